This is an optimization exercise on Yosys and OpenROAD, whose aim is small area and a short achievable clock period, not a production implementation.
At most, simulation tests tie the RTL to the original design; equivalence was not proved.
The runs stand in the order in which they began. Some may have run side by side, so a run need not build on the results above it, and the first need not be the original design.
Not every run is shown, and edits may drop behaviour that the tests do not exercise.
No functional check of the RTL was part of runs 9, 14 to 16, 20, 21 and 36.
Power figures rest on the tool's default switching activity, not on a simulated workload.

### design/flow/config.mk
export PLATFORM = sky130hd
export DESIGN_NAME = FIR
export DESIGN_NICKNAME = FIR
export VERILOG_FILES = /design/flow/design.v
export SDC_FILE = /design/flow/constraint.sdc
export NUM_CORES = 8
export LEC_CHECK = 0
export CAP_MARGIN = 20
export CORE_MARGIN = 2
export CORE_UTILIZATION = 40
export SLEW_MARGIN = 20
### design/flow/constraint.sdc
create_clock -name core_clock -period 24.0 [get_ports {CLK}]
set_input_delay 4.8000 -clock core_clock [delete_from_list [all_inputs] [get_ports {CLK}]]
set_output_delay 4.8000 -clock core_clock [all_outputs]
set_load 0.01 [all_outputs]
### design/flow/design.v
module signed_mul #(
	parameter IN_WIDTH  = 16,
	parameter OUT_WIDTH = 2 * IN_WIDTH
)
(
	input  wire [IN_WIDTH-1:0]  in0,
	input  wire [IN_WIDTH-1:0]  in1,
	output wire [OUT_WIDTH-1:0] out
);
wire [IN_WIDTH-1:0]  passed_in0;
wire [IN_WIDTH-1:0]  passed_in1;
wire [OUT_WIDTH-1:0] passed_out;
assign passed_in0 = (in0[IN_WIDTH-1])? (~in0 + 1): in0;
assign passed_in1 = (in1[IN_WIDTH-1])? (~in1 + 1): in1;
assign passed_out = passed_in0 * passed_in1;
assign out = (in0[IN_WIDTH-1] ^ in1[IN_WIDTH-1])? (~passed_out + 1) : passed_out;
endmodule
module FIR #(
	parameter SAMPLE_IN_WIDTH  = 16,
	parameter SAMPLE_OUT_WIDTH = SAMPLE_IN_WIDTH*2,
	parameter TAPS	 		   = 67
)
(
	input  wire 	   				    rst_n,
	input  wire 	   				    CLK,
	input  wire  [SAMPLE_IN_WIDTH-1:0]  sample_in,
	input  wire        				    En_FIR,
	output wire  [SAMPLE_OUT_WIDTH-1:0] sample_out 
);
integer i;
wire [SAMPLE_IN_WIDTH-1:0]  FIR_Coef   [TAPS-1:0];
wire [SAMPLE_OUT_WIDTH-1:0] mul_res    [TAPS-1:0];
reg  [SAMPLE_OUT_WIDTH-1:0] add_res    [TAPS-2:0];
reg  [SAMPLE_IN_WIDTH-1:0]  delay_regs [TAPS-1:0];
genvar x;
generate
for (x = 0; x < TAPS; x = x + 1) begin
	signed_mul mul_insts (
		.in0(FIR_Coef[x]),
		.in1(delay_regs[x]),
		.out(mul_res[x])
	);
end
endgenerate
assign FIR_Coef[0]  = 16'hFFF8; 
assign FIR_Coef[1]  = 16'hFFE7; 
assign FIR_Coef[2]  = 16'hFFE8; 
assign FIR_Coef[3]  = 16'h0000; 
assign FIR_Coef[4]  = 16'h0021; 
assign FIR_Coef[5]  = 16'h002F; 
assign FIR_Coef[6]  = 16'h0012; 
assign FIR_Coef[7]  = 16'hFFD6; 
assign FIR_Coef[8]  = 16'hFFA9; 
assign FIR_Coef[9]  = 16'hFFC3; 
assign FIR_Coef[10] = 16'h0026; 
assign FIR_Coef[11] = 16'h008C; 
assign FIR_Coef[12] = 16'h008C; 
assign FIR_Coef[13] = 16'h0000; 
assign FIR_Coef[14] = 16'hFF40; 
assign FIR_Coef[15] = 16'hFEFA; 
assign FIR_Coef[16] = 16'hFF9E; 
assign FIR_Coef[17] = 16'h00D8; 
assign FIR_Coef[18] = 16'h01A6; 
assign FIR_Coef[19] = 16'h011C; 
assign FIR_Coef[20] = 16'hFF55; 
assign FIR_Coef[21] = 16'hFDA3; 
assign FIR_Coef[22] = 16'hFDB0; 
assign FIR_Coef[23] = 16'h0000; 
assign FIR_Coef[24] = 16'h0316; 
assign FIR_Coef[25] = 16'h043C; 
assign FIR_Coef[26] = 16'h01A0; 
assign FIR_Coef[27] = 16'hFC4B; 
assign FIR_Coef[28] = 16'hF841; 
assign FIR_Coef[29] = 16'hFA33; 
assign FIR_Coef[30] = 16'h0420; 
assign FIR_Coef[31] = 16'h133E; 
assign FIR_Coef[32] = 16'h20F2; 
assign FIR_Coef[33] = 16'h2676; 
assign FIR_Coef[34] = 16'h20F2; 
assign FIR_Coef[35] = 16'h133E; 
assign FIR_Coef[36] = 16'h0420; 
assign FIR_Coef[37] = 16'hFA33; 
assign FIR_Coef[38] = 16'hF841; 
assign FIR_Coef[39] = 16'hFC4B; 
assign FIR_Coef[40] = 16'h01A0; 
assign FIR_Coef[41] = 16'h043C; 
assign FIR_Coef[42] = 16'h0316; 
assign FIR_Coef[43] = 16'h0000; 
assign FIR_Coef[44] = 16'hFDB0; 
assign FIR_Coef[45] = 16'hFDA3; 
assign FIR_Coef[46] = 16'hFF55; 
assign FIR_Coef[47] = 16'h011C; 
assign FIR_Coef[48] = 16'h01A6; 
assign FIR_Coef[49] = 16'h00D8; 
assign FIR_Coef[50] = 16'hFF9E; 
assign FIR_Coef[51] = 16'hFEFA; 
assign FIR_Coef[52] = 16'hFF40; 
assign FIR_Coef[53] = 16'h0000; 
assign FIR_Coef[54] = 16'h008C; 
assign FIR_Coef[55] = 16'h008C; 
assign FIR_Coef[56] = 16'h0026; 
assign FIR_Coef[57] = 16'hFFC3; 
assign FIR_Coef[58] = 16'hFFA9; 
assign FIR_Coef[59] = 16'hFFD6; 
assign FIR_Coef[60] = 16'h0012; 
assign FIR_Coef[61] = 16'h002F; 
assign FIR_Coef[62] = 16'h0021; 
assign FIR_Coef[63] = 16'h0000; 
assign FIR_Coef[64] = 16'hFFE8; 
assign FIR_Coef[65] = 16'hFFE7; 
assign FIR_Coef[66] = 16'hFFF8; 
always @(posedge CLK,negedge rst_n) begin
	if (!rst_n) begin
		for (i = 0; i < TAPS;i = i + 1) begin
			delay_regs[i] <= 'b0;
		end
	end
	else if (En_FIR) begin
		delay_regs[0] <= sample_in;
		for (i = 1; i < TAPS;i = i + 1) begin
			delay_regs[i] <= delay_regs[i-1];
		end
	end
end
always @(*) begin
	add_res[0] = mul_res[0] + mul_res[1];
	for (i = 1;i < TAPS - 1; i = i + 1) begin
		add_res[i] = add_res[i-1] + mul_res[i+1];
	end 
end
assign sample_out = (En_FIR)? add_res[TAPS-2] : 'b0;
endmodule
### design/flow/run.sh
#!/bin/bash
# synth_recipe.tcl (not shown) runs the flow's synth.tcl, then flattens the netlist and writes it again
# the make line also repeats each setting of config.mk as NAME=value (left out here)
make -C /OpenROAD-flow-scripts/flow DESIGN_CONFIG=/design/flow/config.mk WORK_HOME=/design/flow/orfs CLKGATE_MAP_FILE= SYNTH_SCRIPT=/design/flow/synth_recipe.tcl finish
==> results of run 1 <==
Yosys cell counts, types with 185 or more instances:
| cell type | instances |
|---|---|
| inv_1 | 5568 |
| ha_1 | 3408 |
| fa_1 | 3361 |
| xnor2_1 | 2213 |
| nand2_1 | 1304 |
| nor2_1 | 1134 |
| o21ai_0 | 1105 |
| dfrtp_1 | 1072 |
| a21oi_1 | 991 |
| mux2_2 | 951 |
| xor2_1 | 896 |
| clkbuf_1 | 557 |
| nor3_1 | 430 |
| o31ai_1 | 400 |
| a21o_1 | 324 |
| or3_1 | 312 |
| nand2b_1 | 305 |
| nand3_1 | 245 |
| o21a_1 | 217 |
| a31oi_1 | 211 |
| nor2b_1 | 208 |
| o41ai_1 | 185 |
layer usage:
metal,up-vias,GRT usage [%]
met3,1159,3.94
met4,16,11.8
met1,95600,33.9
met2,5219,41.0
met5,-,0
li1,89700,-
placed cells by master, fill, tap and decap left out, types with 154 or more instances in the layout:
cell       count
inv_1       5568
ha_1        3408
fa_1        3361
xnor2_1     2206
nand2_1     1304
nor2_1      1134
o21ai_0     1103
dfrtp_1     1072
a21oi_1      990
mux2_2       951
xor2_1       895
nor3_1       430
o31ai_1      398
a21o_1       324
or3_1        312
nand2b_1     305
nand3_1      245
o21a_1       217
a31oi_1      210
nor2b_1      207
buf_4        184
o41ai_1      178
clkbuf_16    154
worst paths after layout:
| check | start | endpoint | slack (ns) | depth (start not counted) |
|---|---|---|---|---|
| max | delay_regs[29][0]$_DFFE_PN0P_ | sample_out[31] | 0.90 | 55 |
| min | delay_regs[53][1]$_DFFE_PN0P_ | delay_regs[54][1]$_DFFE_PN0P_ | 0.46 | 2 |
| max reg2reg | delay_regs[57][15]$_DFFE_PN0P_ | delay_regs[57][15]$_DFFE_PN0P_ | 21.71 | 2 |
| min reg2reg | delay_regs[53][1]$_DFFE_PN0P_ | delay_regs[54][1]$_DFFE_PN0P_ | 0.46 | 2 |
| max in group asynchronous | rst_n | delay_regs[53][0]$_DFFE_PN0P_ | 16.62 | 5 |
| min in group asynchronous | rst_n | delay_regs[21][14]$_DFFE_PN0P_ | 3.84 | 1 |
repair_timing:
action / in CTS / in global routing
setup buffers: 0 / 0
gates resized for setup: 0 / 8
setup endpoints to repair: 0 / 1
critical path: cells and delay by family (launching register included):
kind | cells | cell delay, ns
simple gates | 9 | 2.19
flops | 1 | 0.48
fa+ha+maj | 17 | 8.00
buf+inv | 14 | 1.71
compound gates | 12 | 3.88
xor+xnor | 3 | 1.03
cells by family after synthesis:
kind of cell / after synthesis / share of synthesized area (%)
and+or+nand+nor: 4939 / 9.87
AOI/OAI and AO/OA: 4393 / 11.4
muxes: 982 / 4.37
adders and majority gates: 6769 / 43.6
buffers and inverters: 6169 / 9.19
xor gates and xnor gates: 3126 / 11.0
DFF: 1072 / 10.6
through the flow:
stage	util, %	hold slack (ns)	worst slack [ns]
2_1_floorplan	-	0.449	4.07
3_3_place_gp	41.8	0.460	1.76
3_5_place_dp	41.8	0.466	1.71
4_1_cts	42.6	0.462	0.600
5_1_grt	42.6	0.503	0.0372
6_report	42.6	0.457	0.902
area by class of cell:
class	count	share of cell area [%]
Antenna cell	19	0.0178
Tap cell	8350	3.91
Multi-Input combinational cell	20200	75.6
Timing Repair Buffer	238	0.741
Inverter	5576	7.82
Sequential cell	1072	10.0
Clock buffer	189	1.56
Clock inverter	77	0.302
==> results_dict.tcl, run 1 <==
set metrics [dict create \
    status "timing/DRC/antenna clean" \
    unrepaired_setup_endpoints_after_global_routing "no" \
    tritoncts_clock_tree "yes" \
    hpwl_um 716000 \
    asyncSetResetFlopFracSynth_pct 100 \
    route.vias.total 192000 \
    worst-endpoint-required_ns 19.20 \
    fin_tns_setup_ns 0 \
    multi_input_area_sq_um 202000 \
    die-area_sq_um 636000 \
    biggestRegsByFlops "delay_regs (1072)" \
    synth_top_cells_by_area "fa_1 (27%), ha_1 (17%), dfrtp_1 (11%)" \
    synthesis.instances 27500 \
    routed_wirelength_um 817000 \
    grt_overflow_total 0 \
    syn_area_sq_um 252000 \
    timing.critical_path.mode_cell "fa_1" \
    drive_gt1_share_pct 6.25 \
    dieWidth_um 798 \
    finalSetupViolations 0 \
    floorplan.die.height_um 798 \
    post_dp_cell_area_sq_um 262000 \
    grt_pass1_vias 193000 \
    cts_num_sinks 1072 \
    drtAntennaViolNets 0 \
    worst_slew_pin_slew_ns 1.18 \
    placed_cells_incl_taps 35400 \
    clkLatencyLatePin_ns 0.97 \
    yosys.cell_types.count 95 \
    drv_cap 0 \
    routed_wire_length_per_instance_um 22.9 \
    final.period_utilization_pct 96.2 \
    final_max_slew_viol_count 0 \
    numPortBuffers 50 \
    pin_count 51 \
    timing.critical_path.slowest_stage_cell "o41ai_1" \
    cts_root_buffer "clkbuf_16" \
    end_kind "output pin" \
    synth.largest_area_cell "fa_1" \
    cts_htree_levels 4 \
    met3RoutedLength_um 52300 \
    hold_path.class "flop to flop" \
    min_period_ns 23.10 \
    start_kind "flop" \
    max_freq_mhz 43.3 \
    cts.hold.buffers_added 0 \
    grt_pass1_wl_um 1230000 \
    largest_net_degree_at_the_start_of_global_routing 157 \
    numCtsBuffers 151 \
    core.rowCount 291 \
    synth_flop_cell "dfrtp_1" \
    path_max_fanout 8 \
    initial_antenna_violation_count 20 \
    synth_seq_cells 1072 \
    cp.arrival_ns 18.30 \
    cpPeakStageDelay_ns 0.72 \
    m1WireLength_um 349000 \
    routed_via_density 5.37 \
    fillers 61700 \
    dr.max_layer_used "met5" \
    number_of_flops_mapped_to_enable_cells_by_yosys 0 \
    netlist.area_leader.share_pct 26.7 \
    met2WireLength_um 368000 \
    syn_avg_cell_area_sq_um 9.18 \
    finalWeightedCongestion 1.04 \
    synth.yosys.seq_area_share_pct 10.6 \
    finish.net_count 34000 \
    drtPass1Iterations 7 \
    initial_utilization_pct 40.2 \
    seq_area_sq_um 26800 \
    post_route_drc 0 \
    ys.warnings.count 5 \
    dr.first_iter.drc_count 13800 \
    largest_register_ff_count 1072 \
    cts_buffer_depth 4 \
    track_usage_pct 25.5 \
    final_design_area_no_fill_sq_um 267000 \
    coreArea_sq_um 628000 \
    timing.clock.skew_ns 0.0775 \
    number_of_endpoints_with_negative_hold_slack_in_the_final_report 0 \
    synthToLayoutAreaGrowth_pct 6.13 \
    largest_register "delay_regs" \
    critical_path_class "flop to output pin" \
    max-slew-margin-rel_pct 20.8 \
    cts.reportedPaths.clkPinSlew_ns 0.08 \
    final-instance-count-excl-fill 35700 \
]
Power of run 1 is not shown: default switching activity piles up to over one toggle a cycle in this logic, so the estimate is an artifact.
## Run 2: large edit since run 1, in outline
design/flow/design.v: 132 -> 7780 lines; modules unchanged: 0
  fa: new, 10 lines
  sel16: new, 9 lines
  FIR: edited, 115 -> 7761 lines, shown in part
  removed: signed_mul
==> module fa as of run 2 <==
module fa (
	input  wire a,
	input  wire b,
	input  wire c,
	output wire s,
	output wire co
);
assign s  = a ^ b ^ c;
assign co = (a & b) | (a & c) | (b & c);
endmodule
==> module sel16 as of run 2 <==
module sel16 (
	input  wire        s1,
	input  wire        s0,
	input  wire [15:0] a,
	input  wire [15:0] b,
	output wire [15:0] y
);
assign y = ({16{s1}} & a) | ({16{s0}} & b);
endmodule
==> module FIR, changes in run 2, first 85 of 7874 lines <==
@@ -1,115 +1,7761 @@
-module FIR #(
-	parameter SAMPLE_IN_WIDTH  = 16,
-	parameter SAMPLE_OUT_WIDTH = SAMPLE_IN_WIDTH*2,
-	parameter TAPS	 		   = 67
-)
-(
-	input  wire 	   				    rst_n,
-	input  wire 	   				    CLK,
-	input  wire  [SAMPLE_IN_WIDTH-1:0]  sample_in,
-	input  wire        				    En_FIR,
-	output wire  [SAMPLE_OUT_WIDTH-1:0] sample_out 
+module FIR (
+	input  wire        rst_n,
+	input  wire        CLK,
+	input  wire [15:0] sample_in,
+	input  wire        En_FIR,
+	output wire [31:0] sample_out
 );
-integer i;
-wire [SAMPLE_IN_WIDTH-1:0]  FIR_Coef   [TAPS-1:0];
-wire [SAMPLE_OUT_WIDTH-1:0] mul_res    [TAPS-1:0];
-reg  [SAMPLE_OUT_WIDTH-1:0] add_res    [TAPS-2:0];
-reg  [SAMPLE_IN_WIDTH-1:0]  delay_regs [TAPS-1:0];
-genvar x;
-generate
-for (x = 0; x < TAPS; x = x + 1) begin
-	signed_mul mul_insts (
-		.in0(FIR_Coef[x]),
-		.in1(delay_regs[x]),
-		.out(mul_res[x])
-	);
+reg [15:0] x0;
+reg [15:0] x1;
+reg [15:0] x2;
+reg [15:0] x3;
+reg [15:0] x4;
+reg [15:0] x5;
+reg [15:0] x6;
+reg [15:0] x7;
+reg [15:0] x8;
+reg [15:0] x9;
+reg [15:0] x10;
+reg [15:0] x11;
+reg [15:0] x12;
+reg [15:0] x13;
+reg [15:0] x14;
+reg [15:0] x15;
+reg [15:0] x16;
+reg [15:0] x17;
+reg [15:0] x18;
+reg [15:0] x19;
+reg [15:0] x20;
+reg [15:0] x21;
+reg [15:0] x22;
+reg [15:0] x23;
+reg [15:0] x24;
+reg [15:0] x25;
+reg [15:0] x26;
+reg [15:0] x27;
+reg [15:0] x28;
+reg [15:0] x29;
+reg [15:0] x30;
+reg [15:0] x31;
+reg [15:0] x32;
+reg [15:0] x33;
+reg [15:0] x34;
+reg [15:0] x35;
+reg [15:0] x36;
+reg [15:0] x37;
+reg [15:0] x38;
+reg [15:0] x39;
+reg [15:0] x40;
+reg [15:0] x41;
+reg [15:0] x42;
+reg [15:0] x43;
+reg [15:0] x44;
+reg [15:0] x45;
+reg [15:0] x46;
+reg [15:0] x47;
+reg [15:0] x48;
+reg [15:0] x49;
+reg [15:0] x50;
+reg [15:0] x51;
+reg [15:0] x52;
--- a/design/flow/config.mk
+++ b/design/flow/config.mk
@@ -9,3 +9,4 @@
 export CORE_MARGIN = 2
 export CORE_UTILIZATION = 40
 export SLEW_MARGIN = 20
+export SYNTH_HIERARCHICAL = 1
==> run 2 against run 1 <==
- still clean on timing, DRC and antenna
- non-clock buffer count fell by 152
- final area fell by 66%
- worst hold slack gained 0.011 ns
- maximum frequency increased by 100%
- sequential share of layout area is 14 points higher
- setup slack improved by 12 ns
- global-route usage increased by 3.5 points
- flip-flop and latch count grew 17
- area after synthesis shrank 66%
- first-iteration DRC count down 64%
- via count fell by 75%
==> results_dict.tcl, run 2 <==
set metrics [dict create \
    status "timing/DRC/antenna clean" \
    power.internal_uw 3720 \
    routed_via_density 5.80 \
    numPortBuffers 50 \
    yosys.cell_count.top_type "fa_1" \
    routed_wirelength_um 310000 \
    numCtsBuffers 118 \
    hold_path.class "flop to flop" \
    post_synth_most_frequent_cells "fa_1 (2313), dfxtp_1 (1056), a22o_1 (661), a22o_2 (396), buf_6 (198)" \
    synth_flop_cell "dfxtp_1" \
    critical-path-top-delay-family "adder cells" \
    drive_gt1_share_pct 12.0 \
    ys.warnings.count 7 \
    final.period_utilization_pct 47.4 \
    hpwl_um 269000 \
    tritoncts_clock_tree "yes" \
    layout_common_cells "fa_1 (2313), dfxtp_1 (1056), a22o_1 (661)" \
    grt_pass1_wl_um 431000 \
    ctsResizeCount 0 \
    critical_path_class "flop to flop" \
    grt_pass1_vias 53700 \
    drtAntennaViolNets 0 \
    cellLeakagePower_uw 0.0431 \
    path_max_fanout 9 \
    cts.reportedPaths.clkPinSlew_ns 0.06 \
    finish.net_count 7777 \
    drtPass1Iterations 5 \
    grt_overflow_total 0 \
    largest_register "q" \
    synth_seq_cells 1089 \
    pwr_density_cell_nw_per_um2 63.4 \
    p_comb_share_pct 33.4 \
    synth.largest_area_cell "fa_1" \
    core.rowCount 170 \
    cp.arrival_ns 12.08 \
    number_of_endpoints_with_negative_hold_slack_in_the_final_report 0 \
    finalWeightedCongestion 0.998 \
    min_period_ns 11.38 \
    largest_voltage_drop_on_the_vdd_net_v 0.000157 \
    start_kind "flop" \
    total_switching_power_uw 2060 \
    cts_root_buffer "clkbuf_16" \
    finalSetupViolations 0 \
    unrepaired_setup_endpoints_after_global_routing "no" \
    synthToLayoutAreaGrowth_pct 6.12 \
    largest_net_degree_at_the_start_of_global_routing 220 \
    coreArea_sq_um 214000 \
    cpPeakStageDelay_ns 0.90 \
    cp.depth 27 \
    netlist.area_leader.share_pct 53.9 \
    post_route_drc 0 \
    worst-endpoint-required_ns 24.70 \
    route.vias.total 47800 \
    initial_antenna_violation_count 7 \
    floorplan.die.height_um 467 \
    layout_commonest_cell "fa_1" \
    number_of_flops_mapped_to_enable_cells_by_yosys 0 \
    syn_area_sq_um 85800 \
    cts_htree_levels 3 \
    synth.yosys.seq_area_share_pct 25.6 \
    syn_avg_cell_area_sq_um 15.9 \
    timing.clock.skew_ns 0.0434 \
    max-slew-margin-rel_pct 24.7 \
    timing.critical_path.mode_cell "fa_1" \
    power.sequential.fraction_pct 32.3 \
    totalPowerFinal_uw 5780 \
    critical_path.n_buffers_inverters 1 \
    yosys.cell_types.count 64 \
    postCtsSetupBuffers 0 \
    fin_tns_setup_ns 0 \
    asyncSetResetFlopFracSynth_pct 3.03 \
    final_max_slew_viol_count 0 \
    initial_utilization_pct 40.1 \
    synthesis.instances 5397 \
    synth_top_cells_by_area "fa_1 (54%), dfxtp_1 (25%), a22o_1 (6.7%)" \
    track_usage_pct 29.1 \
    hold_depth 1 \
    timing.critical_path.slowest_stage_cell "dfxtp_1" \
    dieWidth_um 467 \
    drv_cap 0 \
    largest_register_ff_count 32 \
    swShare_pct 35.6 \
    end_kind "flop" \
    cts_num_sinks 1089 \
    cts.hold.buffers_added 0 \
    die-area_sq_um 218000 \
    routed_wire_length_per_instance_um 37.6 \
    clkLatencyLatePin_ns 0.84 \
    r2r_cells 27 \
    worst_slew_pin_slew_ns 1.13 \
    dr.first_iter.drc_count 4981 \
    cts_buffer_depth 3 \
    pin_count 51 \
    max_freq_mhz 87.9 \
    clkPwrFrac_pct 34.3 \
]
-- run 2: cell count changes in the layout (fill, tap and decap cells not counted), moves of 654 or more --
cell,previous run,this run
dfxtp_1,0,1056
ha_1,3408,132
a21oi_1,990,25
dfrtp_1,1072,33
nand2_1,1304,37
inv_1,5568,160
a22o_1,7,661
fa_1,3361,2313
nor2_1,1134,25
o21ai_0,1103,21
xnor2_1,2206,6
mux2_2,951,7
xor2_1,895,6
-- run 2: layout make-up --
type,instances,area (sq um)
Multi-Input combinational cell,3858,60000
Antenna cell,5,12.5
Fill cell,19400,123000
Sequential cell,1089,22000
Inverter,160,601
Timing Repair Buffer,86,821
Clock buffer,157,3350
Clock inverter,53,823
Tap cell,2838,3550
-- run 2: power by group through the flow --
stage,clock [uW],combinational [uW],sequential [uW]
finish,1980,1930,1860
detailed placement,0,1920,1900
global route,2090,2110,1870
CTS,2020,1930,1870
global placement,0,1920,1900
floorplan,0,1310,1900
-- run 2: modules after synthesis (local to each module, per instance) --
module	cell area [sq um]	flops+latches
FIR	26600	1089
fa	20.0	0
sel16	196	0
-- run 2: logic make-up after synthesis --
family                     Yosys count  synth area share (%)
adders and majority gates         2445                  55.9
muxes                                8                 0.105
xor gates and xnor gates            12                 0.122
and+or+nand+nor                    214                  1.37
DFF                               1089                  25.6
buffers and inverters              450                  4.57
other                                1               0.00437
AOI/OAI and AO/OA                 1178                  12.4
-- run 2: metrics by stage --
stage                     hold slack [ns]  cells  util (%)  setup slack (ns)  cell area (sq um)
final                               0.468   8246      42.6             12.62              91100
after global routing                0.486   8246      42.6             12.32              91100
after CTS                           0.474   8241      42.6             12.65              91100
after detailed placement            0.455   8031      40.6             12.64              86900
after global placement              0.455   8031      40.6             12.68              86900
after floorplan                     0.440   5397         -             13.72              85800
-- run 2: worst paths after layout --
| path | from | end | slack, ns |
|---|---|---|---|
| worst max-delay path | x32[10]$_DFF_P_ | q[31]$_DFFE_PN0P_ | 12.62 |
| min in group asynchronous | rst_n | q[29]$_DFFE_PN0P_ | 4.06 |
| worst min register to register | x62[11]$_DFF_P_ | x62[11]$_DFF_P_ | 0.47 |
| worst min-delay path | x62[11]$_DFF_P_ | x62[11]$_DFF_P_ | 0.47 |
| max in group asynchronous | rst_n | flag$_DFF_PN0_ | 19.41 |
| worst max register to register | x32[10]$_DFF_P_ | q[31]$_DFFE_PN0P_ | 12.62 |
-- run 2: routing by layer --
layer	global-route usage, %	share of wire [%]
met3	5.48	6.7
met4	19.8	8.3
met1	36.3	38
met2	45.9	47
met5	0	0
==> run 3: too many edits to list; what changed since run 2 <==
design/flow/design.v: 7780 -> 7817 lines; modules unchanged: 2
  FIR: edited, 7761 -> 7798 lines, shown in part
==> module FIR, changes in run 3, first 104 of 15218 lines <==
@@ -5,7624 +5,7650 @@
 	input  wire        En_FIR,
 	output wire [31:0] sample_out
 );
-reg [15:0] x0;
-reg [15:0] x1;
-reg [15:0] x2;
-reg [15:0] x3;
-reg [15:0] x4;
-reg [15:0] x5;
-reg [15:0] x6;
-reg [15:0] x7;
-reg [15:0] x8;
-reg [15:0] x9;
-reg [15:0] x10;
-reg [15:0] x11;
-reg [15:0] x12;
-reg [15:0] x13;
-reg [15:0] x14;
-reg [15:0] x15;
-reg [15:0] x16;
-reg [15:0] x17;
-reg [15:0] x18;
-reg [15:0] x19;
-reg [15:0] x20;
-reg [15:0] x21;
-reg [15:0] x22;
-reg [15:0] x23;
-reg [15:0] x24;
-reg [15:0] x25;
-reg [15:0] x26;
-reg [15:0] x27;
-reg [15:0] x28;
-reg [15:0] x29;
-reg [15:0] x30;
-reg [15:0] x31;
-reg [15:0] x32;
-reg [15:0] x33;
-reg [15:0] x34;
-reg [15:0] x35;
-reg [15:0] x36;
-reg [15:0] x37;
-reg [15:0] x38;
-reg [15:0] x39;
-reg [15:0] x40;
-reg [15:0] x41;
-reg [15:0] x42;
-reg [15:0] x43;
-reg [15:0] x44;
-reg [15:0] x45;
-reg [15:0] x46;
-reg [15:0] x47;
-reg [15:0] x48;
-reg [15:0] x49;
-reg [15:0] x50;
-reg [15:0] x51;
-reg [15:0] x52;
-reg [15:0] x53;
-reg [15:0] x54;
-reg [15:0] x55;
-reg [15:0] x56;
-reg [15:0] x57;
-reg [15:0] x58;
-reg [15:0] x59;
-reg [15:0] x60;
-reg [15:0] x61;
-reg [15:0] x62;
-reg [15:0] x63;
-reg [15:0] x64;
-reg [15:0] x65;
-reg flag;
+reg  [15:0] x0;
 wire [15:0] d0;
+reg  [15:0] x1;
 wire [15:0] d1;
+reg  [15:0] x2;
 wire [15:0] d2;
+reg  [15:0] x3;
 wire [15:0] d3;
+reg  [15:0] x4;
 wire [15:0] d4;
+reg  [15:0] x5;
 wire [15:0] d5;
+reg  [15:0] x6;
 wire [15:0] d6;
+reg  [15:0] x7;
 wire [15:0] d7;
+reg  [15:0] x8;
 wire [15:0] d8;
+reg  [15:0] x9;
 wire [15:0] d9;
+reg  [15:0] x10;
 wire [15:0] d10;
+reg  [15:0] x11;
 wire [15:0] d11;
+reg  [15:0] x12;
 wire [15:0] d12;
+reg  [15:0] x13;
 wire [15:0] d13;
+reg  [15:0] x14;
 wire [15:0] d14;
+reg  [15:0] x15;
 wire [15:0] d15;
+reg  [15:0] x16;
==> run 3 against run 2 <==
- worst hold slack gained 0.0063 ns
- sequential share of layout area grew 0.32 points
- first-iteration DRC count grew 4.4%
- largest cell class unchanged
- total power shrank 18%
- area after synthesis grew 1.1%
- highest routed layer is now met5
- clock skew grew 0.011 ns
- critical endpoint is now sample_out[31]
==> results_dict.tcl, run 3 <==
set metrics [dict create \
    worst-endpoint-required_ns 19.20 \
    pwr_density_cell_nw_per_um2 51.8 \
    track_usage_pct 29.0 \
    synth.largest_area_cell "fa_1" \
    initial_antenna_violation_count 5 \
    post_layout_utilization_of_the_core_pct 42.7 \
    tritoncts_clock_tree "yes" \
    timing.clock.skew_ns 0.0541 \
    cts_root_buffer "clkbuf_16" \
    final_max_slew_viol_count 0 \
    max-slew-margin-rel_pct 17.2 \
    hold_path.class "flop to flop" \
    pin_count 51 \
    worstSetupStartpoint "En_FIR" \
    clkLatencyLatePin_ns 0.81 \
    number_of_flops_mapped_to_enable_cells_by_yosys 0 \
    path_max_fanout 127 \
    totalPowerFinal_uw 4760 \
    critical-path-top-delay-family "buffers and inverters" \
    end_kind "output pin" \
    netlist.area_leader.share_pct 53.4 \
    cts_num_sinks 1121 \
    largest_net_degree_at_the_start_of_global_routing 264 \
    drive_gt1_share_pct 12.4 \
    cellLeakagePower_uw 0.0437 \
    min_period_ns 12.56 \
    grt_pass1_vias 54500 \
    final-instance-count-excl-fill 8323 \
    unrepaired_setup_endpoints_after_global_routing "no" \
    cts.reportedPaths.clkPinSlew_ns 0.06 \
    ctsResizeCount 0 \
    max_freq_mhz 79.6 \
    routed_via_density 5.89 \
    multi_input_area_sq_um 60300 \
    numPortBuffers 50 \
    layout_common_cells "fa_1 (2314), dfxtp_1 (1120), a22o_1 (701)" \
    finalWeightedCongestion 1.02 \
    post_route_drc 0 \
    number_of_endpoints_with_negative_hold_slack_in_the_final_report 0 \
    cells_along_the_critical_path "buf_4, nand2_2, inv_8, buf_4, nand2_1, mux2i_1, clkdlybuf4s50_1" \
    hold_depth 1 \
    finalSetupViolations 0 \
    initial_utilization_pct 40.3 \
    coreArea_sq_um 215000 \
    synth_seq_cells 1121 \
    grt_pass1_wl_um 437000 \
    grt_overflow_total 0 \
    dr.first_iter.drc_count 5202 \
    ff2ff_setup_slack_ns 14.15 \
    ys.warnings.count 7 \
    biggestRegsByFlops "qa (32), qb (32)" \
    routed_wire_length_per_instance_um 38.1 \
    cts.hold.buffers_added 0 \
    cp.arrival_ns 7.76 \
    cts_htree_levels 3 \
    reg2reg_to "qa[17]$_DFF_P_" \
    numCtsBuffers 121 \
    status "timing/DRC/antenna clean" \
    timing.hold.ws_ns 0.474 \
    start_kind "primary input" \
    routed_wirelength_um 317000 \
    hpwl_um 274000 \
    syn_area_sq_um 86800 \
    synth_flop_cell "dfxtp_1" \
    cts_buffer_depth 3 \
    fillers 19300 \
    finish.net_count 7859 \
    postCtsSetupBuffers 0 \
    synthesis.instances 5445 \
    seq_area_sq_um 22400 \
    syn_avg_cell_area_sq_um 15.9 \
    asyncSetResetFlopFracSynth_pct 0.0892 \
    hold_path_end "x52[9]$_DFF_P_" \
    timing.critical_path.slowest_stage_cell "buf_4" \
    cpPeakStageDelay_ns 0.72 \
    core.rowCount 170 \
    drv_cap 0 \
    timing.critical_path.mode_cell "buf_4" \
    yosys.cell_count.top_type "fa_1" \
    placed_cells_incl_taps 8099 \
    drtPass1Iterations 7 \
    critical_path_class "primary input to output pin" \
    worst_slew_pin_slew_ns 1.24 \
    synthToLayoutAreaGrowth_pct 5.90 \
    layout_commonest_cell "fa_1" \
    fin_tns_setup_ns 0 \
    rr_startpoint "x14[0]$_DFF_P_" \
    r2r_cells 23 \
    largest_voltage_drop_on_the_vdd_net_v 0.0000585 \
    post_synth_most_frequent_cells "fa_1 (2314), dfxtp_1 (1120), a22o_1 (701), a22o_2 (420), buf_6 (210)" \
    synth.yosys.seq_area_share_pct 25.9 \
    min_delay_startpoint "x52[9]$_DFF_P_" \
    floorplan.die.height_um 470 \
    route.vias.total 49000 \
    yosys.cell_types.count 55 \
    final.period_utilization_pct 52.4 \
    synth_top_cells_by_area "fa_1 (53%), dfxtp_1 (26%), a22o_1 (7.1%)" \
    dieWidth_um 470 \
    critical_path.n_buffers_inverters 4 \
    drtAntennaViolNets 0 \
    die-area_sq_um 221000 \
]
run 3: cells by family (layout without fill, tap and decap cells):
| kind of cell | Yosys count | in the layout | share of synthesized area, % |
|---|---|---|---|
| adder cells (fa/ha/maj) | 2455 | 2455 | 55.4 |
| AO/OA/AOI/OAI | 1227 | 1227 | 12.8 |
| flip-flops | 1121 | 1121 | 25.9 |
| buffers and inverters | 442 | 472 | 4.64 |
| AND/OR/NAND/NOR | 177 | 177 | 1.07 |
| XOR/XNOR | 19 | 19 | 0.192 |
| other | 2 | 12 | 0.00866 |
| multiplexers | 2 | 2 | 0.0231 |
run 3: layer usage:
layer / track usage (%) / vias up / wire, um
met3: 5.89 / 823 / 21400
met5: 0 / - / 13
met1: 35.4 / 27300 / 118000
met2: 45.9 / 2294 / 149000
li1: - / 18600 / -
met4: 21.4 / 2 / 29200
run 3: area by class of cell:
| type | count | share of cell area (%) |
|---|---|---|
| clock inverter | 46 | 0.633 |
| tap | 2838 | 3.86 |
| timing repair buffer | 107 | 1.06 |
| inverter | 145 | 0.601 |
| clock buffer | 174 | 3.74 |
| antenna | 3 | 0.00817 |
| multi-input combinational | 3889 | 65.7 |
| sequential | 1121 | 24.4 |
run 3: worst max-delay path by stage:
stage	to	cells after the start
global placement	sample_out[31]	7
floorplan	sample_out[31]	4
finish	sample_out[31]	7
detailed placement	sample_out[31]	7
CTS	sample_out[31]	7
global route	sample_out[31]	7
run 3: Yosys stat by module (local to each module, per instance):
module | times used | flops+latches | cells inside
FIR | 1 | 1121 | 1732
sel16 | 70 | 0 | 20
fa | 2313 | 0 | 1
run 3: metrics by stage:
| stage | setup slack (ns) | instance area [sq um] |
|---|---|---|
| 4_1_cts | 10.93 | 91800 |
| 3_5_place_dp | 10.93 | 87800 |
| 2_1_floorplan | 12.07 | 86800 |
| 5_1_grt | 11.14 | 91900 |
| 3_3_place_gp | 11.03 | 87800 |
| 6_report | 11.44 | 91900 |
run 3: report_power, final:
part | total (uW) | switching (uW) | internal [uW]
sequential | 1920 | 28.1 | 1900
combinational | 929 | 532 | 397
clock | 1910 | 831 | 1070
total | 4760 | 1390 | 3370
run 3: worst register-to-register path, delay by kind of cell, from the launching register on:
family / cells / cell delay (ns)
AOI/OAI and AO/OA: 1 / 0.26
adders and majority gates: 18 / 8.80
buffers and inverters: 3 / 0.20
DFF: 1 / 0.33
and+or+nand+nor: 1 / 0.18
--- run 4: outline of the changes from run 3 ---
design/flow/design.v: 7817 -> 8666 lines; modules unchanged: 2
  sel1: new, 9 lines
  FIR: edited, 7798 -> 8638 lines, shown in part
==> module sel1 as of run 4 <==
module sel1 (
	input  wire s1,
	input  wire s0,
	input  wire a,
	input  wire b,
	output wire y
);
assign y = (s1 & a) | (s0 & b);
endmodule
==> module FIR as of run 4, first 104 of 8638 lines <==
module FIR (
	input  wire        rst_n,
	input  wire        CLK,
	input  wire [15:0] sample_in,
	input  wire        En_FIR,
	output wire [31:0] sample_out
);
reg  [15:0] x0;
wire [15:0] d0;
reg  [15:0] x1;
wire [15:0] d1;
reg  [15:0] x2;
wire [15:0] d2;
reg  [15:0] x3;
wire [15:0] d3;
reg  [15:0] x4;
wire [15:0] d4;
reg  [15:0] x5;
wire [15:0] d5;
reg  [15:0] x6;
wire [15:0] d6;
reg  [15:0] x7;
wire [15:0] d7;
reg  [15:0] x8;
wire [15:0] d8;
reg  [15:0] x9;
wire [15:0] d9;
reg  [15:0] x10;
wire [15:0] d10;
reg  [15:0] x11;
wire [15:0] d11;
reg  [15:0] x12;
wire [15:0] d12;
reg  [15:0] x13;
wire [15:0] d13;
reg  [15:0] x14;
wire [15:0] d14;
reg  [15:0] x15;
wire [15:0] d15;
reg  [15:0] x16;
wire [15:0] d16;
reg  [15:0] x17;
wire [15:0] d17;
reg  [15:0] x18;
wire [15:0] d18;
reg  [15:0] x19;
wire [15:0] d19;
reg  [15:0] x20;
wire [15:0] d20;
reg  [15:0] x21;
wire [15:0] d21;
reg  [15:0] x22;
wire [15:0] d22;
reg  [15:0] x23;
wire [15:0] d23;
reg  [15:0] x24;
wire [15:0] d24;
reg  [15:0] x25;
wire [15:0] d25;
reg  [15:0] x26;
wire [15:0] d26;
reg  [15:0] x27;
wire [15:0] d27;
reg  [15:0] x28;
wire [15:0] d28;
reg  [15:0] x29;
wire [15:0] d29;
reg  [15:0] x30;
wire [15:0] d30;
reg  [15:0] x31;
wire [15:0] d31;
reg  [15:0] x32;
wire [15:0] d32;
reg  [15:0] x33;
wire [15:0] d33;
reg  [15:0] x34;
wire [15:0] d34;
reg  [15:0] x35;
wire [15:0] d35;
reg  [15:0] x36;
wire [15:0] d36;
reg  [15:0] x37;
wire [15:0] d37;
reg  [15:0] x38;
wire [15:0] d38;
reg  [15:0] x39;
wire [15:0] d39;
reg  [15:0] x40;
wire [15:0] d40;
reg  [15:0] x41;
wire [15:0] d41;
reg  [15:0] x42;
wire [15:0] d42;
reg  [15:0] x43;
wire [15:0] d43;
reg  [15:0] x44;
wire [15:0] d44;
reg  [15:0] x45;
wire [15:0] d45;
reg  [15:0] x46;
wire [15:0] d46;
reg  [15:0] x47;
wire [15:0] d47;
reg  [15:0] x48;
==> run 4 against run 3 <==
- still clean
- die area down 4.1%
- critical path depth grew 1
- wire length rose by 2.1%
- synthesized cell count decreased by 3.7%
- critical path type unchanged
==> results_dict.tcl, run 4 <==
set metrics [dict create \
    postCtsSetupBuffers 0 \
    end_kind "output pin" \
    finalSetupViolations 0 \
    cellLeakagePower_uw 0.0438 \
    worst-endpoint-required_ns 19.20 \
    hold_depth 1 \
    fillers 18400 \
    synth_flop_cell "dfxtp_1" \
    placed_cells_incl_taps 8052 \
    synth_top_cells_by_area "fa_1 (56%), dfxtp_1 (27%), a22o_1 (12%)" \
    finish.net_count 7946 \
    clkLatencyLatePin_ns 0.81 \
    cts_htree_levels 3 \
    final-instance-count-excl-fill 8273 \
    layout_commonest_cell "fa_1" \
    post_synth_most_frequent_cells "fa_1 (2327), a22o_1 (1120), dfxtp_1 (1120), inv_1 (265), ha_1 (131)" \
    max-slew-margin-rel_pct 21.0 \
    min_delay_startpoint "qb[22]$_DFF_P_" \
    dp_worst_setup_slack_ns 11.90 \
    route.vias.total 49900 \
    yosys.cell_count.top_type "fa_1" \
    reg2reg_to "qa[17]$_DFF_P_" \
    ff2ff_setup_slack_ns 14.74 \
    synthesis.instances 5243 \
    yosys.cell_types.count 57 \
    worst_setup_path_endpoint "sample_out[22]" \
    drv_cap 0 \
    rr_startpoint "x0[12]$_DFF_P_" \
    final.period_utilization_pct 50.5 \
    asyncSetResetFlopFracSynth_pct 0.0892 \
    cts_buffer_depth 3 \
    cts.hold.buffers_added 0 \
    numCtsBuffers 119 \
    routed_via_density 6.03 \
    die-area_sq_um 212000 \
    ctsResizeCount 0 \
    ys.warnings.count 7 \
    biggestRegsByFlops "qa (32), qb (32)" \
    cts_root_buffer "clkbuf_16" \
    drtAntennaViolNets 0 \
    drtPass1Iterations 6 \
    worst_slew_pin_slew_ns 1.18 \
    number_of_flops_mapped_to_enable_cells_by_yosys 0 \
    multi_input_area_sq_um 59600 \
    synthToLayoutAreaGrowth_pct 10.1 \
    numPortBuffers 50 \
    core.rowCount 167 \
    max_freq_mhz 82.5 \
    initial_antenna_violation_count 3 \
    synth.yosys.seq_area_share_pct 27.0 \
    number_of_endpoints_with_negative_hold_slack_in_the_final_report 0 \
    min_period_ns 12.12 \
    path_max_fanout 89 \
    finalWeightedCongestion 1.04 \
    largest_voltage_drop_on_the_vdd_net_v 0.0000575 \
    fin_tns_setup_ns 0 \
    syn_avg_cell_area_sq_um 15.9 \
    pwr_density_cell_nw_per_um2 52.8 \
    coreArea_sq_um 207000 \
    start_kind "primary input" \
    routed_wire_length_per_instance_um 39.2 \
    cts.reportedPaths.clkPinSlew_ns 0.06 \
    synth_seq_cells 1121 \
    grt_pass1_vias 54400 \
    drive_gt1_share_pct 4.83 \
    seq_area_sq_um 22400 \
    worstSetupStartpoint "En_FIR" \
    pin_count 51 \
    cp.arrival_ns 7.32 \
    netlist.area_leader.share_pct 56.0 \
    track_usage_pct 31.2 \
    r2r_cells 20 \
    post_route_drc 0 \
    initial_utilization_pct 40.2 \
    syn_area_sq_um 83100 \
    unrepaired_setup_endpoints_after_global_routing "no" \
    tritoncts_clock_tree "yes" \
    critical_path_class "primary input to output pin" \
    largest_net_degree_at_the_start_of_global_routing 254 \
    grt_overflow_total 0 \
    timing.clock.skew_ns 0.0444 \
    hold_path.class "flop to flop" \
    hpwl_um 278000 \
    dieWidth_um 460 \
    dr.first_iter.drc_count 5739 \
    post_layout_utilization_of_the_core_pct 44.3 \
    final_max_slew_viol_count 0 \
    routed_wirelength_um 324000 \
    floorplan.die.height_um 460 \
    cts_num_sinks 1121 \
    status "timing/DRC/antenna clean" \
    synth.largest_area_cell "fa_1" \
    layout_common_cells "fa_1 (2327), a22o_1 (1120), dfxtp_1 (1120)" \
    grt_pass1_wl_um 444000 \
    timing.final.ws_setup_ns 11.88 \
]
-- run 4: changes by cell type in the layout (fill, tap and decap cells not counted), moves of 8 or more --
| cell | delta |
|---|---|
| and2_1 | -28 |
| a22o_2 | -420 |
| nand2_1 | +12 |
| ha_1 | -10 |
| fa_1 | +13 |
| a22o_1 | +419 |
| a21oi_1 | +8 |
| inv_1 | +120 |
| nand2b_1 | -10 |
| nor2b_1 | -17 |
-- run 4: per-layer routing --
layer,global-route usage (%),up-vias,share of wire (%),wire length [um]
li1,-,18700,-,-
met1,36.0,27400,35,112000
met2,48.3,2727,46,149000
met3,8.21,1070,8.3,26800
met4,27.2,2,11,36400
met5,0,-,0.0040,13
-- run 4: final cells by class --
cell class	instances	share of cell area [%]
diodes	3	0.00820
repair buffers	113	1.11
clock buffers	169	3.71
flip-flops and latches	1121	24.5
clock inverters	49	0.739
inverters	265	1.09
well taps	2704	3.69
multi-input cells	3849	65.1
-- run 4: worst min-delay path by stage --
| stage | endpoint | slack [ns] |
|---|---|---|
| 6_report | qb[22]$_DFF_P_ | 0.47 |
| 5_1_grt | qa[8]$_DFF_P_ | 0.48 |
| 4_1_cts | x53[14]$_DFF_P_ | 0.47 |
| 3_5_place_dp | x52[4]$_DFF_P_ | 0.45 |
| 3_3_place_gp | x52[4]$_DFF_P_ | 0.45 |
| 2_1_floorplan | qa[10]$_DFF_P_ | 0.44 |
-- run 4: per-stage QoR --
stage	hold WS [ns]	power (uW)	instance area, sq um
2_1_floorplan	0.439	2650	83200
3_3_place_gp	0.453	2950	87500
3_5_place_dp	0.453	2960	87500
4_1_cts	0.473	4880	91600
5_1_grt	0.480	5060	91600
6_report	0.469	4830	91600
-- run 4: where the power goes --
group | leakage, uW | switching, uW | internal [uW] | total, uW
combinational | 0.0328 | 602 | 408 | 1010
sequential | 0.00905 | 20.6 | 1890 | 1910
clock | 0.00198 | 827 | 1090 | 1920
-- run 4: kinds of logic (layout without fill, tap and decap cells) --
kind of cell,after synthesis,after routing,synth area share (%)
adder cells (fa/ha/maj),2458,2458,58.0
AO/OA/AOI/OAI,1228,1228,12.7
flip-flops,1121,1121,27.0
buffers and inverters,281,596,1.32
AND/OR/NAND/NOR,127,127,0.743
XOR/XNOR,22,22,0.232
multiplexers,4,4,0.0482
other,2,13,0.00903
-- run 4: critical path, stage by stage --
cell	delay [ns]
clkdlybuf4s50_1	0.45
buf_4	0.28
nand2_1	0.09
buf_4	0.27
inv_8	0.45
nand3_1	0.14
o211ai_1	0.18
clkdlybuf4s50_1	0.56
-- run 4: Yosys stat by module, one instance, submodules excluded --
module | copies in the design | flip-flops and latches
FIR | 1 | 1121
fa | 2299 | 0
sel1 | 1120 | 0
==> run 5: changes to the inputs <==
--- a/design/flow/design.v
+++ b/design/flow/design.v
@@ -26,6 +26,13 @@
 );
 assign y = (s1 & a) | (s0 & b);
 endmodule
+module og1 (
+	input  wire en,
+	input  wire v,
+	output wire y
+);
+assign y = en & v;
+endmodule
 module FIR (
 	input  wire        rst_n,
 	input  wire        CLK,
@@ -8662,5 +8669,37 @@
   qb <= db;
 end
 wire [31:0] sum = qa + qb - {{13{x0[15]}}, x0, 3'b000};
-assign sample_out = (En_FIR & flag) ? sum : 32'd0;
+wire [31:0] osum = {32{flag}} & sum;
+og1 u_og_0 (.en(En_FIR), .v(osum[0]), .y(sample_out[0]));
+og1 u_og_1 (.en(En_FIR), .v(osum[1]), .y(sample_out[1]));
+og1 u_og_2 (.en(En_FIR), .v(osum[2]), .y(sample_out[2]));
+og1 u_og_3 (.en(En_FIR), .v(osum[3]), .y(sample_out[3]));
+og1 u_og_4 (.en(En_FIR), .v(osum[4]), .y(sample_out[4]));
+og1 u_og_5 (.en(En_FIR), .v(osum[5]), .y(sample_out[5]));
+og1 u_og_6 (.en(En_FIR), .v(osum[6]), .y(sample_out[6]));
+og1 u_og_7 (.en(En_FIR), .v(osum[7]), .y(sample_out[7]));
+og1 u_og_8 (.en(En_FIR), .v(osum[8]), .y(sample_out[8]));
+og1 u_og_9 (.en(En_FIR), .v(osum[9]), .y(sample_out[9]));
+og1 u_og_10 (.en(En_FIR), .v(osum[10]), .y(sample_out[10]));
+og1 u_og_11 (.en(En_FIR), .v(osum[11]), .y(sample_out[11]));
+og1 u_og_12 (.en(En_FIR), .v(osum[12]), .y(sample_out[12]));
+og1 u_og_13 (.en(En_FIR), .v(osum[13]), .y(sample_out[13]));
+og1 u_og_14 (.en(En_FIR), .v(osum[14]), .y(sample_out[14]));
+og1 u_og_15 (.en(En_FIR), .v(osum[15]), .y(sample_out[15]));
+og1 u_og_16 (.en(En_FIR), .v(osum[16]), .y(sample_out[16]));
+og1 u_og_17 (.en(En_FIR), .v(osum[17]), .y(sample_out[17]));
+og1 u_og_18 (.en(En_FIR), .v(osum[18]), .y(sample_out[18]));
+og1 u_og_19 (.en(En_FIR), .v(osum[19]), .y(sample_out[19]));
+og1 u_og_20 (.en(En_FIR), .v(osum[20]), .y(sample_out[20]));
+og1 u_og_21 (.en(En_FIR), .v(osum[21]), .y(sample_out[21]));
+og1 u_og_22 (.en(En_FIR), .v(osum[22]), .y(sample_out[22]));
+og1 u_og_23 (.en(En_FIR), .v(osum[23]), .y(sample_out[23]));
+og1 u_og_24 (.en(En_FIR), .v(osum[24]), .y(sample_out[24]));
+og1 u_og_25 (.en(En_FIR), .v(osum[25]), .y(sample_out[25]));
+og1 u_og_26 (.en(En_FIR), .v(osum[26]), .y(sample_out[26]));
+og1 u_og_27 (.en(En_FIR), .v(osum[27]), .y(sample_out[27]));
+og1 u_og_28 (.en(En_FIR), .v(osum[28]), .y(sample_out[28]));
+og1 u_og_29 (.en(En_FIR), .v(osum[29]), .y(sample_out[29]));
+og1 u_og_30 (.en(En_FIR), .v(osum[30]), .y(sample_out[30]));
+og1 u_og_31 (.en(En_FIR), .v(osum[31]), .y(sample_out[31]));
 endmodule
==> run 5 against run 4 <==
- still clean
- sequential power barely moved
- synthesized cell count increased by 0.19%
- critical path depth fell by 5
- die area grew 0.28%
- flip-flop and latch count stayed put
- register-to-register slack about the same
- largest cell class unchanged
==> results_dict.tcl, run 5 <==
set metrics [dict create \
    cts_htree_levels 3 \
    timing.clock.skew_ns 0.0418 \
    cts_num_sinks 1121 \
    status "timing/DRC/antenna clean" \
    cts_root_buffer "clkbuf_16" \
    min_period_ns 11.10 \
    ctsResizeCount 0 \
    layout_commonest_cell "fa_1" \
    routed_via_density 5.93 \
    ys.warnings.count 7 \
    synth_top_cells_by_area "fa_1 (56%), dfxtp_1 (27%), a22o_1 (12%)" \
    biggestRegsByFlops "qa (32), qb (32)" \
    final.period_utilization_pct 46.3 \
    dr.first_iter.drc_count 5233 \
    floorplan.die.height_um 461 \
    pwr_density_cell_nw_per_um2 52.4 \
    drv_cap 0 \
    netlist.area_leader.share_pct 55.9 \
    die-area_sq_um 212000 \
    clkLatencyLatePin_ns 0.79 \
    postCtsSetupBuffers 0 \
    totalPowerFinal_uw 4810 \
    worst-endpoint-required_ns 19.20 \
    worst_slew_pin_slew_ns 1.21 \
    drtAntennaViolNets 0 \
    max-slew-margin-rel_pct 19.2 \
    initial_utilization_pct 40.3 \
    start_kind "primary input" \
    synth.yosys.seq_area_share_pct 26.9 \
    cts_buffer_depth 3 \
    max_freq_mhz 90.1 \
    yosys.cell_types.count 64 \
    synthToLayoutAreaGrowth_pct 10.0 \
    drtPass1Iterations 7 \
    cpPeakStageDelay_ns 0.68 \
    unrepaired_setup_endpoints_after_global_routing "no" \
    timing.critical_path.slowest_stage_cell "buf_2" \
    pin_count 51 \
    cellLeakagePower_uw 0.0438 \
    finish.net_count 7946 \
    synthesis.instances 5253 \
    number_of_endpoints_with_negative_hold_slack_in_the_final_report 0 \
    layout_common_cells "fa_1 (2327), a22o_1 (1120), dfxtp_1 (1120)" \
    largest_voltage_drop_on_the_vdd_net_v 0.0000628 \
    post_route_drc 0 \
    cells_along_the_critical_path "buf_2, and2_1, clkdlybuf4s50_1" \
    initial_antenna_violation_count 5 \
    core.rowCount 167 \
    tritoncts_clock_tree "yes" \
    fin_tns_setup_ns 0 \
    post_synth_most_frequent_cells "fa_1 (2327), a22o_1 (1120), dfxtp_1 (1120), inv_1 (263), ha_1 (131)" \
    synth.largest_area_cell "fa_1" \
    number_of_flops_mapped_to_enable_cells_by_yosys 0 \
    yosys.cell_count.top_type "fa_1" \
    grt_overflow_total 0 \
    critical_path_class "primary input to output pin" \
    synth_seq_cells 1121 \
    routed_wire_length_per_instance_um 38.9 \
    finalWeightedCongestion 1.04 \
    path_max_fanout 50 \
    numCtsBuffers 117 \
    cts.hold.buffers_added 0 \
    cp.arrival_ns 6.30 \
    routed_wirelength_um 325000 \
    asyncSetResetFlopFracSynth_pct 0.0892 \
    grt_pass1_vias 54200 \
    largest_net_degree_at_the_start_of_global_routing 237 \
    finalSetupViolations 0 \
    syn_avg_cell_area_sq_um 15.9 \
    hpwl_um 281000 \
    route.vias.total 49600 \
    dieWidth_um 461 \
    end_kind "output pin" \
    synth_flop_cell "dfxtp_1" \
    coreArea_sq_um 207000 \
    drive_gt1_share_pct 4.88 \
    cts.reportedPaths.clkPinSlew_ns 0.06 \
    track_usage_pct 31.3 \
    hold_path.class "flop to flop" \
    numPortBuffers 50 \
    grt_pass1_wl_um 446000 \
    syn_area_sq_um 83400 \
    final_max_slew_viol_count 0 \
]
==> run 5: changes by cell type after synthesis, moves of 5 or more <==
cell	previous run	this run
nor3_1	16	4
nand2_1	40	31
clkbuf_8	0	5
a21oi_1	35	30
and2_1	4	36
==> run 5: final cells by class <==
type | instances | area (sq um)
Antenna cell | 2 | 5.00
Clock buffer | 163 | 3370
Clock inverter | 56 | 687
Fill cell | 18500 | 115000
Inverter | 265 | 995
Multi-Input combinational cell | 3859 | 59800
Sequential cell | 1121 | 22400
Tap cell | 2788 | 3490
Timing Repair Buffer | 105 | 946
==> run 5: cell families (layout without fill, tap and decap cells) <==
family	Yosys count	in the layout	share of synthesized area (%)
compound gates	1232	1232	12.7
xor+xnor	19	19	0.200
fa+ha+maj	2458	2458	57.8
buf+inv	281	589	1.40
flops	1121	1121	26.9
mux	6	6	0.0720
other cells	2	12	0.00901
simple gates	134	134	0.834
==> run 5: Yosys stat by module (local to each module, per instance) <==
module	cell area (sq um)	flops+latches
FIR	27300	1121
fa	20.0	0
og1	6.26	0
sel1	8.76	0
==> run 5: stage by stage <==
stage,hold WS (ns),util [%],instances,setup slack [ns],cell area [sq um]
after floorplan,0.439,-,5261,6.59,83400
after global placement,0.452,42.3,8138,12.95,87700
after detailed placement,0.453,42.3,8138,12.91,87700
after CTS,0.451,44.3,8357,12.90,91700
after global routing,0.469,44.3,8357,12.79,91700
final,0.466,44.3,8359,12.90,91700
==> run 5: worst paths after layout <==
kind,startpoint,endpoint,slack [ns],cells past startpoint
max in group asynchronous,rst_n,flag$_DFF_PN0_,19.74,1
setup / recovery,En_FIR,sample_out[2],12.90,3
min in group asynchronous,rst_n,flag$_DFF_PN0_,4.16,1
setup reg to reg,x3[12]$_DFF_P_,qa[17]$_DFF_P_,14.74,19
hold reg to reg,x62[8]$_DFF_P_,x63[8]$_DFF_P_,0.47,1
hold / removal,x62[8]$_DFF_P_,x63[8]$_DFF_P_,0.47,1
==> run 5: metal layers <==
layer	global-route usage, %	up-vias	wire length [um]
li1	-	18700	-
met5	0.321	-	139
met1	36.7	27200	115000
met3	7.42	1034	24100
met2	48.6	2582	151000
met4	26.9	10	35500
==> run 5: power breakdown <==
part | internal (uW) | switching (uW) | total [uW] | leakage, uW
sequential | 1890 | 18.9 | 1910 | 0.00905
clock | 1090 | 818 | 1900 | 0.00199
combinational | 406 | 593 | 999 | 0.0328
total | 3380 | 1430 | 4810 | 0.0438
==> run 5: critical path, delay by kind of cell <==
family	cells	cell delay, ns
and+or+nand+nor	1	0.24
buffers and inverters	2	1.22
==> run 6: changes to the inputs <==
==> design/flow/flow/run.sh (new file) <==
#!/bin/bash
# Own flow: the standard layout (standard.sh, unchanged synthesis), with
# timing repair aimed below the achieved period instead of the 24 ns clock,
# and port buffers of a plain buffer cell.  Each tool's output goes to its
# own log in this folder.
set -euo pipefail
export SETUP_SLACK_MARGIN=13.5
export BUFFER_PORTS_ARGS="-buffer_cell sky130_fd_sc_hd__buf_4"
bash standard.sh synth      > synth.log 2>&1
bash standard.sh floorplan  > floorplan.log 2>&1
bash standard.sh place      > place.log 2>&1
bash standard.sh cts        > cts.log 2>&1
bash standard.sh route      > route.log 2>&1
bash standard.sh finish     > finish.log 2>&1
==> design/flow/standard.sh (new file) <==
#!/bin/bash
# synth_recipe.tcl (not shown) runs the flow's synth.tcl, then flattens the netlist and writes it again
# the make line also repeats each setting of config.mk as NAME=value (left out here)
make -C /OpenROAD-flow-scripts/flow DESIGN_CONFIG=/design/flow/config.mk WORK_HOME=/design/flow/orfs CLKGATE_MAP_FILE= SYNTH_SCRIPT=/design/flow/synth_recipe.tcl "${@:-finish}"
removed: design/flow/run.sh
==> run 6 against run 5 <==
- still clean
- maximum frequency grew 7.1%
- register-to-register slack lost 0.06 ns
- clock power is essentially flat
- clock skew grew 0.013 ns
- die area is the same
- critical endpoint unchanged
- largest power group unchanged
==> results_dict.tcl, run 6 <==
set metrics [dict create \
    timing.clock.skew_ns 0.0546 \
    ys.warnings.count 7 \
    syn_area_sq_um 83400 \
    fillers 18500 \
    dieWidth_um 461 \
    placed_cells_incl_taps 8144 \
    number_of_flops_mapped_to_enable_cells_by_yosys 0 \
    totalPowerFinal_uw 4800 \
    clkLatencyLatePin_ns 0.82 \
    layout_common_cells "fa_1 (2326), a22o_1 (1120), dfxtp_1 (1120)" \
    tritoncts_clock_tree "yes" \
    drv_cap 0 \
    max-slew-margin-rel_pct 11.4 \
    number_of_endpoints_with_negative_hold_slack_in_the_final_report 0 \
    dr.first_iter.drc_count 5501 \
    yosys.cell_types.count 64 \
    syn_avg_cell_area_sq_um 15.9 \
    grt_overflow_total 0 \
    routed_wire_length_per_instance_um 38.8 \
    synth_top_cells_by_area "fa_1 (56%), dfxtp_1 (27%), a22o_1 (12%)" \
    cts.hold.buffers_added 0 \
    fin_tns_setup_ns 0 \
    initial_antenna_violation_count 5 \
    pin_count 51 \
    power.sequential.fraction_pct 39.7 \
    grt_pass1_vias 54700 \
    path_max_fanout 50 \
    yosys.cell_count.top_type "fa_1" \
    total_switching_power_uw 1420 \
    clkPwrFrac_pct 39.8 \
    power.internal_uw 3380 \
    ctsResizeCount 0 \
    worst_slew_pin_slew_ns 1.33 \
    track_usage_pct 31.2 \
    critical_path_class "primary input to output pin" \
    status "timing/DRC/antenna clean" \
    synth.largest_area_cell "fa_1" \
    cts_htree_levels 3 \
    worst-endpoint-required_ns 19.20 \
    cells_along_the_critical_path "buf_4, and2_1, buf_4" \
    route.vias.total 50100 \
    largest_voltage_drop_on_the_vdd_net_v 0.0000610 \
    hpwl_um 278000 \
    timing.hold.ws_ns 0.468 \
    cp.arrival_ns 5.57 \
    initial_utilization_pct 40.3 \
    swShare_pct 29.7 \
    largest_net_degree_at_the_start_of_global_routing 260 \
    unrepaired_setup_endpoints_after_global_routing "no" \
    post_route_drc 0 \
    cpPeakStageDelay_ns 0.41 \
    post_dp_cell_area_sq_um 87600 \
    numPortBuffers 50 \
    drtAntennaViolNets 0 \
    max_freq_mhz 96.5 \
    end_kind "output pin" \
    cts_num_sinks 1121 \
    final.period_utilization_pct 43.2 \
    routed_wirelength_um 325000 \
    biggestRegsByFlops "qa (32), qb (32)" \
    p_comb_share_pct 20.5 \
    layout_commonest_cell "fa_1" \
    postCtsSetupBuffers 0 \
    drive_gt1_share_pct 5.76 \
    grt_pass1_wl_um 445000 \
    floorplan.die.height_um 461 \
    numCtsBuffers 118 \
    synthesis.instances 5253 \
    synth_seq_cells 1121 \
    post_synth_most_frequent_cells "fa_1 (2327), a22o_1 (1120), dfxtp_1 (1120), inv_1 (263), ha_1 (131)" \
    drtPass1Iterations 5 \
    cts_buffer_depth 3 \
    final-instance-count-excl-fill 8370 \
    timing.critical_path.mode_cell "buf_4" \
    min_period_ns 10.37 \
    synth_flop_cell "dfxtp_1" \
    netlist.area_leader.share_pct 55.9 \
    core.rowCount 167 \
    die-area_sq_um 212000 \
    asyncSetResetFlopFracSynth_pct 0.0892 \
    cellLeakagePower_uw 0.0439 \
    coreArea_sq_um 207000 \
    synthToLayoutAreaGrowth_pct 9.93 \
    final_design_area_no_fill_sq_um 91700 \
    finish.net_count 7953 \
    pwr_density_cell_nw_per_um2 52.4 \
    synth.yosys.seq_area_share_pct 26.9 \
    hold_path.class "flop to flop" \
    routed_via_density 5.98 \
    final_max_slew_viol_count 0 \
    finalSetupViolations 0 \
    timing.critical_path.slowest_stage_cell "buf_4" \
    start_kind "primary input" \
    cts_root_buffer "clkbuf_16" \
    cts.reportedPaths.clkPinSlew_ns 0.06 \
    finalWeightedCongestion 1.05 \
    ff2ff_setup_slack_ns 14.68 \
]
==> run 6: per-module statistics from Yosys (local to each module, per instance) <==
module	flip-flops and latches	times used	cell area [sq um]	cells inside
FIR	1121	1	27300	1802
fa	0	2299	20.0	1
sel1	0	1120	8.76	1
og1	0	32	6.26	1
==> run 6: per-layer routing <==
metal	part of all wire [%]	vias to the layer above	track usage [%]	wire [um]
li1	-	18700	-	-
met1	35	27600	36.3	114000
met2	45	2660	47.7	147000
met3	7.9	1091	7.99	25500
met4	12	10	27.9	37400
met5	0.021	-	0.0230	67
==> run 6: final cells by class <==
type / count / area (sq um) / area share [%]
multi-input combinational: 3859 / 59800 / 65.3
sequential: 1121 / 22400 / 24.5
clock buffer: 179 / 3520 / 3.84
tap: 2788 / 3490 / 3.81
inverter: 265 / 995 / 1.09
timing repair buffer: 111 / 850 / 0.927
clock inverter: 41 / 529 / 0.577
antenna: 6 / 15.0 / 0.0164
==> run 6: logic make-up after synthesis <==
group / Yosys count / synth area share [%]
and+or+nand+nor: 134 / 0.834
xor gates and xnor gates: 19 / 0.200
DFF: 1121 / 26.9
other: 2 / 0.00901
adders and majority gates: 2458 / 57.8
buffers and inverters: 281 / 1.40
AOI/OAI and AO/OA: 1232 / 12.7
muxes: 6 / 0.0720
==> run 6: worst paths after layout <==
path,end,start,depth (start not counted)
worst max-delay path,sample_out[2],En_FIR,3
worst min-delay path,qa[28]$_DFF_P_,qa[28]$_DFF_P_,1
worst max register to register,qa[17]$_DFF_P_,x3[12]$_DFF_P_,19
worst min register to register,qa[28]$_DFF_P_,qa[28]$_DFF_P_,1
max in group asynchronous,flag$_DFF_PN0_,rst_n,1
min in group asynchronous,flag$_DFF_PN0_,rst_n,1
==> run 6: power groups by stage <==
stage / clock network [uW] / logic, uW / registers (uW)
after global placement: 0 / 975 / 1950
after CTS: 1940 / 989 / 1910
after detailed placement: 0 / 981 / 1950
after global routing: 2020 / 1100 / 1910
after floorplan: 0 / 729 / 1940
final: 1910 / 984 / 1910
==> run 6: worst max-delay path, delay by kind of cell <==
family,cells,cell delay [ns]
buf+inv,2,0.53
simple gates,1,0.21
==> run 6: stage by stage <==
stage / util (%) / setup slack [ns]
2_1_floorplan: - / 6.59
3_3_place_gp: 42.3 / 13.58
3_5_place_dp: 42.3 / 13.48
4_1_cts: 44.3 / 13.63
5_1_grt: 44.3 / 13.55
6_report: 44.3 / 13.63
==> run 7: changes to the inputs <==
--- a/design/flow/flow/run.sh
+++ b/design/flow/flow/run.sh
@@ -4,7 +4,7 @@
 # and port buffers of a plain buffer cell.  Each tool's output goes to its
 # own log in this folder.
 set -euo pipefail
-export SETUP_SLACK_MARGIN=13.5
+export SETUP_SLACK_MARGIN=14.0
 export BUFFER_PORTS_ARGS="-buffer_cell sky130_fd_sc_hd__buf_4"
 bash standard.sh synth      > synth.log 2>&1
 bash standard.sh floorplan  > floorplan.log 2>&1
==> run 7 against run 6 <==
- still clean
- final area rose by 0.41%
- final cell count barely moved
- clock skew barely moved
- global-route usage rose by 0.15 points
- flip-flop and latch count did not move
- maximum frequency rose by 3.5%
- synthesized cell count did not move
- critical path depth did not move
- via count barely moved
- largest power group unchanged
==> results_dict.tcl, run 7 <==
set metrics [dict create \
    start_kind "primary input" \
    final_design_area_no_fill_sq_um 92000 \
    drtPass1Iterations 5 \
    yosys.cell_types.count 64 \
    final_max_slew_viol_count 0 \
    clkLatencyLatePin_ns 0.82 \
    critical-path-top-delay-family "buffers and inverters" \
    multi_input_area_sq_um 59900 \
    seq_area_sq_um 22400 \
    initial_utilization_pct 40.3 \
    coreArea_sq_um 207000 \
    synth.largest_area_cell "fa_1" \
    drtAntennaViolNets 0 \
    syn_area_sq_um 83400 \
    dieWidth_um 461 \
    p_comb_share_pct 21.2 \
    met2WireLength_um 148000 \
    synthToLayoutAreaGrowth_pct 10.4 \
    cts_htree_levels 3 \
    dr.max_layer_used "met5" \
    yosys.cell_count.top_type "fa_1" \
    asyncSetResetFlopFracSynth_pct 0.0892 \
    layout_commonest_cell "fa_1" \
    power.sequential.fraction_pct 39.4 \
    biggestRegsByFlops "qa (32), qb (32)" \
    pwr_density_cell_nw_per_um2 52.5 \
    finish.net_count 7960 \
    placed_cells_incl_taps 8144 \
    die-area_sq_um 212000 \
    met3RoutedLength_um 25500 \
    layout_common_cells "fa_1 (2326), a22o_1 (1120), dfxtp_1 (1120)" \
    netlist.area_leader.share_pct 55.9 \
    synth_seq_cells 1121 \
    post_dp_cell_area_sq_um 87600 \
    track_usage_pct 31.4 \
    grt_pass1_vias 54800 \
    min_period_ns 10.02 \
    timing.clock.skew_ns 0.0546 \
    hpwl_um 278000 \
    synth_top_cells_by_area "fa_1 (56%), dfxtp_1 (27%), a22o_1 (12%)" \
    finalSetupViolations 0 \
    synth_flop_cell "dfxtp_1" \
    fin_tns_setup_ns 0 \
    number_of_endpoints_with_negative_hold_slack_in_the_final_report 0 \
    worst-endpoint-required_ns 19.20 \
    max-slew-margin-rel_pct 12.7 \
    core.rowCount 167 \
    end_kind "output pin" \
    path_max_fanout 6 \
    swShare_pct 29.6 \
    route.vias.total 50100 \
    critical_path.n_buffers_inverters 2 \
    drv_cap 0 \
    routed_via_density 5.98 \
    status "timing/DRC/antenna clean" \
    grt_pass1_wl_um 446000 \
    final-instance-count-excl-fill 8376 \
    synth.yosys.seq_area_share_pct 26.9 \
    unrepaired_setup_endpoints_after_global_routing "yes" \
    timing.final.ws_setup_ns 13.98 \
    tritoncts_clock_tree "yes" \
    cellLeakagePower_uw 0.0441 \
    number_of_flops_mapped_to_enable_cells_by_yosys 0 \
    finalWeightedCongestion 1.05 \
    initial_antenna_violation_count 5 \
    final.period_utilization_pct 41.7 \
    cts_num_sinks 1121 \
    largest_net_degree_at_the_start_of_global_routing 260 \
    power.internal_uw 3400 \
    timing.critical_path.slowest_stage_cell "and2_4" \
    routed_wire_length_per_instance_um 38.9 \
    grt_overflow_total 0 \
    syn_avg_cell_area_sq_um 15.9 \
    routed_wirelength_um 326000 \
    cp.arrival_ns 5.22 \
    floorplan.die.height_um 461 \
    m1WireLength_um 115000 \
    total_switching_power_uw 1430 \
    cells_along_the_critical_path "buf_16, and2_4, buf_6" \
    drive_gt1_share_pct 6.45 \
    critical_path_class "primary input to output pin" \
    pin_count 51 \
    ys.warnings.count 7 \
    max_freq_mhz 99.8 \
    post_route_drc 0 \
    dp_worst_setup_slack_ns 13.48 \
    synthesis.instances 5253 \
    largest_voltage_drop_on_the_vdd_net_v 0.0000615 \
    clkPwrFrac_pct 39.4 \
    cts_buffer_depth 3 \
    dr.first_iter.drc_count 5551 \
    cpPeakStageDelay_ns 0.16 \
    hold_path.class "flop to flop" \
    cts_root_buffer "clkbuf_16" \
    post_synth_most_frequent_cells "fa_1 (2327), a22o_1 (1120), dfxtp_1 (1120), inv_1 (263), ha_1 (131)" \
    worst_slew_pin_slew_ns 1.31 \
    numCtsBuffers 118 \
    fillers 18500 \
    cts.reportedPaths.clkPinSlew_ns 0.06 \
    timing.hold.ws_ns 0.468 \
    numPortBuffers 50 \
]
run 7: cell families (layout without fill, tap and decap cells):
group	after synthesis	after routing	share of synthesized area, %
AOI/OAI and AO/OA	1232	1232	12.7
and+or+nand+nor	134	134	0.834
DFF	1121	1121	26.9
adders and majority gates	2458	2458	57.8
xor gates and xnor gates	19	19	0.200
buffers and inverters	281	603	1.40
other	2	15	0.00901
muxes	6	6	0.0720
run 7: repair_timing:
item / CTS / global route
hold buffers: 0 / 0
setup endpoints to repair: 32 / 21
setup buffers: 2 / 0
cloned: 5 / 0
resized for setup: 70 / 2
pin swaps: 11 / 8
run 7: stage by stage:
stage | util, % | total power (uW)
after global placement | 42.3 | 2920
after global routing | 44.4 | 5070
after detailed placement | 42.3 | 2930
after floorplan | - | 2670
after CTS | 44.4 | 4880
final | 44.4 | 4840
run 7: routing by layer:
metal	GRT usage, %	vias up
li1	-	18800
met1	36.6	27500
met2	47.8	2658
met3	8.06	1066
met4	27.9	10
met5	0.0230	-
run 7: modules after synthesis (local to each module, per instance):
module,flops+latches,copies in the design,cells inside,cell area (sq um)
sel1,0,1120,1,8.76
fa,0,2299,1,20.0
FIR,1121,1,1802,27300
og1,0,32,1,6.26
run 7: area by class of cell:
type,instances,share of cell area [%]
clock inverter,41,0.575
timing repair buffer,118,1.25
antenna,5,0.0136
multi-input combinational,3859,65.1
clock buffer,179,3.83
sequential,1121,24.4
inverter,265,1.08
tap,2788,3.79
run 7: path summary, 6_finish.rpt:
check | slack [ns] | cells after the start | endpoint | from
min in group asynchronous | 3.74 | 1 | flag$_DFF_PN0_ | rst_n
max in group asynchronous | 20.18 | 1 | flag$_DFF_PN0_ | rst_n
worst max-delay path | 13.98 | 3 | sample_out[27] | En_FIR
worst min-delay path | 0.47 | 1 | qa[28]$_DFF_P_ | qa[28]$_DFF_P_
worst max register to register | 14.66 | 19 | qa[17]$_DFF_P_ | x3[12]$_DFF_P_
worst min register to register | 0.47 | 1 | qa[28]$_DFF_P_ | qa[28]$_DFF_P_
run 7: power groups by stage:
stage	logic, uW	registers (uW)	clock network [uW]
2_1_floorplan	729	1940	0
3_3_place_gp	975	1950	0
3_5_place_dp	981	1950	0
4_1_cts	1020	1910	1940
5_1_grt	1140	1910	2020
6_report	1020	1910	1910
==> run 8: changes to the inputs <==
--- a/design/flow/flow/run.sh
+++ b/design/flow/flow/run.sh
@@ -4,7 +4,7 @@
 # and port buffers of a plain buffer cell.  Each tool's output goes to its
 # own log in this folder.
 set -euo pipefail
-export SETUP_SLACK_MARGIN=14.0
+export SETUP_SLACK_MARGIN=14.4
 export BUFFER_PORTS_ARGS="-buffer_cell sky130_fd_sc_hd__buf_4"
 bash standard.sh synth      > synth.log 2>&1
 bash standard.sh floorplan  > floorplan.log 2>&1
==> run 8 against run 7 <==
- sequential share of layout area is essentially flat
- non-clock buffer count unchanged
- worst hold slack about the same
- total power is essentially flat
- synthesized cell count did not move
- largest power group unchanged
- final area hardly changed
- largest cell class unchanged
==> results_dict.tcl, run 8 <==
set metrics [dict create \
    status "timing/DRC/antenna clean" \
    cts_buffer_depth 3 \
    unrepaired_setup_endpoints_after_global_routing "yes" \
    number_of_endpoints_with_negative_hold_slack_in_the_final_report 0 \
    pwr_density_cell_nw_per_um2 52.6 \
    synth.yosys.seq_area_share_pct 26.9 \
    reg2reg_to "qa[17]$_DFF_P_" \
    final.period_utilization_pct 41.7 \
    r2r_cells 19 \
    drv_cap 0 \
    finalWeightedCongestion 1.05 \
    fillers 18500 \
    synth_top_cells_by_area "fa_1 (56%), dfxtp_1 (27%), a22o_1 (12%)" \
    grt.met3_usage_pct 8.02 \
    fin_tns_setup_ns 0 \
    number_of_flops_mapped_to_enable_cells_by_yosys 0 \
    synth_seq_cells 1121 \
    numCtsBuffers 118 \
    cp.arrival_ns 5.22 \
    layout_commonest_cell "fa_1" \
    track_usage_pct 31.4 \
    post_synth_most_frequent_cells "fa_1 (2327), a22o_1 (1120), dfxtp_1 (1120), inv_1 (263), ha_1 (131)" \
    largest_net_degree_at_the_start_of_global_routing 260 \
    drtPass1Iterations 7 \
    seq_area_sq_um 22400 \
    grt_overflow_total 0 \
    cts_htree_levels 3 \
    grt_pass1_vias 54800 \
    post_route_drc 0 \
    max-slew-margin-rel_pct 17.4 \
    tritoncts_clock_tree "yes" \
    worst_slew_pin_slew_ns 1.24 \
    layout_common_cells "fa_1 (2326), a22o_1 (1120), dfxtp_1 (1120)" \
    cts.reportedPaths.clkPinSlew_ns 0.06 \
    ys.warnings.count 7 \
    synth_flop_cell "dfxtp_1" \
    drtAntennaViolNets 0 \
    grt_pass1_wl_um 446000 \
    start_kind "primary input" \
    min_period_ns 10.02 \
    finish.net_count 7960 \
    cts_num_sinks 1121 \
    total_switching_power_uw 1430 \
    die-area_sq_um 212000 \
    synthesis.instances 5253 \
    totalPowerFinal_uw 4840 \
    initial_antenna_violation_count 5 \
    biggestRegsByFlops "qa (32), qb (32)" \
    rr_startpoint "x3[12]$_DFF_P_" \
    ff2ff_setup_slack_ns 14.64 \
    syn_avg_cell_area_sq_um 15.9 \
    clkLatencyLatePin_ns 0.81 \
    pin_count 51 \
    drive_gt1_share_pct 6.45 \
    asyncSetResetFlopFracSynth_pct 0.0892 \
    synth.largest_area_cell "fa_1" \
    routed_wirelength_um 326000 \
    timing.clock.skew_ns 0.0520 \
    initial_utilization_pct 40.3 \
    synthToLayoutAreaGrowth_pct 10.4 \
    core.rowCount 167 \
    syn_area_sq_um 83400 \
    p_comb_share_pct 21.2 \
    hold_path.class "flop to flop" \
    final_max_slew_viol_count 0 \
    path_max_fanout 6 \
    grt.busiest_layer "met2" \
    hold_path_end "qa[28]$_DFF_P_" \
    multi_input_area_sq_um 59900 \
    numPortBuffers 50 \
    clkPwrFrac_pct 39.4 \
    gr-usage-met2_pct 47.8 \
    max_freq_mhz 99.8 \
    worst-endpoint-required_ns 19.20 \
    hpwl_um 278000 \
    power.internal_uw 3400 \
    finalSetupViolations 0 \
    floorplan.die.height_um 461 \
    yosys.cell_types.count 64 \
    route.vias.total 50100 \
    coreArea_sq_um 207000 \
    critical_path_class "primary input to output pin" \
    largest_voltage_drop_on_the_vdd_net_v 0.0000609 \
    hold_depth 1 \
    yosys.cell_count.top_type "fa_1" \
    min_delay_startpoint "qa[28]$_DFF_P_" \
    cts_root_buffer "clkbuf_16" \
    dr.first_iter.drc_count 5584 \
    routed_wire_length_per_instance_um 38.9 \
    dieWidth_um 461 \
    end_kind "output pin" \
    routed_via_density 5.98 \
    swShare_pct 29.6 \
    cts.hold.buffers_added 0 \
    final-instance-count-excl-fill 8377 \
    netlist.area_leader.share_pct 55.9 \
    cellLeakagePower_uw 0.0441 \
    power.sequential.fraction_pct 39.4 \
    placed_cells_incl_taps 8144 \
    met1_usage_pct 36.7 \
]
==> run 8: cell types whose count changed in the layout (fill, tap and decap cells not counted), sizes merged <==
cell | before | now
diode | 5 | 6
==> run 8: power by group through the flow <==
stage / clock (uW) / sequential, uW / combinational (uW)
after floorplan: 0 / 1940 / 729
after global placement: 0 / 1950 / 975
after detailed placement: 0 / 1950 / 981
after CTS: 1940 / 1910 / 1030
after global routing: 2020 / 1910 / 1140
final: 1910 / 1910 / 1020
==> run 8: final cells by class <==
type	instances	area share (%)
Antenna cell	6	0.0163
Clock inverter	41	0.575
Timing Repair Buffer	118	1.25
Tap cell	2788	3.79
Inverter	265	1.08
Clock buffer	179	3.83
Multi-Input combinational cell	3859	65.1
Sequential cell	1121	24.4
==> run 8: cells by family (layout without fill, tap and decap cells) <==
family / count (synthesis) / count (layout) / synth area share (%)
fa+ha+maj: 2458 / 2458 / 57.8
compound gates: 1232 / 1232 / 12.7
flops: 1121 / 1121 / 26.9
buf+inv: 281 / 603 / 1.40
simple gates: 134 / 134 / 0.834
xor+xnor: 19 / 19 / 0.200
mux: 6 / 6 / 0.0720
other cells: 2 / 16 / 0.00901
==> run 8: per-stage QoR <==
stage          cell area, sq um  util [%]  hold WS, ns  setup slack [ns]
2_1_floorplan             83400         -        0.439              6.59
3_3_place_gp              87600      42.3        0.452             13.58
3_5_place_dp              87600      42.3        0.453             13.48
4_1_cts                   92000      44.4        0.472             13.99
5_1_grt                   92000      44.4        0.482             13.99
6_report                  92000      44.4        0.468             13.98
==> run 8: worst max-delay path by stage <==
stage / end / slack [ns] / startpoint
finish: sample_out[27] / 13.98 / En_FIR
global route: sample_out[27] / 13.99 / En_FIR
CTS: sample_out[30] / 13.99 / En_FIR
detailed placement: x21[11]$_DFF_P_ / 13.48 / En_FIR
global placement: x48[11]$_DFF_P_ / 13.58 / En_FIR
floorplan: qa[0]$_DFF_P_ / 6.59 / En_FIR
==> run 8: metal layers <==
layer	vias up	part of all wire (%)	wire length [um]
li1	18800	-	-
met3	1100	8.0	25900
met2	2652	45	148000
met4	10	11	37400
met5	-	0.021	67
met1	27600	35	115000
==> run 8: critical path: stages <==
cell,delay [ns]
buf_16,0.14
and2_4,0.16
buf_6,0.11
==> run 8: repair_timing <==
| item | CTS | global route |
|---|---|---|
| setup buffers | 2 | 0 |
| pin swaps | 18 | 1 |
| endpoints found under the setup margin | 124 | 124 |
| cloned | 5 | 0 |
| gates resized for setup | 72 | 2 |
==> run 8: per-module statistics from Yosys (local to each module, per instance) <==
module  cell area (sq um)  flip-flops and latches
FIR                 27300                    1121
sel1                 8.76                       0
og1                  6.26                       0
fa                   20.0                       0
==> run 9: too many edits to list; what changed since run 8 <==
design/flow/design.v: 8705 -> 8395 lines; modules unchanged: 4
  FIR: edited, 8670 -> 8360 lines, shown in part
==> module FIR as of run 9, first 104 of 8360 lines <==
module FIR (
	input  wire        rst_n,
	input  wire        CLK,
	input  wire [15:0] sample_in,
	input  wire        En_FIR,
	output wire [31:0] sample_out
);
reg  [15:0] x0;
wire [15:0] d0;
reg  [15:0] x1;
wire [15:0] d1;
reg  [15:0] x2;
wire [15:0] d2;
reg  [15:0] x3;
wire [15:0] d3;
reg  [15:0] x4;
wire [15:0] d4;
reg  [15:0] x5;
wire [15:0] d5;
reg  [15:0] x6;
wire [15:0] d6;
reg  [15:0] x7;
wire [15:0] d7;
reg  [15:0] x8;
wire [15:0] d8;
reg  [15:0] x9;
wire [15:0] d9;
reg  [15:0] x10;
wire [15:0] d10;
reg  [15:0] x11;
wire [15:0] d11;
reg  [15:0] x12;
wire [15:0] d12;
reg  [15:0] x13;
wire [15:0] d13;
reg  [15:0] x14;
wire [15:0] d14;
reg  [15:0] x15;
wire [15:0] d15;
reg  [15:0] x16;
wire [15:0] d16;
reg  [15:0] x17;
wire [15:0] d17;
reg  [15:0] x18;
wire [15:0] d18;
reg  [15:0] x19;
wire [15:0] d19;
reg  [15:0] x20;
wire [15:0] d20;
reg  [15:0] x21;
wire [15:0] d21;
reg  [15:0] x22;
wire [15:0] d22;
reg  [15:0] x23;
wire [15:0] d23;
reg  [15:0] x24;
wire [15:0] d24;
reg  [15:0] x25;
wire [15:0] d25;
reg  [15:0] x26;
wire [15:0] d26;
reg  [15:0] x27;
wire [15:0] d27;
reg  [15:0] x28;
wire [15:0] d28;
reg  [15:0] x29;
wire [15:0] d29;
reg  [15:0] x30;
wire [15:0] d30;
reg  [15:0] x31;
wire [15:0] d31;
reg  [15:0] x32;
wire [15:0] d32;
reg  [15:0] x33;
wire [15:0] d33;
reg  [15:0] x34;
wire [15:0] d34;
reg  [15:0] x35;
wire [15:0] d35;
reg  [15:0] x36;
wire [15:0] d36;
reg  [15:0] x37;
wire [15:0] d37;
reg  [15:0] x38;
wire [15:0] d38;
reg  [15:0] x39;
wire [15:0] d39;
reg  [15:0] x40;
wire [15:0] d40;
reg  [15:0] x41;
wire [15:0] d41;
reg  [15:0] x42;
wire [15:0] d42;
reg  [15:0] x43;
wire [15:0] d43;
reg  [15:0] x44;
wire [15:0] d44;
reg  [15:0] x45;
wire [15:0] d45;
reg  [15:0] x46;
wire [15:0] d46;
reg  [15:0] x47;
wire [15:0] d47;
reg  [15:0] x48;
--- a/design/flow/config.mk
+++ b/design/flow/config.mk
@@ -7,6 +7,8 @@
 export LEC_CHECK = 0
 export CAP_MARGIN = 20
 export CORE_MARGIN = 2
-export CORE_UTILIZATION = 40
+export CORE_UTILIZATION = 55
+export CTS_BUF_LIST = sky130_fd_sc_hd__clkbuf_4
+export PLACE_DENSITY = 0.7
 export SLEW_MARGIN = 20
 export SYNTH_HIERARCHICAL = 1
==> run 9 against run 8 <==
- still clean on timing, DRC and antenna
- worst hold slack worse by 0.0042 ns
- wire length is 14% lower
- clock power is 8% lower
- clock skew is 0.055 ns higher
- via count is 0.16% lower
- non-clock buffer count is 26 lower
- final cell count is 8.2% lower
- utilization is 16 points higher
- flip-flop and latch count stayed put
- maximum frequency is 0.13% higher
- global-route usage is 6.7 points higher
- critical path type unchanged
- critical endpoint is now sample_out[17]
==> results_dict.tcl, run 9 <==
set metrics [dict create \
    core.rowCount 141 \
    yosys.cell_count.top_type "fa_1" \
    post_route_drc 0 \
    synthAdderAreaFrac_pct 57.2 \
    status "timing/DRC/antenna clean" \
    hold_path.class "flop to flop" \
    numCtsBuffers 319 \
    largest_net_degree_at_the_start_of_global_routing 245 \
    final.period_utilization_pct 41.7 \
    ys.warnings.count 7 \
    fillers 11400 \
    route.vias.total 50100 \
    synthToLayoutAreaGrowth_pct 9.19 \
    cts.reportedPaths.clkPinSlew_ns 0.06 \
    largest_voltage_drop_on_the_vdd_net_v 0.0000582 \
    dr.first_iter.drc_count 5697 \
    coreArea_sq_um 147000 \
    cts_root_buffer "clkbuf_4" \
    post_synth_mux_area_share_pct 0.0737 \
    met3RoutedLength_um 25800 \
    cp.arrival_ns 5.21 \
    clkLatencyLatePin_ns 1.28 \
    min_period_ns 10.01 \
    fin_tns_setup_ns 0 \
    placed_cells_incl_taps 7147 \
    timing.final.ws_setup_ns 13.99 \
    floorplan.die.height_um 389 \
    track_usage_pct 38.0 \
    synth.yosys.seq_area_share_pct 27.6 \
    routed_via_density 6.51 \
    synth.largest_area_cell "fa_1" \
    die-area_sq_um 151000 \
    netlist.area_leader.share_pct 55.6 \
    layout_common_cells "fa_1 (2229), a22o_1 (1120), dfxtp_1 (1118)" \
    seq_area_sq_um 22400 \
    yosys.cell_types.count 48 \
    syn_area_sq_um 81400 \
    worst_slew_pin_slew_ns 1.23 \
    final-instance-count-excl-fill 7686 \
    drive_gt1_share_pct 11.4 \
    initial_antenna_violation_count 5 \
    critical_path_class "primary input to output pin" \
    synth_seq_cells 1121 \
    synth_top_cells_by_area "fa_1 (56%), dfxtp_1 (28%), a22o_1 (12%)" \
    grt_overflow_total 0 \
    post_synth_most_frequent_cells "fa_1 (2261), a22o_1 (1120), dfxtp_1 (1120), inv_1 (263), ha_1 (103)" \
    numPortBuffers 50 \
    routed_wirelength_um 280000 \
    cts_buffer_depth 4 \
    finalWeightedCongestion 1.04 \
    drv_cap 0 \
    dp_worst_setup_slack_ns 13.65 \
    synth_flop_cell "dfxtp_1" \
    number_of_flops_mapped_to_enable_cells_by_yosys 0 \
    number_of_endpoints_with_negative_hold_slack_in_the_final_report 0 \
    largest_family_of_logic_cells_by_synthesized_area "adder cells" \
    post_synthesis_simple_gate_area_fraction_pct 0.794 \
    grt_pass1_vias 54700 \
    dieWidth_um 389 \
    syn_avg_cell_area_sq_um 15.9 \
    dr.max_layer_used "met5" \
    initial_utilization_pct 55.3 \
    drtAntennaViolNets 0 \
    hpwl_um 234000 \
    start_kind "primary input" \
    m1WireLength_um 99400 \
    cts_num_sinks 1121 \
    pin_count 51 \
    layout_commonest_cell "fa_1" \
    max-slew-margin-rel_pct 17.8 \
    grt_pass1_wl_um 395000 \
    pwr_density_cell_nw_per_um2 52.3 \
    worst-endpoint-required_ns 19.20 \
    routed_wire_length_per_instance_um 36.4 \
    cts_htree_levels 5 \
    synthesis.instances 5135 \
    multi_input_area_sq_um 58200 \
    finish.net_count 7931 \
    drtPass1Iterations 5 \
    end_kind "output pin" \
    final_max_slew_viol_count 0 \
    biggestRegsByFlops "qa (32), qb (32)" \
    unrepaired_setup_endpoints_after_global_routing "yes" \
    timing.clock.skew_ns 0.107 \
    area_fraction_in_compound_gates_after_synthesis_pct 12.9 \
    tritoncts_clock_tree "yes" \
    asyncSetResetFlopFracSynth_pct 0.0892 \
    path_max_fanout 7 \
    cellLeakagePower_uw 0.0430 \
    max_freq_mhz 99.9 \
    totalPowerFinal_uw 4650 \
    finalSetupViolations 0 \
    yosys.area_share.xor_xnor_pct 0.226 \
    met2WireLength_um 130000 \
]
[run 9: cell count changes after synthesis, moves of 5 or more]
cell | previous run | this run
xor2_1 | 10 | 5
xnor2_1 | 9 | 16
clkbuf_8 | 5 | 0
fa_1 | 2327 | 2261
nor2_1 | 31 | 25
nand2_1 | 31 | 26
o21ai_1 | 6 | 0
ha_1 | 131 | 103
[run 9: cell type report]
type,instances,share of cell area (%)
sequential,1121,25.2
clock buffer,449,3.79
multi-input combinational,3751,65.5
inverter,263,1.11
timing repair buffer,92,1.11
tap,1930,2.72
clock inverter,66,0.533
antenna,14,0.0394
[run 9: routing by layer]
layer	GRT usage (%)	up-vias
met5	0	-
met4	27.1	4
met3	9.35	960
met2	57.9	3024
met1	48.1	27200
li1	-	18900
[run 9: kinds of logic (layout without fill, tap and decap cells)]
logic type	after synthesis	in the layout
fa+ha+maj	2364	2364
flops	1121	1121
compound gates	1227	1227
xor+xnor	21	21
simple gates	123	123
buf+inv	271	870
mux	6	6
other cells	2	24
[run 9: where the power goes]
group	internal [uW]	switching (uW)
registers	1890	20.3
clock network	939	817
logic	417	572
total	3240	1410
[run 9: modules after synthesis (local to each module, per instance)]
module,times used,flip-flops and latches
FIR,1,1121
fa,2233,0
sel1,1120,0
og1,32,0
[run 9: what timing repair did]
action	CTS	global route
pin swaps	4	0
hold endpoints to repair	0	0
gates cloned	6	0
setup endpoints to repair	33	35
setup buffers	4	0
gates resized for setup	74	47
hold buffers	0	0
[run 9: worst paths after layout]
kind / slack, ns / depth (start not counted) / end / start
setup / recovery: 13.99 / 3 / sample_out[17] / En_FIR
hold / removal: 0.46 / 1 / x53[8]$_DFF_P_ / x52[8]$_DFF_P_
setup reg to reg: 14.47 / 21 / qa[20]$_DFF_P_ / x16[0]$_DFF_P_
hold reg to reg: 0.46 / 1 / x53[8]$_DFF_P_ / x52[8]$_DFF_P_
max in group asynchronous: 20.54 / 1 / flag$_DFF_PN0_ / rst_n
min in group asynchronous: 3.38 / 1 / flag$_DFF_PN0_ / rst_n
[run 9: critical path, cell delays in order]
cell and delay [ns]:
buf_16 0.13, and2_4 0.16, buf_6 0.11
[run 9: metrics by stage]
stage	util [%]	area (sq um)	hold WS (ns)
floorplan	-	81500	0.439
global placement	57.4	84500	0.452
detailed placement	57.4	84500	0.453
CTS	60.3	88800	0.437
global route	60.4	88900	0.471
finish	60.4	88900	0.463
==> run 10: changes to the inputs <==
==> design/flow/design.v: back to that of run 5 <==
==> run 10 against run 9 <==
- still clean on timing, DRC and antenna
- sequential share of layout area decreased by 0.48 points
- critical path type unchanged
- highest routed layer unchanged
- flip-flop and latch count unchanged
- first-iteration DRC count increased by 7.5%
==> results_dict.tcl, run 10 <==
set metrics [dict create \
    drtAntennaViolNets 0 \
    drive_gt1_share_pct 10.5 \
    yosys.cell_count.top_type "fa_1" \
    finalWeightedCongestion 1.12 \
    synth_seq_cells 1121 \
    dp_worst_setup_slack_ns 13.66 \
    layout_common_cells "fa_1 (2322), a22o_1 (1120), dfxtp_1 (1118)" \
    drv_cap 0 \
    largest_voltage_drop_on_the_vdd_net_v 0.0000540 \
    cts.reportedPaths.clkPinSlew_ns 0.07 \
    largest_net_degree_at_the_start_of_global_routing 211 \
    tritoncts_clock_tree "yes" \
    layout_commonest_cell "fa_1" \
    worst_slew_pin_slew_ns 1.29 \
    finalSetupViolations 0 \
    timing.final.ws_setup_ns 13.99 \
    synthToLayoutAreaGrowth_pct 8.70 \
    worst-endpoint-required_ns 19.20 \
    core.rowCount 142 \
    area_fraction_in_compound_gates_after_synthesis_pct 12.7 \
    cts_root_buffer "clkbuf_4" \
    cts_num_sinks 1121 \
    unrepaired_setup_endpoints_after_global_routing "yes" \
    post_synth_most_frequent_cells "fa_1 (2327), a22o_1 (1120), dfxtp_1 (1120), inv_1 (263), ha_1 (131)" \
    cts.hold.buffers_added 0 \
    cpPeakStageDelay_ns 0.16 \
    syn_area_sq_um 83400 \
    yosys.cell_types.count 64 \
    die-area_sq_um 155000 \
    cts_htree_levels 5 \
    timing.critical_path.slowest_stage_cell "and2_4" \
    synthesis.instances 5253 \
    grt_pass1_vias 56600 \
    final.period_utilization_pct 41.7 \
    initial_antenna_violation_count 15 \
    pin_count 51 \
    path_max_fanout 7 \
    final_design_area_no_fill_sq_um 90600 \
    hold_path.class "flop to flop" \
    timing.clock.skew_ns 0.114 \
    fin_tns_setup_ns 0 \
    start_kind "primary input" \
    syn_avg_cell_area_sq_um 15.9 \
    dr.first_iter.drc_count 6124 \
    cellLeakagePower_uw 0.0442 \
    synth_top_cells_by_area "fa_1 (56%), dfxtp_1 (27%), a22o_1 (12%)" \
    max_freq_mhz 99.9 \
    biggestRegsByFlops "qa (32), qb (32)" \
    ys.warnings.count 7 \
    grt_pass1_wl_um 449000 \
    hpwl_um 268000 \
    routed_wirelength_um 328000 \
    synth.largest_area_cell "fa_1" \
    dieWidth_um 393 \
    status "timing/DRC/antenna clean" \
    post_dp_cell_area_sq_um 86600 \
    timing.hold.ws_ns 0.420 \
    synth.yosys.seq_area_share_pct 26.9 \
    track_usage_pct 43.6 \
    min_period_ns 10.01 \
    numPortBuffers 50 \
    cells_along_the_critical_path "buf_16, and2_4, buf_6" \
    clkLatencyLatePin_ns 1.45 \
    drtPass1Iterations 5 \
    netlist.area_leader.share_pct 55.9 \
    cp.arrival_ns 5.21 \
    cts_buffer_depth 4 \
    coreArea_sq_um 150000 \
    route.vias.total 52500 \
    number_of_flops_mapped_to_enable_cells_by_yosys 0 \
    routed_via_density 6.65 \
    post_synth_mux_area_share_pct 0.0720 \
    asyncSetResetFlopFracSynth_pct 0.0892 \
    initial_utilization_pct 55.5 \
    critical-path-top-delay-family "buffers and inverters" \
    pwr_density_cell_nw_per_um2 50.7 \
    critical_path_class "primary input to output pin" \
    floorplan.die.height_um 393 \
    number_of_endpoints_with_negative_hold_slack_in_the_final_report 0 \
    largest_family_of_logic_cells_by_synthesized_area "adder cells" \
    critical_path.n_buffers_inverters 2 \
    numCtsBuffers 313 \
    post_synthesis_simple_gate_area_fraction_pct 0.834 \
    finish.net_count 8150 \
    end_kind "output pin" \
    synth_flop_cell "dfxtp_1" \
    max-slew-margin-rel_pct 14.0 \
    final_max_slew_viol_count 0 \
    synthAdderAreaFrac_pct 57.8 \
    grt_overflow_total 0 \
    post_route_drc 0 \
    yosys.area_share.xor_xnor_pct 0.200 \
    routed_wire_length_per_instance_um 41.6 \
]
-- run 10: cell count changes after synthesis, sizes merged, moves of 5 or more --
cell / delta
fa: +66
a21boi: -5
buf: +5
ha: +28
nor2: +7
nand2: +6
xnor2: -7
xor2: +5
-- run 10: worst reg2reg max path, stage by stage (launching register included) --
cell and delay, ns:
dfxtp_1 0.33, ha_1 0.22, fa_1 0.40, fa_1 1.37, fa_1 0.62, fa_1 0.48, fa_1 0.77, fa_1 0.50
fa_1 0.41, fa_1 0.45, fa_1 0.50, fa_1 0.49, fa_1 0.51, fa_1 0.53, inv_1 0.06, fa_1 0.40
inv_1 0.07, fa_1 0.42, fa_1 0.44, a22o_1 0.21
-- run 10: modules after synthesis, one instance, submodules excluded --
module | copies in the design | cell area [sq um] | flops+latches
og1 | 32 | 6.26 | 0
fa | 2299 | 20.0 | 0
FIR | 1 | 27300 | 1121
sel1 | 1120 | 8.76 | 0
-- run 10: power by group --
part,switching [uW],internal (uW)
clock network,824,834
logic,602,426
registers,22.1,1890
-- run 10: stage by stage --
step | std cells | util, % | total power (uW)
2_1_floorplan | 5261 | - | 2670
3_3_place_gp | 7364 | 57.7 | 2900
3_5_place_dp | 7364 | 57.7 | 2920
4_1_cts | 7866 | 60.3 | 4610
5_1_grt | 7871 | 60.3 | 4830
6_report | 7887 | 60.4 | 4600
-- run 10: final timing paths --
path,startpoint,endpoint,slack [ns],depth (start not counted)
max,En_FIR,sample_out[27],13.99,3
min,x12[13]$_DFF_P_,x13[13]$_DFF_P_,0.42,1
max reg2reg,x20[6]$_DFF_P_,qa[17]$_DFF_P_,14.69,19
min reg2reg,x12[13]$_DFF_P_,x13[13]$_DFF_P_,0.42,1
max in group asynchronous,rst_n,flag$_DFF_PN0_,20.78,1
min in group asynchronous,rst_n,flag$_DFF_PN0_,3.14,1
-- run 10: metal layers --
metal / GRT usage [%] / up-vias / part of all wire (%)
li1: - / 19300 / -
met1: 48.6 / 28100 / 32
met2: 63.8 / 3577 / 45
met3: 14.9 / 1485 / 10
met4: 44.6 / 14 / 13
met5: 0 / - / 0.029
-- run 10: cell families after synthesis --
group,count (synthesis)
adder cells (fa/ha/maj),2458
AO/OA/AOI/OAI,1232
flip-flops,1121
buffers and inverters,281
AND/OR/NAND/NOR,134
XOR/XNOR,19
multiplexers,6
other,2
-- run 10: area by class of cell --
class / count / area [sq um]
clock buffers: 419 / 3150
well taps: 2016 / 2520
inverters: 265 / 995
flip-flops and latches: 1121 / 22400
repair buffers: 113 / 1160
fillers: 11600 / 59500
clock inverters: 76 / 383
multi-input cells: 3859 / 59900
diodes: 18 / 45.0
-- run 10: timing repair --
| action | CTS | global route |
|---|---|---|
| endpoints found under the hold margin | 0 | 0 |
| cloned | 5 | 0 |
| endpoints found under the setup margin | 32 | 32 |
| resized for setup | 74 | 7 |
| buffers inserted | 2 | 1 |
| pin swaps | 18 | 2 |
## Run 11: large edit since run 10, in outline
design/flow/design.v: 8705 -> 7870 lines; modules unchanged: 4
  FIR: edited, 8670 -> 7835 lines, shown in part
==> module FIR as of run 11, first 104 of 7835 lines <==
module FIR (
	input  wire        rst_n,
	input  wire        CLK,
	input  wire [15:0] sample_in,
	input  wire        En_FIR,
	output wire [31:0] sample_out
);
reg  [15:0] x0;
wire [15:0] d0;
reg  [15:0] x1;
wire [15:0] d1;
reg  [15:0] x2;
wire [15:0] d2;
reg  [15:0] x3;
wire [15:0] d3;
reg  [15:0] x4;
wire [15:0] d4;
reg  [15:0] x5;
wire [15:0] d5;
reg  [15:0] x6;
wire [15:0] d6;
reg  [15:0] x7;
wire [15:0] d7;
reg  [15:0] x8;
wire [15:0] d8;
reg  [15:0] x9;
wire [15:0] d9;
reg  [15:0] x10;
wire [15:0] d10;
reg  [15:0] x11;
wire [15:0] d11;
reg  [15:0] x12;
wire [15:0] d12;
reg  [15:0] x13;
wire [15:0] d13;
reg  [15:0] x14;
wire [15:0] d14;
reg  [15:0] x15;
wire [15:0] d15;
reg  [15:0] x16;
wire [15:0] d16;
reg  [15:0] x17;
wire [15:0] d17;
reg  [15:0] x18;
wire [15:0] d18;
reg  [15:0] x19;
wire [15:0] d19;
reg  [15:0] x20;
wire [15:0] d20;
reg  [15:0] x21;
wire [15:0] d21;
reg  [15:0] x22;
wire [15:0] d22;
reg  [15:0] x23;
wire [15:0] d23;
reg  [15:0] x24;
wire [15:0] d24;
reg  [15:0] x25;
wire [15:0] d25;
reg  [15:0] x26;
wire [15:0] d26;
reg  [15:0] x27;
wire [15:0] d27;
reg  [15:0] x28;
wire [15:0] d28;
reg  [15:0] x29;
wire [15:0] d29;
reg  [15:0] x30;
wire [15:0] d30;
reg  [15:0] x31;
wire [15:0] d31;
reg  [15:0] x32;
wire [15:0] d32;
reg  [15:0] x33;
wire [15:0] d33;
reg  [15:0] x34;
wire [15:0] d34;
reg  [15:0] x35;
wire [15:0] d35;
reg  [15:0] x36;
wire [15:0] d36;
reg  [15:0] x37;
wire [15:0] d37;
reg  [15:0] x38;
wire [15:0] d38;
reg  [15:0] x39;
wire [15:0] d39;
reg  [15:0] x40;
wire [15:0] d40;
reg  [15:0] x41;
wire [15:0] d41;
reg  [15:0] x42;
wire [15:0] d42;
reg  [15:0] x43;
wire [15:0] d43;
reg  [15:0] x44;
wire [15:0] d44;
reg  [15:0] x45;
wire [15:0] d45;
reg  [15:0] x46;
wire [15:0] d46;
reg  [15:0] x47;
wire [15:0] d47;
reg  [15:0] x48;
==> run 11 against run 10 <==
- via count is 7.7% lower
- combinational power is 96% higher
- clock power hardly changed
- utilization is 0.053 points higher
- sequential power hardly changed
- setup slack better by 0.0013 ns
- maximum frequency hardly changed
- area after synthesis is 7.4% lower
- synthesized cell count is 0.95% lower
- critical path type unchanged
- highest routed layer unchanged
==> results_dict.tcl, run 11 <==
set metrics [dict create \
    fillers 11000 \
    min_period_ns 10.01 \
    cts.hold.buffers_added 0 \
    track_usage_pct 42.3 \
    initial_utilization_pct 55.4 \
    synth_seq_cells 1121 \
    max_freq_mhz 99.9 \
    number_of_flops_mapped_to_enable_cells_by_yosys 0 \
    total_switching_power_uw 1920 \
    synth_flop_cell "dfxtp_1" \
    post_synth_most_frequent_cells "fa_1 (1914), a22o_1 (1120), dfxtp_1 (1120), inv_1 (513), ha_1 (232)" \
    pwr_density_cell_nw_per_um2 66.7 \
    route.vias.total 48500 \
    cts_htree_levels 5 \
    finish.net_count 7766 \
    core.rowCount 137 \
    power.internal_uw 3700 \
    unrepaired_setup_endpoints_after_global_routing "yes" \
    final_max_slew_viol_count 0 \
    clkLatencyLatePin_ns 1.35 \
    asyncSetResetFlopFracSynth_pct 0.0892 \
    dr.first_iter.drc_count 4896 \
    biggestRegsByFlops "qa (32), qb (32)" \
    synth_top_cells_by_area "fa_1 (50%), dfxtp_1 (29%), a22o_1 (13%)" \
    initial_antenna_violation_count 11 \
    critical_path_class "primary input to output pin" \
    largest_voltage_drop_on_the_vdd_net_v 0.000126 \
    die-area_sq_um 143000 \
    hold_path.class "flop to flop" \
    cellLeakagePower_uw 0.0394 \
    timing.critical_path.slowest_stage_cell "and2_4" \
    path_max_fanout 7 \
    cells_along_the_critical_path "buf_16, and2_4, buf_6" \
    end_kind "output pin" \
    grt_overflow_total 0 \
    synthToLayoutAreaGrowth_pct 9.06 \
    largest_net_degree_at_the_start_of_global_routing 249 \
    cts_num_sinks 1121 \
    routed_wire_length_per_instance_um 38.6 \
    netlist.area_leader.share_pct 49.6 \
    worst_slew_pin_slew_ns 1.19 \
    syn_avg_cell_area_sq_um 14.8 \
    number_of_endpoints_with_negative_hold_slack_in_the_final_report 0 \
    layout_commonest_cell "fa_1" \
    cts_buffer_depth 4 \
    synth.largest_area_cell "fa_1" \
    max-slew-margin-rel_pct 20.9 \
    status "timing/DRC/antenna clean" \
    layout_common_cells "fa_1 (1911), a22o_1 (1120), dfxtp_1 (1120)" \
    synth.yosys.seq_area_share_pct 29.1 \
    finalWeightedCongestion 1.10 \
    worst-endpoint-required_ns 19.20 \
    final-instance-count-excl-fill 7647 \
    grt_pass1_vias 51600 \
    drive_gt1_share_pct 10.0 \
    numPortBuffers 50 \
    tritoncts_clock_tree "yes" \
    timing.final.ws_setup_ns 13.99 \
    power.sequential.fraction_pct 34.1 \
    start_kind "primary input" \
    pin_count 51 \
    hpwl_um 255000 \
    numCtsBuffers 308 \
    yosys.cell_count.top_type "fa_1" \
    placed_cells_incl_taps 7158 \
    coreArea_sq_um 139000 \
    yosys.cell_types.count 54 \
    timing.clock.skew_ns 0.115 \
    p_comb_share_pct 36.1 \
    cp.arrival_ns 5.21 \
    drv_cap 0 \
    floorplan.die.height_um 379 \
    cts_root_buffer "clkbuf_4" \
    dp_worst_setup_slack_ns 13.73 \
    synthesis.instances 5203 \
    fin_tns_setup_ns 0 \
    routed_wirelength_um 295000 \
    clkPwrFrac_pct 29.8 \
    cpPeakStageDelay_ns 0.16 \
    drtPass1Iterations 5 \
    swShare_pct 34.1 \
    ys.warnings.count 7 \
    finalSetupViolations 0 \
    grt_pass1_wl_um 403000 \
    cts.reportedPaths.clkPinSlew_ns 0.06 \
    syn_area_sq_um 77200 \
    final.period_utilization_pct 41.7 \
    dieWidth_um 379 \
    post_route_drc 0 \
    drtAntennaViolNets 0 \
    routed_via_density 6.34 \
]
[run 11: metal layers]
layer | part of all wire [%] | vias to the layer above | wire [um] | track usage, %
li1 | - | 18900 | - | -
met1 | 34 | 26000 | 101000 | 48.6
met2 | 46 | 2487 | 137000 | 65.1
met3 | 7.7 | 1031 | 22600 | 10.2
met4 | 12 | 12 | 34400 | 40.2
met5 | 0.022 | - | 64 | 0
[run 11: layout make-up]
class | count | area [sq um] | area share, %
multi-input combinational | 3568 | 52900 | 62.8
sequential | 1121 | 22400 | 26.7
clock buffer | 425 | 3190 | 3.79
tap | 1876 | 2350 | 2.79
inverter | 514 | 1930 | 2.29
timing repair buffer | 88 | 988 | 1.17
clock inverter | 46 | 365 | 0.434
antenna | 9 | 22.5 | 0.0267
[run 11: final timing paths]
kind / from / endpoint / slack (ns) / cells past startpoint
worst min-delay path: x62[3]$_DFF_P_ / x63[3]$_DFF_P_ / 0.41 / 1
max in group asynchronous: rst_n / flag$_DFF_PN0_ / 20.62 / 1
worst min register to register: x62[3]$_DFF_P_ / x63[3]$_DFF_P_ / 0.41 / 1
worst max-delay path: En_FIR / sample_out[14] / 13.99 / 3
min in group asynchronous: rst_n / flag$_DFF_PN0_ / 3.30 / 1
worst max register to register: x8[5]$_DFF_P_ / qa[19]$_DFF_P_ / 14.52 / 20
[run 11: logic make-up after synthesis]
| group | Yosys count | synth area share (%) |
|---|---|---|
| DFF | 1121 | 29.1 |
| AOI/OAI and AO/OA | 1223 | 13.6 |
| adders and majority gates | 2146 | 53.4 |
| muxes | 9 | 0.117 |
| xor gates and xnor gates | 15 | 0.170 |
| and+or+nand+nor | 163 | 1.08 |
| other | 2 | 0.00973 |
| buffers and inverters | 524 | 2.57 |
[run 11: what timing repair did]
item / CTS / global route
pin swaps: 2 / 0
cloned: 5 / 1
buffers inserted: 1 / 1
endpoints found under the setup margin: 32 / 33
gates resized for setup: 72 / 3
[run 11: Yosys stat by module (local to each module, per instance)]
module	cells inside	times used
FIR	2165	1
fa	1	1886
og1	1	32
sel1	1	1120
[run 11: through the flow]
step	util [%]	hold slack, ns	cell area, sq um	power [uW]
floorplan	-	0.439	77300	3460
global placement	57.5	0.452	80200	3930
detailed placement	57.5	0.453	80200	3980
CTS	60.4	0.420	84100	5690
global route	60.4	0.439	84200	6050
finish	60.4	0.408	84200	5610
[run 11: critical path, delay by kind of cell]
family	cells	cell delay (ns)
buf+inv	2	0.24
simple gates	1	0.16
[run 11: power groups by stage]
stage | clock [uW] | sequential [uW] | combinational, uW
6_report | 1670 | 1910 | 2020
2_1_floorplan | 0 | 1950 | 1510
5_1_grt | 1810 | 1920 | 2330
4_1_cts | 1710 | 1910 | 2070
3_3_place_gp | 0 | 1960 | 1970
3_5_place_dp | 0 | 1960 | 2020
==> run 12: changes to the inputs <==
==> design/flow/flow/run.sh (replaced) <==
#!/bin/bash
# Own flow: the standard layout (standard.sh, unchanged synthesis), with
# timing repair aimed below the achieved period instead of the 24 ns clock,
# port buffers of a plain buffer cell, and a clock tree with larger sink
# clusters.  Each tool's output goes to its own log in this folder.
set -euo pipefail
export SETUP_SLACK_MARGIN=14.4
export BUFFER_PORTS_ARGS="-buffer_cell sky130_fd_sc_hd__buf_4"
export CTS_ARGS="-sink_clustering_enable -repair_clock_nets -buf_list sky130_fd_sc_hd__clkbuf_16 -sink_clustering_size 24 -sink_clustering_max_diameter 60 -dont_use_dummy_load"
bash standard.sh synth      > synth.log 2>&1
bash standard.sh floorplan  > floorplan.log 2>&1
bash standard.sh place      > place.log 2>&1
bash standard.sh cts        > cts.log 2>&1
bash standard.sh route      > route.log 2>&1
bash standard.sh finish     > finish.log 2>&1
--- a/design/flow/config.mk
+++ b/design/flow/config.mk
@@ -8,7 +8,6 @@
 export CAP_MARGIN = 20
 export CORE_MARGIN = 2
 export CORE_UTILIZATION = 55
-export CTS_BUF_LIST = sky130_fd_sc_hd__clkbuf_4
 export PLACE_DENSITY = 0.7
 export SLEW_MARGIN = 20
 export SYNTH_HIERARCHICAL = 1
==> run 12 against run 11 <==
- clock-buffer cell count down 342
- final area down 1.8%
- area after synthesis unchanged
- flip-flop and latch count unchanged
- utilization down 1.1 points
- wire length down 1.4%
- worst hold slack better by 0.023 ns
- sequential power about the same
- first-iteration DRC count up 2.1%
- critical path type unchanged
- highest routed layer unchanged
==> results_dict.tcl, run 12 <==
set metrics [dict create \
    grt_overflow_total 0 \
    routed_wire_length_per_instance_um 40.1 \
    yosys.cell_count.top_type "fa_1" \
    drv_cap 0 \
    syn_avg_cell_area_sq_um 14.8 \
    layout_common_cells "fa_1 (1910), a22o_1 (1120), dfxtp_1 (1120)" \
    numPortBuffers 50 \
    cp.depth 3 \
    drive_gt1_share_pct 4.09 \
    hold_path.class "flop to flop" \
    rr_startpoint "x8[5]$_DFF_P_" \
    max-slew-margin-rel_pct 25.1 \
    synthesis.instances 5203 \
    cts_buffer_depth 3 \
    synth_flop_cell "dfxtp_1" \
    fin_tns_setup_ns 0 \
    cts_htree_levels 3 \
    path_max_fanout 7 \
    hold_path_end "x3[3]$_DFF_P_" \
    synth.yosys.seq_area_share_pct 29.1 \
    critical_path_class "primary input to output pin" \
    finalSetupViolations 0 \
    layout_commonest_cell "fa_1" \
    start_kind "primary input" \
    pwr_density_cell_nw_per_um2 62.7 \
    synth_seq_cells 1121 \
    number_of_endpoints_with_negative_hold_slack_in_the_final_report 0 \
    power.sequential.fraction_pct 36.9 \
    cellLeakagePower_uw 0.0382 \
    worst_slew_pin_slew_ns 1.12 \
    yosys.cell_types.count 54 \
    number_of_flops_mapped_to_enable_cells_by_yosys 0 \
    finalWeightedCongestion 1.10 \
    cp.arrival_ns 5.20 \
    initial_antenna_violation_count 5 \
    cells_along_the_critical_path "buf_16, and2_4, buf_6" \
    synthToLayoutAreaGrowth_pct 7.15 \
    finish.net_count 7542 \
    largest_net_degree_at_the_start_of_global_routing 249 \
    timing.clock.skew_ns 0.128 \
    numCtsBuffers 83 \
    final.period_utilization_pct 41.7 \
    cts.hold.buffers_added 0 \
    ff2ff_setup_slack_ns 14.50 \
    post_dp_cell_area_sq_um 80200 \
    ys.warnings.count 7 \
    track_usage_pct 41.7 \
    cts.reportedPaths.clkPinSlew_ns 0.08 \
    reg2reg_to "qa[19]$_DFF_P_" \
    unrepaired_setup_endpoints_after_global_routing "yes" \
    cts_root_buffer "clkbuf_16" \
    hold_depth 1 \
    dr.first_iter.drc_count 5001 \
    min_delay_startpoint "x2[3]$_DFF_P_" \
    synth_top_cells_by_area "fa_1 (50%), dfxtp_1 (29%), a22o_1 (13%)" \
    grt_pass1_vias 49400 \
    floorplan.die.height_um 379 \
    final-instance-count-excl-fill 7258 \
    coreArea_sq_um 139000 \
    worst-endpoint-required_ns 19.20 \
    routed_wirelength_um 291000 \
    synth.largest_area_cell "fa_1" \
    biggestRegsByFlops "qa (32), qb (32)" \
    syn_area_sq_um 77200 \
    total_switching_power_uw 1760 \
    cpPeakStageDelay_ns 0.16 \
    largest_voltage_drop_on_the_vdd_net_v 0.000124 \
    dieWidth_um 379 \
    drtAntennaViolNets 0 \
    status "timing/DRC/antenna clean" \
    critical-path-top-delay-family "buffers and inverters" \
    core.rowCount 137 \
    clkPwrFrac_pct 24.1 \
    die-area_sq_um 143000 \
    route.vias.total 46800 \
    critical_path.n_buffers_inverters 2 \
    cts_num_sinks 1121 \
    r2r_cells 20 \
    final_design_area_no_fill_sq_um 82700 \
    max_freq_mhz 100 \
    totalPowerFinal_uw 5190 \
    post_route_drc 0 \
    drtPass1Iterations 7 \
    tritoncts_clock_tree "yes" \
    swShare_pct 34.0 \
    timing.critical_path.slowest_stage_cell "and2_4" \
    power.internal_uw 3420 \
    routed_via_density 6.45 \
    min_period_ns 10.00 \
    pin_count 51 \
    final_max_slew_viol_count 0 \
    hpwl_um 255000 \
    placed_cells_incl_taps 7158 \
    netlist.area_leader.share_pct 49.6 \
    post_synth_most_frequent_cells "fa_1 (1914), a22o_1 (1120), dfxtp_1 (1120), inv_1 (513), ha_1 (232)" \
    asyncSetResetFlopFracSynth_pct 0.0892 \
    grt_pass1_wl_um 396000 \
    initial_utilization_pct 55.4 \
    end_kind "output pin" \
    clkLatencyLatePin_ns 0.78 \
    p_comb_share_pct 39.0 \
]
run 12: cell counts after synthesis:
No cell type changed its count.
run 12: what timing repair did:
action | 4_1_cts | 5_1_grt
gates cloned | 5 | 1
resized for setup | 72 | 4
endpoints found under the setup margin | 32 | 33
pin swaps | 2 | 0
setup buffers | 2 | 1
run 12: power groups by stage:
stage / logic (uW) / registers [uW] / clock network, uW
final: 2020 / 1910 / 1250
after detailed placement: 2020 / 1960 / 0
after global placement: 1970 / 1960 / 0
after CTS: 2070 / 1910 / 1270
after global routing: 2340 / 1920 / 1340
after floorplan: 1510 / 1950 / 0
run 12: worst max path at each step:
| stage | slack [ns] | endpoint | from |
|---|---|---|---|
| final | 14.00 | sample_out[18] | En_FIR |
| after CTS | 14.01 | sample_out[4] | En_FIR |
| after global placement | 13.76 | sample_out[5] | En_FIR |
| after global routing | 14.00 | sample_out[3] | En_FIR |
| after detailed placement | 13.73 | sample_out[8] | En_FIR |
| after floorplan | 6.60 | qa[0]$_DFF_P_ | En_FIR |
run 12: layer usage:
metal	vias to the layer above	wire length (um)	global-route usage, %
met5	-	13	0
met3	932	19400	7.92
met4	2	34100	38.7
li1	18300	-	-
met1	25400	102000	49.4
met2	2200	135000	64.7
run 12: stage by stage:
step           utilization (%)  setup slack, ns  hold slack, ns
6_report                  59.4            14.00           0.431
3_5_place_dp              57.5            13.73           0.453
2_1_floorplan                -             6.60           0.439
5_1_grt                   59.4            14.00           0.453
3_3_place_gp              57.5            13.76           0.452
4_1_cts                   59.3            14.01           0.425
run 12: logic make-up after synthesis:
family,count (synthesis),synth area share [%]
xor gates and xnor gates,15,0.170
adders and majority gates,2146,53.4
AOI/OAI and AO/OA,1223,13.6
DFF,1121,29.1
muxes,9,0.117
buffers and inverters,524,2.57
other,2,0.00973
and+or+nand+nor,163,1.08
run 12: worst register-to-register path, delay by kind of cell (launching register included):
| family | cells | cell delay, ns |
|---|---|---|
| buffers and inverters | 1 | 0.04 |
| adder cells (fa/ha/maj) | 18 | 8.77 |
| flip-flops | 1 | 0.34 |
| AO/OA/AOI/OAI | 1 | 0.19 |
run 12: modules after synthesis (local to each module, per instance):
module | flops+latches | times used
fa | 0 | 1886
og1 | 0 | 32
sel1 | 0 | 1120
FIR | 1121 | 1
run 12: area by class of cell:
cell class	instances	area (sq um)
sequential	1121	22400
inverter	514	1930
timing repair buffer	89	996
tap	1876	2350
fill	11000	56600
clock buffer	83	2080
antenna	7	17.5
multi-input combinational	3568	52900
==> run 13: changes to the inputs <==
--- a/design/flow/flow/run.sh
+++ b/design/flow/flow/run.sh
@@ -6,7 +6,7 @@
 set -euo pipefail
 export SETUP_SLACK_MARGIN=14.4
 export BUFFER_PORTS_ARGS="-buffer_cell sky130_fd_sc_hd__buf_4"
-export CTS_ARGS="-sink_clustering_enable -repair_clock_nets -buf_list sky130_fd_sc_hd__clkbuf_16 -sink_clustering_size 24 -sink_clustering_max_diameter 60 -dont_use_dummy_load"
+export CTS_ARGS="-sink_clustering_enable -repair_clock_nets -buf_list sky130_fd_sc_hd__clkbuf_8 -sink_clustering_size 12 -sink_clustering_max_diameter 50 -dont_use_dummy_load"
 bash standard.sh synth      > synth.log 2>&1
 bash standard.sh floorplan  > floorplan.log 2>&1
 bash standard.sh place      > place.log 2>&1
==> run 13 against run 12 <==
- still clean on timing, DRC and antenna
- clock power shrank 14%
- wire length grew 0.10%
- flip-flop and latch count is the same
- synthesized cell count is the same
- utilization shrank 0.36 points
- clock skew shrank 0.0078 ns
- via count shrank 0.22%
- first-iteration DRC count shrank 7.8%
- critical endpoint is now sample_out[14]
==> results_dict.tcl, run 13 <==
set metrics [dict create \
    status "timing/DRC/antenna clean" \
    largest_voltage_drop_on_the_vdd_net_v 0.000126 \
    cts.hold.buffers_added 0 \
    tritoncts_clock_tree "yes" \
    seq_area_sq_um 22400 \
    finalSetupViolations 0 \
    numPortBuffers 50 \
    timing.critical_path.slowest_stage_cell "and2_4" \
    syn_avg_cell_area_sq_um 14.8 \
    hold_depth 1 \
    r2r_cells 21 \
    cts_buffer_depth 3 \
    max_freq_mhz 99.9 \
    drtAntennaViolNets 0 \
    min_period_ns 10.01 \
    synthToLayoutAreaGrowth_pct 6.51 \
    drive_gt1_share_pct 4.66 \
    worst_setup_path_endpoint "sample_out[14]" \
    worst-endpoint-required_ns 19.20 \
    drtPass1Iterations 7 \
    end_kind "output pin" \
    post_layout_utilization_of_the_core_pct 59.0 \
    cts.reportedPaths.clkPinSlew_ns 0.09 \
    cts_root_buffer "clkbuf_8" \
    initial_utilization_pct 55.4 \
    rr_startpoint "x15[5]$_DFF_P_" \
    route.vias.total 46700 \
    synthesis.instances 5203 \
    final_max_slew_viol_count 0 \
    synth.largest_area_cell "fa_1" \
    post_synthesis_simple_gate_area_fraction_pct 1.08 \
    ys.warnings.count 7 \
    layout_common_cells "fa_1 (1911), a22o_1 (1120), dfxtp_1 (1120)" \
    unrepaired_setup_endpoints_after_global_routing "yes" \
    final.period_utilization_pct 41.7 \
    coreArea_sq_um 139000 \
    synth.yosys.seq_area_share_pct 29.1 \
    worstSetupStartpoint "En_FIR" \
    cts_htree_levels 3 \
    critical_path.n_buffers_inverters 2 \
    die-area_sq_um 143000 \
    cp.arrival_ns 5.21 \
    synthAdderAreaFrac_pct 53.4 \
    cells_along_the_critical_path "buf_16, and2_4, buf_6" \
    post_route_drc 0 \
    ff2ff_setup_slack_ns 14.48 \
    floorplan.die.height_um 379 \
    routed_wirelength_um 291000 \
    finish.net_count 7575 \
    largest_net_degree_at_the_start_of_global_routing 249 \
    hold_path.class "flop to flop" \
    biggestRegsByFlops "qa (32), qb (32)" \
    fillers 11100 \
    critical-path-top-delay-family "buffers and inverters" \
    hpwl_um 255000 \
    core.rowCount 137 \
    synth_seq_cells 1121 \
    routed_wire_length_per_instance_um 39.9 \
    initial_antenna_violation_count 10 \
    drv_cap 0 \
    asyncSetResetFlopFracSynth_pct 0.0892 \
    cellLeakagePower_uw 0.0380 \
    yosys.area_share.xor_xnor_pct 0.170 \
    timing.hold.ws_ns 0.385 \
    netlist.area_leader.share_pct 49.6 \
    path_max_fanout 7 \
    reg2reg_to "qa[19]$_DFF_P_" \
    fin_tns_setup_ns 0 \
    number_of_endpoints_with_negative_hold_slack_in_the_final_report 0 \
    yosys.cell_types.count 54 \
    worst_slew_pin_slew_ns 1.35 \
    grt_overflow_total 0 \
    multi_input_area_sq_um 52900 \
    post_synth_mux_area_share_pct 0.117 \
    synth_flop_cell "dfxtp_1" \
    critical_path_class "primary input to output pin" \
    number_of_flops_mapped_to_enable_cells_by_yosys 0 \
    cts_num_sinks 1121 \
    dieWidth_um 379 \
    track_usage_pct 41.7 \
    finalWeightedCongestion 1.10 \
    yosys.cell_count.top_type "fa_1" \
    area_fraction_in_compound_gates_after_synthesis_pct 13.6 \
    cp.depth 3 \
    syn_area_sq_um 77200 \
    cpPeakStageDelay_ns 0.16 \
    dr.first_iter.drc_count 4610 \
    routed_via_density 6.41 \
    largest_family_of_logic_cells_by_synthesized_area "adder cells" \
    synth_top_cells_by_area "fa_1 (50%), dfxtp_1 (29%), a22o_1 (13%)" \
    layout_commonest_cell "fa_1" \
    post_synth_most_frequent_cells "fa_1 (1914), a22o_1 (1120), dfxtp_1 (1120), inv_1 (513), ha_1 (232)" \
    clkLatencyLatePin_ns 0.93 \
    grt_pass1_wl_um 397000 \
    pwr_density_cell_nw_per_um2 60.9 \
    timing.clock.skew_ns 0.120 \
    numCtsBuffers 118 \
    grt_pass1_vias 49800 \
    max-slew-margin-rel_pct 10.1 \
    pin_count 51 \
    start_kind "primary input" \
]
-- run 13: cell counts after synthesis --
No cell type changed its count.
-- run 13: layout make-up --
| type | instances | share of cell area, % |
|---|---|---|
| multi-input combinational | 3568 | 64.3 |
| sequential | 1121 | 27.3 |
| tap | 1876 | 2.85 |
| inverter | 514 | 2.35 |
| clock buffer | 118 | 1.97 |
| timing repair buffer | 87 | 1.17 |
| antenna | 5 | 0.0152 |
-- run 13: worst min path at each step --
stage / start / to
floorplan: qa[10]$_DFF_P_ / qa[10]$_DFF_P_
detailed placement: qb[15]$_DFF_P_ / qb[15]$_DFF_P_
global placement: qa[4]$_DFF_P_ / qa[4]$_DFF_P_
global route: x64[5]$_DFF_P_ / x65[5]$_DFF_P_
finish: x64[5]$_DFF_P_ / x65[5]$_DFF_P_
CTS: x64[5]$_DFF_P_ / x65[5]$_DFF_P_
-- run 13: cell families after synthesis --
family / Yosys count
buf+inv: 524
xor+xnor: 15
mux: 9
other cells: 2
compound gates: 1223
fa+ha+maj: 2146
flops: 1121
simple gates: 163
-- run 13: metrics by stage --
step | worst slack, ns | area, sq um | cells | power, uW
floorplan | 6.60 | 77300 | 5213 | 3460
global placement | 13.76 | 80200 | 7158 | 3930
detailed placement | 13.73 | 80200 | 7158 | 3980
finish | 13.99 | 82200 | 7289 | 5010
global route | 14.00 | 82200 | 7287 | 5400
CTS | 14.01 | 82200 | 7282 | 5080
-- run 13: modules after synthesis, one instance, submodules excluded --
| module | times used | flip-flops and latches | cells |
|---|---|---|---|
| FIR | 1 | 1121 | 2165 |
| sel1 | 1120 | 0 | 1 |
| fa | 1886 | 0 | 1 |
| og1 | 32 | 0 | 1 |
-- run 13: where the power goes --
group          internal (uW)  switching [uW]  total (uW)  leakage (uW)
clock network            431             642        1070      0.000848
registers               1890            19.4        1910       0.00905
logic                    921            1100        2020        0.0282
-- run 13: repair_timing --
action,in CTS,in global routing
gates cloned,5,1
setup endpoints to repair,32,33
buffers inserted,1,1
pin swaps,2,0
gates resized for setup,72,3
-- run 13: per-layer routing --
layer | share of wire [%] | track usage (%) | up-vias
met5 | 0.026 | 0 | -
met4 | 12 | 38.3 | 12
met3 | 7.1 | 9.18 | 965
met2 | 46 | 64.7 | 2239
met1 | 35 | 48.6 | 25200
li1 | - | - | 18300
## Run 14: large edit since run 13, in outline
design/flow/design.v: 7870 -> 7722 lines; modules unchanged: 4
  ha: new, 9 lines
  sel1s: new, 10 lines
  FIR: edited, 7835 -> 7668 lines, shown in part
==> module ha as of run 14 <==
module ha (
	input  wire a,
	input  wire b,
	output wire s,
	output wire co
);
assign s  = a ^ b;
assign co = a & b;
endmodule
==> module sel1s as of run 14 <==
module sel1s (
	input  wire s1,
	input  wire s0,
	input  wire c,
	input  wire a,
	input  wire b,
	output wire y
);
assign y = (s1 & a) | (s0 & b) | c;
endmodule
==> module FIR, changes in run 14, first 20 of 3577 lines <==
@@ -4311,95 +4311,77 @@
 wire ws4171;
 wire wc4172;
 wire [31:0] na, nb;
-assign na = {wc4170, wc4166, wc4158, wc4144, wc4120, ws4119, wc4038, wc3980, ~wc3906, ~wc3834, ~wc3744, ~wc3642, ~ws3641, ~wc3426, wc3296, wc3170, wc3034, ws3033, wc2786, ~wc2660, ~ws2659, ~ws2537, ~wc2332, ~ws2331, ~ws2239, ~ws2155, ~ws2073, ~ws2013, ~ws1965, ~ws1925, ~ws1897, ws1875};
-assign nb = {ws4171, ws4169, ws4165, ws4157, ws4143, 1'b0, ws4081, ws4037, ws3979, ~ws3905, ~ws3833, ~ws3743, 1'b0, ~ws3543, ~ws3425, ws3295, ws3169, 1'b0, ws2903, ws2785, 1'b0, 1'b0, ~ws2433, 1'b0, 1'b0, 1'b0, 1'b0, ws2015, ws1967, 1'b0, 1'b0, ~ws1879};
-assign ws1 = x0[0] ^ x64[0];
-assign wc2 = x0[0] & x64[0];
+assign na = {wc4170, wc4168, ~wc4158, ~ws4157, wc4118, wc4082, ws4081, ~wc3978, ~ws3977, wc3830, ws3829, ~wc3638, wc3540, wc3420, wc3288, ws3287, wc3026, ws3025, ~wc2778, ~ws2777, ~wc2528, ~ws2527, ~ws2423, ~ws2321, ~ws2231, ~ws2149, ~ws2069, ~ws2011, ~ws1965, ~ws1925, ~ws1897, ws1875};
+assign nb = {wc4172, ws4171, ws4167, 1'b0, ws4141, ws4117, 1'b0, ws4037, 1'b0, ws3901, 1'b0, ws3739, ~ws3637, ws3539, ws3419, 1'b0, ws3161, 1'b0, ws2895, 1'b0, ~ws2649, 1'b0, 1'b0, 1'b0, 1'b0, 1'b0, 1'b0, ~ws2013, ws1967, 1'b0, 1'b0, ~ws1879};
+ha u_ws1 (.a(x0[0]), .b(x64[0]), .s(ws1), .co(wc2));
 fa u_ws3 (.a(x0[1]), .b(x64[1]), .c(wc2), .s(ws3), .co(wc4));
 fa u_ws5 (.a(x0[2]), .b(x64[2]), .c(wc4), .s(ws5), .co(wc6));
 fa u_ws7 (.a(x0[3]), .b(x64[3]), .c(wc6), .s(ws7), .co(wc8));
 fa u_ws9 (.a(x0[4]), .b(x64[4]), .c(wc8), .s(ws9), .co(wc10));
-assign ws11 = x0[5] ^ x64[5];
-assign wc12 = x0[5] & x64[5];
+ha u_ws11 (.a(x0[5]), .b(x64[5]), .s(ws11), .co(wc12));
 fa u_ws13 (.a(x0[6]), .b(x64[6]), .c(wc12), .s(ws13), .co(wc14));
 fa u_ws15 (.a(x0[7]), .b(x64[7]), .c(wc14), .s(ws15), .co(wc16));
==> run 14 against run 13 <==
- flip-flop and latch count unchanged
- total power increased by 11%
- first-iteration DRC count increased by 7.2%
- non-clock buffer count increased by 32
- maximum frequency about the same
- wire length increased by 2.4%
- final cell count decreased by 1.4%
- critical endpoint is now sample_out[23]
- synthesized cell count decreased by 2.6%
- sequential share of layout area decreased by 0.16 points
- final area increased by 0.67%
==> results_dict.tcl, run 14 <==
set metrics [dict create \
    fillers 10900 \
    final.period_utilization_pct 41.7 \
    layout_common_cells "fa_1 (1743), dfxtp_1 (1109), a22o_1 (1106)" \
    seq_area_sq_um 22500 \
    largest_voltage_drop_on_the_vdd_net_v 0.000181 \
    numCtsBuffers 117 \
    power.internal_uw 3530 \
    drtPass1Iterations 6 \
    cellLeakagePower_uw 0.0374 \
    routed_wirelength_um 298000 \
    cts.reportedPaths.clkPinSlew_ns 0.07 \
    cts_root_buffer "clkbuf_8" \
    post_synth_most_frequent_cells "fa_1 (1902), dfxtp_1 (1120), a22o_1 (1106), inv_1 (373), ha_1 (260)" \
    cts_buffer_depth 3 \
    grt_overflow_total 0 \
    finalSetupViolations 0 \
    synthesis.instances 5066 \
    path_max_fanout 6 \
    critical_path_class "primary input to output pin" \
    hold_path.class "flop to flop" \
    layout_commonest_cell "fa_1" \
    yosys.cell_types.count 52 \
    core.rowCount 137 \
    final_max_slew_viol_count 0 \
    cells_along_the_critical_path "buf_16, and2_4, buf_6" \
    unrepaired_setup_endpoints_after_global_routing "yes" \
    number_of_flops_mapped_to_enable_cells_by_yosys 0 \
    start_kind "primary input" \
    r2r_cells 24 \
    numPortBuffers 50 \
    total_switching_power_uw 2050 \
    coreArea_sq_um 139000 \
    syn_avg_cell_area_sq_um 15.2 \
    finalWeightedCongestion 1.11 \
    routed_via_density 6.49 \
    worst-endpoint-required_ns 19.20 \
    synth_top_cells_by_area "fa_1 (50%), dfxtp_1 (29%), a22o_1 (13%)" \
    finish.net_count 7485 \
    clkLatencyLatePin_ns 0.94 \
    cts_htree_levels 3 \
    max-slew-margin-rel_pct 19.3 \
    post_layout_utilization_of_the_core_pct 59.5 \
    critical-path-top-delay-family "buffers and inverters" \
    cts_num_sinks 1121 \
    reg2reg_to "qa[23]$_DFF_P_" \
    grt_pass1_wl_um 404000 \
    multi_input_area_sq_um 53700 \
    initial_utilization_pct 55.3 \
    drtAntennaViolNets 0 \
    ys.warnings.count 7 \
    floorplan.die.height_um 378 \
    power.sequential.fraction_pct 34.5 \
    netlist.area_leader.share_pct 49.6 \
    initial_antenna_violation_count 5 \
    ff2ff_setup_slack_ns 14.45 \
    yosys.cell_count.top_type "fa_1" \
    max_freq_mhz 100 \
    cpPeakStageDelay_ns 0.15 \
    p_comb_share_pct 46.5 \
    min_delay_startpoint "x2[3]$_DFF_P_" \
    die-area_sq_um 143000 \
    rr_startpoint "x18[5]$_DFF_P_" \
    dr.first_iter.drc_count 4940 \
    route.vias.total 46600 \
    hold_depth 1 \
    synthToLayoutAreaGrowth_pct 7.78 \
    clkPwrFrac_pct 19.0 \
    largest_net_degree_at_the_start_of_global_routing 252 \
    hold_path_end "x3[3]$_DFF_P_" \
    hpwl_um 262000 \
    fin_tns_setup_ns 0 \
    pwr_density_cell_nw_per_um2 67.4 \
    routed_wire_length_per_instance_um 41.5 \
    post_route_drc 0 \
    worst_slew_pin_slew_ns 1.21 \
    syn_area_sq_um 76800 \
    cp.arrival_ns 5.20 \
    asyncSetResetFlopFracSynth_pct 0.0892 \
    critical_path.n_buffers_inverters 2 \
    drive_gt1_share_pct 9.51 \
    timing.critical_path.slowest_stage_cell "and2_4" \
    min_period_ns 10.00 \
    grt_pass1_vias 49700 \
    biggestRegsByFlops "qa (32), qb (32)" \
    synth_flop_cell "dfxtp_1" \
    synth.largest_area_cell "fa_1" \
    drv_cap 0 \
    status "timing/DRC/antenna clean" \
    end_kind "output pin" \
    dieWidth_um 378 \
    pin_count 51 \
    tritoncts_clock_tree "yes" \
    track_usage_pct 42.9 \
    timing.clock.skew_ns 0.168 \
    number_of_endpoints_with_negative_hold_slack_in_the_final_report 0 \
    synth.yosys.seq_area_share_pct 29.2 \
    synth_seq_cells 1121 \
    swShare_pct 36.7 \
]
## run 14: cell families (layout without fill, tap and decap cells)
logic type      after synthesis  in the layout  synth area share [%]
compound gates             1227           1227                  13.8
buf+inv                     388            609                  1.91
mux                           8              8                 0.104
simple gates                142            142                 0.959
fa+ha+maj                  2162           2162                  53.8
flops                      1121           1121                  29.2
xor+xnor                     16             16                 0.182
other cells                   2             23               0.00978
## run 14: what timing repair did
| action | in CTS | in global routing |
|---|---|---|
| hold buffers | 0 | 0 |
| endpoints found under the setup margin | 38 | 40 |
| pin swaps | 24 | 43 |
| buffers inserted | 11 | 17 |
| gates resized for setup | 175 | 128 |
| cloned | 5 | 0 |
## run 14: layer usage
layer	track usage (%)	part of all wire (%)	wire length, um
met1	50.2	35	104000
met2	66.7	47	139000
met3	8.68	6.6	19700
met4	39.8	12	35100
met5	0	0.013	38
## run 14: modules after synthesis (local to each module, per instance)
module	flops+latches	area, sq um	times used
FIR	1121	26200	1
fa	0	20.0	1900
ha	0	12.5	202
sel1s	0	10.0	15
sel1	0	8.76	1105
og1	0	6.26	32
## run 14: layout make-up
type / instances / area share (%)
sequential: 1121 / 27.1
antenna: 6 / 0.0181
inverter: 373 / 1.69
clock buffer: 117 / 1.95
tap: 1876 / 2.84
multi-input combinational: 3572 / 64.9
timing repair buffer: 119 / 1.47
## run 14: power groups by stage
stage                     clock (uW)  sequential (uW)  combinational [uW]
after CTS                       1080             1920                2660
after global placement             0             1970                2550
final                           1060             1920                2590
after detailed placement           0             1970                2600
after floorplan                    0             1960                1970
after global routing            1150             1930                3010
## run 14: how the worst max path moves through the flow
stage | from | end | slack [ns] | cells after the start
floorplan | En_FIR | qa[18]$_DFF_P_ | 6.50 | 2
global placement | En_FIR | sample_out[5] | 13.74 | 3
detailed placement | En_FIR | sample_out[8] | 13.71 | 3
CTS | En_FIR | sample_out[18] | 14.01 | 3
global route | En_FIR | sample_out[5] | 14.00 | 3
finish | En_FIR | sample_out[23] | 14.00 | 3
## run 14: per-stage QoR
stage | area, sq um | hold WS, ns | power (uW) | instances | setup slack, ns
3_5_place_dp | 79800 | 0.455 | 4570 | 7028 | 13.71
2_1_floorplan | 76900 | 0.439 | 3930 | 5081 | 6.50
6_report | 82800 | 0.409 | 5580 | 7184 | 14.00
5_1_grt | 82800 | 0.445 | 6090 | 7182 | 14.00
4_1_cts | 82200 | 0.401 | 5670 | 7161 | 14.01
3_3_place_gp | 79800 | 0.453 | 4520 | 7028 | 13.74
--- run 15: outline of the changes from run 14 ---
design/flow/design.v: 7722 -> 7461 lines; modules unchanged: 6
  FIR: edited, 7668 -> 7407 lines, shown in part
==> module FIR as of run 15, first 104 of 7407 lines <==
module FIR (
	input  wire        rst_n,
	input  wire        CLK,
	input  wire [15:0] sample_in,
	input  wire        En_FIR,
	output wire [31:0] sample_out
);
reg  [15:0] x0;
wire [15:0] d0;
reg  [15:0] x1;
wire [15:0] d1;
reg  [15:0] x2;
wire [15:0] d2;
reg  [15:0] x3;
wire [15:0] d3;
reg  [15:0] x4;
wire [15:0] d4;
reg  [15:0] x5;
wire [15:0] d5;
reg  [15:0] x6;
wire [15:0] d6;
reg  [15:0] x7;
wire [15:0] d7;
reg  [15:0] x8;
wire [15:0] d8;
reg  [15:0] x9;
wire [15:0] d9;
reg  [15:0] x10;
wire [15:0] d10;
reg  [15:0] x11;
wire [15:0] d11;
reg  [15:0] x12;
wire [15:0] d12;
reg  [15:0] x13;
wire [15:0] d13;
reg  [15:0] x14;
wire [15:0] d14;
reg  [15:0] x15;
wire [15:0] d15;
reg  [15:0] x16;
wire [15:0] d16;
reg  [15:0] x17;
wire [15:0] d17;
reg  [15:0] x18;
wire [15:0] d18;
reg  [15:0] x19;
wire [15:0] d19;
reg  [15:0] x20;
wire [15:0] d20;
reg  [15:0] x21;
wire [15:0] d21;
reg  [15:0] x22;
wire [15:0] d22;
reg  [15:0] x23;
wire [15:0] d23;
reg  [15:0] x24;
wire [15:0] d24;
reg  [15:0] x25;
wire [15:0] d25;
reg  [15:0] x26;
wire [15:0] d26;
reg  [15:0] x27;
wire [15:0] d27;
reg  [15:0] x28;
wire [15:0] d28;
reg  [15:0] x29;
wire [15:0] d29;
reg  [15:0] x30;
wire [15:0] d30;
reg  [15:0] x31;
wire [15:0] d31;
reg  [15:0] x32;
wire [15:0] d32;
reg  [15:0] x33;
wire [15:0] d33;
reg  [15:0] x34;
wire [15:0] d34;
reg  [15:0] x35;
wire [15:0] d35;
reg  [15:0] x36;
wire [15:0] d36;
reg  [15:0] x37;
wire [15:0] d37;
reg  [15:0] x38;
wire [15:0] d38;
reg  [15:0] x39;
wire [15:0] d39;
reg  [15:0] x40;
wire [15:0] d40;
reg  [15:0] x41;
wire [15:0] d41;
reg  [15:0] x42;
wire [15:0] d42;
reg  [15:0] x43;
wire [15:0] d43;
reg  [15:0] x44;
wire [15:0] d44;
reg  [15:0] x45;
wire [15:0] d45;
reg  [15:0] x46;
wire [15:0] d46;
reg  [15:0] x47;
wire [15:0] d47;
reg  [15:0] x48;
==> run 15 against run 14 <==
- critical path depth is the same
- die area shrank 2.2%
- first-iteration DRC count decreased by 7.9%
- largest cell class unchanged
- largest power group unchanged
==> results_dict.tcl, run 15 <==
set metrics [dict create \
    number_of_flops_mapped_to_enable_cells_by_yosys 0 \
    timing.clock.skew_ns 0.116 \
    cpPeakStageDelay_ns 0.16 \
    post_synth_most_frequent_cells "fa_1 (1850), dfxtp_1 (1120), a22o_1 (1106), inv_1 (317), ha_1 (225)" \
    initial_antenna_violation_count 7 \
    drtAntennaViolNets 0 \
    clkLatencyLatePin_ns 0.89 \
    p_comb_share_pct 40.6 \
    fin_tns_setup_ns 0 \
    cells_along_the_critical_path "buf_16, and2_4, buf_6" \
    drtPass1Iterations 6 \
    cts_num_sinks 1121 \
    synth.yosys.seq_area_share_pct 29.9 \
    min_period_ns 10.00 \
    netlist.area_leader.share_pct 49.3 \
    met1_usage_pct 48.2 \
    worst-endpoint-required_ns 19.20 \
    numPortBuffers 50 \
    synth_seq_cells 1121 \
    grt.met3_usage_pct 8.52 \
    biggestRegsByFlops "qa (32), qb (32)" \
    power.sequential.fraction_pct 37.5 \
    track_usage_pct 41.0 \
    grt_pass1_vias 48600 \
    synthesis.instances 4923 \
    post_dp_cell_area_sq_um 77900 \
    cp.arrival_ns 5.20 \
    unrepaired_setup_endpoints_after_global_routing "yes" \
    dr.first_iter.drc_count 4548 \
    grt_overflow_total 0 \
    swShare_pct 35.2 \
    numCtsBuffers 130 \
    hpwl_um 243000 \
    layout_common_cells "fa_1 (1577), a22o_1 (1106), dfxtp_1 (1106)" \
    fillers 10500 \
    finalSetupViolations 0 \
    worst_slew_pin_slew_ns 1.19 \
    timing.hold.ws_ns 0.462 \
    cts.reportedPaths.clkPinSlew_ns 0.07 \
    cts_buffer_depth 3 \
    start_kind "primary input" \
    tritoncts_clock_tree "yes" \
    routed_wirelength_um 280000 \
    hold_path.class "flop to flop" \
    ff2ff_setup_slack_ns 14.40 \
    cts.hold.buffers_added 0 \
    core.rowCount 135 \
    cts_htree_levels 4 \
    finalWeightedCongestion 1.11 \
    max-slew-margin-rel_pct 20.8 \
    synth_flop_cell "dfxtp_1" \
    largest_net_degree_at_the_start_of_global_routing 244 \
    synthToLayoutAreaGrowth_pct 8.44 \
    gr-usage-met2_pct 64.5 \
    post_route_drc 0 \
    routed_via_density 6.55 \
    grt_pass1_wl_um 387000 \
    total_switching_power_uw 1810 \
    syn_avg_cell_area_sq_um 15.3 \
    initial_utilization_pct 55.5 \
    final.period_utilization_pct 41.7 \
    yosys.cell_types.count 52 \
    ys.warnings.count 7 \
    number_of_endpoints_with_negative_hold_slack_in_the_final_report 0 \
    synth.largest_area_cell "fa_1" \
    power.internal_uw 3330 \
    largest_voltage_drop_on_the_vdd_net_v 0.000127 \
    coreArea_sq_um 135000 \
    status "timing/DRC/antenna clean" \
    dieWidth_um 374 \
    asyncSetResetFlopFracSynth_pct 0.0892 \
    timing.critical_path.slowest_stage_cell "and2_4" \
    max_freq_mhz 100 \
    drive_gt1_share_pct 12.6 \
    cts_root_buffer "clkbuf_8" \
    pwr_density_cell_nw_per_um2 63.0 \
    drv_cap 0 \
    finish.net_count 7269 \
    pin_count 51 \
    die-area_sq_um 140000 \
    critical_path_class "primary input to output pin" \
    grt.busiest_layer "met2" \
    floorplan.die.height_um 374 \
    path_max_fanout 9 \
    final_design_area_no_fill_sq_um 81500 \
    cellLeakagePower_uw 0.0363 \
    final_max_slew_viol_count 0 \
    clkPwrFrac_pct 21.9 \
    end_kind "output pin" \
    route.vias.total 45600 \
    routed_wire_length_per_instance_um 40.3 \
    layout_commonest_cell "fa_1" \
    syn_area_sq_um 75100 \
    synth_top_cells_by_area "fa_1 (49%), dfxtp_1 (30%), a22o_1 (13%)" \
    yosys.cell_count.top_type "fa_1" \
]
-- run 15: cell count changes in the layout (fill, tap and decap cells not counted), moves of 2 or more --
cell,previous run,this run
ha_2,22,26
ha_1,219,183
inv_2,1,8
inv_1,372,309
dfxtp_4,0,2
clkbuf_8,117,130
fa_2,159,273
conb_1,17,9
ha_4,19,16
buf_4,74,82
fa_1,1743,1577
dfxtp_1,1109,1106
-- run 15: worst paths after layout --
path | start | end | cells after the start
max in group asynchronous | rst_n | flag$_DFF_PN0_ | 1
worst min-delay path | x42[15]$_DFF_P_ | x43[15]$_DFF_P_ | 1
worst min register to register | x42[15]$_DFF_P_ | x43[15]$_DFF_P_ | 1
min in group asynchronous | rst_n | flag$_DFF_PN0_ | 1
worst max register to register | x61[13]$_DFF_P_ | qa[19]$_DFF_P_ | 23
worst max-delay path | En_FIR | sample_out[29] | 3
-- run 15: cells by family (layout without fill, tap and decap cells) --
family,count (synthesis),after routing,synth area share (%)
and+or+nand+nor,142,142,0.981
buffers and inverters,332,575,1.67
other,2,16,0.0100
adders and majority gates,2075,2075,53.0
xor gates and xnor gates,16,16,0.187
DFF,1121,1121,29.9
muxes,8,8,0.107
AOI/OAI and AO/OA,1227,1227,14.1
-- run 15: worst max-delay path, delay by kind of cell --
family	cells	cell delay [ns]
simple gates	1	0.16
buf+inv	2	0.23
-- run 15: repair_timing --
item                                    4_1_cts  5_1_grt
endpoints found under the setup margin       43       43
buffers inserted                             21       25
pin swaps                                    69       89
resized for setup                           291      136
cloned                                        5        0
-- run 15: power groups by stage --
stage,sequential (uW),clock [uW],combinational [uW]
after detailed placement,1970,0,2040
after floorplan,1960,0,1500
after CTS,1920,1150,2090
after global routing,1930,1210,2400
final,1920,1120,2080
after global placement,1970,0,2020
-- run 15: area by class of cell --
cell class              count  area (sq um)  share of cell area (%)
diodes                      7          17.5                  0.0215
repair buffers            128          1290                    1.58
multi-input cells        3477         52500                    64.4
clock buffers             130          1790                    2.20
flip-flops and latches   1121         22500                    27.6
inverters                 317          1190                    1.46
well taps                1781          2230                    2.74
-- run 15: through the flow --
| step | util (%) | setup WS [ns] | cells | total power, uW |
|---|---|---|---|---|
| after floorplan | - | 6.50 | 4930 | 3450 |
| after global placement | 57.5 | 13.68 | 6773 | 3990 |
| after detailed placement | 57.5 | 13.65 | 6773 | 4010 |
| after CTS | 59.7 | 14.00 | 6929 | 5170 |
| after global routing | 60.1 | 13.99 | 6955 | 5540 |
| final | 60.1 | 14.00 | 6961 | 5130 |
-- run 15: routing by layer --
layer  vias up  wire length [um]  share of wire, %
li1      17800                 -                 -
met1     24700             98100                35
met2      2229            132000                47
met3       874             18900               6.8
met4         4             31700                11
met5         -                33             0.012
-- run 15: per-module statistics from Yosys, one instance, submodules excluded --
| module | cells inside | cell area [sq um] | times used |
|---|---|---|---|
| FIR | 1756 | 26000 | 1 |
| fa | 1 | 20.0 | 1848 |
| ha | 1 | 12.5 | 167 |
| sel1s | 1 | 10.0 | 15 |
| sel1 | 1 | 8.76 | 1105 |
| og1 | 1 | 6.26 | 32 |
==> run 16: changes to the inputs <==
--- a/design/flow/flow/run.sh
+++ b/design/flow/flow/run.sh
@@ -4,7 +4,7 @@
 # port buffers of a plain buffer cell, and a clock tree with larger sink
 # clusters.  Each tool's output goes to its own log in this folder.
 set -euo pipefail
-export SETUP_SLACK_MARGIN=14.4
+export SETUP_SLACK_MARGIN=14.05
 export BUFFER_PORTS_ARGS="-buffer_cell sky130_fd_sc_hd__buf_4"
 export CTS_ARGS="-sink_clustering_enable -repair_clock_nets -buf_list sky130_fd_sc_hd__clkbuf_8 -sink_clustering_size 12 -sink_clustering_max_diameter 50 -dont_use_dummy_load"
 bash standard.sh synth      > synth.log 2>&1
==> run 16 against run 15 <==
- sequential power barely moved
- register-to-register slack worse by 0.32 ns
- sequential share of layout area rose by 0.37 points
- critical path depth is the same
- largest power group unchanged
- critical endpoint unchanged
- critical path type unchanged
- non-clock buffer count fell by 42
==> results_dict.tcl, run 16 <==
set metrics [dict create \
    syn_avg_cell_area_sq_um 15.3 \
    start_kind "primary input" \
    placed_cells_incl_taps 6773 \
    synth.yosys.seq_area_share_pct 29.9 \
    number_of_flops_mapped_to_enable_cells_by_yosys 0 \
    swShare_pct 35.2 \
    p_comb_share_pct 40.1 \
    timing.clock.skew_ns 0.112 \
    finish.net_count 7227 \
    max_freq_mhz 99.9 \
    ys.warnings.count 7 \
    area_fraction_in_compound_gates_after_synthesis_pct 14.1 \
    coreArea_sq_um 135000 \
    max-slew-margin-rel_pct 21.9 \
    worst_slew_pin_slew_ns 1.17 \
    post_synthesis_simple_gate_area_fraction_pct 0.981 \
    end_kind "output pin" \
    cts_htree_levels 4 \
    syn_area_sq_um 75100 \
    synth_flop_cell "dfxtp_1" \
    post_route_drc 0 \
    routed_via_density 6.53 \
    floorplan.die.height_um 374 \
    post_synth_most_frequent_cells "fa_1 (1850), dfxtp_1 (1120), a22o_1 (1106), inv_1 (317), ha_1 (225)" \
    unrepaired_setup_endpoints_after_global_routing "yes" \
    cts.hold.buffers_added 0 \
    synth.largest_area_cell "fa_1" \
    biggestRegsByFlops "qa (32), qb (32)" \
    fin_tns_setup_ns 0 \
    power.sequential.fraction_pct 37.8 \
    dr.first_iter.drc_count 4520 \
    grt_pass1_vias 48500 \
    fillers 10600 \
    tritoncts_clock_tree "yes" \
    largest_voltage_drop_on_the_vdd_net_v 0.000119 \
    clkLatencyLatePin_ns 0.89 \
    drtAntennaViolNets 0 \
    path_max_fanout 9 \
    drive_gt1_share_pct 6.59 \
    track_usage_pct 41.0 \
    status "timing/DRC/antenna clean" \
    netlist.area_leader.share_pct 49.3 \
    cts.reportedPaths.clkPinSlew_ns 0.07 \
    worst-endpoint-required_ns 19.20 \
    cts_buffer_depth 3 \
    synth_seq_cells 1121 \
    asyncSetResetFlopFracSynth_pct 0.0892 \
    drv_cap 0 \
    final-instance-count-excl-fill 6916 \
    yosys.cell_count.top_type "fa_1" \
    hpwl_um 243000 \
    grt_pass1_wl_um 386000 \
    synthToLayoutAreaGrowth_pct 6.90 \
    layout_commonest_cell "fa_1" \
    finalWeightedCongestion 1.11 \
    critical_path_class "primary input to output pin" \
    post_synth_mux_area_share_pct 0.107 \
    final_max_slew_viol_count 0 \
    cts_root_buffer "clkbuf_8" \
    drtPass1Iterations 5 \
    finalSetupViolations 0 \
    total_switching_power_uw 1790 \
    number_of_endpoints_with_negative_hold_slack_in_the_final_report 0 \
    synthAdderAreaFrac_pct 53.0 \
    largest_net_degree_at_the_start_of_global_routing 244 \
    pin_count 51 \
    synthesis.instances 4923 \
    yosys.cell_types.count 52 \
    initial_antenna_violation_count 6 \
    yosys.area_share.xor_xnor_pct 0.187 \
    core.rowCount 135 \
    clkPwrFrac_pct 22.1 \
    dieWidth_um 374 \
    route.vias.total 45200 \
    pwr_density_cell_nw_per_um2 63.3 \
    initial_utilization_pct 55.5 \
    routed_wirelength_um 280000 \
    min_period_ns 10.01 \
    largest_family_of_logic_cells_by_synthesized_area "adder cells" \
    power.internal_uw 3300 \
    layout_common_cells "fa_1 (1792), dfxtp_1 (1120), a22o_1 (1106)" \
    hold_path.class "flop to flop" \
    cts_num_sinks 1121 \
    die-area_sq_um 140000 \
    cp.arrival_ns 5.21 \
    final.period_utilization_pct 41.7 \
    synth_top_cells_by_area "fa_1 (49%), dfxtp_1 (30%), a22o_1 (13%)" \
    numPortBuffers 50 \
    numCtsBuffers 130 \
    routed_wire_length_per_instance_um 40.4 \
    cellLeakagePower_uw 0.0366 \
    grt_overflow_total 0 \
]
[run 16: cell counts after synthesis]
Identical to the previous run, type by type.
[run 16: final cells by class]
class                      count  area, sq um  area share (%)
multi-input combinational   3477        51700            64.4
sequential                  1121        22400            28.0
tap                         1781         2230            2.77
clock buffer                 130         1790            2.23
inverter                     317         1190            1.48
timing repair buffer          86          941            1.17
antenna                        4         10.0          0.0125
[run 16: final timing paths]
check / from / endpoint / slack, ns / cells past startpoint
min reg2reg: x42[15]$_DFF_P_ / x43[15]$_DFF_P_ / 0.46 / 1
max in group asynchronous: rst_n / flag$_DFF_PN0_ / 20.13 / 1
min in group asynchronous: rst_n / flag$_DFF_PN0_ / 3.79 / 1
max reg2reg: x63[8]$_DFF_P_ / qa[19]$_DFF_P_ / 14.08 / 20
max: En_FIR / sample_out[29] / 13.99 / 3
min: x42[15]$_DFF_P_ / x43[15]$_DFF_P_ / 0.46 / 1
[run 16: stage by stage]
stage	setup WS (ns)	hold WS (ns)	area [sq um]	total power [uW]	utilization, %
2_1_floorplan	6.50	0.439	75200	3450	-
3_3_place_gp	13.68	0.452	77900	3990	57.5
3_5_place_dp	13.65	0.453	77900	4010	57.5
4_1_cts	14.00	0.454	80100	5160	59.1
5_1_grt	13.99	0.472	80300	5500	59.3
6_report	13.99	0.461	80300	5090	59.3
[run 16: cell families after synthesis]
kind of cell             Yosys count
multiplexers                       8
adder cells (fa/ha/maj)         2075
AO/OA/AOI/OAI                   1227
AND/OR/NAND/NOR                  142
XOR/XNOR                          16
other                              2
flip-flops                      1121
buffers and inverters            332
[run 16: what timing repair did]
action	CTS	global route
resized for setup	75	63
gates cloned	5	0
setup endpoints to repair	33	36
buffers inserted	2	2
pin swaps	15	5
[run 16: per-module statistics from Yosys (local to each module, per instance)]
module  copies in the design  cells  flip-flops and latches  area (sq um)
ha                       167      1                       0          12.5
og1                       32      1                       0          6.26
FIR                        1   1756                    1121         26000
sel1                    1105      1                       0          8.76
sel1s                     15      1                       0          10.0
fa                      1848      1                       0          20.0
[run 16: critical path, stage by stage]
cell and delay (ns):
buf_16 0.12, and2_4 0.16, buf_6 0.11
[run 16: metal layers]
layer,global-route usage [%],vias to the layer above,wire (um)
li1,-,17700,-
met1,48.4,24600,98400
met2,64.3,2036,132000
met3,8.23,846,18300
met4,36.0,6,31400
met5,0,-,48
[run 16: power by group through the flow]
| stage | clock network [uW] | logic [uW] | registers (uW) |
|---|---|---|---|
| finish | 1120 | 2040 | 1920 |
| global route | 1210 | 2360 | 1930 |
| CTS | 1150 | 2090 | 1920 |
| detailed placement | 0 | 2040 | 1970 |
| global placement | 0 | 2020 | 1970 |
| floorplan | 0 | 1500 | 1960 |
--- run 17: outline of the changes from run 16 ---
design/flow/design.v: 7461 -> 7278 lines; modules unchanged: 6
  FIR: edited, 7407 -> 7224 lines, shown in part
==> module FIR as of run 17, first 104 of 7224 lines <==
module FIR (
	input  wire        rst_n,
	input  wire        CLK,
	input  wire [15:0] sample_in,
	input  wire        En_FIR,
	output wire [31:0] sample_out
);
reg  [15:0] x0;
wire [15:0] d0;
reg  [15:0] x1;
wire [15:0] d1;
reg  [15:0] x2;
wire [15:0] d2;
reg  [15:0] x3;
wire [15:0] d3;
reg  [15:0] x4;
wire [15:0] d4;
reg  [15:0] x5;
wire [15:0] d5;
reg  [15:0] x6;
wire [15:0] d6;
reg  [15:0] x7;
wire [15:0] d7;
reg  [15:0] x8;
wire [15:0] d8;
reg  [15:0] x9;
wire [15:0] d9;
reg  [15:0] x10;
wire [15:0] d10;
reg  [15:0] x11;
wire [15:0] d11;
reg  [15:0] x12;
wire [15:0] d12;
reg  [15:0] x13;
wire [15:0] d13;
reg  [15:0] x14;
wire [15:0] d14;
reg  [15:0] x15;
wire [15:0] d15;
reg  [15:0] x16;
wire [15:0] d16;
reg  [15:0] x17;
wire [15:0] d17;
reg  [15:0] x18;
wire [15:0] d18;
reg  [15:0] x19;
wire [15:0] d19;
reg  [15:0] x20;
wire [15:0] d20;
reg  [15:0] x21;
wire [15:0] d21;
reg  [15:0] x22;
wire [15:0] d22;
reg  [15:0] x23;
wire [15:0] d23;
reg  [15:0] x24;
wire [15:0] d24;
reg  [15:0] x25;
wire [15:0] d25;
reg  [15:0] x26;
wire [15:0] d26;
reg  [15:0] x27;
wire [15:0] d27;
reg  [15:0] x28;
wire [15:0] d28;
reg  [15:0] x29;
wire [15:0] d29;
reg  [15:0] x30;
wire [15:0] d30;
reg  [15:0] x31;
wire [15:0] d31;
reg  [15:0] x32;
wire [15:0] d32;
reg  [15:0] x33;
wire [15:0] d33;
reg  [15:0] x34;
wire [15:0] d34;
reg  [15:0] x35;
wire [15:0] d35;
reg  [15:0] x36;
wire [15:0] d36;
reg  [15:0] x37;
wire [15:0] d37;
reg  [15:0] x38;
wire [15:0] d38;
reg  [15:0] x39;
wire [15:0] d39;
reg  [15:0] x40;
wire [15:0] d40;
reg  [15:0] x41;
wire [15:0] d41;
reg  [15:0] x42;
wire [15:0] d42;
reg  [15:0] x43;
wire [15:0] d43;
reg  [15:0] x44;
wire [15:0] d44;
reg  [15:0] x45;
wire [15:0] d45;
reg  [15:0] x46;
wire [15:0] d46;
reg  [15:0] x47;
wire [15:0] d47;
reg  [15:0] x48;
==> run 17 against run 16 <==
- setup slack better by 0.0067 ns
- final area down 0.65%
- clock-buffer cell count down 15
- total power up 5.5%
- largest cell class unchanged
- via count down 1.7%
- largest power group unchanged
- maximum frequency about the same
==> results_dict.tcl, run 17 <==
set metrics [dict create \
    cts_buffer_depth 3 \
    path_max_fanout 7 \
    grt_pass1_wl_um 364000 \
    final_max_slew_viol_count 0 \
    pin_count 51 \
    cells_along_the_critical_path "buf_16, and2_4, buf_6" \
    biggestRegsByFlops "qa (32), qb (32)" \
    track_usage_pct 39.2 \
    critical_path_class "primary input to output pin" \
    worst-endpoint-required_ns 19.20 \
    numCtsBuffers 115 \
    drtPass1Iterations 7 \
    grt_overflow_total 0 \
    yosys.cell_types.count 58 \
    synthesis.instances 4896 \
    pwr_density_cell_nw_per_um2 67.3 \
    unrepaired_setup_endpoints_after_global_routing "yes" \
    timing.critical_path.slowest_stage_cell "and2_4" \
    cpPeakStageDelay_ns 0.16 \
    synth_flop_cell "dfxtp_1" \
    cts_htree_levels 3 \
    totalPowerFinal_uw 5370 \
    final.period_utilization_pct 41.7 \
    cellLeakagePower_uw 0.0352 \
    initial_utilization_pct 55.4 \
    syn_avg_cell_area_sq_um 15.1 \
    cts.reportedPaths.clkPinSlew_ns 0.08 \
    asyncSetResetFlopFracSynth_pct 0.0892 \
    finalSetupViolations 0 \
    synth_seq_cells 1121 \
    routed_via_density 6.44 \
    ff2ff_setup_slack_ns 14.13 \
    floorplan.die.height_um 371 \
    largest_net_degree_at_the_start_of_global_routing 246 \
    dr.first_iter.drc_count 4474 \
    synthToLayoutAreaGrowth_pct 7.75 \
    worst_slew_pin_slew_ns 1.16 \
    cts.hold.buffers_added 0 \
    cp.arrival_ns 5.20 \
    layout_common_cells "fa_1 (1577), dfxtp_1 (1112), a22o_1 (1105)" \
    drtAntennaViolNets 0 \
    post_synth_most_frequent_cells "fa_1 (1796), dfxtp_1 (1120), a22o_1 (1105), inv_1 (354), ha_1 (218)" \
    finish.net_count 7163 \
    r2r_cells 21 \
    reg2reg_to "qa[23]$_DFF_P_" \
    initial_antenna_violation_count 7 \
    timing.clock.skew_ns 0.124 \
    syn_area_sq_um 74000 \
    routed_wire_length_per_instance_um 37.9 \
    layout_commonest_cell "fa_1" \
    route.vias.total 44400 \
    grt_pass1_vias 47500 \
    yosys.cell_count.top_type "fa_1" \
    synth_top_cells_by_area "fa_1 (49%), dfxtp_1 (30%), a22o_1 (13%)" \
    dieWidth_um 371 \
    die-area_sq_um 138000 \
    fin_tns_setup_ns 0 \
    end_kind "output pin" \
    worst_setup_path_endpoint "sample_out[28]" \
    cts_num_sinks 1121 \
    max_freq_mhz 100 \
    routed_wirelength_um 262000 \
    min_period_ns 10.0 \
    number_of_flops_mapped_to_enable_cells_by_yosys 0 \
    ys.warnings.count 7 \
    drive_gt1_share_pct 10.2 \
    finalWeightedCongestion 1.09 \
    max-slew-margin-rel_pct 22.4 \
    numPortBuffers 50 \
    coreArea_sq_um 134000 \
    cts_root_buffer "clkbuf_8" \
    post_route_drc 0 \
    netlist.area_leader.share_pct 48.6 \
    hpwl_um 225000 \
    synth.yosys.seq_area_share_pct 30.3 \
    status "timing/DRC/antenna clean" \
    synth.largest_area_cell "fa_1" \
    tritoncts_clock_tree "yes" \
    number_of_endpoints_with_negative_hold_slack_in_the_final_report 0 \
    hold_path.class "flop to flop" \
    start_kind "primary input" \
    largest_voltage_drop_on_the_vdd_net_v 0.000156 \
    drv_cap 0 \
    core.rowCount 134 \
    worstSetupStartpoint "En_FIR" \
    rr_startpoint "x24[6]$_DFF_P_" \
    clkLatencyLatePin_ns 0.91 \
]
-- run 17: layer usage --
layer	GRT usage, %	wire length (um)	vias to the layer above
met3	8.27	19300	781
met1	47.0	92300	24000
met2	61.3	122000	2056
met5	0	59	-
met4	32.1	27700	8
li1	-	-	17600
-- run 17: critical path: cells and delay by family --
kind / cells / cell delay (ns)
buffers and inverters: 2 / 0.23
AND/OR/NAND/NOR: 1 / 0.16
-- run 17: worst min path at each step --
stage / from / end / slack [ns] / depth (start not counted)
CTS: x62[3]$_DFF_P_ / x63[3]$_DFF_P_ / 0.44 / 1
finish: x62[3]$_DFF_P_ / x63[3]$_DFF_P_ / 0.45 / 1
floorplan: qb[19]$_DFF_P_ / qb[19]$_DFF_P_ / 0.44 / 1
detailed placement: x12[7]$_DFF_P_ / x12[7]$_DFF_P_ / 0.46 / 1
global placement: x42[15]$_DFF_P_ / x42[15]$_DFF_P_ / 0.45 / 1
global route: x62[3]$_DFF_P_ / x63[3]$_DFF_P_ / 0.47 / 1
-- run 17: cell type report --
| cell class | count | area [sq um] |
|---|---|---|
| diodes | 4 | 10.0 |
| fillers | 10400 | 53800 |
| clock buffers | 115 | 1580 |
| repair buffers | 121 | 1250 |
| inverters | 355 | 1330 |
| well taps | 1768 | 2210 |
| multi-input cells | 3416 | 50900 |
| flip-flops and latches | 1121 | 22500 |
-- run 17: cells by family (layout without fill, tap and decap cells) --
kind of cell               Yosys count  in the layout  share of synthesized area [%]
and+or+nand+nor                    155            155                           1.08
xor gates and xnor gates            18             18                          0.213
other                                2             16                         0.0101
adders and majority gates         2014           2014                           52.2
DFF                               1121           1121                           30.3
AOI/OAI and AO/OA                 1211           1211                           14.1
buffers and inverters              369            591                           1.93
muxes                                6              6                         0.0811
-- run 17: per-stage QoR --
step	util (%)	setup slack, ns	hold slack [ns]	area (sq um)	cells
after floorplan	-	6.51	0.439	74100	4906
after global placement	57.5	13.71	0.452	76900	6738
after detailed placement	57.5	13.62	0.455	76900	6738
after CTS	59.2	14.02	0.435	79200	6866
after global routing	59.7	14.00	0.469	79800	6898
final	59.7	14.00	0.448	79800	6900
-- run 17: power by group --
group | total, uW | internal, uW | switching [uW]
sequential | 1930 | 1900 | 25.8
clock | 1060 | 422 | 634
combinational | 2380 | 1100 | 1280
total | 5370 | 3420 | 1940
-- run 17: modules after synthesis (local to each module, per instance) --
| module | cells inside | flops+latches | times used | cell area [sq um] |
|---|---|---|---|---|
| FIR | 1790 | 1121 | 1 | 26100 |
| fa | 1 | 0 | 1794 | 20.0 |
| ha | 1 | 0 | 160 | 12.5 |
| sel1s | 1 | 0 | 15 | 10.0 |
| sel1 | 1 | 0 | 1105 | 8.76 |
| og1 | 1 | 0 | 32 | 6.26 |
-- run 17: timing repair --
item | CTS | global route
pin swaps | 29 | 62
buffers inserted | 7 | 30
endpoints found under the setup margin | 37 | 37
gates cloned | 6 | 0
gates resized for setup | 177 | 144
==> run 18: changes to the inputs <==
--- a/design/flow/config.mk
+++ b/design/flow/config.mk
@@ -7,7 +7,7 @@
 export LEC_CHECK = 0
 export CAP_MARGIN = 20
 export CORE_MARGIN = 2
-export CORE_UTILIZATION = 55
-export PLACE_DENSITY = 0.7
+export CORE_UTILIZATION = 70
+export PLACE_DENSITY = 0.8
 export SLEW_MARGIN = 20
 export SYNTH_HIERARCHICAL = 1
==> run 18 against run 17 <==
- area after synthesis stayed put
- largest power group unchanged
- non-clock buffer count increased by 11
- via count increased by 8.3%
- sequential power about the same
- final area down 0.48%
- critical path type unchanged
- sequential share of layout area is 0.13 points higher
- clock power hardly changed
- still clean on timing, DRC and antenna
==> results_dict.tcl, run 18 <==
set metrics [dict create \
    numPortBuffers 50 \
    routed_wire_length_per_instance_um 41.7 \
    tritoncts_clock_tree "yes" \
    syn_avg_cell_area_sq_um 15.1 \
    synthesis.instances 4896 \
    fin_tns_setup_ns 0 \
    worst_slew_pin_slew_ns 1.07 \
    totalPowerFinal_uw 5570 \
    netlist.area_leader.share_pct 48.6 \
    cpPeakStageDelay_ns 0.16 \
    hold_path.class "flop to flop" \
    cts_htree_levels 3 \
    routed_wirelength_um 273000 \
    timing.hold.ws_ns 0.447 \
    critical_path_class "primary input to output pin" \
    routed_via_density 7.35 \
    timing.clock.skew_ns 0.144 \
    pin_count 51 \
    ys.warnings.count 7 \
    yosys.cell_count.top_type "fa_1" \
    worst-endpoint-required_ns 19.20 \
    end_kind "output pin" \
    dr.first_iter.drc_count 5859 \
    cts.reportedPaths.clkPinSlew_ns 0.08 \
    initial_antenna_violation_count 14 \
    largest_net_degree_at_the_start_of_global_routing 216 \
    track_usage_pct 52.0 \
    grt_pass1_vias 50600 \
    syn_area_sq_um 74000 \
    initial_utilization_pct 70.4 \
    start_kind "primary input" \
    synth_flop_cell "dfxtp_1" \
    synth_top_cells_by_area "fa_1 (49%), dfxtp_1 (30%), a22o_1 (13%)" \
    drv_cap 0 \
    max-slew-margin-rel_pct 28.4 \
    final_max_slew_viol_count 0 \
    drtAntennaViolNets 0 \
    cellLeakagePower_uw 0.0353 \
    min_period_ns 10.0 \
    critical-path-top-delay-family "buffers and inverters" \
    drive_gt1_share_pct 10.2 \
    pwr_density_cell_nw_per_um2 70.1 \
    die-area_sq_um 108000 \
    post_route_drc 0 \
    clkLatencyLatePin_ns 0.86 \
    synthToLayoutAreaGrowth_pct 7.23 \
    max_freq_mhz 100 \
    number_of_endpoints_with_negative_hold_slack_in_the_final_report 0 \
    post_synthesis_simple_gate_area_fraction_pct 1.08 \
    timing.critical_path.slowest_stage_cell "and2_4" \
    path_max_fanout 7 \
    numCtsBuffers 114 \
    asyncSetResetFlopFracSynth_pct 0.0892 \
    timing.final.ws_setup_ns 14.00 \
    number_of_flops_mapped_to_enable_cells_by_yosys 0 \
    yosys.cell_types.count 58 \
    final.period_utilization_pct 41.6 \
    grt_pass1_wl_um 380000 \
    coreArea_sq_um 105000 \
    largest_voltage_drop_on_the_vdd_net_v 0.000157 \
    synth.yosys.seq_area_share_pct 30.3 \
    finalWeightedCongestion 1.12 \
    dr.max_layer_used "met5" \
    cts_root_buffer "clkbuf_8" \
    grt_overflow_total 0 \
    m1WireLength_um 85600 \
    route.vias.total 48100 \
    critical_path.n_buffers_inverters 2 \
    dp_worst_setup_slack_ns 13.69 \
    cts_num_sinks 1121 \
    synth.largest_area_cell "fa_1" \
    area_fraction_in_compound_gates_after_synthesis_pct 14.1 \
    finalSetupViolations 0 \
    cts.hold.buffers_added 0 \
    synthAdderAreaFrac_pct 52.2 \
    post_synth_mux_area_share_pct 0.0811 \
    yosys.area_share.xor_xnor_pct 0.213 \
    floorplan.die.height_um 329 \
    dieWidth_um 329 \
    biggestRegsByFlops "qa (32), qb (32)" \
    layout_commonest_cell "fa_1" \
    largest_family_of_logic_cells_by_synthesized_area "adder cells" \
    met2WireLength_um 121000 \
    cells_along_the_critical_path "buf_16, and2_4, buf_6" \
    synth_seq_cells 1121 \
    met3RoutedLength_um 30400 \
    finish.net_count 7173 \
    post_synth_most_frequent_cells "fa_1 (1796), dfxtp_1 (1120), a22o_1 (1105), inv_1 (354), ha_1 (218)" \
    unrepaired_setup_endpoints_after_global_routing "yes" \
    layout_common_cells "fa_1 (1591), dfxtp_1 (1114), a22o_1 (1105)" \
    drtPass1Iterations 8 \
    core.rowCount 119 \
    cts_buffer_depth 3 \
    cp.arrival_ns 5.20 \
    post_layout_utilization_of_the_core_pct 75.5 \
    status "timing/DRC/antenna clean" \
    hpwl_um 227000 \
]
## run 18: changes by cell type in the layout (fill, tap and decap cells not counted), moves of 5 or more
cell / before / now
fa_1: 1577 / 1591
ha_1: 202 / 195
fa_2: 219 / 205
diode_2: 4 / 18
buf_4: 75 / 87
ha_2: 11 / 16
## run 18: metal layers
layer,GRT usage [%],up-vias
li1,-,17600
met1,59.2,25300
met2,76.5,3818
met3,17.3,1391
met4,51.2,10
met5,0.391,-
## run 18: cell type report
cell class              instances  area (sq um)
multi-input cells            3416         50900
flip-flops and latches       1121         22500
fillers                      6145         25700
well taps                    1391          1740
diodes                         18          45.0
inverters                     355          1330
clock buffers                 114          1570
repair buffers                132          1320
## run 18: path summary, 6_finish.rpt
path	to	cells past startpoint	startpoint	slack, ns
max	sample_out[28]	3	En_FIR	14.00
min	x17[5]$_DFF_P_	1	x16[5]$_DFF_P_	0.45
max reg2reg	qa[18]$_DFF_P_	23	x49[0]$_DFF_P_	14.03
min reg2reg	x17[5]$_DFF_P_	1	x16[5]$_DFF_P_	0.45
max in group asynchronous	flag$_DFF_PN0_	1	rst_n	20.11
min in group asynchronous	flag$_DFF_PN0_	1	rst_n	3.81
## run 18: cells by family (layout without fill, tap and decap cells)
kind of cell,count (synthesis),in the layout
AO/OA/AOI/OAI,1211,1211
other,2,30
adder cells (fa/ha/maj),2014,2014
flip-flops,1121,1121
XOR/XNOR,18,18
multiplexers,6,6
buffers and inverters,369,601
AND/OR/NAND/NOR,155,155
## run 18: through the flow
| stage | instances | cell area, sq um |
|---|---|---|
| floorplan | 4906 | 74100 |
| global placement | 6368 | 76400 |
| detailed placement | 6368 | 76400 |
| CTS | 6497 | 78700 |
| global route | 6530 | 79400 |
| finish | 6547 | 79400 |
## run 18: Yosys stat by module, one instance, submodules excluded
module  cells  flops+latches  cell area [sq um]
FIR      1790           1121              26100
sel1s       1              0               10.0
fa          1              0               20.0
og1         1              0               6.26
sel1        1              0               8.76
ha          1              0               12.5
## run 18: report_power, final
| part | leakage (uW) | switching [uW] | internal, uW |
|---|---|---|---|
| Clock | 0.000820 | 625 | 418 |
| Combinational | 0.0254 | 1430 | 1160 |
| Sequential | 0.00905 | 29.0 | 1900 |
| Total | 0.0353 | 2090 | 3480 |
## run 18: worst reg2reg max path: cells and delay by family (launching register included)
| kind | cells | cell delay, ns |
|---|---|---|
| fa+ha+maj | 19 | 8.79 |
| buf+inv | 3 | 0.17 |
| flops | 1 | 0.49 |
| compound gates | 1 | 0.31 |
## run 18: what timing repair did
item	4_1_cts	5_1_grt
endpoints found under the hold margin	0	0
resized for setup	187	127
gates cloned	5	1
setup endpoints to repair	39	40
pin swaps	45	45
setup buffers	10	31
==> run 19: changes to the inputs <==
--- a/design/flow/flow/run.sh
+++ b/design/flow/flow/run.sh
@@ -6,7 +6,7 @@
 set -euo pipefail
 export SETUP_SLACK_MARGIN=14.05
 export BUFFER_PORTS_ARGS="-buffer_cell sky130_fd_sc_hd__buf_4"
-export CTS_ARGS="-sink_clustering_enable -repair_clock_nets -buf_list sky130_fd_sc_hd__clkbuf_8 -sink_clustering_size 12 -sink_clustering_max_diameter 50 -dont_use_dummy_load"
+export CTS_ARGS="-sink_clustering_enable -repair_clock_nets -buf_list sky130_fd_sc_hd__clkbuf_8 -sink_clustering_size 16 -sink_clustering_max_diameter 40 -dont_use_dummy_load"
 bash standard.sh synth      > synth.log 2>&1
 bash standard.sh floorplan  > floorplan.log 2>&1
 bash standard.sh place      > place.log 2>&1
--- a/design/flow/config.mk
+++ b/design/flow/config.mk
@@ -7,7 +7,7 @@
 export LEC_CHECK = 0
 export CAP_MARGIN = 20
 export CORE_MARGIN = 2
-export CORE_UTILIZATION = 70
-export PLACE_DENSITY = 0.8
+export CORE_UTILIZATION = 55
+export PLACE_DENSITY = 0.7
 export SLEW_MARGIN = 20
 export SYNTH_HIERARCHICAL = 1
==> run 19 against run 18 <==
- combinational power fell by 8.1%
- clock skew increased by 0.015 ns
- final cell count is 6.0% higher
- via count down 6.7%
- utilization down 15 points
- total power fell by 0.87%
- critical path depth did not move
- worst hold slack worse by 0.031 ns
- critical endpoint unchanged
- highest routed layer unchanged
==> results_dict.tcl, run 19 <==
set metrics [dict create \
    status "timing/DRC/antenna clean" \
    cts.hold.buffers_added 0 \
    synthesis.instances 4896 \
    pwr_density_cell_nw_per_um2 68.6 \
    hold_path.class "flop to flop" \
    cp.arrival_ns 5.20 \
    grt_pass1_vias 47900 \
    final_max_slew_viol_count 0 \
    post_synth_most_frequent_cells "fa_1 (1796), dfxtp_1 (1120), a22o_1 (1105), inv_1 (354), ha_1 (218)" \
    syn_avg_cell_area_sq_um 15.1 \
    track_usage_pct 39.3 \
    post_route_drc 0 \
    drtPass1Iterations 5 \
    route.vias.total 44900 \
    hpwl_um 225000 \
    initial_utilization_pct 55.4 \
    dp_worst_setup_slack_ns 13.62 \
    unrepaired_setup_endpoints_after_global_routing "yes" \
    cpPeakStageDelay_ns 0.16 \
    finalWeightedCongestion 1.09 \
    coreArea_sq_um 134000 \
    drive_gt1_share_pct 11.4 \
    number_of_endpoints_with_negative_hold_slack_in_the_final_report 0 \
    final-instance-count-excl-fill 6940 \
    floorplan.die.height_um 371 \
    max_freq_mhz 100 \
    tritoncts_clock_tree "yes" \
    fin_tns_setup_ns 0 \
    routed_via_density 6.47 \
    number_of_flops_mapped_to_enable_cells_by_yosys 0 \
    dr.first_iter.drc_count 4646 \
    routed_wire_length_per_instance_um 37.8 \
    synth_flop_cell "dfxtp_1" \
    timing.hold.ws_ns 0.416 \
    end_kind "output pin" \
    dieWidth_um 371 \
    synth_top_cells_by_area "fa_1 (49%), dfxtp_1 (30%), a22o_1 (13%)" \
    numPortBuffers 50 \
    biggestRegsByFlops "qa (32), qb (32)" \
    yosys.cell_count.top_type "fa_1" \
    start_kind "primary input" \
    cells_along_the_critical_path "buf_16, and2_4, buf_6" \
    ys.warnings.count 7 \
    die-area_sq_um 138000 \
    finish.net_count 7202 \
    placed_cells_incl_taps 6738 \
    cts_buffer_depth 3 \
    largest_voltage_drop_on_the_vdd_net_v 0.000156 \
    netlist.area_leader.share_pct 48.6 \
    synth_seq_cells 1121 \
    layout_commonest_cell "fa_1" \
    drtAntennaViolNets 0 \
    grt_pass1_wl_um 365000 \
    cts_root_buffer "clkbuf_8" \
    asyncSetResetFlopFracSynth_pct 0.0892 \
    cts_htree_levels 4 \
    min_period_ns 10.0 \
    drv_cap 0 \
    largest_net_degree_at_the_start_of_global_routing 246 \
    ff2ff_setup_slack_ns 14.16 \
    core.rowCount 134 \
    initial_antenna_violation_count 5 \
    final.period_utilization_pct 41.7 \
    cellLeakagePower_uw 0.0354 \
    clkLatencyLatePin_ns 0.95 \
    path_max_fanout 7 \
    worst_slew_pin_slew_ns 1.14 \
    synthToLayoutAreaGrowth_pct 8.62 \
    layout_common_cells "fa_1 (1555), dfxtp_1 (1110), a22o_1 (1105)" \
    synth.yosys.seq_area_share_pct 30.3 \
    critical_path_class "primary input to output pin" \
    finalSetupViolations 0 \
    pin_count 51 \
    syn_area_sq_um 74000 \
    timing.critical_path.slowest_stage_cell "and2_4" \
    worst-endpoint-required_ns 19.20 \
    synth.largest_area_cell "fa_1" \
    timing.clock.skew_ns 0.160 \
    grt_overflow_total 0 \
    critical-path-top-delay-family "buffers and inverters" \
    cts.reportedPaths.clkPinSlew_ns 0.07 \
    routed_wirelength_um 263000 \
    max-slew-margin-rel_pct 23.7 \
    cts_num_sinks 1121 \
    timing.final.ws_setup_ns 14.00 \
    numCtsBuffers 148 \
    yosys.cell_types.count 58 \
    critical_path.n_buffers_inverters 2 \
]
## run 19: cell counts after synthesis
Identical to the previous run, type by type.
## run 19: logic make-up after synthesis
group / Yosys count / share of synthesized area, %
mux: 6 / 0.0811
flops: 1121 / 30.3
compound gates: 1211 / 14.1
other cells: 2 / 0.0101
simple gates: 155 / 1.08
fa+ha+maj: 2014 / 52.2
buf+inv: 369 / 1.93
xor+xnor: 18 / 0.213
## run 19: path summary, 6_finish.rpt
kind	from	endpoint	depth (start not counted)
min in group asynchronous	rst_n	flag$_DFF_PN0_	1
min	x62[3]$_DFF_P_	x63[3]$_DFF_P_	1
min reg2reg	x62[3]$_DFF_P_	x63[3]$_DFF_P_	1
max reg2reg	x20[6]$_DFF_P_	qa[20]$_DFF_P_	22
max in group asynchronous	rst_n	flag$_DFF_PN0_	1
max	En_FIR	sample_out[28]	3
## run 19: power breakdown
part | internal (uW) | switching (uW)
Sequential | 1900 | 25.8
Clock | 543 | 659
Combinational | 1100 | 1290
Total | 3550 | 1970
## run 19: Yosys stat by module, one instance, submodules excluded
module | cells | cell area [sq um]
sel1 | 1 | 8.76
fa | 1 | 20.0
FIR | 1790 | 26100
sel1s | 1 | 10.0
og1 | 1 | 6.26
ha | 1 | 12.5
## run 19: layer usage
metal	global-route usage (%)	wire length, um	vias to the layer above	part of all wire, %
met5	0	39	-	0.015
met4	32.5	27600	6	11
met3	7.78	18600	796	7.1
met2	61.5	123000	2125	47
met1	47.4	93100	24300	35
li1	-	-	17700	-
## run 19: per-stage QoR
step           cell area, sq um  util [%]  total power (uW)
6_report                  80400      60.2              5520
5_1_grt                   80400      60.2              6020
4_1_cts                   79700      59.7              5600
3_5_place_dp              76900      57.5              4360
3_3_place_gp              76900      57.5              4340
2_1_floorplan             74100         -              3780
## run 19: what timing repair did
action | 4_1_cts | 5_1_grt
resized for setup | 213 | 141
endpoints found under the hold margin | 0 | 0
pin swaps | 37 | 74
gates cloned | 5 | 1
endpoints found under the setup margin | 39 | 38
buffers inserted | 13 | 30
## run 19: cell type report
class	count	area (sq um)
Multi-Input combinational cell	3416	51100
Clock buffer	148	2040
Sequential cell	1121	22500
Tap cell	1768	2210
Fill cell	10300	53200
Antenna cell	5	12.5
Timing Repair Buffer	127	1320
Inverter	355	1330
## Run 20: large edit since run 19, in outline
design/flow/design.v: 7278 -> 7203 lines; modules unchanged: 6
  FIR: edited, 7224 -> 7149 lines, shown in part
==> module FIR as of run 20, first 104 of 7149 lines <==
module FIR (
	input  wire        rst_n,
	input  wire        CLK,
	input  wire [15:0] sample_in,
	input  wire        En_FIR,
	output wire [31:0] sample_out
);
reg  [15:0] x0;
wire [15:0] d0;
reg  [15:0] x1;
wire [15:0] d1;
reg  [15:0] x2;
wire [15:0] d2;
reg  [15:0] x3;
wire [15:0] d3;
reg  [15:0] x4;
wire [15:0] d4;
reg  [15:0] x5;
wire [15:0] d5;
reg  [15:0] x6;
wire [15:0] d6;
reg  [15:0] x7;
wire [15:0] d7;
reg  [15:0] x8;
wire [15:0] d8;
reg  [15:0] x9;
wire [15:0] d9;
reg  [15:0] x10;
wire [15:0] d10;
reg  [15:0] x11;
wire [15:0] d11;
reg  [15:0] x12;
wire [15:0] d12;
reg  [15:0] x13;
wire [15:0] d13;
reg  [15:0] x14;
wire [15:0] d14;
reg  [15:0] x15;
wire [15:0] d15;
reg  [15:0] x16;
wire [15:0] d16;
reg  [15:0] x17;
wire [15:0] d17;
reg  [15:0] x18;
wire [15:0] d18;
reg  [15:0] x19;
wire [15:0] d19;
reg  [15:0] x20;
wire [15:0] d20;
reg  [15:0] x21;
wire [15:0] d21;
reg  [15:0] x22;
wire [15:0] d22;
reg  [15:0] x23;
wire [15:0] d23;
reg  [15:0] x24;
wire [15:0] d24;
reg  [15:0] x25;
wire [15:0] d25;
reg  [15:0] x26;
wire [15:0] d26;
reg  [15:0] x27;
wire [15:0] d27;
reg  [15:0] x28;
wire [15:0] d28;
reg  [15:0] x29;
wire [15:0] d29;
reg  [15:0] x30;
wire [15:0] d30;
reg  [15:0] x31;
wire [15:0] d31;
reg  [15:0] x32;
wire [15:0] d32;
reg  [15:0] x33;
wire [15:0] d33;
reg  [15:0] x34;
wire [15:0] d34;
reg  [15:0] x35;
wire [15:0] d35;
reg  [15:0] x36;
wire [15:0] d36;
reg  [15:0] x37;
wire [15:0] d37;
reg  [15:0] x38;
wire [15:0] d38;
reg  [15:0] x39;
wire [15:0] d39;
reg  [15:0] x40;
wire [15:0] d40;
reg  [15:0] x41;
wire [15:0] d41;
reg  [15:0] x42;
wire [15:0] d42;
reg  [15:0] x43;
wire [15:0] d43;
reg  [15:0] x44;
wire [15:0] d44;
reg  [15:0] x45;
wire [15:0] d45;
reg  [15:0] x46;
wire [15:0] d46;
reg  [15:0] x47;
wire [15:0] d47;
reg  [15:0] x48;
--- a/design/flow/flow/run.sh
+++ b/design/flow/flow/run.sh
@@ -6,7 +6,7 @@
 set -euo pipefail
 export SETUP_SLACK_MARGIN=14.05
 export BUFFER_PORTS_ARGS="-buffer_cell sky130_fd_sc_hd__buf_4"
-export CTS_ARGS="-sink_clustering_enable -repair_clock_nets -buf_list sky130_fd_sc_hd__clkbuf_8 -sink_clustering_size 16 -sink_clustering_max_diameter 40 -dont_use_dummy_load"
+export CTS_ARGS="-sink_clustering_enable -repair_clock_nets -buf_list sky130_fd_sc_hd__clkbuf_8 -sink_clustering_size 12 -sink_clustering_max_diameter 50 -dont_use_dummy_load"
 bash standard.sh synth      > synth.log 2>&1
 bash standard.sh floorplan  > floorplan.log 2>&1
 bash standard.sh place      > place.log 2>&1
==> run 20 against run 19 <==
- worst hold slack improved by 0.038 ns
- flip-flop and latch count unchanged
- global-route usage decreased by 1.7 points
- sequential power about the same
- clock power decreased by 6%
- final area decreased by 0.61%
- critical path type unchanged
- largest cell class unchanged
- highest routed layer is now met4
==> results_dict.tcl, run 20 <==
set metrics [dict create \
    routed_wire_length_per_instance_um 36.5 \
    end_kind "output pin" \
    initial_utilization_pct 55.3 \
    critical_path_class "primary input to output pin" \
    final.period_utilization_pct 41.7 \
    cts.reportedPaths.clkPinSlew_ns 0.08 \
    ys.warnings.count 7 \
    grt_pass1_vias 47500 \
    grt_pass1_wl_um 352000 \
    placed_cells_incl_taps 6674 \
    start_kind "primary input" \
    grt_overflow_total 0 \
    reg2reg_to "qa[23]$_DFF_P_" \
    numCtsBuffers 131 \
    yosys.cell_count.top_type "fa_1" \
    cts.hold.buffers_added 0 \
    layout_common_cells "fa_1 (1470), a22o_1 (1105), dfxtp_1 (1095)" \
    rr_startpoint "x11[15]$_DFF_P_" \
    path_max_fanout 6 \
    drive_gt1_share_pct 13.6 \
    coreArea_sq_um 133000 \
    pin_count 51 \
    hpwl_um 214000 \
    routed_via_density 6.49 \
    max_freq_mhz 99.9 \
    netlist.area_leader.share_pct 48.9 \
    fin_tns_setup_ns 0 \
    yosys.cell_types.count 58 \
    routed_wirelength_um 250000 \
    drtPass1Iterations 6 \
    route.vias.total 44500 \
    die-area_sq_um 137000 \
    synthToLayoutAreaGrowth_pct 8.64 \
    core.rowCount 134 \
    synthesis.instances 4830 \
    cts_htree_levels 4 \
    post_layout_utilization_of_the_core_pct 60.1 \
    tritoncts_clock_tree "yes" \
    final-instance-count-excl-fill 6860 \
    finalSetupViolations 0 \
    syn_area_sq_um 73600 \
    number_of_endpoints_with_negative_hold_slack_in_the_final_report 0 \
    initial_antenna_violation_count 3 \
    synth.largest_area_cell "fa_1" \
    largest_net_degree_at_the_start_of_global_routing 244 \
    timing.clock.skew_ns 0.0941 \
    worst_slew_pin_slew_ns 1.15 \
    synth_top_cells_by_area "fa_1 (49%), dfxtp_1 (30%), a22o_1 (13%)" \
    status "timing/DRC/antenna clean" \
    floorplan.die.height_um 370 \
    synth.yosys.seq_area_share_pct 30.5 \
    layout_commonest_cell "fa_1" \
    biggestRegsByFlops "qa (32), qb (32)" \
    finalWeightedCongestion 1.07 \
    min_period_ns 10.01 \
    synth_flop_cell "dfxtp_1" \
    hold_depth 1 \
    numPortBuffers 50 \
    dr.first_iter.drc_count 4646 \
    ff2ff_setup_slack_ns 14.07 \
    largest_voltage_drop_on_the_vdd_net_v 0.000145 \
    post_route_drc 0 \
    cts_buffer_depth 3 \
    cellLeakagePower_uw 0.0358 \
    clkLatencyLatePin_ns 0.90 \
    unrepaired_setup_endpoints_after_global_routing "yes" \
    cts_num_sinks 1121 \
    pwr_density_cell_nw_per_um2 65.2 \
    synth_seq_cells 1121 \
    cts_root_buffer "clkbuf_8" \
    drtAntennaViolNets 0 \
    final_max_slew_viol_count 0 \
    track_usage_pct 37.6 \
    dieWidth_um 370 \
    finish.net_count 7097 \
    max-slew-margin-rel_pct 23.2 \
    asyncSetResetFlopFracSynth_pct 0.0892 \
    drv_cap 0 \
    syn_avg_cell_area_sq_um 15.2 \
    fillers 10400 \
    worst-endpoint-required_ns 19.20 \
    r2r_cells 21 \
    post_synth_most_frequent_cells "fa_1 (1796), dfxtp_1 (1120), a22o_1 (1105), inv_1 (313), ha_1 (193)" \
    min_delay_startpoint "x2[13]$_DFF_P_" \
    number_of_flops_mapped_to_enable_cells_by_yosys 0 \
    hold_path_end "x3[13]$_DFF_P_" \
    hold_path.class "flop to flop" \
    cp.arrival_ns 5.21 \
]
[run 20: cell count changes after synthesis, sizes merged]
cell	before	now
inv	354	313
ha	218	193
[run 20: cell families after synthesis]
family,Yosys count,synth area share (%)
xor gates and xnor gates,18,0.214
AOI/OAI and AO/OA,1211,14.2
buffers and inverters,328,1.73
muxes,6,0.0816
DFF,1121,30.5
and+or+nand+nor,155,1.09
adders and majority gates,1989,52.1
other,2,0.0102
[run 20: how the worst max path moves through the flow]
stage                               from              to  slack (ns)  depth (start not counted)
after detailed placement  x21[0]$_DFF_P_  qa[19]$_DFF_P_       13.41                         23
after CTS                 x43[0]$_DFF_P_  qa[19]$_DFF_P_       13.94                         23
after floorplan                   En_FIR  qa[18]$_DFF_P_        6.51                          2
final                             En_FIR  sample_out[28]       13.99                          3
after global routing      x64[8]$_DFF_P_  qa[19]$_DFF_P_       13.91                         23
after global placement    x21[0]$_DFF_P_  qa[19]$_DFF_P_       13.41                         23
[run 20: critical path, stage by stage]
cell       delay (ns)
clkbuf_16        0.14
and2_4           0.15
buf_6            0.11
[run 20: layout make-up]
type	instances	area (sq um)	share of cell area, %
multi-input combinational	3389	51000	63.7
sequential	1121	22500	28.1
timing repair buffer	132	1290	1.62
inverter	314	1180	1.47
antenna	5	12.5	0.0157
tap	1768	2210	2.77
clock buffer	131	1800	2.26
[run 20: power breakdown]
part	internal [uW]	leakage [uW]	switching [uW]
Clock	483	0.000942	649
Combinational	985	0.0258	1170
Sequential	1900	0.00906	27.3
Total	3370	0.0358	1840
[run 20: timing repair]
action	CTS	global route
endpoints found under the setup margin	50	45
setup buffers	28	16
cloned	2	3
resized for setup	278	185
pin swaps	51	94
[run 20: metal layers]
layer  part of all wire (%)  up-vias  wire [um]  GRT usage, %
met1                     35    24100      88700          45.5
met4                     10        0      25100          29.1
li1                       -    17400          -             -
met3                    8.6      829      21500          10.2
met5                      0        -          0             0
met2                     46     2191     115000          57.4
[run 20: modules after synthesis (local to each module, per instance)]
module | flip-flops and latches | copies in the design
FIR | 1121 | 1
fa | 0 | 1794
ha | 0 | 135
sel1s | 0 | 15
sel1 | 0 | 1105
og1 | 0 | 32
[run 20: stage by stage]
stage	total power (uW)	cell area, sq um	worst slack, ns	hold slack, ns
4_1_cts	5220	79200	13.94	0.452
3_3_place_gp	4030	76400	13.41	0.452
6_report	5210	79900	13.99	0.454
3_5_place_dp	4060	76400	13.41	0.454
5_1_grt	5610	79900	13.91	0.473
2_1_floorplan	3480	73600	6.51	0.439
## Run 21: large edit since run 20, in outline
design/flow/design.v: 7203 -> 7098 lines; modules unchanged: 6
  FIR: edited, 7149 -> 7044 lines, shown in part
==> module FIR as of run 21, first 104 of 7044 lines <==
module FIR (
	input  wire        rst_n,
	input  wire        CLK,
	input  wire [15:0] sample_in,
	input  wire        En_FIR,
	output wire [31:0] sample_out
);
reg  [15:0] x0;
wire [15:0] d0;
reg  [15:0] x1;
wire [15:0] d1;
reg  [15:0] x2;
wire [15:0] d2;
reg  [15:0] x3;
wire [15:0] d3;
reg  [15:0] x4;
wire [15:0] d4;
reg  [15:0] x5;
wire [15:0] d5;
reg  [15:0] x6;
wire [15:0] d6;
reg  [15:0] x7;
wire [15:0] d7;
reg  [15:0] x8;
wire [15:0] d8;
reg  [15:0] x9;
wire [15:0] d9;
reg  [15:0] x10;
wire [15:0] d10;
reg  [15:0] x11;
wire [15:0] d11;
reg  [15:0] x12;
wire [15:0] d12;
reg  [15:0] x13;
wire [15:0] d13;
reg  [15:0] x14;
wire [15:0] d14;
reg  [15:0] x15;
wire [15:0] d15;
reg  [15:0] x16;
wire [15:0] d16;
reg  [15:0] x17;
wire [15:0] d17;
reg  [15:0] x18;
wire [15:0] d18;
reg  [15:0] x19;
wire [15:0] d19;
reg  [15:0] x20;
wire [15:0] d20;
reg  [15:0] x21;
wire [15:0] d21;
reg  [15:0] x22;
wire [15:0] d22;
reg  [15:0] x23;
wire [15:0] d23;
reg  [15:0] x24;
wire [15:0] d24;
reg  [15:0] x25;
wire [15:0] d25;
reg  [15:0] x26;
wire [15:0] d26;
reg  [15:0] x27;
wire [15:0] d27;
reg  [15:0] x28;
wire [15:0] d28;
reg  [15:0] x29;
wire [15:0] d29;
reg  [15:0] x30;
wire [15:0] d30;
reg  [15:0] x31;
wire [15:0] d31;
reg  [15:0] x32;
wire [15:0] d32;
reg  [15:0] x33;
wire [15:0] d33;
reg  [15:0] x34;
wire [15:0] d34;
reg  [15:0] x35;
wire [15:0] d35;
reg  [15:0] x36;
wire [15:0] d36;
reg  [15:0] x37;
wire [15:0] d37;
reg  [15:0] x38;
wire [15:0] d38;
reg  [15:0] x39;
wire [15:0] d39;
reg  [15:0] x40;
wire [15:0] d40;
reg  [15:0] x41;
wire [15:0] d41;
reg  [15:0] x42;
wire [15:0] d42;
reg  [15:0] x43;
wire [15:0] d43;
reg  [15:0] x44;
wire [15:0] d44;
reg  [15:0] x45;
wire [15:0] d45;
reg  [15:0] x46;
wire [15:0] d46;
reg  [15:0] x47;
wire [15:0] d47;
reg  [15:0] x48;
==> run 21 against run 20 <==
- combinational power is 19% higher
- synthesized cell count shrank 0.31%
- final area is 0.24% lower
- maximum frequency shrank 4.3%
- wire length grew 2.9%
- flip-flop and latch count is the same
- area after synthesis down 0.84%
- first-iteration DRC count down 0.86%
- total power increased by 6.7%
- global-route usage rose by 1.4 points
- critical path type is now flop to flop
- largest cell class unchanged
- largest power group unchanged
- highest routed layer is now met5
==> results_dict.tcl, run 21 <==
set metrics [dict create \
    fin_tns_setup_ns 0 \
    grt_pass1_wl_um 361000 \
    synth_flop_cell "dfxtp_1" \
    drv_cap 0 \
    tritoncts_clock_tree "yes" \
    post_synth_mux_area_share_pct 0.0823 \
    biggestRegsByFlops "qa (32), qb (32)" \
    coreArea_sq_um 132000 \
    yosys.cell_types.count 58 \
    final_design_area_no_fill_sq_um 79800 \
    drtPass1Iterations 6 \
    dieWidth_um 368 \
    post_synth_most_frequent_cells "fa_1 (1762), dfxtp_1 (1120), a22o_1 (1105), inv_1 (333), ha_1 (192)" \
    min_delay_startpoint "x12[1]$_DFF_P_" \
    status "timing/DRC/antenna clean" \
    post_route_drc 0 \
    layout_commonest_cell "fa_1" \
    reg2reg_to "qa[20]$_DFF_P_" \
    asyncSetResetFlopFracSynth_pct 0.0892 \
    routed_wirelength_um 258000 \
    track_usage_pct 39.0 \
    rr_startpoint "x7[8]$_DFF_P_" \
    cells_along_the_critical_path "ha_1, fa_1, fa_1, fa_1, fa_1, fa_1, fa_1, fa_2, fa_1, fa_1, fa_1, fa_1, fa_2, fa_2, fa_1, fa_2, fa_2, fa_2, fa_1, inv_2, fa_2, inv_2, fa_2, a221o_1" \
    cpPeakStageDelay_ns 0.92 \
    finalSetupViolations 0 \
    cts.reportedPaths.clkPinSlew_ns 0.08 \
    cp.arrival_ns 11.19 \
    clkPwrFrac_pct 19.3 \
    numPortBuffers 50 \
    critical_path_class "flop to flop" \
    timing.final.ws_setup_ns 13.54 \
    max-slew-margin-rel_pct 22.9 \
    synthesis.instances 4815 \
    cts_htree_levels 3 \
    pin_count 51 \
    timing.critical_path.slowest_stage_cell "fa_1" \
    hold_path_end "x13[1]$_DFF_P_" \
    number_of_flops_mapped_to_enable_cells_by_yosys 0 \
    timing.clock.skew_ns 0.121 \
    drive_gt1_share_pct 16.3 \
    die-area_sq_um 136000 \
    final.period_utilization_pct 43.6 \
    ff2ff_setup_slack_ns 13.54 \
    route.vias.total 44200 \
    cts_root_buffer "clkbuf_8" \
    ys.warnings.count 7 \
    largest_family_of_logic_cells_by_synthesized_area "adder cells" \
    core.rowCount 133 \
    final_max_slew_viol_count 0 \
    cts_num_sinks 1121 \
    critical-path-top-delay-family "adder cells" \
    synth.largest_area_cell "fa_1" \
    yosys.area_share.xor_xnor_pct 0.216 \
    cts.hold.buffers_added 0 \
    synth.yosys.seq_area_share_pct 30.8 \
    finalWeightedCongestion 1.12 \
    netlist.area_leader.share_pct 48.3 \
    initial_antenna_violation_count 8 \
    cts_buffer_depth 3 \
    routed_via_density 6.46 \
    largest_voltage_drop_on_the_vdd_net_v 0.000126 \
    end_kind "flop" \
    start_kind "flop" \
    swShare_pct 36.1 \
    max_freq_mhz 95.6 \
    syn_area_sq_um 73000 \
    area_fraction_in_compound_gates_after_synthesis_pct 14.3 \
    grt_pass1_vias 47700 \
    fillers 10100 \
    unrepaired_setup_endpoints_after_global_routing "yes" \
    initial_utilization_pct 55.4 \
    synthToLayoutAreaGrowth_pct 9.30 \
    power.sequential.fraction_pct 34.8 \
    total_switching_power_uw 2010 \
    numCtsBuffers 120 \
    layout_common_cells "fa_1 (1330), a22o_1 (1105), dfxtp_1 (1098)" \
    min_period_ns 10.46 \
    dr.first_iter.drc_count 4606 \
    dp_worst_setup_slack_ns 13.01 \
    worstSetupStartpoint "x7[8]$_DFF_P_" \
    worst_slew_pin_slew_ns 1.16 \
    post_layout_utilization_of_the_core_pct 60.6 \
    largest_net_degree_at_the_start_of_global_routing 236 \
    power.internal_uw 3550 \
    routed_wire_length_per_instance_um 37.6 \
    hold_depth 1 \
    timing.critical_path.mode_cell "fa_1" \
    yosys.cell_count.top_type "fa_1" \
    synth_seq_cells 1121 \
    p_comb_share_pct 45.9 \
    syn_avg_cell_area_sq_um 15.2 \
    hpwl_um 221000 \
    grt_overflow_total 0 \
    hold_path.class "flop to flop" \
    cellLeakagePower_uw 0.0341 \
    multi_input_area_sq_um 50600 \
    post_synthesis_simple_gate_area_fraction_pct 1.10 \
    number_of_endpoints_with_negative_hold_slack_in_the_final_report 0 \
    critical_path.n_buffers_inverters 2 \
    synthAdderAreaFrac_pct 51.6 \
    finish.net_count 7063 \
    path_max_fanout 3 \
    seq_area_sq_um 22500 \
    pwr_density_cell_nw_per_um2 69.7 \
    r2r_cells 24 \
    synth_top_cells_by_area "fa_1 (48%), dfxtp_1 (31%), a22o_1 (13%)" \
    drtAntennaViolNets 0 \
    floorplan.die.height_um 368 \
    clkLatencyLatePin_ns 0.92 \
    post_dp_cell_area_sq_um 75700 \
    timing.hold.ws_ns 0.462 \
    worst-endpoint-required_ns 24.72 \
]
[run 21: cell types whose count changed in the layout (fill, tap and decap cells not counted), sizes merged]
cell    change
ha          -1
diode       -1
fa         -34
clkbuf     -13
inv        +20
conb        -3
buf        +32
[run 21: per-stage QoR]
step	power (uW)	cells
floorplan	3720	4820
global placement	4290	6637
detailed placement	4330	6637
CTS	5550	6817
global route	6010	6846
finish	5560	6847
[run 21: final cells by class]
class / instances / share of cell area (%)
multi-input cells: 3351 / 63.4
flip-flops and latches: 1121 / 28.2
well taps: 1755 / 2.75
clock buffers: 120 / 2.07
repair buffers: 162 / 1.97
inverters: 334 / 1.57
diodes: 4 / 0.0126
[run 21: cells by family after synthesis]
family	count (synthesis)
muxes	6
and+or+nand+nor	155
other	2
buffers and inverters	348
DFF	1121
xor gates and xnor gates	18
adders and majority gates	1954
AOI/OAI and AO/OA	1211
[run 21: layer usage]
layer  wire length (um)  share of wire [%]  global-route usage, %
met1              90400                 35                   46.8
met2             117000                 46                   59.5
met3              21700                8.4                   10.1
met4              28000                 11                   32.0
met5                 54              0.021                      0
[run 21: per-module statistics from Yosys (local to each module, per instance)]
module / cell area [sq um] / flip-flops and latches
ha: 12.5 / 0
FIR: 26000 / 1121
fa: 20.0 / 0
sel1: 8.76 / 0
sel1s: 10.0 / 0
og1: 6.26 / 0
[run 21: worst max-delay path by stage]
stage / to / cells past startpoint
after detailed placement: qa[26]$_DFF_P_ / 27
final: qa[20]$_DFF_P_ / 24
after floorplan: qa[18]$_DFF_P_ / 2
after global placement: qa[26]$_DFF_P_ / 27
after CTS: qb[24]$_DFF_P_ / 25
after global routing: qa[23]$_DFF_P_ / 29
[run 21: worst register-to-register path, cell delays in order (launching register included)]
cell and delay, ns:
dfxtp_1 0.34, ha_1 0.22, fa_1 0.38, fa_1 0.40
fa_1 0.92, fa_1 0.54, fa_1 0.45, fa_1 0.44
fa_2 0.42, fa_1 0.53, fa_1 0.41, fa_1 0.51
fa_1 0.45, fa_2 0.42, fa_2 0.38, fa_1 0.47
fa_2 0.46, fa_2 0.36, fa_2 0.37, fa_1 0.50
inv_2 0.04, fa_2 0.52, inv_2 0.04, fa_2 0.42
a221o_1 0.31
[run 21: power by group through the flow]
stage / Sequential (uW) / Clock (uW) / Combinational [uW]
2_1_floorplan: 1970 / 0 / 1760
3_3_place_gp: 1970 / 0 / 2310
3_5_place_dp: 1970 / 0 / 2360
4_1_cts: 1930 / 1100 / 2520
5_1_grt: 1940 / 1160 / 2910
6_report: 1930 / 1070 / 2550
[run 21: what timing repair did]
action,in CTS,in global routing
endpoints found under the setup margin,55,53
setup buffers,54,26
resized for setup,438,159
cloned,6,0
pin swaps,150,128
==> run 22: changes to the inputs <==
==> design/flow/design.v: back to that of run 17 <==
--- a/design/flow/flow/run.sh
+++ b/design/flow/flow/run.sh
@@ -4,7 +4,7 @@
 # port buffers of a plain buffer cell, and a clock tree with larger sink
 # clusters.  Each tool's output goes to its own log in this folder.
 set -euo pipefail
-export SETUP_SLACK_MARGIN=14.05
+export SETUP_SLACK_MARGIN=14.0
 export BUFFER_PORTS_ARGS="-buffer_cell sky130_fd_sc_hd__buf_4"
 export CTS_ARGS="-sink_clustering_enable -repair_clock_nets -buf_list sky130_fd_sc_hd__clkbuf_8 -sink_clustering_size 12 -sink_clustering_max_diameter 50 -dont_use_dummy_load"
 bash standard.sh synth      > synth.log 2>&1
==> run 22 against run 21 <==
- sequential share of layout area shrank 0.051 points
- highest routed layer unchanged
- largest power group unchanged
- combinational power shrank 7%
- area after synthesis grew 1.5%
- register-to-register slack gained 0.58 ns
- via count grew 0.55%
==> results_dict.tcl, run 22 <==
set metrics [dict create \
    status "timing/DRC/antenna clean" \
    yosys.cell_count.top_type "fa_1" \
    pin_count 51 \
    syn_avg_cell_area_sq_um 15.1 \
    hold_depth 1 \
    cts.reportedPaths.clkPinSlew_ns 0.08 \
    initial_antenna_violation_count 5 \
    grt_overflow_total 0 \
    final.period_utilization_pct 41.7 \
    cts.hold.buffers_added 0 \
    layout_common_cells "fa_1 (1588), dfxtp_1 (1115), a22o_1 (1105)" \
    cp.arrival_ns 5.21 \
    synth_top_cells_by_area "fa_1 (49%), dfxtp_1 (30%), a22o_1 (13%)" \
    synthesis.instances 4896 \
    drtAntennaViolNets 0 \
    end_kind "output pin" \
    drive_gt1_share_pct 10.1 \
    synth_seq_cells 1121 \
    post_route_drc 0 \
    synthToLayoutAreaGrowth_pct 7.77 \
    ys.warnings.count 7 \
    pwr_density_cell_nw_per_um2 67.2 \
    worst_slew_pin_slew_ns 1.16 \
    r2r_cells 23 \
    fillers 10400 \
    drv_cap 0 \
    drtPass1Iterations 5 \
    cts_num_sinks 1121 \
    max_freq_mhz 99.9 \
    post_layout_utilization_of_the_core_pct 59.7 \
    initial_utilization_pct 55.4 \
    largest_net_degree_at_the_start_of_global_routing 246 \
    min_period_ns 10.01 \
    critical_path_class "primary input to output pin" \
    post_synth_most_frequent_cells "fa_1 (1796), dfxtp_1 (1120), a22o_1 (1105), inv_1 (354), ha_1 (218)" \
    finalWeightedCongestion 1.09 \
    route.vias.total 44500 \
    synth.largest_area_cell "fa_1" \
    hold_path_end "x63[3]$_DFF_P_" \
    dieWidth_um 371 \
    synth_flop_cell "dfxtp_1" \
    cellLeakagePower_uw 0.0353 \
    core.rowCount 134 \
    unrepaired_setup_endpoints_after_global_routing "yes" \
    worst-endpoint-required_ns 19.20 \
    fin_tns_setup_ns 0 \
    routed_via_density 6.44 \
    number_of_endpoints_with_negative_hold_slack_in_the_final_report 0 \
    rr_startpoint "x24[6]$_DFF_P_" \
    min_delay_startpoint "x62[3]$_DFF_P_" \
    layout_commonest_cell "fa_1" \
    grt_pass1_vias 47400 \
    number_of_flops_mapped_to_enable_cells_by_yosys 0 \
    synth.yosys.seq_area_share_pct 30.3 \
    start_kind "primary input" \
    track_usage_pct 39.1 \
    cts_htree_levels 3 \
    yosys.cell_types.count 58 \
    ff2ff_setup_slack_ns 14.12 \
    dr.first_iter.drc_count 4385 \
    path_max_fanout 6 \
    netlist.area_leader.share_pct 48.6 \
    finalSetupViolations 0 \
    hpwl_um 225000 \
    final_max_slew_viol_count 0 \
    asyncSetResetFlopFracSynth_pct 0.0892 \
    biggestRegsByFlops "qa (32), qb (32)" \
    syn_area_sq_um 74000 \
    numCtsBuffers 115 \
    largest_voltage_drop_on_the_vdd_net_v 0.000155 \
    cts_root_buffer "clkbuf_8" \
    hold_path.class "flop to flop" \
    die-area_sq_um 138000 \
    clkLatencyLatePin_ns 0.90 \
    routed_wirelength_um 262000 \
    routed_wire_length_per_instance_um 37.9 \
    coreArea_sq_um 134000 \
    tritoncts_clock_tree "yes" \
    numPortBuffers 50 \
    finish.net_count 7170 \
    grt_pass1_wl_um 364000 \
    max-slew-margin-rel_pct 22.5 \
    cts_buffer_depth 3 \
    floorplan.die.height_um 371 \
    timing.clock.skew_ns 0.117 \
    reg2reg_to "qa[25]$_DFF_P_" \
]
==> run 22: per-stage QoR <==
step,std cells,power (uW),worst slack (ns),instance area (sq um),hold WS [ns]
6_report,6910,5360,13.99,79800,0.451
5_1_grt,6908,5860,13.99,79800,0.468
4_1_cts,6860,5440,13.97,79000,0.435
3_5_place_dp,6738,4360,13.62,76900,0.455
2_1_floorplan,4906,3780,6.51,74100,0.439
3_3_place_gp,6738,4340,13.71,76900,0.452
==> run 22: repair_timing <==
action | in CTS | in global routing
setup endpoints to repair | 37 | 34
resized for setup | 140 | 165
buffers inserted | 3 | 42
pin swaps | 11 | 69
cloned | 4 | 1
==> run 22: kinds of logic (layout without fill, tap and decap cells) <==
family                   after synthesis  count (layout)  synth area share [%]
other                                  2              19                0.0101
AO/OA/AOI/OAI                       1211            1211                  14.1
multiplexers                           6               6                0.0811
AND/OR/NAND/NOR                      155             155                  1.08
adder cells (fa/ha/maj)             2014            2014                  52.2
flip-flops                          1121            1121                  30.3
XOR/XNOR                              18              18                 0.213
buffers and inverters                369             598                  1.93
==> run 22: where the power goes <==
part / switching [uW] / internal (uW) / total (uW) / leakage (uW)
Sequential: 25.9 / 1900 / 1930 / 0.00905
Clock: 631 / 421 / 1050 / 0.000827
Combinational: 1280 / 1100 / 2380 / 0.0254
==> run 22: per-module statistics from Yosys (local to each module, per instance) <==
module | flip-flops and latches | area (sq um) | cells inside
FIR | 1121 | 26100 | 1790
og1 | 0 | 6.26 | 1
fa | 0 | 20.0 | 1
sel1s | 0 | 10.0 | 1
sel1 | 0 | 8.76 | 1
ha | 0 | 12.5 | 1
==> run 22: worst max path at each step <==
stage | start | endpoint | slack [ns] | depth (start not counted)
global placement | En_FIR | x12[9]$_DFF_P_ | 13.71 | 8
detailed placement | En_FIR | x3[11]$_DFF_P_ | 13.62 | 8
finish | En_FIR | sample_out[29] | 13.99 | 3
global route | En_FIR | sample_out[29] | 13.99 | 3
floorplan | En_FIR | qa[18]$_DFF_P_ | 6.51 | 2
CTS | x24[6]$_DFF_P_ | qa[25]$_DFF_P_ | 13.97 | 23
==> run 22: layout make-up <==
cell class                      instances  area (sq um)  share of cell area (%)
Sequential cell                      1121         22500                    28.1
Timing Repair Buffer                  128          1290                    1.62
Clock buffer                          115          1580                    1.98
Multi-Input combinational cell       3416         50900                    63.8
Inverter                              355          1330                    1.67
Antenna cell                            7          17.5                  0.0220
Tap cell                             1768          2210                    2.77
==> run 22: critical path, stage by stage <==
cell and delay [ns]:
clkbuf_16 0.14, and2_4 0.15, buf_6 0.11
==> run 22: metal layers <==
metal | share of wire (%) | vias to the layer above | global-route usage (%)
met2 | 47 | 2085 | 61.6
met4 | 10 | 4 | 31.4
met5 | 0.0095 | - | 0
met3 | 7.6 | 790 | 8.86
li1 | - | 17600 | -
met1 | 35 | 24000 | 46.4
==> run 23: changes to the inputs <==
--- a/design/flow/flow/run.sh
+++ b/design/flow/flow/run.sh
@@ -4,9 +4,9 @@
 # port buffers of a plain buffer cell, and a clock tree with larger sink
 # clusters.  Each tool's output goes to its own log in this folder.
 set -euo pipefail
-export SETUP_SLACK_MARGIN=14.0
+export SETUP_SLACK_MARGIN=14.05
 export BUFFER_PORTS_ARGS="-buffer_cell sky130_fd_sc_hd__buf_4"
-export CTS_ARGS="-sink_clustering_enable -repair_clock_nets -buf_list sky130_fd_sc_hd__clkbuf_8 -sink_clustering_size 12 -sink_clustering_max_diameter 50 -dont_use_dummy_load"
+export CTS_ARGS="-sink_clustering_enable -repair_clock_nets -buf_list sky130_fd_sc_hd__clkbuf_8 -sink_clustering_size 18 -sink_clustering_max_diameter 60 -dont_use_dummy_load"
 bash standard.sh synth      > synth.log 2>&1
 bash standard.sh floorplan  > floorplan.log 2>&1
 bash standard.sh place      > place.log 2>&1
==> run 23 against run 22 <==
- global-route usage shrank 0.12 points
- die area is the same
- total power shrank 2.6%
- register-to-register slack gained 0.03 ns
- via count grew 0.20%
- first-iteration DRC count grew 4.0%
- sequential share of layout area grew 0.15 points
- critical endpoint is now sample_out[15]
- highest routed layer unchanged
==> results_dict.tcl, run 23 <==
set metrics [dict create \
    finish.net_count 7133 \
    totalPowerFinal_uw 5220 \
    route.vias.total 44600 \
    path_max_fanout 7 \
    cp.depth 3 \
    post_layout_utilization_of_the_core_pct 59.4 \
    r2r_cells 20 \
    ys.warnings.count 7 \
    worst_slew_pin_slew_ns 1.15 \
    pwr_density_cell_nw_per_um2 65.8 \
    routed_wirelength_um 261000 \
    drtPass1Iterations 7 \
    fin_tns_setup_ns 0 \
    routed_wire_length_per_instance_um 38.0 \
    largest_voltage_drop_on_the_vdd_net_v 0.000156 \
    critical-path-top-delay-family "buffers and inverters" \
    floorplan.die.height_um 371 \
    power.internal_uw 3320 \
    post_synth_most_frequent_cells "fa_1 (1796), dfxtp_1 (1120), a22o_1 (1105), inv_1 (354), ha_1 (218)" \
    cts_htree_levels 3 \
    synth_flop_cell "dfxtp_1" \
    final-instance-count-excl-fill 6868 \
    number_of_flops_mapped_to_enable_cells_by_yosys 0 \
    synthToLayoutAreaGrowth_pct 7.25 \
    total_switching_power_uw 1910 \
    cts.reportedPaths.clkPinSlew_ns 0.11 \
    routed_via_density 6.49 \
    timing.critical_path.slowest_stage_cell "and2_4" \
    reg2reg_to "qa[20]$_DFF_P_" \
    number_of_endpoints_with_negative_hold_slack_in_the_final_report 0 \
    dieWidth_um 371 \
    coreArea_sq_um 134000 \
    die-area_sq_um 138000 \
    yosys.cell_count.top_type "fa_1" \
    track_usage_pct 39.0 \
    cp.arrival_ns 5.20 \
    numPortBuffers 50 \
    grt_pass1_vias 47100 \
    post_route_drc 0 \
    yosys.cell_types.count 58 \
    synthesis.instances 4896 \
    max-slew-margin-rel_pct 23.5 \
    core.rowCount 134 \
    grt_overflow_total 0 \
    layout_common_cells "fa_1 (1566), a22o_1 (1105), dfxtp_1 (1104)" \
    final.period_utilization_pct 41.7 \
    swShare_pct 36.5 \
    rr_startpoint "x27[0]$_DFF_P_" \
    start_kind "primary input" \
    ff2ff_setup_slack_ns 14.15 \
    synth.yosys.seq_area_share_pct 30.3 \
    timing.hold.ws_ns 0.437 \
    worst-endpoint-required_ns 19.20 \
    cts_num_sinks 1121 \
    layout_commonest_cell "fa_1" \
    cts_root_buffer "clkbuf_8" \
    critical_path_class "primary input to output pin" \
    cts_buffer_depth 3 \
    syn_avg_cell_area_sq_um 15.1 \
    critical_path.n_buffers_inverters 2 \
    pin_count 51 \
    cpPeakStageDelay_ns 0.16 \
    finalSetupViolations 0 \
    clkPwrFrac_pct 17.4 \
    placed_cells_incl_taps 6738 \
    synth_seq_cells 1121 \
    hold_path.class "flop to flop" \
    drv_cap 0 \
    hold_depth 1 \
    min_period_ns 10.00 \
    initial_utilization_pct 55.4 \
    hold_path_end "x63[3]$_DFF_P_" \
    drtAntennaViolNets 0 \
    initial_antenna_violation_count 5 \
    max_freq_mhz 100 \
    status "timing/DRC/antenna clean" \
    synth_top_cells_by_area "fa_1 (49%), dfxtp_1 (30%), a22o_1 (13%)" \
    final_max_slew_viol_count 0 \
    dr.first_iter.drc_count 4562 \
    synth.largest_area_cell "fa_1" \
    seq_area_sq_um 22500 \
    power.sequential.fraction_pct 36.9 \
    syn_area_sq_um 74000 \
    numCtsBuffers 83 \
    end_kind "output pin" \
    asyncSetResetFlopFracSynth_pct 0.0892 \
    timing.clock.skew_ns 0.154 \
    multi_input_area_sq_um 51000 \
    netlist.area_leader.share_pct 48.6 \
    cellLeakagePower_uw 0.0350 \
    p_comb_share_pct 45.8 \
    grt_pass1_wl_um 363000 \
    min_delay_startpoint "x62[3]$_DFF_P_" \
    finalWeightedCongestion 1.09 \
    biggestRegsByFlops "qa (32), qb (32)" \
    clkLatencyLatePin_ns 0.86 \
    drive_gt1_share_pct 10.1 \
    hpwl_um 225000 \
    cells_along_the_critical_path "buf_16, and2_4, buf_6" \
    tritoncts_clock_tree "yes" \
    largest_net_degree_at_the_start_of_global_routing 246 \
    fillers 10400 \
    unrepaired_setup_endpoints_after_global_routing "yes" \
]
run 23: cell types whose count changed in the layout (fill, tap and decap cells not counted), sizes merged:
cell,before,now
clkbuf,116,83
buf,126,122
diode,7,2
run 23: layout make-up:
type / instances / share of cell area, %
diodes: 2 / 0.00630
clock buffers: 83 / 1.44
inverters: 355 / 1.68
multi-input cells: 3416 / 64.2
flip-flops and latches: 1121 / 28.3
well taps: 1768 / 2.79
repair buffers: 123 / 1.58
run 23: worst max-delay path by stage:
stage | to | from | slack (ns)
after floorplan | qa[18]$_DFF_P_ | En_FIR | 6.51
after global placement | x12[9]$_DFF_P_ | En_FIR | 13.71
after detailed placement | x3[11]$_DFF_P_ | En_FIR | 13.62
after CTS | sample_out[30] | En_FIR | 14.02
after global routing | sample_out[28] | En_FIR | 14.00
final | sample_out[15] | En_FIR | 14.00
run 23: through the flow:
stage | cell area, sq um | setup WS (ns)
6_report | 79400 | 14.00
5_1_grt | 79400 | 14.00
4_1_cts | 78700 | 14.02
3_5_place_dp | 76900 | 13.62
3_3_place_gp | 76900 | 13.71
2_1_floorplan | 74100 | 6.51
run 23: metal layers:
layer / track usage, % / share of wire, % / up-vias
met5: 0 / 0.011 / -
met1: 46.9 / 35 / 24200
met3: 8.10 / 7.2 / 801
met4: 32.2 / 11 / 4
li1: - / - / 17500
met2: 61.0 / 47 / 2082
run 23: modules after synthesis, one instance, submodules excluded:
| module | cell area, sq um | copies in the design | cells |
|---|---|---|---|
| sel1 | 8.76 | 1105 | 1 |
| sel1s | 10.0 | 15 | 1 |
| og1 | 6.26 | 32 | 1 |
| FIR | 26100 | 1 | 1790 |
| fa | 20.0 | 1794 | 1 |
| ha | 12.5 | 160 | 1 |
run 23: power by group through the flow:
stage	Clock (uW)	Sequential, uW	Combinational [uW]
2_1_floorplan	0	1960	1820
3_3_place_gp	0	1970	2370
3_5_place_dp	0	1970	2390
4_1_cts	924	1930	2450
5_1_grt	987	1930	2800
6_report	906	1930	2390
run 23: timing repair:
action,4_1_cts,5_1_grt
cloned,6,0
hold buffers,0,0
gates resized for setup,185,161
buffers inserted,8,31
endpoints found under the setup margin,38,38
pin swaps,27,57
run 23: kinds of logic (layout without fill, tap and decap cells):
family                   Yosys count  after routing  synth area share, %
AO/OA/AOI/OAI                   1211           1211                 14.1
XOR/XNOR                          18             18                0.213
adder cells (fa/ha/maj)         2014           2014                 52.2
buffers and inverters            369            561                 1.93
flip-flops                      1121           1121                 30.3
multiplexers                       6              6               0.0811
other                              2             14               0.0101
AND/OR/NAND/NOR                  155            155                 1.08
==> run 24: changes to the inputs <==
--- a/design/flow/flow/run.sh
+++ b/design/flow/flow/run.sh
@@ -6,7 +6,7 @@
 set -euo pipefail
 export SETUP_SLACK_MARGIN=14.05
 export BUFFER_PORTS_ARGS="-buffer_cell sky130_fd_sc_hd__buf_4"
-export CTS_ARGS="-sink_clustering_enable -repair_clock_nets -buf_list sky130_fd_sc_hd__clkbuf_8 -sink_clustering_size 18 -sink_clustering_max_diameter 60 -dont_use_dummy_load"
+export CTS_ARGS="-sink_clustering_enable -repair_clock_nets -buf_list sky130_fd_sc_hd__clkbuf_4 -sink_clustering_size 10 -sink_clustering_max_diameter 50 -dont_use_dummy_load"
 bash standard.sh synth      > synth.log 2>&1
 bash standard.sh floorplan  > floorplan.log 2>&1
 bash standard.sh place      > place.log 2>&1
==> run 24 against run 23 <==
- still clean on timing, DRC and antenna
- clock power decreased by 3.1%
- final area decreased by 0.29%
- first-iteration DRC count decreased by 3.8%
- setup slack improved by 0.0032 ns
- utilization decreased by 0.17 points
- worst hold slack got worse by 0.026 ns
- critical path depth unchanged
- sequential power about the same
- global-route usage increased by 0.19 points
- final cell count increased by 0.84%
- synthesized cell count unchanged
- non-clock buffer count decreased by 6
- largest power group unchanged
==> results_dict.tcl, run 24 <==
set metrics [dict create \
    status "timing/DRC/antenna clean" \
    hold_path_end "x63[14]$_DFF_P_" \
    grt_pass1_wl_um 364000 \
    synth_flop_cell "dfxtp_1" \
    drive_gt1_share_pct 10.3 \
    synth_top_cells_by_area "fa_1 (49%), dfxtp_1 (30%), a22o_1 (13%)" \
    dr.first_iter.drc_count 4387 \
    min_period_ns 10.0 \
    p_comb_share_pct 46.0 \
    pin_count 51 \
    dp_worst_setup_slack_ns 13.62 \
    clkLatencyLatePin_ns 1.17 \
    initial_antenna_violation_count 8 \
    finish.net_count 7182 \
    worst-endpoint-required_ns 19.20 \
    cts_root_buffer "clkbuf_4" \
    cts_buffer_depth 3 \
    post_route_drc 0 \
    final.period_utilization_pct 41.7 \
    dieWidth_um 371 \
    drtPass1Iterations 7 \
    core.rowCount 134 \
    cellLeakagePower_uw 0.0350 \
    timing.clock.skew_ns 0.121 \
    routed_wirelength_um 262000 \
    synthesis.instances 4896 \
    tritoncts_clock_tree "yes" \
    cts_num_sinks 1121 \
    number_of_flops_mapped_to_enable_cells_by_yosys 0 \
    max_freq_mhz 100 \
    cts.reportedPaths.clkPinSlew_ns 0.11 \
    finalSetupViolations 0 \
    grt_overflow_total 0 \
    asyncSetResetFlopFracSynth_pct 0.0892 \
    synth.yosys.seq_area_share_pct 30.3 \
    start_kind "primary input" \
    final_max_slew_viol_count 0 \
    biggestRegsByFlops "qa (32), qb (32)" \
    cts_htree_levels 4 \
    r2r_cells 22 \
    yosys.cell_types.count 58 \
    pwr_density_cell_nw_per_um2 65.5 \
    floorplan.die.height_um 371 \
    track_usage_pct 39.2 \
    power.internal_uw 3270 \
    drv_cap 0 \
    largest_voltage_drop_on_the_vdd_net_v 0.000157 \
    total_switching_power_uw 1920 \
    critical_path_class "primary input to output pin" \
    coreArea_sq_um 134000 \
    layout_commonest_cell "fa_1" \
    die-area_sq_um 138000 \
    multi_input_area_sq_um 50900 \
    cts.hold.buffers_added 0 \
    number_of_endpoints_with_negative_hold_slack_in_the_final_report 0 \
    power.sequential.fraction_pct 37.1 \
    netlist.area_leader.share_pct 48.6 \
    initial_utilization_pct 55.4 \
    clkPwrFrac_pct 16.9 \
    largest_net_degree_at_the_start_of_global_routing 246 \
    unrepaired_setup_endpoints_after_global_routing "yes" \
    swShare_pct 37.0 \
    numCtsBuffers 138 \
    max-slew-margin-rel_pct 25.6 \
    hold_path.class "flop to flop" \
    path_max_fanout 7 \
    syn_area_sq_um 74000 \
    cp.arrival_ns 5.20 \
    synth_seq_cells 1121 \
    rr_startpoint "x36[6]$_DFF_P_" \
    hpwl_um 225000 \
    synth.largest_area_cell "fa_1" \
    drtAntennaViolNets 0 \
    synthToLayoutAreaGrowth_pct 6.94 \
    grt_pass1_vias 47700 \
    routed_wire_length_per_instance_um 37.8 \
    min_delay_startpoint "x62[14]$_DFF_P_" \
    fin_tns_setup_ns 0 \
    end_kind "output pin" \
    finalWeightedCongestion 1.09 \
    layout_common_cells "fa_1 (1587), dfxtp_1 (1117), a22o_1 (1105)" \
    yosys.cell_count.top_type "fa_1" \
    worst_slew_pin_slew_ns 1.12 \
    fillers 10500 \
    reg2reg_to "qa[20]$_DFF_P_" \
    route.vias.total 44700 \
    post_synth_most_frequent_cells "fa_1 (1796), dfxtp_1 (1120), a22o_1 (1105), inv_1 (354), ha_1 (218)" \
    syn_avg_cell_area_sq_um 15.1 \
    ys.warnings.count 7 \
    timing.final.ws_setup_ns 14.00 \
    routed_via_density 6.45 \
    seq_area_sq_um 22500 \
    worstSetupStartpoint "En_FIR" \
    hold_depth 1 \
    ff2ff_setup_slack_ns 14.15 \
    numPortBuffers 50 \
]
run 24: cell counts after synthesis:
Identical to the previous run, type by type.
run 24: worst max path at each step:
stage                endpoint  depth (start not counted)
3_3_place_gp   x12[9]$_DFF_P_                          8
4_1_cts        sample_out[30]                          3
2_1_floorplan  qa[18]$_DFF_P_                          2
3_5_place_dp   x3[11]$_DFF_P_                          8
6_report       sample_out[28]                          3
5_1_grt        qa[20]$_DFF_P_                         24
run 24: area by class of cell:
cell class / count / share of cell area [%]
repair buffers: 117 / 1.52
flip-flops and latches: 1121 / 28.4
diodes: 11 / 0.0348
inverters: 355 / 1.68
well taps: 1768 / 2.79
clock buffers: 138 / 1.31
multi-input cells: 3416 / 64.3
run 24: kinds of logic after synthesis:
group                    after synthesis  synth area share (%)
AO/OA/AOI/OAI                       1211                  14.1
XOR/XNOR                              18                 0.213
adder cells (fa/ha/maj)             2014                  52.2
buffers and inverters                369                  1.93
flip-flops                          1121                  30.3
multiplexers                           6                0.0811
other                                  2                0.0101
AND/OR/NAND/NOR                      155                  1.08
run 24: per-module statistics from Yosys, one instance, submodules excluded:
module | cells inside | flops+latches
sel1 | 1 | 0
ha | 1 | 0
og1 | 1 | 0
fa | 1 | 0
sel1s | 1 | 0
FIR | 1790 | 1121
run 24: through the flow:
stage	hold slack [ns]	power, uW	instance area [sq um]	std cells	util [%]
floorplan	0.439	3780	74100	4906	-
global placement	0.452	4340	76900	6738	57.5
detailed placement	0.455	4360	76900	6738	57.5
CTS	0.403	5280	78600	6886	58.8
global route	0.421	5690	79200	6924	59.3
finish	0.411	5190	79200	6926	59.3
run 24: power by group through the flow:
stage | logic (uW) | clock network [uW] | registers (uW)
finish | 2380 | 878 | 1930
global route | 2790 | 973 | 1930
CTS | 2450 | 902 | 1930
detailed placement | 2390 | 0 | 1970
floorplan | 1820 | 0 | 1960
global placement | 2370 | 0 | 1970
run 24: worst max-delay path, cell delays in order:
cell    delay (ns)
buf_16        0.12
and2_4        0.16
buf_6         0.11
run 24: per-layer routing:
layer,vias up,part of all wire [%],global-route usage [%]
met2,2032,47,61.1
met4,8,10,32.5
met1,24200,35,46.8
met5,-,0.021,0
li1,17700,-,-
met3,804,7.3,8.65
run 24: what timing repair did:
item | 4_1_cts | 5_1_grt
gates resized for setup | 172 | 135
setup buffers | 5 | 29
cloned | 5 | 0
endpoints found under the hold margin | 0 | 0
pin swaps | 27 | 59
endpoints found under the setup margin | 37 | 39
==> run 25: changes to the inputs <==
--- a/design/flow/flow/run.sh
+++ b/design/flow/flow/run.sh
@@ -6,7 +6,7 @@
 set -euo pipefail
 export SETUP_SLACK_MARGIN=14.05
 export BUFFER_PORTS_ARGS="-buffer_cell sky130_fd_sc_hd__buf_4"
-export CTS_ARGS="-sink_clustering_enable -repair_clock_nets -buf_list sky130_fd_sc_hd__clkbuf_4 -sink_clustering_size 10 -sink_clustering_max_diameter 50 -dont_use_dummy_load"
+export CTS_ARGS="-sink_clustering_enable -repair_clock_nets -buf_list sky130_fd_sc_hd__clkbuf_4 -sink_clustering_size 8 -sink_clustering_max_diameter 50 -dont_use_dummy_load"
 bash standard.sh synth      > synth.log 2>&1
 bash standard.sh floorplan  > floorplan.log 2>&1
 bash standard.sh place      > place.log 2>&1
==> run 25 against run 24 <==
- clock skew is 0.0048 ns higher
- critical path type unchanged
- clock-buffer cell count is 27 higher
- critical path depth stayed put
- largest cell class unchanged
- still clean on timing, DRC and antenna
- highest routed layer unchanged
- utilization is 0.31 points higher
==> results_dict.tcl, run 25 <==
set metrics [dict create \
    floorplan.die.height_um 371 \
    syn_avg_cell_area_sq_um 15.1 \
    final-instance-count-excl-fill 6964 \
    clkLatencyLatePin_ns 1.22 \
    track_usage_pct 39.3 \
    cts_root_buffer "clkbuf_4" \
    initial_utilization_pct 55.4 \
    min_period_ns 9.99 \
    route.vias.total 45000 \
    die-area_sq_um 138000 \
    coreArea_sq_um 134000 \
    drv_cap 0 \
    synth.yosys.seq_area_share_pct 30.3 \
    reg2reg_to "qb[22]$_DFF_P_" \
    post_synth_most_frequent_cells "fa_1 (1796), dfxtp_1 (1120), a22o_1 (1105), inv_1 (354), ha_1 (218)" \
    yosys.cell_types.count 58 \
    pin_count 51 \
    min_delay_startpoint "x62[15]$_DFF_P_" \
    grt_pass1_wl_um 365000 \
    initial_antenna_violation_count 6 \
    cts_htree_levels 4 \
    totalPowerFinal_uw 5270 \
    cts_num_sinks 1121 \
    final_max_slew_viol_count 0 \
    numPortBuffers 50 \
    hold_path.class "flop to flop" \
    critical_path_class "primary input to output pin" \
    r2r_cells 21 \
    largest_net_degree_at_the_start_of_global_routing 246 \
    path_max_fanout 7 \
    routed_wirelength_um 262000 \
    status "timing/DRC/antenna clean" \
    layout_common_cells "fa_1 (1562), dfxtp_1 (1110), a22o_1 (1105)" \
    post_route_drc 0 \
    worst_slew_pin_slew_ns 1.16 \
    asyncSetResetFlopFracSynth_pct 0.0892 \
    unrepaired_setup_endpoints_after_global_routing "yes" \
    timing.clock.skew_ns 0.125 \
    post_layout_utilization_of_the_core_pct 59.6 \
    synth_top_cells_by_area "fa_1 (49%), dfxtp_1 (30%), a22o_1 (13%)" \
    synthToLayoutAreaGrowth_pct 7.51 \
    hold_depth 1 \
    fillers 10400 \
    netlist.area_leader.share_pct 48.6 \
    end_kind "output pin" \
    synth_flop_cell "dfxtp_1" \
    dieWidth_um 371 \
    drive_gt1_share_pct 11.6 \
    tritoncts_clock_tree "yes" \
    cts_buffer_depth 3 \
    worst-endpoint-required_ns 19.20 \
    final.period_utilization_pct 41.6 \
    cellLeakagePower_uw 0.0351 \
    ys.warnings.count 7 \
    start_kind "primary input" \
    core.rowCount 134 \
    grt_overflow_total 0 \
    multi_input_area_sq_um 51000 \
    hold_path_end "x63[15]$_DFF_P_" \
    number_of_flops_mapped_to_enable_cells_by_yosys 0 \
    pwr_density_cell_nw_per_um2 66.2 \
    drtAntennaViolNets 0 \
    worstSetupStartpoint "En_FIR" \
    synthesis.instances 4896 \
    synth.largest_area_cell "fa_1" \
    routed_wire_length_per_instance_um 37.7 \
    grt_pass1_vias 48000 \
    cts.hold.buffers_added 0 \
    dr.first_iter.drc_count 4397 \
    number_of_endpoints_with_negative_hold_slack_in_the_final_report 0 \
    max-slew-margin-rel_pct 22.8 \
    rr_startpoint "x37[0]$_DFF_P_" \
    synth_seq_cells 1121 \
    routed_via_density 6.46 \
    yosys.cell_count.top_type "fa_1" \
    cts.reportedPaths.clkPinSlew_ns 0.09 \
    ff2ff_setup_slack_ns 14.17 \
    drtPass1Iterations 8 \
    placed_cells_incl_taps 6738 \
    finalWeightedCongestion 1.09 \
    numCtsBuffers 165 \
    cp.arrival_ns 5.19 \
    largest_voltage_drop_on_the_vdd_net_v 0.000156 \
    finalSetupViolations 0 \
    seq_area_sq_um 22500 \
    syn_area_sq_um 74000 \
    finish.net_count 7221 \
    max_freq_mhz 100 \
    biggestRegsByFlops "qa (32), qb (32)" \
    hpwl_um 225000 \
    layout_commonest_cell "fa_1" \
    fin_tns_setup_ns 0 \
]
## run 25: how the worst max path moves through the flow
stage,to,slack [ns],cells after the start
detailed placement,x3[11]$_DFF_P_,13.62,8
finish,sample_out[3],14.01,3
CTS,qa[23]$_DFF_P_,14.00,21
global route,qa[20]$_DFF_P_,13.97,24
global placement,x12[9]$_DFF_P_,13.71,8
floorplan,qa[18]$_DFF_P_,6.51,2
## run 25: where the power goes
group | switching [uW] | internal [uW] | leakage (uW)
logic | 1290 | 1110 | 0.0253
registers | 26.0 | 1900 | 0.00906
clock network | 635 | 315 | 0.000759
total | 1950 | 3320 | 0.0351
## run 25: logic make-up after synthesis
logic type / count (synthesis) / share of synthesized area, %
adders and majority gates: 2014 / 52.2
AOI/OAI and AO/OA: 1211 / 14.1
DFF: 1121 / 30.3
buffers and inverters: 369 / 1.93
and+or+nand+nor: 155 / 1.08
xor gates and xnor gates: 18 / 0.213
muxes: 6 / 0.0811
other: 2 / 0.0101
## run 25: repair_timing
| action | in CTS | in global routing |
|---|---|---|
| buffers inserted | 7 | 38 |
| endpoints found under the hold margin | 0 | 0 |
| pin swaps | 44 | 64 |
| endpoints found under the setup margin | 39 | 38 |
| gates resized for setup | 201 | 144 |
| cloned | 6 | 0 |
## run 25: critical path, stage by stage
cell and delay [ns]:
buf_16 0.12, and2_4 0.15, buf_6 0.11
## run 25: layout make-up
cell class                 instances  area share, %
multi-input combinational       3416           64.1
sequential                      1121           28.2
tap                             1768           2.78
inverter                         355           1.67
timing repair buffer             129           1.65
clock buffer                     165           1.56
antenna                           10         0.0314
## run 25: modules after synthesis, one instance, submodules excluded
module / cell area, sq um / flip-flops and latches
sel1: 8.76 / 0
FIR: 26100 / 1121
ha: 12.5 / 0
sel1s: 10.0 / 0
fa: 20.0 / 0
og1: 6.26 / 0
## run 25: routing by layer
| metal | track usage, % | share of wire [%] | vias to the layer above |
|---|---|---|---|
| li1 | - | - | 17800 |
| met4 | 32.5 | 11 | 4 |
| met5 | 0 | 0.0095 | - |
| met1 | 47.1 | 35 | 24300 |
| met2 | 61.4 | 47 | 2099 |
| met3 | 8.36 | 7.3 | 815 |
## run 25: per-stage QoR
stage | setup WS [ns] | hold slack (ns) | area, sq um
3_5_place_dp | 13.62 | 0.455 | 76900
3_3_place_gp | 13.71 | 0.452 | 76900
5_1_grt | 13.97 | 0.428 | 79600
6_report | 14.01 | 0.406 | 79600
4_1_cts | 14.00 | 0.414 | 78900
2_1_floorplan | 6.51 | 0.439 | 74100
==> run 26: changes to the inputs <==
--- a/design/flow/flow/run.sh
+++ b/design/flow/flow/run.sh
@@ -6,7 +6,7 @@
 set -euo pipefail
 export SETUP_SLACK_MARGIN=14.05
 export BUFFER_PORTS_ARGS="-buffer_cell sky130_fd_sc_hd__buf_4"
-export CTS_ARGS="-sink_clustering_enable -repair_clock_nets -buf_list sky130_fd_sc_hd__clkbuf_4 -sink_clustering_size 8 -sink_clustering_max_diameter 50 -dont_use_dummy_load"
+export CTS_ARGS="-sink_clustering_enable -repair_clock_nets -buf_list sky130_fd_sc_hd__clkbuf_4 -sink_clustering_size 10 -sink_clustering_max_diameter 35 -dont_use_dummy_load"
 bash standard.sh synth      > synth.log 2>&1
 bash standard.sh floorplan  > floorplan.log 2>&1
 bash standard.sh place      > place.log 2>&1
==> run 26 against run 25 <==
- still clean on timing, DRC and antenna
- clock-buffer cell count increased by 15
- total power increased by 0.60%
- final area about the same
- final cell count about the same
- first-iteration DRC count increased by 1.3%
- worst hold slack improved by 0.025 ns
- area after synthesis unchanged
- critical path type unchanged
==> results_dict.tcl, run 26 <==
set metrics [dict create \
    unrepaired_setup_endpoints_after_global_routing "yes" \
    finish.net_count 7227 \
    end_kind "output pin" \
    largest_net_degree_at_the_start_of_global_routing 246 \
    numPortBuffers 50 \
    yosys.cell_count.top_type "fa_1" \
    largest_voltage_drop_on_the_vdd_net_v 0.000156 \
    grt_overflow_total 0 \
    die-area_sq_um 138000 \
    layout_common_cells "fa_1 (1586), dfxtp_1 (1115), a22o_1 (1105)" \
    drive_gt1_share_pct 11.2 \
    cp.depth 3 \
    critical_path_class "primary input to output pin" \
    path_max_fanout 7 \
    cts_htree_levels 4 \
    finalSetupViolations 0 \
    dr.first_iter.drc_count 4452 \
    multi_input_area_sq_um 51000 \
    grt.busiest_layer "met2" \
    cts.hold.buffers_added 0 \
    met1_usage_pct 47.0 \
    timing.final.ws_setup_ns 14.01 \
    grt.met3_usage_pct 8.53 \
    max-slew-margin-rel_pct 18.0 \
    synth_seq_cells 1121 \
    hold_path.class "flop to flop" \
    number_of_flops_mapped_to_enable_cells_by_yosys 0 \
    ys.warnings.count 7 \
    power.internal_uw 3350 \
    seq_area_sq_um 22500 \
    power.sequential.fraction_pct 36.3 \
    asyncSetResetFlopFracSynth_pct 0.0892 \
    clkLatencyLatePin_ns 1.26 \
    post_route_drc 0 \
    r2r_cells 20 \
    worst_setup_path_endpoint "sample_out[12]" \
    routed_wire_length_per_instance_um 37.7 \
    biggestRegsByFlops "qa (32), qb (32)" \
    syn_avg_cell_area_sq_um 15.1 \
    hpwl_um 225000 \
    cts_root_buffer "clkbuf_4" \
    routed_via_density 6.45 \
    timing.clock.skew_ns 0.146 \
    gr-usage-met2_pct 61.1 \
    cp.arrival_ns 5.19 \
    finalWeightedCongestion 1.09 \
    cts_buffer_depth 3 \
    critical_path.n_buffers_inverters 2 \
    cellLeakagePower_uw 0.0352 \
    swShare_pct 36.8 \
    grt_pass1_vias 48000 \
    drv_cap 0 \
    fin_tns_setup_ns 0 \
    timing.critical_path.slowest_stage_cell "and2_4" \
    synth.yosys.seq_area_share_pct 30.3 \
    cells_along_the_critical_path "buf_16, and2_4, buf_6" \
    floorplan.die.height_um 371 \
    layout_commonest_cell "fa_1" \
    pwr_density_cell_nw_per_um2 66.7 \
    worstSetupStartpoint "En_FIR" \
    cts_num_sinks 1121 \
    drtAntennaViolNets 0 \
    number_of_endpoints_with_negative_hold_slack_in_the_final_report 0 \
    min_period_ns 9.99 \
    track_usage_pct 39.3 \
    timing.hold.ws_ns 0.431 \
    status "timing/DRC/antenna clean" \
    rr_startpoint "x27[0]$_DFF_P_" \
    worst-endpoint-required_ns 19.20 \
    dieWidth_um 371 \
    total_switching_power_uw 1950 \
    core.rowCount 134 \
    synthToLayoutAreaGrowth_pct 7.45 \
    drtPass1Iterations 7 \
    coreArea_sq_um 134000 \
    post_synth_most_frequent_cells "fa_1 (1796), dfxtp_1 (1120), a22o_1 (1105), inv_1 (354), ha_1 (218)" \
    max_freq_mhz 100 \
    initial_utilization_pct 55.4 \
    synthesis.instances 4896 \
    synth_flop_cell "dfxtp_1" \
    pin_count 51 \
    ff2ff_setup_slack_ns 14.14 \
    synth.largest_area_cell "fa_1" \
    worst_slew_pin_slew_ns 1.23 \
    routed_wirelength_um 262000 \
    cpPeakStageDelay_ns 0.15 \
    cts.reportedPaths.clkPinSlew_ns 0.10 \
    dp_worst_setup_slack_ns 13.62 \
    final_max_slew_viol_count 0 \
    start_kind "primary input" \
    critical-path-top-delay-family "buffers and inverters" \
    final.period_utilization_pct 41.6 \
    initial_antenna_violation_count 5 \
    numCtsBuffers 180 \
    reg2reg_to "qa[18]$_DFF_P_" \
    yosys.cell_types.count 58 \
    fillers 10500 \
    p_comb_share_pct 45.2 \
    route.vias.total 45000 \
    grt_pass1_wl_um 365000 \
    netlist.area_leader.share_pct 48.6 \
    syn_area_sq_um 74000 \
    clkPwrFrac_pct 18.5 \
    synth_top_cells_by_area "fa_1 (49%), dfxtp_1 (30%), a22o_1 (13%)" \
    tritoncts_clock_tree "yes" \
]
[run 26: cell count changes in the layout (fill, tap and decap cells not counted), sizes merged]
cell / change
buf: -9
clkbuf: +15
[run 26: kinds of logic after synthesis]
family,after synthesis,share of synthesized area [%]
xor+xnor,18,0.213
other cells,2,0.0101
simple gates,155,1.08
buf+inv,369,1.93
compound gates,1211,14.1
fa+ha+maj,2014,52.2
mux,6,0.0811
flops,1121,30.3
[run 26: repair_timing]
item	CTS	global route
cloned	5	0
setup endpoints to repair	40	40
resized for setup	184	131
setup buffers	6	31
pin swaps	28	62
[run 26: through the flow]
step           power (uW)  cells  area (sq um)  util [%]
3_3_place_gp         4340   6738         76900      57.5
3_5_place_dp         4360   6738         76900      57.5
5_1_grt              5810   6969         79600      59.5
6_report             5300   6970         79600      59.5
2_1_floorplan        3780   4906         74100         -
4_1_cts              5380   6929         78900      59.1
[run 26: metal layers]
metal | part of all wire (%) | vias up
li1 | - | 17800
met1 | 35 | 24200
met2 | 47 | 2137
met3 | 7.3 | 810
met4 | 10 | 8
met5 | 0.022 | -
[run 26: area by class of cell]
type | count | area share [%]
multi-input cells | 3416 | 64.1
flip-flops and latches | 1121 | 28.2
well taps | 1768 | 2.78
clock buffers | 180 | 1.70
inverters | 355 | 1.67
repair buffers | 120 | 1.52
diodes | 10 | 0.0314
[run 26: how the worst min path moves through the flow]
stage                     from              end  cells after the start
6_report        x62[3]$_DFF_P_   x63[3]$_DFF_P_                      1
5_1_grt        x62[11]$_DFF_P_  x63[11]$_DFF_P_                      1
4_1_cts        x62[11]$_DFF_P_  x63[11]$_DFF_P_                      1
3_5_place_dp    x12[7]$_DFF_P_   x12[7]$_DFF_P_                      1
3_3_place_gp   x42[15]$_DFF_P_  x42[15]$_DFF_P_                      1
2_1_floorplan   qb[19]$_DFF_P_   qb[19]$_DFF_P_                      1
[run 26: modules after synthesis, one instance, submodules excluded]
module,cell area (sq um),cells,flops+latches,copies in the design
og1,6.26,1,0,32
fa,20.0,1,0,1794
sel1,8.76,1,0,1105
FIR,26100,1790,1121,1
sel1s,10.0,1,0,15
ha,12.5,1,0,160
[run 26: power by group through the flow]
stage / clock network, uW / logic, uW / registers (uW)
final: 979 / 2400 / 1930
after global routing: 1080 / 2800 / 1930
after CTS: 1000 / 2450 / 1930
after detailed placement: 0 / 2390 / 1970
after global placement: 0 / 2370 / 1970
after floorplan: 0 / 1820 / 1960
[run 26: worst reg2reg max path: cells and delay by family, from the launching register on]
kind                     cells  cell delay [ns]
buffers and inverters        1             0.04
flip-flops                   1             0.35
adder cells (fa/ha/maj)     18             9.01
AO/OA/AOI/OAI                1             0.30
--- run 27: outline of the changes from run 26 ---
design/flow/design.v: 7278 -> 7278 lines; modules unchanged: 6
  FIR: edited, 7224 -> 7224 lines, shown in part
==> module FIR as of run 27, first 104 of 7224 lines <==
module FIR (
	input  wire        rst_n,
	input  wire        CLK,
	input  wire [15:0] sample_in,
	input  wire        En_FIR,
	output wire [31:0] sample_out
);
reg  [15:0] x0;
wire [15:0] d0;
reg  [15:0] x1;
wire [15:0] d1;
reg  [15:0] x2;
wire [15:0] d2;
reg  [15:0] x3;
wire [15:0] d3;
reg  [15:0] x4;
wire [15:0] d4;
reg  [15:0] x5;
wire [15:0] d5;
reg  [15:0] x6;
wire [15:0] d6;
reg  [15:0] x7;
wire [15:0] d7;
reg  [15:0] x8;
wire [15:0] d8;
reg  [15:0] x9;
wire [15:0] d9;
reg  [15:0] x10;
wire [15:0] d10;
reg  [15:0] x11;
wire [15:0] d11;
reg  [15:0] x12;
wire [15:0] d12;
reg  [15:0] x13;
wire [15:0] d13;
reg  [15:0] x14;
wire [15:0] d14;
reg  [15:0] x15;
wire [15:0] d15;
reg  [15:0] x16;
wire [15:0] d16;
reg  [15:0] x17;
wire [15:0] d17;
reg  [15:0] x18;
wire [15:0] d18;
reg  [15:0] x19;
wire [15:0] d19;
reg  [15:0] x20;
wire [15:0] d20;
reg  [15:0] x21;
wire [15:0] d21;
reg  [15:0] x22;
wire [15:0] d22;
reg  [15:0] x23;
wire [15:0] d23;
reg  [15:0] x24;
wire [15:0] d24;
reg  [15:0] x25;
wire [15:0] d25;
reg  [15:0] x26;
wire [15:0] d26;
reg  [15:0] x27;
wire [15:0] d27;
reg  [15:0] x28;
wire [15:0] d28;
reg  [15:0] x29;
wire [15:0] d29;
reg  [15:0] x30;
wire [15:0] d30;
reg  [15:0] x31;
wire [15:0] d31;
reg  [15:0] x32;
wire [15:0] d32;
reg  [15:0] x33;
wire [15:0] d33;
reg  [15:0] x34;
wire [15:0] d34;
reg  [15:0] x35;
wire [15:0] d35;
reg  [15:0] x36;
wire [15:0] d36;
reg  [15:0] x37;
wire [15:0] d37;
reg  [15:0] x38;
wire [15:0] d38;
reg  [15:0] x39;
wire [15:0] d39;
reg  [15:0] x40;
wire [15:0] d40;
reg  [15:0] x41;
wire [15:0] d41;
reg  [15:0] x42;
wire [15:0] d42;
reg  [15:0] x43;
wire [15:0] d43;
reg  [15:0] x44;
wire [15:0] d44;
reg  [15:0] x45;
wire [15:0] d45;
reg  [15:0] x46;
wire [15:0] d46;
reg  [15:0] x47;
wire [15:0] d47;
reg  [15:0] x48;
==> run 27 against run 26 <==
- clock power is 2% lower
- utilization is 0.054 points lower
- non-clock buffer count is 8 higher
- sequential share of layout area is 0.059 points higher
- wire length is 3.2% higher
- clock-buffer cell count is 2 lower
- synthesized cell count is 0.80% lower
- die area hardly changed
- critical path type unchanged
- maximum frequency is 0.14% lower
- flip-flop and latch count stayed put
- via count is 0.35% lower
==> results_dict.tcl, run 27 <==
set metrics [dict create \
    status "timing/DRC/antenna clean" \
    cts.hold.buffers_added 0 \
    cts_htree_levels 4 \
    largest_net_degree_at_the_start_of_global_routing 238 \
    worst-endpoint-required_ns 19.20 \
    cts.reportedPaths.clkPinSlew_ns 0.09 \
    syn_avg_cell_area_sq_um 15.2 \
    drv_cap 0 \
    cts_num_sinks 1121 \
    synth_top_cells_by_area "fa_1 (49%), dfxtp_1 (30%), a22o_1 (13%)" \
    end_kind "output pin" \
    netlist.area_leader.share_pct 48.8 \
    yosys.cell_count.top_type "fa_1" \
    layout_commonest_cell "fa_1" \
    clkLatencyLatePin_ns 1.22 \
    finalWeightedCongestion 1.08 \
    hold_path.class "flop to flop" \
    initial_utilization_pct 55.4 \
    final.period_utilization_pct 41.7 \
    post_synth_most_frequent_cells "fa_1 (1802), dfxtp_1 (1120), a22o_1 (1106), inv_1 (312), ha_1 (212)" \
    synthToLayoutAreaGrowth_pct 7.33 \
    cts_buffer_depth 3 \
    tritoncts_clock_tree "yes" \
    max_freq_mhz 99.9 \
    final_max_slew_viol_count 0 \
    synth_flop_cell "dfxtp_1" \
    rr_startpoint "x31[6]$_DFF_P_" \
    path_max_fanout 7 \
    core.rowCount 134 \
    unrepaired_setup_endpoints_after_global_routing "yes" \
    number_of_flops_mapped_to_enable_cells_by_yosys 0 \
    yosys.cell_types.count 52 \
    hpwl_um 235000 \
    asyncSetResetFlopFracSynth_pct 0.0892 \
    synth.yosys.seq_area_share_pct 30.3 \
    routed_wirelength_um 271000 \
    floorplan.die.height_um 371 \
    pin_count 51 \
    coreArea_sq_um 133000 \
    fin_tns_setup_ns 0 \
    ys.warnings.count 7 \
    largest_voltage_drop_on_the_vdd_net_v 0.000145 \
    finalSetupViolations 0 \
    routed_via_density 6.46 \
    grt_pass1_wl_um 373000 \
    ff2ff_setup_slack_ns 14.10 \
    pwr_density_cell_nw_per_um2 64.2 \
    track_usage_pct 40.5 \
    route.vias.total 44800 \
    max-slew-margin-rel_pct 26.2 \
    critical_path_class "primary input to output pin" \
    start_kind "primary input" \
    drtPass1Iterations 6 \
    dr.first_iter.drc_count 4429 \
    dieWidth_um 371 \
    synth.largest_area_cell "fa_1" \
    grt_pass1_vias 47500 \
    drive_gt1_share_pct 10.6 \
    worstSetupStartpoint "En_FIR" \
    cellLeakagePower_uw 0.0360 \
    die-area_sq_um 137000 \
    post_dp_cell_area_sq_um 76800 \
    grt_overflow_total 0 \
    numPortBuffers 50 \
    synthesis.instances 4857 \
    synth_seq_cells 1121 \
    post_route_drc 0 \
    finish.net_count 7189 \
    min_period_ns 10.01 \
    routed_wire_length_per_instance_um 39.1 \
    syn_area_sq_um 74000 \
    numCtsBuffers 178 \
    layout_common_cells "fa_1 (1644), dfxtp_1 (1116), a22o_1 (1106)" \
    cts_root_buffer "clkbuf_4" \
    min_delay_startpoint "x22[3]$_DFF_P_" \
    initial_antenna_violation_count 12 \
    cp.arrival_ns 5.21 \
    biggestRegsByFlops "qa (32), qb (32)" \
    worst_slew_pin_slew_ns 1.11 \
    timing.clock.skew_ns 0.213 \
    drtAntennaViolNets 0 \
    final_design_area_no_fill_sq_um 79400 \
    number_of_endpoints_with_negative_hold_slack_in_the_final_report 0 \
]
## run 27: changes by cell type after synthesis, sizes merged, moves of 6 or more
cell,change
inv,-42
nor2,-9
nand3,-7
a211oi,+6
fa,+6
ha,-6
nor3,+6
## run 27: power breakdown
part           switching (uW)  leakage, uW  internal [uW]
clock network             623     0.000819            337
logic                    1210       0.0261           1000
registers                27.1      0.00905           1900
## run 27: metal layers
| layer | GRT usage [%] | share of wire [%] | vias up |
|---|---|---|---|
| met5 | 0 | 0.042 | - |
| met4 | 31.0 | 9.8 | 16 |
| met3 | 8.70 | 7.3 | 775 |
| met2 | 63.5 | 47 | 2022 |
| met1 | 49.2 | 36 | 24300 |
| li1 | - | - | 17700 |
## run 27: per-stage QoR
step	worst slack, ns	instances	utilization [%]	total power, uW	hold slack, ns
floorplan	6.50	4863	-	3550	0.439
detailed placement	13.65	6700	57.6	4180	0.453
finish	13.99	6933	59.5	5100	0.396
CTS	14.00	6893	59.0	5170	0.387
global placement	13.68	6700	57.6	4140	0.452
global route	13.97	6931	59.5	5530	0.410
## run 27: area by class of cell
class                      count  area (sq um)
antenna                       11          27.5
timing repair buffer         128          1290
clock buffer                 178          1340
multi-input combinational   3415         50900
sequential                  1121         22500
inverter                     312          1190
tap                         1768          2210
fill                       10500         54100
## run 27: final timing paths
path                                        to  cells past startpoint
worst min-delay path            x23[3]$_DFF_P_                      1
worst max register to register  qa[22]$_DFF_P_                     21
max in group asynchronous       flag$_DFF_PN0_                      1
worst min register to register  x23[3]$_DFF_P_                      1
worst max-delay path            sample_out[23]                      3
min in group asynchronous       flag$_DFF_PN0_                      1
## run 27: kinds of logic after synthesis
family	share of synthesized area (%)
flip-flops	30.3
multiplexers	0.108
buffers and inverters	1.67
other	0.0102
adder cells (fa/ha/maj)	52.3
AO/OA/AOI/OAI	14.3
AND/OR/NAND/NOR	0.996
XOR/XNOR	0.189
## run 27: critical path, stage by stage
cell and delay, ns:
buf_16 0.13, and2_4 0.16, buf_6 0.11
## run 27: modules after synthesis, one instance, submodules excluded
module	cells	area, sq um	copies in the design	flops+latches
fa	1	20.0	1800	0
sel1	1	8.76	1105	0
og1	1	6.26	32	0
FIR	1751	26000	1	1121
sel1s	1	10.0	15	0
ha	1	12.5	154	0
## run 27: repair_timing
action / CTS / global route
gates cloned: 4 / 2
pin swaps: 20 / 37
setup buffers: 11 / 27
gates resized for setup: 146 / 114
setup endpoints to repair: 37 / 42
==> run 28: changes to the inputs <==
--- a/design/flow/config.mk
+++ b/design/flow/config.mk
@@ -5,6 +5,7 @@
 export SDC_FILE = /design/flow/constraint.sdc
 export NUM_CORES = 8
 export LEC_CHECK = 0
+export ABC_AREA = 1
 export CAP_MARGIN = 20
 export CORE_MARGIN = 2
 export CORE_UTILIZATION = 55
==> run 28 against run 27 <==
- sequential power hardly changed
- setup slack better by 0.018 ns
- total power is 2.1% higher
- clock power is 4% higher
- via count is 18% higher
- largest cell class unchanged
- largest power group unchanged
==> results_dict.tcl, run 28 <==
set metrics [dict create \
    synth.yosys.seq_area_share_pct 29.0 \
    final.period_utilization_pct 41.6 \
    routed_via_density 5.53 \
    clkLatencyLatePin_ns 1.29 \
    largest_net_degree_at_the_start_of_global_routing 257 \
    hpwl_um 242000 \
    p_comb_share_pct 43.8 \
    yosys.cell_types.count 27 \
    pin_count 51 \
    post_synth_most_frequent_cells "nand2_1 (3574), fa_1 (1802), dfxtp_1 (1120), inv_1 (450), ha_1 (212)" \
    numPortBuffers 50 \
    layout_common_cells "nand2_1 (3542), fa_1 (1745), dfxtp_1 (1120)" \
    drive_gt1_share_pct 5.77 \
    syn_area_sq_um 77300 \
    pwr_density_cell_nw_per_um2 63.1 \
    dr.first_iter.drc_count 4867 \
    max_freq_mhz 100 \
    min_delay_startpoint "x1[15]$_DFF_P_" \
    end_kind "output pin" \
    drv_cap 0 \
    critical_path_class "primary input to output pin" \
    status "timing/DRC/antenna clean" \
    hold_depth 2 \
    tritoncts_clock_tree "yes" \
    yosys.cell_count.top_type "nand2_1" \
    synth_seq_cells 1121 \
    number_of_endpoints_with_negative_hold_slack_in_the_final_report 0 \
    cp.depth 4 \
    timing.critical_path.slowest_stage_cell "clkbuf_16" \
    worst-endpoint-required_ns 19.20 \
    dieWidth_um 379 \
    fillers 12000 \
    track_usage_pct 40.0 \
    route.vias.total 52700 \
    cts.hold.buffers_added 0 \
    hold_path.class "flop to flop" \
    power.sequential.fraction_pct 37.0 \
    cts_buffer_depth 3 \
    timing.clock.skew_ns 0.212 \
    layout_commonest_cell "nand2_1" \
    netlist.area_leader.share_pct 46.7 \
    cts_root_buffer "clkbuf_4" \
    synth_flop_cell "dfxtp_1" \
    cts.reportedPaths.clkPinSlew_ns 0.10 \
    routed_wire_length_per_instance_um 29.2 \
    grt_overflow_total 0 \
    biggestRegsByFlops "qa (32), qb (32)" \
    finalWeightedCongestion 1.12 \
    drtPass1Iterations 5 \
    dp_worst_setup_slack_ns 13.68 \
    core.rowCount 137 \
    synth.largest_area_cell "fa_1" \
    largest_voltage_drop_on_the_vdd_net_v 0.000115 \
    final_max_slew_viol_count 0 \
    worst_setup_path_endpoint "sample_out[3]" \
    rr_startpoint "x1[8]$_DFF_P_" \
    floorplan.die.height_um 379 \
    swShare_pct 38.5 \
    max-slew-margin-rel_pct 22.8 \
    ff2ff_setup_slack_ns 14.17 \
    start_kind "primary input" \
    cp.arrival_ns 5.19 \
    critical_path.n_buffers_inverters 3 \
    synth_top_cells_by_area "fa_1 (47%), dfxtp_1 (29%), nand2_1 (17%)" \
    total_switching_power_uw 2000 \
    ys.warnings.count 7 \
    fin_tns_setup_ns 0 \
    worst_slew_pin_slew_ns 1.16 \
    grt_pass1_wl_um 391000 \
    numCtsBuffers 192 \
    drtAntennaViolNets 0 \
    cpPeakStageDelay_ns 0.17 \
    worstSetupStartpoint "En_FIR" \
    post_route_drc 0 \
    routed_wirelength_um 278000 \
    timing.final.ws_setup_ns 14.01 \
    initial_antenna_violation_count 9 \
    syn_avg_cell_area_sq_um 10.5 \
    grt_pass1_vias 54600 \
    synthesis.instances 7354 \
    cts_htree_levels 4 \
    cts_num_sinks 1121 \
    power.internal_uw 3200 \
    path_max_fanout 7 \
    critical-path-top-delay-family "buffers and inverters" \
    synthToLayoutAreaGrowth_pct 6.74 \
    initial_utilization_pct 55.4 \
    clkPwrFrac_pct 19.2 \
    cellLeakagePower_uw 0.0429 \
    min_period_ns 9.99 \
    asyncSetResetFlopFracSynth_pct 0.0892 \
    die-area_sq_um 144000 \
    finalSetupViolations 0 \
    number_of_flops_mapped_to_enable_cells_by_yosys 0 \
    coreArea_sq_um 140000 \
    r2r_cells 24 \
    cells_along_the_critical_path "clkbuf_16, nand2_4, inv_2, buf_6" \
    reg2reg_to "qa[22]$_DFF_P_" \
    unrepaired_setup_endpoints_after_global_routing "yes" \
    finish.net_count 9673 \
]
==> run 28: cell families after synthesis <==
logic type                 count (synthesis)  synth area share [%]
buffers and inverters                    456                  2.22
adders and majority gates               2014                  50.1
xor gates and xnor gates                   6                0.0680
DFF                                     1121                  29.0
other                                      2               0.00971
AOI/OAI and AO/OA                         52                 0.353
and+or+nand+nor                         3703                  18.2
==> run 28: how the worst min path moves through the flow <==
stage,to,slack (ns)
after global placement,x62[10]$_DFF_P_,0.42
after floorplan,x2[0]$_DFF_P_,0.42
after detailed placement,x23[5]$_DFF_P_,0.43
after global routing,x2[15]$_DFF_P_,0.33
after CTS,x63[4]$_DFF_P_,0.30
final,x2[15]$_DFF_P_,0.30
==> run 28: power groups by stage <==
stage                     clock network (uW)  registers, uW  logic, uW
after floorplan                            0           1960       1600
after global placement                     0           1970       2230
after detailed placement                   0           1970       2270
after CTS                               1040           1930       2300
after global routing                    1110           1930       2600
final                                   1000           1930       2280
==> run 28: area by class of cell <==
class | instances | area (sq um) | area share (%)
diodes | 9 | 22.5 | 0.0273
clock buffers | 192 | 1440 | 1.75
inverters | 453 | 1700 | 2.06
multi-input cells | 5783 | 53600 | 64.9
flip-flops and latches | 1121 | 22400 | 27.2
well taps | 1876 | 2350 | 2.84
repair buffers | 89 | 1010 | 1.23
==> run 28: Yosys stat by module, one instance, submodules excluded <==
module / times used / area (sq um) / cells inside
FIR: 1 / 26400 / 1961
sel1s: 15 / 21.3 / 4
fa: 1800 / 20.0 / 1
ha: 154 / 12.5 / 1
sel1: 1105 / 11.3 / 3
og1: 32 / 7.51 / 2
==> run 28: stage by stage <==
| stage | util (%) | hold WS (ns) | cells | total power [uW] | area, sq um |
|---|---|---|---|---|---|
| floorplan | - | 0.415 | 7360 | 3560 | 77400 |
| global placement | 57.6 | 0.424 | 9311 | 4190 | 80400 |
| detailed placement | 57.6 | 0.428 | 9311 | 4240 | 80400 |
| CTS | 58.8 | 0.300 | 9508 | 5260 | 82000 |
| global route | 59.1 | 0.326 | 9520 | 5640 | 82500 |
| finish | 59.2 | 0.301 | 9523 | 5210 | 82500 |
==> run 28: worst min-delay path: stages, from the launching register on <==
cell	delay [ns]
dfxtp_1	0.33
nand2_1	0.06
nand2_1	0.05
==> run 28: per-layer routing <==
layer  share of wire (%)  global-route usage (%)  vias to the layer above
li1                    -                       -                    22700
met1                  36                    47.3                    27000
met2                  46                    62.2                     2186
met3                 7.6                    9.64                      782
met4                  10                    33.3                       10
met5               0.022                       0                        -
==> run 28: what timing repair did <==
item,CTS,global route
resized for setup,36,151
pin swaps,1,25
endpoints found under the setup margin,33,40
gates cloned,3,3
setup buffers,2,3
==> run 29: changes to the inputs <==
--- a/design/flow/design.v
+++ b/design/flow/design.v
@@ -7241,7 +7241,211 @@
 wire os18, oc18;
 fa u_of18 (.a(qa[18]), .b(qb[18]), .c(x0[15]), .s(os18), .co(oc18));
 wire [31:0] sum;
-assign sum = {qa[31], qa[30], qa[29], qa[28], qa[27], qa[26], qa[25], qa[24], qa[23], qa[22], qa[21], qa[20], qa[19], os18, os17, os16, os15, os14, os13, os12, os11, os10, os9, os8, os7, os6, os5, os4, os3, qa[2], qa[1], qa[0]} + {qb[31], qb[30], qb[29], qb[28], qb[27], qb[26], qb[25], qb[24], qb[23], qb[22], qb[21], qb[20], oc18, oc17, oc16, oc15, oc14, oc13, oc12, oc11, oc10, oc9, oc8, oc7, oc6, oc5, oc4, oc3, 1'b0, qb[2], qb[1], qb[0]} + {12'd0, qb[19], 19'd0};
+wire hs19, hc19;
+ha u_oh19 (.a(qa[19]), .b(qb[19]), .s(hs19), .co(hc19));
+wire hs20, hc20;
+ha u_oh20 (.a(qa[20]), .b(qb[20]), .s(hs20), .co(hc20));
+wire hs21, hc21;
+ha u_oh21 (.a(qa[21]), .b(qb[21]), .s(hs21), .co(hc21));
+wire hs22, hc22;
+ha u_oh22 (.a(qa[22]), .b(qb[22]), .s(hs22), .co(hc22));
+wire hs23, hc23;
+ha u_oh23 (.a(qa[23]), .b(qb[23]), .s(hs23), .co(hc23));
+wire hs24, hc24;
+ha u_oh24 (.a(qa[24]), .b(qb[24]), .s(hs24), .co(hc24));
+wire hs25, hc25;
+ha u_oh25 (.a(qa[25]), .b(qb[25]), .s(hs25), .co(hc25));
+wire hs26, hc26;
+ha u_oh26 (.a(qa[26]), .b(qb[26]), .s(hs26), .co(hc26));
+wire hs27, hc27;
+ha u_oh27 (.a(qa[27]), .b(qb[27]), .s(hs27), .co(hc27));
+wire hs28, hc28;
+ha u_oh28 (.a(qa[28]), .b(qb[28]), .s(hs28), .co(hc28));
+wire hs29, hc29;
+ha u_oh29 (.a(qa[29]), .b(qb[29]), .s(hs29), .co(hc29));
+wire hs30, hc30;
+ha u_oh30 (.a(qa[30]), .b(qb[30]), .s(hs30), .co(hc30));
+wire hs31, hc31;
+ha u_oh31 (.a(qa[31]), .b(qb[31]), .s(hs31), .co(hc31));
+wire [31:0] pg_g, pg_p;
+ha u_pg0 (.a(qa[0]), .b(qb[0]), .s(pg_p[0]), .co(pg_g[0]));
+ha u_pg1 (.a(qa[1]), .b(qb[1]), .s(pg_p[1]), .co(pg_g[1]));
+ha u_pg2 (.a(qa[2]), .b(qb[2]), .s(pg_p[2]), .co(pg_g[2]));
+assign pg_g[3] = 1'b0; assign pg_p[3] = os3;
+ha u_pg4 (.a(os4), .b(oc3), .s(pg_p[4]), .co(pg_g[4]));
+ha u_pg5 (.a(os5), .b(oc4), .s(pg_p[5]), .co(pg_g[5]));
+ha u_pg6 (.a(os6), .b(oc5), .s(pg_p[6]), .co(pg_g[6]));
+ha u_pg7 (.a(os7), .b(oc6), .s(pg_p[7]), .co(pg_g[7]));
+ha u_pg8 (.a(os8), .b(oc7), .s(pg_p[8]), .co(pg_g[8]));
+ha u_pg9 (.a(os9), .b(oc8), .s(pg_p[9]), .co(pg_g[9]));
+ha u_pg10 (.a(os10), .b(oc9), .s(pg_p[10]), .co(pg_g[10]));
+ha u_pg11 (.a(os11), .b(oc10), .s(pg_p[11]), .co(pg_g[11]));
+ha u_pg12 (.a(os12), .b(oc11), .s(pg_p[12]), .co(pg_g[12]));
+ha u_pg13 (.a(os13), .b(oc12), .s(pg_p[13]), .co(pg_g[13]));
+ha u_pg14 (.a(os14), .b(oc13), .s(pg_p[14]), .co(pg_g[14]));
+ha u_pg15 (.a(os15), .b(oc14), .s(pg_p[15]), .co(pg_g[15]));
+ha u_pg16 (.a(os16), .b(oc15), .s(pg_p[16]), .co(pg_g[16]));
+ha u_pg17 (.a(os17), .b(oc16), .s(pg_p[17]), .co(pg_g[17]));
+ha u_pg18 (.a(os18), .b(oc17), .s(pg_p[18]), .co(pg_g[18]));
+ha u_pg19 (.a(hs19), .b(oc18), .s(pg_p[19]), .co(pg_g[19]));
+ha u_pg20 (.a(hs20), .b(hc19), .s(pg_p[20]), .co(pg_g[20]));
+ha u_pg21 (.a(hs21), .b(hc20), .s(pg_p[21]), .co(pg_g[21]));
+ha u_pg22 (.a(hs22), .b(hc21), .s(pg_p[22]), .co(pg_g[22]));
+ha u_pg23 (.a(hs23), .b(hc22), .s(pg_p[23]), .co(pg_g[23]));
+ha u_pg24 (.a(hs24), .b(hc23), .s(pg_p[24]), .co(pg_g[24]));
+ha u_pg25 (.a(hs25), .b(hc24), .s(pg_p[25]), .co(pg_g[25]));
+ha u_pg26 (.a(hs26), .b(hc25), .s(pg_p[26]), .co(pg_g[26]));
+ha u_pg27 (.a(hs27), .b(hc26), .s(pg_p[27]), .co(pg_g[27]));
+ha u_pg28 (.a(hs28), .b(hc27), .s(pg_p[28]), .co(pg_g[28]));
+ha u_pg29 (.a(hs29), .b(hc28), .s(pg_p[29]), .co(pg_g[29]));
+ha u_pg30 (.a(hs30), .b(hc29), .s(pg_p[30]), .co(pg_g[30]));
+ha u_pg31 (.a(hs31), .b(hc30), .s(pg_p[31]), .co(pg_g[31]));
+wire bkg1 = pg_g[1] | (pg_p[1] & pg_g[0]);
+wire bkp1 = pg_p[1] & pg_p[0];
+wire bkg2 = pg_g[3] | (pg_p[3] & pg_g[2]);
+wire bkp2 = pg_p[3] & pg_p[2];
+wire bkg3 = pg_g[5] | (pg_p[5] & pg_g[4]);
+wire bkp3 = pg_p[5] & pg_p[4];
+wire bkg4 = pg_g[7] | (pg_p[7] & pg_g[6]);
+wire bkp4 = pg_p[7] & pg_p[6];
+wire bkg5 = pg_g[9] | (pg_p[9] & pg_g[8]);
+wire bkp5 = pg_p[9] & pg_p[8];
+wire bkg6 = pg_g[11] | (pg_p[11] & pg_g[10]);
+wire bkp6 = pg_p[11] & pg_p[10];
+wire bkg7 = pg_g[13] | (pg_p[13] & pg_g[12]);
+wire bkp7 = pg_p[13] & pg_p[12];
+wire bkg8 = pg_g[15] | (pg_p[15] & pg_g[14]);
+wire bkp8 = pg_p[15] & pg_p[14];
+wire bkg9 = pg_g[17] | (pg_p[17] & pg_g[16]);
+wire bkp9 = pg_p[17] & pg_p[16];
+wire bkg10 = pg_g[19] | (pg_p[19] & pg_g[18]);
+wire bkp10 = pg_p[19] & pg_p[18];
+wire bkg11 = pg_g[21] | (pg_p[21] & pg_g[20]);
+wire bkp11 = pg_p[21] & pg_p[20];
+wire bkg12 = pg_g[23] | (pg_p[23] & pg_g[22]);
+wire bkp12 = pg_p[23] & pg_p[22];
+wire bkg13 = pg_g[25] | (pg_p[25] & pg_g[24]);
+wire bkp13 = pg_p[25] & pg_p[24];
+wire bkg14 = pg_g[27] | (pg_p[27] & pg_g[26]);
+wire bkp14 = pg_p[27] & pg_p[26];
+wire bkg15 = pg_g[29] | (pg_p[29] & pg_g[28]);
+wire bkp15 = pg_p[29] & pg_p[28];
+wire bkg16 = pg_g[31] | (pg_p[31] & pg_g[30]);
+wire bkp16 = pg_p[31] & pg_p[30];
+wire bkg17 = bkg2 | (bkp2 & bkg1);
+wire bkp17 = bkp2 & bkp1;
+wire bkg18 = bkg4 | (bkp4 & bkg3);
+wire bkp18 = bkp4 & bkp3;
+wire bkg19 = bkg6 | (bkp6 & bkg5);
+wire bkp19 = bkp6 & bkp5;
+wire bkg20 = bkg8 | (bkp8 & bkg7);
+wire bkp20 = bkp8 & bkp7;
+wire bkg21 = bkg10 | (bkp10 & bkg9);
+wire bkp21 = bkp10 & bkp9;
+wire bkg22 = bkg12 | (bkp12 & bkg11);
+wire bkp22 = bkp12 & bkp11;
+wire bkg23 = bkg14 | (bkp14 & bkg13);
+wire bkp23 = bkp14 & bkp13;
+wire bkg24 = bkg16 | (bkp16 & bkg15);
+wire bkp24 = bkp16 & bkp15;
+wire bkg25 = bkg18 | (bkp18 & bkg17);
+wire bkp25 = bkp18 & bkp17;
+wire bkg26 = bkg20 | (bkp20 & bkg19);
+wire bkp26 = bkp20 & bkp19;
+wire bkg27 = bkg22 | (bkp22 & bkg21);
+wire bkp27 = bkp22 & bkp21;
+wire bkg28 = bkg24 | (bkp24 & bkg23);
+wire bkp28 = bkp24 & bkp23;
+wire bkg29 = bkg26 | (bkp26 & bkg25);
+wire bkp29 = bkp26 & bkp25;
+wire bkg30 = bkg28 | (bkp28 & bkg27);
+wire bkp30 = bkp28 & bkp27;
+wire bkg31 = bkg30 | (bkp30 & bkg29);
+wire bkp31 = bkp30 & bkp29;
+wire bkg32 = bkg27 | (bkp27 & bkg29);
+wire bkp32 = bkp27 & bkp29;
+wire bkg33 = bkg19 | (bkp19 & bkg25);
+wire bkp33 = bkp19 & bkp25;
+wire bkg34 = bkg21 | (bkp21 & bkg29);
+wire bkp34 = bkp21 & bkp29;
+wire bkg35 = bkg23 | (bkp23 & bkg32);
+wire bkp35 = bkp23 & bkp32;
+wire bkg36 = bkg3 | (bkp3 & bkg17);
+wire bkp36 = bkp3 & bkp17;
+wire bkg37 = bkg5 | (bkp5 & bkg25);
+wire bkp37 = bkp5 & bkp25;
+wire bkg38 = bkg7 | (bkp7 & bkg33);
+wire bkp38 = bkp7 & bkp33;
+wire bkg39 = bkg9 | (bkp9 & bkg29);
+wire bkp39 = bkp9 & bkp29;
+wire bkg40 = bkg11 | (bkp11 & bkg34);
+wire bkp40 = bkp11 & bkp34;
+wire bkg41 = bkg13 | (bkp13 & bkg32);
+wire bkp41 = bkp13 & bkp32;
+wire bkg42 = bkg15 | (bkp15 & bkg35);
+wire bkp42 = bkp15 & bkp35;
+wire bkg43 = pg_g[2] | (pg_p[2] & bkg1);
+wire bkp43 = pg_p[2] & bkp1;
+wire bkg44 = pg_g[4] | (pg_p[4] & bkg17);
+wire bkp44 = pg_p[4] & bkp17;
+wire bkg45 = pg_g[6] | (pg_p[6] & bkg36);
+wire bkp45 = pg_p[6] & bkp36;
+wire bkg46 = pg_g[8] | (pg_p[8] & bkg25);
+wire bkp46 = pg_p[8] & bkp25;
+wire bkg47 = pg_g[10] | (pg_p[10] & bkg37);
+wire bkp47 = pg_p[10] & bkp37;
+wire bkg48 = pg_g[12] | (pg_p[12] & bkg33);
+wire bkp48 = pg_p[12] & bkp33;
+wire bkg49 = pg_g[14] | (pg_p[14] & bkg38);
+wire bkp49 = pg_p[14] & bkp38;
+wire bkg50 = pg_g[16] | (pg_p[16] & bkg29);
+wire bkp50 = pg_p[16] & bkp29;
+wire bkg51 = pg_g[18] | (pg_p[18] & bkg39);
+wire bkp51 = pg_p[18] & bkp39;
+wire bkg52 = pg_g[20] | (pg_p[20] & bkg34);
+wire bkp52 = pg_p[20] & bkp34;
+wire bkg53 = pg_g[22] | (pg_p[22] & bkg40);
+wire bkp53 = pg_p[22] & bkp40;
+wire bkg54 = pg_g[24] | (pg_p[24] & bkg32);
+wire bkp54 = pg_p[24] & bkp32;
+wire bkg55 = pg_g[26] | (pg_p[26] & bkg41);
+wire bkp55 = pg_p[26] & bkp41;
+wire bkg56 = pg_g[28] | (pg_p[28] & bkg35);
+wire bkp56 = pg_p[28] & bkp35;
+wire bkg57 = pg_g[30] | (pg_p[30] & bkg42);
+wire bkp57 = pg_p[30] & bkp42;
+assign sum[0] = pg_p[0];
+assign sum[1] = pg_p[1] ^ pg_g[0];
+assign sum[2] = pg_p[2] ^ bkg1;
+assign sum[3] = pg_p[3] ^ bkg43;
+assign sum[4] = pg_p[4] ^ bkg17;
+assign sum[5] = pg_p[5] ^ bkg44;
+assign sum[6] = pg_p[6] ^ bkg36;
+assign sum[7] = pg_p[7] ^ bkg45;
+assign sum[8] = pg_p[8] ^ bkg25;
+assign sum[9] = pg_p[9] ^ bkg46;
+assign sum[10] = pg_p[10] ^ bkg37;
+assign sum[11] = pg_p[11] ^ bkg47;
+assign sum[12] = pg_p[12] ^ bkg33;
+assign sum[13] = pg_p[13] ^ bkg48;
+assign sum[14] = pg_p[14] ^ bkg38;
+assign sum[15] = pg_p[15] ^ bkg49;
+assign sum[16] = pg_p[16] ^ bkg29;
+assign sum[17] = pg_p[17] ^ bkg50;
+assign sum[18] = pg_p[18] ^ bkg39;
+assign sum[19] = pg_p[19] ^ bkg51;
+assign sum[20] = pg_p[20] ^ bkg34;
+assign sum[21] = pg_p[21] ^ bkg52;
+assign sum[22] = pg_p[22] ^ bkg40;
+assign sum[23] = pg_p[23] ^ bkg53;
+assign sum[24] = pg_p[24] ^ bkg32;
+assign sum[25] = pg_p[25] ^ bkg54;
+assign sum[26] = pg_p[26] ^ bkg41;
+assign sum[27] = pg_p[27] ^ bkg55;
+assign sum[28] = pg_p[28] ^ bkg35;
+assign sum[29] = pg_p[29] ^ bkg56;
+assign sum[30] = pg_p[30] ^ bkg42;
+assign sum[31] = pg_p[31] ^ bkg57;
 wire [31:0] osum = {32{flag}} & sum;
 og1 u_og_0 (.en(En_FIR), .v(osum[0]), .y(sample_out[0]));
 og1 u_og_1 (.en(En_FIR), .v(osum[1]), .y(sample_out[1]));
--- a/design/flow/config.mk
+++ b/design/flow/config.mk
@@ -5,7 +5,6 @@
 export SDC_FILE = /design/flow/constraint.sdc
 export NUM_CORES = 8
 export LEC_CHECK = 0
-export ABC_AREA = 1
 export CAP_MARGIN = 20
 export CORE_MARGIN = 2
 export CORE_UTILIZATION = 55
==> run 29 against run 28 <==
- wire length is 5.5% lower
- largest cell class unchanged
- still clean
- critical path type unchanged
- largest power group unchanged
- flip-flop and latch count unchanged
- sequential power about the same
==> results_dict.tcl, run 29 <==
set metrics [dict create \
    status "timing/DRC/antenna clean" \
    dieWidth_um 369 \
    cp.arrival_ns 5.20 \
    worstSetupStartpoint "En_FIR" \
    final_max_slew_viol_count 0 \
    cts.hold.buffers_added 0 \
    fillers 10300 \
    largest_voltage_drop_on_the_vdd_net_v 0.000164 \
    reg2reg_to "qa[22]$_DFF_P_" \
    cellLeakagePower_uw 0.0357 \
    biggestRegsByFlops "qa (32), qb (32)" \
    routed_via_density 6.45 \
    drtAntennaViolNets 0 \
    syn_avg_cell_area_sq_um 15.5 \
    yosys.cell_types.count 39 \
    cts_num_sinks 1121 \
    clkLatencyLatePin_ns 1.25 \
    numCtsBuffers 180 \
    initial_antenna_violation_count 5 \
    route.vias.total 43800 \
    routed_wirelength_um 263000 \
    number_of_endpoints_with_negative_hold_slack_in_the_final_report 0 \
    unrepaired_setup_endpoints_after_global_routing "yes" \
    worst_slew_pin_slew_ns 1.12 \
    grt_overflow_total 0 \
    finalWeightedCongestion 1.11 \
    timing.critical_path.slowest_stage_cell "and2_4" \
    yosys.cell_count.top_type "fa_1" \
    floorplan.die.height_um 369 \
    pwr_density_cell_nw_per_um2 61.9 \
    end_kind "output pin" \
    grt_pass1_vias 47200 \
    finish.net_count 7055 \
    drtPass1Iterations 7 \
    seq_area_sq_um 22500 \
    post_layout_utilization_of_the_core_pct 59.6 \
    initial_utilization_pct 55.5 \
    asyncSetResetFlopFracSynth_pct 0.0892 \
    layout_common_cells "fa_1 (1648), dfxtp_1 (1110), a22o_1 (1105)" \
    post_route_drc 0 \
    final.period_utilization_pct 41.7 \
    cts.reportedPaths.clkPinSlew_ns 0.11 \
    post_synth_most_frequent_cells "fa_1 (1800), dfxtp_1 (1120), a22o_1 (1105), inv_1 (301), ha_1 (214)" \
    coreArea_sq_um 132000 \
    multi_input_area_sq_um 50100 \
    netlist.area_leader.share_pct 49.3 \
    timing.clock.skew_ns 0.188 \
    final_design_area_no_fill_sq_um 78400 \
    cts_buffer_depth 3 \
    largest_net_degree_at_the_start_of_global_routing 241 \
    synth_top_cells_by_area "fa_1 (49%), dfxtp_1 (31%), a22o_1 (13%)" \
    track_usage_pct 39.9 \
    rr_startpoint "x30[6]$_DFF_P_" \
    worst-endpoint-required_ns 19.20 \
    pin_count 51 \
    max_freq_mhz 100 \
    number_of_flops_mapped_to_enable_cells_by_yosys 0 \
    cpPeakStageDelay_ns 0.16 \
    path_max_fanout 7 \
    synth_seq_cells 1121 \
    timing.final.ws_setup_ns 14.00 \
    hpwl_um 227000 \
    cells_along_the_critical_path "buf_16, and2_4, buf_6" \
    synth.largest_area_cell "fa_1" \
    dr.first_iter.drc_count 4547 \
    fin_tns_setup_ns 0 \
    synthToLayoutAreaGrowth_pct 7.30 \
    max-slew-margin-rel_pct 25.6 \
    synthesis.instances 4721 \
    grt_pass1_wl_um 365000 \
    cts_htree_levels 4 \
    critical_path_class "primary input to output pin" \
    drv_cap 0 \
    tritoncts_clock_tree "yes" \
    min_period_ns 10.00 \
    start_kind "primary input" \
    post_dp_cell_area_sq_um 76000 \
    synth_flop_cell "dfxtp_1" \
    cts_root_buffer "clkbuf_4" \
    synth.yosys.seq_area_share_pct 30.7 \
    hold_path.class "flop to flop" \
    syn_area_sq_um 73100 \
    routed_wire_length_per_instance_um 38.8 \
    worst_setup_path_endpoint "sample_out[15]" \
    finalSetupViolations 0 \
    die-area_sq_um 136000 \
    ys.warnings.count 7 \
    ff2ff_setup_slack_ns 14.07 \
    r2r_cells 22 \
    layout_commonest_cell "fa_1" \
    numPortBuffers 50 \
    core.rowCount 133 \
    drive_gt1_share_pct 10.3 \
    dp_worst_setup_slack_ns 13.64 \
]
-- run 29: cell type report --
| cell class | instances | share of cell area, % |
|---|---|---|
| clock buffers | 180 | 1.72 |
| multi-input cells | 3302 | 63.9 |
| repair buffers | 115 | 1.48 |
| flip-flops and latches | 1121 | 28.6 |
| inverters | 302 | 1.45 |
| well taps | 1755 | 2.80 |
| diodes | 8 | 0.0255 |
-- run 29: logic make-up (layout without fill, tap and decap cells) --
logic type	Yosys count	in the layout	share of synthesized area, %
flops	1121	1121	30.7
other cells	2	16	0.0103
fa+ha+maj	2014	2014	53.0
compound gates	1159	1159	13.8
xor+xnor	15	15	0.180
simple gates	106	106	0.786
buf+inv	304	597	1.56
-- run 29: how the worst min path moves through the flow --
| stage | start | endpoint | slack, ns | cells after the start |
|---|---|---|---|---|
| after CTS | x62[7]$_DFF_P_ | x63[7]$_DFF_P_ | 0.39 | 1 |
| after global routing | x62[7]$_DFF_P_ | x63[7]$_DFF_P_ | 0.43 | 1 |
| final | x62[7]$_DFF_P_ | x63[7]$_DFF_P_ | 0.41 | 1 |
| after global placement | x2[0]$_DFF_P_ | x2[0]$_DFF_P_ | 0.45 | 1 |
| after detailed placement | x62[14]$_DFF_P_ | x62[14]$_DFF_P_ | 0.45 | 1 |
| after floorplan | x12[0]$_DFF_P_ | x12[0]$_DFF_P_ | 0.44 | 1 |
-- run 29: critical path: cells and delay by family --
kind	cells	cell delay, ns
buffers and inverters	2	0.24
AND/OR/NAND/NOR	1	0.16
-- run 29: through the flow --
step	instances	total power, uW	hold WS [ns]
6_report	6783	4860	0.407
5_1_grt	6779	5290	0.429
4_1_cts	6757	4940	0.394
3_5_place_dp	6564	3940	0.453
3_3_place_gp	6564	3900	0.453
2_1_floorplan	4727	3390	0.440
-- run 29: repair_timing --
item | in CTS | in global routing
resized for setup | 141 | 119
endpoints found under the setup margin | 37 | 40
pin swaps | 38 | 36
gates cloned | 5 | 0
setup buffers | 8 | 18
-- run 29: report_power, final --
part	switching [uW]	total, uW	internal, uW
Clock	632	973	341
Sequential	26.8	1930	1900
Combinational	1040	1960	924
Total	1690	4860	3160
-- run 29: metal layers --
metal	routed length, um	track usage [%]	vias to the layer above
met1	93400	47.7	23600
met5	14	0	-
met4	29400	35.4	2
li1	-	-	17200
met3	18500	8.33	815
met2	122000	61.4	2103
-- run 29: modules after synthesis, one instance, submodules excluded --
module	cell area [sq um]	times used	cells inside	flip-flops and latches
ha	12.5	198	1	0
fa	20.0	1800	1	0
sel1	8.76	1105	1	0
sel1s	10.0	15	1	0
og1	6.26	32	1	0
FIR	24600	1	1571	1121
==> run 30: changes to the inputs <==
--- a/design/flow/config.mk
+++ b/design/flow/config.mk
@@ -8,6 +8,6 @@
 export CAP_MARGIN = 20
 export CORE_MARGIN = 2
 export CORE_UTILIZATION = 55
-export PLACE_DENSITY = 0.7
+export PLACE_DENSITY = 0.6
 export SLEW_MARGIN = 20
 export SYNTH_HIERARCHICAL = 1
==> run 30 against run 29 <==
- utilization grew 0.070 points
- worst hold slack improved by 0.017 ns
- combinational power decreased by 2%
- register-to-register slack gained 0.07 ns
- clock-buffer cell count increased by 2
- setup slack gained 0.0077 ns
- maximum frequency about the same
==> results_dict.tcl, run 30 <==
set metrics [dict create \
    final_design_area_no_fill_sq_um 78500 \
    power.internal_uw 3150 \
    max_freq_mhz 100 \
    number_of_flops_mapped_to_enable_cells_by_yosys 0 \
    synthesis.instances 4721 \
    tritoncts_clock_tree "yes" \
    largest_net_degree_at_the_start_of_global_routing 243 \
    die-area_sq_um 136000 \
    cellLeakagePower_uw 0.0357 \
    routed_via_density 6.43 \
    finalSetupViolations 0 \
    track_usage_pct 39.9 \
    synth_top_cells_by_area "fa_1 (49%), dfxtp_1 (31%), a22o_1 (13%)" \
    grt_pass1_vias 46900 \
    cts_root_buffer "clkbuf_4" \
    min_period_ns 10.0 \
    start_kind "primary input" \
    drtPass1Iterations 5 \
    cts_htree_levels 4 \
    syn_area_sq_um 73100 \
    layout_commonest_cell "fa_1" \
    worst-endpoint-required_ns 19.20 \
    finalWeightedCongestion 1.10 \
    largest_voltage_drop_on_the_vdd_net_v 0.000160 \
    cts_buffer_depth 3 \
    hold_path.class "flop to flop" \
    numPortBuffers 50 \
    ys.warnings.count 7 \
    floorplan.die.height_um 369 \
    synth.largest_area_cell "fa_1" \
    timing.clock.skew_ns 0.178 \
    routed_wire_length_per_instance_um 38.9 \
    netlist.area_leader.share_pct 49.3 \
    syn_avg_cell_area_sq_um 15.5 \
    initial_antenna_violation_count 8 \
    clkPwrFrac_pct 20.2 \
    post_route_drc 0 \
    hpwl_um 229000 \
    synth.yosys.seq_area_share_pct 30.7 \
    asyncSetResetFlopFracSynth_pct 0.0892 \
    post_dp_cell_area_sq_um 76000 \
    yosys.cell_types.count 39 \
    p_comb_share_pct 39.8 \
    routed_wirelength_um 264000 \
    status "timing/DRC/antenna clean" \
    final_max_slew_viol_count 0 \
    cts_num_sinks 1121 \
    drive_gt1_share_pct 10.3 \
    final.period_utilization_pct 41.7 \
    critical_path_class "primary input to output pin" \
    drv_cap 0 \
    finish.net_count 7056 \
    power.sequential.fraction_pct 40.0 \
    grt_overflow_total 0 \
    pin_count 51 \
    drtAntennaViolNets 0 \
    layout_common_cells "fa_1 (1648), dfxtp_1 (1110), a22o_1 (1105)" \
    core.rowCount 133 \
    synth_seq_cells 1121 \
    post_synth_most_frequent_cells "fa_1 (1800), dfxtp_1 (1120), a22o_1 (1105), inv_1 (301), ha_1 (214)" \
    synthToLayoutAreaGrowth_pct 7.43 \
    path_max_fanout 7 \
    grt_pass1_wl_um 365000 \
    dieWidth_um 369 \
    numCtsBuffers 182 \
    totalPowerFinal_uw 4820 \
    pwr_density_cell_nw_per_um2 61.3 \
    number_of_endpoints_with_negative_hold_slack_in_the_final_report 0 \
    swShare_pct 34.5 \
    coreArea_sq_um 132000 \
    cts.reportedPaths.clkPinSlew_ns 0.09 \
    dr.first_iter.drc_count 4758 \
    fin_tns_setup_ns 0 \
    route.vias.total 43600 \
    clkLatencyLatePin_ns 1.21 \
    worst_slew_pin_slew_ns 1.16 \
    cp.arrival_ns 5.20 \
    biggestRegsByFlops "qa (32), qb (32)" \
    synth_flop_cell "dfxtp_1" \
    initial_utilization_pct 55.5 \
    total_switching_power_uw 1660 \
    unrepaired_setup_endpoints_after_global_routing "yes" \
    yosys.cell_count.top_type "fa_1" \
    end_kind "output pin" \
    max-slew-margin-rel_pct 22.8 \
]
==> run 30: cell counts after synthesis <==
No cell type changed its count.
==> run 30: repair_timing <==
action	4_1_cts	5_1_grt
gates resized for setup	125	136
pin swaps	36	50
hold buffers	0	0
gates cloned	5	1
setup buffers	7	20
endpoints found under the setup margin	40	39
==> run 30: worst max-delay path, stage by stage <==
cell	delay, ns
clkbuf_16	0.14
and2_4	0.14
buf_6	0.11
==> run 30: routing by layer <==
metal	track usage (%)	vias to the layer above	part of all wire (%)
met5	0	-	0.0045
met4	33.6	2	11
met3	9.69	828	7.8
met2	60.8	2069	46
met1	48.0	23500	36
li1	-	17200	-
==> run 30: power by group through the flow <==
stage	clock [uW]	sequential [uW]	combinational, uW
3_5_place_dp	0	1970	1920
4_1_cts	1010	1930	1970
2_1_floorplan	0	1960	1430
5_1_grt	1080	1930	2250
3_3_place_gp	0	1970	1910
6_report	975	1920	1920
==> run 30: cell type report <==
class / instances / area, sq um
Fill cell: 10500 / 53100
Multi-Input combinational cell: 3302 / 50100
Sequential cell: 1121 / 22500
Tap cell: 1755 / 2200
Clock buffer: 182 / 1370
Timing Repair Buffer: 114 / 1190
Inverter: 302 / 1140
Antenna cell: 13 / 32.5
==> run 30: cells by family after synthesis <==
logic type                 share of synthesized area (%)
AOI/OAI and AO/OA                                   13.8
xor gates and xnor gates                           0.180
adders and majority gates                           53.0
buffers and inverters                               1.56
DFF                                                 30.7
other                                             0.0103
and+or+nand+nor                                    0.786
==> run 30: final timing paths <==
check / start / to / slack (ns) / cells past startpoint
max reg2reg: x26[6]$_DFF_P_ / qa[22]$_DFF_P_ / 14.14 / 23
min in group asynchronous: rst_n / flag$_DFF_PN0_ / 3.50 / 1
max: En_FIR / sample_out[17] / 14.00 / 3
max in group asynchronous: rst_n / flag$_DFF_PN0_ / 20.42 / 1
min: x52[12]$_DFF_P_ / x53[12]$_DFF_P_ / 0.42 / 1
min reg2reg: x52[12]$_DFF_P_ / x53[12]$_DFF_P_ / 0.42 / 1
==> run 30: per-stage QoR <==
step / cells / worst slack (ns) / utilization, % / hold slack (ns)
final: 6789 / 14.00 / 59.7 / 0.425
after global placement: 6561 / 13.68 / 57.7 / 0.452
after global routing: 6786 / 13.99 / 59.7 / 0.463
after detailed placement: 6561 / 13.55 / 57.7 / 0.454
after floorplan: 4727 / 6.50 / - / 0.440
after CTS: 6755 / 14.02 / 59.2 / 0.424
==> run 30: Yosys stat by module (local to each module, per instance) <==
module  cells  times used
sel1        1        1105
fa          1        1800
og1         1          32
ha          1         198
sel1s       1          15
FIR      1571           1
==> run 31: changes to the inputs <==
--- a/design/flow/config.mk
+++ b/design/flow/config.mk
@@ -7,7 +7,7 @@
 export LEC_CHECK = 0
 export CAP_MARGIN = 20
 export CORE_MARGIN = 2
-export CORE_UTILIZATION = 55
-export PLACE_DENSITY = 0.6
+export CORE_UTILIZATION = 60
+export PLACE_DENSITY = 0.75
 export SLEW_MARGIN = 20
 export SYNTH_HIERARCHICAL = 1
==> run 31 against run 30 <==
- critical endpoint is now sample_out[23]
- worst hold slack worse by 0.028 ns
- sequential share of layout area hardly changed
- clock-buffer cell count is 9 lower
- still clean
- maximum frequency hardly changed
- critical path type unchanged
- utilization is 4.9 points higher
- largest power group is now combinational cells
- wire length is 2.3% higher
- total power is 0.28% higher
- synthesized cell count stayed put
- clock skew is 0.027 ns lower
- global-route usage is 4.6 points higher
- critical path depth stayed put
==> results_dict.tcl, run 31 <==
set metrics [dict create \
    worst-endpoint-required_ns 19.20 \
    initial_antenna_violation_count 7 \
    drtPass1Iterations 7 \
    yosys.cell_types.count 39 \
    cts_num_sinks 1121 \
    drive_gt1_share_pct 10.9 \
    grt_overflow_total 0 \
    routed_wirelength_um 270000 \
    synthesis.instances 4721 \
    pin_count 51 \
    ff2ff_setup_slack_ns 14.14 \
    numPortBuffers 50 \
    synth_seq_cells 1121 \
    layout_common_cells "fa_1 (1607), dfxtp_1 (1113), a22o_1 (1105)" \
    syn_area_sq_um 73100 \
    netlist.area_leader.share_pct 49.3 \
    synth.yosys.seq_area_share_pct 30.7 \
    drtAntennaViolNets 0 \
    cts.reportedPaths.clkPinSlew_ns 0.10 \
    dp_worst_setup_slack_ns 13.70 \
    layout_commonest_cell "fa_1" \
    grt_pass1_vias 47700 \
    cells_along_the_critical_path "buf_16, and2_4, buf_6" \
    start_kind "primary input" \
    dr.first_iter.drc_count 4820 \
    hpwl_um 233000 \
    number_of_endpoints_with_negative_hold_slack_in_the_final_report 0 \
    ys.warnings.count 7 \
    number_of_flops_mapped_to_enable_cells_by_yosys 0 \
    path_max_fanout 6 \
    die-area_sq_um 125000 \
    timing.final.ws_setup_ns 13.99 \
    min_delay_startpoint "x22[15]$_DFF_P_" \
    cts_buffer_depth 3 \
    core.rowCount 128 \
    cellLeakagePower_uw 0.0356 \
    syn_avg_cell_area_sq_um 15.5 \
    synth_top_cells_by_area "fa_1 (49%), dfxtp_1 (31%), a22o_1 (13%)" \
    coreArea_sq_um 121000 \
    synth_flop_cell "dfxtp_1" \
    drv_cap 0 \
    floorplan.die.height_um 353 \
    fin_tns_setup_ns 0 \
    largest_voltage_drop_on_the_vdd_net_v 0.000144 \
    fillers 8921 \
    dieWidth_um 353 \
    track_usage_pct 44.5 \
    grt_pass1_wl_um 372000 \
    worst_setup_path_endpoint "sample_out[23]" \
    routed_via_density 6.67 \
    yosys.cell_count.top_type "fa_1" \
    critical_path_class "primary input to output pin" \
    worstSetupStartpoint "En_FIR" \
    initial_utilization_pct 60.2 \
    pwr_density_cell_nw_per_um2 61.6 \
    worst_slew_pin_slew_ns 1.18 \
    max_freq_mhz 99.9 \
    timing.critical_path.slowest_stage_cell "and2_4" \
    cp.arrival_ns 5.21 \
    max-slew-margin-rel_pct 21.0 \
    synth.largest_area_cell "fa_1" \
    route.vias.total 44300 \
    finish.net_count 7051 \
    critical_path.n_buffers_inverters 2 \
    status "timing/DRC/antenna clean" \
    cts_htree_levels 4 \
    asyncSetResetFlopFracSynth_pct 0.0892 \
    end_kind "output pin" \
    synthToLayoutAreaGrowth_pct 7.28 \
    critical-path-top-delay-family "buffers and inverters" \
    clkLatencyLatePin_ns 1.22 \
    timing.clock.skew_ns 0.151 \
    cts_root_buffer "clkbuf_4" \
    finalSetupViolations 0 \
    finalWeightedCongestion 1.08 \
    post_synth_most_frequent_cells "fa_1 (1800), dfxtp_1 (1120), a22o_1 (1105), inv_1 (301), ha_1 (214)" \
    post_route_drc 0 \
    rr_startpoint "x34[6]$_DFF_P_" \
    hold_path.class "flop to flop" \
    cp.depth 3 \
    routed_wire_length_per_instance_um 40.7 \
    final_max_slew_viol_count 0 \
    tritoncts_clock_tree "yes" \
    min_period_ns 10.01 \
    reg2reg_to "qa[22]$_DFF_P_" \
    cpPeakStageDelay_ns 0.16 \
    final.period_utilization_pct 41.7 \
    biggestRegsByFlops "qa (32), qb (32)" \
    numCtsBuffers 173 \
    largest_net_degree_at_the_start_of_global_routing 265 \
    r2r_cells 23 \
    unrepaired_setup_endpoints_after_global_routing "yes" \
]
==> run 31: cell counts after synthesis <==
No cell type changed its count.
==> run 31: what timing repair did <==
item,4_1_cts,5_1_grt
hold buffers,0,0
endpoints found under the setup margin,36,41
gates cloned,5,0
gates resized for setup,176,120
pin swaps,29,60
buffers inserted,11,23
==> run 31: how the worst min path moves through the flow <==
stage	cells after the start	slack (ns)	endpoint
after floorplan	1	0.44	x12[0]$_DFF_P_
after global placement	1	0.45	x62[2]$_DFF_P_
after detailed placement	1	0.45	x42[6]$_DFF_P_
after CTS	1	0.39	x23[15]$_DFF_P_
after global routing	1	0.39	x23[15]$_DFF_P_
final	1	0.40	x23[15]$_DFF_P_
==> run 31: per-layer routing <==
metal,GRT usage (%),wire (um),vias to the layer above
met1,52.6,93000,24000
met4,42.6,33500,8
li1,-,-,17200
met2,67.7,124000,2250
met5,0,44,-
met3,9.80,20000,948
==> run 31: kinds of logic after synthesis <==
| group | share of synthesized area (%) |
|---|---|
| AO/OA/AOI/OAI | 13.8 |
| XOR/XNOR | 0.180 |
| adder cells (fa/ha/maj) | 53.0 |
| buffers and inverters | 1.56 |
| flip-flops | 30.7 |
| other | 0.0103 |
| AND/OR/NAND/NOR | 0.786 |
==> run 31: worst register-to-register path, stage by stage (launching register included) <==
cell	delay, ns
dfxtp_1	0.34
ha_1	0.21
fa_1	0.39
fa_1	0.40
fa_1	0.58
fa_1	0.43
fa_1	0.49
fa_2	0.49
fa_1	0.51
fa_1	0.43
fa_1	0.45
fa_1	0.44
fa_1	0.47
fa_1	0.60
fa_1	0.46
fa_1	0.51
fa_1	0.43
fa_1	0.49
inv_1	0.05
fa_1	0.48
inv_1	0.04
ha_1	0.18
fa_1	0.44
a221o_1	0.32
==> run 31: layout make-up <==
type	instances	area [sq um]	area share, %
Tap cell	1625	2030	2.59
Inverter	302	1130	1.45
Antenna cell	8	20.0	0.0255
Clock buffer	173	1300	1.66
Timing Repair Buffer	118	1260	1.61
Sequential cell	1121	22500	28.6
Multi-Input combinational cell	3302	50200	64.0
==> run 31: per-module statistics from Yosys (local to each module, per instance) <==
module	flops+latches	cells
ha	0	1
sel1s	0	1
FIR	1121	1571
fa	0	1
og1	0	1
sel1	0	1
==> run 31: power by group <==
part           internal [uW]  switching, uW
Sequential              1900           27.9
Clock                    328            625
Combinational            922           1030
==> run 31: stage by stage <==
stage	cells	hold slack [ns]	util (%)	power (uW)	instance area (sq um)
global placement	6427	0.452	62.5	3840	75800
global route	6648	0.391	64.6	5220	78400
finish	6649	0.397	64.6	4830	78400
floorplan	4727	0.440	-	3390	73100
CTS	6616	0.389	64.1	4890	77800
detailed placement	6427	0.453	62.5	3920	75800
==> run 32: changes to the inputs <==
--- a/design/flow/flow/run.sh
+++ b/design/flow/flow/run.sh
@@ -6,7 +6,7 @@
 set -euo pipefail
 export SETUP_SLACK_MARGIN=14.05
 export BUFFER_PORTS_ARGS="-buffer_cell sky130_fd_sc_hd__buf_4"
-export CTS_ARGS="-sink_clustering_enable -repair_clock_nets -buf_list sky130_fd_sc_hd__clkbuf_4 -sink_clustering_size 10 -sink_clustering_max_diameter 35 -dont_use_dummy_load"
+export CTS_ARGS="-sink_clustering_enable -repair_clock_nets -buf_list {sky130_fd_sc_hd__clkbuf_4 sky130_fd_sc_hd__clkbuf_8} -sink_clustering_size 10 -sink_clustering_max_diameter 35 -dont_use_dummy_load"
 bash standard.sh synth      > synth.log 2>&1
 bash standard.sh floorplan  > floorplan.log 2>&1
 bash standard.sh place      > place.log 2>&1
--- a/design/flow/config.mk
+++ b/design/flow/config.mk
@@ -7,7 +7,7 @@
 export LEC_CHECK = 0
 export CAP_MARGIN = 20
 export CORE_MARGIN = 2
-export CORE_UTILIZATION = 60
-export PLACE_DENSITY = 0.75
+export CORE_UTILIZATION = 55
+export PLACE_DENSITY = 0.7
 export SLEW_MARGIN = 20
 export SYNTH_HIERARCHICAL = 1
==> run 32 against run 31 <==
- sequential share of layout area down 0.39 points
- worst hold slack better by 0.015 ns
- clock power increased by 39%
- maximum frequency hardly changed
- largest cell class unchanged
- largest power group unchanged
- flip-flop and latch count unchanged
==> results_dict.tcl, run 32 <==
set metrics [dict create \
    routed_wire_length_per_instance_um 38.8 \
    number_of_flops_mapped_to_enable_cells_by_yosys 0 \
    initial_antenna_violation_count 5 \
    yosys.cell_types.count 39 \
    hpwl_um 227000 \
    critical_path.n_buffers_inverters 2 \
    grt_pass1_wl_um 365000 \
    unrepaired_setup_endpoints_after_global_routing "yes" \
    worst-endpoint-required_ns 19.20 \
    clkLatencyLatePin_ns 0.94 \
    biggestRegsByFlops "qa (32), qb (32)" \
    routed_via_density 6.44 \
    placed_cells_incl_taps 6564 \
    numCtsBuffers 180 \
    final.period_utilization_pct 41.7 \
    initial_utilization_pct 55.5 \
    timing.clock.skew_ns 0.131 \
    die-area_sq_um 136000 \
    synthToLayoutAreaGrowth_pct 8.75 \
    numPortBuffers 50 \
    cellLeakagePower_uw 0.0362 \
    grt_pass1_vias 47200 \
    synth_top_cells_by_area "fa_1 (49%), dfxtp_1 (31%), a22o_1 (13%)" \
    end_kind "output pin" \
    ys.warnings.count 7 \
    netlist.area_leader.share_pct 49.3 \
    synth_flop_cell "dfxtp_1" \
    dieWidth_um 369 \
    cpPeakStageDelay_ns 0.16 \
    finalSetupViolations 0 \
    syn_area_sq_um 73100 \
    hold_path.class "flop to flop" \
    rr_startpoint "x30[6]$_DFF_P_" \
    post_synth_most_frequent_cells "fa_1 (1800), dfxtp_1 (1120), a22o_1 (1105), inv_1 (301), ha_1 (214)" \
    cts_buffer_depth 3 \
    finalWeightedCongestion 1.11 \
    finish.net_count 7052 \
    post_dp_cell_area_sq_um 76000 \
    syn_avg_cell_area_sq_um 15.5 \
    coreArea_sq_um 132000 \
    largest_net_degree_at_the_start_of_global_routing 241 \
    worst_slew_pin_slew_ns 1.13 \
    min_delay_startpoint "x62[7]$_DFF_P_" \
    dr.first_iter.drc_count 4576 \
    timing.critical_path.slowest_stage_cell "and2_4" \
    drtPass1Iterations 7 \
    cp.arrival_ns 5.20 \
    cells_along_the_critical_path "buf_16, and2_4, buf_6" \
    yosys.cell_count.top_type "fa_1" \
    routed_wirelength_um 263000 \
    cts_num_sinks 1121 \
    timing.hold.ws_ns 0.411 \
    max_freq_mhz 100 \
    pin_count 51 \
    route.vias.total 43600 \
    synth_seq_cells 1121 \
    floorplan.die.height_um 369 \
    number_of_endpoints_with_negative_hold_slack_in_the_final_report 0 \
    drive_gt1_share_pct 10.0 \
    max-slew-margin-rel_pct 24.5 \
    layout_commonest_cell "fa_1" \
    worstSetupStartpoint "En_FIR" \
    critical-path-top-delay-family "buffers and inverters" \
    track_usage_pct 39.9 \
    path_max_fanout 7 \
    final-instance-count-excl-fill 6776 \
    fin_tns_setup_ns 0 \
    drv_cap 0 \
    start_kind "primary input" \
    post_route_drc 0 \
    cts_htree_levels 4 \
    cts_root_buffer "clkbuf_8" \
    largest_voltage_drop_on_the_vdd_net_v 0.000164 \
    cts.reportedPaths.clkPinSlew_ns 0.07 \
    pwr_density_cell_nw_per_um2 65.7 \
    grt_overflow_total 0 \
    tritoncts_clock_tree "yes" \
    asyncSetResetFlopFracSynth_pct 0.0892 \
    drtAntennaViolNets 0 \
    synth.largest_area_cell "fa_1" \
    final_design_area_no_fill_sq_um 79500 \
    min_period_ns 10.0 \
    layout_common_cells "fa_1 (1654), dfxtp_1 (1113), a22o_1 (1105)" \
    core.rowCount 133 \
    status "timing/DRC/antenna clean" \
    final_max_slew_viol_count 0 \
    synth.yosys.seq_area_share_pct 30.7 \
    critical_path_class "primary input to output pin" \
    synthesis.instances 4721 \
]
## run 32: cell counts after synthesis
Identical to the previous run, type by type.
## run 32: what timing repair did
item / CTS / global route
resized for setup: 130 / 120
cloned: 5 / 0
buffers inserted: 7 / 16
setup endpoints to repair: 36 / 39
hold buffers: 0 / 0
pin swaps: 33 / 35
## run 32: worst paths after layout
path / to / slack, ns / cells past startpoint
min in group asynchronous: flag$_DFF_PN0_ / 3.74 / 1
hold / removal: x63[7]$_DFF_P_ / 0.41 / 1
setup reg to reg: qa[22]$_DFF_P_ / 14.11 / 22
setup / recovery: sample_out[15] / 14.00 / 3
max in group asynchronous: flag$_DFF_PN0_ / 20.17 / 1
hold reg to reg: x63[7]$_DFF_P_ / 0.41 / 1
## run 32: where the power goes
part / switching [uW] / internal [uW]
Combinational: 1030 / 924
Sequential: 27.1 / 1900
Clock: 679 / 654
Total: 1740 / 3480
## run 32: modules after synthesis (local to each module, per instance)
module  flops+latches  copies in the design  cell area [sq um]  cells inside
og1                 0                    32               6.26             1
ha                  0                   198               12.5             1
sel1s               0                    15               10.0             1
FIR              1121                     1              24600          1571
sel1                0                  1105               8.76             1
fa                  0                  1800               20.0             1
## run 32: worst register-to-register path, cell delays in order (launching register included)
cell and delay [ns]:
dfxtp_1 0.34, ha_1 0.26, fa_1 0.43, fa_1 0.71, ha_1 0.44, fa_1 0.44
fa_1 0.47, fa_1 0.58, fa_1 0.55, fa_1 0.58, fa_1 0.46, fa_1 0.50
fa_1 0.57, fa_1 0.46, fa_1 0.58, fa_1 0.43, fa_1 0.49, inv_1 0.05
fa_1 0.47, inv_1 0.04, ha_1 0.17, fa_1 0.43, a221o_1 0.31
## run 32: metrics by stage
step                      total power [uW]  util (%)  worst slack [ns]
after CTS                             5310      60.1             14.00
final                                 5220      60.4             14.00
after floorplan                       3390         -              6.50
after global placement                3900      57.7             13.68
after detailed placement              3940      57.7             13.64
after global routing                  5660      60.4             13.98
## run 32: final cells by class
cell class	instances	area [sq um]
flip-flops and latches	1121	22500
fillers	10200	52100
inverters	302	1140
diodes	4	10.0
repair buffers	112	1140
multi-input cells	3302	50100
clock buffers	180	2480
well taps	1755	2200
## run 32: cell families after synthesis
| family | synth area share [%] |
|---|---|
| AO/OA/AOI/OAI | 13.8 |
| XOR/XNOR | 0.180 |
| flip-flops | 30.7 |
| other | 0.0103 |
| AND/OR/NAND/NOR | 0.786 |
| adder cells (fa/ha/maj) | 53.0 |
| buffers and inverters | 1.56 |
## run 32: metal layers
metal  GRT usage (%)  wire [um]  vias to the layer above
li1                -          -                    17100
met1            47.0      92800                    23600
met3            9.15      18900                      843
met5               0         21                        -
met2            61.3     121000                     2066
met4            35.9      30200                        4
==> run 33: changes to the inputs <==
--- a/design/flow/flow/run.sh
+++ b/design/flow/flow/run.sh
@@ -6,7 +6,7 @@
 set -euo pipefail
 export SETUP_SLACK_MARGIN=14.05
 export BUFFER_PORTS_ARGS="-buffer_cell sky130_fd_sc_hd__buf_4"
-export CTS_ARGS="-sink_clustering_enable -repair_clock_nets -buf_list {sky130_fd_sc_hd__clkbuf_4 sky130_fd_sc_hd__clkbuf_8} -sink_clustering_size 10 -sink_clustering_max_diameter 35 -dont_use_dummy_load"
+export CTS_ARGS="-sink_clustering_enable -repair_clock_nets -buf_list {sky130_fd_sc_hd__clkbuf_2 sky130_fd_sc_hd__clkbuf_4} -sink_clustering_size 8 -sink_clustering_max_diameter 35 -dont_use_dummy_load"
 bash standard.sh synth      > synth.log 2>&1
 bash standard.sh floorplan  > floorplan.log 2>&1
 bash standard.sh place      > place.log 2>&1
==> run 33 against run 32 <==
- non-clock buffer count fell by 1
- die area unchanged
- critical path depth did not move
- final area decreased by 1.3%
- sequential share of layout area up 0.37 points
- clock power fell by 24%
- first-iteration DRC count fell by 2.0%
- area after synthesis unchanged
- combinational power about the same
- clock skew grew 0.056 ns
- global-route usage up 0.092 points
- critical path type unchanged
- critical endpoint unchanged
- highest routed layer unchanged
==> results_dict.tcl, run 33 <==
set metrics [dict create \
    path_max_fanout 7 \
    synth_top_cells_by_area "fa_1 (49%), dfxtp_1 (31%), a22o_1 (13%)" \
    cts_num_sinks 1121 \
    max_freq_mhz 100 \
    max-slew-margin-rel_pct 18.3 \
    post_synth_most_frequent_cells "fa_1 (1800), dfxtp_1 (1120), a22o_1 (1105), inv_1 (301), ha_1 (214)" \
    start_kind "primary input" \
    r2r_cells 21 \
    tritoncts_clock_tree "yes" \
    die-area_sq_um 136000 \
    grt_pass1_vias 47400 \
    reg2reg_to "qa[22]$_DFF_P_" \
    cellLeakagePower_uw 0.0358 \
    drtPass1Iterations 5 \
    pin_count 51 \
    min_delay_startpoint "x10[2]$_DFF_P_" \
    worst-endpoint-required_ns 19.20 \
    timing.hold.ws_ns 0.408 \
    number_of_endpoints_with_negative_hold_slack_in_the_final_report 0 \
    finalWeightedCongestion 1.11 \
    critical_path_class "primary input to output pin" \
    synthToLayoutAreaGrowth_pct 7.34 \
    timing.clock.skew_ns 0.187 \
    floorplan.die.height_um 369 \
    cp.arrival_ns 5.20 \
    drive_gt1_share_pct 10.2 \
    clkPwrFrac_pct 20.6 \
    dr.first_iter.drc_count 4483 \
    ff2ff_setup_slack_ns 14.09 \
    final_design_area_no_fill_sq_um 78500 \
    routed_wirelength_um 263000 \
    synth_flop_cell "dfxtp_1" \
    swShare_pct 34.8 \
    yosys.cell_types.count 39 \
    layout_commonest_cell "fa_1" \
    hold_depth 1 \
    cp.depth 3 \
    synthesis.instances 4721 \
    power.sequential.fraction_pct 39.4 \
    synth_seq_cells 1121 \
    numPortBuffers 50 \
    final.period_utilization_pct 41.7 \
    largest_net_degree_at_the_start_of_global_routing 241 \
    worst_slew_pin_slew_ns 1.23 \
    cts.reportedPaths.clkPinSlew_ns 0.09 \
    timing.critical_path.slowest_stage_cell "and2_4" \
    syn_area_sq_um 73100 \
    finish.net_count 7065 \
    drtAntennaViolNets 0 \
    placed_cells_incl_taps 6564 \
    largest_voltage_drop_on_the_vdd_net_v 0.000164 \
    post_route_drc 0 \
    route.vias.total 43900 \
    grt_pass1_wl_um 366000 \
    end_kind "output pin" \
    critical-path-top-delay-family "buffers and inverters" \
    routed_wire_length_per_instance_um 38.8 \
    total_switching_power_uw 1700 \
    synth.yosys.seq_area_share_pct 30.7 \
    coreArea_sq_um 132000 \
    hold_path_end "x11[2]$_DFF_P_" \
    cts_htree_levels 4 \
    cts_buffer_depth 3 \
    track_usage_pct 40.0 \
    critical_path.n_buffers_inverters 2 \
    initial_utilization_pct 55.5 \
    fin_tns_setup_ns 0 \
    post_dp_cell_area_sq_um 76000 \
    routed_via_density 6.47 \
    biggestRegsByFlops "qa (32), qb (32)" \
    unrepaired_setup_endpoints_after_global_routing "yes" \
    cpPeakStageDelay_ns 0.16 \
    ys.warnings.count 7 \
    p_comb_share_pct 40.0 \
    hpwl_um 227000 \
    power.internal_uw 3190 \
    number_of_flops_mapped_to_enable_cells_by_yosys 0 \
    dieWidth_um 369 \
    grt_overflow_total 0 \
    cells_along_the_critical_path "buf_16, and2_4, buf_6" \
    min_period_ns 10.0 \
    hold_path.class "flop to flop" \
    pwr_density_cell_nw_per_um2 62.3 \
    core.rowCount 133 \
    drv_cap 0 \
    initial_antenna_violation_count 8 \
    status "timing/DRC/antenna clean" \
    cts.hold.buffers_added 0 \
    final-instance-count-excl-fill 6791 \
    layout_common_cells "fa_1 (1660), dfxtp_1 (1111), a22o_1 (1105)" \
    netlist.area_leader.share_pct 49.3 \
    rr_startpoint "x31[6]$_DFF_P_" \
    asyncSetResetFlopFracSynth_pct 0.0892 \
    yosys.cell_count.top_type "fa_1" \
    clkLatencyLatePin_ns 1.22 \
    finalSetupViolations 0 \
    numCtsBuffers 194 \
    synth.largest_area_cell "fa_1" \
    final_max_slew_viol_count 0 \
    cts_root_buffer "clkbuf_4" \
    syn_avg_cell_area_sq_um 15.5 \
]
## run 33: cell count changes in the layout (fill, tap and decap cells not counted), sizes merged
cell | previous run | this run
clkbuf | 180 | 194
diode | 4 | 6
buf | 111 | 110
## run 33: stage by stage
step / util, % / setup slack [ns] / power [uW]
6_report: 59.6 / 14.00 / 4890
3_3_place_gp: 57.7 / 13.68 / 3900
4_1_cts: 59.3 / 14.00 / 4980
2_1_floorplan: - / 6.50 / 3390
3_5_place_dp: 57.7 / 13.64 / 3940
5_1_grt: 59.6 / 13.97 / 5330
## run 33: worst reg2reg max path, stage by stage, from the launching register on
cell and delay (ns):
dfxtp_1 0.35, ha_1 0.28, fa_2 0.38, fa_1 1.04, fa_1 0.58, fa_1 0.58, fa_1 0.46, fa_1 0.53
fa_1 0.59, fa_1 0.45, fa_1 0.50, fa_1 0.57, fa_1 0.46, fa_1 0.58, fa_1 0.43, fa_1 0.48
inv_1 0.05, fa_1 0.47, inv_1 0.04, ha_1 0.17, fa_1 0.42, a221o_1 0.31
## run 33: worst max-delay path by stage
stage,startpoint,endpoint,slack (ns)
after detailed placement,En_FIR,sample_out[0],13.64
final,En_FIR,sample_out[15],14.00
after global routing,x40[12]$_DFF_P_,qa[22]$_DFF_P_,13.97
after CTS,En_FIR,sample_out[15],14.00
after floorplan,En_FIR,qa[18]$_DFF_P_,6.50
after global placement,En_FIR,sample_out[1],13.68
## run 33: repair_timing
action                                  4_1_cts  5_1_grt
cloned                                        5        0
endpoints found under the setup margin       35       39
pin swaps                                    33       28
resized for setup                           122      122
setup buffers                                 9       13
## run 33: modules after synthesis, one instance, submodules excluded
module,cells inside,flops+latches,times used,area (sq um)
FIR,1571,1121,1,24600
fa,1,0,1800,20.0
ha,1,0,198,12.5
sel1s,1,0,15,10.0
sel1,1,0,1105,8.76
og1,1,0,32,6.26
## run 33: area by class of cell
| cell class | instances | area (sq um) |
|---|---|---|
| Fill cell | 10400 | 53200 |
| Tap cell | 1755 | 2200 |
| Multi-Input combinational cell | 3302 | 50100 |
| Inverter | 302 | 1130 |
| Timing Repair Buffer | 111 | 1130 |
| Antenna cell | 6 | 15.0 |
| Sequential cell | 1121 | 22500 |
| Clock buffer | 194 | 1460 |
## run 33: logic make-up (layout without fill, tap and decap cells)
group                      Yosys count  after routing  synth area share (%)
adders and majority gates         2014           2014                  53.0
AOI/OAI and AO/OA                 1159           1159                  13.8
DFF                               1121           1121                  30.7
buffers and inverters              304            607                  1.56
and+or+nand+nor                    106            106                 0.786
xor gates and xnor gates            15             15                 0.180
other                                2             14                0.0103
## run 33: power by group through the flow
stage / sequential [uW] / clock, uW / combinational (uW)
floorplan: 1960 / 0 / 1430
global placement: 1970 / 0 / 1940
detailed placement: 1970 / 0 / 1970
CTS: 1930 / 1040 / 2020
global route: 1930 / 1120 / 2290
finish: 1930 / 1010 / 1960
## run 33: layer usage
layer | global-route usage [%] | part of all wire [%]
met2 | 61.9 | 47
met5 | 0 | 0.011
met3 | 8.78 | 7.1
met4 | 34.7 | 11
met1 | 47.4 | 35
==> run 34: changes to the inputs <==
--- a/design/flow/design.v
+++ b/design/flow/design.v
@@ -4056,21 +4056,9 @@
 wire wc3862;
 wire ws3863;
 wire wc3864;
-wire ws3865;
-wire wc3866;
-wire ws3867;
-wire wc3868;
-wire ws3869;
-wire wc3870;
-wire ws3871;
-wire wc3872;
-wire ws3873;
-wire wc3874;
-wire ws3875;
-wire wc3876;
 wire [31:0] na, nb;
-assign na = {wc3874, wc3872, wc3864, wc3850, wc3826, wc3790, wc3744, ~wc3686, wc3628, ws3627, wc3464, ws3463, ~wc3296, wc3190, wc3080, ws3079, ~ws2957, ~wc2744, ~ws2743, wc2520, ~wc2440, wc2348, ~wc2266, ~ws2265, ~ws2175, ws2115, ws2053, ~ws2009, ws1963, ~ws1939, ws1913, ~ws1033};
-assign nb = {wc3876, ws3875, ws3871, ws3863, ws3849, ws3825, ws3789, ws3743, ws3689, 1'b0, ws3547, 1'b0, ws3373, ~ws3295, ws3189, 1'b0, ws2959, ~ws2863, 1'b0, ~ws2631, ws2519, ~ws2439, ws2347, 1'b0, ws2177, ~ws2117, ~ws2057, ws2011, ~ws1967, 1'b0, ~ws1915, ws1901};
+assign na = {wc3864, wc3862, wc3854, wc3840, ws3839, ~wc3782, wc3738, ~ws3735, ~wc3626, wc3548, wc3464, ws3463, ~wc3296, wc3190, wc3080, ws3079, ~ws2957, ~wc2744, ~ws2743, wc2520, ~wc2440, wc2348, ~wc2266, ~ws2265, ~ws2175, ws2115, ws2053, ~ws2009, ws1963, ~ws1939, ws1913, ~ws1033};
+assign nb = {1'b0, ws3863, ws3861, ws3853, 1'b0, ws3815, ~ws3781, ws3737, ws3685, ~ws3625, ws3547, 1'b0, ws3373, ~ws3295, ws3189, 1'b0, ws2959, ~ws2863, 1'b0, ~ws2631, ws2519, ~ws2439, ws2347, 1'b0, ws2177, ~ws2117, ~ws2057, ws2011, ~ws1967, 1'b0, ~ws1915, ws1901};
 ha u_ws1 (.a(x0[0]), .b(x64[0]), .s(ws1), .co(wc2));
 fa u_ws3 (.a(x0[1]), .b(x64[1]), .c(wc2), .s(ws3), .co(wc4));
 fa u_ws5 (.a(x0[2]), .b(x64[2]), .c(wc4), .s(ws5), .co(wc6));
@@ -5803,212 +5791,206 @@
 fa u_ws3459 (.a(wc3368), .b(ws3455), .c(wc1480), .s(ws3459), .co(wc3460));
 fa u_ws3461 (.a(~ws3457), .b(wc3370), .c(ws3459), .s(ws3461), .co(wc3462));
 fa u_ws3463 (.a(wc3372), .b(~ws3461), .c(wc3374), .s(ws3463), .co(wc3464));
-fa u_ws3465 (.a(wc1686), .b(ws1677), .c(wc1004), .s(ws3465), .co(wc3466));
-fa u_ws3467 (.a(ws313), .b(wc1672), .c(ws187), .s(ws3467), .co(wc3468));
-fa u_ws3469 (.a(ws251), .b(wc1006), .c(wc1674), .s(ws3469), .co(wc3470));
-fa u_ws3471 (.a(ws3465), .b(ws465), .c(wc3378), .s(ws3471), .co(wc3472));
-fa u_ws3473 (.a(wc3376), .b(ws3467), .c(wc160), .s(ws3473), .co(wc3474));
-fa u_ws3475 (.a(ws3469), .b(wc3380), .c(ws3471), .s(ws3475), .co(wc3476));
-fa u_ws3477 (.a(wc288), .b(ws383), .c(ws1603), .s(ws3477), .co(wc3478));
-fa u_ws3479 (.a(ws3473), .b(ws373), .c(ws405), .s(ws3479), .co(wc3480));
-fa u_ws3481 (.a(wc1676), .b(wc1008), .c(wc3382), .s(ws3481), .co(wc3482));
-fa u_ws3483 (.a(wc3384), .b(ws1559), .c(wc312), .s(ws3483), .co(wc3484));
-fa u_ws3485 (.a(ws1891), .b(ws501), .c(ws3475), .s(ws3485), .co(wc3486));
-fa u_ws3487 (.a(wc3386), .b(wc3390), .c(wc3392), .s(ws3487), .co(wc3488));
-fa u_ws3489 (.a(ws3477), .b(wc3388), .c(ws3479), .s(ws3489), .co(wc3490));
-fa u_ws3491 (.a(ws3481), .b(ws3485), .c(wc650), .s(ws3491), .co(wc3492));
-fa u_ws3493 (.a(wc3394), .b(ws3483), .c(ws3489), .s(ws3493), .co(wc3494));
-fa u_ws3495 (.a(wc3396), .b(wc1588), .c(ws1743), .s(ws3495), .co(wc3496));
-fa u_ws3497 (.a(ws1589), .b(wc3398), .c(ws3487), .s(ws3497), .co(wc3498));
-fa u_ws3499 (.a(wc1010), .b(ws1017), .c(wc3402), .s(ws3499), .co(wc3500));
-fa u_ws3501 (.a(wc3400), .b(wc3404), .c(ws3493), .s(ws3501), .co(wc3502));
-fa u_ws3503 (.a(ws3491), .b(wc1748), .c(wc3406), .s(ws3503), .co(wc3504));
-fa u_ws3505 (.a(ws3495), .b(ws1547), .c(ws3497), .s(ws3505), .co(wc3506));
-fa u_ws3507 (.a(ws655), .b(ws3499), .c(wc3408), .s(ws3507), .co(wc3508));
-fa u_ws3509 (.a(wc3412), .b(wc3414), .c(ws3503), .s(ws3509), .co(wc3510));
-fa u_ws3511 (.a(wc3410), .b(ws3501), .c(wc3416), .s(ws3511), .co(wc3512));
-fa u_ws3513 (.a(ws3505), .b(wc1012), .c(wc1600), .s(ws3513), .co(wc3514));
-fa u_ws3515 (.a(ws1887), .b(wc3420), .c(ws605), .s(ws3515), .co(wc3516));
-fa u_ws3517 (.a(wc3418), .b(ws3507), .c(wc1602), .s(ws3517), .co(wc3518));
-fa u_ws3519 (.a(wc3422), .b(ws3509), .c(wc3426), .s(ws3519), .co(wc3520));
-fa u_ws3521 (.a(wc3424), .b(wc3428), .c(ws3511), .s(ws3521), .co(wc3522));
-fa u_ws3523 (.a(ws3513), .b(wc3430), .c(ws3517), .s(ws3523), .co(wc3524));
-fa u_ws3525 (.a(wc3432), .b(ws3515), .c(wc3436), .s(ws3525), .co(wc3526));
-fa u_ws3527 (.a(wc3434), .b(ws3519), .c(wc652), .s(ws3527), .co(wc3528));
-fa u_ws3529 (.a(ws3521), .b(wc3440), .c(ws3525), .s(ws3529), .co(wc3530));
-fa u_ws3531 (.a(wc3438), .b(ws3523), .c(wc3442), .s(ws3531), .co(wc3532));
-fa u_ws3533 (.a(wc654), .b(ws3527), .c(wc3446), .s(ws3533), .co(wc3534));
-fa u_ws3535 (.a(ws3531), .b(wc3448), .c(ws1501), .s(ws3535), .co(wc3536));
-fa u_ws3537 (.a(wc3444), .b(ws3529), .c(wc3452), .s(ws3537), .co(wc3538));
-fa u_ws3539 (.a(ws3533), .b(wc3450), .c(ws3535), .s(ws3539), .co(wc3540));
-fa u_ws3541 (.a(wc3454), .b(~ws3537), .c(ws3539), .s(ws3541), .co(wc3542));
-fa u_ws3543 (.a(ws1479), .b(wc3458), .c(ws3541), .s(ws3543), .co(wc3544));
+fa u_ws3465 (.a(wc1686), .b(ws313), .c(wc1672), .s(ws3465), .co(wc3466));
+fa u_ws3467 (.a(ws1677), .b(wc1004), .c(ws251), .s(ws3467), .co(wc3468));
+fa u_ws3469 (.a(ws187), .b(wc3376), .c(ws3465), .s(ws3469), .co(wc3470));
+fa u_ws3471 (.a(wc1006), .b(wc1674), .c(ws3467), .s(ws3471), .co(wc3472));
+fa u_ws3473 (.a(ws465), .b(wc3378), .c(ws3471), .s(ws3473), .co(wc3474));
+fa u_ws3475 (.a(ws3469), .b(wc160), .c(wc288), .s(ws3475), .co(wc3476));
+fa u_ws3477 (.a(ws383), .b(ws1603), .c(ws373), .s(ws3477), .co(wc3478));
+fa u_ws3479 (.a(wc3380), .b(wc1676), .c(wc1008), .s(ws3479), .co(wc3480));
+fa u_ws3481 (.a(ws405), .b(wc3384), .c(ws3475), .s(ws3481), .co(wc3482));
+fa u_ws3483 (.a(wc3382), .b(ws3473), .c(ws1891), .s(ws3483), .co(wc3484));
+fa u_ws3485 (.a(ws501), .b(wc3386), .c(wc3390), .s(ws3485), .co(wc3486));
+fa u_ws3487 (.a(ws1559), .b(wc312), .c(wc3388), .s(ws3487), .co(wc3488));
+fa u_ws3489 (.a(wc3392), .b(ws3479), .c(ws3483), .s(ws3489), .co(wc3490));
+fa u_ws3491 (.a(ws3477), .b(ws3481), .c(wc3394), .s(ws3491), .co(wc3492));
+fa u_ws3493 (.a(wc650), .b(wc3396), .c(wc1588), .s(ws3493), .co(wc3494));
+fa u_ws3495 (.a(ws3485), .b(ws1743), .c(ws1589), .s(ws3495), .co(wc3496));
+fa u_ws3497 (.a(wc3398), .b(wc1010), .c(ws1017), .s(ws3497), .co(wc3498));
+fa u_ws3499 (.a(ws3487), .b(wc3400), .c(ws3491), .s(ws3499), .co(wc3500));
+fa u_ws3501 (.a(ws3489), .b(wc3402), .c(wc1748), .s(ws3501), .co(wc3502));
+fa u_ws3503 (.a(wc3406), .b(ws3493), .c(ws3495), .s(ws3503), .co(wc3504));
+fa u_ws3505 (.a(ws1547), .b(ws3497), .c(ws655), .s(ws3505), .co(wc3506));
+fa u_ws3507 (.a(wc3404), .b(ws3499), .c(wc3410), .s(ws3507), .co(wc3508));
+fa u_ws3509 (.a(wc3408), .b(wc3412), .c(ws3501), .s(ws3509), .co(wc3510));
+fa u_ws3511 (.a(wc3414), .b(ws3503), .c(wc1012), .s(ws3511), .co(wc3512));
+fa u_ws3513 (.a(ws3505), .b(wc1600), .c(wc3418), .s(ws3513), .co(wc3514));
+fa u_ws3515 (.a(wc3416), .b(ws1887), .c(wc3420), .s(ws3515), .co(wc3516));
+fa u_ws3517 (.a(ws605), .b(ws3507), .c(wc3424), .s(ws3517), .co(wc3518));
+fa u_ws3519 (.a(wc1602), .b(wc3422), .c(ws3509), .s(ws3519), .co(wc3520));
+fa u_ws3521 (.a(wc3426), .b(ws3511), .c(wc3430), .s(ws3521), .co(wc3522));
+fa u_ws3523 (.a(wc3428), .b(wc3432), .c(ws3515), .s(ws3523), .co(wc3524));
+fa u_ws3525 (.a(ws3513), .b(wc3434), .c(ws3519), .s(ws3525), .co(wc3526));
+fa u_ws3527 (.a(ws3517), .b(wc3436), .c(ws3523), .s(ws3527), .co(wc3528));
+fa u_ws3529 (.a(wc652), .b(wc3438), .c(ws3521), .s(ws3529), .co(wc3530));
+fa u_ws3531 (.a(wc3442), .b(ws3525), .c(wc654), .s(ws3531), .co(wc3532));
+fa u_ws3533 (.a(wc3440), .b(ws3527), .c(wc3444), .s(ws3533), .co(wc3534));
+fa u_ws3535 (.a(wc3446), .b(ws3529), .c(ws3531), .s(ws3535), .co(wc3536));
+fa u_ws3537 (.a(wc3448), .b(ws1501), .c(wc3450), .s(ws3537), .co(wc3538));
+fa u_ws3539 (.a(ws3533), .b(~ws3535), .c(wc3452), .s(ws3539), .co(wc3540));
+fa u_ws3541 (.a(wc3454), .b(ws3537), .c(~ws3539), .s(ws3541), .co(wc3542));
+fa u_ws3543 (.a(ws1479), .b(ws3541), .c(wc3458), .s(ws3543), .co(wc3544));
 fa u_ws3545 (.a(wc3456), .b(wc3460), .c(~ws3543), .s(ws3545), .co(wc3546));
 ha u_ws3547 (.a(~wc3462), .b(~ws3545), .s(ws3547), .co(wc3548));
-fa u_ws3549 (.a(wc1686), .b(ws1679), .c(wc3466), .s(ws3549), .co(wc3550));
-fa u_ws3551 (.a(ws315), .b(wc1460), .c(ws189), .s(ws3551), .co(wc3552));
-fa u_ws3553 (.a(ws253), .b(wc3470), .c(ws3549), .s(ws3553), .co(wc3554));
-fa u_ws3555 (.a(wc3468), .b(ws3551), .c(wc384), .s(ws3555), .co(wc3556));
-fa u_ws3557 (.a(ws467), .b(wc604), .c(ws547), .s(ws3557), .co(wc3558));
-fa u_ws3559 (.a(wc3472), .b(ws3553), .c(ws1889), .s(ws3559), .co(wc3560));
-fa u_ws3561 (.a(wc1462), .b(wc3474), .c(ws3555), .s(ws3561), .co(wc3562));
-fa u_ws3563 (.a(wc1882), .b(ws3557), .c(wc3476), .s(ws3563), .co(wc3564));
-fa u_ws3565 (.a(wc1464), .b(ws1605), .c(wc3478), .s(ws3565), .co(wc3566));
-fa u_ws3567 (.a(ws1893), .b(ws3559), .c(wc3482), .s(ws3567), .co(wc3568));
-fa u_ws3569 (.a(ws1561), .b(ws375), .c(ws407), .s(ws3569), .co(wc3570));
-fa u_ws3571 (.a(wc3480), .b(ws3561), .c(wc1466), .s(ws3571), .co(wc3572));
-fa u_ws3573 (.a(ws503), .b(wc1884), .c(wc3486), .s(ws3573), .co(wc3574));
-fa u_ws3575 (.a(ws3563), .b(wc3488), .c(ws3567), .s(ws3575), .co(wc3576));
-fa u_ws3577 (.a(wc3484), .b(ws3565), .c(wc3490), .s(ws3577), .co(wc3578));
-fa u_ws3579 (.a(wc1468), .b(ws3573), .c(ws1745), .s(ws3579), .co(wc3580));
-fa u_ws3581 (.a(ws3569), .b(ws3571), .c(wc1886), .s(ws3581), .co(wc3582));
-fa u_ws3583 (.a(ws1593), .b(ws1025), .c(wc3492), .s(ws3583), .co(wc3584));
-fa u_ws3585 (.a(wc3496), .b(ws3575), .c(wc3498), .s(ws3585), .co(wc3586));
-fa u_ws3587 (.a(wc1470), .b(ws3579), .c(ws1551), .s(ws3587), .co(wc3588));
-fa u_ws3589 (.a(ws3577), .b(wc3494), .c(ws3581), .s(ws3589), .co(wc3590));
-fa u_ws3591 (.a(wc3500), .b(ws3583), .c(wc3504), .s(ws3591), .co(wc3592));
-fa u_ws3593 (.a(wc3502), .b(wc1472), .c(wc1888), .s(ws3593), .co(wc3594));
-fa u_ws3595 (.a(wc3506), .b(ws3585), .c(ws659), .s(ws3595), .co(wc3596));
-fa u_ws3597 (.a(ws3587), .b(wc3508), .c(wc3510), .s(ws3597), .co(wc3598));
-fa u_ws3599 (.a(wc606), .b(ws3589), .c(ws3593), .s(ws3599), .co(wc3600));
-fa u_ws3601 (.a(ws3591), .b(ws3595), .c(wc3514), .s(ws3601), .co(wc3602));
-fa u_ws3603 (.a(wc3512), .b(wc1474), .c(wc3516), .s(ws3603), .co(wc3604));
-fa u_ws3605 (.a(wc3518), .b(ws3597), .c(wc3520), .s(ws3605), .co(wc3606));
-fa u_ws3607 (.a(ws3599), .b(wc3522), .c(ws3603), .s(ws3607), .co(wc3608));
-fa u_ws3609 (.a(ws3601), .b(wc3524), .c(ws3605), .s(ws3609), .co(wc3610));
-fa u_ws3611 (.a(ws1489), .b(wc1476), .c(wc3526), .s(ws3611), .co(wc3612));
-fa u_ws3613 (.a(wc3528), .b(wc3532), .c(wc1478), .s(ws3613), .co(wc3614));
-fa u_ws3615 (.a(ws3607), .b(wc3530), .c(ws3611), .s(ws3615), .co(wc3616));
-fa u_ws3617 (.a(ws3609), .b(wc3534), .c(ws1511), .s(ws3617), .co(wc3618));
-fa u_ws3619 (.a(wc3536), .b(ws3613), .c(~ws3615), .s(ws3619), .co(wc3620));
-fa u_ws3621 (.a(wc3540), .b(ws3617), .c(ws3619), .s(ws3621), .co(wc3622));
-fa u_ws3623 (.a(wc1480), .b(wc3542), .c(ws3621), .s(ws3623), .co(wc3624));
-fa u_ws3625 (.a(~wc3538), .b(wc3544), .c(ws3623), .s(ws3625), .co(wc3626));
-fa u_ws3627 (.a(~wc3546), .b(ws3625), .c(wc3548), .s(ws3627), .co(wc3628));
-fa u_ws3629 (.a(~wc1686), .b(ws377), .c(ws409), .s(ws3629), .co(wc3630));
-fa u_ws3631 (.a(ws3629), .b(ws317), .c(~ws1681), .s(ws3631), .co(wc3632));
-fa u_ws3633 (.a(wc3550), .b(ws191), .c(wc548), .s(ws3633), .co(wc3634));
-fa u_ws3635 (.a(ws255), .b(wc3552), .c(ws3631), .s(ws3635), .co(wc3636));
-fa u_ws3637 (.a(wc3554), .b(ws469), .c(wc3558), .s(ws3637), .co(wc3638));
-fa u_ws3639 (.a(wc3556), .b(ws3635), .c(wc1606), .s(ws3639), .co(wc3640));
-fa u_ws3641 (.a(ws3633), .b(ws1891), .c(wc3560), .s(ws3641), .co(wc3642));
-fa u_ws3643 (.a(wc1562), .b(wc376), .c(wc408), .s(ws3643), .co(wc3644));
-fa u_ws3645 (.a(wc3562), .b(ws3639), .c(wc3566), .s(ws3645), .co(wc3646));
-fa u_ws3647 (.a(ws3637), .b(ws1895), .c(wc3564), .s(ws3647), .co(wc3648));
-fa u_ws3649 (.a(ws3641), .b(wc3568), .c(ws505), .s(ws3649), .co(wc3650));
-fa u_ws3651 (.a(wc3570), .b(ws3643), .c(wc3572), .s(ws3651), .co(wc3652));
-fa u_ws3653 (.a(wc3574), .b(ws3647), .c(wc3576), .s(ws3653), .co(wc3654));
-fa u_ws3655 (.a(ws3645), .b(wc3578), .c(ws3651), .s(ws3655), .co(wc3656));
-fa u_ws3657 (.a(ws1747), .b(ws3649), .c(wc3580), .s(ws3657), .co(wc3658));
-fa u_ws3659 (.a(ws1597), .b(ws1029), .c(wc3584), .s(ws3659), .co(wc3660));
-fa u_ws3661 (.a(ws3653), .b(wc3586), .c(ws1555), .s(ws3661), .co(wc3662));
-fa u_ws3663 (.a(wc3582), .b(ws3655), .c(wc3590), .s(ws3663), .co(wc3664));
-fa u_ws3665 (.a(ws3657), .b(wc3588), .c(ws3659), .s(ws3665), .co(wc3666));
-fa u_ws3667 (.a(wc3592), .b(ws3661), .c(ws663), .s(ws3667), .co(wc3668));
-fa u_ws3669 (.a(wc3596), .b(ws3665), .c(wc3598), .s(ws3669), .co(wc3670));
-fa u_ws3671 (.a(wc3594), .b(ws3663), .c(wc3600), .s(ws3671), .co(wc3672));
-fa u_ws3673 (.a(ws3667), .b(wc3602), .c(ws3669), .s(ws3673), .co(wc3674));
-fa u_ws3675 (.a(wc3604), .b(ws3671), .c(wc3608), .s(ws3675), .co(wc3676));
-fa u_ws3677 (.a(wc3606), .b(ws3673), .c(wc3610), .s(ws3677), .co(wc3678));
-fa u_ws3679 (.a(ws1501), .b(wc3612), .c(ws3675), .s(ws3679), .co(wc3680));
-fa u_ws3681 (.a(wc3614), .b(ws3677), .c(~wc3616), .s(ws3681), .co(wc3682));
-fa u_ws3683 (.a(wc3618), .b(wc3620), .c(ws3681), .s(ws3683), .co(wc3684));
-fa u_ws3685 (.a(ws3679), .b(ws1517), .c(~wc3622), .s(ws3685), .co(wc3686));
-fa u_ws3687 (.a(ws3683), .b(wc3624), .c(~ws3685), .s(ws3687), .co(wc3688));
-ha u_ws3689 (.a(wc3626), .b(ws3687), .s(ws3689), .co(wc3690));
-fa u_ws3691 (.a(ws379), .b(ws411), .c(wc3630), .s(ws3691), .co(wc3692));
-fa u_ws3693 (.a(wc1686), .b(wc192), .c(ws319), .s(ws3693), .co(wc3694));
-fa u_ws3695 (.a(ws3691), .b(wc256), .c(wc3632), .s(ws3695), .co(wc3696));
-fa u_ws3697 (.a(ws1683), .b(ws3693), .c(wc3634), .s(ws3697), .co(wc3698));
-fa u_ws3699 (.a(wc288), .b(ws1557), .c(wc3636), .s(ws3699), .co(wc3700));
-fa u_ws3701 (.a(ws3695), .b(ws3699), .c(wc3640), .s(ws3701), .co(wc3702));
-fa u_ws3703 (.a(ws1893), .b(ws471), .c(wc1896), .s(ws3703), .co(wc3704));
-fa u_ws3705 (.a(wc3638), .b(ws3697), .c(wc3642), .s(ws3705), .co(wc3706));
-fa u_ws3707 (.a(wc3644), .b(ws3701), .c(wc3646), .s(ws3707), .co(wc3708));
-fa u_ws3709 (.a(wc506), .b(ws507), .c(ws3703), .s(ws3709), .co(wc3710));
-fa u_ws3711 (.a(wc3648), .b(ws3705), .c(wc1748), .s(ws3711), .co(wc3712));
-fa u_ws3713 (.a(wc1554), .b(wc3652), .c(ws3707), .s(ws3713), .co(wc3714));
-fa u_ws3715 (.a(wc3650), .b(ws3709), .c(ws3711), .s(ws3715), .co(wc3716));
-fa u_ws3717 (.a(wc3654), .b(wc1556), .c(wc3658), .s(ws3717), .co(wc3718));
-fa u_ws3719 (.a(wc1514), .b(wc3656), .c(ws1031), .s(ws3719), .co(wc3720));
-fa u_ws3721 (.a(wc3660), .b(ws3715), .c(ws1601), .s(ws3721), .co(wc3722));
-fa u_ws3723 (.a(ws3713), .b(ws3719), .c(wc3664), .s(ws3723), .co(wc3724));
-fa u_ws3725 (.a(wc3662), .b(ws3717), .c(wc3666), .s(ws3725), .co(wc3726));
-fa u_ws3727 (.a(ws3721), .b(ws667), .c(wc3668), .s(ws3727), .co(wc3728));
-fa u_ws3729 (.a(ws3725), .b(ws1519), .c(wc3670), .s(ws3729), .co(wc3730));
-fa u_ws3731 (.a(ws3723), .b(wc1516), .c(wc3672), .s(ws3731), .co(wc3732));
-fa u_ws3733 (.a(ws3727), .b(wc3674), .c(ws3729), .s(ws3733), .co(wc3734));
-fa u_ws3735 (.a(ws3731), .b(wc3676), .c(ws1511), .s(ws3735), .co(wc3736));
-fa u_ws3737 (.a(ws3733), .b(wc3678), .c(wc3682), .s(ws3737), .co(wc3738));
-fa u_ws3739 (.a(wc3680), .b(wc1518), .c(ws3735), .s(ws3739), .co(wc3740));
-fa u_ws3741 (.a(~ws3739), .b(wc3684), .c(ws3737), .s(ws3741), .co(wc3742));
-fa u_ws3743 (.a(ws3741), .b(wc3688), .c(wc3690), .s(ws3743), .co(wc3744));
-fa u_ws3745 (.a(wc1686), .b(~ws1685), .c(ws473), .s(ws3745), .co(wc3746));
-fa u_ws3747 (.a(ws381), .b(ws413), .c(wc3692), .s(ws3747), .co(wc3748));
-fa u_ws3749 (.a(ws3745), .b(wc320), .c(wc1684), .s(ws3749), .co(wc3750));
-fa u_ws3751 (.a(ws3747), .b(wc416), .c(ws1603), .s(ws3751), .co(wc3752));
-fa u_ws3753 (.a(wc3694), .b(ws3749), .c(ws1559), .s(ws3753), .co(wc3754));
-fa u_ws3755 (.a(wc3696), .b(ws3751), .c(wc3700), .s(ws3755), .co(wc3756));
-fa u_ws3757 (.a(wc472), .b(wc3698), .c(ws1895), .s(ws3757), .co(wc3758));
-fa u_ws3759 (.a(ws3753), .b(wc3704), .c(ws3757), .s(ws3759), .co(wc3760));
-fa u_ws3761 (.a(wc3706), .b(ws509), .c(wc3710), .s(ws3761), .co(wc3762));
-fa u_ws3763 (.a(ws3755), .b(wc3702), .c(wc3708), .s(ws3763), .co(wc3764));
-fa u_ws3765 (.a(ws3759), .b(wc3712), .c(ws3761), .s(ws3765), .co(wc3766));
-fa u_ws3767 (.a(wc1600), .b(wc3716), .c(wc1602), .s(ws3767), .co(wc3768));
-fa u_ws3769 (.a(wc1032), .b(wc3714), .c(ws3763), .s(ws3769), .co(wc3770));
-fa u_ws3771 (.a(wc666), .b(wc3720), .c(ws3769), .s(ws3771), .co(wc3772));
-fa u_ws3773 (.a(ws513), .b(ws3765), .c(wc3718), .s(ws3773), .co(wc3774));
-fa u_ws3775 (.a(ws3767), .b(wc3722), .c(wc668), .s(ws3775), .co(wc3776));
-fa u_ws3777 (.a(ws3773), .b(wc1520), .c(wc3726), .s(ws3777), .co(wc3778));
-fa u_ws3779 (.a(wc3728), .b(ws3775), .c(ws3777), .s(ws3779), .co(wc3780));
-fa u_ws3781 (.a(ws3771), .b(wc3724), .c(wc3732), .s(ws3781), .co(wc3782));
-fa u_ws3783 (.a(wc3730), .b(ws3779), .c(wc3734), .s(ws3783), .co(wc3784));
-fa u_ws3785 (.a(~ws3781), .b(ws3783), .c(ws1517), .s(ws3785), .co(wc3786));
-fa u_ws3787 (.a(wc3736), .b(wc3740), .c(~ws3785), .s(ws3787), .co(wc3788));
-fa u_ws3789 (.a(wc3738), .b(~ws3787), .c(wc3742), .s(ws3789), .co(wc3790));
-fa u_ws3791 (.a(wc1686), .b(wc1686), .c(~ws475), .s(ws3791), .co(wc3792));
-fa u_ws3793 (.a(wc3746), .b(ws383), .c(ws415), .s(ws3793), .co(wc3794));
-fa u_ws3795 (.a(ws3791), .b(wc3748), .c(ws1605), .s(ws3795), .co(wc3796));
-fa u_ws3797 (.a(wc3750), .b(ws3793), .c(ws1561), .s(ws3797), .co(wc3798));
-fa u_ws3799 (.a(wc3752), .b(~wc1896), .c(ws3795), .s(ws3799), .co(wc3800));
-fa u_ws3801 (.a(wc3754), .b(ws3797), .c(wc3758), .s(ws3801), .co(wc3802));
-fa u_ws3803 (.a(wc3756), .b(ws3799), .c(~ws3801), .s(ws3803), .co(wc3804));
-fa u_ws3805 (.a(wc3760), .b(ws511), .c(wc3762), .s(ws3805), .co(wc3806));
-fa u_ws3807 (.a(wc1514), .b(wc3766), .c(ws3805), .s(ws3807), .co(wc3808));
-fa u_ws3809 (.a(ws3803), .b(wc3764), .c(wc3770), .s(ws3809), .co(wc3810));
-fa u_ws3811 (.a(ws669), .b(wc3768), .c(ws3807), .s(ws3811), .co(wc3812));
-fa u_ws3813 (.a(wc3774), .b(wc3776), .c(ws3811), .s(ws3813), .co(wc3814));
-fa u_ws3815 (.a(wc3772), .b(ws3809), .c(ws1519), .s(ws3815), .co(wc3816));
-fa u_ws3817 (.a(wc1516), .b(wc3778), .c(ws3813), .s(ws3817), .co(wc3818));
-fa u_ws3819 (.a(~ws3815), .b(wc3780), .c(ws3817), .s(ws3819), .co(wc3820));
-fa u_ws3821 (.a(wc3784), .b(ws3819), .c(wc1518), .s(ws3821), .co(wc3822));
-fa u_ws3823 (.a(~wc3782), .b(wc3786), .c(ws3821), .s(ws3823), .co(wc3824));
-ha u_ws3825 (.a(~wc3788), .b(ws3823), .s(ws3825), .co(wc3826));
-fa u_ws3827 (.a(ws477), .b(wc384), .c(wc416), .s(ws3827), .co(wc3828));
-fa u_ws3829 (.a(~wc3792), .b(wc3794), .c(ws3827), .s(ws3829), .co(wc3830));
-fa u_ws3831 (.a(~wc1606), .b(wc1562), .c(ws3829), .s(ws3831), .co(wc3832));
-fa u_ws3833 (.a(~wc3796), .b(wc3798), .c(ws3831), .s(ws3833), .co(wc3834));
-fa u_ws3835 (.a(~wc3800), .b(wc3802), .c(ws3833), .s(ws3835), .co(wc3836));
-fa u_ws3837 (.a(ws3835), .b(ws513), .c(wc3806), .s(ws3837), .co(wc3838));
-fa u_ws3839 (.a(wc3808), .b(ws3837), .c(ws671), .s(ws3839), .co(wc3840));
-fa u_ws3841 (.a(wc3804), .b(wc3810), .c(wc1520), .s(ws3841), .co(wc3842));
-fa u_ws3843 (.a(wc3812), .b(ws3839), .c(wc3814), .s(ws3843), .co(wc3844));
-fa u_ws3845 (.a(ws3841), .b(wc3816), .c(~wc3818), .s(ws3845), .co(wc3846));
-fa u_ws3847 (.a(ws3843), .b(wc3820), .c(~ws3845), .s(ws3847), .co(wc3848));
-fa u_ws3849 (.a(ws3847), .b(wc3822), .c(wc3824), .s(ws3849), .co(wc3850));
-fa u_ws3851 (.a(ws479), .b(~ws515), .c(wc3828), .s(ws3851), .co(wc3852));
-fa u_ws3853 (.a(wc3830), .b(ws3851), .c(wc3832), .s(ws3853), .co(wc3854));
-fa u_ws3855 (.a(ws3853), .b(wc3834), .c(wc3836), .s(ws3855), .co(wc3856));
-fa u_ws3857 (.a(wc514), .b(ws3855), .c(wc3838), .s(ws3857), .co(wc3858));
-fa u_ws3859 (.a(wc672), .b(ws3857), .c(wc3840), .s(ws3859), .co(wc3860));
-fa u_ws3861 (.a(~wc3842), .b(ws3859), .c(wc3844), .s(ws3861), .co(wc3862));
-fa u_ws3863 (.a(~wc3846), .b(ws3861), .c(wc3848), .s(ws3863), .co(wc3864));
-fa u_ws3865 (.a(wc480), .b(ws479), .c(wc516), .s(ws3865), .co(wc3866));
-fa u_ws3867 (.a(~ws3865), .b(wc3852), .c(wc3854), .s(ws3867), .co(wc3868));
-fa u_ws3869 (.a(ws3867), .b(wc3856), .c(wc3858), .s(ws3869), .co(wc3870));
-fa u_ws3871 (.a(ws3869), .b(wc3860), .c(wc3862), .s(ws3871), .co(wc3872));
-fa u_ws3873 (.a(1'b1), .b(~wc3866), .c(wc3868), .s(ws3873), .co(wc3874));
-ha u_ws3875 (.a(ws3873), .b(wc3870), .s(ws3875), .co(wc3876));
+fa u_ws3549 (.a(ws315), .b(wc1460), .c(wc3466), .s(ws3549), .co(wc3550));
+fa u_ws3551 (.a(ws1679), .b(ws253), .c(wc3468), .s(ws3551), .co(wc3552));
+fa u_ws3553 (.a(ws189), .b(wc3470), .c(ws3549), .s(ws3553), .co(wc3554));
+fa u_ws3555 (.a(wc3472), .b(ws3551), .c(ws467), .s(ws3555), .co(wc3556));
+fa u_ws3557 (.a(wc384), .b(wc1462), .c(ws3553), .s(ws3557), .co(wc3558));
+fa u_ws3559 (.a(wc604), .b(ws547), .c(ws1889), .s(ws3559), .co(wc3560));
+fa u_ws3561 (.a(wc3476), .b(wc1464), .c(ws1605), .s(ws3561), .co(wc3562));
+fa u_ws3563 (.a(wc3474), .b(wc1882), .c(ws3555), .s(ws3563), .co(wc3564));
+fa u_ws3565 (.a(ws3557), .b(ws1561), .c(ws375), .s(ws3565), .co(wc3566));
+fa u_ws3567 (.a(ws1893), .b(ws3559), .c(wc3480), .s(ws3567), .co(wc3568));
+fa u_ws3569 (.a(ws407), .b(wc3478), .c(wc3482), .s(ws3569), .co(wc3570));
+fa u_ws3571 (.a(wc3484), .b(ws503), .c(wc1884), .s(ws3571), .co(wc3572));
+fa u_ws3573 (.a(wc1466), .b(~ws3563), .c(ws3561), .s(ws3573), .co(wc3574));
+fa u_ws3575 (.a(wc3486), .b(ws3567), .c(wc3490), .s(ws3575), .co(wc3576));
+fa u_ws3577 (.a(wc3488), .b(ws3565), .c(ws3569), .s(ws3577), .co(wc3578));
+fa u_ws3579 (.a(ws3571), .b(wc1468), .c(ws1745), .s(ws3579), .co(wc3580));
+fa u_ws3581 (.a(ws3573), .b(wc3492), .c(wc1886), .s(ws3581), .co(wc3582));
+fa u_ws3583 (.a(ws1593), .b(ws1025), .c(wc3494), .s(ws3583), .co(wc3584));
+fa u_ws3585 (.a(wc3496), .b(wc3498), .c(ws3575), .s(ws3585), .co(wc3586));
+fa u_ws3587 (.a(ws3577), .b(wc3500), .c(ws3581), .s(ws3587), .co(wc3588));
+fa u_ws3589 (.a(wc1470), .b(ws3579), .c(ws1551), .s(ws3589), .co(wc3590));
+fa u_ws3591 (.a(wc3502), .b(ws3583), .c(wc3504), .s(ws3591), .co(wc3592));
+fa u_ws3593 (.a(ws3585), .b(ws659), .c(wc3506), .s(ws3593), .co(wc3594));
+fa u_ws3595 (.a(wc1472), .b(wc1888), .c(wc606), .s(ws3595), .co(wc3596));
+fa u_ws3597 (.a(ws3589), .b(wc3510), .c(ws3591), .s(ws3597), .co(wc3598));
+fa u_ws3599 (.a(wc3508), .b(ws3587), .c(wc1474), .s(ws3599), .co(wc3600));
+fa u_ws3601 (.a(wc3512), .b(ws3593), .c(wc3514), .s(ws3601), .co(wc3602));
+fa u_ws3603 (.a(wc3516), .b(ws3595), .c(wc3518), .s(ws3603), .co(wc3604));
+fa u_ws3605 (.a(wc3520), .b(ws3597), .c(wc3522), .s(ws3605), .co(wc3606));
+fa u_ws3607 (.a(ws3599), .b(wc3524), .c(ws1489), .s(ws3607), .co(wc3608));
+fa u_ws3609 (.a(ws3601), .b(wc3526), .c(~ws3603), .s(ws3609), .co(wc3610));
+fa u_ws3611 (.a(wc1476), .b(wc3528), .c(ws3607), .s(ws3611), .co(wc3612));
+fa u_ws3613 (.a(wc3530), .b(ws3605), .c(wc3532), .s(ws3613), .co(wc3614));
+fa u_ws3615 (.a(ws3609), .b(wc1478), .c(wc3536), .s(ws3615), .co(wc3616));
+fa u_ws3617 (.a(wc3534), .b(ws3611), .c(~ws3613), .s(ws3617), .co(wc3618));
+fa u_ws3619 (.a(ws1511), .b(wc3538), .c(ws3615), .s(ws3619), .co(wc3620));
+fa u_ws3621 (.a(ws3619), .b(wc1480), .c(wc3542), .s(ws3621), .co(wc3622));
+fa u_ws3623 (.a(ws3617), .b(wc3540), .c(~ws3621), .s(ws3623), .co(wc3624));
+fa u_ws3625 (.a(~wc3544), .b(ws3623), .c(wc3546), .s(ws3625), .co(wc3626));
+fa u_ws3627 (.a(ws377), .b(ws409), .c(ws317), .s(ws3627), .co(wc3628));
+fa u_ws3629 (.a(ws1681), .b(ws191), .c(wc3552), .s(ws3629), .co(wc3630));
+fa u_ws3631 (.a(wc3550), .b(ws255), .c(ws3627), .s(ws3631), .co(wc3632));
+fa u_ws3633 (.a(wc548), .b(ws3629), .c(ws469), .s(ws3633), .co(wc3634));
+fa u_ws3635 (.a(wc3554), .b(ws3631), .c(wc1606), .s(ws3635), .co(wc3636));
+fa u_ws3637 (.a(wc3556), .b(ws1891), .c(wc3560), .s(ws3637), .co(wc3638));
+fa u_ws3639 (.a(wc3558), .b(wc1562), .c(wc376), .s(ws3639), .co(wc3640));
+fa u_ws3641 (.a(wc408), .b(ws3635), .c(wc3562), .s(ws3641), .co(wc3642));
+fa u_ws3643 (.a(wc3564), .b(ws3633), .c(ws1895), .s(ws3643), .co(wc3644));
+fa u_ws3645 (.a(ws3637), .b(wc3568), .c(ws505), .s(ws3645), .co(wc3646));
+fa u_ws3647 (.a(wc3566), .b(wc3570), .c(ws3639), .s(ws3647), .co(wc3648));
+fa u_ws3649 (.a(wc3572), .b(ws3643), .c(~wc3574), .s(ws3649), .co(wc3650));
+fa u_ws3651 (.a(ws3641), .b(wc3578), .c(ws3647), .s(ws3651), .co(wc3652));
+fa u_ws3653 (.a(ws1747), .b(wc3576), .c(ws3645), .s(ws3653), .co(wc3654));
+fa u_ws3655 (.a(ws3649), .b(wc3580), .c(ws1597), .s(ws3655), .co(wc3656));
+fa u_ws3657 (.a(ws1029), .b(wc3584), .c(wc3586), .s(ws3657), .co(wc3658));
+fa u_ws3659 (.a(ws3653), .b(ws1555), .c(ws3655), .s(ws3659), .co(wc3660));
+fa u_ws3661 (.a(wc3582), .b(ws3651), .c(wc3588), .s(ws3661), .co(wc3662));
+fa u_ws3663 (.a(wc3590), .b(wc3592), .c(ws3657), .s(ws3663), .co(wc3664));
+fa u_ws3665 (.a(ws663), .b(wc3594), .c(ws3659), .s(ws3665), .co(wc3666));
+fa u_ws3667 (.a(wc3598), .b(ws3663), .c(ws3665), .s(ws3667), .co(wc3668));
+fa u_ws3669 (.a(wc3596), .b(ws3661), .c(wc3600), .s(ws3669), .co(wc3670));
+fa u_ws3671 (.a(wc3602), .b(ws3667), .c(wc3606), .s(ws3671), .co(wc3672));
+fa u_ws3673 (.a(wc3604), .b(ws3669), .c(wc3608), .s(ws3673), .co(wc3674));
+fa u_ws3675 (.a(wc3610), .b(ws3671), .c(wc3614), .s(ws3675), .co(wc3676));
+fa u_ws3677 (.a(ws1501), .b(ws3673), .c(wc3612), .s(ws3677), .co(wc3678));
+fa u_ws3679 (.a(ws3677), .b(wc3618), .c(ws1517), .s(ws3679), .co(wc3680));
+fa u_ws3681 (.a(wc3616), .b(ws3675), .c(wc3620), .s(ws3681), .co(wc3682));
+fa u_ws3683 (.a(~ws3679), .b(ws3681), .c(wc3622), .s(ws3683), .co(wc3684));
+ha u_ws3685 (.a(~wc3624), .b(ws3683), .s(ws3685), .co(wc3686));
+fa u_ws3687 (.a(ws379), .b(ws411), .c(wc256), .s(ws3687), .co(wc3688));
+fa u_ws3689 (.a(wc192), .b(ws319), .c(ws1683), .s(ws3689), .co(wc3690));
+fa u_ws3691 (.a(wc3628), .b(wc288), .c(ws1557), .s(ws3691), .co(wc3692));
+fa u_ws3693 (.a(~wc3630), .b(ws3687), .c(wc3632), .s(ws3693), .co(wc3694));
+fa u_ws3695 (.a(ws3689), .b(ws1893), .c(ws471), .s(ws3695), .co(wc3696));
+fa u_ws3697 (.a(ws3691), .b(ws3693), .c(wc3636), .s(ws3697), .co(wc3698));
+fa u_ws3699 (.a(wc1896), .b(wc3634), .c(wc3638), .s(ws3699), .co(wc3700));
+fa u_ws3701 (.a(wc3640), .b(ws3697), .c(wc3642), .s(ws3701), .co(wc3702));
+fa u_ws3703 (.a(wc506), .b(ws507), .c(ws3695), .s(ws3703), .co(wc3704));
+fa u_ws3705 (.a(wc3644), .b(ws3699), .c(wc1748), .s(ws3705), .co(wc3706));
+fa u_ws3707 (.a(wc1554), .b(wc3648), .c(ws3701), .s(ws3707), .co(wc3708));
+fa u_ws3709 (.a(wc3646), .b(ws3703), .c(wc3650), .s(ws3709), .co(wc3710));
+fa u_ws3711 (.a(ws3705), .b(wc1556), .c(wc3654), .s(ws3711), .co(wc3712));
+fa u_ws3713 (.a(wc3652), .b(wc1514), .c(ws3707), .s(ws3713), .co(wc3714));
+fa u_ws3715 (.a(ws3709), .b(wc3656), .c(ws1601), .s(ws3715), .co(wc3716));
+fa u_ws3717 (.a(wc3658), .b(ws3711), .c(wc3660), .s(ws3717), .co(wc3718));
+fa u_ws3719 (.a(ws1031), .b(ws3713), .c(wc3662), .s(ws3719), .co(wc3720));
+fa u_ws3721 (.a(ws3715), .b(wc3664), .c(ws667), .s(ws3721), .co(wc3722));
+fa u_ws3723 (.a(wc3666), .b(ws3717), .c(ws1519), .s(ws3723), .co(wc3724));
+fa u_ws3725 (.a(ws3719), .b(wc1516), .c(wc3670), .s(ws3725), .co(wc3726));
+fa u_ws3727 (.a(ws3721), .b(wc3668), .c(ws3723), .s(ws3727), .co(wc3728));
+fa u_ws3729 (.a(ws3725), .b(wc3674), .c(ws1511), .s(ws3729), .co(wc3730));
+fa u_ws3731 (.a(wc3672), .b(ws3727), .c(wc3676), .s(ws3731), .co(wc3732));
+fa u_ws3733 (.a(wc3678), .b(wc1518), .c(ws3729), .s(ws3733), .co(wc3734));
+fa u_ws3735 (.a(~ws3731), .b(wc3680), .c(ws3733), .s(ws3735), .co(wc3736));
+fa u_ws3737 (.a(wc3682), .b(wc3684), .c(wc3686), .s(ws3737), .co(wc3738));
+fa u_ws3739 (.a(ws1685), .b(ws381), .c(ws413), .s(ws3739), .co(wc3740));
+fa u_ws3741 (.a(ws473), .b(wc320), .c(wc1684), .s(ws3741), .co(wc3742));
+fa u_ws3743 (.a(ws3739), .b(wc416), .c(ws1603), .s(ws3743), .co(wc3744));
+fa u_ws3745 (.a(wc3690), .b(ws3741), .c(ws1559), .s(ws3745), .co(wc3746));
+fa u_ws3747 (.a(wc3688), .b(ws3743), .c(wc3692), .s(ws3747), .co(wc3748));
+fa u_ws3749 (.a(wc472), .b(ws1895), .c(ws3745), .s(ws3749), .co(wc3750));
+fa u_ws3751 (.a(wc3694), .b(ws3747), .c(wc3698), .s(ws3751), .co(wc3752));
+fa u_ws3753 (.a(wc3696), .b(ws3749), .c(wc3700), .s(ws3753), .co(wc3754));
+fa u_ws3755 (.a(ws509), .b(wc3704), .c(ws3753), .s(ws3755), .co(wc3756));
+fa u_ws3757 (.a(ws3751), .b(wc3702), .c(wc3708), .s(ws3757), .co(wc3758));
+fa u_ws3759 (.a(wc3706), .b(wc3710), .c(wc1600), .s(ws3759), .co(wc3760));
+fa u_ws3761 (.a(wc1032), .b(wc666), .c(wc3714), .s(ws3761), .co(wc3762));
+fa u_ws3763 (.a(ws3755), .b(wc1602), .c(wc3712), .s(ws3763), .co(wc3764));
+fa u_ws3765 (.a(ws513), .b(ws3759), .c(wc3716), .s(ws3765), .co(wc3766));
+fa u_ws3767 (.a(ws3763), .b(wc668), .c(wc3718), .s(ws3767), .co(wc3768));
+fa u_ws3769 (.a(ws3757), .b(ws3761), .c(wc3720), .s(ws3769), .co(wc3770));
+fa u_ws3771 (.a(wc1520), .b(ws3765), .c(wc3722), .s(ws3771), .co(wc3772));
+fa u_ws3773 (.a(ws3767), .b(wc3724), .c(ws3771), .s(ws3773), .co(wc3774));
+fa u_ws3775 (.a(ws3769), .b(wc3726), .c(~wc3728), .s(ws3775), .co(wc3776));
+fa u_ws3777 (.a(ws3773), .b(~ws3775), .c(ws1517), .s(ws3777), .co(wc3778));
+fa u_ws3779 (.a(wc3730), .b(~wc3732), .c(wc3734), .s(ws3779), .co(wc3780));
+fa u_ws3781 (.a(~ws3777), .b(wc3736), .c(ws3779), .s(ws3781), .co(wc3782));
+fa u_ws3783 (.a(ws475), .b(ws383), .c(ws415), .s(ws3783), .co(wc3784));
+fa u_ws3785 (.a(wc1686), .b(wc3740), .c(ws1605), .s(ws3785), .co(wc3786));
+fa u_ws3787 (.a(wc3742), .b(ws3783), .c(ws1561), .s(ws3787), .co(wc3788));
+fa u_ws3789 (.a(wc3744), .b(ws3785), .c(wc3748), .s(ws3789), .co(wc3790));
+fa u_ws3791 (.a(wc1896), .b(wc3746), .c(ws3787), .s(ws3791), .co(wc3792));
+fa u_ws3793 (.a(wc3750), .b(ws3791), .c(wc3754), .s(ws3793), .co(wc3794));
+fa u_ws3795 (.a(ws3789), .b(wc3752), .c(~ws511), .s(ws3795), .co(wc3796));
+fa u_ws3797 (.a(wc1514), .b(wc3756), .c(ws3793), .s(ws3797), .co(wc3798));
+fa u_ws3799 (.a(wc3760), .b(ws3797), .c(ws669), .s(ws3799), .co(wc3800));
+fa u_ws3801 (.a(ws3795), .b(wc3758), .c(wc3762), .s(ws3801), .co(wc3802));
+fa u_ws3803 (.a(wc3764), .b(ws3799), .c(wc3766), .s(ws3803), .co(wc3804));
+fa u_ws3805 (.a(ws1519), .b(ws3801), .c(wc3770), .s(ws3805), .co(wc3806));
+fa u_ws3807 (.a(wc1516), .b(wc3768), .c(ws3803), .s(ws3807), .co(wc3808));
+fa u_ws3809 (.a(wc3772), .b(ws3807), .c(wc3774), .s(ws3809), .co(wc3810));
+fa u_ws3811 (.a(ws3805), .b(wc3776), .c(~ws3809), .s(ws3811), .co(wc3812));
+fa u_ws3813 (.a(wc1518), .b(~ws3811), .c(wc3778), .s(ws3813), .co(wc3814));
+ha u_ws3815 (.a(~wc3780), .b(ws3813), .s(ws3815), .co(wc3816));
+fa u_ws3817 (.a(ws477), .b(wc384), .c(wc416), .s(ws3817), .co(wc3818));
+fa u_ws3819 (.a(wc3784), .b(ws3817), .c(~wc1606), .s(ws3819), .co(wc3820));
+fa u_ws3821 (.a(wc1562), .b(ws3819), .c(~wc3786), .s(ws3821), .co(wc3822));
+fa u_ws3823 (.a(wc3788), .b(ws3821), .c(wc3792), .s(ws3823), .co(wc3824));
+fa u_ws3825 (.a(ws3823), .b(wc3794), .c(ws513), .s(ws3825), .co(wc3826));
+fa u_ws3827 (.a(wc3790), .b(wc3796), .c(~wc3798), .s(ws3827), .co(wc3828));
+fa u_ws3829 (.a(ws3825), .b(ws671), .c(wc3800), .s(ws3829), .co(wc3830));
+fa u_ws3831 (.a(ws3827), .b(wc1520), .c(wc3802), .s(ws3831), .co(wc3832));
+fa u_ws3833 (.a(ws3829), .b(wc3804), .c(~ws3831), .s(ws3833), .co(wc3834));
+fa u_ws3835 (.a(~wc3806), .b(wc3808), .c(ws3833), .s(ws3835), .co(wc3836));
+fa u_ws3837 (.a(wc3810), .b(ws3835), .c(~wc3812), .s(ws3837), .co(wc3838));
+fa u_ws3839 (.a(ws3837), .b(wc3814), .c(wc3816), .s(ws3839), .co(wc3840));
+fa u_ws3841 (.a(ws479), .b(ws515), .c(~wc3818), .s(ws3841), .co(wc3842));
+fa u_ws3843 (.a(~ws3841), .b(wc3820), .c(wc3822), .s(ws3843), .co(wc3844));
+fa u_ws3845 (.a(ws3843), .b(wc3824), .c(wc514), .s(ws3845), .co(wc3846));
+fa u_ws3847 (.a(wc3826), .b(ws3845), .c(wc672), .s(ws3847), .co(wc3848));
+fa u_ws3849 (.a(~wc3828), .b(ws3847), .c(wc3830), .s(ws3849), .co(wc3850));
+fa u_ws3851 (.a(~wc3832), .b(ws3849), .c(wc3834), .s(ws3851), .co(wc3852));
+fa u_ws3853 (.a(wc3836), .b(ws3851), .c(wc3838), .s(ws3853), .co(wc3854));
+fa u_ws3855 (.a(wc480), .b(wc516), .c(wc3842), .s(ws3855), .co(wc3856));
+fa u_ws3857 (.a(~ws3855), .b(wc3844), .c(wc3846), .s(ws3857), .co(wc3858));
+fa u_ws3859 (.a(ws3857), .b(wc3848), .c(wc3850), .s(ws3859), .co(wc3860));
+ha u_ws3861 (.a(ws3859), .b(wc3852), .s(ws3861), .co(wc3862));
+fa u_ws3863 (.a(~wc3856), .b(wc3858), .c(wc3860), .s(ws3863), .co(wc3864));
 always @(posedge CLK or negedge rst_n)
   if (!rst_n) flag <= 1'b0;
   else        flag <= 1'b1;
@@ -7161,16 +7143,16 @@
 sel1s u_qa_18 (.s1(sh), .s0(sk), .c(~flag), .a(na[18]), .b(qa[18]), .y(da[18]));
 sel1s u_qa_19 (.s1(sh), .s0(sk), .c(~flag), .a(na[19]), .b(qa[19]), .y(da[19]));
 sel1s u_qa_20 (.s1(sh), .s0(sk), .c(~flag), .a(na[20]), .b(qa[20]), .y(da[20]));
-sel1s u_qa_21 (.s1(sh), .s0(sk), .c(~flag), .a(na[21]), .b(qa[21]), .y(da[21]));
-sel1s u_qa_22 (.s1(sh), .s0(sk), .c(~flag), .a(na[22]), .b(qa[22]), .y(da[22]));
-sel1s u_qa_23 (.s1(sh), .s0(sk), .c(~flag), .a(na[23]), .b(qa[23]), .y(da[23]));
-sel1s u_qa_24 (.s1(sh), .s0(sk), .c(~flag), .a(na[24]), .b(qa[24]), .y(da[24]));
-sel1s u_qa_25 (.s1(sh), .s0(sk), .c(~flag), .a(na[25]), .b(qa[25]), .y(da[25]));
+sel1 u_qa_21 (.s1(sh), .s0(sk), .a(na[21]), .b(qa[21]), .y(da[21]));
+sel1 u_qa_22 (.s1(sh), .s0(sk), .a(na[22]), .b(qa[22]), .y(da[22]));
+sel1 u_qa_23 (.s1(sh), .s0(sk), .a(na[23]), .b(qa[23]), .y(da[23]));
+sel1 u_qa_24 (.s1(sh), .s0(sk), .a(na[24]), .b(qa[24]), .y(da[24]));
+sel1 u_qa_25 (.s1(sh), .s0(sk), .a(na[25]), .b(qa[25]), .y(da[25]));
 sel1s u_qa_26 (.s1(sh), .s0(sk), .c(~flag), .a(na[26]), .b(qa[26]), .y(da[26]));
 sel1s u_qa_27 (.s1(sh), .s0(sk), .c(~flag), .a(na[27]), .b(qa[27]), .y(da[27]));
-sel1s u_qa_28 (.s1(sh), .s0(sk), .c(~flag), .a(na[28]), .b(qa[28]), .y(da[28]));
+sel1 u_qa_28 (.s1(sh), .s0(sk), .a(na[28]), .b(qa[28]), .y(da[28]));
 sel1s u_qa_29 (.s1(sh), .s0(sk), .c(~flag), .a(na[29]), .b(qa[29]), .y(da[29]));
-sel1s u_qa_30 (.s1(sh), .s0(sk), .c(~flag), .a(na[30]), .b(qa[30]), .y(da[30]));
+sel1 u_qa_30 (.s1(sh), .s0(sk), .a(na[30]), .b(qa[30]), .y(da[30]));
 sel1s u_qa_31 (.s1(sh), .s0(sk), .c(~flag), .a(na[31]), .b(qa[31]), .y(da[31]));
 sel1 u_qb_0 (.s1(sh), .s0(sk), .a(nb[0]), .b(qb[0]), .y(db[0]));
 sel1 u_qb_1 (.s1(sh), .s0(sk), .a(nb[1]), .b(qb[1]), .y(db[1]));
@@ -7246,25 +7228,32 @@
 wire hs20, hc20;
 ha u_oh20 (.a(qa[20]), .b(qb[20]), .s(hs20), .co(hc20));
 wire hs21, hc21;
-ha u_oh21 (.a(qa[21]), .b(qb[21]), .s(hs21), .co(hc21));
+assign hs21 = ~(qa[21] ^ qb[21]);
+assign hc21 = qa[21] | qb[21];
 wire hs22, hc22;
-ha u_oh22 (.a(qa[22]), .b(qb[22]), .s(hs22), .co(hc22));
+assign hs22 = ~(qa[22] ^ qb[22]);
+assign hc22 = qa[22] | qb[22];
 wire hs23, hc23;
-ha u_oh23 (.a(qa[23]), .b(qb[23]), .s(hs23), .co(hc23));
+assign hs23 = ~(qa[23] ^ qb[23]);
+assign hc23 = qa[23] | qb[23];
 wire hs24, hc24;
-ha u_oh24 (.a(qa[24]), .b(qb[24]), .s(hs24), .co(hc24));
+assign hs24 = ~(qa[24] ^ qb[24]);
+assign hc24 = qa[24] | qb[24];
 wire hs25, hc25;
-ha u_oh25 (.a(qa[25]), .b(qb[25]), .s(hs25), .co(hc25));
+assign hs25 = ~(qa[25] ^ qb[25]);
+assign hc25 = qa[25] | qb[25];
 wire hs26, hc26;
 ha u_oh26 (.a(qa[26]), .b(qb[26]), .s(hs26), .co(hc26));
 wire hs27, hc27;
 ha u_oh27 (.a(qa[27]), .b(qb[27]), .s(hs27), .co(hc27));
 wire hs28, hc28;
-ha u_oh28 (.a(qa[28]), .b(qb[28]), .s(hs28), .co(hc28));
+assign hs28 = ~(qa[28] ^ qb[28]);
+assign hc28 = qa[28] | qb[28];
 wire hs29, hc29;
 ha u_oh29 (.a(qa[29]), .b(qb[29]), .s(hs29), .co(hc29));
 wire hs30, hc30;
-ha u_oh30 (.a(qa[30]), .b(qb[30]), .s(hs30), .co(hc30));
+assign hs30 = ~(qa[30] ^ qb[30]);
+assign hc30 = qa[30] | qb[30];
 wire hs31, hc31;
 ha u_oh31 (.a(qa[31]), .b(qb[31]), .s(hs31), .co(hc31));
 wire [31:0] pg_g, pg_p;
--- a/design/flow/flow/run.sh
+++ b/design/flow/flow/run.sh
@@ -6,7 +6,7 @@
 set -euo pipefail
 export SETUP_SLACK_MARGIN=14.05
 export BUFFER_PORTS_ARGS="-buffer_cell sky130_fd_sc_hd__buf_4"
-export CTS_ARGS="-sink_clustering_enable -repair_clock_nets -buf_list {sky130_fd_sc_hd__clkbuf_2 sky130_fd_sc_hd__clkbuf_4} -sink_clustering_size 8 -sink_clustering_max_diameter 35 -dont_use_dummy_load"
+export CTS_ARGS="-sink_clustering_enable -repair_clock_nets -buf_list sky130_fd_sc_hd__clkbuf_4 -sink_clustering_size 10 -sink_clustering_max_diameter 35 -dont_use_dummy_load"
 bash standard.sh synth      > synth.log 2>&1
 bash standard.sh floorplan  > floorplan.log 2>&1
 bash standard.sh place      > place.log 2>&1
==> run 34 against run 33 <==
- final area fell by 0.59%
- final cell count increased by 0.15%
- global-route usage is 0.23 points lower
- non-clock buffer count decreased by 15
- synthesized cell count rose by 0.76%
- clock power fell by 5%
- total power shrank 0.74%
- wire length is 0.29% lower
- setup slack gained 0.0058 ns
- die area is essentially flat
- worst hold slack better by 0.012 ns
- critical endpoint is now sample_out[23]
- highest routed layer unchanged
==> results_dict.tcl, run 34 <==
set metrics [dict create \
    numPortBuffers 50 \
    fillers 10400 \
    timing.clock.skew_ns 0.160 \
    path_max_fanout 7 \
    number_of_flops_mapped_to_enable_cells_by_yosys 0 \
    cts.reportedPaths.clkPinSlew_ns 0.09 \
    largest_voltage_drop_on_the_vdd_net_v 0.000141 \
    final.period_utilization_pct 41.6 \
    min_period_ns 9.99 \
    floorplan.die.height_um 369 \
    dr.first_iter.drc_count 4603 \
    tritoncts_clock_tree "yes" \
    ys.warnings.count 7 \
    pwr_density_cell_nw_per_um2 62.2 \
    end_kind "output pin" \
    grt_overflow_total 0 \
    die-area_sq_um 136000 \
    largest_net_degree_at_the_start_of_global_routing 244 \
    max_freq_mhz 100 \
    drv_cap 0 \
    core.rowCount 133 \
    status "timing/DRC/antenna clean" \
    finalSetupViolations 0 \
    asyncSetResetFlopFracSynth_pct 0.0892 \
    routed_wirelength_um 263000 \
    pin_count 51 \
    yosys.cell_count.top_type "fa_1" \
    finish.net_count 7063 \
    initial_antenna_violation_count 6 \
    cp.arrival_ns 5.19 \
    numCtsBuffers 177 \
    number_of_endpoints_with_negative_hold_slack_in_the_final_report 0 \
    route.vias.total 43900 \
    yosys.cell_types.count 41 \
    initial_utilization_pct 55.5 \
    layout_common_cells "fa_1 (1745), dfxtp_1 (1116), a22o_1 (1112)" \
    post_dp_cell_area_sq_um 76000 \
    cts_root_buffer "clkbuf_4" \
    synth_top_cells_by_area "fa_1 (49%), dfxtp_1 (31%), a22o_1 (13%)" \
    post_synth_most_frequent_cells "fa_1 (1794), dfxtp_1 (1120), a22o_1 (1112), inv_1 (336), ha_1 (214)" \
    synth_flop_cell "dfxtp_1" \
    power.sequential.fraction_pct 39.6 \
    routed_wire_length_per_instance_um 38.6 \
    p_comb_share_pct 40.6 \
    cts_num_sinks 1121 \
    max-slew-margin-rel_pct 25.6 \
    cellLeakagePower_uw 0.0359 \
    swShare_pct 34.9 \
    grt_pass1_vias 47100 \
    cts_buffer_depth 3 \
    worst_slew_pin_slew_ns 1.12 \
    cts_htree_levels 4 \
    drtPass1Iterations 5 \
    synth.largest_area_cell "fa_1" \
    routed_via_density 6.45 \
    unrepaired_setup_endpoints_after_global_routing "yes" \
    final_design_area_no_fill_sq_um 78000 \
    critical_path_class "primary input to output pin" \
    hold_path.class "flop to flop" \
    grt_pass1_wl_um 364000 \
    post_route_drc 0 \
    synth_seq_cells 1121 \
    synthToLayoutAreaGrowth_pct 6.63 \
    netlist.area_leader.share_pct 49.1 \
    coreArea_sq_um 132000 \
    clkLatencyLatePin_ns 1.22 \
    power.internal_uw 3160 \
    fin_tns_setup_ns 0 \
    drive_gt1_share_pct 7.39 \
    layout_commonest_cell "fa_1" \
    final_max_slew_viol_count 0 \
    hpwl_um 227000 \
    start_kind "primary input" \
    finalWeightedCongestion 1.08 \
    syn_avg_cell_area_sq_um 15.4 \
    synth.yosys.seq_area_share_pct 30.7 \
    total_switching_power_uw 1700 \
    clkPwrFrac_pct 19.8 \
    biggestRegsByFlops "qa (32), qb (32)" \
    drtAntennaViolNets 0 \
    dieWidth_um 369 \
    track_usage_pct 39.7 \
    worst-endpoint-required_ns 19.20 \
    synthesis.instances 4757 \
    syn_area_sq_um 73200 \
]
==> run 34: metal layers <==
layer | up-vias | track usage, % | wire, um
met4 | 2 | 33.3 | 28200
li1 | 17200 | - | -
met1 | 23800 | 47.8 | 93800
met5 | - | 0 | 15
met2 | 2095 | 61.8 | 122000
met3 | 797 | 8.33 | 18600
==> run 34: cell families after synthesis <==
| family | after synthesis | share of synthesized area (%) |
|---|---|---|
| xor gates and xnor gates | 15 | 0.180 |
| buffers and inverters | 339 | 1.74 |
| adders and majority gates | 2008 | 52.7 |
| other | 2 | 0.0103 |
| and+or+nand+nor | 116 | 0.852 |
| DFF | 1121 | 30.7 |
| AOI/OAI and AO/OA | 1156 | 13.8 |
==> run 34: Yosys stat by module, one instance, submodules excluded <==
module,cell area [sq um],copies in the design
sel1s,10.0,8
fa,20.0,1794
sel1,8.76,1112
ha,12.5,191
og1,6.26,32
FIR,24800,1
==> run 34: critical path, stage by stage <==
cell    delay, ns
buf_16       0.13
and2_4       0.14
buf_6        0.11
==> run 34: what timing repair did <==
item | in CTS | in global routing
setup endpoints to repair | 35 | 39
gates cloned | 6 | 0
pin swaps | 31 | 16
endpoints found under the hold margin | 0 | 0
gates resized for setup | 79 | 56
hold buffers | 0 | 0
buffers inserted | 3 | 6
==> run 34: cell type report <==
class | count | area (sq um) | area share, %
multi-input combinational | 3303 | 49700 | 63.7
antenna | 12 | 30.0 | 0.0385
timing repair buffer | 96 | 1030 | 1.32
clock buffer | 177 | 1330 | 1.70
sequential | 1121 | 22500 | 28.8
tap | 1755 | 2200 | 2.81
inverter | 337 | 1270 | 1.63
==> run 34: path summary, 6_finish.rpt <==
| check | from | slack [ns] | end | depth (start not counted) |
|---|---|---|---|---|
| max in group asynchronous | rst_n | 20.42 | flag$_DFF_PN0_ | 1 |
| max reg2reg | x7[12]$_DFF_P_ | 14.12 | qa[20]$_DFF_P_ | 20 |
| min | x52[3]$_DFF_P_ | 0.42 | x53[3]$_DFF_P_ | 1 |
| min in group asynchronous | rst_n | 3.50 | flag$_DFF_PN0_ | 1 |
| max | En_FIR | 14.01 | sample_out[23] | 3 |
| min reg2reg | x52[3]$_DFF_P_ | 0.42 | x53[3]$_DFF_P_ | 1 |
==> run 34: metrics by stage <==
stage | hold slack, ns | setup slack (ns) | util, % | cells | total power [uW]
finish | 0.420 | 14.01 | 59.2 | 6801 | 4860
global route | 0.432 | 13.99 | 59.2 | 6799 | 5250
CTS | 0.415 | 13.99 | 59.0 | 6783 | 4940
detailed placement | 0.456 | 13.64 | 57.7 | 6597 | 3940
global placement | 0.452 | 13.68 | 57.7 | 6597 | 3890
floorplan | 0.439 | 6.50 | - | 4763 | 3380
==> run 34: power by group through the flow <==
stage / sequential (uW) / clock, uW / combinational [uW]
after global routing: 1930 / 1060 / 2260
after CTS: 1920 / 987 / 2030
after detailed placement: 1970 / 0 / 1980
after floorplan: 1960 / 0 / 1430
after global placement: 1960 / 0 / 1920
final: 1920 / 962 / 1970
==> run 35: changes to the inputs <==
==> design/flow/run.sh (new file) <==
#!/bin/bash
# synth_recipe.tcl (not shown) runs the flow's synth.tcl, then flattens the netlist and writes it again
# the make line also repeats each setting of config.mk as NAME=value (left out here)
make -C /OpenROAD-flow-scripts/flow DESIGN_CONFIG=/design/flow/config.mk WORK_HOME=/design/flow/orfs CLKGATE_MAP_FILE= SYNTH_SCRIPT=/design/flow/synth_recipe.tcl finish
--- a/design/flow/config.mk
+++ b/design/flow/config.mk
@@ -8,6 +8,10 @@
 export CAP_MARGIN = 20
 export CORE_MARGIN = 2
 export CORE_UTILIZATION = 55
+export CTS_BUF_LIST = sky130_fd_sc_hd__clkbuf_4
+export CTS_CLUSTER_DIAMETER = 35
+export CTS_CLUSTER_SIZE = 10
 export PLACE_DENSITY = 0.7
+export SETUP_SLACK_MARGIN = 5
 export SLEW_MARGIN = 20
 export SYNTH_HIERARCHICAL = 1
removed: design/flow/flow/run.sh
removed: design/flow/standard.sh
==> run 35 against run 34 <==
- clock skew down 0.048 ns
- final area increased by 1.1%
- die area is the same
- first-iteration DRC count down 9.2%
==> results_dict.tcl, run 35 <==
set metrics [dict create \
    hpwl_um 235000 \
    post_dp_cell_area_sq_um 76100 \
    yosys.cell_types.count 41 \
    fillers 10500 \
    cts_num_sinks 1121 \
    drive_gt1_share_pct 6.52 \
    path_max_fanout 50 \
    start_kind "primary input" \
    layout_commonest_cell "fa_1" \
    number_of_endpoints_with_negative_hold_slack_in_the_final_report 0 \
    power.sequential.fraction_pct 36.6 \
    timing.hold.ws_ns 0.462 \
    hold_path_end "x3[1]$_DFF_P_" \
    grt_pass1_vias 47100 \
    finalWeightedCongestion 1.08 \
    netlist.area_leader.share_pct 49.1 \
    ff2ff_setup_slack_ns 13.84 \
    final_design_area_no_fill_sq_um 78900 \
    grt_pass1_wl_um 372000 \
    ys.warnings.count 7 \
    numCtsBuffers 179 \
    routed_wirelength_um 270000 \
    asyncSetResetFlopFracSynth_pct 0.0892 \
    grt_overflow_total 0 \
    synth_seq_cells 1121 \
    synthToLayoutAreaGrowth_pct 7.79 \
    syn_avg_cell_area_sq_um 15.4 \
    yosys.cell_count.top_type "fa_1" \
    cells_along_the_critical_path "buf_2, and2_1, clkdlybuf4s50_1" \
    cts.reportedPaths.clkPinSlew_ns 0.10 \
    cts.hold.buffers_added 0 \
    cellLeakagePower_uw 0.0364 \
    worst_slew_pin_slew_ns 1.28 \
    ctsResizeCount 0 \
    power.internal_uw 3390 \
    seq_area_sq_um 22400 \
    track_usage_pct 40.8 \
    critical_path_class "primary input to output pin" \
    post_route_drc 0 \
    synth.largest_area_cell "fa_1" \
    floorplan.die.height_um 369 \
    synth_top_cells_by_area "fa_1 (49%), dfxtp_1 (31%), a22o_1 (13%)" \
    total_switching_power_uw 1870 \
    cts_root_buffer "clkbuf_4" \
    routed_via_density 6.37 \
    initial_utilization_pct 55.5 \
    finish.net_count 7049 \
    unrepaired_setup_endpoints_after_global_routing "no" \
    syn_area_sq_um 73200 \
    routed_wire_length_per_instance_um 39.0 \
    hold_depth 1 \
    drv_cap 0 \
    rr_startpoint "x18[6]$_DFF_P_" \
    coreArea_sq_um 132000 \
    critical-path-top-delay-family "buffers and inverters" \
    clkPwrFrac_pct 26.4 \
    p_comb_share_pct 37.0 \
    max_freq_mhz 90.7 \
    timing.critical_path.slowest_stage_cell "buf_2" \
    synth_flop_cell "dfxtp_1" \
    cpPeakStageDelay_ns 0.64 \
    final.period_utilization_pct 45.9 \
    worst-endpoint-required_ns 19.20 \
    fin_tns_setup_ns 0 \
    max-slew-margin-rel_pct 15.0 \
    numPortBuffers 50 \
    clkLatencyLatePin_ns 1.28 \
    biggestRegsByFlops "qa (32), qb (32)" \
    placed_cells_incl_taps 6595 \
    multi_input_area_sq_um 49500 \
    final_max_slew_viol_count 0 \
    post_synth_most_frequent_cells "fa_1 (1794), dfxtp_1 (1120), a22o_1 (1112), inv_1 (336), ha_1 (214)" \
    finalSetupViolations 0 \
    reg2reg_to "qa[20]$_DFF_P_" \
    hold_path.class "flop to flop" \
    initial_antenna_violation_count 8 \
    synthesis.instances 4757 \
    core.rowCount 133 \
    drtAntennaViolNets 0 \
    final-instance-count-excl-fill 6923 \
    cts_htree_levels 4 \
    layout_common_cells "fa_1 (1794), dfxtp_1 (1120), a22o_1 (1112)" \
    cts_buffer_depth 3 \
    worstSetupStartpoint "En_FIR" \
    r2r_cells 22 \
    largest_net_degree_at_the_start_of_global_routing 237 \
    status "timing/DRC/antenna clean" \
    dieWidth_um 369 \
    tritoncts_clock_tree "yes" \
    pwr_density_cell_nw_per_um2 66.7 \
    end_kind "output pin" \
    drtPass1Iterations 5 \
    timing.clock.skew_ns 0.112 \
    largest_voltage_drop_on_the_vdd_net_v 0.000129 \
    min_period_ns 11.03 \
    cp.arrival_ns 6.23 \
    postCtsSetupBuffers 0 \
    critical_path.n_buffers_inverters 2 \
    die-area_sq_um 136000 \
    route.vias.total 44100 \
    pin_count 51 \
    number_of_flops_mapped_to_enable_cells_by_yosys 0 \
    dr.first_iter.drc_count 4180 \
    min_delay_startpoint "x2[1]$_DFF_P_" \
    swShare_pct 35.6 \
    synth.yosys.seq_area_share_pct 30.7 \
]
==> run 35: cell type report <==
type / instances / share of cell area (%)
Timing Repair Buffer: 80 / 0.987
Clock inverter: 112 / 1.44
Inverter: 337 / 1.60
Antenna cell: 11 / 0.0349
Clock buffer: 204 / 1.94
Sequential cell: 1121 / 28.5
Tap cell: 1755 / 2.78
Multi-Input combinational cell: 3303 / 62.7
==> run 35: how the worst max path moves through the flow <==
stage	depth (start not counted)	to
floorplan	2	qa[18]$_DFF_P_
global placement	3	sample_out[0]
detailed placement	3	sample_out[31]
CTS	3	sample_out[31]
global route	3	sample_out[1]
finish	3	sample_out[31]
==> run 35: stage by stage <==
step / util, % / worst slack [ns] / total power [uW]
floorplan: - / 6.50 / 3380
global placement: 57.8 / 13.00 / 3930
detailed placement: 57.8 / 12.96 / 3970
CTS: 59.8 / 12.96 / 5350
global route: 59.8 / 12.84 / 5670
finish: 59.8 / 12.97 / 5260
==> run 35: power by group through the flow <==
stage / registers, uW / clock network (uW) / logic, uW
detailed placement: 1970 / 0 / 2000
global route: 1930 / 1490 / 2250
global placement: 1970 / 0 / 1970
CTS: 1920 / 1420 / 2010
finish: 1920 / 1390 / 1950
floorplan: 1960 / 0 / 1430
==> run 35: per-layer routing <==
layer | GRT usage [%] | share of wire, % | vias to the layer above
li1 | - | - | 17300
met1 | 49.2 | 36 | 24100
met2 | 64.5 | 47 | 1921
met3 | 8.00 | 6.3 | 745
met4 | 32.5 | 10 | 6
met5 | 0 | 0.013 | -
==> run 35: cells by family after synthesis <==
kind of cell	after synthesis	synth area share, %
other cells	2	0.0103
buf+inv	339	1.74
xor+xnor	15	0.180
flops	1121	30.7
simple gates	116	0.852
fa+ha+maj	2008	52.7
compound gates	1156	13.8
==> run 35: worst reg2reg max path, stage by stage, from the launching register on <==
cell	delay [ns]
dfxtp_1	0.35
ha_1	0.24
fa_1	0.45
fa_1	0.44
fa_1	0.40
fa_1	0.39
fa_1	0.87
inv_1	0.13
fa_1	0.51
inv_1	0.05
fa_1	0.72
fa_1	0.50
fa_1	0.43
fa_1	0.51
fa_1	0.54
fa_1	0.43
fa_1	0.57
fa_1	0.45
fa_1	0.43
fa_1	0.42
fa_1	0.41
fa_1	0.45
a221o_1	0.32
==> run 35: Yosys stat by module, one instance, submodules excluded <==
module,copies in the design,cells inside,cell area [sq um]
sel1s,8,1,10.0
og1,32,1,6.26
FIR,1,1620,24800
ha,191,1,12.5
fa,1794,1,20.0
sel1,1112,1,8.76
==> run 36: too many edits to list; what changed since run 35 <==
design/flow/design.v: 7471 -> 7407 lines; modules unchanged: 6
  sel1n: new, 9 lines
  FIR: edited, 7417 -> 7344 lines, shown in part
==> module sel1n as of run 36 <==
module sel1n (
	input  wire s1n,
	input  wire s0,
	input  wire a,
	input  wire b,
	output wire y
);
assign y = (~s1n & ~a) | (s0 & b);
endmodule
==> module FIR as of run 36, first 104 of 7344 lines <==
module FIR (
	input  wire        rst_n,
	input  wire        CLK,
	input  wire [15:0] sample_in,
	input  wire        En_FIR,
	output wire [31:0] sample_out
);
reg  [15:0] x0;
wire [15:0] d0;
reg  [15:0] x1;
wire [15:0] d1;
reg  [15:0] x2;
wire [15:0] d2;
reg  [15:0] x3;
wire [15:0] d3;
reg  [15:0] x4;
wire [15:0] d4;
reg  [15:0] x5;
wire [15:0] d5;
reg  [15:0] x6;
wire [15:0] d6;
reg  [15:0] x7;
wire [15:0] d7;
reg  [15:0] x8;
wire [15:0] d8;
reg  [15:0] x9;
wire [15:0] d9;
reg  [15:0] x10;
wire [15:0] d10;
reg  [15:0] x11;
wire [15:0] d11;
reg  [15:0] x12;
wire [15:0] d12;
reg  [15:0] x13;
wire [15:0] d13;
reg  [15:0] x14;
wire [15:0] d14;
reg  [15:0] x15;
wire [15:0] d15;
reg  [15:0] x16;
wire [15:0] d16;
reg  [15:0] x17;
wire [15:0] d17;
reg  [15:0] x18;
wire [15:0] d18;
reg  [15:0] x19;
wire [15:0] d19;
reg  [15:0] x20;
wire [15:0] d20;
reg  [15:0] x21;
wire [15:0] d21;
reg  [15:0] x22;
wire [15:0] d22;
reg  [15:0] x23;
wire [15:0] d23;
reg  [15:0] x24;
wire [15:0] d24;
reg  [15:0] x25;
wire [15:0] d25;
reg  [15:0] x26;
wire [15:0] d26;
reg  [15:0] x27;
wire [15:0] d27;
reg  [15:0] x28;
wire [15:0] d28;
reg  [15:0] x29;
wire [15:0] d29;
reg  [15:0] x30;
wire [15:0] d30;
reg  [15:0] x31;
wire [15:0] d31;
reg  [15:0] x32;
wire [15:0] d32;
reg  [15:0] x33;
wire [15:0] d33;
reg  [15:0] x34;
wire [15:0] d34;
reg  [15:0] x35;
wire [15:0] d35;
reg  [15:0] x36;
wire [15:0] d36;
reg  [15:0] x37;
wire [15:0] d37;
reg  [15:0] x38;
wire [15:0] d38;
reg  [15:0] x39;
wire [15:0] d39;
reg  [15:0] x40;
wire [15:0] d40;
reg  [15:0] x41;
wire [15:0] d41;
reg  [15:0] x42;
wire [15:0] d42;
reg  [15:0] x43;
wire [15:0] d43;
reg  [15:0] x44;
wire [15:0] d44;
reg  [15:0] x45;
wire [15:0] d45;
reg  [15:0] x46;
wire [15:0] d46;
reg  [15:0] x47;
wire [15:0] d47;
reg  [15:0] x48;
removed: design/flow/run.sh
==> design/flow/flow/run.sh (new file) <==
#!/bin/bash
# Own flow: the standard layout (standard.sh, unchanged synthesis), with
# timing repair aimed below the achieved period instead of the 24 ns clock,
# port buffers of a plain buffer cell, and a clock tree with larger sink
# clusters.  Each tool's output goes to its own log in this folder.
set -euo pipefail
export SETUP_SLACK_MARGIN=14.05
export BUFFER_PORTS_ARGS="-buffer_cell sky130_fd_sc_hd__buf_4"
export CTS_ARGS="-sink_clustering_enable -repair_clock_nets -buf_list sky130_fd_sc_hd__clkbuf_4 -sink_clustering_size 10 -sink_clustering_max_diameter 35 -dont_use_dummy_load"
bash standard.sh synth      > synth.log 2>&1
bash standard.sh floorplan  > floorplan.log 2>&1
bash standard.sh place      > place.log 2>&1
bash standard.sh cts        > cts.log 2>&1
bash standard.sh route      > route.log 2>&1
bash standard.sh finish     > finish.log 2>&1
==> design/flow/standard.sh (new file) <==
#!/bin/bash
# synth_recipe.tcl (not shown) runs the flow's synth.tcl, then flattens the netlist and writes it again
# the make line also repeats each setting of config.mk as NAME=value (left out here)
make -C /OpenROAD-flow-scripts/flow DESIGN_CONFIG=/design/flow/config.mk WORK_HOME=/design/flow/orfs CLKGATE_MAP_FILE= SYNTH_SCRIPT=/design/flow/synth_recipe.tcl "${@:-finish}"
==> design/flow/config.mk (replaced) <==
export PLATFORM = sky130hd
export DESIGN_NAME = FIR
export DESIGN_NICKNAME = FIR
export VERILOG_FILES = /design/flow/design.v
export SDC_FILE = /design/flow/constraint.sdc
export NUM_CORES = 8
export LEC_CHECK = 0
export CAP_MARGIN = 20
export CORE_MARGIN = 2
export CORE_UTILIZATION = 55
export PLACE_DENSITY = 0.7
export SLEW_MARGIN = 20
export SYNTH_HIERARCHICAL = 1
==> run 36 against run 35 <==
- still clean
- first-iteration DRC count grew 11%
- worst hold slack got worse by 0.011 ns
- maximum frequency increased by 10%
- synthesized cell count shrank 0.32%
- sequential power is essentially flat
- clock skew up 0.014 ns
- flip-flop and latch count stayed put
- clock power shrank about 30%
- non-clock buffer count up 48
==> results_dict.tcl, run 36 <==
set metrics [dict create \
    path_max_fanout 7 \
    pin_count 51 \
    drtPass1Iterations 5 \
    clkLatencyLatePin_ns 1.21 \
    largest_net_degree_at_the_start_of_global_routing 114 \
    grt_pass1_wl_um 345000 \
    final_max_slew_viol_count 0 \
    met1_usage_pct 45.0 \
    routed_wirelength_um 246000 \
    track_usage_pct 37.2 \
    netlist.area_leader.share_pct 49.3 \
    grt.met3_usage_pct 8.88 \
    fin_tns_setup_ns 0 \
    cts_root_buffer "clkbuf_4" \
    number_of_flops_mapped_to_enable_cells_by_yosys 0 \
    timing.clock.skew_ns 0.126 \
    cpPeakStageDelay_ns 0.16 \
    cts_buffer_depth 3 \
    critical-path-top-delay-family "buffers and inverters" \
    syn_area_sq_um 72900 \
    min_period_ns 10.01 \
    pwr_density_cell_nw_per_um2 61.6 \
    critical_path.n_buffers_inverters 2 \
    gr-usage-met2_pct 57.4 \
    final.period_utilization_pct 41.7 \
    grt_overflow_total 0 \
    finish.net_count 7054 \
    worst_slew_pin_slew_ns 1.06 \
    post_route_drc 0 \
    post_synth_mux_area_share_pct 0 \
    finalSetupViolations 0 \
    layout_commonest_cell "fa_1" \
    max-slew-margin-rel_pct 29.2 \
    dr.first_iter.drc_count 4645 \
    dieWidth_um 368 \
    synth.largest_area_cell "fa_1" \
    die-area_sq_um 135000 \
    post_dp_cell_area_sq_um 75800 \
    hold_path.class "flop to flop" \
    cts.reportedPaths.clkPinSlew_ns 0.10 \
    cells_along_the_critical_path "buf_16, and2_4, buf_6" \
    biggestRegsByFlops "qa (32), qb (32)" \
    worst-endpoint-required_ns 19.20 \
    grt.busiest_layer "met2" \
    unrepaired_setup_endpoints_after_global_routing "yes" \
    synth_seq_cells 1121 \
    cts_htree_levels 4 \
    largest_voltage_drop_on_the_vdd_net_v 0.000193 \
    numPortBuffers 50 \
    drtAntennaViolNets 0 \
    hpwl_um 210000 \
    routed_via_density 6.43 \
    synthesis.instances 4742 \
    syn_avg_cell_area_sq_um 15.4 \
    max_freq_mhz 99.9 \
    initial_antenna_violation_count 8 \
    critical_path_class "primary input to output pin" \
    post_synth_most_frequent_cells "fa_1 (1796), dfxtp_1 (1120), a22o_1 (1110), inv_1 (345), ha_1 (188)" \
    numCtsBuffers 175 \
    grt_pass1_vias 47100 \
    synth_top_cells_by_area "fa_1 (49%), dfxtp_1 (31%), a22o_1 (13%)" \
    route.vias.total 43800 \
    synth.yosys.seq_area_share_pct 30.8 \
    cp.arrival_ns 5.21 \
    core.rowCount 133 \
    area_fraction_in_compound_gates_after_synthesis_pct 13.8 \
    end_kind "output pin" \
    cellLeakagePower_uw 0.0352 \
    cts_num_sinks 1121 \
    final_design_area_no_fill_sq_um 78400 \
    yosys.cell_types.count 41 \
    number_of_endpoints_with_negative_hold_slack_in_the_final_report 0 \
    floorplan.die.height_um 368 \
    drv_cap 0 \
    synth_flop_cell "dfxtp_1" \
    finalWeightedCongestion 1.06 \
    largest_family_of_logic_cells_by_synthesized_area "adder cells" \
    post_layout_utilization_of_the_core_pct 59.6 \
    layout_common_cells "fa_1 (1612), a22o_1 (1110), dfxtp_1 (1090)" \
    post_synthesis_simple_gate_area_fraction_pct 0.853 \
    synthAdderAreaFrac_pct 52.5 \
    routed_wire_length_per_instance_um 36.1 \
    timing.critical_path.slowest_stage_cell "and2_4" \
    coreArea_sq_um 131000 \
    synthToLayoutAreaGrowth_pct 7.55 \
    initial_utilization_pct 55.5 \
    start_kind "primary input" \
    yosys.cell_count.top_type "fa_1" \
    asyncSetResetFlopFracSynth_pct 0.0892 \
    tritoncts_clock_tree "yes" \
    ys.warnings.count 7 \
    yosys.area_share.xor_xnor_pct 0.180 \
    drive_gt1_share_pct 11.6 \
    status "timing/DRC/antenna clean" \
]
[run 36: cell count changes after synthesis, sizes merged, moves of 2 or more]
cell,before,now
inv,336,345
nand3b,2,0
fa,1794,1796
ha,214,188
nand2,7,9
a221o,10,12
nor2,37,35
a22o,1112,1110
[run 36: timing repair]
action                     4_1_cts  5_1_grt
pin swaps                       40       47
hold endpoints to repair         0        0
setup buffers                    9       23
hold buffers                     0        0
cloned                           5        1
resized for setup              165      157
setup endpoints to repair       44       42
[run 36: cells by family after synthesis]
group / count (synthesis)
buf+inv: 348
xor+xnor: 15
simple gates: 116
fa+ha+maj: 1984
other cells: 2
compound gates: 1156
flops: 1121
[run 36: modules after synthesis, one instance, submodules excluded]
module	cells	flip-flops and latches	area [sq um]	times used
FIR	1627	1121	24800	1
fa	1	0	20.0	1796
ha	1	0	12.5	167
og1	1	0	6.26	32
sel1	1	0	8.76	1110
sel1s	1	0	10.0	10
[run 36: stage by stage]
stage	hold WS, ns	worst slack (ns)	cells	total power [uW]
floorplan	0.439	6.50	4748	3310
global placement	0.452	13.68	6590	3800
detailed placement	0.453	13.65	6590	3850
CTS	0.423	14.00	6779	4860
global route	0.423	13.95	6811	5210
finish	0.451	13.99	6813	4830
[run 36: power by group]
group	leakage, uW	internal, uW	total, uW	switching (uW)
clock	0.000805	332	968	636
sequential	0.00906	1900	1920	24.6
combinational	0.0254	929	1940	1010
total	0.0352	3160	4830	1670
[run 36: layout make-up]
| type | count | area [sq um] |
|---|---|---|
| antenna | 9 | 22.5 |
| clock buffer | 175 | 1310 |
| fill | 10300 | 53100 |
| inverter | 346 | 1300 |
| multi-input combinational | 3279 | 49800 |
| sequential | 1121 | 22500 |
| tap | 1755 | 2200 |
| timing repair buffer | 128 | 1260 |
[run 36: worst paths after layout]
check	start	end	slack, ns	cells past startpoint
setup / recovery	En_FIR	sample_out[31]	13.99	3
hold / removal	x2[6]$_DFF_P_	x3[6]$_DFF_P_	0.45	1
setup reg to reg	x14[0]$_DFF_P_	qb[21]$_DFF_P_	14.17	25
hold reg to reg	x2[6]$_DFF_P_	x3[6]$_DFF_P_	0.45	1
max in group asynchronous	rst_n	flag$_DFF_PN0_	20.57	1
min in group asynchronous	rst_n	flag$_DFF_PN0_	3.35	1
[run 36: per-layer routing]
| layer | part of all wire [%] | wire length, um | vias up |
|---|---|---|---|
| met3 | 7.8 | 19100 | 797 |
| met1 | 35 | 87200 | 23600 |
| met5 | 0.037 | 92 | - |
| li1 | - | - | 17200 |
| met4 | 10 | 24800 | 8 |
| met2 | 47 | 115000 | 2220 |
[run 36: worst register-to-register path, cell delays in order, from the launching register on]
cell and delay (ns):
dfxtp_1 0.34, ha_1 0.22, fa_1 0.39, fa_1 0.40
fa_1 0.43, fa_1 0.47, fa_1 0.52, fa_2 0.70
fa_1 0.48, fa_2 0.60, fa_2 0.48, fa_1 0.43
fa_1 0.53, fa_1 0.17, inv_1 0.07, fa_1 0.44
fa_1 0.42, fa_1 0.46, fa_2 0.36, fa_1 0.48
inv_1 0.05, fa_1 0.35, inv_1 0.07, ha_2 0.17
fa_2 0.42, a22o_1 0.21
==> run 37: changes to the inputs <==
==> design/flow/design.v: back to that of run 34 <==
--- a/design/flow/flow/run.sh
+++ b/design/flow/flow/run.sh
@@ -5,7 +5,7 @@
 # clusters.  Each tool's output goes to its own log in this folder.
 set -euo pipefail
 export SETUP_SLACK_MARGIN=14.05
-export BUFFER_PORTS_ARGS="-buffer_cell sky130_fd_sc_hd__buf_4"
+export BUFFER_PORTS_ARGS="-buffer_cell sky130_fd_sc_hd__buf_1"
 export CTS_ARGS="-sink_clustering_enable -repair_clock_nets -buf_list sky130_fd_sc_hd__clkbuf_4 -sink_clustering_size 10 -sink_clustering_max_diameter 35 -dont_use_dummy_load"
 bash standard.sh synth      > synth.log 2>&1
 bash standard.sh floorplan  > floorplan.log 2>&1
==> run 37 against run 36 <==
- wire length up 6.1%
- via count decreased by 0.36%
- clock skew up 0.081 ns
- critical endpoint is now sample_out[5]
- highest routed layer unchanged
- final area shrank 0.48%
- critical path type unchanged
- utilization fell by 0.44 points
==> results_dict.tcl, run 37 <==
set metrics [dict create \
    status "timing/DRC/antenna clean" \
    asyncSetResetFlopFracSynth_pct 0.0892 \
    cp.arrival_ns 5.23 \
    routed_wirelength_um 261000 \
    start_kind "primary input" \
    layout_common_cells "fa_1 (1721), dfxtp_1 (1119), a22o_1 (1112)" \
    reg2reg_to "qa[20]$_DFF_P_" \
    syn_area_sq_um 73200 \
    tritoncts_clock_tree "yes" \
    netlist.area_leader.share_pct 49.1 \
    number_of_flops_mapped_to_enable_cells_by_yosys 0 \
    fillers 10500 \
    grt_overflow_total 0 \
    final_max_slew_viol_count 0 \
    cts_root_buffer "clkbuf_4" \
    dr.first_iter.drc_count 4453 \
    largest_voltage_drop_on_the_vdd_net_v 0.000133 \
    synth.yosys.seq_area_share_pct 30.7 \
    cts_num_sinks 1121 \
    clkLatencyLatePin_ns 1.26 \
    final.period_utilization_pct 41.8 \
    max-slew-margin-rel_pct 17.4 \
    drtPass1Iterations 7 \
    syn_avg_cell_area_sq_um 15.4 \
    yosys.cell_types.count 41 \
    drtAntennaViolNets 0 \
    finish.net_count 7072 \
    layout_commonest_cell "fa_1" \
    r2r_cells 19 \
    coreArea_sq_um 132000 \
    worst-endpoint-required_ns 19.20 \
    initial_utilization_pct 55.5 \
    cts.reportedPaths.clkPinSlew_ns 0.07 \
    ff2ff_setup_slack_ns 14.17 \
    cts_buffer_depth 3 \
    route.vias.total 43600 \
    routed_via_density 6.41 \
    fin_tns_setup_ns 0 \
    min_delay_startpoint "x42[11]$_DFF_P_" \
    final-instance-count-excl-fill 6808 \
    drive_gt1_share_pct 7.73 \
    biggestRegsByFlops "qa (32), qb (32)" \
    post_synth_most_frequent_cells "fa_1 (1794), dfxtp_1 (1120), a22o_1 (1112), inv_1 (336), ha_1 (214)" \
    cells_along_the_critical_path "buf_6, and2_4, buf_6" \
    finalWeightedCongestion 1.09 \
    pin_count 51 \
    synthToLayoutAreaGrowth_pct 6.66 \
    unrepaired_setup_endpoints_after_global_routing "yes" \
    critical_path_class "primary input to output pin" \
    finalSetupViolations 0 \
    routed_wire_length_per_instance_um 38.3 \
    min_period_ns 10.03 \
    synth.largest_area_cell "fa_1" \
    timing.critical_path.mode_cell "buf_6" \
    timing.critical_path.slowest_stage_cell "and2_4" \
    ys.warnings.count 7 \
    hold_path_end "x43[11]$_DFF_P_" \
    max_freq_mhz 99.7 \
    hpwl_um 225000 \
    dieWidth_um 369 \
    grt_pass1_wl_um 360000 \
    rr_startpoint "x34[0]$_DFF_P_" \
    grt_pass1_vias 47000 \
    initial_antenna_violation_count 7 \
    track_usage_pct 39.3 \
    die-area_sq_um 136000 \
    yosys.cell_count.top_type "fa_1" \
    worst_slew_pin_slew_ns 1.24 \
    hold_path.class "flop to flop" \
    cts_htree_levels 4 \
    hold_depth 1 \
    drv_cap 0 \
    numCtsBuffers 177 \
    synth_seq_cells 1121 \
    end_kind "output pin" \
    core.rowCount 133 \
    numPortBuffers 50 \
    synth_flop_cell "dfxtp_1" \
    floorplan.die.height_um 369 \
    placed_cells_incl_taps 6598 \
    synthesis.instances 4757 \
    number_of_endpoints_with_negative_hold_slack_in_the_final_report 0 \
    post_route_drc 0 \
    cpPeakStageDelay_ns 0.17 \
    cellLeakagePower_uw 0.0358 \
    timing.clock.skew_ns 0.207 \
    path_max_fanout 6 \
    largest_net_degree_at_the_start_of_global_routing 254 \
    synth_top_cells_by_area "fa_1 (49%), dfxtp_1 (31%), a22o_1 (13%)" \
    pwr_density_cell_nw_per_um2 62.2 \
]
## run 37: stage by stage
| step | total power [uW] | utilization, % | hold WS [ns] | setup WS (ns) | area, sq um |
|---|---|---|---|---|---|
| after detailed placement | 3930 | 57.5 | 0.453 | 13.28 | 75800 |
| final | 4850 | 59.2 | 0.401 | 13.97 | 78000 |
| after global routing | 5280 | 59.2 | 0.418 | 13.96 | 78000 |
| after floorplan | 3380 | - | 0.439 | 6.50 | 73200 |
| after CTS | 4900 | 58.7 | 0.394 | 13.95 | 77400 |
| after global placement | 3890 | 57.5 | 0.452 | 13.34 | 75800 |
## run 37: Yosys stat by module (local to each module, per instance)
module	cell area (sq um)	flip-flops and latches
sel1	8.76	0
sel1s	10.0	0
og1	6.26	0
FIR	24800	1121
ha	12.5	0
fa	20.0	0
## run 37: cell type report
class                           instances  area [sq um]  share of cell area, %
Antenna cell                           10          25.0                 0.0321
Clock buffer                          177          1330                   1.70
Inverter                              337          1280                   1.64
Multi-Input combinational cell       3303         49800                   63.8
Sequential cell                      1121         22400                   28.8
Tap cell                             1755          2200                   2.81
Timing Repair Buffer                  105           957                   1.23
## run 37: worst max-delay path by stage
stage | start | endpoint
6_report | En_FIR | sample_out[5]
2_1_floorplan | En_FIR | qa[18]$_DFF_P_
4_1_cts | En_FIR | sample_out[0]
5_1_grt | x0[6]$_DFF_P_ | sample_out[31]
3_3_place_gp | En_FIR | sample_out[0]
3_5_place_dp | En_FIR | sample_out[0]
## run 37: cells by family after synthesis
group           after synthesis  synth area share [%]
simple gates                116                 0.852
other cells                   2                0.0103
flops                      1121                  30.7
buf+inv                     339                  1.74
xor+xnor                     15                 0.180
fa+ha+maj                  2008                  52.7
compound gates             1156                  13.8
## run 37: timing repair
action	CTS	global route
pin swaps	7	41
gates resized for setup	39	171
setup endpoints to repair	37	41
setup buffers	2	14
hold buffers	0	0
gates cloned	3	2
## run 37: per-layer routing
layer	up-vias	wire length [um]	GRT usage (%)
met5	-	30	0
met4	6	28100	33.5
met3	789	18500	8.39
met2	2026	121000	60.9
met1	23600	93000	47.1
li1	17200	-	-
## run 37: critical path, delay by kind of cell
family                 cells  cell delay (ns)
AND/OR/NAND/NOR            1             0.17
buffers and inverters      2             0.25
## run 37: where the power goes
| group | leakage [uW] | switching, uW | internal [uW] |
|---|---|---|---|
| Combinational | 0.0259 | 1050 | 915 |
| Clock | 0.000814 | 629 | 336 |
| Sequential | 0.00905 | 26.1 | 1900 |
==> run 38: changes to the inputs <==
--- a/design/flow/flow/run.sh
+++ b/design/flow/flow/run.sh
@@ -5,7 +5,7 @@
 # clusters.  Each tool's output goes to its own log in this folder.
 set -euo pipefail
 export SETUP_SLACK_MARGIN=14.05
-export BUFFER_PORTS_ARGS="-buffer_cell sky130_fd_sc_hd__buf_1"
+export BUFFER_PORTS_ARGS="-buffer_cell sky130_fd_sc_hd__buf_4"
 export CTS_ARGS="-sink_clustering_enable -repair_clock_nets -buf_list sky130_fd_sc_hd__clkbuf_4 -sink_clustering_size 10 -sink_clustering_max_diameter 35 -dont_use_dummy_load"
 bash standard.sh synth      > synth.log 2>&1
 bash standard.sh floorplan  > floorplan.log 2>&1
==> design/flow/config.mk (replaced) <==
export PLATFORM = sky130hd
export DESIGN_NAME = FIR
export DESIGN_NICKNAME = FIR
export VERILOG_FILES = /design/flow/design.v
export SDC_FILE = /design/flow/constraint.sdc
export NUM_CORES = 8
export LEC_CHECK = 0
export CAP_MARGIN = 0
export CORE_MARGIN = 2
export CORE_UTILIZATION = 55
export PLACE_DENSITY = 0.7
export SLEW_MARGIN = 0
export SYNTH_HIERARCHICAL = 1
==> run 38 against run 37 <==
- non-clock buffer count fell by 9
- first-iteration DRC count up 4.8%
- maximum frequency rose by 0.33%
- clock power fell by 0.4%
- sequential share of layout area is essentially flat
- die area is the same
- critical path depth stayed put
- via count up 1.2%
- combinational power hardly changed
- clock skew decreased by 0.050 ns
==> results_dict.tcl, run 38 <==
set metrics [dict create \
    post_route_drc 0 \
    hold_path_end "x53[3]$_DFF_P_" \
    synthToLayoutAreaGrowth_pct 6.62 \
    routed_via_density 6.49 \
    placed_cells_incl_taps 6597 \
    cpPeakStageDelay_ns 0.14 \
    grt_pass1_wl_um 364000 \
    dieWidth_um 369 \
    ff2ff_setup_slack_ns 14.11 \
    initial_antenna_violation_count 6 \
    largest_voltage_drop_on_the_vdd_net_v 0.000140 \
    numCtsBuffers 177 \
    pwr_density_cell_nw_per_um2 62.2 \
    largest_family_of_logic_cells_by_synthesized_area "adder cells" \
    grt_pass1_vias 47100 \
    core.rowCount 133 \
    netlist.area_leader.share_pct 49.1 \
    routed_wirelength_um 263000 \
    drv_cap 0 \
    yosys.cell_types.count 41 \
    pin_count 51 \
    status "timing/DRC/antenna clean" \
    die-area_sq_um 136000 \
    post_synth_mux_area_share_pct 0 \
    start_kind "primary input" \
    timing.clock.skew_ns 0.157 \
    finish.net_count 7063 \
    route.vias.total 44200 \
    finalWeightedCongestion 1.08 \
    reg2reg_to "qa[20]$_DFF_P_" \
    grt_overflow_total 0 \
    clkLatencyLatePin_ns 1.23 \
    largest_net_degree_at_the_start_of_global_routing 244 \
    critical_path_class "primary input to output pin" \
    critical-path-top-delay-family "buffers and inverters" \
    synth_top_cells_by_area "fa_1 (49%), dfxtp_1 (31%), a22o_1 (13%)" \
    cts.reportedPaths.clkPinSlew_ns 0.10 \
    track_usage_pct 39.7 \
    yosys.area_share.xor_xnor_pct 0.180 \
    coreArea_sq_um 132000 \
    syn_avg_cell_area_sq_um 15.4 \
    routed_wire_length_per_instance_um 38.6 \
    post_layout_utilization_of_the_core_pct 59.2 \
    synth_seq_cells 1121 \
    timing.final.ws_setup_ns 14.01 \
    biggestRegsByFlops "qa (32), qb (32)" \
    synthAdderAreaFrac_pct 52.7 \
    critical_path.n_buffers_inverters 2 \
    worst-endpoint-required_ns 19.20 \
    end_kind "output pin" \
    drtPass1Iterations 5 \
    post_synthesis_simple_gate_area_fraction_pct 0.852 \
    synth_flop_cell "dfxtp_1" \
    cells_along_the_critical_path "buf_16, and2_4, buf_6" \
    hold_depth 1 \
    synthesis.instances 4757 \
    unrepaired_setup_endpoints_after_global_routing "yes" \
    worst_slew_pin_slew_ns 1.19 \
    cts_num_sinks 1121 \
    asyncSetResetFlopFracSynth_pct 0.0892 \
    initial_utilization_pct 55.5 \
    area_fraction_in_compound_gates_after_synthesis_pct 13.8 \
    timing.critical_path.slowest_stage_cell "and2_4" \
    cts_buffer_depth 3 \
    tritoncts_clock_tree "yes" \
    post_synth_most_frequent_cells "fa_1 (1794), dfxtp_1 (1120), a22o_1 (1112), inv_1 (336), ha_1 (214)" \
    ys.warnings.count 7 \
    cp.arrival_ns 5.19 \
    floorplan.die.height_um 369 \
    hold_path.class "flop to flop" \
    path_max_fanout 7 \
    synth.largest_area_cell "fa_1" \
    layout_common_cells "fa_1 (1745), dfxtp_1 (1116), a22o_1 (1112)" \
    cts.hold.buffers_added 0 \
    cts_root_buffer "clkbuf_4" \
    cellLeakagePower_uw 0.0359 \
    final-instance-count-excl-fill 6803 \
    yosys.cell_count.top_type "fa_1" \
    fin_tns_setup_ns 0 \
    rr_startpoint "x7[12]$_DFF_P_" \
    number_of_endpoints_with_negative_hold_slack_in_the_final_report 0 \
    final_max_slew_viol_count 0 \
    drtAntennaViolNets 0 \
    max_freq_mhz 100 \
    numPortBuffers 50 \
    finalSetupViolations 0 \
    drive_gt1_share_pct 7.39 \
    dp_worst_setup_slack_ns 13.64 \
    fillers 10400 \
    dr.first_iter.drc_count 4668 \
    cts_htree_levels 4 \
    syn_area_sq_um 73200 \
    r2r_cells 20 \
    number_of_flops_mapped_to_enable_cells_by_yosys 0 \
    final.period_utilization_pct 41.6 \
    min_period_ns 9.99 \
    hpwl_um 227000 \
    min_delay_startpoint "x52[3]$_DFF_P_" \
    synth.yosys.seq_area_share_pct 30.7 \
    layout_commonest_cell "fa_1" \
    max-slew-margin-rel_pct 20.5 \
]
==> run 38: cell counts after synthesis <==
Identical to the previous run, type by type.
==> run 38: repair_timing <==
item,in CTS,in global routing
gates resized for setup,79,56
hold endpoints to repair,0,0
pin swaps,31,16
setup buffers,3,6
endpoints found under the setup margin,35,39
cloned,6,0
==> run 38: cell families (layout without fill, tap and decap cells) <==
| kind of cell | count (synthesis) | in the layout |
|---|---|---|
| AO/OA/AOI/OAI | 1156 | 1156 |
| other | 2 | 22 |
| adder cells (fa/ha/maj) | 2008 | 2008 |
| AND/OR/NAND/NOR | 116 | 116 |
| buffers and inverters | 339 | 610 |
| XOR/XNOR | 15 | 15 |
| flip-flops | 1121 | 1121 |
==> run 38: worst max-delay path by stage <==
stage | start | end | cells after the start
final | En_FIR | sample_out[0] | 3
after global routing | x0[7]$_DFF_P_ | sample_out[31] | 15
after CTS | En_FIR | sample_out[0] | 3
after detailed placement | En_FIR | sample_out[0] | 3
after global placement | En_FIR | sample_out[0] | 3
after floorplan | En_FIR | qa[18]$_DFF_P_ | 2
==> run 38: layout make-up <==
class                   count  area [sq um]  share of cell area (%)
well taps                1755          2200                    2.81
diodes                     14          35.0                  0.0449
inverters                 337          1270                    1.63
repair buffers             96          1020                    1.31
flip-flops and latches   1121         22500                    28.8
multi-input cells        3303         49700                    63.7
clock buffers             177          1330                    1.70
==> run 38: layer usage <==
layer / track usage, % / wire length (um)
met1: 47.8 / 94000
met2: 61.8 / 123000
met3: 8.33 / 18400
met4: 33.3 / 27800
met5: 0 / 0
==> run 38: power by group <==
part	total (uW)	switching [uW]	internal (uW)
Clock	961	626	336
Combinational	1970	1040	925
Sequential	1920	25.3	1900
==> run 38: modules after synthesis (local to each module, per instance) <==
module / copies in the design / flip-flops and latches / cells / cell area (sq um)
FIR: 1 / 1121 / 1620 / 24800
ha: 191 / 0 / 1 / 12.5
fa: 1794 / 0 / 1 / 20.0
og1: 32 / 0 / 1 / 6.26
sel1: 1112 / 0 / 1 / 8.76
sel1s: 8 / 0 / 1 / 10.0
==> run 38: worst reg2reg max path, cell delays in order, from the launching register on <==
cell and delay, ns:
dfxtp_1 0.35, ha_1 0.22, fa_1 0.38, fa_1 0.81
fa_1 0.54, fa_1 0.41, fa_1 0.43, fa_1 0.52
fa_1 0.59, fa_1 0.48, fa_1 0.49, fa_1 0.51
fa_1 0.54, fa_1 0.44, fa_1 0.58, fa_1 0.45
fa_1 0.43, fa_1 0.42, fa_1 0.41, fa_1 0.44
a221o_1 0.31
==> run 38: metrics by stage <==
| step | area (sq um) | power (uW) | hold slack, ns |
|---|---|---|---|
| floorplan | 73200 | 3380 | 0.439 |
| global route | 78000 | 5250 | 0.432 |
| CTS | 77800 | 4940 | 0.415 |
| detailed placement | 76000 | 3940 | 0.456 |
| finish | 78000 | 4850 | 0.425 |
| global placement | 76000 | 3890 | 0.452 |

[afterwards: timing with drivers on the ports]
Ports are ideal in the flow. The routed layouts listed here were re-timed in OpenROAD.
Step 1 (the two cells are an assumption about what drives the block):
set clk [get_ports {CLK}]
set_driving_cell -lib_cell sky130_fd_sc_hd__clkbuf_16 $clk
set_driving_cell -lib_cell sky130_fd_sc_hd__buf_2 [delete_from_list [all_inputs] $clk]
Step 2 moves the port delays by t, midway between the first and last clock arrival at a register: inputs arrive t later, outputs are due t later. That takes back most of the time a late clock gives input paths.
Three values: ideal ports, drivers, drivers and shift; two values: the first two.
run | shift t [ns] | setup WS [ns] | worst setup path after step 2 | worst data-port slew with drivers (ns) | cell pins on the clock port's net
run 1 | 1.067 | 0.902 / 0.767 / 1.834 | register to output | 0.08 | 1
run 2 | 0.901 | 12.620 / 12.620 / 12.620 | register to register | 0.09 | 1
run 3 | 0.881 | 11.436 / 11.406 / 11.406 | input to output | 0.08 | 1
run 4 | 0.881 | 11.882 / 11.857 / 11.857 | input to output | 0.07 | 1
run 5 | 0.857 | 12.897 / 12.871 / 12.871 | input to output | 0.05 | 1
run 6 | 0.884 | 13.634 / 13.611 / 13.343 | input to register | 0.07 | 1
run 7 | 0.881 | 13.980 / 13.624 / 13.195 | input to register | 0.45 | 1
run 8 | 0.877 | 13.981 / 13.625 / 13.625 | input to output | 0.45 | 1
run 9 | 1.300 | 13.994 / 13.546 / 13.546 | input to output | 0.57 | 1
run 10 | 1.466 | 13.991 / 13.619 / 13.619 | input to output | 0.47 | 1
run 11 | 1.370 | 13.992 / 13.570 / 13.533 | input to register | 0.51 | 1
run 12 | 0.791 | 13.997 / 13.579 / 13.565 | input to register | 0.50 | 1
run 13 | 0.934 | 13.989 / 13.575 / 13.521 | input to register | 0.50 | 1
run 14 | 0.931 | 13.997 / 13.622 / 13.622 | input to output | 0.49 | 1
run 15 | 0.905 | 13.995 / 13.629 / 13.629 | input to output | 0.47 | 1
run 16 | 0.910 | 13.994 / 13.628 / 13.628 | input to output | 0.47 | 1
run 17 | 0.934 | 14.001 / 13.607 / 13.401 | input to register | 0.51 | 1
run 18 | 0.869 | 14.004 / 13.605 / 13.605 | input to output | 0.48 | 1
run 19 | 0.957 | 14.003 / 13.598 / 13.257 | input to register | 0.48 | 1
run 20 | 0.935 | 13.993 / 13.652 / 13.652 | input to output | 0.40 | 1
run 21 | 0.912 | 13.538 / 13.538 / 13.471 | input to register | 0.59 | 1
run 22 | 0.927 | 13.988 / 13.633 / 13.619 | input to register | 0.42 | 1
run 23 | 0.863 | 14.000 / 13.604 / 13.326 | input to register | 0.51 | 1
run 24 | 1.192 | 14.003 / 13.665 / 13.511 | input to register | 0.44 | 1
run 25 | 1.242 | 14.006 / 13.606 / 13.271 | input to register | 0.52 | 1
run 26 | 1.250 | 14.007 / 13.670 / 13.316 | input to register | 0.44 | 1
run 27 | 1.191 | 13.993 / 13.590 / 13.590 | input to output | 0.48 | 1
run 28 | 1.231 | 14.012 / 13.583 / 13.583 | input to output | 0.46 | 1
run 29 | 1.236 | 13.996 / 13.644 / 13.644 | input to output | 0.45 | 1
run 30 | 1.200 | 14.003 / 13.562 / 13.272 | input to register | 0.50 | 1
run 31 | 1.222 | 13.995 / 13.661 / 13.661 | input to output | 0.43 | 1
run 32 | 0.936 | 14.000 / 13.646 / 13.646 | input to output | 0.45 | 1
run 33 | 1.216 | 14.000 / 13.635 / 13.635 | input to output | 0.47 | 1
run 34 | 1.214 | 14.006 / 13.553 / 13.324 | input to register | 0.56 | 1
run 35 | 1.308 | 12.973 / 12.950 / 12.950 | input to output | 0.06 | 1
run 36 | 1.241 | 13.989 / 13.583 / 13.437 | input to register | 0.50 | 1
run 37 | 1.231 | 13.973 / 13.673 / 13.673 | input to output | 0.33 | 1
run 38 | 1.222 | 14.006 / 13.550 / 13.306 | input to register | 0.56 | 1
After both steps every run listed still meets setup and hold. The setup slack of run 7, which loses most, moves by -0.356 ns with the drivers and by -0.785 ns with both steps.
